What follows belongs to an exercise in optimizing a design on an open flow for small area and a short achievable clock period; a production flow would make more cautious choices.
Where RTL was checked, it was by simulation tests only, not by an equivalence proof against the original.
Runs are listed by start time; runs that overlapped did not see each other's results, and the first one shown may already differ from the original design.
Some runs may be left out. An edit can pass the tests and still lose a function that they never use.
Function not checked in runs 1 to 3, 7, 8, 10, 11, 16, 19, 21, 22, 25 and 30 to 34: the RTL went through the layout flow alone.
Power is estimated from default activity; no workload was simulated.

<file path="run.sh">
#!/bin/bash
# synth_recipe.tcl (not shown) runs the flow's synth.tcl, then flattens the netlist and writes it again
# the make line also repeats each setting of config.mk as NAME=value (left out here)
make -C /OpenROAD-flow-scripts/flow DESIGN_CONFIG=/design/flow/config.mk WORK_HOME=/design/flow/orfs CLKGATE_MAP_FILE= SYNTH_SCRIPT=/design/flow/synth_recipe.tcl finish
</file>
<file path="config.mk">
export PLATFORM = sky130hd
export DESIGN_NAME = arith_eg3_mod
export DESIGN_NICKNAME = arith_eg3_mod
export VERILOG_FILES = /design/flow/design.v
export SDC_FILE = /design/flow/constraint.sdc
export NUM_CORES = 4
export LEC_CHECK = 0
export CAP_MARGIN = 20
export CORE_MARGIN = 2
export CORE_UTILIZATION = 40
export SLEW_MARGIN = 20
</file>
<file path="constraint.sdc">
create_clock -name core_clock -period 75.0 [get_ports {clk}]
set_input_delay 15.0000 -clock core_clock [delete_from_list [all_inputs] [get_ports {clk}]]
set_output_delay 15.0000 -clock core_clock [all_outputs]
set_load 0.01 [all_outputs]
</file>
<file path="design.v">
module arith_eg3_mod(
    input clk,
    input rst,
    input int a,
    input int b,
    input [1:0] sel,
    output int r
);
    int w_a;
    int w_b;
    int w_r;
    logic [1:0] w_s;
    always_ff @(posedge clk) begin
        if(rst) begin
            r <= 0;
        end
        else begin
            w_a <= a;
            w_b <= b;
            w_s <= sel;
            r   <= w_r;
        end
    end
    always_comb begin
        case (w_s)
            2'b00: w_r = w_a + w_b;
            2'b01: w_r = w_a - w_b;
            2'b10: w_r = w_a * w_b;
            2'b11: w_r = (w_b != 0) ? ((w_a == 32'h80000000 && w_b == -1) ? 32'sh80000000 : w_a / w_b) : -1;
        endcase      
    end
endmodule
</file>
==> results of run 1 <==
## metal layers
| layer | up-vias | GRT usage |
|---|---|---|
| met5 | - | 0 |
| met4 | 16 | 0.1639 |
| met3 | 681 | 0.06837 |
| met2 | 2801 | 0.5760 |
| met1 | 28160 | 0.4793 |
| li1 | 26250 | - |
## worst reg2reg max path: cells and delay by family (launching register included)
family | cells | cell delay, ns
AND/OR/NAND/NOR | 94 | 17.86
AO/OA/AOI/OAI | 177 | 36.94
XOR/XNOR | 2 | 0.51
adder cells (fa/ha/maj) | 32 | 8.81
flip-flops | 1 | 0.60
buffers and inverters | 45 | 6.77
multiplexers | 3 | 0.87
## cell type report
class | instances | area (µm²) | area share
Antenna cell | 2 | 5.005 | 0.00007576
Clock buffer | 9 | 225.2 | 0.003409
Clock inverter | 7 | 78.83 | 0.001193
Inverter | 688 | 2587 | 0.03917
Multi-Input combinational cell | 5846 | 47940 | 0.7257
Sequential cell | 98 | 2623 | 0.03970
Tap cell | 1742 | 2180 | 0.03299
Timing Repair Buffer | 1330 | 10420 | 0.1577
## stage by stage
step	worst slack, ns	setup TNS, ns
4_1_cts	0.005670	0
2_1_floorplan	0.05009	0
5_1_grt	-0.5754	-11.29
3_5_place_dp	-4.257	-114.84
3_3_place_gp	-3.413	-84.61
6_report	2.526	0
## placed cells by master, fill, tap and decap left out, drive strengths merged, types with 19 or more instances in the layout
master and n:
o21a 126, xnor2 344, and2 190, mux2i 29
buf 1230, or3 59, dfxtp 32, clkdlybuf4s50 99
mux2 78, o21bai 28, o22ai 19, a21o 209
or2 51, edfxtp 66, nor2b 80, a21boi 21
o21ai 297, nand3 151, fa 409, a21oi 420
o211ai 54, xor2 224, a221oi 27, nand2 854
a31oi 80, o31ai 64, o31a 19, ha 715
a211o 19, a211oi 54, or4 19, nor2 522
nand2b 71, nor3 174, inv 689, and3 49
nor4 47, nand4 84
## flip-flops by register name (all words and copies together) (netlist names)
| register | count |
|---|---|
| r | 32 |
| w_b | 32 |
| w_s | 2 |
| w_a | 32 |
## cell families after synthesis
| kind of cell | after synthesis |
|---|---|
| DFF | 98 |
| buffers and inverters | 981 |
| adders and majority gates | 1124 |
| muxes | 107 |
| and+or+nand+nor | 2398 |
| xor gates and xnor gates | 568 |
| AOI/OAI and AO/OA | 1649 |
## what timing repair did
action | in CTS | in global routing
hold buffers | 0 | 0
buffers inserted | 9 | 86
pin swaps | 13 | 145
hold endpoints to repair | 0 | 0
cloned | 1 | 1
setup endpoints to repair | 32 | 32
gates resized for setup | 100 | 331
## worst max-delay path by stage
stage | to | slack (ns) | cells past startpoint
floorplan | r[17] | 0.05 | 359
global placement | r[17] | -3.41 | 350
detailed placement | r[24] | -4.26 | 349
CTS | r[17] | 0.006 | 364
global route | r[17] | -0.58 | 373
finish | r[17] | 2.53 | 353
==> run summary, run 1 <==
STA
The max-slew violation count was 0. The number of failing hold endpoints at the final stage was 0. The worst clock skew is around 0.018 ns. Final hold analysis gives a worst-case slack of just over 0.9 ns. Setup violations remaining at the end of the flow were counted as 0. The final worst-path cycle share is 0.9663. Static timing analysis puts the maximum clock frequency at 13.80 MHz. The worst path in the final design needs a cycle of 72.47 ns, including I/O delays and setup. For the pin with the worst max-slew slack, the measured transition is 1.082 ns. The headroom to the max-slew limit is 0.2785.

Clock network
TritonCTS built the clock tree. The clock passes through at most 2 buffers. The H-tree depth is 3. The clock root buffer is sky130_fd_sc_hd__clkbuf_16. The later pin in the worst-skew pair is clocked with a latency of ~0.44 ns. Clock tree synthesis inserted a total of 9 buffers. The clock sink count is 98.

The clock-pin slew on the worst setup and hold paths is around 0.1 ns.

Yosys
Ranked by total cell area, the synthesized netlist is headed by sky130_fd_sc_hd__ha_1 (17%), sky130_fd_sc_hd__fa_1 (16%), sky130_fd_sc_hd__nand2_1 (6.2%), sky130_fd_sc_hd__xnor2_1 (5.8%), sky130_fd_sc_hd__inv_1 (5.0%). The mux share of post-synthesis cell area is 0.02257. For this run, the number of Yosys warnings is 1. The share of the synthesized area in the top cell type is 0.1722. Of the total synthesized cell area, the portion taken by full adders, half adders and majority gates is 0.3298.

The mapped netlist covers just over 0.05 mm². Counting instances in the post-synthesis netlist gives the leading cell types as sky130_fd_sc_hd__nand2_1 (854), sky130_fd_sc_hd__ha_1 (715), sky130_fd_sc_hd__inv_1 (686), sky130_fd_sc_hd__nor2_1 (522), sky130_fd_sc_hd__a21oi_1 (420). Of all flip-flops after synthesis, the portion carrying an async set or reset was 0.

The number of nets produced by synthesis is roughly 8100. After synthesis, the largest family of logic cells by area is adder cells. The complex-gate fraction of the synthesized area is 0.2103. In the synthesized netlist the dominant register cell turns out to be sky130_fd_sc_hd__edfxtp_1. The number of enable flip-flop cells after synthesis is 66. Of the total synthesized cell area, the portion taken by XOR and XNOR cells is 0.09576. The synthesized flop and latch total is 98. The netlist uses 95 different library cells. The most common cell in the netlist is sky130_fd_sc_hd__nand2_1. For this run, the register share of the synthesized area comes to 0.05048. The largest area contributor in the netlist is sky130_fd_sc_hd__ha_1. In the synthesized netlist, the number of instances is roughly 6900. Each instance of the synthesized netlist takes up on average 7.502 µm². The area share of and/or/nand/nor cells after synthesis is 0.2193.

Route
For this block, the initial DRC count from the detailed router was 5753. For this block, the routed nets add up to 249300 µm of wire. The count of vias placed by the detailed router is a little under 60000.

The final routed wire length divided by cell count is ~26 µm. Wire segments on met3 add up to approximately 23000 µm in the final route. The first detailed-routing pass took 9 iterations.

The average via count per standard cell is ~6. The remaining routing DRC violations is 0. The count of nets left with antenna violations once routing finished came out at 0. The met1 layer wirelength in the final routing is 104000 µm. The uppermost layer routed is met5. The wire length on met2 is roughly 110000 µm.

Cells and area
Relative to the synthesized area, the layout overhead comes to 27.17%. The number of nets in the finished design is slightly above 9000. Measured on the finished design, the core utilization comes to 0.5115.

After the flow finishes, the layout carries non-filler instances totaling ~9700. The area of all placed cells without fillers is about 0.066 mm². The fill cell instance count of the final layout is 12700. In the final layout, the share of cells above drive strength 1 is 0.2226.

Critical path
The required time reported for the critical path endpoint is 75.30 ns. The critical path is of the reg2reg type. The length in cells of the worst reg-to-reg path is approximately 350. The slowest stage of the critical path is the sky130_fd_sc_hd__or4b_2 cell.

The worst setup path is captured at a flop. The setup slack of the most critical reg-to-reg path is approximately 2.5 ns. For this run, the slowest stage of the critical path takes 0.66 ns. The most frequent cell on the critical path is sky130_fd_sc_hd__buf_4.

The data arrival time of the critical path is between 70 and 80 ns. In this run the critical register-to-register path is captured at r[17]. In this run the critical register-to-register path is launched from w_a[2]. On the critical path the largest part of the delay comes from compound AO/OA/AOI/OAI gates.

STA classifies the critical path startpoint as a flop. The critical path startpoint is w_a[2]. The critical path buffer and inverter count is 45. In this run the worst path has a maximum fanout of 21.

GRT
The largest net degree at the start of global routing is 61. The number of global-route vias before repair is 55850. In the global route stage, overall resource usage came out at 0.3637. The final global-route overflow total is 0. The global-route wire length before repair is roughly 360000 µm. The initial antenna violation count is 11.

Place
Once detailed placement completed, the half-perimeter wirelength came to 199400 µm. After detailed placement, the total cell area comes to 0.06305 mm². The number of cells in the design after placement is ~9600. The count of buffers inserted at the top-level ports is 99. The congestion estimate from routability-driven global placement came to 1.064.

Floorplan
After floorplanning, the core was divided into 132 placement rows. The vertical extent of the die is roughly 360 µm. For this configuration, the core starts out at a cell density of 0.4022. The die is around 360 µm wide. The boundary pin count is 100.

The total area inside the core boundary comes to 0.1292 mm². The total die area is ~0.13 mm².

Worst hold path
The path class of the tightest hold or removal check is reg2reg. In this run the most critical hold path is launched from w_s[1]. The worst-case hold path end point is r[31]. The count of cells along the worst hold path is 3.

Flow run
The max-capacitance violation count is 0.

Status
The flow ran to the end and the layout has no timing, DRC or antenna violations.
Power of run 1 is not shown: default switching activity piles up to over one toggle a cycle in this logic, so the estimate is an artifact.
==> inputs of run 2 (changes only) <==
==> design.v (replaced) <==
module arith_eg3_mod(
    input clk,
    input rst,
    input int a,
    input int b,
    input [1:0] sel,
    output int r
);
    localparam int K1 = 11;
    localparam int K2 = 24;
    localparam int RIPPLE_MAX = 4;    
    logic        mul0, mul1, mul2;       
    logic        div0, div1, div2;       
    logic        inv0, inv1, inv2;       
    logic        nq0,  nq1,  nq2;        
    logic [31:0] ns0,  ns1,  ns2;        
    logic [31:0] y0,   y1,   y2;         
    logic [31:0] xr1,  xr2;              
    logic [31:0] qr1,  qr2;              
    wire  [2:0]        m_mul = {mul2, mul1, mul0};
    wire  [2:0]        m_div = {div2, div1, div0};
    wire  [2:0]        m_inv = {inv2, inv1, inv0};
    wire  [2:0][31:0]  nsrc  = {ns2, ns1, ns0};
    wire  [2:0][31:0]  y     = {y2, y1, y0};
    wire  [2:0][31:0]  xreg  = {xr2, xr1, 32'd0};
    wire  [31:0][31:0] xo;       
    wire  [31:0] qc;               
    wire        s_div = (sel == 2'd3);
    wire        s_mul = (sel == 2'd2);
    wire        s_inv = sel[0];
    wire [31:0] a_abs = a[31] ? -a : a;
    wire [31:0] b_abs = b[31] ? -b : b;
    assign mul0 = s_mul;
    assign div0 = s_div;
    assign inv0 = s_inv;
    assign nq0  = s_div & (a[31] ^ b[31]) & (b != 32'd0);
    assign ns0  = s_div ? a_abs : a;
    assign y0   = (s_div ? b_abs : b) ^ {32{s_inv}};
    for (genvar k = 0; k < 32; k++) begin : row
        localparam int S = (k < K1) ? 0 : (k < K2) ? 1 : 2;
        wire         nb = ~m_mul[S] & nsrc[S][31-k];
        wire [k:0]   xin;
        if (k == 0)                  assign xin = nb;
        else if (k == K1 || k == K2) assign xin = {xreg[S][k-1:0], nb};
        else                         assign xin = {xo[k-1][k-1:0], nb};
        wire [k:0]   s;
        wire         co;
        alu_row #(.W(k+1), .FAST(k >= RIPPLE_MAX)) add (.x(xin), .y(y[S][k:0]), .ci(m_inv[S]), .s(s), .co(co));
        wire hz;
        if (k == 31) assign hz = 1'b1;
        else         assign hz = &y[S][31:k+1];
        wire keep = m_mul[S] ? nsrc[S][31-k] : m_div[S] ? (co & hz) : (k == 31);
        assign qc[31-k] = keep;
        assign xo[k] = {{(31-k){1'b0}}, keep ? s : xin};
    end
    logic sd, sx;    
    always_ff @(posedge clk) begin
        mul1 <= mul0;
        div1 <= div0;
        inv1 <= inv0;
        nq1  <= nq0;
        ns1  <= ns0;
        y1   <= y0;
        xr1  <= xo[K1-1];
        qr1  <= qc;
        mul2 <= mul1;
        div2 <= div1;
        inv2 <= inv1;
        nq2  <= nq1;
        ns2  <= ns1;
        y2   <= y1;
        xr2  <= xo[K2-1];
        qr2  <= {qr1[31:32-K1], qc[31-K1:0]};
        if (rst) begin
            sd <= 1'b0;
            sx <= 1'b0;
        end else begin
            sd <= div1;
            sx <= ~div1;
        end
    end
    wire [31:0] q = {qr2[31:32-K2], qc[31-K2:0]};
    wire [31:0] qf = nq2 ? -q : q;
    assign r = ({32{sd}} & qf) | ({32{sx}} & xo[31]);
endmodule
module alu_row #(parameter int W = 8, parameter bit FAST = 1) (
    input  [W-1:0] x,
    input  [W-1:0] y,
    input          ci,
    output [W-1:0] s,
    output         co
);
    wire [W-1:0] p = x ^ y;
    wire [W:0]   c;
    assign c[0] = ci;
    if (!FAST || W < 3) begin : ripple
        for (genvar j = 0; j < W; j++) begin : bit_
            assign c[j+1] = (x[j] & y[j]) | (c[j] & p[j]);
        end
    end else begin : prefix
        localparam int L = $clog2(W);
        wire [W-1:0] g [0:L];
        wire [W-1:0] q [0:L];
        assign g[0][0] = (x[0] & y[0]) | (ci & p[0]);
        assign q[0][0] = 1'b0;
        for (genvar j = 1; j < W; j++) begin : gp
            assign g[0][j] = x[j] & y[j];
            assign q[0][j] = p[j];
        end
        for (genvar l = 0; l < L; l++) begin : lev
            for (genvar j = 0; j < W; j++) begin : node
                if ((j >> l) & 1) begin : comb
                    localparam int J = ((j >> (l + 1)) << (l + 1)) + (1 << l) - 1;
                    assign g[l+1][j] = g[l][j] | (q[l][j] & g[l][J]);
                    assign q[l+1][j] = q[l][j] & q[l][J];
                end else begin : pass
                    assign g[l+1][j] = g[l][j];
                    assign q[l+1][j] = q[l][j];
                end
            end
        end
        for (genvar j = 0; j < W; j++) begin : carry
            assign c[j+1] = g[L][j];
        end
    end
    assign s  = p ^ c[W-1:0];
    assign co = c[W];
endmodule
==> run 2 against run 1 <==
Effect of this change:
- still clean
- via count is 42% lower
- sequential share of layout area up 5.2 points
- hold slack worse by 0.59 ns
- register-to-register slack better by 32 ns
- global-route usage shrank 9.1 points
- clock skew decreased by 0.0033 ns
- synthesized area decreased by 33%
- cell count is 41% lower
- non-clock buffer count shrank 1172
- critical path depth is 262 lower
- critical endpoint is now r[30]
==> run summary, run 2 <==
Critical path
The data arrival time of the critical path is ~30 ns. The kind of critical path is reg2out. The nature of the critical path endpoint is an output port.

The nature of the critical path startpoint is a flop. Measured in cells, the most critical reg-to-reg path has a length of about 140. The largest individual stage delay along the critical path comes from the cell sky130_fd_sc_hd__o21ai_1. Among the stages of the critical path, the cell type that occurs most often is sky130_fd_sc_hd__inv_1. The delay of the slowest cell on the worst path is roughly 0.73 ns. The highest net fanout along the worst path is 39. The required time reported for the critical path endpoint is 60.00 ns.

Yosys
A synthesized cell averages 7.762 µm². In the synthesized netlist the async set-or-reset flop fraction comes to 0. The netlist uses around 120 different library cells. During synthesis, Yosys emitted a total of 29 warnings. Sorting the synthesized cells by area gives the leading types as sky130_fd_sc_hd__ha_1 (17%), sky130_fd_sc_hd__dfxtp_1 (9.9%), sky130_fd_sc_hd__fa_1 (8.7%), sky130_fd_sc_hd__xnor2_1 (6.8%), sky130_fd_sc_hd__a21oi_1 (5.0%). The post-synthesis sequential area ratio is 0.09918. By count the netlist is led by sky130_fd_sc_hd__ha_1 (462), sky130_fd_sc_hd__nor2_1 (398), sky130_fd_sc_hd__nand2_1 (394), sky130_fd_sc_hd__a21oi_1 (350), sky130_fd_sc_hd__xnor2_1 (270). Synthesis produced between 4000 and 5000 cells.

The number of nets in the synthesized netlist is slightly above 5000. sky130_fd_sc_hd__ha_1 is the most common cell in the netlist. sky130_fd_sc_hd__ha_1 takes more of the synthesized area than any other cell. The combined area of all synthesized cells is approximately 0.035 mm².

The share of synthesized area in the top cell type comes to 0.1655. In this run, synthesis produced a sequential element count of between 150 and 200. The synthesized design contains 0 enable-type register cells. The most used flip-flop cell after synthesis is sky130_fd_sc_hd__dfxtp_1.

STA
The final worst-path cycle share is 0.5991. The count of endpoints failing setup in the final report is 0. For the pin with the worst max-slew slack, the measured transition is ~1.0 ns. The number of failing hold endpoints at the final stage is 0. The shortest period the worst path allows is 44.93 ns.

Setup slack closes at 30.07 ns. Setup repair after global routing left no endpoint under its margin. The headroom to the max-slew limit is 0.3034. The max-slew violation count came to 0. Timing would allow up to approximately 22 MHz. Across the routed clock network, the largest skew measured is ~0.015 ns. On the final layout, the worst hold slack is about 0.33 ns. In the final timing run, aggregate negative setup slack is 0 ns.

Clock network
The clock root buffer is sky130_fd_sc_hd__clkbuf_16. The CTS tree is yes. The number of buffers created by CTS is 17.

The insertion delay to the later sink of the worst-skew pair is about 0.48 ns. Post-CTS repair changed the size of 0 cells. The maximum clock insertion buffer count is 2. The number of buffers inserted for hold repair after clock tree synthesis is 0. The clock tree synthesis step divided the H-tree into 4 levels.

The clock sink count is ~170. The post-CTS repair timing setup buffer count is 0. Clock-pin slew was measured on the worst setup and hold paths at about 0.07 ns.

Status
The flow ran to the end and the layout has no timing, DRC or antenna violations.

Route
Once detail routing completed, the nets flagged for antenna violations numbered 0. In this run, the number of DRC markers left after iteration 0 of detailed routing was around 2900. The final routed wire length divided by cell count is ~22 µm. The routed layout has about 34000 vias. The remaining routing DRC violations is 0.

The average via count per standard cell is approximately 5.9. The first detailed-routing pass ran for 5 iterations. The post-detailed-routing wire length is approximately 120000 µm.

Cells and area
The number of nets in the finished design is about 5200. In the final layout, the registers with the most flip-flops are y1: 32 flops, y2: 32 flops. The library cells used most frequently in the layout, excluding fill and tap cells, are sky130_fd_sc_hd__ha_1 (462), sky130_fd_sc_hd__nor2_1 (397), sky130_fd_sc_hd__nand2_1 (394), sky130_fd_sc_hd__a21oi_1 (350), sky130_fd_sc_hd__xnor2_1 (270). The most common library cell in the layout ignoring fill and taps is sky130_fd_sc_hd__ha_1. The synthesis-to-layout area growth is 8.227%. Of the cells placed in the final design, the portion with a size suffix greater than 1 is 0.06113. Leaving out filler cells and counting taps, the final layout contains between 5000 and 6000. The repair_antennas step left the layout with diodes totalling 0.

Worst hold path
The min-delay analysis places its worst path in the category reg2reg. The worst hold path was traced through 0 stages.

Floorplan
The floorplan die width is between 200 and 300 µm. The number of cell rows is approximately 110. The vertical extent of the die is around 300 µm. The region available for standard cell placement spans around 0.087 mm². For this design the top-level I/O count stands at 100. The initial standard-cell utilization of the core is 0.4031. The total die area is around 0.090 mm².

Place
The count of buffers inserted at the top-level ports is slightly below 100. At the end of routability-driven placement, the weighted congestion stood at 0.9645. Timing analysis after detailed placement gives a worst setup slack of between 30 and 40 ns.

In this run, placement finished with an instance count of between 5000 and 6000. The placed wire-length estimate after detailed placement is between 100000 and 150000 µm.

GRT
Entering global routing, the biggest net connects 63 pins. The global-route wire length before repair is roughly 190000 µm. The total overflow left after global routing is 0. The number of global-route vias before repair is between 30000 and 40000. The overall track demand over capacity in global routing is 0.2725.

The initial antenna violation count is 5.

Flow run
Max-cap violations in this run came to 0.
run 2: cell count changes in the layout (fill, tap and decap cells not counted), moves of 141 or more:
cell | previous run | this run
sky130_fd_sc_hd__nand2_1 | 844 | 394
sky130_fd_sc_hd__and2_1 | 188 | 47
sky130_fd_sc_hd__buf_4 | 1203 | 59
sky130_fd_sc_hd__inv_1 | 684 | 245
sky130_fd_sc_hd__fa_1 | 409 | 151
sky130_fd_sc_hd__ha_1 | 695 | 462
run 2: worst paths after layout:
kind              startpoint  slack, ns  endpoint
setup / recovery        inv2      30.07     r[30]
hold / removal        ns1[2]       0.33    ns2[2]
setup reg to reg        mul1      34.74   xr2[18]
hold reg to reg       ns1[2]       0.33    ns2[2]
run 2: cell families (layout without fill, tap and decap cells):
family	count (synthesis)	after routing	share of synthesized area
AO/OA/AOI/OAI	1376	1376	0.2617
XOR/XNOR	421	421	0.1060
adder cells (fa/ha/maj)	613	613	0.2521
buffers and inverters	390	439	0.04400
flip-flops	173	173	0.09918
multiplexers	150	150	0.04604
AND/OR/NAND/NOR	1376	1376	0.1910
run 2: final cells by class:
class,count,area [µm²]
Timing Repair Buffer,158,1429
Clock buffer,19,442.9
Fill cell,8818,48830
Sequential cell,173,3465
Tap cell,1155,1445
Inverter,249,934.6
Multi-Input combinational cell,3936,29950
Clock inverter,13,125.1
run 2: through the flow:
step,cell area (µm²),util
floorplan,34920,-
global placement,37220,0.4297
detailed placement,37220,0.4297
CTS,37790,0.4362
global route,37790,0.4363
finish,37790,0.4363
run 2: layer usage:
metal / vias to the layer above / share of wire / GRT usage
met2: 1180 / 0.45 / 0.4467
met3: 167 / 0.064 / 0.03044
li1: 16440 / - / -
met1: 16080 / 0.45 / 0.3746
met4: 2 / 0.034 / 0.08321
met5: - / 0.000081 / 0
run 2: critical path, delay by kind of cell, from the launching register on:
family                     cells  cell delay (ns)
AOI/OAI and AO/OA             48            15.46
xor gates and xnor gates       1             0.09
buffers and inverters         13             3.25
and+or+nand+nor               16             4.97
adders and majority gates     10             3.54
DFF                            1             0.68
muxes                          3             1.33
Power of run 2 is not shown: the default activity estimate is doubtful for this run.
==> inputs of run 3 (changes only) <==
--- a/config.mk
+++ b/config.mk
@@ -9,3 +9,4 @@
 export CORE_MARGIN = 2
-export CORE_UTILIZATION = 40
+export CORE_UTILIZATION = 65
+export PLACE_DENSITY = 0.75
 export SLEW_MARGIN = 20
==> run 3 against run 2 <==
Effect of this change:
- synthesized cell count stayed put
- first-iteration DRC count is 27% higher
- core utilization is 27 points higher
- hold slack hardly changed
==> run summary, run 3 <==
Status
The run finished with no timing, DRC or antenna violations.

STA
The max-slew violation count came to 0. The fmax is 22.21 MHz. The headroom to the max-slew limit is 0.2245. The final worst-path cycle share is 0.6004. The transition time at the pin with the least slew margin is 1.163 ns. The clock arrives with 0.01950 ns of skew. The setup TNS is 0 ns. The number of failing hold endpoints at the final stage is 0. Setup repair after global routing left no endpoint under its margin. The count of endpoints failing setup in the final report is 0. The clock period could shrink to 45.03 ns.

Yosys
The share of synthesized area in the top cell type comes to 0.1655. The post-synthesis cell type count is 119. Of the total synthesized cell area, the portion taken by XOR and XNOR cells is 0.1060. Among all flip-flop cells after synthesis, the most frequent one is sky130_fd_sc_hd__dfxtp_1. The commonest cells after synthesis are sky130_fd_sc_hd__ha_1 (462), sky130_fd_sc_hd__nor2_1 (398), sky130_fd_sc_hd__nand2_1 (394), sky130_fd_sc_hd__a21oi_1 (350), sky130_fd_sc_hd__xnor2_1 (270). By instance count, the leading cell after synthesis is sky130_fd_sc_hd__ha_1.

The mapped netlist covers roughly 0.035 mm². Of all cell types, the one taking the most synthesized area is sky130_fd_sc_hd__ha_1. After synthesis, the largest family of logic cells by area is compound AO/OA/AOI/OAI gates.

After synthesis the netlist holds a flip-flop and latch count of 173. The mean instance size in the synthesized netlist is between 7 and 8 µm². The count of synthesis-stage warnings from yosys is 29.

The complex-gate fraction of the synthesized area is 0.2617. Of the total synthesized cell area, the portion taken by AND, OR, NAND and NOR gates is 0.1910. The post-synthesis async set-or-reset flop share is 0. Ranked by total cell area, the synthesized netlist is headed by sky130_fd_sc_hd__ha_1 (17%), sky130_fd_sc_hd__dfxtp_1 (9.9%), sky130_fd_sc_hd__fa_1 (8.7%), sky130_fd_sc_hd__xnor2_1 (6.8%), sky130_fd_sc_hd__a21oi_1 (5.0%).

The gate count of the mapped netlist is roughly 4500. The mux share of post-synthesis cell area is 0.04604. The post-synthesis sequential area ratio is 0.09918. The area share of fa/ha/maj cells after synthesis is 0.2521. The number of nets produced by synthesis is roughly 5200. Yosys mapped a number of flops with a built-in enable equal to 0.

GRT
The largest net degree at the start of global routing is 63. The busiest layer in global routing is met2. The global-route wire length before repair is roughly 180000 µm. Across every metal layer, demand over resource in global routing totals 0.4073.

The met1 track demand over resource is 0.5470. The met2 usage in global routing is 0.6425. For met3 alone, demand over resource in global routing was 0.06448.

The initial antenna violation count is 4. The final global-route overflow total is 0. The number of global-route vias before repair is around 32000.

Worst hold path
The path class of the lowest-slack min-delay path is reg2reg. The worst hold path was traced through 0 stages. The beginning of the worst hold path is ns1[6].

Cells and area
The total area of sequential cells is approximately 0.0035 mm². The fill cell instance count of the final layout is 4555. Relative to the synthesized area, the layout overhead comes to 6.557%.

The largest registers in the layout are y1: 32 flops, y2: 32 flops. Of the cells placed in the final design, the portion with a size suffix greater than 1 is 0.06011. In the final layout, the multi-input gates occupy between 0.02 and 0.03 mm². The most common library cell in the layout ignoring fill and taps is sky130_fd_sc_hd__ha_1. The number of nets in the finished design is 5210. The library cells used most frequently in the layout, excluding fill and tap cells, are sky130_fd_sc_hd__ha_1 (462), sky130_fd_sc_hd__nor2_1 (396), sky130_fd_sc_hd__nand2_1 (394), sky130_fd_sc_hd__a21oi_1 (350), sky130_fd_sc_hd__xnor2_1 (270).

Floorplan
In this run the standard cell core region covers 0.05287 mm². The floorplan die width is between 200 and 250 µm. Measured along the y axis, the die boundary spans 235.8 µm. The number of cell rows is 84.

The initial standard-cell utilization of the core is 0.6605. The total die area is 0.05559 mm². In this run the count of I/O pins placed on the die edge is 100.

Clock network
No sink is reached through more buffers than the 2 on the longest clock path. In this run, CTS created clock tree buffers numbering 17. Buffers added to address setup during post-CTS repair amount to 0. Gates resized during post-CTS repair numbered 0. The clock-pin slew on the worst setup and hold paths is roughly 0.07 ns. The H-tree depth is 4. The CTS tree is yes.

For this design, the CTS-stage hold fixing added 0 buffers. The root buffer cell chosen for the clock tree is sky130_fd_sc_hd__clkbuf_16. Clock tree synthesis found a total of between 150 and 200 sinks.

The clock reaches the later pin of the worst-skew pair after between 0.4 and 0.5 ns.

Route
The first-pass iteration count of the detailed router is 7. The count of vias placed by the detailed router is between 30000 and 40000. The average via count per standard cell is 6.624. The detail route stage leaves a number of antenna-violating nets equal to 0. The initial detailed-routing violation count is around 3700. The post-detailed-routing wire length is between 100000 and 150000 µm. The final routed wire length divided by cell count is ~22 µm. In the routed design, unresolved DRC markers number 0.

Critical path
In this run the register-to-register setup slack is around 34 ns. The delay of the slowest cell on the worst path is ~0.71 ns. In this run the critical register-to-register path is launched from mul1.

The endpoint identified for the worst register-to-register timing path is xr2[18]. The most critical setup path has its startpoint at inv2. The nature of the critical path startpoint is a flop. The highest net fanout along the worst path is 39. Counting cells, the worst reg-to-reg path comes to 142. The largest individual stage delay along the critical path comes from the cell sky130_fd_sc_hd__o21ai_1. The kind of critical path is reg2out.

At the worst endpoint, the arrival time is roughly 30 ns. STA classifies the critical path endpoint as an output port. For the worst setup path, the data required time is ~60 ns. The worst setup path endpoint is r[30].

Place
The congestion estimate from routability-driven global placement came to between 1 and 1.5. Detailed placement finished with a half-perimeter wire length of 92910 µm. During placement, the flow inserted port buffers numbering around 100.

Flow run
Max-cap violations in this run came to 0.
## run 3: area by class of cell
| cell class | count | share of cell area |
|---|---|---|
| Antenna cell | 3 | 0.0002018 |
| Inverter | 249 | 0.02512 |
| Multi-Input combinational cell | 3936 | 0.8050 |
| Tap cell | 688 | 0.02313 |
| Clock buffer | 18 | 0.01180 |
| Clock inverter | 14 | 0.004472 |
| Timing Repair Buffer | 152 | 0.03719 |
| Sequential cell | 173 | 0.09311 |
## run 3: critical path: cells and delay by family (launching register included)
kind / cells / cell delay [ns]
AOI/OAI and AO/OA: 49 / 16.19
and+or+nand+nor: 17 / 4.71
adders and majority gates: 10 / 3.53
buffers and inverters: 12 / 3.41
muxes: 2 / 0.87
DFF: 1 / 0.68
xor gates and xnor gates: 1 / 0.10
## run 3: metrics by stage
step / cell area, µm² / cells / hold slack [ns] / setup slack [ns] / utilization
2_1_floorplan: 34920 / 4499 / 0.3096 / 36.31 / -
3_3_place_gp: 36590 / 5198 / 0.3103 / 31.02 / 0.6921
5_1_grt: 37210 / 5233 / 0.3289 / 28.18 / 0.7038
4_1_cts: 37190 / 5230 / 0.3268 / 30.34 / 0.7035
6_report: 37210 / 5233 / 0.3270 / 29.97 / 0.7038
3_5_place_dp: 36590 / 5198 / 0.3121 / 30.98 / 0.6921
## run 3: kinds of logic (layout without fill, tap and decap cells)
group           count (synthesis)  in the layout
other cells                     0              3
fa+ha+maj                     613            613
mux                           150            150
compound gates               1376           1376
buf+inv                       390            433
simple gates                 1376           1376
flops                         173            173
xor+xnor                      421            421
## run 3: worst min path at each step
stage | end | slack, ns
after global routing | ns2[5] | 0.33
after detailed placement | qr2[21] | 0.31
final | ns2[6] | 0.33
after global placement | ns2[6] | 0.31
after floorplan | nq2 | 0.31
after CTS | ns2[6] | 0.33
## run 3: routing by layer
metal | part of all wire | up-vias
met2 | 0.43 | 1729
met4 | 0.050 | 0
li1 | - | 16430
met3 | 0.097 | 298
met5 | 0 | -
met1 | 0.42 | 16200
Power of run 3 is not shown: the default activity estimate is doubtful for this run.
==> inputs of run 4 (changes only) <==
--- a/design.v
+++ b/design.v
@@ -100,3 +100,3 @@
     end else begin : prefix
-        localparam int L = $clog2(W);
+        localparam int L = (W > 16) ? 5 : (W > 8) ? 4 : (W > 4) ? 3 : (W > 2) ? 2 : 1;
         wire [W-1:0] g [0:L];
--- a/config.mk
+++ b/config.mk
@@ -9,4 +9,3 @@
 export CORE_MARGIN = 2
-export CORE_UTILIZATION = 65
-export PLACE_DENSITY = 0.75
+export CORE_UTILIZATION = 40
 export SLEW_MARGIN = 20
==> run 4 against run 3 <==
Effect of this change:
- still clean on timing, DRC and antenna
- first-iteration DRC count decreased by 21%
- synthesized cell count stayed put
- maximum frequency increased by 0.23%
- via count decreased by 2.3%
- highest routed layer is now met5
- hold slack about the same
- global-route usage decreased by 13 points
==> run summary, run 4 <==
Status
The run finished with no timing, DRC or antenna violations.

STA
Static timing analysis puts the maximum clock frequency at 22.26 MHz. Measured against its own limit, the worst slew margin works out to 0.3034. The number of failing hold endpoints at the final stage came to 0. For the final database, setup skew stands at between 0.01 and 0.015 ns. The shortest period the worst path allows is about 45 ns.

The max-slew violation count is 0. The count of endpoints failing setup in the final report is 0. Setup repair after global routing left no endpoint under its margin. The final worst-path cycle share is 0.5991. For the final routed database, the setup TNS stands at 0 ns. The transition time at the pin with the least slew margin is 1.038 ns.

Worst hold path
The min-delay analysis places its worst path in the category reg2reg.

Clock network
The H-tree depth is 4. TritonCTS created 17 clock buffers. Buffers inserted to repair hold after CTS numbered 0. The clock sink count is 173.

The post-CTS repair timing setup buffer count is 0. The root buffer cell chosen for the clock tree is sky130_fd_sc_hd__clkbuf_16. The maximum clock insertion buffer count is 2. Once the clock tree was built, the resizer swapped 0 gates to a different size.

The insertion delay to the later sink of the worst-skew pair is 0.48 ns. The clock-pin slew on the worst setup and hold paths is ~0.070 ns. The CTS tree is yes.

Route
In this run, the number of DRC markers left after iteration 0 of detailed routing was 2895. For this run, the detailed router's first-pass iteration total came to 5. The count of vias placed by the detailed router is about 34000.

The routed design has 123900 µm of wire. Dividing the detail-routed wire length by the instance count gives approximately 22 µm. After detailed routing, the number of remaining DRC violations is 0. The final antenna-violating net count is 0. The average via count per standard cell is 5.938.

Critical path
The kind of critical path is reg2out. STA puts the critical path data arrival time at around 30 ns. The required time reported for the critical path endpoint is around 60 ns. Among the stages of the critical path, the cell type that occurs most often is sky130_fd_sc_hd__inv_1. On the critical path, the stage with the largest delay is an instance of sky130_fd_sc_hd__o21ai_1. The highest net fanout along the worst path is 39. The nature of the critical path startpoint is a flop.

The worst setup path is captured at an output port. In this design, the stage delay of the slowest critical-path cell is between 0.7 and 0.8 ns.

Yosys
The most used flip-flop cell after synthesis is sky130_fd_sc_hd__dfxtp_1. The count of synthesis-stage warnings from yosys is 29. The post-synthesis sequential area ratio is 0.09918. After synthesis, the netlist uses approximately 120 different library cells.

After synthesis, the mean cell area works out to 7.762 µm². Sorting the synthesized cells by area gives the leading types as sky130_fd_sc_hd__ha_1 (17%), sky130_fd_sc_hd__dfxtp_1 (9.9%), sky130_fd_sc_hd__fa_1 (8.7%), sky130_fd_sc_hd__xnor2_1 (6.8%), sky130_fd_sc_hd__a21oi_1 (5.0%). Among all cell types in the netlist, the one instantiated most often is sky130_fd_sc_hd__ha_1.

Summed over all instances, the cell type with the most area after synthesis is sky130_fd_sc_hd__ha_1. For this run, asynchronously set or reset flops after synthesis account for 0. The number of enable flip-flop cells after synthesis is 0. The synthesized flop and latch total is between 150 and 200. The share of the synthesized area in the top cell type is 0.1655. The commonest cells after synthesis are sky130_fd_sc_hd__ha_1 (462), sky130_fd_sc_hd__nor2_1 (398), sky130_fd_sc_hd__nand2_1 (394), sky130_fd_sc_hd__a21oi_1 (350), sky130_fd_sc_hd__xnor2_1 (270). The combined area of all synthesized cells is 0.03492 mm².

The number of nets produced by synthesis is 5180. The gate count of the mapped netlist is 4499.

GRT
The initial antenna violation count came to 5. The global-route wire length before repair is 191600 µm. The largest net degree at the start of global routing is between 60 and 70.

For this run, the total global-route usage over all layers was measured as 0.2725. For this run the aggregate overflow at the end of global routing stands at 0. The number of global-route vias before repair is approximately 32000.

Cells and area
The area growth from synthesis to layout is 8.227%. The layout has 8818 filler cells. The number of antenna diodes in the final layout is 0. In the final design database the tool counted roughly 5200 nets.

Leaving out fill and tap cells, the most frequent cells in the layout are sky130_fd_sc_hd__ha_1 (462), sky130_fd_sc_hd__nor2_1 (397), sky130_fd_sc_hd__nand2_1 (394), sky130_fd_sc_hd__a21oi_1 (350), sky130_fd_sc_hd__xnor2_1 (270). In the final layout, the multi-input gates occupy ~0.03 mm². The library cell used most frequently in the layout, excluding fill and tap cells, is sky130_fd_sc_hd__ha_1. The largest registers in the layout are y1: 32 flops, y2: 32 flops. The share of layout cells above drive strength 1 is 0.06113. Registers take around 0.0035 mm².

Floorplan
The die is ~300 µm wide. The total area inside the core boundary comes to approximately 0.087 mm². The floorplan has about 110 rows. The initial standard-cell utilization of the core is 0.4031. The boundary pin count is 100.

The floorplan step set the die height to about 300 µm. The total die area is roughly 0.090 mm².

Place
The count of buffers inserted at the top-level ports is between 90 and 100. At the end of routability-driven placement, the weighted congestion stood at between 0.9 and 1. The HPWL after detailed placement is 100600 µm.

Flow run
Across the run, the number of max-cap violations was 0.
run 4: stage by stage:
stage | utilization | hold slack, ns | std cells | cell area (µm²) | setup WS, ns
detailed placement | 0.4297 | 0.3121 | 5671 | 37220 | 31.05
global route | 0.4363 | 0.3330 | 5703 | 37790 | 27.95
CTS | 0.4362 | 0.3290 | 5703 | 37790 | 30.37
finish | 0.4363 | 0.3274 | 5703 | 37790 | 30.07
global placement | 0.4297 | 0.3100 | 5671 | 37220 | 30.98
floorplan | - | 0.3096 | 4499 | 34920 | 36.31
run 4: critical path, delay by kind of cell, from the launching register on:
kind            cells  cell delay, ns
compound gates     48           15.46
simple gates       16            4.97
fa+ha+maj          10            3.54
buf+inv            13            3.25
mux                 3            1.33
flops               1            0.68
xor+xnor            1            0.09
run 4: kinds of logic after synthesis:
| group | count (synthesis) | synth area share |
|---|---|---|
| AND/OR/NAND/NOR | 1376 | 0.1910 |
| AO/OA/AOI/OAI | 1376 | 0.2617 |
| multiplexers | 150 | 0.04604 |
| flip-flops | 173 | 0.09918 |
| adder cells (fa/ha/maj) | 613 | 0.2521 |
| buffers and inverters | 390 | 0.04400 |
| XOR/XNOR | 421 | 0.1060 |
run 4: layout make-up:
type | instances | share of cell area
Multi-Input combinational cell | 3936 | 0.7925
Sequential cell | 173 | 0.09167
Tap cell | 1155 | 0.03824
Timing Repair Buffer | 158 | 0.03781
Inverter | 249 | 0.02473
Clock buffer | 19 | 0.01172
Clock inverter | 13 | 0.003311
run 4: metal layers:
metal | track usage | vias to the layer above | wire length (µm)
met5 | 0 | - | 10
met4 | 0.08321 | 2 | 4193
met3 | 0.03044 | 167 | 7975
met2 | 0.4467 | 1180 | 55650
met1 | 0.3746 | 16080 | 56070
li1 | - | 16440 | -
run 4: final timing paths:
kind,from,to,slack (ns),depth (start not counted)
worst min-delay path,ns1[2],ns2[2],0.33,0
worst max register to register,mul1,xr2[18],34.74,144
worst min register to register,ns1[2],ns2[2],0.33,0
worst max-delay path,inv2,r[30],30.07,91
Power of run 4 is not shown: the default activity estimate is doubtful for this run.
==> inputs of run 5 (changes only) <==
--- a/config.mk
+++ b/config.mk
@@ -7,5 +7,5 @@
 export LEC_CHECK = 0
-export CAP_MARGIN = 20
+export CAP_MARGIN = 85
 export CORE_MARGIN = 2
 export CORE_UTILIZATION = 40
-export SLEW_MARGIN = 20
+export SLEW_MARGIN = 92
==> run 5 against run 4 <==
Effect of this change:
- the run now fails in 3_5_place_dp
- synthesized cell count is the same
- synthesized area is the same
==> run summary, run 5 <==
Yosys
The largest total area in the synthesized netlist belongs to sky130_fd_sc_hd__ha_1. Yosys instantiated no cell more often than sky130_fd_sc_hd__ha_1. The number of enable flip-flop cells after synthesis is 0. Ranked by instance count, the synthesized netlist is headed by sky130_fd_sc_hd__ha_1 (462), sky130_fd_sc_hd__nor2_1 (398), sky130_fd_sc_hd__nand2_1 (394), sky130_fd_sc_hd__a21oi_1 (350), sky130_fd_sc_hd__xnor2_1 (270).

The leading register cell type out of synthesis is sky130_fd_sc_hd__dfxtp_1. A synthesized cell averages a little under 8 µm². Of the total synthesized cell area, the portion taken by XOR and XNOR cells is 0.1060. The area share of and/or/nand/nor cells after synthesis is 0.1910.

The combined area of all synthesized cells is between 0.03 and 0.04 mm². The complex-gate fraction of the synthesized area is 0.2617. The number of nets produced by synthesis is about 5200. Of the total synthesized cell area, the portion taken by full adders, half adders and majority gates is 0.2521. The count of synthesis-stage warnings from yosys is 29. The post-synthesis sequential area ratio is 0.09918. The mux share of post-synthesis cell area is 0.04604. In this run, synthesis produced a sequential element count of between 150 and 200.

Sorting the synthesized cells by area gives the leading types as sky130_fd_sc_hd__ha_1 (17%), sky130_fd_sc_hd__dfxtp_1 (9.9%), sky130_fd_sc_hd__fa_1 (8.7%), sky130_fd_sc_hd__xnor2_1 (6.8%), sky130_fd_sc_hd__a21oi_1 (5.0%). Of the post-synthesis cell area, the dominant cell type holds 0.1655. The gate count of the mapped netlist is 4499. Yosys mapped the design onto around 120 distinct sky130hd cell types. After synthesis, the largest family of logic cells by area is compound AO/OA/AOI/OAI gates.

In the synthesized netlist the async set-or-reset flop fraction comes to 0.

Place
The placer's final routability congestion estimate is 0.9645. The count of buffers inserted at the top-level ports is between 90 and 100.

Floorplan
The vertical extent of the die is approximately 300 µm. The floorplan has 108 rows. For this configuration, the core starts out at a cell density of 0.4031.

The boundary pin count is 100. The floorplan die width is about 300 µm.

Status
The tool reported: "[ERROR DPL-0038] Utilization greater than 100%, impossible to legalize". The last flow stage reached is 3_5_place_dp. The run stopped with a tool error.
## run 5: cell counts after synthesis
Identical to the previous run, type by type.
## run 5: kinds of logic after synthesis
kind of cell | Yosys count
compound gates | 1376
fa+ha+maj | 613
simple gates | 1376
flops | 173
mux | 150
buf+inv | 390
xor+xnor | 421
## run 5: how the worst min path moves through the flow
stage,from,end,cells past startpoint
3_3_place_gp,ns1[7],ns2[7],0
2_1_floorplan,nq1,nq2,0
## run 5: metrics by stage
step / instance area, µm² / std cells / setup WS [ns] / hold WS (ns)
floorplan: 34920 / 4499 / 36.31 / 0.3096
global placement: 37220 / 5671 / 30.98 / 0.3100
==> inputs of run 6 (changes only) <==
--- a/config.mk
+++ b/config.mk
@@ -7,5 +7,5 @@
 export LEC_CHECK = 0
-export CAP_MARGIN = 85
+export CAP_MARGIN = 20
 export CORE_MARGIN = 2
 export CORE_UTILIZATION = 40
-export SLEW_MARGIN = 92
+export SLEW_MARGIN = 50
==> run 6 against run 5 <==
Effect of this change:
- synthesized cell count stayed put
- the run now finishes clean
- synthesized area stayed put
==> run summary, run 6 <==
Route
The first-pass iteration count of the detailed router is 6. Routed signal wires occupy layers up through met5. The post-detailed-routing wire length is roughly 120000 µm.

The initial detailed-routing violation count is 2709. Summed over all nets, wire length on met3 after detailed routing comes to slightly below 8000 µm. The routed layout has 33940 vias. In the final routed layout, each cell accounts on average for ~22 µm. The wire length on met2 is roughly 55000 µm. The met1 layer wirelength in the final routing is approximately 56000 µm. The remaining routing DRC violations is 0. Dividing the detail-routed via count by the number of cells gives 5.950. The final antenna-violating net count is 0.

Place
The placer's final routability congestion estimate is roughly 0.96. The placed wire-length estimate after detailed placement is 100500 µm. In this run the tool buffered the top-level ports with between 90 and 100 buffer cells.

GRT
The first global-routing pass estimated around 190000 µm of wire. Entering global routing, the biggest net connects 63 pins. The initial antenna violation count is 5. The number of global-route vias before repair is about 32000.

The final global-route overflow total is 0. The overall track demand over capacity in global routing is 0.2713.

Cells and area
The most common library cell in the layout ignoring fill and taps is sky130_fd_sc_hd__ha_1. The share of layout cells above drive strength 1 is 0.06772. The largest registers in the layout are y1: 32 flops, y2: 32 flops. Relative to the synthesized area, the layout overhead comes to 8.606%.

The number of nets in the finished design is around 5200. Fill cells in the final layout number between 8000 and 9000. Leaving out fill and tap cells, the most frequent cells in the layout are sky130_fd_sc_hd__ha_1 (462), sky130_fd_sc_hd__nor2_1 (395), sky130_fd_sc_hd__nand2_1 (392), sky130_fd_sc_hd__a21oi_1 (348), sky130_fd_sc_hd__xnor2_1 (269).

Clock network
At the later pin of the worst-skew pair, clock insertion delay measures roughly 0.47 ns. After clock tree synthesis, the clock-pin slew on the worst setup and hold paths is roughly 0.07 ns. TritonCTS built the clock tree.

The post-cts gate resize count is 0. The tree built by TritonCTS fans out to around 170 sinks. Buffers inserted during clock tree synthesis total 17. Post-CTS timing repair inserted 0 buffers for setup.

The H-tree depth is 4. The number of buffers inserted for hold repair after clock tree synthesis is 0. The clock root buffer is sky130_fd_sc_hd__clkbuf_16.

The clock passes through at most 2 buffers.

Critical path
The highest net fanout along the worst path is 29. The critical path contains buffers and inverters numbering 12 combined. The worst register-to-register path begins at mul1. The nature of the critical path startpoint is a flop.

Among all stages on the critical path, the largest delay is contributed by sky130_fd_sc_hd__a2111oi_2. The required time reported for the critical path endpoint is approximately 60 ns. The nature of the critical path endpoint is an output port. The worst register-to-register path has a depth of between 100 and 150. The worst register-to-register path ends at xr2[18]. The delay of the slowest cell on the worst path is approximately 0.80 ns. The critical path startpoint is inv2.

The most frequent cell on the critical path is sky130_fd_sc_hd__ha_1. The critical path's top delay family is compound AO/OA/AOI/OAI gates. Data on the critical path arrives at its endpoint at 29.19 ns. The kind of critical path is reg2out. The worst register-to-register path has a setup slack of roughly 36 ns.

Yosys
The number of nets produced by synthesis is ~5200. The mean instance size in the synthesized netlist is slightly below 8 µm². The post-synthesis cell type count is ~120.

By count the netlist is led by sky130_fd_sc_hd__ha_1 (462), sky130_fd_sc_hd__nor2_1 (398), sky130_fd_sc_hd__nand2_1 (394), sky130_fd_sc_hd__a21oi_1 (350), sky130_fd_sc_hd__xnor2_1 (270). Of the post-synthesis cell area, the dominant cell type holds 0.1655. The combined area of all synthesized cells is approximately 0.035 mm².

The count of synthesis-stage warnings from yosys is 29. Synthesis produced a netlist whose cell count is 4499. The number of enable flip-flop cells after synthesis is 0. After synthesis, the share of flip-flops with an asynchronous set or reset is 0. In this run, synthesis produced a sequential element count of ~170. The largest total area in the synthesized netlist belongs to sky130_fd_sc_hd__ha_1. The post-synthesis sequential area ratio is 0.09918. By area the synthesized netlist is led by sky130_fd_sc_hd__ha_1 (17%), sky130_fd_sc_hd__dfxtp_1 (9.9%), sky130_fd_sc_hd__fa_1 (8.7%), sky130_fd_sc_hd__xnor2_1 (6.8%), sky130_fd_sc_hd__a21oi_1 (5.0%). The most common cell in the netlist is sky130_fd_sc_hd__ha_1. The leading register cell type out of synthesis is sky130_fd_sc_hd__dfxtp_1.

STA
For this run, the top clock speed supported by timing is approximately 23 MHz. On the final layout, the worst clock skew is around 0.014 ns. The max-slew violation count was 0.

The count of endpoints failing setup in the final report is 0. In the final timing run, aggregate negative setup slack is 0 ns. The number of failing hold endpoints at the final stage is 0.

In this run the tightest slew margin relative to its limit is 0.4730. At the pin with the least slew margin, the transition time is approximately 0.77 ns. Subtracting the final worst setup slack from the clock period gives between 40 and 50 ns. Setup repair after global routing left no endpoint under its margin. In the finished design, the share of the clock period the worst path needs comes to 0.5892.

Floorplan
The die covers 0.08968 mm². The area of the core is 0.08662 mm². The floorplan die width is about 300 µm. The initial utilization of the core area, before any placement, comes to 0.4031. The floorplan has roughly 110 rows.

For this design the top-level I/O count stands at 100. The vertical extent of the die is roughly 300 µm.

Worst hold path
The beginning of the worst hold path is ns1[2]. The path class of the lowest-slack min-delay path is reg2reg. The worst-case hold path end point is ns2[2]. The count of cells along the worst hold path is 0.

Status
The flow ran to the end and the layout has no timing, DRC or antenna violations.

Flow run
The max-capacitance violation count is 0.
run 6: how the worst max path moves through the flow:
stage	end	slack, ns	depth (start not counted)
2_1_floorplan	r[30]	36.31	104
3_3_place_gp	r[30]	30.98	93
3_5_place_dp	r[30]	31.61	92
4_1_cts	r[30]	30.93	92
5_1_grt	r[30]	28.68	95
6_report	r[30]	30.81	92
run 6: worst register-to-register path: cells and delay by family, from the launching register on:
kind	cells	cell delay (ns)
and+or+nand+nor	24	3.84
buffers and inverters	26	7.24
AOI/OAI and AO/OA	77	20.92
muxes	3	1.30
DFF	1	0.30
adders and majority gates	15	5.24
run 6: stage by stage:
| stage | cell area [µm²] | util | instances | setup slack (ns) | hold slack (ns) |
|---|---|---|---|---|---|
| floorplan | 34920 | - | 4499 | 36.31 | 0.3096 |
| global placement | 37220 | 0.4297 | 5671 | 30.98 | 0.3100 |
| detailed placement | 37310 | 0.4307 | 5673 | 31.61 | 0.3143 |
| CTS | 37890 | 0.4374 | 5703 | 30.93 | 0.3295 |
| global route | 37920 | 0.4378 | 5703 | 28.68 | 0.3336 |
| finish | 37930 | 0.4378 | 5705 | 30.81 | 0.3266 |
run 6: cell families (layout without fill, tap and decap cells):
group,Yosys count,after routing,share of synthesized area
AO/OA/AOI/OAI,1376,1376,0.2617
XOR/XNOR,421,421,0.1060
adder cells (fa/ha/maj),613,613,0.2521
buffers and inverters,390,439,0.04400
flip-flops,173,173,0.09918
multiplexers,150,150,0.04604
other,0,2,0
AND/OR/NAND/NOR,1376,1376,0.1910
run 6: per-layer routing:
metal | track usage | up-vias
li1 | - | 16420
met1 | 0.3733 | 16100
met2 | 0.4408 | 1201
met3 | 0.02798 | 219
met4 | 0.09405 | 2
met5 | 0 | -
run 6: cell type report:
cell class              instances  area [µm²]  share of cell area
clock buffers                  18       429.2             0.01132
diodes                          2       5.005           0.0001320
inverters                     249       934.6             0.02464
multi-input cells            3936       30040              0.7920
clock inverters                12       155.1            0.004091
flip-flops and latches        173        3475             0.09162
well taps                    1155        1445             0.03811
repair buffers                160        1445             0.03811
Power of run 6 is not shown: the default activity estimate is doubtful for this run.
==> inputs of run 7 (changes only) <==
--- a/design.v
+++ b/design.v
@@ -9,3 +9,3 @@
     localparam int K1 = 11;
-    localparam int K2 = 24;
+    localparam int K2 = 25;
     localparam int RIPPLE_MAX = 4;    
--- a/config.mk
+++ b/config.mk
@@ -10,2 +10,2 @@
 export CORE_UTILIZATION = 40
-export SLEW_MARGIN = 50
+export SLEW_MARGIN = 70
==> run 7 against run 6 <==
Effect of this change:
- critical path type is now reg2reg
- worst setup slack better by 1.0 ns
- first-iteration DRC count grew 5.6%
- core utilization increased by 2.1 points
- wire length increased by 2.5%
- synthesized cell count down 1.4%
==> run summary, run 7 <==
Critical path
The worst register-to-register path has a depth of 168. Tracing the worst setup path back leads to its startpoint at mul1. Across all register-to-register paths, the minimum setup slack is between 30 and 40 ns. The worst register-to-register path ends at xr2[20]. The data arrival time of the critical path is approximately 44 ns. The worst setup path is captured at a flop.

The most frequent cell on the critical path is sky130_fd_sc_hd__a21o_1. The slowest stage of the critical path belongs to the cell sky130_fd_sc_hd__or4b_2. The critical path is of the reg2reg type. The largest single stage delay on the critical path is approximately 0.76 ns. In this run the critical register-to-register path is launched from mul1.

Along the worst path, the maximum fanout reaches between 40 and 50. Data on the critical path is required at its endpoint by approximately 75 ns. The nature of the critical path startpoint is a flop.

Yosys
Of the post-synthesis cell area, the dominant cell type holds 0.1670. The biggest area contributor in the post-synthesis netlist is sky130_fd_sc_hd__ha_1. The cell area that synthesis handed to floorplanning was between 0.03 and 0.04 mm². Among all cell types in the netlist, the one instantiated most often is sky130_fd_sc_hd__ha_1.

In this run, synthesis inferred 0 flip-flops with an integrated enable. The count of synthesis-stage warnings from yosys is 29. The post-synthesis sequential area ratio is 0.1006. Yosys attributes the largest share of cell area to sky130_fd_sc_hd__ha_1 (17%), sky130_fd_sc_hd__dfxtp_1 (10%), sky130_fd_sc_hd__fa_1 (8.7%), sky130_fd_sc_hd__xnor2_1 (6.8%), sky130_fd_sc_hd__a21oi_1 (4.7%). The post-synthesis async set-or-reset flop share is 0. Sorting the synthesized cells by how often they occur yields sky130_fd_sc_hd__ha_1 (462), sky130_fd_sc_hd__nand2_1 (385), sky130_fd_sc_hd__nor2_1 (363), sky130_fd_sc_hd__a21oi_1 (323), sky130_fd_sc_hd__xnor2_1 (269). The synthesized flop and latch total is between 150 and 200. The cell count after synthesis came out at between 4000 and 5000. The post-synthesis cell type count is 94. After synthesis, the mean cell area works out to slightly below 8 µm². The most used flip-flop cell after synthesis is sky130_fd_sc_hd__dfxtp_1. When the netlist entered floorplanning its net count stood at 5116.

Route
The initial detailed-routing violation count is ~2900. In the routed design, unresolved DRC markers number 0. The final layout contains routed wiring with a total length of approximately 130000 µm. Dividing the detail-routed via count by the number of cells gives between 6 and 7. The final antenna-violating net count is 0. After detailed routing, the average wire length per cell comes to between 20 and 25 µm.

For this block, the via count after detailed routing is 34380. The first TritonRoute pass finished after 8 iterations.

Worst hold path
The count of cells along the worst hold path is 0. The path class of the lowest-slack min-delay path is reg2reg. The worst hold path terminates at ns2[2]. The worst hold path begins at ns1[2].

STA
Setup violations remaining at the end of the flow were counted as 0. The number of failing hold endpoints at the final stage is 0. Adding up every negative setup slack in the final design gives 0 ns.

The transition time at the pin with the least slew margin is around 0.48 ns. The max-slew violation count is 0. The worst clock skew is around 0.02 ns. The final worst-path cycle share is 0.5757.

The shortest period the worst path allows is about 43 ns. The headroom to the max-slew limit is 0.6808. Setup repair after global routing left no endpoint under its margin. For this run, the top clock speed supported by timing is around 23 MHz.

Clock network
The maximum clock insertion buffer count is 2. Clock-pin slew was measured on the worst setup and hold paths at around 0.070 ns. The post-cts gate resize count is 0. The clock sink count is 174. After clock tree synthesis, the flow added hold-fix buffers numbering 0. The post-CTS repair timing setup buffer count is 0. The number of buffers created by CTS is 17.

The CTS tree is yes. In this run the clock root is driven by a sky130_fd_sc_hd__clkbuf_16. The clock tree synthesis step divided the H-tree into 4 levels.

Clock latency on the worst-skew pair, taken at its later pin, is roughly 0.50 ns.

Place
During placement, the flow inserted port buffers numbering a little under 100. The placer's final routability congestion estimate is approximately 0.95. The placed wire-length estimate after detailed placement is 100900 µm.

Floorplan
The vertical extent of the die is approximately 300 µm. The boundary pin count is 100. The number of cell rows is 107.

The floorplan die width is 298.2 µm. The die covers 0.08891 mm². The initial standard-cell utilization of the core is 0.4053. The area of the core is 0.08541 mm².

Cells and area
In the layout the commonest cells are sky130_fd_sc_hd__ha_1 (462), sky130_fd_sc_hd__nand2_1 (380), sky130_fd_sc_hd__nor2_1 (351), sky130_fd_sc_hd__a21oi_1 (309), sky130_fd_sc_hd__xnor2_1 (262). The share of layout cells above drive strength 1 is 0.1159. The synthesis-to-layout area growth is 13.19%. The most common library cell in the layout ignoring fill and taps is sky130_fd_sc_hd__ha_1. The number of nets in the finished design is just over 5000.

The fill cell instance count of the final layout is approximately 8600. The largest registers in the layout are y1: 32 flops, y2: 32 flops. The number of antenna diodes in the final layout is 0.

GRT
The number of global-route vias before repair is around 32000. The initial antenna violation count is 3. The first global-routing pass estimated between 150000 and 200000 µm of wire.

For this run, the total global-route usage over all layers was measured as 0.2777. The final global-route overflow total is 0. The largest net degree at the start of global routing is 45.

Status
The run finished with no timing, DRC or antenna violations.

Flow run
The tool flagged a number of max-cap violations equal to 0.
## run 7: how the worst max path moves through the flow
stage / endpoint / slack (ns)
4_1_cts: xr2[20] / 32.21
3_3_place_gp: xr2[16] / 27.46
5_1_grt: xr2[20] / 28.82
3_5_place_dp: xr2[16] / 32.41
2_1_floorplan: xr2[20] / 35.38
6_report: xr2[20] / 31.82
## run 7: stage by stage
stage                     instance area [µm²]  setup slack, ns  cells  utilization  hold slack [ns]
after CTS                               38720            32.21   5664       0.4533           0.3271
after global placement                  37040            27.46   5604       0.4337           0.3119
final                                   39180            31.82   5672       0.4587           0.3268
after detailed placement                38120            32.41   5632       0.4463           0.3121
after floorplan                         34620            35.38   4435            -           0.3096
after global routing                    39180            28.82   5672       0.4587           0.3345
## run 7: cell type report
cell class                      instances  area [µm²]  share of cell area
Clock buffer                           17       425.4             0.01086
Multi-Input combinational cell       3899       31060              0.7929
Tap cell                             1144        1431             0.03653
Sequential cell                       174        3547             0.09053
Clock inverter                         15       170.2            0.004343
Inverter                              223       847.1             0.02162
Timing Repair Buffer                  200        1694             0.04324
## run 7: critical path: cells and delay by family, from the launching register on
family          cells  cell delay, ns
compound gates     89           20.73
fa+ha+maj          16            5.63
buf+inv            33            8.57
flops               1            0.32
mux                 2            0.76
simple gates       28            6.91
## run 7: kinds of logic after synthesis
logic type	share of synthesized area
AOI/OAI and AO/OA	0.2687
DFF	0.1006
buffers and inverters	0.04019
adders and majority gates	0.2543
muxes	0.04460
xor gates and xnor gates	0.1063
and+or+nand+nor	0.1853
## run 7: routing by layer
metal  wire [µm]  track usage  share of wire  vias up
li1            -            -              -    16440
met1       58080       0.3903           0.46    16520
met2       56080       0.4422           0.44     1232
met3        8504      0.03274          0.067      186
met4        4269      0.08507          0.034        0
met5           0            0              0        -
Power of run 7 is not shown: the default activity estimate is doubtful for this run.
==> inputs of run 8 (changes only) <==
--- a/config.mk
+++ b/config.mk
@@ -10,2 +10,2 @@
 export CORE_UTILIZATION = 40
-export SLEW_MARGIN = 70
+export SLEW_MARGIN = 75
==> run 8 against run 7 <==
Effect of this change:
- synthesized cell count unchanged
- core utilization up 1.6 points
- global-route usage up 0.17 points
- critical path depth up 2
- first-iteration DRC count up 4.1%
- highest routed layer unchanged
==> run summary, run 8 <==
Status
The flow ran to the end and the layout has no timing, DRC or antenna violations.

Yosys
The most common cell in the netlist is sky130_fd_sc_hd__ha_1. The number of enable flip-flop cells after synthesis is 0. After synthesis, the mean cell area works out to between 7 and 8 µm². Among all flip-flop cells after synthesis, the most frequent one is sky130_fd_sc_hd__dfxtp_1. After synthesis the cells add up to around 0.035 mm². The number of nets produced by synthesis is about 5000. The post-synthesis cell type count is 94.

By area the synthesized netlist is led by sky130_fd_sc_hd__ha_1 (17%), sky130_fd_sc_hd__dfxtp_1 (10%), sky130_fd_sc_hd__fa_1 (8.7%), sky130_fd_sc_hd__xnor2_1 (6.8%), sky130_fd_sc_hd__a21oi_1 (4.7%). Yosys printed 29 warnings. The commonest cells after synthesis are sky130_fd_sc_hd__ha_1 (462), sky130_fd_sc_hd__nand2_1 (385), sky130_fd_sc_hd__nor2_1 (363), sky130_fd_sc_hd__a21oi_1 (323), sky130_fd_sc_hd__xnor2_1 (269). For this run, asynchronously set or reset flops after synthesis account for 0. Of the synthesized area, sequential elements account for 0.1006. The synthesized design contains 174 register bits.

The largest area contributor in the netlist is sky130_fd_sc_hd__ha_1. The share of the synthesized area in the top cell type is 0.1670. The cell count after synthesis came out at 4435.

Place
Routability-driven placement finished with a final weighted congestion of 0.9518. In this run the tool buffered the top-level ports with 99 buffer cells. The number of placed instances, taps included, is between 5000 and 6000. The placed wire-length estimate after detailed placement is between 100000 and 150000 µm.

Critical path
Counting stages on the worst path, the most repeated cell is sky130_fd_sc_hd__a21o_1. The critical path's top delay family is compound AO/OA/AOI/OAI gates. The nature of the critical path endpoint is a flop. The critical path buffer and inverter count is 34. The kind of critical path is reg2reg. On the worst path, the slowest cell contributes a delay of ~0.59 ns. The nature of the critical path startpoint is a flop. On the critical path, the stage with the largest delay is an instance of sky130_fd_sc_hd__clkdlybuf4s50_1. For the worst setup path, the data arrival time is between 40 and 50 ns. The highest net fanout along the worst path is 44. The required time reported for the critical path endpoint is 75.44 ns.

Floorplan
The total die area is about 0.089 mm². The boundary pin count is 100. The vertical extent of the die is 298.2 µm. After floorplanning, the core was sized to cover approximately 0.085 mm². For this configuration, the core starts out at a cell density of 0.4053. The initialized floorplan defines 107 standard-cell rows. The floorplan die width is slightly below 300 µm.

Clock network
Buffers added to address setup during post-CTS repair amount to 0. The clock-pin slew on the worst setup and hold paths is approximately 0.08 ns. Counting along the longest clock path gives a buffer depth of 2. The number of buffers inserted for hold repair after clock tree synthesis is 0. The tree is rooted in a sky130_fd_sc_hd__clkbuf_16. TritonCTS built the clock tree. The post-cts gate resize count is 0. The H-tree depth is 4. For this design, the sink count on the clock tree is approximately 170.

The insertion delay to the later sink of the worst-skew pair is ~0.50 ns. The number of buffers created by CTS is 17.

STA
The count of endpoints failing setup in the final report is 0. The transition time at the pin with the least slew margin is 0.4207 ns. The number of failing hold endpoints at the final stage was 0. The final worst-path cycle share is 0.5554. The max-slew violation count is 0.

Setup repair after global routing left no endpoint under its margin. The shortest period the worst path allows is approximately 42 ns. The headroom to the max-slew limit is 0.7171. For the final database, setup skew stands at ~0.027 ns. For this run, the top clock speed supported by timing is 24.00 MHz. The worst hold slack is 0.3279 ns.

The setup TNS is 0 ns.

GRT
The final global-route overflow total is 0. For this run, the total global-route usage over all layers was measured as 0.2794. The initial antenna violation count is 3. The largest net degree at the start of global routing is 45. The first global-routing pass estimated 194800 µm of wire.

The number of global-route vias before repair was around 33000.

Cells and area
The library cells used most frequently in the layout, excluding fill and tap cells, are sky130_fd_sc_hd__ha_1 (462), sky130_fd_sc_hd__nand2_1 (380), sky130_fd_sc_hd__nor2_1 (345), sky130_fd_sc_hd__a21oi_1 (291), sky130_fd_sc_hd__xnor2_1 (256). Once layout is complete, the cells apart from fillers number 5712. In the final layout, the registers with the most flip-flops are y1: 32 flops, y2: 32 flops. Measured on the finished design, the core utilization comes to 0.4746.

The most common library cell in the layout ignoring fill and taps is sky130_fd_sc_hd__ha_1. The number of nets in the finished design is ~5200. The number of antenna diodes in the final layout is 0. The synthesis-to-layout area growth is 17.11%. The share of layout cells above drive strength 1 is 0.1486.

Route
Dividing the detail-routed wire length by the instance count gives 22.33 µm. The average via count per standard cell is 6.054. The remaining routing DRC violations is 0. The first-pass iteration count of the detailed router is 6. The final antenna-violating net count is 0. The count of vias placed by the detailed router is around 35000. The post-detailed-routing wire length is approximately 130000 µm. The initial detailed-routing violation count is just under 3000.

Flow run
Across the run, the number of max-cap violations was 0.

Worst hold path
The path class of the lowest-slack min-delay path is reg2reg.
run 8: logic make-up after synthesis:
logic type,synth area share
flops,0.1006
buf+inv,0.04019
simple gates,0.1853
fa+ha+maj,0.2543
mux,0.04460
compound gates,0.2687
xor+xnor,0.1063
run 8: area by class of cell:
class                           count  area (µm²)
Clock inverter                     15       146.4
Multi-Input combinational cell   3899       32100
Fill cell                        8496       44880
Inverter                          223       872.1
Tap cell                         1144        1431
Sequential cell                   174        3558
Timing Repair Buffer              240        2006
Clock buffer                       17       425.4
run 8: worst reg2reg max path: cells and delay by family, from the launching register on:
kind	cells	cell delay, ns
AOI/OAI and AO/OA	86	19.06
DFF	1	0.32
adders and majority gates	16	5.76
and+or+nand+nor	32	7.15
muxes	2	0.80
buffers and inverters	34	8.48
run 8: worst paths after layout:
| check | start | to | slack [ns] | cells past startpoint |
|---|---|---|---|---|
| max reg2reg | mul1 | xr2[20] | 33.34 | 170 |
| min | ns1[1] | ns2[1] | 0.33 | 0 |
| max | mul1 | xr2[20] | 33.34 | 170 |
| min reg2reg | ns1[1] | ns2[1] | 0.33 | 0 |
run 8: per-stage QoR:
step / cell area (µm²) / setup WS [ns]
3_5_place_dp: 39230 / 33.18
6_report: 40540 / 33.34
5_1_grt: 40540 / 30.68
4_1_cts: 39800 / 33.03
3_3_place_gp: 37040 / 27.46
2_1_floorplan: 34620 / 35.38
run 8: metal layers:
layer	wire length, µm	track usage
met5	0	0
met4	4753	0.09584
met3	9101	0.03529
met2	56140	0.4425
met1	57570	0.3893
Power of run 8 is not shown: the default activity estimate is doubtful for this run.
==> inputs of run 9 (changes only) <==
--- a/design.v
+++ b/design.v
@@ -9,3 +9,3 @@
     localparam int K1 = 11;
-    localparam int K2 = 25;
+    localparam int K2 = 24;
     localparam int RIPPLE_MAX = 4;    
--- a/config.mk
+++ b/config.mk
@@ -10,2 +10,2 @@
 export CORE_UTILIZATION = 40
-export SLEW_MARGIN = 75
+export SLEW_MARGIN = 65
==> run 9 against run 8 <==
Effect of this change:
- die area rose by 0.87%
- cell count about the same
- hold slack improved by 0.0016 ns
- worst setup slack got worse by 0.44 ns
- critical path type is now reg2out
- largest cell class unchanged
==> run summary, run 9 <==
Worst hold path
The count of cells along the worst hold path is 0. The worst hold path terminates at qr2[27]. The path class of the tightest hold or removal check is reg2reg. The worst hold path begins at qr1[27].

Clock network
After clock tree synthesis, the clock-pin slew on the worst setup and hold paths is 0.07 ns. The post-cts gate resize count is 0. TritonCTS built the clock tree. The post-CTS repair timing setup buffer count is 0.

The clock sink count is around 170. In this run, post-CTS hold repair placed 0 buffers. The H-tree was split into 4 levels. In this run, CTS created clock tree buffers numbering 17. No sink is reached through more buffers than the 2 on the longest clock path.

The insertion delay to the later sink of the worst-skew pair is 0.48 ns. The clock root buffer is sky130_fd_sc_hd__clkbuf_16.

Critical path
The endpoint of the most critical register-to-register path is xr2[18]. Measured in cells, the most critical reg-to-reg path has a length of 146. The nature of the critical path endpoint is an output port. In this run the worst path has a maximum fanout of 39. The required time reported for the critical path endpoint is about 60 ns.

For flop-to-flop paths, the worst setup slack is between 30 and 40 ns. The origin of the critical flop-to-flop path is mul1. The data arrival time of the critical path is 27.10 ns. The largest single stage delay on the critical path is slightly above 0.6 ns.

The setup path with the least slack is of type reg2out. The most numerous cell type found on the critical path is sky130_fd_sc_hd__a21o_1. The slowest stage of the critical path is the sky130_fd_sc_hd__dfxtp_1 cell.

The nature of the critical path startpoint is a flop.

STA
The max-slew violation count was 0. The shortest period the worst path allows is approximately 42 ns. The fmax is approximately 24 MHz. At the pin with the least slew margin, the transition time is 0.5166 ns. In the post-route analysis, the smallest setup slack over all paths is about 33 ns. The number of failing hold endpoints at the final stage came to 0. The final worst-path cycle share is 0.5613. Summed over all failing endpoints, the final setup total negative slack is 0 ns. On the final layout, the worst clock skew is around 0.013 ns.

Setup violations remaining at the end of the flow were counted as 0. Setup repair after global routing left no endpoint under its margin. The headroom to the max-slew limit is 0.6457.

Route
The post-detailed-routing wire length is between 100000 and 150000 µm. The detail route stage leaves a number of antenna-violating nets equal to 0. The first-pass iteration count of the detailed router is 6.

In this run, the number of DRC markers left after iteration 0 of detailed routing was roughly 2700. After detailed routing, the number of vias per cell comes to about 6.0. In the routed design, unresolved DRC markers number 0. Across all layers, the routed design uses around 34000 vias. The final routed wire length divided by cell count is 21.75 µm.

Cells and area
0 antenna diodes ended up in the layout. The largest registers in the layout are y1: 32 flops, y2: 32 flops. The total area of multi-input combinational cells is roughly 0.03 mm². Measured on the finished design, the core utilization comes to 0.4439. The share of layout cells above drive strength 1 is 0.09440. Leaving out fill and tap cells, the most frequent cells in the layout are sky130_fd_sc_hd__ha_1 (462), sky130_fd_sc_hd__nor2_1 (393), sky130_fd_sc_hd__nand2_1 (392), sky130_fd_sc_hd__a21oi_1 (337), sky130_fd_sc_hd__xnor2_1 (266). In the final layout, flip-flops and latches occupy approximately 0.0035 mm². The fill cell instance count of the final layout is ~8700. At the end of the flow, the number of nets in the layout was ~5200. The most common library cell in the layout ignoring fill and taps is sky130_fd_sc_hd__ha_1. The synthesis-to-layout area growth is 10.11%.

Floorplan
The total die area is roughly 0.090 mm². In this run the horizontal extent of the chip is 299.5 µm. The boundary pin count is 100. The area of the core is about 0.087 mm². The initial standard-cell utilization of the core is 0.4031. The number of cell rows is 108. The vertical extent of the die is ~300 µm.

Yosys
The mux share of post-synthesis cell area is 0.04604. A synthesized cell averages roughly 7.8 µm². The leading register cell type out of synthesis is sky130_fd_sc_hd__dfxtp_1. Counting flops with a built-in enable in the synthesized netlist gives 0. By area the synthesized netlist is led by sky130_fd_sc_hd__ha_1 (17%), sky130_fd_sc_hd__dfxtp_1 (9.9%), sky130_fd_sc_hd__fa_1 (8.7%), sky130_fd_sc_hd__xnor2_1 (6.8%), sky130_fd_sc_hd__a21oi_1 (5.0%). The xor/xnor cell area share of the yosys netlist is 0.1060. Yosys printed 29 warnings. Of the total synthesized cell area, the portion taken by AND, OR, NAND and NOR gates is 0.1910. Of all flip-flops after synthesis, the portion carrying an async set or reset was 0. The largest total area in the synthesized netlist belongs to sky130_fd_sc_hd__ha_1.

The complex-gate fraction of the synthesized area was 0.2617. The mapped netlist covers approximately 0.035 mm². The synthesized flop and latch total is approximately 170. The number of nets produced by synthesis is 5180. Sorting the synthesized cells by how often they occur yields sky130_fd_sc_hd__ha_1 (462), sky130_fd_sc_hd__nor2_1 (398), sky130_fd_sc_hd__nand2_1 (394), sky130_fd_sc_hd__a21oi_1 (350), sky130_fd_sc_hd__xnor2_1 (270). Of the total synthesized cell area, the portion taken by full adders, half adders and majority gates is 0.2521. After technology mapping, the gate count stands at between 4000 and 5000. The post-synthesis sequential area ratio is 0.09918. After synthesis, the netlist uses 119 different library cells. The most common cell in the netlist is sky130_fd_sc_hd__ha_1.

Of the post-synthesis cell area, the dominant cell type holds 0.1655. The dominant combinational cell family by area after synthesis is compound AO/OA/AOI/OAI gates.

GRT
Across every metal layer, demand over resource in global routing totals 0.2712. Entering global routing, the biggest net connects between 60 and 70 pins. The number of global-route vias before repair is between 30000 and 40000. The first global-routing pass estimated roughly 190000 µm of wire.

The initial antenna violation count is 2. The final global-route overflow total is 0.

Place
The placer's final routability congestion estimate is approximately 0.96. Prior to clock tree synthesis, the placed netlist has a worst setup slack of 33.55 ns. Buffers placed on the I/O ports in this run total between 90 and 100.

The HPWL after detailed placement is around 100000 µm.

Status
The run finished with no timing, DRC or antenna violations.

Flow run
The tool flagged a number of max-cap violations equal to 0.
## run 9: cell types whose count changed after synthesis, moves of 11 or more
| cell | delta |
|---|---|
| sky130_fd_sc_hd__nor2_1 | +35 |
| sky130_fd_sc_hd__inv_1 | +31 |
| sky130_fd_sc_hd__a21oi_1 | +27 |
| sky130_fd_sc_hd__nand3_1 | +27 |
| sky130_fd_sc_hd__buf_2 | +24 |
| sky130_fd_sc_hd__clkbuf_1 | -24 |
| sky130_fd_sc_hd__mux2i_1 | +18 |
| sky130_fd_sc_hd__a31oi_1 | -15 |
| sky130_fd_sc_hd__nor3_1 | -11 |
| sky130_fd_sc_hd__o211ai_1 | -11 |
## run 9: worst max path at each step
stage	start	slack (ns)	end	depth (start not counted)
2_1_floorplan	mul2	36.31	r[30]	104
3_3_place_gp	inv2	30.98	r[30]	93
3_5_place_dp	y2[0]	33.55	r[30]	94
4_1_cts	y2[0]	32.88	r[30]	94
5_1_grt	y2[0]	31.06	r[30]	93
6_report	y2[0]	32.90	r[30]	93
## run 9: logic make-up (layout without fill, tap and decap cells)
logic type	Yosys count	count (layout)
AO/OA/AOI/OAI	1376	1376
XOR/XNOR	421	421
adder cells (fa/ha/maj)	613	613
buffers and inverters	390	446
flip-flops	173	173
multiplexers	150	150
AND/OR/NAND/NOR	1376	1376
## run 9: critical path: cells and delay by family (launching register included)
family | cells | cell delay (ns)
fa+ha+maj | 10 | 3.71
simple gates | 20 | 4.73
xor+xnor | 1 | 0.10
mux | 3 | 1.15
buf+inv | 13 | 3.65
compound gates | 46 | 12.52
flops | 1 | 0.62
## run 9: final cells by class
| cell class | instances | area share |
|---|---|---|
| Inverter | 249 | 0.02434 |
| Clock inverter | 15 | 0.004002 |
| Sequential cell | 173 | 0.09124 |
| Tap cell | 1155 | 0.03758 |
| Multi-Input combinational cell | 3936 | 0.7938 |
| Timing Repair Buffer | 165 | 0.03801 |
| Clock buffer | 17 | 0.01106 |
## run 9: layer usage
metal  up-vias  GRT usage  routed length (µm)
met5         -          0                  10
met4         2    0.09393                4749
met3       193    0.03747                8093
met2      1123     0.4408               55300
met1     16280     0.3673               56020
li1      16450          -                   -
## run 9: per-stage QoR
stage                     std cells  instance area, µm²  hold WS, ns
after CTS                      5709               38290       0.3298
final                          5710               38450       0.3295
after global placement         5671               37220       0.3100
after global routing           5710               38450       0.3342
after floorplan                4499               34920       0.3096
after detailed placement       5677               37710       0.3121
Power of run 9 is not shown: the default activity estimate is doubtful for this run.
==> inputs of run 10 (changes only) <==
--- a/design.v
+++ b/design.v
@@ -9,3 +9,3 @@
     localparam int K1 = 11;
-    localparam int K2 = 24;
+    localparam int K2 = 25;
     localparam int RIPPLE_MAX = 4;    
--- a/config.mk
+++ b/config.mk
@@ -7,2 +7,3 @@
 export LEC_CHECK = 0
+export ABC_AREA = 1
 export CAP_MARGIN = 20
==> run 10 against run 9 <==
Effect of this change:
- still clean on timing, DRC and antenna
- register-to-register slack worse by 2.6 ns
- sequential share of layout area up 0.066 points
- via count is 3.6% higher
- first-iteration DRC count is 11% lower
- design area is 0.65% lower
- worst setup slack gained 2.9 ns
- critical endpoint is now r[10]
==> run summary, run 10 <==
Cells and area
The largest registers in the layout are y1: 32 flops, y2: 32 flops. The final standard cell count with taps included and fillers excluded is 6734. The most common library cell in the layout ignoring fill and taps is sky130_fd_sc_hd__nand2_1.

The net count of the finished layout is between 6000 and 7000. Of the cells placed in the final design, the portion with a size suffix greater than 1 is 0.07225. The library cells used most frequently in the layout, excluding fill and tap cells, are sky130_fd_sc_hd__nand2_1 (1607), sky130_fd_sc_hd__nand3_1 (645), sky130_fd_sc_hd__inv_1 (619), sky130_fd_sc_hd__ha_1 (462), sky130_fd_sc_hd__nor2_1 (307). The area of all placed cells without fillers is between 0.03 and 0.04 mm².

The synthesis-to-layout area growth is 8.612%.

Place
The count of buffers inserted at the top-level ports is roughly 100. The congestion estimate from routability-driven global placement came to a little over 0.9. Detailed placement ended at an HPWL of ~96000 µm. The number of cells in the design after placement is 6698. The standard cell area after detailed placement is around 0.037 mm².

Floorplan
The initial standard-cell utilization of the core is 0.4048. The core region is a little under 0.09 mm². In this run the vertical extent of the chip is ~300 µm.

100 I/O pins were placed. The number of cell rows is ~110. The floorplan die width is between 300 and 400 µm. The total die area is 0.09032 mm².

Yosys
Yosys printed 29 warnings. sky130_fd_sc_hd__nand2_1 is the most common cell in the netlist. The gate count of the mapped netlist is 5516. The largest area contributor in the netlist is sky130_fd_sc_hd__nand2_1.

Counting every net in the synthesized netlist gives a little over 6000. The share of synthesized area in the top cell type comes to 0.1721. The dominant combinational cell family by area after synthesis is simple AND/OR/NAND/NOR gates.

The synthesized netlist occupies a cell area of 0.03517 mm². The leading register cell type out of synthesis is sky130_fd_sc_hd__dfxtp_1. The post-synthesis cell type count is 71. The area share of and/or/nand/nor cells after synthesis is 0.3777. Ranked by total cell area, the synthesized netlist is headed by sky130_fd_sc_hd__nand2_1 (17%), sky130_fd_sc_hd__ha_1 (16%), sky130_fd_sc_hd__dfxtp_1 (9.9%), sky130_fd_sc_hd__nand3_1 (9.2%), sky130_fd_sc_hd__fa_1 (8.6%).

Averaged over all synthesized cells, the footprint is 6.376 µm². The area share of fa/ha/maj cells after synthesis is 0.2503. The synthesized flop and latch total is around 170. Counting instances in the post-synthesis netlist gives the leading cell types as sky130_fd_sc_hd__nand2_1 (1613), sky130_fd_sc_hd__nand3_1 (645), sky130_fd_sc_hd__inv_1 (632), sky130_fd_sc_hd__ha_1 (462), sky130_fd_sc_hd__nor2_1 (307). The number of enable flip-flop cells after synthesis is 0. The mux share of post-synthesis cell area is 0.0005692. In the synthesized netlist the async set-or-reset flop fraction comes to 0. The complex-gate fraction of the synthesized area was 0.1014.

The post-synthesis sequential area ratio is 0.09904. Of the total synthesized cell area, the portion taken by XOR and XNOR cells is 0.08121.

Critical path
The most frequent cell on the critical path is sky130_fd_sc_hd__nand2_1. Setup slack on the worst reg-to-reg path comes out at ~36 ns. STA classifies the critical path startpoint as a flop. The length in cells of the worst reg-to-reg path is 261. The highest net fanout along the worst path is 42. The kind of critical path is reg2out. The delay of the slowest cell on the worst path is roughly 0.6 ns. The origin of the critical flop-to-flop path is mul1.

The slowest cell on the critical path is sky130_fd_sc_hd__dfxtp_1. The critical path startpoint is inv2. The nature of the critical path endpoint is an output port.

The worst register-to-register path ends at xr2[0]. Data arrives at the worst endpoint at ~24 ns. The required time reported for the critical path endpoint is about 60 ns.

GRT
The number of global-route vias before repair is ~34000. The overall track demand over capacity in global routing is 0.2584. The initial antenna violation count is 2. The total overflow left after global routing is 0. The global-route wire length before repair is 184700 µm.

The largest net degree at the start of global routing is 44.

Clock network
The number of buffers created by CTS is 17. The post-CTS repair timing setup buffer count is 0. No sink is reached through more buffers than the 2 on the longest clock path. The H-tree depth is 4. Buffers inserted to repair hold after CTS numbered 0.

The CTS tree is yes. The clock sink count is roughly 170. The clock-pin slew on the worst setup and hold paths is approximately 0.07 ns. The insertion delay to the later sink of the worst-skew pair is around 0.48 ns. The post-cts gate resize count is 0.

The clock root buffer is sky130_fd_sc_hd__clkbuf_16.

Route
The final antenna-violating net count is 0. The count of vias placed by the detailed router is approximately 35000. In the routed design, unresolved DRC markers number 0. In the routed layout, each cell is associated on average with a via count of 5.238. The post-detailed-routing wire length is ~120000 µm. After the first detailed-routing iteration, the DRC count stood at 2423. After detailed routing, the average wire length per cell comes to roughly 17 µm. The first-pass iteration count of the detailed router is 6.

Worst hold path
For hold timing, the worst endpoint is ns2[4]. Counting instances, the worst hold path has a depth of 0. In this run the worst hold path is classified as reg2reg.

In this run the most critical hold path is launched from ns1[4].

STA
The setup TNS is 0 ns. Timing would allow up to 25.50 MHz. Dividing the final minimum period by the clock period gives 0.5229. The max-slew violation count is 0. The worst clock skew is between 0.015 and 0.02 ns. Setup repair after global routing left no endpoint under its margin.

Setup violations remaining at the end of the flow were counted as 0. The transition time at the pin with the least slew margin is 0.5100 ns. The shortest period the worst path allows is approximately 40 ns. The number of failing hold endpoints at the final stage is 0.

Measured against its own limit, the worst slew margin works out to 0.6592.

Flow run
Max-cap violations in this run came to 0.

Power
For this design the static power due to leakage is approximately 20 nW. The ratio of total power to cell area is 38.06 mW/mm². The maximum vdd drop is between 0.02 and 0.025 mV.

Status
The flow ran to the end and the layout has no timing, DRC or antenna violations.
[run 10: cell count changes in the layout (fill, tap and decap cells not counted), sizes merged, moves of 76 or more]
cell   before   now
or2        25   148
inv       255   670
nor2      400   321
nand2     395  1645
mux2       85     0
o21a       80     4
nand3     110   666
a21o      190    36
xnor2     272   133
[run 10: worst max path at each step]
stage / endpoint / slack, ns / cells past startpoint
floorplan: xr1[1] / 41.64 / 133
global placement: xr2[0] / 32.71 / 262
detailed placement: xr2[0] / 36.14 / 261
CTS: r[10] / 35.74 / 149
global route: xr2[0] / 31.47 / 260
finish: r[10] / 35.78 / 149
[run 10: worst max-delay path, delay by kind of cell, from the launching register on]
kind | cells | cell delay, ns
DFF | 1 | 0.60
adders and majority gates | 9 | 3.32
buffers and inverters | 17 | 4.10
and+or+nand+nor | 84 | 8.37
AOI/OAI and AO/OA | 39 | 7.25
[run 10: cell families (layout without fill, tap and decap cells)]
family / Yosys count / in the layout
compound gates: 627 / 627
xor+xnor: 321 / 321
fa+ha+maj: 613 / 613
buf+inv: 786 / 848
flops: 174 / 174
mux: 2 / 2
other cells: 0 / 1
simple gates: 2993 / 2993
[run 10: metal layers]
layer  global-route usage  share of wire  vias up
met3              0.03225          0.051      179
met2               0.4294           0.45      882
met5                    0              0        -
met1               0.3435           0.46    16160
met4              0.09204          0.037        0
li1                     -              -    18050
[run 10: metrics by stage]
stage	util	setup slack (ns)	hold WS, ns	power, W
floorplan	-	41.64	0.3096	0.001067
CTS	0.4383	35.74	0.3288	0.001447
global placement	0.4295	32.71	0.3108	0.001337
finish	0.4397	35.78	0.3276	0.001454
detailed placement	0.4315	36.14	0.3121	0.001350
global route	0.4396	31.47	0.3339	0.001643
[run 10: layout make-up]
cell class              count  area, µm²
well taps                1155       1445
clock inverters            13      138.9
clock buffers              19      452.9
fillers                  9292      48690
repair buffers            152       1449
flip-flops and latches    174       3511
diodes                      1      2.502
inverters                 664       2502
multi-input cells        4556      28700
[run 10: power by group]
| group | total [W] | internal [W] | switching (W) |
|---|---|---|---|
| registers | 0.000132 | 0.000109 | 0.0000231 |
| clock network | 0.0000895 | 0.0000461 | 0.0000434 |
| logic | 0.00123 | 0.000488 | 0.000744 |
| total | 0.00145 | 0.000643 | 0.000811 |
==> inputs of run 11 (changes only) <==
--- a/config.mk
+++ b/config.mk
@@ -11,2 +11,2 @@
 export CORE_UTILIZATION = 40
-export SLEW_MARGIN = 65
+export SLEW_MARGIN = 72
==> run 11 against run 10 <==
Effect of this change:
- still clean on timing, DRC and antenna
- synthesized area is the same
- clock power is 2% higher
- wire length about the same
- first-iteration DRC count decreased by 3.7%
- combinational power hardly changed
- cell count barely moved
- global-route usage shrank 0.18 points
- die area unchanged
- sequential share of layout area hardly changed
- clock skew grew 0.0073 ns
- power rose by 0.54%
- via count up 0.14%
- critical path type unchanged
- largest cell class unchanged
- largest power group unchanged
==> run summary, run 11 <==
Critical path
The worst setup path is of the reg2out kind. The largest single stage delay on the critical path is about 0.53 ns. The slowest cell on the critical path is sky130_fd_sc_hd__clkdlybuf4s50_1.

The highest net fanout along the worst path is between 40 and 50. The critical path's top delay family is simple AND/OR/NAND/NOR gates. The required time reported for the critical path endpoint is roughly 60 ns. The worst setup path is launched from a flop. The nature of the critical path endpoint is an output port.

The most frequent cell on the critical path is sky130_fd_sc_hd__nand2_1. The critical path buffer and inverter count is 17. For the worst setup path, the data arrival time is around 23 ns.

Cells and area
After routing the design area is approximately 0.038 mm². The number of diodes added for antenna fixing is 0. In the final layout, the share of cells above drive strength 1 is 0.08311. Counting the fill cells in the layout gives between 9000 and 10000. The total area of multi-input combinational cells is 0.02889 mm². The most common library cell in the layout ignoring fill and taps is sky130_fd_sc_hd__nand2_1. In the layout the commonest cells are sky130_fd_sc_hd__nand2_1 (1600), sky130_fd_sc_hd__nand3_1 (645), sky130_fd_sc_hd__inv_1 (613), sky130_fd_sc_hd__ha_1 (462), sky130_fd_sc_hd__nor2_1 (306). In the final layout, the registers with the most flip-flops are y1: 32 flops, y2: 32 flops. The synthesis-to-layout area growth is 9.345%. The total area of sequential cells is between 0.003 and 0.004 mm². The net count of the finished layout is 6251.

Place
The standard cell area after detailed placement is 0.03772 mm². Summed over all nets, the half-perimeter wirelength after detailed placement is roughly 96000 µm. The count of buffers inserted at the top-level ports is around 100.

The congestion estimate from routability-driven global placement came to between 0.9 and 1.

GRT
The first global-routing pass estimated 183500 µm of wire. The final global-route overflow total is 0. The initial antenna violation count is 2.

Entering global routing, the biggest net connects 44 pins. The number of global-route vias before repair came to 33360. The overall track demand over capacity in global routing is 0.2566.

Yosys
The synthesized netlist contains 71 unique library cells. The largest area contributor in the netlist is sky130_fd_sc_hd__nand2_1. Counting every instance in the synthesized netlist gives 5516.

The count of synthesis-stage warnings from yosys is 29. In the post-synthesis netlist, the cell with the most instances is sky130_fd_sc_hd__nand2_1. After synthesis the netlist holds a flip-flop and latch count of between 150 and 200. The most used flip-flop cell after synthesis is sky130_fd_sc_hd__dfxtp_1.

For this run, asynchronously set or reset flops after synthesis account for 0. By count the netlist is led by sky130_fd_sc_hd__nand2_1 (1613), sky130_fd_sc_hd__nand3_1 (645), sky130_fd_sc_hd__inv_1 (632), sky130_fd_sc_hd__ha_1 (462), sky130_fd_sc_hd__nor2_1 (307). In this run the mean area of a mapped cell was approximately 6.4 µm². The share of the synthesized area in the top cell type is 0.1721. The number of nets produced by synthesis is ~6200. The mapped netlist covers ~0.035 mm².

The number of enable flip-flop cells after synthesis is 0. Of the synthesized area, sequential elements account for 0.09904. By area the synthesized netlist is led by sky130_fd_sc_hd__nand2_1 (17%), sky130_fd_sc_hd__ha_1 (16%), sky130_fd_sc_hd__dfxtp_1 (9.9%), sky130_fd_sc_hd__nand3_1 (9.2%), sky130_fd_sc_hd__fa_1 (8.6%).

STA
The shortest period the worst path allows is just under 40 ns. The final worst-path cycle share is 0.5127. Setup repair after global routing left no endpoint under its margin. The number of failing hold endpoints at the final stage was 0. On the final layout, the worst clock skew is roughly 0.023 ns. The count of endpoints failing setup in the final report is 0. The max-slew violation count is 0.

Based on the critical path, the design can be clocked at up to 26.01 MHz. In this run the tightest slew margin relative to its limit is 0.7153. The setup TNS is 0 ns. At the pin with the least slew margin, the transition time is 0.4236 ns.

Route
The final layout contains routed wiring with a total length of 115900 µm. The count of vias placed by the detailed router is about 35000. After detailed routing, the average wire length per cell comes to 17.21 µm. The remaining routing DRC violations is 0. The average via count per standard cell is around 5.2. After the first detailed-routing iteration, the DRC count stood at 2334.

The final antenna-violating net count is 0. The first-pass iteration count of the detailed router is 5.

Clock network
The clock passes through at most 2 buffers. The post-cts gate resize count is 0. The clock sink count is ~170. The clock root buffer is sky130_fd_sc_hd__clkbuf_16. TritonCTS built the clock tree. The number of buffers inserted for hold repair after clock tree synthesis is 0. The H-tree depth is 4. The clock-pin slew on the worst setup and hold paths is around 0.070 ns. The later pin in the worst-skew pair is clocked with a latency of roughly 0.48 ns. The number of clock buffers added by TritonCTS is 17.

In this run the post-CTS setup repair buffer count came out at 0.

Power
The maximum vdd drop is a little over 0.02 mV. The internal cell power is between 0.0006 and 0.0007 W. The part of the total power dissipated in sequential elements is 0.090.

The combinational fraction of design power is 0.848. Power spread over the standard cell area amounts to ~38 mW/mm². The overall power is between 0.001 and 0.0015 W. The switching share of power is 0.5582. The clock network fraction of total power is 0.062. The cell leakage power is roughly 20 nW. The switching power is ~0.00082 W.

Worst hold path
The path class of the lowest-slack min-delay path is reg2reg.

Floorplan
The total die area is between 0.09 and 0.1 mm². The floorplan has 108 rows. The initial standard-cell utilization of the core is 0.4048.

The vertical extent of the die is 300.5 µm. The core region is a little under 0.09 mm². During I/O placement, the number of pins put on the boundary was 100.

The floorplan die width is 300.5 µm.

Flow run
Max-cap violations in this run came to 0.

Status
The run finished with no timing, DRC or antenna violations.
run 11: logic make-up after synthesis:
kind of cell               after synthesis  share of synthesized area
xor gates and xnor gates               321                    0.08121
muxes                                    2                  0.0005692
DFF                                    174                    0.09904
buffers and inverters                  786                    0.08979
and+or+nand+nor                       2993                     0.3777
adders and majority gates              613                     0.2503
AOI/OAI and AO/OA                      627                     0.1014
run 11: worst register-to-register path: cells and delay by family, from the launching register on:
family          cells  cell delay [ns]
buf+inv            26             4.55
fa+ha+maj          16             6.20
simple gates      171            17.74
compound gates     44             8.15
flops               1             0.32
run 11: final timing paths:
check / from / endpoint / slack [ns] / cells past startpoint
hold / removal: qr1[24] / qr2[24] / 0.33 / 0
setup reg to reg: mul1 / xr2[0] / 37.87 / 257
setup / recovery: ns2[6] / r[10] / 36.55 / 150
hold reg to reg: qr1[24] / qr2[24] / 0.33 / 0
run 11: per-stage QoR:
step	hold slack (ns)	setup WS (ns)	std cells	util
final	0.3290	36.55	6738	0.4426
after detailed placement	0.3121	36.88	6706	0.4341
after CTS	0.3289	36.26	6738	0.4411
after global routing	0.3344	33.82	6738	0.4426
after floorplan	0.3096	41.64	5516	-
after global placement	0.3108	32.71	6695	0.4295
run 11: per-layer routing:
metal,track usage,vias up,wire length (µm)
met2,0.4372,781,53970
met3,0.02071,118,4895
met4,0.07048,0,3004
met5,0,-,0
li1,-,18050,-
met1,0.3472,16370,54070
run 11: area by class of cell:
type | count | area share
well taps | 1155 | 0.03758
flip-flops and latches | 174 | 0.09220
clock inverters | 14 | 0.004327
inverters | 664 | 0.06536
multi-input cells | 4556 | 0.7511
clock buffers | 18 | 0.01142
repair buffers | 157 | 0.03800
run 11: power by group through the flow:
stage           clock, W  combinational, W  sequential [W]
2_1_floorplan          0          0.000942        0.000125
3_3_place_gp           0           0.00120        0.000135
3_5_place_dp           0           0.00122        0.000134
4_1_cts        0.0000929           0.00123        0.000132
5_1_grt        0.0000966           0.00142        0.000133
6_report       0.0000909           0.00124        0.000132
==> inputs of run 12 (changes only) <==
--- a/design.v
+++ b/design.v
@@ -8,3 +8,3 @@
 );
-    localparam int K1 = 11;
+    localparam int K1 = 12;
     localparam int K2 = 25;
--- a/config.mk
+++ b/config.mk
@@ -11,2 +11,2 @@
 export CORE_UTILIZATION = 40
-export SLEW_MARGIN = 72
+export SLEW_MARGIN = 65
==> run 12 against run 11 <==
Effect of this change:
- power down 4.6%
- synthesized cell count increased by 1.1%
- clock skew grew 0.0051 ns
- synthesized area is essentially flat
- design area decreased by 0.67%
- non-clock buffer count increased by 1
- critical path depth unchanged
- sequential share of layout area is 0.055 points higher
- core utilization decreased by 0.30 points
- first-iteration DRC count grew 6.6%
- sequential cell count up 1
- count of clock-buffer cells in the layout decreased by 1
==> run summary, run 12 <==
Status
The flow ran to the end and the layout has no timing, DRC or antenna violations.

Route
The wire length on met2 is roughly 55000 µm. Across all layers, the routed design uses around 36000 vias. The post-detailed-routing wire length is approximately 120000 µm. The final antenna-violating net count is 0. The initial detailed-routing violation count is about 2500. The average via count per standard cell is approximately 5.2. The met1 layer wirelength in the final routing is 54060 µm. Wire segments on met3 add up to ~6500 µm in the final route.

Routed signal wires occupy layers up through met5. The first detailed-routing pass ran for 5 iterations. The remaining routing DRC violations is 0. In the final routed layout, each cell accounts on average for between 15 and 20 µm.

Cells and area
The most common library cell in the layout ignoring fill and taps is sky130_fd_sc_hd__nand2_1. After the last flow step, the layout net total stands at between 6000 and 7000. The largest registers in the layout are y1: 32 flops, y2: 32 flops. Once layout is complete, the utilization of the core stands at 0.4397.

The area growth from synthesis to layout is 8.627%. In the final layout, the share of cells above drive strength 1 is 0.07152. The top cell types in the final layout, fill and taps aside, are sky130_fd_sc_hd__nand2_1 (1664), sky130_fd_sc_hd__nand3_1 (680), sky130_fd_sc_hd__inv_1 (662), sky130_fd_sc_hd__ha_1 (462), sky130_fd_sc_hd__nor2_1 (285).

Clock network
The post-CTS repair timing setup buffer count is 0. The number of buffers created by CTS is 17. The post-cts gate resize count is 0. In this run the deepest clock path goes through 2 buffers. For this design, the CTS-stage hold fixing added 0 buffers. The CTS tree is yes.

The clock root buffer is sky130_fd_sc_hd__clkbuf_16. The clock-pin slew on the worst setup and hold paths is about 0.08 ns. The H-tree generated during clock tree synthesis spans 4 levels. The clock sink count is ~180. For the worst-skew pair, the clock arrives at the later sink with an insertion delay of 0.48 ns.

Floorplan
The floorplan step set the die height to between 300 and 400 µm. In this run the standard cell core region covers 0.08689 mm². The initial standard-cell utilization of the core is 0.4048.

The total die area is around 0.090 mm². The boundary pin count is 100. The number of cell rows is roughly 110. In this run the horizontal extent of the chip is ~300 µm.

Yosys
Counting flops with an async set or reset pin after synthesis yields a share of 0. The synthesized design contains between 150 and 200 register bits. The share of the synthesized area in the top cell type is 0.1778.

The number of enable flip-flop cells after synthesis is 0. By area the synthesized netlist is led by sky130_fd_sc_hd__nand2_1 (18%), sky130_fd_sc_hd__ha_1 (16%), sky130_fd_sc_hd__dfxtp_1 (10%), sky130_fd_sc_hd__nand3_1 (9.7%), sky130_fd_sc_hd__fa_1 (8.5%). For this run, the number of Yosys warnings is 29.

By instance count, the leading cell after synthesis is sky130_fd_sc_hd__nand2_1. The gate count of the mapped netlist is around 5600. After synthesis the cells add up to about 0.035 mm². The most used flip-flop cell after synthesis is sky130_fd_sc_hd__dfxtp_1. Ranked by instance count, the synthesized netlist is headed by sky130_fd_sc_hd__nand2_1 (1666), sky130_fd_sc_hd__nand3_1 (680), sky130_fd_sc_hd__inv_1 (672), sky130_fd_sc_hd__ha_1 (462), sky130_fd_sc_hd__nor2_1 (287).

Counting every net in the synthesized netlist gives about 6300. The post-synthesis sequential area ratio is 0.09962. The largest area contributor in the netlist is sky130_fd_sc_hd__nand2_1. The mean instance size in the synthesized netlist is 6.305 µm². The post-synthesis cell type count is 64.

GRT
For this run the aggregate overflow at the end of global routing stands at 0. The number of global-route vias before repair came to ~34000. The largest net degree at the start of global routing is 41. The global-route wire length before repair is about 190000 µm. The initial antenna violation count is 6.

In the global route stage, overall resource usage came out at 0.2634.

Critical path
The slowest stage of the critical path is the sky130_fd_sc_hd__dfxtp_1 cell. The highest net fanout along the worst path is 40. The setup slack of the most critical reg-to-reg path is 37.73 ns.

The most frequent cell on the critical path is sky130_fd_sc_hd__nand2_1. The nature of the critical path endpoint is an output port. The required time reported for the critical path endpoint is ~60 ns. The nature of the critical path startpoint is a flop. For this run, the slowest stage of the critical path takes a little under 0.6 ns. The kind of critical path is reg2out.

Data arrives at the worst endpoint at around 24 ns.

STA
The clock arrives with roughly 0.028 ns of skew. The number of failing hold endpoints at the final stage is 0. Static timing analysis puts the maximum clock frequency at ~26 MHz. Setup violations remaining at the end of the flow were counted as 0.

For the pin with the worst max-slew slack, the measured transition is about 0.55 ns. The worst hold slack is 0.3242 ns. In the finished design, the share of the clock period the worst path needs comes to 0.5218. The setup TNS is 0 ns.

Setup repair after global routing left no endpoint under its margin. The shortest period the worst path allows is roughly 40 ns. The max-slew violation count is 0.

The headroom to the max-slew limit is 0.6329.

Flow run
Max-cap violations in this run came to 0.

Worst hold path
In this run the worst hold path is classified as reg2reg.

Power
In this run the power density over the cells is ~37 mW/mm². The cell leakage power is about 20 nW. The maximum vdd drop is around 0.015 mV.

Place
Routability-driven placement finished with a final weighted congestion of between 0.9 and 1. The count of buffers inserted at the top-level ports is 99. The wire-length estimate of the detail-placed layout is between 90000 and 100000 µm.
==> run 12: changes by cell type after synthesis, sizes merged, moves of 6 or more <==
cell	previous run	this run
or2	148	162
o21bai	12	18
a21o	36	24
nand3	666	691
inv	662	698
buf	84	77
nand4	40	28
xnor2	133	124
a21oi	288	272
nand2	1645	1693
and2	71	84
o21ai	214	208
nor2	321	306
==> run 12: worst paths after layout <==
path | from | end | cells after the start
hold / removal | ns1[4] | ns2[4] | 0
setup / recovery | y2[0] | r[20] | 150
hold reg to reg | ns1[4] | ns2[4] | 0
setup reg to reg | mul1 | xr2[0] | 269
==> run 12: routing by layer <==
layer / up-vias / GRT usage
met4: 4 / 0.07667
met3: 174 / 0.03658
met5: - / 0
met1: 16310 / 0.3479
li1: 18170 / -
met2: 875 / 0.4451
==> run 12: layout make-up <==
class                           count  area, µm²
Clock buffer                       17      425.4
Timing Repair Buffer              158       1450
Inverter                          703       2660
Clock inverter                     15      161.4
Multi-Input combinational cell   4581      28510
Sequential cell                   175       3543
Tap cell                         1155       1445
Antenna cell                        2      5.005
Fill cell                        9326      48690
==> run 12: kinds of logic after synthesis <==
family | after synthesis | share of synthesized area
flops | 175 | 0.09962
buf+inv | 822 | 0.09246
xor+xnor | 309 | 0.07738
compound gates | 591 | 0.09499
fa+ha+maj | 612 | 0.2498
simple gates | 3069 | 0.3858
==> run 12: metrics by stage <==
step           instances  cell area (µm²)  setup slack, ns  total power [W]
3_5_place_dp        6771            37570            36.26         0.001286
6_report            6806            38200            35.87         0.001394
3_3_place_gp        6767            37410            35.12         0.001275
4_1_cts             6803            38160            35.82         0.001387
2_1_floorplan       5578            35170            39.69         0.001013
5_1_grt             6804            38200            33.42         0.001570
==> run 12: report_power, final <==
group,total (W),leakage [nW],switching [W],internal (W)
Combinational,0.00116,18.4,0.000704,0.000460
Clock,0.0000940,0.279,0.0000444,0.0000495
Sequential,0.000137,1.47,0.0000273,0.000109
==> run 12: critical path: cells and delay by family (launching register included) <==
family                   cells  cell delay, ns
flip-flops                   1            0.58
AND/OR/NAND/NOR             83            8.52
adder cells (fa/ha/maj)      9            2.86
AO/OA/AOI/OAI               41            7.68
buffers and inverters       17            3.93
==> inputs of run 13 (changes only) <==
--- a/config.mk
+++ b/config.mk
@@ -10,3 +10,4 @@
 export CORE_MARGIN = 2
-export CORE_UTILIZATION = 40
-export SLEW_MARGIN = 65
+export CORE_UTILIZATION = 55
+export PLACE_DENSITY = 0.7
+export SLEW_MARGIN = 72
==> run 13 against run 12 <==
Effect of this change:
- design area shrank 0.47%
- sequential share of layout area is 0.16 points higher
- highest routed layer unchanged
- still clean
- via count rose by 0.26%
- largest cell class unchanged
- global-route usage increased by 7.4 points
- largest power group unchanged
- synthesized area stayed put
==> run summary, run 13 <==
STA
Between clock sinks in the finished design, the worst skew comes to 0.03233 ns. The number of failing hold endpoints at the final stage is 0. Subtracting the final worst setup slack from the clock period gives roughly 40 ns. The final worst-path cycle share is 0.5207. At the pin with the least slew margin, the transition time is around 0.43 ns.

After routing, the total negative slack on setup checks comes to 0 ns. The count of endpoints failing setup in the final report is 0. The worst hold slack is 0.3278 ns.

Setup repair after global routing left no endpoint under its margin. The fmax is roughly 26 MHz. The max-slew violation count is 0. The worst pin sits at a relative slew slack of 0.7113.

GRT
The overall track demand over capacity in global routing is 0.3374. The largest net degree at the start of global routing is between 40 and 50. Summed over all layers, the global routing overflow is 0.

The number of global-route vias before repair is 33440. The global-route wire length before repair is about 180000 µm. The initial antenna violation count is 4.

Yosys
The post-synthesis async set-or-reset flop share is 0. The combined area of all synthesized cells is between 0.03 and 0.04 mm². The count of synthesis-stage warnings from yosys is 29. The area share of fa/ha/maj cells after synthesis is 0.2498. The share of synthesized area in the top cell type comes to 0.1778.

Averaged over all synthesized cells, the footprint is between 6 and 7 µm². Ranked by instance count, the synthesized netlist is headed by sky130_fd_sc_hd__nand2_1 (1666), sky130_fd_sc_hd__nand3_1 (680), sky130_fd_sc_hd__inv_1 (672), sky130_fd_sc_hd__ha_1 (462), sky130_fd_sc_hd__nor2_1 (287). Of the total synthesized cell area, the portion taken by AND, OR, NAND and NOR gates is 0.3858. The xor/xnor cell area share of the yosys netlist is 0.07738. The complex-gate fraction of the synthesized area was 0.09499.

The mux share of post-synthesis cell area is 0. The share of the Yosys chip area taken by registers is 0.09962. The dominant combinational cell family by area after synthesis is simple AND/OR/NAND/NOR gates. The gate count of the mapped netlist is around 5600. The number of enable flip-flop cells after synthesis is 0.

By area the synthesized netlist is led by sky130_fd_sc_hd__nand2_1 (18%), sky130_fd_sc_hd__ha_1 (16%), sky130_fd_sc_hd__dfxtp_1 (10%), sky130_fd_sc_hd__nand3_1 (9.7%), sky130_fd_sc_hd__fa_1 (8.5%). The most common cell in the netlist is sky130_fd_sc_hd__nand2_1. The post-synthesis cell type count is 64. The leading register cell type out of synthesis is sky130_fd_sc_hd__dfxtp_1. The number of nets produced by synthesis is 6258.

The synthesized flop and latch total is around 180. The largest area contributor in the netlist is sky130_fd_sc_hd__nand2_1.

Critical path
For this run, the slowest stage of the critical path takes 0.53 ns. Data on the critical path arrives at its endpoint at 24.05 ns. Among all stages on the critical path, the largest delay is contributed by sky130_fd_sc_hd__clkdlybuf4s50_1. STA classifies the critical path endpoint as an output port. At the worst endpoint, the required time is 60.00 ns. The critical path in this run is classified as reg2out. The nature of the critical path startpoint is a flop. In this run the worst path has a maximum fanout of 39. By instance count, the cell type seen most on the critical path is sky130_fd_sc_hd__nand2_1.

Clock network
Clock-pin slew was measured on the worst setup and hold paths at 0.06 ns. TritonCTS built the clock tree. The insertion delay to the later sink of the worst-skew pair is ~0.5 ns. The clock passes through at most 2 buffers. Clock tree synthesis found a total of ~180 sinks. After clock tree synthesis, the flow added hold-fix buffers numbering 0. The root buffer cell chosen for the clock tree is sky130_fd_sc_hd__clkbuf_16. The post-cts gate resize count is 0. The number of clock buffers added by TritonCTS is 17.

The clock tree synthesis step divided the H-tree into 4 levels. The post-CTS repair timing setup buffer count is 0.

Cells and area
In the final layout, the registers with the most flip-flops are y1: 32 flops, y2: 32 flops. Relative to the synthesized area, the layout overhead comes to 8.112%. The share of layout cells above drive strength 1 is 0.07974. Leaving out fill and tap cells, the most frequent cells in the layout are sky130_fd_sc_hd__nand2_1 (1658), sky130_fd_sc_hd__nand3_1 (680), sky130_fd_sc_hd__inv_1 (657), sky130_fd_sc_hd__ha_1 (462), sky130_fd_sc_hd__nor2_1 (283). After the last flow step, the layout net total stands at approximately 6300. The number of diodes added for antenna fixing is 0. The library cell used most frequently in the layout, excluding fill and tap cells, is sky130_fd_sc_hd__nand2_1.

Floorplan
The initialized floorplan defines between 90 and 100 standard-cell rows. The vertical extent of the die is about 260 µm. The floorplan die width is about 260 µm. The boundary pin count is 100. The core region is 0.06320 mm². The total die area is 0.06598 mm². The initial utilization of the core area, before any placement, comes to 0.5565.

Route
For this block, the initial DRC count from the detailed router was around 2700. The count of vias placed by the detailed router is between 30000 and 40000. The first-pass iteration count of the detailed router is 6.

The remaining routing DRC violations is 0. The final antenna-violating net count is 0. The post-detailed-routing wire length is about 110000 µm. The average via count per standard cell is 5.490. Dividing the detail-routed wire length by the instance count gives ~17 µm.

Power
The clock network fraction of total power is 0.065. The switching share of power is 0.5560. Of the total power, registers draw 0.099. The switching power is roughly 0.00077 W.

Cell internal power was estimated by the tool at slightly above 0.0006 W. The maximum vdd drop is about 0.021 mV. For this design the static power due to leakage is slightly above 20 nW. The combinational fraction of design power is 0.836. Power spread over the standard cell area amounts to about 37 mW/mm².

Status
The run finished with no timing, DRC or antenna violations.

Place
The count of buffers added on input and output ports is just under 100. Routability-driven placement finished with a final weighted congestion of between 0.9 and 1. The placed wire-length estimate after detailed placement is a little over 90000 µm.

Flow run
The max-capacitance violation count is 0.

Worst hold path
The path class of the lowest-slack min-delay path is reg2reg.
## run 13: cell types whose count changed in the layout (fill, tap and decap cells not counted), moves of 4 or more
cell,delta
sky130_fd_sc_hd__dfxtp_1,-25
sky130_fd_sc_hd__clkinv_8,+4
sky130_fd_sc_hd__nand2_1,-6
sky130_fd_sc_hd__buf_4,-14
sky130_fd_sc_hd__dfxtp_4,+5
sky130_fd_sc_hd__inv_1,-5
sky130_fd_sc_hd__dfxtp_2,+20
sky130_fd_sc_hd__o21ai_1,+7
sky130_fd_sc_hd__nand2_2,+6
sky130_fd_sc_hd__o21ai_0,-9
sky130_fd_sc_hd__buf_6,+6
## run 13: cell families (layout without fill, tap and decap cells)
family | after synthesis | in the layout
flip-flops | 175 | 175
adder cells (fa/ha/maj) | 612 | 612
AO/OA/AOI/OAI | 591 | 591
XOR/XNOR | 309 | 309
AND/OR/NAND/NOR | 3069 | 3069
buffers and inverters | 822 | 887
## run 13: worst max-delay path: cells and delay by family, from the launching register on
kind | cells | cell delay, ns
and+or+nand+nor | 88 | 9.52
DFF | 1 | 0.30
AOI/OAI and AO/OA | 39 | 6.98
buffers and inverters | 18 | 3.37
adders and majority gates | 9 | 3.40
## run 13: through the flow
stage,cells,instance area [µm²],setup WS (ns),total power [W],util
6_report,6489,38020,35.95,0.001388,0.6016
3_5_place_dp,6456,37340,36.49,0.001280,0.5908
2_1_floorplan,5578,35170,39.69,0.001013,-
3_3_place_gp,6451,36970,35.35,0.001263,0.5850
4_1_cts,6488,37920,35.87,0.001377,0.6000
5_1_grt,6489,38020,33.45,0.001565,0.6016
## run 13: power by group through the flow
stage          clock network [W]  logic, W  registers, W
2_1_floorplan                  0  0.000888      0.000125
3_3_place_gp                   0   0.00112      0.000138
3_5_place_dp                   0   0.00114      0.000139
4_1_cts                0.0000916   0.00115      0.000137
5_1_grt                0.0000950   0.00133      0.000139
6_report               0.0000904   0.00116      0.000138
## run 13: cell type report
type,instances,area [µm²]
Multi-Input combinational cell,4581,28690
Clock inverter,14,150.1
Clock buffer,18,429.2
Tap cell,846,1059
Fill cell,6209,25170
Sequential cell,175,3587
Inverter,703,2670
Timing Repair Buffer,152,1438
## run 13: layer usage
metal  up-vias  GRT usage  routed length [µm]
met5         -          0                  43
met4         6     0.1101                3728
met3       204    0.03586                6153
met2      1001     0.5712               51210
met1     16240     0.4485               50250
li1      18170          -                   -
## run 13: worst paths after layout
path | startpoint | endpoint | slack [ns] | depth (start not counted)
min | ns1[6] | ns2[6] | 0.33 | 0
max reg2reg | mul1 | xr2[7] | 39.22 | 267
min reg2reg | ns1[6] | ns2[6] | 0.33 | 0
max | mul2 | r[20] | 35.95 | 154
==> inputs of run 14 (changes only) <==
--- a/config.mk
+++ b/config.mk
@@ -10,4 +10,3 @@
 export CORE_MARGIN = 2
-export CORE_UTILIZATION = 55
-export PLACE_DENSITY = 0.7
+export CORE_UTILIZATION = 40
 export SLEW_MARGIN = 72
==> run 14 against run 13 <==
Effect of this change:
- die area grew 37%
- clock skew shrank 0.015 ns
- sequential share of layout area shrank 0.13 points
- core utilization shrank 16 points
- wire length grew 6.7%
- power grew 0.56%
- maximum frequency grew 1.7%
- design area grew 1.2%
- largest cell class unchanged
- largest power group unchanged
==> run summary, run 14 <==
Yosys
The most used flip-flop cell after synthesis is sky130_fd_sc_hd__dfxtp_1. In this run the cell area of the synthesized design comes to about 0.035 mm². For this run, the register share of the synthesized area comes to 0.09962. In this run, synthesis inferred 0 flip-flops with an integrated enable. The largest area contributor in the netlist is sky130_fd_sc_hd__nand2_1. The number of nets produced by synthesis is around 6300. The Yosys step of the flow raised 29 warnings. After synthesis the netlist holds a flip-flop and latch count of approximately 180. The post-synthesis async set-or-reset flop share is 0. The gate count of the mapped netlist is 5578. In this run, distinct cell masters in the synthesized netlist total 64. The mean instance size in the synthesized netlist is 6.305 µm².

The most common cell in the synthesized netlist is sky130_fd_sc_hd__nand2_1. The share of synthesized area in the top cell type comes to 0.1778. After synthesis, the cell types taking the most area are sky130_fd_sc_hd__nand2_1 (18%), sky130_fd_sc_hd__ha_1 (16%), sky130_fd_sc_hd__dfxtp_1 (10%), sky130_fd_sc_hd__nand3_1 (9.7%), sky130_fd_sc_hd__fa_1 (8.5%).

In the synthesized netlist, the cells that appear most often are sky130_fd_sc_hd__nand2_1 (1666), sky130_fd_sc_hd__nand3_1 (680), sky130_fd_sc_hd__inv_1 (672), sky130_fd_sc_hd__ha_1 (462), sky130_fd_sc_hd__nor2_1 (287).

Route
The detail route stage leaves a number of antenna-violating nets equal to 0. The remaining routing DRC violations is 0. Dividing the detail-routed wire length by the instance count gives around 17 µm. The first detailed-routing pass ran for 6 iterations. The post-detailed-routing wire length is ~120000 µm.

The routed layout has around 36000 vias. The average via count per standard cell is 5.238. For this block, the initial DRC count from the detailed router was ~2300.

GRT
Entering global routing, the biggest net connects 41 pins. The first global-routing pass estimated roughly 190000 µm of wire. The overall track demand over capacity in global routing is 0.2644.

The initial antenna violation count is 8. The final global-route overflow total is 0. The number of global-route vias before repair is 34430.

Power
The cell leakage power is between 20 and 25 nW. The ratio of total power to cell area is ~36 mW/mm². The worst-case IR drop observed on VDD is 0.01938 mV.

Place
Counting tap cells, the placed design contains a total of between 6000 and 7000 instances. The setup slack after placement is between 30 and 40 ns. The placed wire-length estimate after detailed placement is ~98000 µm. Summing all placed instances gives a cell area of around 0.038 mm².

The count of buffers added on input and output ports is 99. Routability-driven placement finished with a final weighted congestion of 0.9347.

Critical path
The startpoint identified for the worst register-to-register timing path is mul1. The slowest stage of the critical path belongs to the cell sky130_fd_sc_hd__dfxtp_1. The critical path buffer and inverter count is 16. Data on the critical path arrives at its endpoint at around 23 ns. The worst setup path is launched from a flop. In this run the register-to-register setup slack is roughly 40 ns.

The worst setup path is of the reg2out kind. The highest net fanout along the worst path is 40. The length in cells of the worst reg-to-reg path is 270. The critical path's top delay family is simple AND/OR/NAND/NOR gates. The most frequent cell on the critical path is sky130_fd_sc_hd__nand2_1. The delay of the slowest cell on the worst path is 0.54 ns.

The critical path startpoint is mul2. The nature of the critical path endpoint is an output port. The endpoint of the most critical register-to-register path is xr2[7]. The required time reported for the critical path endpoint is roughly 60 ns.

Worst hold path
The worst-case hold path end point is qr2[24]. The min-delay analysis places its worst path in the category reg2reg. The count of cells along the worst hold path is 0. The beginning of the worst hold path is qr1[24].

Floorplan
The initial utilization of the core area, before any placement, comes to 0.4048. The core region is around 0.087 mm². 100 I/O pins were placed.

The floorplan die width is 300.5 µm. The total die area is approximately 0.09 mm². The die is between 300 and 400 µm tall. The floorplan has roughly 110 rows.

Cells and area
The repair_antennas step left the layout with diodes totalling 0. After the flow finishes, the layout carries non-filler instances totaling 6809. The largest registers in the layout are y1: 32 flops, y2: 32 flops. The sequential cells in the finished layout cover a total of 0.003578 mm². With fillers left out, the area of the finished cells amounts to 0.03847 mm².

The library cell used most frequently in the layout, excluding fill and tap cells, is sky130_fd_sc_hd__nand2_1. In the final layout, the share of cells above drive strength 1 is 0.08224. After filler insertion, the fill cell instance count of the layout stands at between 9000 and 10000.

Leaving out fill and tap cells, the most frequent cells in the layout are sky130_fd_sc_hd__nand2_1 (1660), sky130_fd_sc_hd__nand3_1 (680), sky130_fd_sc_hd__inv_1 (654), sky130_fd_sc_hd__ha_1 (462), sky130_fd_sc_hd__nor2_1 (282). Compared with the post-synthesis result, the final layout area differs by 9.399%. At the end of the flow, the number of nets in the layout was about 6300.

The total area of multi-input combinational cells is between 0.02 and 0.03 mm².

STA
The headroom to the max-slew limit is 0.6969. In the finished design, the share of the clock period the worst path needs comes to 0.5118. Setup repair after global routing left no endpoint under its margin. The setup TNS is 0 ns. Setup violations remaining at the end of the flow were counted as 0. The least setup slack across all paths after layout is between 30 and 40 ns. For the final database, setup skew stands at approximately 0.018 ns. Derived from the worst setup path, the maximum achievable clock frequency is between 20 and 30 MHz.

The number of failing hold endpoints at the final stage is 0. The transition time at the pin with the least slew margin is around 0.45 ns. For the finished layout, the period the worst path requires is roughly 38 ns. The max-slew violation count is 0.

Clock network
The CTS tree is yes. The number of hold buffers added after CTS was 0. The clock reaches the later pin of the worst-skew pair after about 0.48 ns. In this run the post-CTS setup repair buffer count came out at 0. The maximum clock insertion buffer count is 2. The clock root buffer is sky130_fd_sc_hd__clkbuf_16. Clock tree synthesis found a total of roughly 180 sinks.

The post-cts gate resize count is 0. After clock tree synthesis, the clock-pin slew on the worst setup and hold paths is approximately 0.080 ns. Buffers inserted during clock tree synthesis total 17. The H-tree depth is 4.

Flow run
Max-cap violations in this run came to 0.

Status
The run finished with no timing, DRC or antenna violations.
run 14: cell types whose count changed in the layout (fill, tap and decap cells not counted), moves of 3 or more:
cell	before	now
sky130_fd_sc_hd__inv_4	9	13
sky130_fd_sc_hd__nand2_2	32	29
sky130_fd_sc_hd__inv_1	657	654
sky130_fd_sc_hd__clkinv_8	4	0
sky130_fd_sc_hd__dfxtp_4	10	7
sky130_fd_sc_hd__buf_4	40	48
run 14: how the worst max path moves through the flow:
stage          endpoint  cells after the start
2_1_floorplan   xr1[10]                    154
3_3_place_gp       r[7]                    144
3_5_place_dp     xr1[3]                    153
4_1_cts           r[20]                    150
5_1_grt           r[20]                    151
6_report          r[20]                    151
run 14: final cells by class:
class                           instances  area share
Clock inverter                         14    0.003154
Sequential cell                       175     0.09301
Inverter                              703     0.06959
Timing Repair Buffer                  163     0.03974
Multi-Input combinational cell       4581      0.7452
Tap cell                             1155     0.03756
Clock buffer                           18     0.01171
run 14: layer usage:
| layer | share of wire | wire (µm) | vias to the layer above | GRT usage |
|---|---|---|---|---|
| li1 | - | - | 18180 | - |
| met1 | 0.46 | 54560 | 16420 | 0.3528 |
| met2 | 0.47 | 55340 | 889 | 0.4532 |
| met3 | 0.049 | 5883 | 175 | 0.02835 |
| met4 | 0.026 | 3072 | 4 | 0.06702 |
| met5 | 0.00019 | 23 | - | 0 |
run 14: cells by family after synthesis:
family / after synthesis / synth area share
AND/OR/NAND/NOR: 3069 / 0.3858
buffers and inverters: 822 / 0.09246
AO/OA/AOI/OAI: 591 / 0.09499
flip-flops: 175 / 0.09962
adder cells (fa/ha/maj): 612 / 0.2498
XOR/XNOR: 309 / 0.07738
run 14: power breakdown:
group | internal (W) | switching (W) | total [W]
Sequential | 0.000110 | 0.0000258 | 0.000136
Clock | 0.0000456 | 0.0000459 | 0.0000915
Combinational | 0.000463 | 0.000706 | 0.00117
run 14: stage by stage:
stage / utilization / total power (W) / hold slack [ns]
global route: 0.4428 / 0.001572 / 0.3348
CTS: 0.4415 / 0.001388 / 0.3302
floorplan: - / 0.001013 / 0.3096
detailed placement: 0.4349 / 0.001289 / 0.3121
global placement: 0.4305 / 0.001275 / 0.3109
finish: 0.4428 / 0.001396 / 0.3288
run 14: worst reg2reg max path: cells and delay by family (launching register included):
family	cells	cell delay [ns]
compound gates	37	5.41
fa+ha+maj	15	5.57
buf+inv	38	6.46
flops	1	0.30
simple gates	180	18.05
==> inputs of run 15 (changes only) <==
--- a/config.mk
+++ b/config.mk
@@ -8,3 +8,3 @@
 export ABC_AREA = 1
-export CAP_MARGIN = 20
+export CAP_MARGIN = 60
 export CORE_MARGIN = 2
==> run 15 against run 14 <==
Effect of this change:
- first-iteration DRC count unchanged
- power stayed put
- clock power about the same
- sequential cell count is the same
- critical path depth unchanged
- die area did not move
- highest routed layer unchanged
==> run summary, run 15 <==
Status
The flow ran to the end and the layout has no timing, DRC or antenna violations.

Cells and area
The number of nets in the finished design is 6321. Leaving out fill and tap cells, the most frequent cell in the layout is sky130_fd_sc_hd__nand2_1. The number of antenna diodes in the final layout is 0. The final standard cell count with taps included and fillers excluded is 6809. The layout has approximately 9200 filler cells.

The synthesis-to-layout area growth is 9.399%. In the final layout, the share of cells above drive strength 1 is 0.08224. The largest registers in the layout are y1: 32 flops, y2: 32 flops. The area of all placed cells without fillers is 0.03847 mm². The library cells used most frequently in the layout, excluding fill and tap cells, are sky130_fd_sc_hd__nand2_1 (1660), sky130_fd_sc_hd__nand3_1 (680), sky130_fd_sc_hd__inv_1 (654), sky130_fd_sc_hd__ha_1 (462), sky130_fd_sc_hd__nor2_1 (282).

Route
The first-pass iteration count of the detailed router is 6. Dividing the detail-routed wire length by the instance count gives about 17 µm. The remaining routing DRC violations is 0. The post-detailed-routing wire length is between 100000 and 150000 µm. The detail route stage leaves a number of antenna-violating nets equal to 0. The detailed router finished its first iteration with ~2300 violations. The count of vias placed by the detailed router is 35670.

The average via count per standard cell is about 5.2.

Power
Summed over all nets, the switching power comes to between 0.0007 and 0.0008 W. The combinational fraction of design power is 0.837. The part of the total power dissipated in sequential elements is 0.097.

The internal power of the cells totals 0.0006178 W. Of the total power, the share spent switching nets is 0.5573. Of the total power, the clock network draws 0.066.

The overall power is 0.001396 W. Summed over all cells, the static leakage comes to 20.27 nW. Power spread over the standard cell area amounts to between 30 and 40 mW/mm². The maximum vdd drop is around 0.019 mV.

Place
Detailed placement finished with a half-perimeter wire length of ~98000 µm. Once placement finished, the instance area stood at 0.03779 mm². The number of cells in the design after placement is 6775. The count of buffers inserted at the top-level ports is 99.

The placer's final routability congestion estimate is between 0.9 and 1.

Critical path
On the critical path, the stage with the largest delay is an instance of sky130_fd_sc_hd__dfxtp_1. The delay of the slowest cell on the worst path is 0.54 ns. The critical path buffer and inverter count is 16. By startpoint and endpoint, the worst setup path is classified as reg2out. The length in cells of the worst reg-to-reg path is 270. The worst setup path is launched from a flop. STA classifies the critical path endpoint as an output port. The most frequent cell on the critical path is sky130_fd_sc_hd__nand2_1. The data arrival time of the critical path is 23.39 ns. In this run the number of cells on the critical path is approximately 150. Of all nets on the critical path, the largest fanout is 40. The cell family contributing the most delay on the critical path is simple AND/OR/NAND/NOR gates. The required time reported for the critical path endpoint is 60.00 ns.

GRT
The largest net degree at the start of global routing is 41. The number of global-route vias before repair is 34430. For this run the aggregate overflow at the end of global routing stands at 0. The first global-routing pass estimated about 190000 µm of wire. The overall track demand over capacity in global routing is 0.2644. The initial antenna violation count is 8.

Clock network
The H-tree depth is 4. The clock reaches the later pin of the worst-skew pair after 0.48 ns. The clock sink count is around 180.

The root buffer cell chosen for the clock tree is sky130_fd_sc_hd__clkbuf_16. The maximum clock insertion buffer count is 2. The number of gates resized after CTS was 0. Clock-pin slew was measured on the worst setup and hold paths at roughly 0.080 ns.

The post-CTS repair timing setup buffer count is 0. In this run, post-CTS hold repair placed 0 buffers. TritonCTS built the clock tree. In this run, CTS created clock tree buffers numbering 17.

Flow run
The max-capacitance violation count is 0.

STA
After layout, the minimum clock period comes to about 38 ns. Setup repair after global routing left no endpoint under its margin. The worst hold slack is around 0.33 ns.

In the final timing run, aggregate negative setup slack is 0 ns. Of the available clock period, the critical path in the final layout requires 0.5118. The number of failing hold endpoints at the final stage is 0. Setup violations remaining at the end of the flow were counted as 0.

The worst clock skew is roughly 0.018 ns. The fmax is ~26 MHz. For the pin with the worst max-slew slack, the measured transition is 0.4529 ns. The max-slew violation count is 0. In this run the tightest slew margin relative to its limit is 0.6969.

Yosys
The share of the synthesized area in the top cell type is 0.1778. The leading register cell type out of synthesis is sky130_fd_sc_hd__dfxtp_1. The post-synthesis cell type count is 64. The synthesized flop and latch total is 175. Counting every net in the synthesized netlist gives 6258.

The mean instance size in the synthesized netlist is around 6.3 µm². Sorting the synthesized cells by how often they occur yields sky130_fd_sc_hd__nand2_1 (1666), sky130_fd_sc_hd__nand3_1 (680), sky130_fd_sc_hd__inv_1 (672), sky130_fd_sc_hd__ha_1 (462), sky130_fd_sc_hd__nor2_1 (287). The most common cell in the netlist is sky130_fd_sc_hd__nand2_1. The largest area contributor in the netlist is sky130_fd_sc_hd__nand2_1. Yosys attributes the largest share of cell area to sky130_fd_sc_hd__nand2_1 (18%), sky130_fd_sc_hd__ha_1 (16%), sky130_fd_sc_hd__dfxtp_1 (10%), sky130_fd_sc_hd__nand3_1 (9.7%), sky130_fd_sc_hd__fa_1 (8.5%). The count of synthesis-stage warnings from yosys is 29. Counting flops with a built-in enable in the synthesized netlist gives 0. Synthesis handed over a netlist of about 5600 instances. Counting flops with an async set or reset pin after synthesis yields a share of 0. The combined area of all synthesized cells is between 0.03 and 0.04 mm².

The post-synthesis sequential area ratio is 0.09962.

Floorplan
The die covers 0.09031 mm². The number of cell rows is about 110. From left edge to right edge, the die measures 300.5 µm.

Pin placement for this block handled 100 I/O pins. For this configuration, the core starts out at a cell density of 0.4048. The core region is 0.08689 mm².

The die is between 300 and 400 µm tall.

Worst hold path
The worst hold path belongs to the class reg2reg. The count of cells along the worst hold path is 0.
## run 15: cell counts after synthesis
Identical to the previous run, type by type.
## run 15: cells by family (layout without fill, tap and decap cells)
logic type / count (synthesis) / after routing / synth area share
and+or+nand+nor: 3069 / 3069 / 0.3858
adders and majority gates: 612 / 612 / 0.2498
AOI/OAI and AO/OA: 591 / 591 / 0.09499
buffers and inverters: 822 / 898 / 0.09246
DFF: 175 / 175 / 0.09962
xor gates and xnor gates: 309 / 309 / 0.07738
## run 15: per-layer routing
metal	up-vias	track usage	wire length, µm
met2	889	0.4532	55340
met5	-	0	23
met1	16420	0.3528	54560
met3	175	0.02835	5883
li1	18180	-	-
met4	4	0.06702	3072
## run 15: area by class of cell
cell class | instances | area, µm² | share of cell area
multi-input combinational | 4581 | 28670 | 0.7452
sequential | 175 | 3578 | 0.09301
inverter | 703 | 2678 | 0.06959
timing repair buffer | 163 | 1529 | 0.03974
tap | 1155 | 1445 | 0.03756
clock buffer | 18 | 450.4 | 0.01171
clock inverter | 14 | 121.4 | 0.003154
## run 15: power by group through the flow
stage,logic (W),clock network (W),registers (W)
floorplan,0.000888,0,0.000125
global placement,0.00114,0,0.000138
detailed placement,0.00115,0,0.000138
CTS,0.00116,0.0000937,0.000136
global route,0.00134,0.0000969,0.000137
finish,0.00117,0.0000915,0.000136
## run 15: final timing paths
check	start	to	slack, ns
worst max register to register	mul1	xr2[7]	39.03
worst min-delay path	qr1[24]	qr2[24]	0.33
worst max-delay path	mul2	r[20]	36.61
worst min register to register	qr1[24]	qr2[24]	0.33
## run 15: worst reg2reg max path, delay by kind of cell, from the launching register on
family / cells / cell delay, ns
AOI/OAI and AO/OA: 37 / 5.41
adders and majority gates: 15 / 5.57
DFF: 1 / 0.30
and+or+nand+nor: 180 / 18.05
buffers and inverters: 38 / 6.46
## run 15: through the flow
step           setup WS, ns    util
3_3_place_gp          35.12  0.4305
6_report              36.61  0.4428
4_1_cts               36.60  0.4415
3_5_place_dp          36.69  0.4349
2_1_floorplan         39.69       -
5_1_grt               34.20  0.4428
==> inputs of run 16 (changes only) <==
--- a/design.v
+++ b/design.v
@@ -8,5 +8,6 @@
 );
-    localparam int K1 = 12;
+    localparam int K1 = 11;
     localparam int K2 = 25;
     localparam int RIPPLE_MAX = 4;    
+    localparam int STYLE = 2;         
     logic        mul0, mul1, mul2;       
@@ -47,3 +48,3 @@
         wire         co;
-        alu_row #(.W(k+1), .FAST(k >= RIPPLE_MAX)) add (.x(xin), .y(y[S][k:0]), .ci(m_inv[S]), .s(s), .co(co));
+        alu_row #(.W(k+1), .FAST(k >= RIPPLE_MAX), .STYLE(STYLE)) add (.x(xin), .y(y[S][k:0]), .ci(m_inv[S]), .s(s), .co(co));
         wire hz;
@@ -85,3 +86,3 @@
 endmodule
-module alu_row #(parameter int W = 8, parameter bit FAST = 1) (
+module alu_row #(parameter int W = 8, parameter bit FAST = 1, parameter int STYLE = 0) (
     input  [W-1:0] x,
@@ -98,2 +99,35 @@
             assign c[j+1] = (x[j] & y[j]) | (c[j] & p[j]);
+        end
+    end else if (STYLE == 2) begin : plain
+        wire [W:0] t = {1'b0, x} + {1'b0, y} + {{W{1'b0}}, ci};
+        assign c[W:1] = t[W:1] ^ {1'b0, p[W-1:1]};
+    end else if (STYLE == 1) begin : bk
+        localparam int L = (W > 16) ? 5 : (W > 8) ? 4 : (W > 4) ? 3 : (W > 2) ? 2 : 1;
+        localparam int NL = 2 * L - 1;
+        wire [W-1:0] g [0:NL];
+        wire [W-1:0] q [0:NL];
+        assign g[0][0] = (x[0] & y[0]) | (ci & p[0]);
+        assign q[0][0] = 1'b0;
+        for (genvar j = 1; j < W; j++) begin : gp
+            assign g[0][j] = x[j] & y[j];
+            assign q[0][j] = p[j];
+        end
+        for (genvar i = 0; i < NL; i++) begin : lev
+            localparam int UP = (i < L);
+            localparam int LL = UP ? i : (2 * L - 2 - i);
+            for (genvar j = 0; j < W; j++) begin : node
+                localparam bit DO = UP ? (((j + 1) % (1 << (LL + 1))) == 0)
+                                       : ((((j + 1) % (1 << (LL + 1))) == (1 << LL)) && (j >= (1 << (LL + 1))));
+                if (DO) begin : comb
+                    localparam int J = j - (1 << LL);
+                    assign g[i+1][j] = g[i][j] | (q[i][j] & g[i][J]);
+                    assign q[i+1][j] = q[i][j] & q[i][J];
+                end else begin : pass
+                    assign g[i+1][j] = g[i][j];
+                    assign q[i+1][j] = q[i][j];
+                end
+            end
+        end
+        for (genvar j = 0; j < W; j++) begin : carry
+            assign c[j+1] = g[NL][j];
         end
--- a/config.mk
+++ b/config.mk
@@ -8,3 +8,3 @@
 export ABC_AREA = 1
-export CAP_MARGIN = 60
+export CAP_MARGIN = 20
 export CORE_MARGIN = 2
==> run 16 against run 15 <==
Effect of this change:
- combinational power grew 31%
- global-route usage increased by 1.4 points
- largest power group unchanged
- count of clock-buffer cells in the layout shrank 1
- largest cell class unchanged
- clock skew decreased by 0.0025 ns
- highest routed layer is now met4
- wire length rose by 16%
- synthesized area rose by 7.9%
- sequential cell count decreased by 1
- hold slack got worse by 0.0086 ns
- cell count increased by 11%
- worst setup slack gained 1.6 ns
- first-iteration DRC count up 41%
- still clean
- maximum frequency grew 4.3%
==> run summary, run 16 <==
Power
In this run the power spent charging and discharging nets is 0.001011 W. The maximum vdd drop is ~0.021 mV. Of the total power, the share spent switching nets is 0.5749. Of the total power, combinational logic draws 0.870. The clock network fraction of total power is 0.053. Of the total power, registers draw 0.077.

The cell leakage power is 20.72 nW. Power spread over the standard cell area amounts to about 43 mW/mm². The internal power of the cells totals 0.0007477 W.

Critical path
At the worst endpoint, the arrival time is approximately 22 ns. On the worst path, the slowest cell contributes a delay of 0.53 ns. The slowest cell on the critical path is sky130_fd_sc_hd__clkdlybuf4s50_1. The required time reported for the critical path endpoint is 60.00 ns. The nature of the critical path startpoint is a flop. The nature of the critical path endpoint is an output port. In this design, the critical path's most frequently occurring cell is sky130_fd_sc_hd__nand2_1. The critical path is of the reg2out type. The highest net fanout along the worst path is 50.

STA
In this run the tightest slew margin relative to its limit is 0.6846. The transition time at the pin with the least slew margin is between 0.4 and 0.5 ns. The number of failing hold endpoints at the final stage is 0. In the finished design, the share of the clock period the worst path needs comes to 0.4909. The worst clock skew is around 0.015 ns.

Setup total negative slack on the finished layout was measured at 0 ns. Setup repair after global routing left no endpoint under its margin. The max-slew violation count was 0. The count of endpoints failing setup in the final report is 0.

Timing would allow up to ~27 MHz. The smallest clock period supported by the final layout is computed as 36.82 ns.

Clock network
CTS built an H-tree with a depth of 4. The post-CTS repair timing setup buffer count is 0. The maximum clock insertion buffer count is 2. The number of buffers inserted for hold repair after clock tree synthesis is 0. Once the clock tree was built, the resizer swapped 0 gates to a different size. The CTS tree is yes. At the later pin of the worst-skew pair, clock insertion delay measures a little under 0.5 ns. The number of clock buffers added by TritonCTS is 17. The clock root buffer is sky130_fd_sc_hd__clkbuf_16.

The clock-pin slew on the worst setup and hold paths is approximately 0.070 ns. The clock sink count is 174.

Yosys
The leading register cell type out of synthesis is sky130_fd_sc_hd__dfxtp_1. Of the total synthesized cell area, the portion taken by XOR and XNOR cells is 0.1120. The number of enable flip-flop cells after synthesis is 0. The commonest cells after synthesis are sky130_fd_sc_hd__nand2_1 (1774), sky130_fd_sc_hd__inv_1 (643), sky130_fd_sc_hd__a21oi_1 (531), sky130_fd_sc_hd__ha_1 (495), sky130_fd_sc_hd__nand3_1 (441). By area, the combinational part of the netlist is dominated by simple AND/OR/NAND/NOR gates. The largest total area in the synthesized netlist belongs to sky130_fd_sc_hd__nand2_1. The area share of and/or/nand/nor cells after synthesis is 0.3379. Dividing the synthesized area by the synthesized cell count gives between 6 and 7 µm². Sorting the synthesized cells by area gives the leading types as sky130_fd_sc_hd__nand2_1 (18%), sky130_fd_sc_hd__ha_1 (16%), sky130_fd_sc_hd__dfxtp_1 (9.2%), sky130_fd_sc_hd__a21oi_1 (7.0%), sky130_fd_sc_hd__inv_1 (6.4%).

The netlist uses between 70 and 80 different library cells. The gate count of the mapped netlist is around 6200. The mux share of post-synthesis cell area is 0. Summing every instance area after synthesis gives between 0.03 and 0.04 mm². Of the total synthesized cell area, the portion taken by full adders, half adders and majority gates is 0.1923. The share of the Yosys chip area taken by registers is 0.09183. The most common cell in the netlist is sky130_fd_sc_hd__nand2_1. The number of nets produced by synthesis is between 6000 and 7000.

The post-synthesis async set-or-reset flop share is 0. The share of the synthesized area in the top cell type is 0.1755. The count of synthesis-stage warnings from yosys is 1. The complex-gate fraction of the synthesized area is 0.1825. In this run, synthesis produced a sequential element count of around 170.

Floorplan
The initial standard-cell utilization of the core is 0.4052. The initialized floorplan defines between 100 and 150 standard-cell rows. The total die area is ~0.097 mm². Measured along the x axis, the die boundary spans 311.9 µm. The boundary pin count is 100. The die is slightly above 300 µm tall. After floorplanning, the core was sized to cover 0.09361 mm².

Route
The average via count per standard cell is ~5.4. After detailed routing, the number of remaining DRC violations is 0. For this block, the initial DRC count from the detailed router was between 3000 and 4000. The final antenna-violating net count is 0. In the final routed layout, each cell accounts on average for about 18 µm. The routed design has between 100000 and 150000 µm of wire. Detailed routing inserted a total of 40910 vias. The first detailed-routing pass ran for 6 iterations.

Place
The congestion estimate from routability-driven global placement came to a little under 1. The count of buffers inserted at the top-level ports is 99. The placed wire-length estimate after detailed placement is 111600 µm. In this run, placement finished with an instance count of about 7500.

Cells and area
Once layout is complete, the cells apart from fillers number roughly 7500. 0 antenna diodes ended up in the layout. The largest registers in the layout are y1: 32 flops, y2: 32 flops. The synthesis-to-layout area growth is 9.011%. The library cell used most frequently in the layout, excluding fill and tap cells, is sky130_fd_sc_hd__nand2_1. In the final layout, the share of cells above drive strength 1 is 0.06160.

In the layout the commonest cells are sky130_fd_sc_hd__nand2_1 (1771), sky130_fd_sc_hd__inv_1 (628), sky130_fd_sc_hd__a21oi_1 (528), sky130_fd_sc_hd__ha_1 (495), sky130_fd_sc_hd__nand3_1 (441). In the final design database the tool counted 6887 nets.

GRT
Across every metal layer, demand over resource in global routing totals 0.2781. The number of global-route vias before repair is around 39000. Summed over all layers, the global routing overflow is 0. The initial antenna violation count is 5.

The global-route wire length before repair is ~220000 µm. Entering global routing, the biggest net connects slightly above 50 pins.

Status
The run finished with no timing, DRC or antenna violations.

Worst hold path
The tightest min-delay check is of the reg2reg type.

Flow run
The max-capacitance violation count is 0.
==> run 16: critical path: cells and delay by family, from the launching register on <==
kind	cells	cell delay, ns
and+or+nand+nor	69	7.52
adders and majority gates	9	2.87
buffers and inverters	20	3.93
AOI/OAI and AO/OA	37	6.22
DFF	1	0.52
xor gates and xnor gates	1	0.14
==> run 16: power by group through the flow <==
stage               sequential [W]  combinational, W   clock, W
CTS                       0.000136           0.00151  0.0000947
floorplan                 0.000124           0.00115          0
global route              0.000136           0.00173  0.0000979
global placement          0.000137           0.00149          0
detailed placement        0.000138           0.00150          0
finish                    0.000136           0.00153  0.0000930
==> run 16: logic make-up after synthesis <==
group / Yosys count
flip-flops: 174
AO/OA/AOI/OAI: 1238
buffers and inverters: 794
adder cells (fa/ha/maj): 550
XOR/XNOR: 468
AND/OR/NAND/NOR: 2987
==> run 16: stage by stage <==
step	hold WS, ns	util	setup slack [ns]	total power [W]	area (µm²)
finish	0.3201	0.4417	38.18	0.001759	41350
global route	0.3328	0.4417	36.18	0.001960	41350
CTS	0.3265	0.4404	38.10	0.001738	41230
detailed placement	0.3121	0.4341	38.72	0.001636	40630
global placement	0.3097	0.4298	36.74	0.001630	40230
floorplan	0.3096	-	42.48	0.001277	37930
==> run 16: layer usage <==
layer	wire length (µm)	vias up	share of wire	global-route usage
li1	-	20830	-	-
met1	63810	18620	0.46	0.3779
met2	60350	1237	0.44	0.4486
met3	8443	233	0.061	0.03723
met4	5363	0	0.039	0.1006
met5	0	-	0	0
==> run 16: final timing paths <==
path | start | endpoint | slack (ns) | cells after the start
worst min-delay path | qr1[21] | qr2[21] | 0.32 | 0
worst max register to register | mul1 | xr2[23] | 41.01 | 208
worst max-delay path | inv2 | r[30] | 38.18 | 136
worst min register to register | qr1[21] | qr2[21] | 0.32 | 0
==> run 16: final cells by class <==
cell class	instances	area (µm²)
Fill cell	10200	52260
Multi-Input combinational cell	5243	31530
Sequential cell	174	3572
Inverter	678	2596
Tap cell	1254	1569
Timing Repair Buffer	155	1489
Clock buffer	17	425.4
Clock inverter	15	168.9
==> inputs of run 17 (changes only) <==
--- a/design.v
+++ b/design.v
@@ -8,6 +8,5 @@
 );
-    localparam int K1 = 11;
+    localparam int K1 = 12;
     localparam int K2 = 25;
     localparam int RIPPLE_MAX = 4;    
-    localparam int STYLE = 2;         
     logic        mul0, mul1, mul2;       
@@ -48,3 +47,3 @@
         wire         co;
-        alu_row #(.W(k+1), .FAST(k >= RIPPLE_MAX), .STYLE(STYLE)) add (.x(xin), .y(y[S][k:0]), .ci(m_inv[S]), .s(s), .co(co));
+        alu_row #(.W(k+1), .FAST(k >= RIPPLE_MAX)) add (.x(xin), .y(y[S][k:0]), .ci(m_inv[S]), .s(s), .co(co));
         wire hz;
@@ -86,3 +85,3 @@
 endmodule
-module alu_row #(parameter int W = 8, parameter bit FAST = 1, parameter int STYLE = 0) (
+module alu_row #(parameter int W = 8, parameter bit FAST = 1) (
     input  [W-1:0] x,
@@ -99,35 +98,2 @@
             assign c[j+1] = (x[j] & y[j]) | (c[j] & p[j]);
-        end
-    end else if (STYLE == 2) begin : plain
-        wire [W:0] t = {1'b0, x} + {1'b0, y} + {{W{1'b0}}, ci};
-        assign c[W:1] = t[W:1] ^ {1'b0, p[W-1:1]};
-    end else if (STYLE == 1) begin : bk
-        localparam int L = (W > 16) ? 5 : (W > 8) ? 4 : (W > 4) ? 3 : (W > 2) ? 2 : 1;
-        localparam int NL = 2 * L - 1;
-        wire [W-1:0] g [0:NL];
-        wire [W-1:0] q [0:NL];
-        assign g[0][0] = (x[0] & y[0]) | (ci & p[0]);
-        assign q[0][0] = 1'b0;
-        for (genvar j = 1; j < W; j++) begin : gp
-            assign g[0][j] = x[j] & y[j];
-            assign q[0][j] = p[j];
-        end
-        for (genvar i = 0; i < NL; i++) begin : lev
-            localparam int UP = (i < L);
-            localparam int LL = UP ? i : (2 * L - 2 - i);
-            for (genvar j = 0; j < W; j++) begin : node
-                localparam bit DO = UP ? (((j + 1) % (1 << (LL + 1))) == 0)
-                                       : ((((j + 1) % (1 << (LL + 1))) == (1 << LL)) && (j >= (1 << (LL + 1))));
-                if (DO) begin : comb
-                    localparam int J = j - (1 << LL);
-                    assign g[i+1][j] = g[i][j] | (q[i][j] & g[i][J]);
-                    assign q[i+1][j] = q[i][j] & q[i][J];
-                end else begin : pass
-                    assign g[i+1][j] = g[i][j];
-                    assign q[i+1][j] = q[i][j];
-                end
-            end
-        end
-        for (genvar j = 0; j < W; j++) begin : carry
-            assign c[j+1] = g[NL][j];
         end
--- a/config.mk
+++ b/config.mk
@@ -11,2 +11,2 @@
 export CORE_UTILIZATION = 40
-export SLEW_MARGIN = 72
+export SLEW_MARGIN = 76
==> run 17 against run 16 <==
Effect of this change:
- core utilization rose by 0.45 points
- design area decreased by 6.2%
- highest routed layer is now met5
- worst setup slack worse by 1.6 ns
- sequential share of layout area up 0.63 points
- first-iteration DRC count fell by 29%
- critical path depth up 17
- non-clock buffer count grew 19
- cell count decreased by 9.5%
- critical endpoint is now r[20]
- maximum frequency is 4.1% lower
- hold slack improved by 0.0066 ns
- still clean
==> run summary, run 17 <==
Floorplan
The boundary pin count is 100. The vertical extent of the die is between 300 and 400 µm. The floorplan die width is between 300 and 400 µm. The total die area is roughly 0.090 mm². For this configuration, the core starts out at a cell density of 0.4048.

In this run the standard cell core region covers just under 0.09 mm². In this run the core area contains roughly 110 standard-cell rows.

Status
The flow ran to the end and the layout has no timing, DRC or antenna violations.

Critical path
STA classifies the critical path endpoint as an output port. The critical path buffer and inverter count is 18. The worst setup path is launched from a flop. In this design, the stage delay of the slowest critical-path cell is 0.54 ns. By startpoint and endpoint, the worst setup path is classified as reg2out. For the worst setup path, the data arrival time is between 20 and 25 ns. The most numerous cell type found on the critical path is sky130_fd_sc_hd__nand2_1. In this run the worst path has a maximum fanout of 40. The kind of cell with the highest combined delay along the critical path is simple AND/OR/NAND/NOR gates. The required time reported for the critical path endpoint is 60.00 ns. The slowest cell on the critical path is sky130_fd_sc_hd__dfxtp_1.

Power
Of the total power, registers draw 0.096. In this run the power spent charging and discharging nets is 0.0007807 W. Of the total power, the share spent switching nets is 0.5548.

Internal power comes to roughly 0.00063 W. The share of total power dissipated in the clock network is 0.070. The overall power is 0.001407 W. Across the VDD grid, the largest voltage drop is approximately 0.017 mV. Summed over all cells, the static leakage comes to 20.37 nW. The ratio of total power to cell area is approximately 36 mW/mm². The combinational fraction of design power is 0.835.

Route
The count of vias placed by the detailed router is ~36000. The count of nets left with antenna violations once routing finished came out at 0. After detailed routing, the number of remaining DRC violations is 0. The first-pass iteration count of the detailed router is 6. The post-detailed-routing wire length is 118300 µm. The average via count per standard cell is between 5 and 6. The initial detailed-routing violation count is between 2000 and 2500.

Dividing the detail-routed wire length by the instance count gives 17.35 µm.

Clock network
The maximum clock insertion buffer count is 2. The post-cts gate resize count is 0. Clock tree synthesis selected as its root buffer the cell sky130_fd_sc_hd__clkbuf_16. The number of buffers created by CTS is 17. The clock drives 175 sinks. In this run, post-CTS hold repair placed 0 buffers. The H-tree depth is 4. TritonCTS built the clock tree. At the later pin of the worst-skew pair, clock insertion delay measures ~0.48 ns.

The post-CTS repair timing setup buffer count is 0. Clock-pin slew was measured on the worst setup and hold paths at about 0.090 ns.

STA
The final worst-path cycle share is 0.5119. Between clock sinks in the finished design, the worst skew comes to roughly 0.024 ns. Setup repair after global routing left no endpoint under its margin. The count of endpoints failing setup in the final report is 0. The fmax is between 20 and 30 MHz. After routing, the total negative slack on setup checks comes to 0 ns.

The headroom to the max-slew limit is 0.7603. The number of failing hold endpoints at the final stage was 0. The max-slew violation count is 0.

The shortest period the worst path allows is around 38 ns. Final hold analysis gives a worst-case slack of 0.3267 ns. Setup slack closes at ~37 ns.

The transition time at the pin with the least slew margin is between 0.3 and 0.4 ns.

Yosys
For this run, the leading register cell type out of synthesis is sky130_fd_sc_hd__dfxtp_1. By count the netlist is led by sky130_fd_sc_hd__nand2_1 (1666), sky130_fd_sc_hd__nand3_1 (680), sky130_fd_sc_hd__inv_1 (672), sky130_fd_sc_hd__ha_1 (462), sky130_fd_sc_hd__nor2_1 (287). The post-synthesis sequential area ratio is 0.09962. The count of synthesis-stage warnings from yosys is 29. The combined area of all synthesized cells is approximately 0.035 mm².

The mean instance size in the synthesized netlist is ~6.3 µm². For this run, asynchronously set or reset flops after synthesis account for 0. In this run, synthesis produced a sequential element count of approximately 180. Sorting the synthesized cells by area gives the leading types as sky130_fd_sc_hd__nand2_1 (18%), sky130_fd_sc_hd__ha_1 (16%), sky130_fd_sc_hd__dfxtp_1 (10%), sky130_fd_sc_hd__nand3_1 (9.7%), sky130_fd_sc_hd__fa_1 (8.5%). The number of enable flip-flop cells after synthesis is 0. The gate count of the mapped netlist is ~5600. The synthesized netlist contains 64 unique library cells. The share of the synthesized area in the top cell type is 0.1778. Summed over all instances, the cell type with the most area after synthesis is sky130_fd_sc_hd__nand2_1.

The number of nets in the synthesized netlist is between 6000 and 7000. The most common cell in the netlist is sky130_fd_sc_hd__nand2_1.

Cells and area
The repair_antennas step left the layout with diodes totalling 0. The net count of the finished layout is 6332. In the final layout, the registers with the most flip-flops are y1: 32 flops, y2: 32 flops.

The synthesis-to-layout area growth is 10.25%. The filler cells instantiated in the layout total about 9000. The most common library cell in the layout ignoring fill and taps is sky130_fd_sc_hd__nand2_1. At the end of the flow the core is filled with cells to 0.4462. In the final layout, the share of cells above drive strength 1 is 0.08932.

The library cells used most frequently in the layout, excluding fill and tap cells, are sky130_fd_sc_hd__nand2_1 (1659), sky130_fd_sc_hd__nand3_1 (679), sky130_fd_sc_hd__inv_1 (653), sky130_fd_sc_hd__ha_1 (462), sky130_fd_sc_hd__nor2_1 (281).

Worst hold path
The tightest min-delay check is of the reg2reg type.

Place
The setup slack after placement is 37.12 ns. The count of buffers inserted at the top-level ports is 99. The placer's final routability congestion estimate is around 0.93.

The placed wire-length estimate after detailed placement is roughly 98000 µm.

GRT
The largest net degree at the start of global routing is a little over 40. The global-route wire length before repair is around 190000 µm. Global routing finished with a remaining overflow of 0. The initial antenna violation count was 2. The number of global-route vias before repair came to between 30000 and 40000. The overall track demand over capacity in global routing is 0.2642.

Flow run
The max-capacitance violation count is 0.
## run 17: metrics by stage
step | area (µm²) | instances
floorplan | 35170 | 5578
global placement | 37410 | 6767
detailed placement | 38020 | 6787
CTS | 38630 | 6819
global route | 38770 | 6820
finish | 38770 | 6820
## run 17: area by class of cell
class,count,area [µm²],area share
clock inverter,15,188.9,0.004873
multi-input combinational,4581,28800,0.7429
clock buffer,17,425.4,0.01097
tap,1155,1445,0.03727
inverter,703,2688,0.06932
timing repair buffer,174,1630,0.04205
sequential,175,3592,0.09265
## run 17: worst register-to-register path, delay by kind of cell, from the launching register on
family / cells / cell delay [ns]
adder cells (fa/ha/maj): 15 / 5.59
flip-flops: 1 / 0.31
buffers and inverters: 38 / 6.40
AO/OA/AOI/OAI: 37 / 5.47
AND/OR/NAND/NOR: 179 / 17.85
## run 17: kinds of logic (layout without fill, tap and decap cells)
family	count (synthesis)	after routing	share of synthesized area
and+or+nand+nor	3069	3069	0.3858
buffers and inverters	822	909	0.09246
adders and majority gates	612	612	0.2498
AOI/OAI and AO/OA	591	591	0.09499
xor gates and xnor gates	309	309	0.07738
DFF	175	175	0.09962
## run 17: path summary, 6_finish.rpt
kind | start | to | depth (start not counted) | slack [ns]
worst min register to register | qr1[20] | qr2[20] | 0 | 0.33
worst max register to register | mul1 | xr2[0] | 269 | 39.25
worst max-delay path | mul2 | r[20] | 153 | 36.60
worst min-delay path | qr1[20] | qr2[20] | 0 | 0.33
## run 17: power by group through the flow
stage	Sequential [W]	Clock [W]	Combinational, W
after floorplan	0.000125	0	0.000888
after global placement	0.000138	0	0.00114
final	0.000135	0.0000980	0.00117
after global routing	0.000136	0.000103	0.00135
after detailed placement	0.000137	0	0.00116
after CTS	0.000135	0.0000996	0.00116
## run 17: layer usage
layer  global-route usage  vias to the layer above  part of all wire
met5                    0                        -           0.00011
li1                     -                    18220                 -
met3              0.02590                      160             0.046
met4              0.06821                        2             0.028
met1               0.3544                    16480              0.46
met2               0.4520                      846              0.47
==> inputs of run 18 (changes only) <==
--- a/config.mk
+++ b/config.mk
@@ -11,2 +11,2 @@
 export CORE_UTILIZATION = 40
-export SLEW_MARGIN = 76
+export SLEW_MARGIN = 78
==> run 18 against run 17 <==
Effect of this change:
- largest cell class unchanged
- largest power group unchanged
- hold slack got worse by 0.0017 ns
- power increased by 0.61%
- synthesized cell count unchanged
==> run summary, run 18 <==
Yosys
Counting flops and latches in the post-synthesis netlist gives approximately 180. Of all cell types, the one taking the most synthesized area is sky130_fd_sc_hd__nand2_1. The mean instance size in the synthesized netlist is approximately 6.3 µm². The post-synthesis sequential area ratio is 0.09962. Of the post-synthesis cell area, the dominant cell type holds 0.1778.

Synthesis handed over a netlist of between 5000 and 6000 instances. The post-synthesis cell type count is 64. The post-synthesis async set-or-reset flop share is 0.

In the post-synthesis netlist, the cell with the most instances is sky130_fd_sc_hd__nand2_1. After synthesis, the most frequently instantiated cells are sky130_fd_sc_hd__nand2_1 (1666), sky130_fd_sc_hd__nand3_1 (680), sky130_fd_sc_hd__inv_1 (672), sky130_fd_sc_hd__ha_1 (462), sky130_fd_sc_hd__nor2_1 (287). Sorting the synthesized cells by area gives the leading types as sky130_fd_sc_hd__nand2_1 (18%), sky130_fd_sc_hd__ha_1 (16%), sky130_fd_sc_hd__dfxtp_1 (10%), sky130_fd_sc_hd__nand3_1 (9.7%), sky130_fd_sc_hd__fa_1 (8.5%).

The Yosys step of the flow raised 29 warnings. The leading register cell type out of synthesis is sky130_fd_sc_hd__dfxtp_1. The number of enable flip-flop cells after synthesis is 0.

In this run the cell area of the synthesized design comes to ~0.035 mm². The number of nets produced by synthesis is roughly 6300.

Critical path
Along the worst path, the maximum fanout reaches 40. The slowest cell on the critical path is sky130_fd_sc_hd__clkdlybuf4s50_1. The most frequent cell on the critical path is sky130_fd_sc_hd__nand2_1. The nature of the critical path endpoint is an output port. The data arrival time of the critical path is 23.11 ns. STA puts the critical path data required time at 60.00 ns. By startpoint and endpoint, the worst setup path is classified as reg2out. The nature of the critical path startpoint is a flop. For this run, the slowest stage of the critical path takes roughly 0.53 ns.

Cells and area
Leaving out fill and tap cells, the most frequent cell in the layout is sky130_fd_sc_hd__nand2_1. After routing the design area is slightly below 0.04 mm². The largest registers in the layout are y1: 32 flops, y2: 32 flops.

The library cells used most frequently in the layout, excluding fill and tap cells, are sky130_fd_sc_hd__nand2_1 (1658), sky130_fd_sc_hd__nand3_1 (678), sky130_fd_sc_hd__inv_1 (651), sky130_fd_sc_hd__ha_1 (462), sky130_fd_sc_hd__nor2_1 (278). The number of diodes added for antenna fixing is 0. The share of layout cells above drive strength 1 is 0.09459.

The net count of the finished layout is about 6300. The synthesis-to-layout area growth is 11.07%.

Floorplan
The total die area is about 0.09 mm². The initial utilization of the core area, before any placement, comes to 0.4048. The vertical extent of the die is 300.5 µm. Row generation in the floorplan step produced 108 rows.

The floorplan die width is 300.5 µm. The area of the core is 0.08689 mm². 100 I/O pins were placed.

Clock network
The number of buffers inserted for hold repair after clock tree synthesis is 0. The CTS tree is yes. Clock-pin slew was measured on the worst setup and hold paths at 0.09 ns. The clock drives roughly 180 sinks.

The post-CTS repair timing setup buffer count is 0. The number of buffers created by CTS is 17. The insertion delay to the later sink of the worst-skew pair is around 0.48 ns.

The number of gates resized after CTS was 0. The clock root buffer is sky130_fd_sc_hd__clkbuf_16. The H-tree depth is 4. The maximum clock insertion buffer count is 2.

Place
The standard cell area after detailed placement is about 0.038 mm². Buffers placed on the I/O ports in this run total 99. Summed over all nets, the half-perimeter wirelength after detailed placement is 98450 µm.

The placer's final routability congestion estimate is around 0.93.

Power
The ratio of total power to cell area is around 36 mW/mm². IR analysis of the VDD net gives a maximum drop of ~0.017 mV. The cell leakage power is roughly 20 nW.

Status
The flow ran to the end and the layout has no timing, DRC or antenna violations.

GRT
The number of global-route vias before repair was roughly 34000. The total overflow left after global routing is 0. Entering global routing, the biggest net connects slightly above 40 pins. The initial antenna violation count is 3.

Across every metal layer, demand over resource in global routing totals 0.2636. The global-route wire length before repair is approximately 190000 µm.

STA
The worst pin sits at a relative slew slack of 0.7613. Setup repair after global routing left no endpoint under its margin. Static timing analysis puts the maximum clock frequency at approximately 26 MHz. For the pin with the worst max-slew slack, the measured transition is about 0.36 ns.

Clock skew on the completed layout was measured at approximately 0.024 ns. The number of failing hold endpoints at the final stage is 0. The max-slew violation count is 0. Setup violations remaining at the end of the flow were counted as 0.

The shortest period the worst path allows is roughly 38 ns. The final worst-path cycle share is 0.5081. The setup TNS is 0 ns.

Flow run
Across the run, the number of max-cap violations was 0.

Route
The first-pass iteration count of the detailed router is 6. The post-detailed-routing wire length is roughly 120000 µm. The initial detailed-routing violation count is around 2400. Across all layers, the routed design uses around 36000 vias.

The final routed wire length divided by cell count is around 17 µm. For this run, design rule violations remaining after detail routing come to 0. The detail route stage leaves a number of antenna-violating nets equal to 0. The average via count per standard cell is about 5.2.

Worst hold path
The path class of the lowest-slack min-delay path is reg2reg.
[run 18: cell counts after synthesis]
Identical to the previous run, type by type.
[run 18: power by group]
part / switching (W) / internal, W / leakage (nW)
Clock: 0.0000440 / 0.0000537 / 0.301
Sequential: 0.0000248 / 0.000110 / 1.48
Combinational: 0.000714 / 0.000469 / 18.7
Total: 0.000783 / 0.000633 / 20.5
[run 18: cell families (layout without fill, tap and decap cells)]
group,Yosys count,after routing,synth area share
AOI/OAI and AO/OA,591,591,0.09499
adders and majority gates,612,612,0.2498
and+or+nand+nor,3069,3069,0.3858
buffers and inverters,822,921,0.09246
xor gates and xnor gates,309,309,0.07738
DFF,175,175,0.09962
[run 18: final timing paths]
| path | startpoint | endpoint | slack (ns) | cells past startpoint |
|---|---|---|---|---|
| hold reg to reg | ns1[2] | ns2[2] | 0.32 | 0 |
| hold / removal | ns1[2] | ns2[2] | 0.32 | 0 |
| setup / recovery | mul2 | r[20] | 36.89 | 156 |
| setup reg to reg | mul1 | xr2[0] | 39.49 | 269 |
[run 18: cell type report]
class,instances,area (µm²)
inverter,703,2710
multi-input combinational,4581,28970
sequential,175,3600
timing repair buffer,186,1714
clock buffer,20,479.2
fill,9190,47830
clock inverter,12,143.9
tap,1155,1445
[run 18: worst max-delay path, delay by kind of cell, from the launching register on]
family	cells	cell delay, ns
compound gates	38	6.30
fa+ha+maj	9	3.16
buf+inv	20	3.42
flops	1	0.40
simple gates	89	9.20
[run 18: routing by layer]
layer	wire length, µm	vias up	track usage
li1	-	18230	-
met1	54040	16540	0.3523
met2	55610	891	0.4557
met3	5823	149	0.02482
met4	2994	0	0.06298
met5	0	-	0
[run 18: through the flow]
| step | std cells | setup slack, ns | hold slack [ns] | utilization | power (W) |
|---|---|---|---|---|---|
| after floorplan | 5578 | 39.69 | 0.3096 | - | 0.001013 |
| after global placement | 6767 | 35.12 | 0.3109 | 0.4305 | 0.001275 |
| after detailed placement | 6796 | 37.37 | 0.3121 | 0.4400 | 0.001300 |
| after CTS | 6828 | 36.75 | 0.3278 | 0.4472 | 0.001405 |
| after global routing | 6832 | 34.50 | 0.3354 | 0.4496 | 0.001594 |
| final | 6832 | 36.89 | 0.3250 | 0.4496 | 0.001416 |
==> inputs of run 19 (changes only) <==
--- a/design.v
+++ b/design.v
@@ -49,4 +49,5 @@
         wire hz;
-        if (k == 31) assign hz = 1'b1;
-        else         assign hz = &y[S][31:k+1];
+        if (k == 31)     assign hz = 1'b1;
+        else if (S == 0) assign hz = b[31] ? (&b[31:k+1] & |b[k:0]) : ~|b[31:k+1];
+        else             assign hz = &y[S][31:k+1];
         wire keep = m_mul[S] ? nsrc[S][31-k] : m_div[S] ? (co & hz) : (k == 31);
--- a/config.mk
+++ b/config.mk
@@ -11,2 +11,2 @@
 export CORE_UTILIZATION = 40
-export SLEW_MARGIN = 78
+export SLEW_MARGIN = 72
==> run 19 against run 18 <==
Effect of this change:
- via count rose by 2.1%
- sequential cell count did not move
- critical path depth is 15 lower
- clock skew shrank 0.0021 ns
- register-to-register slack gained 2.9 ns
- global-route usage down 1.3 points
- non-clock buffer count decreased by 34
- first-iteration DRC count is 3.8% lower
- hold slack improved by 0.0067 ns
- design area rose by 3.5%
- synthesized cell count rose by 3.9%
- critical path type unchanged
- critical endpoint is now r[12]
- largest power group unchanged
==> run summary, run 19 <==
Floorplan
In this run the vertical extent of the chip is between 300 and 400 µm. The die covers between 0.09 and 0.1 mm². For this configuration, the core starts out at a cell density of 0.4014. The core region is between 0.09 and 0.1 mm². The boundary pin count is 100. Row generation in the floorplan step produced 112 rows. The die is 309.4 µm wide.

Clock network
The post-cts gate resize count is 0. The CTS tree is yes. The H-tree depth is 4.

Counting along the longest clock path gives a buffer depth of 2. In this run, post-CTS hold repair placed 0 buffers. Buffers added to address setup during post-CTS repair amount to 0. Clock tree synthesis inserted a total of 17 buffers. The clock root buffer is sky130_fd_sc_hd__clkbuf_16.

Counting every sink on the clock net gives roughly 180. Clock latency on the worst-skew pair, taken at its later pin, is ~0.46 ns. The clock-pin slew on the worst setup and hold paths is 0.08 ns.

Yosys
Of the total synthesized cell area, the portion taken by AND, OR, NAND and NOR gates is 0.3978. Measured against the total synthesized area, the mux share comes to 0.0005367. Counting distinct cell types in the post-synthesis netlist gives 74.

Yosys printed 29 warnings. Of the total synthesized cell area, the portion taken by XOR and XNOR cells is 0.07655. Of the total synthesized cell area, the portion taken by full adders, half adders and majority gates is 0.2365. Counting every instance in the synthesized netlist gives 5798. The commonest cells after synthesis are sky130_fd_sc_hd__nand2_1 (1633), sky130_fd_sc_hd__inv_1 (734), sky130_fd_sc_hd__nand3_1 (641), sky130_fd_sc_hd__ha_1 (465), sky130_fd_sc_hd__nor2_1 (304).

Yosys mapped a number of flops with a built-in enable equal to 0. The largest area contributor in the netlist is sky130_fd_sc_hd__nand2_1. The dominant combinational cell family by area after synthesis is simple AND/OR/NAND/NOR gates. The synthesized design contains about 180 register bits. In the synthesized netlist the async set-or-reset flop fraction comes to 0. The number of nets produced by synthesis is between 6000 and 7000. The most used flip-flop cell after synthesis is sky130_fd_sc_hd__dfxtp_1.

The share of the synthesized area in the top cell type is 0.1643. For this run, the register share of the synthesized area comes to 0.09393. The mapped netlist covers roughly 0.037 mm². Ranked by total cell area, the synthesized netlist is headed by sky130_fd_sc_hd__nand2_1 (16%), sky130_fd_sc_hd__ha_1 (16%), sky130_fd_sc_hd__dfxtp_1 (9.4%), sky130_fd_sc_hd__nand3_1 (8.6%), sky130_fd_sc_hd__fa_1 (8.1%). The most common cell in the netlist is sky130_fd_sc_hd__nand2_1. The mean instance size in the synthesized netlist is 6.433 µm².

The complex-gate fraction of the synthesized area is 0.09460.

GRT
The final global-route overflow total is 0. The first global-routing pass estimated around 190000 µm of wire. The largest net degree at the start of global routing is 46. The overall track demand over capacity in global routing is 0.2502. The initial antenna violation count is 7. The number of global-route vias before repair is between 30000 and 40000.

STA
Derived from the worst setup path, the maximum achievable clock frequency is about 27 MHz. Across all hold checks on the routed design, the worst slack comes to roughly 0.33 ns. The number of failing hold endpoints at the final stage is 0. The final worst-path cycle share is 0.4946. The shortest period the worst path allows is about 37 ns. The worst clock skew is about 0.021 ns.

Setup repair after global routing left no endpoint under its margin. At the pin with the least slew margin, the transition time is roughly 0.44 ns. The max-slew violation count is 0. In this run the tightest slew margin relative to its limit is 0.7054. Setup violations remaining at the end of the flow were counted as 0. For the final routed database, the setup TNS stands at 0 ns.

Route
The final routed wire length divided by cell count is 16.62 µm. Dividing the detail-routed via count by the number of cells gives 5.146. The first-pass iteration count of the detailed router is 5.

The initial detailed-routing violation count is 2305. The detail route stage leaves a number of antenna-violating nets equal to 0. The remaining routing DRC violations is 0. The post-detailed-routing wire length is approximately 120000 µm. The count of vias placed by the detailed router is roughly 37000.

Critical path
The slowest cell on the critical path is sky130_fd_sc_hd__clkdlybuf4s50_1. At the worst endpoint, the arrival time is approximately 22 ns. By startpoint and endpoint, the worst setup path is classified as reg2out. STA classifies the critical path startpoint as a flop.

The length in cells of the worst reg-to-reg path is 233. The most frequent cell on the critical path is sky130_fd_sc_hd__nand2_1. On the worst path, the slowest cell contributes a delay of 0.57 ns. STA classifies the critical path endpoint as an output port. For the worst setup path, the data required time is 60.00 ns. Of all nets on the critical path, the largest fanout is 45.

Power
The ratio of total power to cell area is roughly 38 mW/mm². The maximum vdd drop is around 0.015 mV. In this run the static leakage power is roughly 21 nW.

Place
The HPWL after detailed placement is 99340 µm. The count of buffers inserted at the top-level ports is 99. The placer's final routability congestion estimate is about 0.95. The number of cells in the design after placement is ~7100.

Cells and area
The count of cells in the finished layout, fillers not included, comes to about 7100. In the final layout, the registers with the most flip-flops are y1: 32 flops, y2: 32 flops. The final cell utilization of the core is 0.4352. The number of antenna diodes in the final layout is 0. The most common library cell in the layout ignoring fill and taps is sky130_fd_sc_hd__nand2_1. The number of nets in the finished design is 6524.

The filler cells instantiated in the layout total ~9800. Of the cells placed in the final design, the portion with a size suffix greater than 1 is 0.1016. The top cell types in the final layout, fill and taps aside, are sky130_fd_sc_hd__nand2_1 (1627), sky130_fd_sc_hd__inv_1 (722), sky130_fd_sc_hd__nand3_1 (641), sky130_fd_sc_hd__ha_1 (465), sky130_fd_sc_hd__nor2_1 (301). The synthesis-to-layout area growth is 8.407%.

Status
The flow ran to the end and the layout has no timing, DRC or antenna violations.

Worst hold path
Counting instances, the worst hold path has a depth of 0. The worst hold path belongs to the class reg2reg.

Flow run
The max-capacitance violation count is 0.
==> run 19: path summary, 6_finish.rpt <==
check	startpoint	end	slack [ns]
worst min-delay path	ns1[3]	ns2[3]	0.33
worst min register to register	ns1[3]	ns2[3]	0.33
worst max register to register	mul1	xr2[7]	42.43
worst max-delay path	mul2	r[12]	37.91
==> run 19: cell families after synthesis <==
logic type	Yosys count
flip-flops	175
multiplexers	2
XOR/XNOR	326
AND/OR/NAND/NOR	3181
adder cells (fa/ha/maj)	615
buffers and inverters	896
AO/OA/AOI/OAI	603
==> run 19: worst max-delay path, delay by kind of cell (launching register included) <==
kind | cells | cell delay [ns]
and+or+nand+nor | 88 | 9.75
buffers and inverters | 20 | 4.54
AOI/OAI and AO/OA | 24 | 3.84
adders and majority gates | 9 | 2.89
DFF | 1 | 0.30
==> run 19: routing by layer <==
metal	up-vias	wire length (µm)	global-route usage
li1	18860	-	-
met3	135	4907	0.02234
met5	-	23	0
met2	716	55990	0.4402
met1	16860	54540	0.3302
met4	4	2689	0.05701
==> run 19: per-stage QoR <==
step	total power, W	cell area [µm²]	setup WS, ns
final	0.001528	40430	37.91
after floorplan	0.001136	37300	40.38
after global routing	0.001737	40430	35.70
after CTS	0.001528	40320	37.74
after detailed placement	0.001428	39690	37.47
after global placement	0.001407	39340	36.38
==> run 19: final cells by class <==
| class | count | area (µm²) | area share |
|---|---|---|---|
| Sequential cell | 175 | 3552 | 0.08785 |
| Inverter | 768 | 2922 | 0.07226 |
| Multi-Input combinational cell | 4727 | 30330 | 0.7501 |
| Clock buffer | 17 | 425.4 | 0.01052 |
| Timing Repair Buffer | 152 | 1434 | 0.03546 |
| Tap cell | 1254 | 1569 | 0.03880 |
| Clock inverter | 15 | 203.9 | 0.005044 |
==> run 19: where the power goes <==
group | internal, W | switching, W | total (W)
Combinational | 0.000513 | 0.000784 | 0.00130
Sequential | 0.000111 | 0.0000271 | 0.000138
Clock | 0.0000460 | 0.0000474 | 0.0000934
Total | 0.000670 | 0.000858 | 0.00153
==> inputs of run 20 (changes only) <==
--- a/design.v
+++ b/design.v
@@ -49,5 +49,4 @@
         wire hz;
-        if (k == 31)     assign hz = 1'b1;
-        else if (S == 0) assign hz = b[31] ? (&b[31:k+1] & |b[k:0]) : ~|b[31:k+1];
-        else             assign hz = &y[S][31:k+1];
+        if (k == 31) assign hz = 1'b1;
+        else         assign hz = &y[S][31:k+1];
         wire keep = m_mul[S] ? nsrc[S][31-k] : m_div[S] ? (co & hz) : (k == 31);
--- a/config.mk
+++ b/config.mk
@@ -11,2 +11,4 @@
 export CORE_UTILIZATION = 40
+export GPL_ROUTABILITY_DRIVEN = 0
+export PLACE_DENSITY = 0.8
 export SLEW_MARGIN = 72
==> run 20 against run 19 <==
Effect of this change:
- still clean
- synthesized area shrank 5.7%
- clock power is 6.1% lower
- die area shrank 5.6%
- wire length down 7.0%
- clock skew shrank 0.010 ns
- sequential power about the same
- cell count shrank 4.4%
- design area down 5.2%
- largest power group unchanged
==> run summary, run 20 <==
Yosys
The biggest area contributor in the post-synthesis netlist is sky130_fd_sc_hd__nand2_1. The count of synthesis-stage warnings from yosys is 29. The number of nets produced by synthesis is approximately 6300.

The number of enable flip-flop cells after synthesis is 0. After synthesis, the mean cell area works out to around 6.3 µm². In the post-synthesis netlist, the biggest area contributors are sky130_fd_sc_hd__nand2_1 (18%), sky130_fd_sc_hd__ha_1 (16%), sky130_fd_sc_hd__dfxtp_1 (10%), sky130_fd_sc_hd__nand3_1 (9.7%), sky130_fd_sc_hd__fa_1 (8.5%). The post-synthesis cell type count is 64.

The most common cell in the netlist is sky130_fd_sc_hd__nand2_1. The commonest cells after synthesis are sky130_fd_sc_hd__nand2_1 (1666), sky130_fd_sc_hd__nand3_1 (680), sky130_fd_sc_hd__inv_1 (672), sky130_fd_sc_hd__ha_1 (462), sky130_fd_sc_hd__nor2_1 (287). Of the post-synthesis cell area, the dominant cell type holds 0.1778. The post-synthesis sequential area ratio is 0.09962. The leading register cell type out of synthesis is sky130_fd_sc_hd__dfxtp_1. The synthesized flop and latch total is 175. The combined area of all synthesized cells is between 0.03 and 0.04 mm².

The gate count of the mapped netlist is between 5000 and 6000. The post-synthesis async set-or-reset flop share is 0.

GRT
The initial antenna violation count is 2. The overall track demand over capacity in global routing is 0.2399. Summed over all layers, the global routing overflow is 0. Entering global routing, the biggest net connects 42 pins. The global-route wire length before repair is approximately 180000 µm. The number of global-route vias before repair is about 35000.

Critical path
The worst setup path endpoint is r[19]. In this run the critical register-to-register path is launched from mul1. The slowest cell on the critical path is sky130_fd_sc_hd__clkdlybuf4s50_1. By startpoint and endpoint, the worst setup path is classified as reg2out.

STA puts the critical path data required time at about 60 ns. The critical path startpoint is inv2. The nature of the critical path startpoint is a flop. The highest net fanout along the worst path is 41. The nature of the critical path endpoint is an output port. The delay of the slowest cell on the worst path is 0.56 ns.

Data arrives at the worst endpoint at ~24 ns. The setup slack of the most critical reg-to-reg path is 38.63 ns. Measured in cells, the most critical reg-to-reg path has a length of roughly 260. The endpoint of the most critical register-to-register path is xr2[9]. By instance count, the cell type seen most on the critical path is sky130_fd_sc_hd__nand2_1.

Power
The switching power is ~0.00078 W. Of the total power, registers draw 0.097. The ratio of total power to cell area is 36.36 mW/mm². The share of total power dissipated in combinational logic is 0.840.

The cell leakage power is approximately 20 nW. Of the total power, the clock network draws 0.063. The maximum vdd drop is roughly 0.022 mV. The switching share of power is 0.5570.

Cell internal power was estimated by the tool at a little over 0.0006 W.

STA
The max-slew violation count is 0. The count of endpoints failing setup in the final report is 0. The setup TNS is 0 ns. Headroom to the max-slew limit came out at 0.7068. Clock skew on the completed layout was measured at between 0.01 and 0.015 ns. The shortest period the worst path allows is 38.91 ns. Dividing the final minimum period by the clock period gives 0.5188. Setup repair after global routing left no endpoint under its margin. Derived from the worst setup path, the maximum achievable clock frequency is between 20 and 30 MHz. The transition time at the pin with the least slew margin is roughly 0.44 ns. The number of failing hold endpoints at the final stage is 0.

Clock network
The number of buffers inserted for hold repair after clock tree synthesis is 0. The insertion delay to the later sink of the worst-skew pair is approximately 0.48 ns. After clock tree synthesis, the clock-pin slew on the worst setup and hold paths is roughly 0.08 ns. The post-CTS repair timing setup buffer count is 0.

The clock passes through at most 2 buffers. CTS built an H-tree with a depth of 4. In this run, post-CTS repair resized a total of 0 instances. TritonCTS built the clock tree. The tree is rooted in a sky130_fd_sc_hd__clkbuf_16.

Clock tree synthesis found a total of roughly 180 sinks. The number of buffers created by CTS is 17.

Cells and area
The net count of the finished layout is about 6300. The number of diodes added for antenna fixing is 0. Leaving out fill and tap cells, the most frequent cell in the layout is sky130_fd_sc_hd__nand2_1. In the final layout, the share of cells above drive strength 1 is 0.07797. The top cell types in the final layout, fill and taps aside, are sky130_fd_sc_hd__nand2_1 (1658), sky130_fd_sc_hd__nand3_1 (680), sky130_fd_sc_hd__inv_1 (657), sky130_fd_sc_hd__ha_1 (462), sky130_fd_sc_hd__nor2_1 (283).

The area of all placed cells without fillers is 0.03834 mm². The fill cell instance count of the final layout is 8755. The largest registers in the layout are y1: 32 flops, y2: 32 flops. The synthesis-to-layout area growth is 9.026%.

Status
The flow ran to the end and the layout has no timing, DRC or antenna violations.

Floorplan
The area of the core is 0.08689 mm². The initial utilization of the core area, before any placement, comes to 0.4048. After floorplanning, the core was divided into 108 placement rows. 100 I/O pins were placed. The total die area is 0.09031 mm². The floorplan die width is roughly 300 µm. The vertical extent of the die is roughly 300 µm.

Worst hold path
The path class of the lowest-slack min-delay path is reg2reg.

Route
The count of nets left with antenna violations once routing finished came out at 0. The average via count per standard cell is 5.449. The post-detailed-routing wire length is about 110000 µm. Before antenna repair, the detailed router went through 8 iterations.

After detailed routing, the average wire length per cell comes to around 16 µm. The final route contains 37040 vias. After detailed routing, the number of remaining DRC violations is 0.

In this run, the number of DRC markers left after iteration 0 of detailed routing was 2919.

Place
The placed instances occupy a cell area of around 0.038 mm². In this run the tool buffered the top-level ports with 99 buffer cells. The placed wire-length estimate after detailed placement is 89670 µm.

Flow run
The max-capacitance violation count is 0.
[run 20: cell types whose count changed after synthesis, sizes merged, moves of 22 or more]
cell / change
nand3b: +22
o21ai: +29
nand2: -31
or2: +23
inv: -69
a21oi: -26
nand3: -69
[run 20: worst min-delay path by stage]
stage / endpoint / cells past startpoint / start / slack (ns)
5_1_grt: qr2[31] / 0 / qr1[31] / 0.33
6_report: qr2[31] / 0 / qr1[31] / 0.32
3_3_place_gp: qr2[22] / 0 / qr1[22] / 0.31
3_5_place_dp: ns2[2] / 0 / ns1[2] / 0.31
2_1_floorplan: nq2 / 0 / nq1 / 0.31
4_1_cts: qr2[31] / 0 / qr1[31] / 0.33
[run 20: layer usage]
metal,global-route usage,wire length [µm]
met5,0,45
met4,0.1327,6361
met3,0.03254,8225
met2,0.4006,49810
met1,0.2977,45390
[run 20: area by class of cell]
| class | instances | area, µm² | share of cell area |
|---|---|---|---|
| multi-input combinational | 4581 | 28680 | 0.7479 |
| clock buffer | 18 | 429.2 | 0.01119 |
| tap | 1155 | 1445 | 0.03769 |
| inverter | 703 | 2676 | 0.06980 |
| timing repair buffer | 152 | 1410 | 0.03678 |
| sequential | 175 | 3568 | 0.09307 |
| clock inverter | 14 | 138.9 | 0.003622 |
[run 20: through the flow]
stage	hold WS (ns)	setup slack (ns)	cells	power, W	util
after floorplan	0.3096	39.69	5578	0.001013	-
after global placement	0.3127	35.30	6757	0.001237	0.4297
after detailed placement	0.3121	36.76	6765	0.001278	0.4333
after CTS	0.3264	36.16	6797	0.001373	0.4398
after global routing	0.3266	34.02	6798	0.001553	0.4413
final	0.3221	36.09	6798	0.001394	0.4413
[run 20: power groups by stage]
stage	logic, W	clock network (W)	registers [W]
after floorplan	0.000888	0	0.000125
after global placement	0.00110	0	0.000136
after detailed placement	0.00114	0	0.000136
after CTS	0.00115	0.0000888	0.000134
after global routing	0.00132	0.0000923	0.000136
final	0.00117	0.0000877	0.000136
[run 20: critical path, delay by kind of cell, from the launching register on]
| family | cells | cell delay [ns] |
|---|---|---|
| AOI/OAI and AO/OA | 41 | 7.65 |
| and+or+nand+nor | 81 | 8.25 |
| adders and majority gates | 8 | 3.06 |
| buffers and inverters | 19 | 3.88 |
| DFF | 1 | 0.55 |
[run 20: cell families after synthesis]
logic type / Yosys count / synth area share
and+or+nand+nor: 3069 / 0.3858
buffers and inverters: 822 / 0.09246
adders and majority gates: 612 / 0.2498
AOI/OAI and AO/OA: 591 / 0.09499
xor gates and xnor gates: 309 / 0.07738
DFF: 175 / 0.09962
==> inputs of run 21 (changes only) <==
--- a/design.v
+++ b/design.v
@@ -8,4 +8,4 @@
 );
-    localparam int K1 = 12;
-    localparam int K2 = 25;
+    localparam int K1 = 8;
+    localparam int K2 = 28;
     localparam int RIPPLE_MAX = 4;    
@@ -97,3 +97,3 @@
         for (genvar j = 0; j < W; j++) begin : bit_
-            assign c[j+1] = (x[j] & y[j]) | (c[j] & p[j]);
+            assign c[j+1] = p[j] ? c[j] : x[j];
         end
@@ -103,6 +103,6 @@
         wire [W-1:0] q [0:L];
-        assign g[0][0] = (x[0] & y[0]) | (ci & p[0]);
+        assign g[0][0] = p[0] ? ci : x[0];
         assign q[0][0] = 1'b0;
         for (genvar j = 1; j < W; j++) begin : gp
-            assign g[0][j] = x[j] & y[j];
+            assign g[0][j] = x[j];
             assign q[0][j] = p[j];
@@ -113,3 +113,3 @@
                     localparam int J = ((j >> (l + 1)) << (l + 1)) + (1 << l) - 1;
-                    assign g[l+1][j] = g[l][j] | (q[l][j] & g[l][J]);
+                    assign g[l+1][j] = q[l][j] ? g[l][J] : g[l][j];
                     assign q[l+1][j] = q[l][j] & q[l][J];
--- a/config.mk
+++ b/config.mk
@@ -11,4 +11,2 @@
 export CORE_UTILIZATION = 40
-export GPL_ROUTABILITY_DRIVEN = 0
-export PLACE_DENSITY = 0.8
 export SLEW_MARGIN = 72
==> run 21 against run 20 <==
Effect of this change:
- highest routed layer is now met4
- synthesized area up 16%
- non-clock buffer count is 25 higher
- critical endpoint is now xr2[25]
- maximum frequency grew 16%
- design area up 13%
- cell count increased by 30%
- clock power is 8.3% higher
==> run summary, run 21 <==
Cells and area
Of the cells placed in the final design, the portion with a size suffix greater than 1 is 0.1551. The largest registers in the layout are y1: 32 flops, y2: 32 flops. Once layout is done, the placed cells without fillers occupy between 0.04 and 0.05 mm². Summing all flip-flop and latch instances after layout gives 0.003506 mm². The fill cell instance count of the final layout is ~11000. Leaving out fill and tap cells, the most frequent cell in the layout is sky130_fd_sc_hd__nand2_1. The number of nets in the finished design is around 7500. In the layout the commonest cells are sky130_fd_sc_hd__nand2_1 (2548), sky130_fd_sc_hd__nand3_1 (788), sky130_fd_sc_hd__inv_1 (777), sky130_fd_sc_hd__nand2_2 (551), sky130_fd_sc_hd__nor2_1 (443). The synthesis-to-layout area growth is 5.895%. The total area of multi-input combinational cells is approximately 0.033 mm². The final cell utilization of the core is 0.4267.

GRT
The initial antenna violation count is 4. The final global-route overflow total is 0. The overall track demand over capacity in global routing is 0.2751. Entering global routing, the biggest net connects 53 pins. The first global-routing pass estimated approximately 230000 µm of wire.

The number of global-route vias before repair was between 40000 and 50000.

STA
The fmax is between 20 and 30 MHz. Setup repair after global routing left no endpoint under its margin. The setup TNS is 0 ns.

The worst clock skew is 0.02397 ns. The headroom to the max-slew limit is 0.6989. The number of failing hold endpoints at the final stage is 0.

The count of endpoints failing setup in the final report is 0. The routed design could run at a clock period as short as around 34 ns. Dividing the final minimum period by the clock period gives 0.4468.

For the pin with the worst max-slew slack, the measured transition is 0.4486 ns. The max-slew violation count came to 0.

Floorplan
During I/O placement, the number of pins put on the boundary was 100. In this run the standard cell core region covers a little over 0.1 mm². The floorplan has between 100 and 150 rows. The total die area is 0.1049 mm².

The die is approximately 320 µm tall. For this configuration, the core starts out at a cell density of 0.4030. The floorplan die width is 323.9 µm.

Clock network
The maximum clock insertion buffer count is 2. The post-CTS repair timing setup buffer count is 0. The clock root buffer is sky130_fd_sc_hd__clkbuf_16. The H-tree depth is 4. The number of buffers created by CTS is 17.

The number of buffers inserted for hold repair after clock tree synthesis is 0. The clock-pin slew on the worst setup and hold paths is approximately 0.090 ns. After clock tree synthesis, the repair step resized 0 gates. The CTS tree is yes. The clock sink count is between 150 and 200.

Clock latency on the worst-skew pair, taken at its later pin, is around 0.5 ns.

Yosys
Counting flops and latches in the post-synthesis netlist gives around 170. The cell area that synthesis handed to floorplanning was just over 0.04 mm². The netlist uses 85 different library cells. Ranked by total cell area, the synthesized netlist is headed by sky130_fd_sc_hd__nand2_1 (23%), sky130_fd_sc_hd__nand3_1 (9.6%), sky130_fd_sc_hd__dfxtp_1 (8.5%), sky130_fd_sc_hd__nand2_2 (8.3%), sky130_fd_sc_hd__inv_1 (7.2%). The share of the synthesized area in the top cell type is 0.2346. The count of synthesis-stage warnings from yosys is 29. The post-synthesis async set-or-reset flop share is 0. The largest area contributor in the netlist is sky130_fd_sc_hd__nand2_1. The synthesized design contains 0 enable-type register cells. Counting every net in the synthesized netlist gives 7527. The mean instance size in the synthesized netlist is approximately 5.5 µm². Ranked by instance count, the synthesized netlist is headed by sky130_fd_sc_hd__nand2_1 (2559), sky130_fd_sc_hd__inv_1 (790), sky130_fd_sc_hd__nand3_1 (788), sky130_fd_sc_hd__nand2_2 (543), sky130_fd_sc_hd__nor2_1 (450). The leading register cell type out of synthesis is sky130_fd_sc_hd__dfxtp_1.

For this run, the register share of the synthesized area comes to 0.08508. sky130_fd_sc_hd__nand2_1 is the most common cell in the netlist. Synthesis produced a netlist whose cell count is between 7000 and 8000.

Power
The internal cell power is between 0.0006 and 0.0007 W. IR analysis of the VDD net gives a maximum drop of 0.01747 mV. Of the total power, registers draw 0.081.

The switching share of power is 0.6060. The combinational fraction of design power is 0.860. Summed over all cells, the static leakage comes to 22.96 nW.

The clock network fraction of total power is 0.059. The switching power is 0.0009708 W. Power spread over the standard cell area amounts to 36.95 mW/mm².

Critical path
Counting cells, the worst reg-to-reg path comes to around 270. The worst setup path is captured at a flop. The endpoint of the most critical register-to-register path is xr2[25]. By startpoint and endpoint, the worst setup path is classified as reg2reg. The slowest stage of the critical path is the sky130_fd_sc_hd__nand2_4 cell. The most frequent cell on the critical path is sky130_fd_sc_hd__nand2_1. The data arrival time of the critical path is approximately 34 ns. The setup slack of the most critical reg-to-reg path is 41.49 ns.

The nature of the critical path startpoint is a flop. Of all nets on the critical path, the largest fanout is 37. The origin of the critical flop-to-flop path is mul1.

For this run, the slowest stage of the critical path takes about 0.35 ns. The required time reported for the critical path endpoint is 75.36 ns.

Place
Port buffering added just under 100 buffers. The placer's final routability congestion estimate is ~0.96. In this run the cell area measured after placement is roughly 0.043 mm². After legalization and detailed placement, the total HPWL measured roughly 120000 µm.

Status
The flow ran to the end and the layout has no timing, DRC or antenna violations.

Route
The remaining routing DRC violations is 0. The first-pass iteration count of the detailed router is 5. The final antenna-violating net count is 0. The post-detailed-routing wire length is roughly 150000 µm. The average via count per standard cell is about 5.3.

The detailed router finished its first iteration with 3894 violations. The count of vias placed by the detailed router is between 40000 and 50000. The final routed wire length divided by cell count is 16.69 µm.

Worst hold path
The beginning of the worst hold path is nq1. The count of cells along the worst hold path is 0. The path with the worst hold slack has its endpoint at nq2. The path class of the lowest-slack min-delay path is reg2reg.

Flow run
Across the run, the number of max-cap violations was 0.
==> run 21: changes by cell type after synthesis, sizes merged, moves of 57 or more <==
cell	delta
a21oi	-102
and2	-57
clkbuf	+63
fa	-150
ha	-459
inv	+143
nand2	+1493
nand3	+172
nor2	+237
o21ai	+213
or2	-97
xor2	+131
==> run 21: final cells by class <==
type                       count  area share
antenna                        1  0.00005772
clock buffer                  17    0.009812
clock inverter                14    0.004012
inverter                     862     0.07625
multi-input combinational   6221      0.7511
sequential                   174     0.08087
tap                         1368     0.03948
timing repair buffer         177     0.03847
==> run 21: layer usage <==
metal,wire [µm],track usage
met1,66860,0.3694
met2,66910,0.4639
met3,9119,0.02435
met4,4518,0.08426
met5,0,0
==> run 21: cell families (layout without fill, tap and decap cells) <==
group                    after synthesis  after routing  synth area share
other                                  0              1                 0
AND/OR/NAND/NOR                     4903           4903            0.5621
XOR/XNOR                             486            486            0.1040
AO/OA/AOI/OAI                        818            818            0.1171
multiplexers                           6              6          0.001467
flip-flops                           174            174           0.08508
buffers and inverters               1061           1070            0.1281
adder cells (fa/ha/maj)                8              8          0.002139
==> run 21: worst max-delay path by stage <==
stage                      from       to  depth (start not counted)
final                      mul1  xr2[25]                        267
after global routing       mul1  xr2[25]                        271
after CTS                  mul1  xr2[25]                        267
after detailed placement  y1[2]  xr2[25]                        266
after global placement     mul1  xr2[25]                        265
after floorplan            inv2    r[26]                         92
==> run 21: worst max-delay path: cells and delay by family (launching register included) <==
kind / cells / cell delay [ns]
AOI/OAI and AO/OA: 2 / 0.46
and+or+nand+nor: 244 / 29.24
buffers and inverters: 21 / 3.03
DFF: 1 / 0.33
==> run 21: power groups by stage <==
stage                     Clock (W)  Sequential [W]  Combinational (W)
after floorplan                   0        0.000121            0.00108
after global placement            0        0.000130            0.00134
after detailed placement          0        0.000131            0.00136
after CTS                 0.0000955        0.000129            0.00136
after global routing      0.0000990        0.000131            0.00155
final                     0.0000950        0.000129            0.00138
==> run 21: per-stage QoR <==
step / setup slack (ns) / power (W) / instances / hold slack (ns)
after floorplan: 47.07 / 0.001196 / 7456 / 0.3096
after CTS: 41.52 / 0.001586 / 8832 / 0.3287
after global routing: 37.72 / 0.001776 / 8833 / 0.3358
after global placement: 40.08 / 0.001468 / 8785 / 0.3106
after detailed placement: 41.62 / 0.001486 / 8801 / 0.3121
final: 41.49 / 0.001602 / 8834 / 0.3277
==> inputs of run 22 (changes only) <==
--- a/design.v
+++ b/design.v
@@ -8,4 +8,4 @@
 );
-    localparam int K1 = 8;
-    localparam int K2 = 28;
+    localparam int K1 = 7;
+    localparam int K2 = 29;
     localparam int RIPPLE_MAX = 4;    
==> run 22 against run 21 <==
Effect of this change:
- still clean on timing, DRC and antenna
- synthesized area up 4.7%
- register-to-register slack worse by 2.5 ns
- via count up 2.7%
- sequential cell count unchanged
- cell count up 3.2%
- combinational power about the same
- core utilization down 0.27 points
- sequential share of layout area down 0.32 points
- clock power up 2.9%
- sequential power about the same
- wire length up 4.3%
- critical endpoint is now xr2[13]
==> run summary, run 22 <==
Place
The placed wire-length estimate after detailed placement is between 100000 and 150000 µm. The number of cells in the design after placement is just over 9000. At the end of routability-driven placement, the weighted congestion stood at around 0.95.

Input and output buffers added on the ports amount to 99.

STA
For the final routed database, the setup TNS stands at 0 ns. The fmax is around 28 MHz. The count of endpoints failing setup in the final report is 0. The max-slew violation count came to 0. For the pin with the worst max-slew slack, the measured transition is between 0.4 and 0.5 ns. The worst clock skew is 0.01233 ns. Measured against its own limit, the worst slew margin works out to 0.6965. The number of failing hold endpoints at the final stage was 0. The worst path needs between 30 and 40 ns of the cycle, external delays included. Setup repair after global routing left no endpoint under its margin. In the finished design, the share of the clock period the worst path needs comes to 0.4800.

Yosys
The number of nets produced by synthesis is 7779. The mean instance size in the synthesized netlist is 5.559 µm². The post-synthesis async set-or-reset flop share is 0. The post-synthesis sequential area ratio is 0.08129.

The largest area contributor in the netlist is sky130_fd_sc_hd__nand2_1. The combined area of all synthesized cells is around 0.043 mm². By instance count, the leading cell after synthesis is sky130_fd_sc_hd__nand2_1.

By count the netlist is led by sky130_fd_sc_hd__nand2_1 (2566), sky130_fd_sc_hd__inv_1 (844), sky130_fd_sc_hd__nand3_1 (841), sky130_fd_sc_hd__nand2_2 (686), sky130_fd_sc_hd__nor2_1 (434). The Yosys step of the flow raised 29 warnings. By area the synthesized netlist is led by sky130_fd_sc_hd__nand2_1 (22%), sky130_fd_sc_hd__nand2_2 (10%), sky130_fd_sc_hd__nand3_1 (9.8%), sky130_fd_sc_hd__dfxtp_1 (8.1%), sky130_fd_sc_hd__inv_1 (7.4%). The synthesized flop and latch total is 174. Counting flops with a built-in enable in the synthesized netlist gives 0.

The synthesized netlist contains 89 unique library cells. The share of synthesized area in the top cell type comes to 0.2248. The gate count of the mapped netlist is between 7000 and 8000.

For this run, the leading register cell type out of synthesis is sky130_fd_sc_hd__dfxtp_1.

Route
The detail route stage leaves a number of antenna-violating nets equal to 0. The first-pass iteration count of the detailed router is 6. After detailed routing, the average wire length per cell comes to about 17 µm. The count of vias placed by the detailed router is 47970. The remaining routing DRC violations is 0. In the routed layout, each cell is associated on average with a via count of between 5 and 6. Wires add up to approximately 150000 µm.

The initial detailed-routing violation count is 3600.

Cells and area
The area growth from synthesis to layout is 5.478%. The number of nets in the finished design is roughly 7800. After filler insertion, the fill cell instance count of the layout stands at ~12000. The most common library cell in the layout ignoring fill and taps is sky130_fd_sc_hd__nand2_1. Leaving out fill and tap cells, the most frequent cells in the layout are sky130_fd_sc_hd__nand2_1 (2557), sky130_fd_sc_hd__nand3_1 (840), sky130_fd_sc_hd__inv_1 (835), sky130_fd_sc_hd__nand2_2 (689), sky130_fd_sc_hd__nor2_1 (432). In the final layout, the registers with the most flip-flops are y1: 32 flops, y2: 32 flops. For this run, the number of standard cells in the final layout without fillers is 9117. The multi-input combinational cells in the finished layout cover a total of between 0.03 and 0.04 mm².

The sequential cells in the finished layout cover a total of around 0.0035 mm². The share of layout cells above drive strength 1 is 0.1814.

Flow run
Across the run, the number of max-cap violations was 0.

Worst hold path
The path class of the lowest-slack min-delay path is reg2reg.

GRT
The number of global-route vias before repair is 43360. Global routing finished with a remaining overflow of 0. The overall track demand over capacity in global routing is 0.2705. The largest net degree at the start of global routing is 44. The first global-routing pass estimated roughly 240000 µm of wire. The initial antenna violation count is 10.

Critical path
The worst setup path is captured at a flop. For this design, the slowest cell found on the critical path is sky130_fd_sc_hd__o21ai_1. The kind of critical path is reg2reg. Setup slack on the worst reg-to-reg path comes out at between 30 and 40 ns.

Data on the critical path arrives at its endpoint at between 30 and 40 ns. The nature of the critical path startpoint is a flop. In this design, the critical path's most frequently occurring cell is sky130_fd_sc_hd__nand2_1.

The delay of the slowest cell on the worst path is 0.34 ns. The required time reported for the critical path endpoint is around 75 ns. In this run the worst path has a maximum fanout of 37.

Floorplan
The area of the core is about 0.11 mm². The floorplan die width is roughly 330 µm. The vertical extent of the die is roughly 330 µm.

The initial standard-cell utilization of the core is 0.4020. The floorplan step defined a die boundary enclosing 0.1098 mm². After floorplanning, the core was divided into 120 placement rows.

The boundary pin count is 100.

Power
The maximum vdd drop is between 0.015 and 0.02 mV. Of the total power, registers draw 0.080. The ratio of total power to cell area is between 30 and 40 mW/mm². For this design the static power due to leakage is between 20 and 25 nW. The share of total power dissipated in combinational logic is 0.857.

The clock network fraction of total power is 0.062. The switching share of power is 0.6045. The internal cell power is 0.0006235 W. Summed over all nets, the switching power comes to 0.0009528 W.

Clock network
After clock tree synthesis, the repair step resized 0 gates. The clock sink count is approximately 170. The post-CTS repair timing setup buffer count is 0. The maximum clock insertion buffer count is 2. The H-tree was split into 4 levels. CTS placed an instance of sky130_fd_sc_hd__clkbuf_16 at the clock tree root.

Clock-pin slew was measured on the worst setup and hold paths at roughly 0.080 ns. The number of buffers created by CTS is 17. Hold repair after CTS inserted 0 buffers.

The insertion delay to the later sink of the worst-skew pair is ~0.5 ns. The CTS tree is yes.

Status
The run finished with no timing, DRC or antenna violations.
-- run 22: cell types whose count changed after synthesis, sizes merged, moves of 12 or more --
cell    previous run  this run
nand3b            61        83
nand2           3186      3349
inv              841       911
nand3            863       933
o211ai            49        36
o21ai            421       385
nor2             543       555
xor2             316       277
-- run 22: cell families (layout without fill, tap and decap cells) --
kind of cell | after synthesis | count (layout) | synth area share
XOR/XNOR | 444 | 444 | 0.09075
adder cells (fa/ha/maj) | 5 | 5 | 0.001343
AO/OA/AOI/OAI | 766 | 766 | 0.1070
multiplexers | 5 | 5 | 0.001168
other | 0 | 6 | 0
flip-flops | 174 | 174 | 0.08129
buffers and inverters | 1144 | 1144 | 0.1350
AND/OR/NAND/NOR | 5170 | 5170 | 0.5835
-- run 22: cell type report --
cell class,instances,area share
Clock inverter,14,0.003765
Tap cell,1403,0.03884
Timing Repair Buffer,178,0.03898
Sequential cell,174,0.07770
Clock buffer,18,0.009495
Inverter,934,0.07934
Multi-Input combinational cell,6390,0.7516
Antenna cell,6,0.0003322
-- run 22: through the flow --
step	hold WS, ns	area (µm²)	setup slack, ns	total power (W)	util
after floorplan	0.3096	42850	48.26	0.001181	-
after global placement	0.3110	43890	36.87	0.001445	0.4117
after detailed placement	0.3118	44370	39.35	0.001460	0.4162
after CTS	0.3262	44960	39.25	0.001562	0.4218
after global routing	0.3297	45190	35.05	0.001744	0.4240
final	0.3262	45200	39.00	0.001576	0.4240
-- run 22: per-layer routing --
layer	wire length (µm)	GRT usage	vias to the layer above
li1	-	-	24420
met1	68270	0.3553	21930
met2	71470	0.4621	1345
met3	8779	0.02368	270
met4	5265	0.09404	0
met5	0	0	-
-- run 22: worst max-delay path: cells and delay by family, from the launching register on --
kind | cells | cell delay, ns
compound gates | 4 | 1.10
buf+inv | 21 | 3.25
flops | 1 | 0.31
simple gates | 259 | 30.85
-- run 22: worst paths after layout --
path         startpoint      end  depth (start not counted)
max              y1[23]  xr2[13]                        284
min                 nq1      nq2                          0
max reg2reg      y1[23]  xr2[13]                        284
min reg2reg         nq1      nq2                          0
-- run 22: power by group through the flow --
stage               combinational [W]  sequential (W)   clock, W
detailed placement            0.00133        0.000128          0
CTS                           0.00134        0.000126  0.0000992
finish                        0.00135        0.000127  0.0000978
floorplan                     0.00106        0.000119          0
global placement              0.00132        0.000128          0
global route                  0.00151        0.000128   0.000103
==> inputs of run 23 (changes only) <==
--- a/design.v
+++ b/design.v
@@ -8,4 +8,4 @@
 );
-    localparam int K1 = 7;
-    localparam int K2 = 29;
+    localparam int K1 = 9;
+    localparam int K2 = 28;
     localparam int RIPPLE_MAX = 4;    
--- a/config.mk
+++ b/config.mk
@@ -11,2 +11,2 @@
 export CORE_UTILIZATION = 40
-export SLEW_MARGIN = 72
+export SLEW_MARGIN = 60
==> run 23 against run 22 <==
Effect of this change:
- synthesized area down 2.7%
- wire length down 5.4%
- die area down 2.6%
- critical path type unchanged
- highest routed layer unchanged
==> run summary, run 23 <==
Clock network
The number of buffers inserted for hold repair after clock tree synthesis is 0. The H-tree depth is 4. The clock sink count is 175.

The number of gates resized after CTS was 0. The later pin in the worst-skew pair is clocked with a latency of approximately 0.47 ns. In this run, CTS created clock tree buffers numbering 17. The post-CTS repair timing setup buffer count is 0. The maximum clock insertion buffer count is 2. TritonCTS built the clock tree. The clock-pin slew on the worst setup and hold paths is 0.08 ns. The clock root buffer is sky130_fd_sc_hd__clkbuf_16.

Cells and area
The most common library cell in the layout ignoring fill and taps is sky130_fd_sc_hd__nand2_1. From synthesis to final layout, the design area changed by 4.733%. In the final layout, the registers with the most flip-flops are y1: 32 flops, y2: 32 flops. The number of diodes added for antenna fixing is 0.

With fillers left out, the area of the finished cells amounts to between 0.04 and 0.05 mm². The share of layout cells above drive strength 1 is 0.1516. For this run, the post-layout net count is between 7000 and 8000. The top cell types in the final layout, fill and taps aside, are sky130_fd_sc_hd__nand2_1 (2591), sky130_fd_sc_hd__inv_1 (834), sky130_fd_sc_hd__nand3_1 (735), sky130_fd_sc_hd__nand2_2 (555), sky130_fd_sc_hd__nor2_1 (479). Once layout is complete, the cells apart from fillers number roughly 9000. For this run, the share of the core covered by cells in the final layout is 0.4221.

Floorplan
In this run the vertical extent of the chip is 326.9 µm. The floorplan has 118 rows. The floorplan die width is approximately 330 µm. The die covers roughly 0.11 mm². The area of the core is roughly 0.10 mm². The boundary pin count is 100. For this configuration, the core starts out at a cell density of 0.4031.

Critical path
The kind of critical path is reg2reg. The nature of the critical path startpoint is a flop. On the worst path, the slowest cell contributes a delay of approximately 0.54 ns.

In this design, the critical path's most frequently occurring cell is sky130_fd_sc_hd__nand2_2. The slowest cell on the critical path is sky130_fd_sc_hd__dfxtp_2. The required time reported for the critical path endpoint is around 75 ns. The worst setup path is captured at a flop. The data arrival time of the critical path is 33.91 ns. The highest net fanout along the worst path is 37.

GRT
The initial antenna violation count came to 10. For this run, the total global-route usage over all layers was measured as 0.2628. The final global-route overflow total is 0. The first global-routing pass estimated 226000 µm of wire.

The number of global-route vias before repair is between 40000 and 50000. Entering global routing, the biggest net connects 55 pins.

Yosys
During synthesis, Yosys emitted a total of 29 warnings. The gate count of the mapped netlist is ~7600. Counting flops with an async set or reset pin after synthesis yields a share of 0. Among all flip-flop cells after synthesis, the most frequent one is sky130_fd_sc_hd__dfxtp_1. Of the synthesized area, sequential elements account for 0.08398. After synthesis, the most frequently instantiated cells are sky130_fd_sc_hd__nand2_1 (2595), sky130_fd_sc_hd__inv_1 (841), sky130_fd_sc_hd__nand3_1 (735), sky130_fd_sc_hd__nand2_2 (555), sky130_fd_sc_hd__nor2_1 (481).

The largest area contributor in the netlist is sky130_fd_sc_hd__nand2_1. Counting every net in the synthesized netlist gives between 7000 and 8000. A synthesized cell averages ~5.5 µm². The combined area of all synthesized cells is 0.04172 mm². The number of enable flip-flop cells after synthesis is 0. Synthesis instantiated between 80 and 90 different standard cells from the library. Yosys attributes the largest share of cell area to sky130_fd_sc_hd__nand2_1 (23%), sky130_fd_sc_hd__nand3_1 (8.8%), sky130_fd_sc_hd__dfxtp_1 (8.4%), sky130_fd_sc_hd__nand2_2 (8.3%), sky130_fd_sc_hd__inv_1 (7.6%).

Of the post-synthesis cell area, the dominant cell type holds 0.2335. Counting flops and latches in the post-synthesis netlist gives about 180. The most common cell in the netlist is sky130_fd_sc_hd__nand2_1.

Place
The count of buffers inserted at the top-level ports is around 100. In this run, placement finished with an instance count of between 8000 and 9000. The placer's final routability congestion estimate is roughly 0.94. The wire-length estimate of the detail-placed layout is roughly 110000 µm. Summing all placed instances gives a cell area of ~0.043 mm².

Route
For this block, the initial DRC count from the detailed router was between 3000 and 4000. The average via count per standard cell is ~5.2. The first-pass iteration count of the detailed router is 6. The count of nets left with antenna violations once routing finished came out at 0. The count of vias placed by the detailed router is between 40000 and 50000.

After detailed routing, the total wire length is between 100000 and 150000 µm. For this run, design rule violations remaining after detail routing come to 0. The final routed wire length divided by cell count is about 16 µm.

STA
The smallest clock period supported by the final layout is computed as about 34 ns. The number of failing hold endpoints at the final stage came to 0. Setup repair after global routing left no endpoint under its margin. For the pin with the worst max-slew slack, the measured transition is between 0.6 and 0.7 ns. The worst clock skew is 0.01932 ns.

The count of endpoints failing setup in the final report is 0. The headroom to the max-slew limit is 0.5872. The fmax is 29.79 MHz. In the finished design, the share of the clock period the worst path needs comes to 0.4476.

The max-slew violation count is 0. Adding up every negative setup slack in the final design gives 0 ns.

Worst hold path
The path class of the tightest hold or removal check is reg2reg.

Power
The overall power is about 0.0016 W. The ratio of total power to cell area is roughly 37 mW/mm². The cell leakage power is approximately 23 nW. The maximum vdd drop is around 0.018 mV.

Flow run
Across the run, the number of max-cap violations was 0.

Status
The flow ran to the end and the layout has no timing, DRC or antenna violations.
==> run 23: kinds of logic (layout without fill, tap and decap cells) <==
group           after synthesis  in the layout  share of synthesized area
simple gates               4932           4932                     0.5557
buf+inv                    1143           1133                     0.1348
compound gates              838            838                     0.1177
xor+xnor                    491            491                     0.1031
flops                       175            175                    0.08398
fa+ha+maj                    12             12                   0.003059
mux                           7              7                   0.001710
==> run 23: worst paths after layout <==
check,from,end,slack [ns],cells after the start
hold / removal,ns1[2],ns2[2],0.33,0
setup / recovery,y1[23],xr2[18],41.43,250
hold reg to reg,ns1[2],ns2[2],0.33,0
setup reg to reg,y1[23],xr2[18],41.43,250
==> run 23: per-layer routing <==
metal | vias up | track usage | wire length (µm)
met4 | 0 | 0.06970 | 4135
met1 | 21150 | 0.3541 | 65960
met5 | - | 0 | 0
met3 | 220 | 0.03076 | 9617
li1 | 24010 | - | -
met2 | 1279 | 0.4421 | 65730
==> run 23: cell type report <==
| cell class | instances | area, µm² |
|---|---|---|
| inverters | 942 | 3591 |
| multi-input cells | 6280 | 32770 |
| repair buffers | 159 | 1446 |
| well taps | 1380 | 1727 |
| clock buffers | 17 | 425.4 |
| fillers | 11460 | 59810 |
| clock inverters | 15 | 214.0 |
| flip-flops and latches | 175 | 3513 |
==> run 23: power by group <==
group          total (W)  switching, W  internal, W
combinational    0.00139      0.000911     0.000483
sequential      0.000129     0.0000196     0.000109
clock          0.0000994     0.0000476    0.0000517
total            0.00162      0.000978     0.000644
==> run 23: critical path, delay by kind of cell, from the launching register on <==
| kind | cells | cell delay (ns) |
|---|---|---|
| compound gates | 3 | 0.73 |
| flops | 1 | 0.54 |
| buf+inv | 19 | 3.04 |
| simple gates | 228 | 28.75 |
==> run 23: metrics by stage <==
stage / hold WS (ns) / worst slack (ns)
2_1_floorplan: 0.3096 / 46.50
3_3_place_gp: 0.3102 / 40.48
3_5_place_dp: 0.3121 / 41.56
4_1_cts: 0.3307 / 41.46
5_1_grt: 0.3395 / 37.53
6_report: 0.3308 / 41.43
==> inputs of run 24 (changes only) <==
--- a/config.mk
+++ b/config.mk
@@ -11,2 +11,2 @@
 export CORE_UTILIZATION = 40
-export SLEW_MARGIN = 60
+export SLEW_MARGIN = 72
==> run 24 against run 23 <==
Effect of this change:
- wire length grew 0.15%
- maximum frequency grew 4.4%
- hold slack gained 0.0017 ns
- largest cell class unchanged
- critical path type unchanged
- global-route usage grew 0.13 points
- design area grew 1.2%
- sequential cell count is the same
- register-to-register slack gained 1.4 ns
- still clean on timing, DRC and antenna
- sequential share of layout area shrank 0.069 points
- power grew 0.59%
- die area is the same
==> run summary, run 24 <==
Yosys
The mean instance size in the synthesized netlist is between 5 and 6 µm². Of all flip-flops after synthesis, the portion carrying an async set or reset was 0. The number of enable flip-flop cells after synthesis is 0.

Counting every instance in the synthesized netlist gives 7598. The combined area of all synthesized cells is roughly 0.042 mm². By area the synthesized netlist is led by sky130_fd_sc_hd__nand2_1 (23%), sky130_fd_sc_hd__nand3_1 (8.8%), sky130_fd_sc_hd__dfxtp_1 (8.4%), sky130_fd_sc_hd__nand2_2 (8.3%), sky130_fd_sc_hd__inv_1 (7.6%).

The synthesized flop and latch total is 175. The largest area contributor in the netlist is sky130_fd_sc_hd__nand2_1. The share of the synthesized area in the top cell type is 0.2335. The most common cell in the netlist is sky130_fd_sc_hd__nand2_1. The leading register cell type out of synthesis is sky130_fd_sc_hd__dfxtp_1.

The post-synthesis cell type count is approximately 90. The post-synthesis sequential area ratio is 0.08398. The Yosys step of the flow raised 29 warnings. By count the netlist is led by sky130_fd_sc_hd__nand2_1 (2595), sky130_fd_sc_hd__inv_1 (841), sky130_fd_sc_hd__nand3_1 (735), sky130_fd_sc_hd__nand2_2 (555), sky130_fd_sc_hd__nor2_1 (481). The number of nets produced by synthesis is between 7000 and 8000.

Route
In this run the remaining antenna-violating nets after routing total 0. In the final routing, the length of wire on met1 measures around 67000 µm. The first routing iteration left approximately 3800 violations. For this block, the routed nets add up to ~150000 µm of wire.

The count of vias placed by the detailed router is 46680. The met3 wire length is 8418 µm. For this run, design rule violations remaining after detail routing come to 0. In the routed layout, each cell is associated on average with a via count of just over 5.

For this run, the detailed router's first-pass iteration total came to 6. The uppermost layer routed is met4. The final routed wire length divided by cell count is between 15 and 20 µm. In the detailed route, the total length drawn on met2 is ~67000 µm.

Clock network
The maximum clock insertion buffer count is 2. The insertion delay to the later sink of the worst-skew pair is 0.47 ns. The clock root buffer is sky130_fd_sc_hd__clkbuf_16.

The clock sink count is 175. After clock tree synthesis, the clock-pin slew on the worst setup and hold paths is roughly 0.08 ns. The CTS tree is yes. After clock tree synthesis, the repair step resized 0 gates. In this run, CTS created clock tree buffers numbering 17. The H-tree depth is 4. The post-CTS repair timing setup buffer count is 0.

In this run, post-CTS hold repair placed 0 buffers.

Cells and area
Leaving out fill and tap cells, the most frequent cell in the layout is sky130_fd_sc_hd__nand2_1. Compared with the post-synthesis result, the final layout area differs by 6.017%. The largest registers in the layout are y1: 32 flops, y2: 32 flops. The number of diodes added for antenna fixing is 0. The number of nets in the finished design is approximately 7700. The top cell types in the final layout, fill and taps aside, are sky130_fd_sc_hd__nand2_1 (2582), sky130_fd_sc_hd__inv_1 (831), sky130_fd_sc_hd__nand3_1 (735), sky130_fd_sc_hd__nand2_2 (560), sky130_fd_sc_hd__nor2_1 (479). Fill cells in the final layout number approximately 11000. Of the cells placed in the final design, the portion with a size suffix greater than 1 is 0.1590.

The finished cells cover 0.04423 mm². The finished layout holds roughly 9000 standard cells, fillers aside. Measured on the finished design, the core utilization comes to 0.4273.

Place
The placer's final routability congestion estimate is approximately 0.94. The count of buffers inserted at the top-level ports is 99. Once placement finished, the instance area stood at between 0.04 and 0.05 mm². The placed wire-length estimate after detailed placement is about 110000 µm.

The number of cells in the design after placement is approximately 9000.

Critical path
At the worst endpoint, the arrival time is 32.50 ns. The most frequent cell on the critical path is sky130_fd_sc_hd__nand2_2. STA classifies the critical path endpoint as a flop.

On the worst path, the slowest cell contributes a delay of 0.57 ns. The kind of critical path is reg2reg. The nature of the critical path startpoint is a flop.

STA puts the critical path data required time at between 70 and 80 ns. The highest net fanout along the worst path is 37. The largest individual stage delay along the critical path comes from the cell sky130_fd_sc_hd__dfxtp_2.

Floorplan
The number of cell rows is 118. From left edge to right edge, the die measures between 300 and 400 µm. In this run the count of I/O pins placed on the die edge is 100.

The total die area is 0.1069 mm². For this configuration, the core starts out at a cell density of 0.4031. The vertical extent of the die is about 330 µm. The area of the core is around 0.10 mm².

STA
The max-slew violation count came to 0. Clock skew on the completed layout was measured at about 0.026 ns. The setup TNS is 0 ns.

For the pin with the worst max-slew slack, the measured transition is 0.4339 ns. Timing would allow up to around 31 MHz. The headroom to the max-slew limit is 0.7107. The number of failing hold endpoints at the final stage is 0. The final worst-path cycle share is 0.4288. The worst path in the final design needs a cycle of 32.16 ns, including I/O delays and setup. Setup violations remaining at the end of the flow were counted as 0. Setup repair after global routing left no endpoint under its margin.

Worst hold path
The path class of the lowest-slack min-delay path is reg2reg.

GRT
The initial antenna violation count is 10. The overall track demand over capacity in global routing is 0.2642. Entering global routing, the biggest net connects 55 pins. The number of global-route vias before repair is between 40000 and 50000. For this run the aggregate overflow at the end of global routing stands at 0.

The first global-routing pass estimated around 230000 µm of wire.

Power
Power spread over the standard cell area amounts to 36.88 mW/mm². The maximum vdd drop is roughly 0.022 mV. In this run the static leakage power is between 20 and 25 nW. The overall power is about 0.0016 W.

Status
The flow ran to the end and the layout has no timing, DRC or antenna violations.

Flow run
Max-cap violations in this run came to 0.
[run 24: cell counts after synthesis]
No cell type changed its count.
[run 24: power breakdown]
group          switching (W)  leakage, nW  internal, W
Combinational       0.000914         21.7     0.000489
Clock              0.0000474        0.310    0.0000516
Sequential         0.0000200         1.47     0.000109
[run 24: final timing paths]
path,start,end,slack (ns),cells after the start
max,y1[23],xr2[19],42.84,256
min,nq1,nq2,0.33,0
min reg2reg,nq1,nq2,0.33,0
max reg2reg,y1[23],xr2[19],42.84,256
[run 24: worst max-delay path: cells and delay by family, from the launching register on]
kind,cells,cell delay [ns]
flip-flops,1,0.57
buffers and inverters,22,2.97
AO/OA/AOI/OAI,3,0.79
AND/OR/NAND/NOR,231,27.32
[run 24: logic make-up (layout without fill, tap and decap cells)]
| group | count (synthesis) | after routing | synth area share |
|---|---|---|---|
| adder cells (fa/ha/maj) | 12 | 12 | 0.003059 |
| AO/OA/AOI/OAI | 838 | 838 | 0.1177 |
| AND/OR/NAND/NOR | 4932 | 4932 | 0.5557 |
| buffers and inverters | 1143 | 1150 | 0.1348 |
| multiplexers | 7 | 7 | 0.001710 |
| flip-flops | 175 | 175 | 0.08398 |
| XOR/XNOR | 491 | 491 | 0.1031 |
[run 24: cell type report]
cell class / instances / area [µm²] / share of cell area
timing repair buffer: 176 / 1687 / 0.03814
clock inverter: 15 / 217.7 / 0.004923
sequential: 175 / 3526 / 0.07972
tap: 1380 / 1727 / 0.03904
clock buffer: 17 / 425.4 / 0.009619
inverter: 942 / 3602 / 0.08145
multi-input combinational: 6280 / 33040 / 0.7471
[run 24: stage by stage]
step                      setup WS (ns)  hold WS, ns
final                             42.84       0.3325
after global routing              39.26       0.3409
after detailed placement          42.81       0.3128
after CTS                         42.76       0.3321
after floorplan                   46.50       0.3096
after global placement            40.48       0.3102
[run 24: layer usage]
metal | up-vias | global-route usage
met2 | 1213 | 0.4472
met3 | 195 | 0.02798
li1 | 24060 | -
met1 | 21220 | 0.3584
met5 | - | 0
met4 | 0 | 0.06203
==> inputs of run 25 (changes only) <==
--- a/design.v
+++ b/design.v
@@ -11,2 +11,3 @@
     localparam int RIPPLE_MAX = 4;    
+    localparam int STYLE = 1;         
     logic        mul0, mul1, mul2;       
@@ -47,3 +48,3 @@
         wire         co;
-        alu_row #(.W(k+1), .FAST(k >= RIPPLE_MAX)) add (.x(xin), .y(y[S][k:0]), .ci(m_inv[S]), .s(s), .co(co));
+        alu_row #(.W(k+1), .FAST(k >= RIPPLE_MAX), .STYLE(STYLE)) add (.x(xin), .y(y[S][k:0]), .ci(m_inv[S]), .s(s), .co(co));
         wire hz;
@@ -85,3 +86,3 @@
 endmodule
-module alu_row #(parameter int W = 8, parameter bit FAST = 1) (
+module alu_row #(parameter int W = 8, parameter bit FAST = 1, parameter int STYLE = 0) (
     input  [W-1:0] x,
@@ -97,8 +98,12 @@
         for (genvar j = 0; j < W; j++) begin : bit_
-            assign c[j+1] = p[j] ? c[j] : x[j];
+            assign c[j+1] = (x[j] & y[j]) | (c[j] & p[j]);
         end
-    end else begin : prefix
+    end else if (STYLE == 2) begin : plain
+        wire [W:0] t = {1'b0, x} + {1'b0, y} + {{W{1'b0}}, ci};
+        assign c[W:1] = t[W:1] ^ {1'b0, p[W-1:1]};
+    end else if (STYLE == 1) begin : bk
         localparam int L = (W > 16) ? 5 : (W > 8) ? 4 : (W > 4) ? 3 : (W > 2) ? 2 : 1;
-        wire [W-1:0] g [0:L];
-        wire [W-1:0] q [0:L];
+        localparam int NL = 2 * L - 1;
+        wire [W-1:0] g [0:NL];
+        wire [W-1:0] q [0:NL];
         assign g[0][0] = p[0] ? ci : x[0];
@@ -109,2 +114,31 @@
         end
+        for (genvar i = 0; i < NL; i++) begin : lev
+            localparam int UP = (i < L);
+            localparam int LL = UP ? i : (2 * L - 2 - i);
+            for (genvar j = 0; j < W; j++) begin : node
+                localparam bit DO = UP ? (((j + 1) % (1 << (LL + 1))) == 0)
+                                       : ((((j + 1) % (1 << (LL + 1))) == (1 << LL)) && (j >= (1 << (LL + 1))));
+                if (DO) begin : comb
+                    localparam int J = j - (1 << LL);
+                    assign g[i+1][j] = q[i][j] ? g[i][J] : g[i][j];
+                    assign q[i+1][j] = q[i][j] & q[i][J];
+                end else begin : pass
+                    assign g[i+1][j] = g[i][j];
+                    assign q[i+1][j] = q[i][j];
+                end
+            end
+        end
+        for (genvar j = 0; j < W; j++) begin : carry
+            assign c[j+1] = g[NL][j];
+        end
+    end else begin : prefix
+        localparam int L = (W > 16) ? 5 : (W > 8) ? 4 : (W > 4) ? 3 : (W > 2) ? 2 : 1;
+        wire [W-1:0] g [0:L];
+        wire [W-1:0] q [0:L];
+        assign g[0][0] = (x[0] & y[0]) | (ci & p[0]);
+        assign q[0][0] = 1'b0;
+        for (genvar j = 1; j < W; j++) begin : gp
+            assign g[0][j] = x[j] & y[j];
+            assign q[0][j] = p[j];
+        end
         for (genvar l = 0; l < L; l++) begin : lev
@@ -113,3 +147,3 @@
                     localparam int J = ((j >> (l + 1)) << (l + 1)) + (1 << l) - 1;
-                    assign g[l+1][j] = q[l][j] ? g[l][J] : g[l][j];
+                    assign g[l+1][j] = g[l][j] | (q[l][j] & g[l][J]);
                     assign q[l+1][j] = q[l][j] & q[l][J];
==> run 25 against run 24 <==
Effect of this change:
- hold slack lost 0.0026 ns
- die area fell by 9.9%
- critical path type is now reg2out
- still clean
- global-route usage grew 0.48 points
- maximum frequency down 10%
==> run summary, run 25 <==
Yosys
After synthesis, the cell types taking the most area are sky130_fd_sc_hd__nand2_1 (25%), sky130_fd_sc_hd__nand3_1 (10%), sky130_fd_sc_hd__dfxtp_1 (9.3%), sky130_fd_sc_hd__inv_1 (7.6%), sky130_fd_sc_hd__xor2_1 (6.4%). The share of synthesized area in the top cell type comes to 0.2549. By instance count, the leading cell after synthesis is sky130_fd_sc_hd__nand2_1. The combined area of all synthesized cells is around 0.038 mm². By count the netlist is led by sky130_fd_sc_hd__nand2_1 (2550), sky130_fd_sc_hd__nand3_1 (786), sky130_fd_sc_hd__inv_1 (762), sky130_fd_sc_hd__nor2_1 (441), sky130_fd_sc_hd__o21ai_0 (333). Counting flops with a built-in enable in the synthesized netlist gives 0.

The post-synthesis async set-or-reset flop share is 0. The gate count of the mapped netlist is between 6000 and 7000. The Yosys step of the flow raised 29 warnings. For this run, the register share of the synthesized area comes to 0.09330. The synthesized flop and latch total is between 150 and 200.

Synthesis produced a netlist with a net count of roughly 7100. The biggest area contributor in the post-synthesis netlist is sky130_fd_sc_hd__nand2_1. Yosys mapped the design onto 83 distinct sky130hd cell types.

The leading register cell type out of synthesis is sky130_fd_sc_hd__dfxtp_1. A synthesized cell averages about 5.4 µm².

Cells and area
The multi-input combinational cells in the finished layout cover a total of ~0.030 mm². The number of nets in the finished design is 7062. The share of layout cells above drive strength 1 is 0.1273.

After routing the design area is 0.04010 mm². The largest registers in the layout are y1: 32 flops, y2: 32 flops. Summing all flip-flop and latch instances after layout gives approximately 0.0035 mm². In the layout the commonest cells are sky130_fd_sc_hd__nand2_1 (2538), sky130_fd_sc_hd__nand3_1 (786), sky130_fd_sc_hd__inv_1 (752), sky130_fd_sc_hd__nor2_1 (438), sky130_fd_sc_hd__nand2_2 (342). The final cell utilization of the core is 0.4304. Fill cells in the final layout number a little over 10000. The synthesis-to-layout area growth is 6.808%. Leaving out fill and tap cells, the most frequent cell in the layout is sky130_fd_sc_hd__nand2_1.

STA
The routed design could run at a clock period as short as 35.87 ns. For this run, the top clock speed supported by timing is between 20 and 30 MHz. Setup total negative slack on the finished layout was measured at 0 ns.

At the pin with the least slew margin, the transition time is between 0.4 and 0.5 ns. Dividing the final minimum period by the clock period gives 0.4782. Clock skew on the completed layout was measured at around 0.030 ns. Setup violations remaining at the end of the flow were counted as 0.

The headroom to the max-slew limit is 0.7057. The max-slew violation count is 0. The number of failing hold endpoints at the final stage is 0.

The tightest hold path in the finished design has a slack of 0.3299 ns. Setup repair after global routing left no endpoint under its margin.

Clock network
The tree is rooted in a sky130_fd_sc_hd__clkbuf_16. TritonCTS built the clock tree. Once the clock tree was built, the setup fixing pass inserted 0 buffers. At the later pin of the worst-skew pair, clock insertion delay measures between 0.4 and 0.5 ns. After clock tree synthesis, the clock-pin slew on the worst setup and hold paths is ~0.070 ns. The clock sink count is about 180. Once the clock tree was built, the resizer swapped 0 gates to a different size. The number of buffers created by CTS is 17. Counting along the longest clock path gives a buffer depth of 2.

The number of buffers inserted for hold repair after clock tree synthesis is 0. The clock tree synthesis step divided the H-tree into 4 levels.

Worst hold path
The worst hold path passes through 0 cells. The path class of the lowest-slack min-delay path is reg2reg. The path with the worst hold slack has its endpoint at ns2[0]. In this run the most critical hold path is launched from ns1[0].

Route
For this block, the routed nets add up to 131100 µm of wire. The final routed wire length divided by cell count is about 16 µm. The remaining routing DRC violations is 0. The first-pass iteration count of the detailed router is 6. The count of vias placed by the detailed router is around 43000. The count of nets left with antenna violations once routing finished came out at 0. After the first detailed-routing iteration, the DRC count stood at between 3000 and 4000. The average via count per standard cell is just over 5.

Floorplan
Pin placement for this block handled 100 I/O pins. The initial utilization of the core area, before any placement, comes to 0.4029. The number of cell rows is ~110.

The total area inside the core boundary comes to a little over 0.09 mm². The die covers just under 0.1 mm². The vertical extent of the die is 310.4 µm. The floorplan die width is between 300 and 400 µm.

Power
The combinational fraction of design power is 0.826. Of the total power, registers draw 0.099. In this run the power density over the cells is 31.78 mW/mm². The switching power is around 0.00074 W. The clock network fraction of total power is 0.075.

The analysis attributes to cell leakage a power of between 20 and 25 nW. Internal power comes to between 0.0005 and 0.0006 W. The maximum vdd drop is about 0.020 mV. The overall power is roughly 0.0013 W. Of the total power, the share spent switching nets is 0.5845.

Place
In this run the cell area measured after placement is ~0.039 mm². The congestion estimate from routability-driven global placement came to approximately 0.96. The placed wire-length estimate after detailed placement is 105100 µm.

During placement, the flow inserted port buffers numbering 99.

GRT
For this run the aggregate overflow at the end of global routing stands at 0. The overall track demand over capacity in global routing is 0.2690. The first global-routing pass estimated slightly above 200000 µm of wire.

The number of global-route vias before repair is roughly 38000. The initial antenna violation count is 10. The largest net degree at the start of global routing is 52.

Status
The run finished with no timing, DRC or antenna violations.

Critical path
The worst register-to-register path ends at xr2[0]. At the worst endpoint, the arrival time is approximately 21 ns. Data on the critical path is required at its endpoint by about 60 ns. In this run the critical register-to-register path is launched from y1[2]. The critical path's top delay family is compound AO/OA/AOI/OAI gates. The setup slack of the most critical reg-to-reg path is roughly 41 ns. In this run the worst setup path begins at ns2[3].

The length in cells of the worst reg-to-reg path is around 280. The largest single stage delay on the critical path is 0.56 ns. By instance count, the cell type seen most on the critical path is sky130_fd_sc_hd__nand2_1. Counting both buffers and inverters, the worst setup path holds a total of 16. The kind of critical path is reg2out. Along the worst path, the maximum fanout reaches 51.

The largest individual stage delay along the critical path comes from the cell sky130_fd_sc_hd__clkdlybuf4s50_1. The worst setup path is launched from a flop. STA classifies the critical path endpoint as an output port.

Flow run
The max-capacitance violation count is 0.
[run 25: how the worst max path moves through the flow]
stage	depth (start not counted)	to	slack, ns
final	118	r[28]	39.13
after floorplan	114	r[28]	43.03
after CTS	117	r[28]	38.46
after global placement	116	r[28]	37.54
after global routing	118	r[28]	36.60
after detailed placement	117	r[28]	39.02
[run 25: metrics by stage]
step,setup slack [ns],std cells
2_1_floorplan,43.03,6991
3_3_place_gp,37.54,8206
3_5_place_dp,39.02,8219
4_1_cts,38.46,8250
5_1_grt,36.60,8253
6_report,39.13,8254
[run 25: cells by family (layout without fill, tap and decap cells)]
group                    Yosys count  count (layout)  synth area share
XOR/XNOR                         409             409           0.09540
other                              0               3                 0
buffers and inverters           1026            1032            0.1289
multiplexers                       5               5          0.001333
AO/OA/AOI/OAI                    754             754            0.1177
flip-flops                       175             175           0.09330
AND/OR/NAND/NOR                 4604            4604            0.5567
adder cells (fa/ha/maj)           18              18          0.006598
[run 25: area by class of cell]
cell class                      count  area share
Multi-Input combinational cell   5790      0.7404
Clock inverter                     13    0.004274
Antenna cell                        3   0.0001872
Sequential cell                   175     0.08782
Clock buffer                       18     0.01095
Tap cell                         1254     0.03912
Inverter                          831     0.07887
Timing Repair Buffer              170     0.03834
[run 25: power by group through the flow]
stage | Sequential (W) | Combinational, W | Clock (W)
after floorplan | 0.000119 | 0.000836 | 0
after global placement | 0.000128 | 0.00102 | 0
after detailed placement | 0.000128 | 0.00104 | 0
after CTS | 0.000126 | 0.00104 | 0.0000961
after global routing | 0.000128 | 0.00119 | 0.0000993
final | 0.000127 | 0.00105 | 0.0000952
[run 25: per-layer routing]
metal  vias to the layer above  share of wire  track usage
li1                      22220              -            -
met1                     19420           0.46       0.3600
met2                      1096           0.46       0.4609
met3                       176          0.056      0.02118
met4                         0          0.029      0.07550
met5                         -              0            0
==> inputs of run 26 (changes only) <==
==> design.v: back to that of run 23 <==
--- a/config.mk
+++ b/config.mk
@@ -10,3 +10,4 @@
 export CORE_MARGIN = 2
-export CORE_UTILIZATION = 40
+export CORE_UTILIZATION = 60
+export PLACE_DENSITY = 0.75
 export SLEW_MARGIN = 72
==> run 26 against run 25 <==
Effect of this change:
- critical endpoint is now xr2[0]
- critical path depth rose by 137
- via count rose by 11%
- count of clock-buffer cells in the layout did not move
- clock skew fell by 0.0029 ns
- first-iteration DRC count rose by 25%
- die area fell by 26%
- largest cell class unchanged
- synthesized area rose by 11%
==> run summary, run 26 <==
Place
Once placement finished, the instance area stood at approximately 0.043 mm². The congestion estimate from routability-driven global placement came to between 1 and 1.5. After detailed placement, the design holds a cell count of 8500. The setup slack after placement is between 40 and 50 ns. The wire-length estimate of the detail-placed layout is 107500 µm.

The count of buffers inserted at the top-level ports is slightly below 100.

Cells and area
Of the cells placed in the final design, the portion with a size suffix greater than 1 is 0.1577. Relative to the synthesized area, the layout overhead comes to 4.385%. The total area of sequential cells is ~0.0035 mm². The total area of multi-input combinational cells is about 0.033 mm². Leaving out fill and tap cells, the most frequent cells in the layout are sky130_fd_sc_hd__nand2_1 (2585), sky130_fd_sc_hd__inv_1 (831), sky130_fd_sc_hd__nand3_1 (735), sky130_fd_sc_hd__nand2_2 (560), sky130_fd_sc_hd__nor2_1 (481). The filler cells instantiated in the layout total ~7000. The area of all placed cells without fillers is 0.04355 mm². The finished layout holds 8535 standard cells, fillers aside.

The largest registers in the layout are y1: 32 flops, y2: 32 flops. The number of nets in the finished design is ~7700. Leaving out fill and tap cells, the most frequent cell in the layout is sky130_fd_sc_hd__nand2_1.

Yosys
Averaged over all synthesized cells, the footprint is 5.490 µm². The synthesized netlist occupies a cell area of approximately 0.042 mm². Sorting the synthesized cells by how often they occur yields sky130_fd_sc_hd__nand2_1 (2595), sky130_fd_sc_hd__inv_1 (841), sky130_fd_sc_hd__nand3_1 (735), sky130_fd_sc_hd__nand2_2 (555), sky130_fd_sc_hd__nor2_1 (481). For this run, the leading register cell type out of synthesis is sky130_fd_sc_hd__dfxtp_1.

The post-synthesis async set-or-reset flop share is 0. After technology mapping, the gate count stands at around 7600. Counting distinct cell types in the post-synthesis netlist gives slightly below 90. Counting every net in the synthesized netlist gives roughly 7700. Synthesis inferred between 150 and 200 register bits.

Ranked by total cell area, the synthesized netlist is headed by sky130_fd_sc_hd__nand2_1 (23%), sky130_fd_sc_hd__nand3_1 (8.8%), sky130_fd_sc_hd__dfxtp_1 (8.4%), sky130_fd_sc_hd__nand2_2 (8.3%), sky130_fd_sc_hd__inv_1 (7.6%). Of the post-synthesis cell area, the dominant cell type holds 0.2335. The number of enable flip-flop cells after synthesis is 0.

Yosys printed 29 warnings. The most common cell in the netlist is sky130_fd_sc_hd__nand2_1. The largest area contributor in the netlist is sky130_fd_sc_hd__nand2_1. Of the synthesized area, sequential elements account for 0.08398.

Critical path
The critical path is of the reg2reg type. Data on the critical path is required at its endpoint by roughly 75 ns. The highest net fanout along the worst path is 37. The nature of the critical path endpoint is a flop.

The worst setup path is launched from a flop. The data arrival time of the critical path is 32.87 ns. The delay of the slowest cell on the worst path is 0.54 ns. In this design, the critical path's most frequently occurring cell is sky130_fd_sc_hd__nand2_2. The slowest cell on the critical path is sky130_fd_sc_hd__dfxtp_4.

Route
The final antenna-violating net count is 0. The routed layout has 47540 vias. After detailed routing, the average wire length per cell comes to approximately 16 µm.

The initial detailed-routing violation count is 4183. In the routed design, unresolved DRC markers number 0. After detailed routing, the number of vias per cell comes to 5.570.

The post-detailed-routing wire length is 136900 µm. The first TritonRoute pass finished after 8 iterations.

Power
The maximum vdd drop is a little over 0.02 mV. In this run the static leakage power is roughly 23 nW. Power spread over the standard cell area amounts to about 37 mW/mm².

Worst hold path
The min-delay analysis places its worst path in the category reg2reg.

STA
Across all setup checks in the final design, the least slack found is between 40 and 50 ns. The fmax is a little over 30 MHz. The final worst-path cycle share is 0.4338. The shortest period the worst path allows is between 30 and 40 ns. The headroom to the max-slew limit is 0.7029.

The max-slew violation count is 0. The number of failing hold endpoints at the final stage was 0. Across the routed clock network, the largest skew measured is ~0.027 ns. Setup repair after global routing left no endpoint under its margin. The setup TNS is 0 ns.

Setup violations remaining at the end of the flow were counted as 0. The transition time at the pin with the least slew margin is roughly 0.45 ns.

GRT
The initial antenna violation count is 12. The first global-routing pass estimated around 220000 µm of wire. Entering global routing, the biggest net connects 56 pins. The number of global-route vias before repair is ~42000. In the global route stage, overall resource usage came out at 0.3723. For this run the aggregate overflow at the end of global routing stands at 0.

Clock network
The number of gates resized after CTS was 0. The CTS tree is yes. In this run the post-CTS setup repair buffer count came out at 0. The clock-pin slew on the worst setup and hold paths is around 0.09 ns.

The clock root buffer is sky130_fd_sc_hd__clkbuf_16. The insertion delay to the later sink of the worst-skew pair is about 0.47 ns. The number of buffers inserted for hold repair after clock tree synthesis is 0. No sink is reached through more buffers than the 2 on the longest clock path. The clock sink count is approximately 180. In this run the number of H-tree levels came out at 4.

TritonCTS created 17 clock buffers.

Status
The run finished with no timing, DRC or antenna violations.

Floorplan
The initial standard-cell utilization of the core is 0.6072. The core region is 0.06871 mm². From left edge to right edge, the die measures about 270 µm. The floorplan has between 90 and 100 rows.

The floorplan step set the die height to approximately 270 µm. The boundary pin count is 100. The total die area is 0.07165 mm².

Flow run
The tool flagged a number of max-cap violations equal to 0.
[run 26: cell types whose count changed after synthesis, sizes merged, moves of 25 or more]
cell    before   now
a21oi      144   186
clkbuf      93   118
inv        810   908
nand2     2937  3221
nor2       495   578
or2        102    70
xnor2      136   185
xor2       273   306
[run 26: area by class of cell]
| type | instances | area share |
|---|---|---|
| Multi-Input combinational cell | 6280 | 0.7586 |
| Tap cell | 931 | 0.02675 |
| Clock buffer | 18 | 0.01009 |
| Sequential cell | 175 | 0.08103 |
| Clock inverter | 14 | 0.004281 |
| Inverter | 942 | 0.08246 |
| Antenna cell | 2 | 0.0001149 |
| Timing Repair Buffer | 173 | 0.03672 |
[run 26: metal layers]
layer	wire [µm]	vias to the layer above	global-route usage	part of all wire
met4	6187	4	0.1582	0.045
met1	57320	21310	0.4795	0.42
met5	24	-	0	0.00018
li1	-	24060	-	-
met2	60950	1810	0.6112	0.45
met3	12390	363	0.06280	0.091
[run 26: worst max-delay path: cells and delay by family (launching register included)]
family,cells,cell delay (ns)
flip-flops,1,0.54
AO/OA/AOI/OAI,3,0.82
AND/OR/NAND/NOR,233,28.09
buffers and inverters,19,2.67
[run 26: through the flow]
| stage | utilization | total power [W] | hold WS (ns) |
|---|---|---|---|
| after detailed placement | 0.6231 | 0.001499 | 0.3157 |
| after global routing | 0.6337 | 0.001791 | 0.3392 |
| after global placement | 0.6157 | 0.001471 | 0.3114 |
| after floorplan | - | 0.001233 | 0.3096 |
| after CTS | 0.6322 | 0.001597 | 0.3337 |
| final | 0.6338 | 0.001619 | 0.3325 |
[run 26: final timing paths]
path,cells past startpoint,slack (ns),start,end
worst max register to register,255,42.46,y1[23],xr2[0]
worst min-delay path,0,0.33,ns1[0],ns2[0]
worst max-delay path,255,42.46,y1[23],xr2[0]
worst min register to register,0,0.33,ns1[0],ns2[0]
[run 26: logic make-up (layout without fill, tap and decap cells)]
logic type | after synthesis | after routing | synth area share
multiplexers | 7 | 7 | 0.001710
AO/OA/AOI/OAI | 838 | 838 | 0.1177
AND/OR/NAND/NOR | 4932 | 4932 | 0.5557
buffers and inverters | 1143 | 1147 | 0.1348
XOR/XNOR | 491 | 491 | 0.1031
flip-flops | 175 | 175 | 0.08398
adder cells (fa/ha/maj) | 12 | 12 | 0.003059
other | 0 | 2 | 0
[run 26: report_power, final]
| part | switching [W] | internal, W | total, W |
|---|---|---|---|
| logic | 0.000908 | 0.000487 | 0.00140 |
| registers | 0.0000214 | 0.000109 | 0.000131 |
| clock network | 0.0000468 | 0.0000464 | 0.0000932 |
==> inputs of run 27 (changes only) <==
--- a/config.mk
+++ b/config.mk
@@ -10,4 +10,4 @@
 export CORE_MARGIN = 2
-export CORE_UTILIZATION = 60
-export PLACE_DENSITY = 0.75
+export CORE_UTILIZATION = 40
+export PLACE_DENSITY = 0.9
 export SLEW_MARGIN = 72
==> run 27 against run 26 <==
Effect of this change:
- core utilization shrank 21 points
- worst setup slack got worse by 0.32 ns
- synthesized area did not move
- hold slack improved by 0.0056 ns
- synthesized cell count stayed put
- first-iteration DRC count up 33%
- die area increased by 49%
- critical endpoint is now xr2[12]
==> run summary, run 27 <==
Status
The flow ran to the end and the layout has no timing, DRC or antenna violations.

GRT
The first global-routing pass estimated about 230000 µm of wire. The number of global-route vias before repair is approximately 45000. The largest net degree at the start of global routing is 49. The overall track demand over capacity in global routing is 0.2592.

The initial antenna violation count is 6. Summed over all layers, the global routing overflow is 0.

Cells and area
In the final layout, the share of cells above drive strength 1 is 0.1583. The largest registers in the layout are y1: 32 flops, y2: 32 flops. The most common library cell in the layout ignoring fill and taps is sky130_fd_sc_hd__nand2_1. The final layout contains between 7000 and 8000 nets. The final cell utilization of the core is 0.4272.

From synthesis to final layout, the design area changed by 5.984%. The fill cell instance count of the final layout is between 10000 and 15000. Leaving out fill and tap cells, the most frequent cells in the layout are sky130_fd_sc_hd__nand2_1 (2582), sky130_fd_sc_hd__inv_1 (831), sky130_fd_sc_hd__nand3_1 (735), sky130_fd_sc_hd__nand2_2 (563), sky130_fd_sc_hd__nor2_1 (480). 0 antenna diodes ended up in the layout. After routing the design area is 0.04421 mm².

Critical path
Broken down by cell family, the worst path's largest delay share belongs to simple AND/OR/NAND/NOR gates. On the critical path, the stage with the largest delay is an instance of sky130_fd_sc_hd__clkinv_2. The length in cells of the worst reg-to-reg path is between 200 and 250. The highest net fanout along the worst path is 37.

The kind of critical path is reg2reg. The delay of the slowest cell on the worst path is 0.40 ns. The critical path contains buffers and inverters numbering 23 combined. For the worst setup path, the data arrival time is between 30 and 40 ns. The required time reported for the critical path endpoint is about 75 ns.

The origin of the critical flop-to-flop path is y1[0]. Counting stages on the worst path, the most repeated cell is sky130_fd_sc_hd__nand2_2. The endpoint identified for the worst register-to-register timing path is xr2[12]. Across all register-to-register paths, the minimum setup slack is roughly 42 ns. The worst setup path is captured at a flop.

The nature of the critical path startpoint is a flop.

Yosys
After synthesis, the cell types taking the most area are sky130_fd_sc_hd__nand2_1 (23%), sky130_fd_sc_hd__nand3_1 (8.8%), sky130_fd_sc_hd__dfxtp_1 (8.4%), sky130_fd_sc_hd__nand2_2 (8.3%), sky130_fd_sc_hd__inv_1 (7.6%). The post-synthesis async set-or-reset flop share is 0. The count of synthesis-stage warnings from yosys is 29. The most common cell in the netlist is sky130_fd_sc_hd__nand2_1. The synthesized design contains 0 enable-type register cells. The biggest area contributor in the post-synthesis netlist is sky130_fd_sc_hd__nand2_1. After synthesis, the most frequently instantiated cells are sky130_fd_sc_hd__nand2_1 (2595), sky130_fd_sc_hd__inv_1 (841), sky130_fd_sc_hd__nand3_1 (735), sky130_fd_sc_hd__nand2_2 (555), sky130_fd_sc_hd__nor2_1 (481).

In this run the cell area of the synthesized design comes to around 0.042 mm². The average instance in the mapped netlist occupies between 5 and 6 µm². The synthesized flop and latch total is 175. Yosys mapped the design onto 88 distinct sky130hd cell types. The post-synthesis sequential area ratio is 0.08398. Of the post-synthesis cell area, the dominant cell type holds 0.2335. Synthesis handed over a netlist of roughly 7600 instances.

The leading register cell type out of synthesis is sky130_fd_sc_hd__dfxtp_1. The number of nets produced by synthesis is approximately 7700.

Place
The placer's final routability congestion estimate is approximately 1.0. The count of buffers inserted at the top-level ports is a little under 100. The setup slack after placement is around 43 ns.

Summed over all nets, the half-perimeter wirelength after detailed placement is 112600 µm. Once placement finished, the instance area stood at 0.04335 mm².

STA
The fmax is 30.44 MHz. The headroom to the max-slew limit is 0.6675. The max-slew violation count is 0. The shortest period the worst path allows is about 33 ns. The count of endpoints failing setup in the final report is 0. The transition time at the pin with the least slew margin is between 0.4 and 0.5 ns. The setup TNS is 0 ns. Clock skew on the completed layout was measured at 0.02549 ns. The number of failing hold endpoints at the final stage was 0. The least setup slack across all paths after layout is roughly 42 ns.

Setup repair after global routing left no endpoint under its margin. The final worst-path cycle share is 0.4380.

Power
Power spread over the standard cell area amounts to between 30 and 40 mW/mm². The cell leakage power is between 20 and 25 nW. IR analysis of the VDD net gives a maximum drop of ~0.018 mV.

Clock network
In this run, post-CTS hold repair placed 0 buffers. Counting the buffers created by CTS gives 17. The post-CTS repair timing setup buffer count is 0. Clock latency on the worst-skew pair, taken at its later pin, is ~0.47 ns. The post-cts gate resize count is 0. The maximum clock insertion buffer count is 2. CTS placed an instance of sky130_fd_sc_hd__clkbuf_16 at the clock tree root. TritonCTS built the clock tree. The H-tree depth is 4. Clock-pin slew was measured on the worst setup and hold paths at around 0.08 ns. The clock sink count is about 180.

Floorplan
The floorplan die width is 326.9 µm. The number of cell rows is about 120. 100 I/O pins were placed. The initial standard-cell utilization of the core is 0.4031.

The die is about 330 µm tall. The area of the core is 0.1035 mm². The total die area is about 0.11 mm².

Route
In this run the remaining antenna-violating nets after routing total 0. For this run, design rule violations remaining after detail routing come to 0. The average via count per standard cell is 5.489.

The final routed wire length divided by cell count is 16.18 µm. For this block, the via count after detailed routing is roughly 49000. The post-detailed-routing wire length is between 100000 and 150000 µm. In this run, the number of DRC markers left after iteration 0 of detailed routing was ~5600. The first detailed-routing pass took 7 iterations.

Flow run
The max-capacitance violation count is 0.

Worst hold path
The beginning of the worst hold path is ns1[2]. The path with the worst hold slack has its endpoint at ns2[2]. The count of cells along the worst hold path is 0. The path class of the tightest hold or removal check is reg2reg.
## run 27: worst max path at each step
stage          startpoint      end  slack, ns  cells past startpoint
2_1_floorplan        b[0]   xr1[4]      46.50                    102
3_3_place_gp       y1[25]  xr2[11]      41.47                    244
3_5_place_dp        y1[0]  xr2[12]      42.74                    253
4_1_cts             y1[0]  xr2[12]      42.62                    253
5_1_grt             y1[0]  xr2[11]      39.07                    253
6_report            y1[0]  xr2[12]      42.15                    245
## run 27: layer usage
metal	vias to the layer above	routed length (µm)	part of all wire	track usage
met4	4	9544	0.066	0.1467
met3	619	16710	0.12	0.04257
li1	24030	-	-	-
met5	-	27	0.00019	0
met2	2599	60950	0.42	0.4052
met1	22030	58020	0.40	0.3377
## run 27: kinds of logic (layout without fill, tap and decap cells)
kind of cell | count (synthesis) | count (layout) | share of synthesized area
multiplexers | 7 | 7 | 0.001710
adder cells (fa/ha/maj) | 12 | 12 | 0.003059
buffers and inverters | 1143 | 1144 | 0.1348
XOR/XNOR | 491 | 491 | 0.1031
AO/OA/AOI/OAI | 838 | 838 | 0.1177
AND/OR/NAND/NOR | 4932 | 4932 | 0.5557
flip-flops | 175 | 175 | 0.08398
## run 27: final cells by class
| class | count | area [µm²] | area share |
|---|---|---|---|
| clock buffers | 18 | 429.2 | 0.009707 |
| clock inverters | 14 | 210.2 | 0.004754 |
| inverters | 942 | 3590 | 0.08119 |
| multi-input cells | 6280 | 33070 | 0.7480 |
| flip-flops and latches | 175 | 3527 | 0.07978 |
| well taps | 1380 | 1727 | 0.03905 |
| repair buffers | 170 | 1659 | 0.03753 |
## run 27: power by group
group | leakage [nW] | switching (W) | total, W | internal (W)
Sequential | 1.47 | 0.0000246 | 0.000134 | 0.000109
Clock | 0.310 | 0.0000465 | 0.0000982 | 0.0000518
Combinational | 21.7 | 0.000941 | 0.00143 | 0.000490
Total | 23.4 | 0.00101 | 0.00166 | 0.000651
## run 27: metrics by stage
step / total power, W / cells / hold WS, ns
after detailed placement: 0.001519 / 8943 / 0.3143
final: 0.001663 / 8979 / 0.3381
after CTS: 0.001623 / 8975 / 0.3354
after global routing: 0.001823 / 8979 / 0.3433
after floorplan: 0.001233 / 7598 / 0.3096
after global placement: 0.001476 / 8930 / 0.3118
==> inputs of run 28 (changes only) <==
--- a/design.v
+++ b/design.v
@@ -11,2 +11,4 @@
     localparam int RIPPLE_MAX = 4;    
+    localparam int MID_STYLE = 1;     
+    localparam int END_STYLE = 0;     
     logic        mul0, mul1, mul2;       
@@ -47,3 +49,3 @@
         wire         co;
-        alu_row #(.W(k+1), .FAST(k >= RIPPLE_MAX)) add (.x(xin), .y(y[S][k:0]), .ci(m_inv[S]), .s(s), .co(co));
+        alu_row #(.W(k+1), .FAST(k >= RIPPLE_MAX), .STYLE(S == 1 ? MID_STYLE : END_STYLE)) add (.x(xin), .y(y[S][k:0]), .ci(m_inv[S]), .s(s), .co(co));
         wire hz;
@@ -85,3 +87,3 @@
 endmodule
-module alu_row #(parameter int W = 8, parameter bit FAST = 1) (
+module alu_row #(parameter int W = 8, parameter bit FAST = 1, parameter int STYLE = 0) (
     input  [W-1:0] x,
@@ -98,2 +100,32 @@
             assign c[j+1] = p[j] ? c[j] : x[j];
+        end
+    end else if (STYLE == 1) begin : bk
+        localparam int L = (W > 16) ? 5 : (W > 8) ? 4 : (W > 4) ? 3 : (W > 2) ? 2 : 1;
+        localparam int NL = 2 * L - 1;
+        wire [W-1:0] g [0:NL];
+        wire [W-1:0] q [0:NL];
+        assign g[0][0] = p[0] ? ci : x[0];
+        assign q[0][0] = 1'b0;
+        for (genvar j = 1; j < W; j++) begin : gp
+            assign g[0][j] = x[j];
+            assign q[0][j] = p[j];
+        end
+        for (genvar i = 0; i < NL; i++) begin : lev
+            localparam int UP = (i < L);
+            localparam int LL = UP ? i : (2 * L - 2 - i);
+            for (genvar j = 0; j < W; j++) begin : node
+                localparam bit DO = UP ? (((j + 1) % (1 << (LL + 1))) == 0)
+                                       : ((((j + 1) % (1 << (LL + 1))) == (1 << LL)) && (j >= (1 << (LL + 1))));
+                if (DO) begin : comb
+                    localparam int J = j - (1 << LL);
+                    assign g[i+1][j] = q[i][j] ? g[i][J] : g[i][j];
+                    assign q[i+1][j] = q[i][j] & q[i][J];
+                end else begin : pass
+                    assign g[i+1][j] = g[i][j];
+                    assign q[i+1][j] = q[i][j];
+                end
+            end
+        end
+        for (genvar j = 0; j < W; j++) begin : carry
+            assign c[j+1] = g[NL][j];
         end
--- a/config.mk
+++ b/config.mk
@@ -11,3 +11,2 @@
 export CORE_UTILIZATION = 40
-export PLACE_DENSITY = 0.9
 export SLEW_MARGIN = 72
==> run 28 against run 27 <==
Effect of this change:
- synthesized cell count fell by 6.2%
- combinational power fell by 13%
- worst setup slack got worse by 0.26 ns
- register-to-register slack improved by 0.42 ns
- count of clock-buffer cells in the layout fell by 1
- core utilization rose by 0.11 points
- clock skew fell by 0.011 ns
- hold slack got worse by 0.0068 ns
- design area fell by 4.8%
- die area fell by 4.9%
- critical endpoint is now xr1[4]
- highest routed layer unchanged
==> run summary, run 28 <==
Yosys
Of the synthesized area, sequential elements account for 0.08837. Synthesis produced a netlist with a net count of approximately 7200. The mux share of post-synthesis cell area is 0.001546. The synthesized flop and latch total is ~180. The gate count of the mapped netlist is a little over 7000. By count the netlist is led by sky130_fd_sc_hd__nand2_1 (2383), sky130_fd_sc_hd__inv_1 (773), sky130_fd_sc_hd__nand3_1 (678), sky130_fd_sc_hd__nand2_2 (557), sky130_fd_sc_hd__nor2_1 (456). The complex-gate fraction of the synthesized area is 0.1207. The most common cell in the netlist is sky130_fd_sc_hd__nand2_1.

The synthesized design contains 0 enable-type register cells. In this run, distinct cell masters in the synthesized netlist total 90. Of the total synthesized cell area, the portion taken by XOR and XNOR cells is 0.1058. In this run the cell area of the synthesized design comes to about 0.040 mm².

Of the total synthesized cell area, the portion taken by AND, OR, NAND and NOR gates is 0.5500. By area, the combinational part of the netlist is dominated by simple AND/OR/NAND/NOR gates. The most used flip-flop cell after synthesis is sky130_fd_sc_hd__dfxtp_1. The mean instance size in the synthesized netlist is approximately 5.6 µm².

The post-synthesis async set-or-reset flop share is 0. The count of synthesis-stage warnings from yosys is 29. Of the total synthesized cell area, the portion taken by full adders, half adders and majority gates is 0.002967. Summed over all instances, the cell type with the most area after synthesis is sky130_fd_sc_hd__nand2_1. Ranked by total cell area, the synthesized netlist is headed by sky130_fd_sc_hd__nand2_1 (23%), sky130_fd_sc_hd__dfxtp_1 (8.8%), sky130_fd_sc_hd__nand2_2 (8.8%), sky130_fd_sc_hd__nand3_1 (8.6%), sky130_fd_sc_hd__inv_1 (7.3%). The share of the synthesized area in the top cell type is 0.2256.

Clock network
The insertion delay to the later sink of the worst-skew pair is 0.47 ns. The CTS tree is yes. CTS saw about 180 sinks. The H-tree depth is 4. The clock-pin slew on the worst setup and hold paths is ~0.08 ns. The tree is rooted in a sky130_fd_sc_hd__clkbuf_16. Once the clock tree was built, the setup fixing pass inserted 0 buffers. The number of gates resized after CTS was 0. The number of buffers created by CTS is 17.

Hold repair after CTS inserted 0 buffers. The clock passes through at most 2 buffers.

GRT
The global-route wire length before repair is 217900 µm. The final global-route overflow total is 0. In the global route stage, overall resource usage came out at 0.2672. The number of global-route vias before repair is between 30000 and 40000. Entering global routing, the biggest net connects 56 pins. The initial antenna violation count came to 7.

Cells and area
After routing the design area is between 0.04 and 0.05 mm². The final cell utilization of the core is 0.4283. In the layout the commonest cells are sky130_fd_sc_hd__nand2_1 (2369), sky130_fd_sc_hd__inv_1 (763), sky130_fd_sc_hd__nand3_1 (677), sky130_fd_sc_hd__nand2_2 (569), sky130_fd_sc_hd__nor2_1 (453). Relative to the synthesized area, the layout overhead comes to 6.176%. In the final layout, the registers with the most flip-flops are y1: 32 flops, y2: 32 flops.

Of the cells placed in the final design, the portion with a size suffix greater than 1 is 0.1699. Leaving out fill and tap cells, the most frequent cell in the layout is sky130_fd_sc_hd__nand2_1. The fill cell instance count of the final layout is about 11000.

The number of nets in the finished design is a little over 7000.

Critical path
The critical path is of the in2reg type. The worst setup path is captured at a flop. The highest net fanout along the worst path is 20. The nature of the critical path startpoint is a primary input.

The delay of the slowest cell on the worst path is approximately 0.4 ns. Data on the critical path is required at its endpoint by between 70 and 80 ns. The data arrival time of the critical path is roughly 33 ns. The slowest stage of the critical path belongs to the cell sky130_fd_sc_hd__o21ai_0. The most frequent cell on the critical path is sky130_fd_sc_hd__nand2_1.

Route
The average via count per standard cell is about 5.2. The initial detailed-routing violation count is 3843. After detailed routing, the number of remaining DRC violations is 0. The final antenna-violating net count is 0. The first-pass iteration count of the detailed router is 6. Summed over all layers, the routed wires come to between 100000 and 150000 µm. The final routed wire length divided by cell count is about 17 µm.

The count of vias placed by the detailed router is roughly 44000.

Place
The placer's final routability congestion estimate is approximately 0.94. The standard cell area after detailed placement is between 0.04 and 0.05 mm². The count of buffers inserted at the top-level ports is ~100. After legalization and detailed placement, the total HPWL measured between 100000 and 150000 µm.

Floorplan
The total die area is roughly 0.10 mm². The floorplan die width is ~320 µm. The initial utilization of the core area, before any placement, comes to 0.4034. In this run the count of I/O pins placed on the die edge is 100.

Measured along the y axis, the die boundary spans around 320 µm. The core region is ~0.098 mm². The floorplan has between 100 and 150 rows.

Power
The analysis attributes to cell leakage a power of between 20 and 25 nW. In this run the power density over the cells is approximately 35 mW/mm². The maximum vdd drop is ~0.014 mV. The design draws about 0.0015 W.

STA
Of the available clock period, the critical path in the final layout requires 0.4415. The max-slew violation count came to 0. Timing would allow up to between 30 and 40 MHz. For the final routed database, the setup TNS stands at 0 ns.

The number of failing hold endpoints at the final stage is 0. The headroom to the max-slew limit is 0.6804. At the pin with the least slew margin, the transition time is ~0.48 ns.

The worst path in the final design needs a cycle of 33.11 ns, including I/O delays and setup. The count of endpoints failing setup in the final report is 0. The worst clock skew is between 0.01 and 0.015 ns.

The worst hold slack is between 0.3 and 0.4 ns. Setup repair after global routing left no endpoint under its margin.

Flow run
Max-cap violations in this run came to 0.

Worst hold path
In this run the worst hold path is classified as reg2reg.

Status
The flow ran to the end and the layout has no timing, DRC or antenna violations.
[run 28: changes by cell type in the layout (fill, tap and decap cells not counted), moves of 25 or more]
cell                      change
sky130_fd_sc_hd__inv_1       -68
sky130_fd_sc_hd__a21oi_1     -25
sky130_fd_sc_hd__o21ai_1     +27
sky130_fd_sc_hd__o21ai_2     +35
sky130_fd_sc_hd__nor2_1      -27
sky130_fd_sc_hd__nand3_1     -58
sky130_fd_sc_hd__o21ai_0     -59
sky130_fd_sc_hd__nand2_1    -213
[run 28: power by group]
part	total, W	leakage [nW]	switching, W	internal (W)
logic	0.00125	20.4	0.000818	0.000436
registers	0.000131	1.47	0.0000221	0.000109
clock network	0.0000947	0.298	0.0000487	0.0000460
[run 28: per-stage QoR]
stage / instances / worst slack [ns]
after floorplan: 7125 / 45.71
after global placement: 8373 / 40.00
after detailed placement: 8392 / 41.56
after CTS: 8424 / 41.96
after global routing: 8426 / 39.02
final: 8427 / 41.89
[run 28: path summary, 6_finish.rpt]
kind | start | to | slack (ns) | cells after the start
max reg2reg | y1[14] | xr2[14] | 42.57 | 261
min | qr1[29] | qr2[29] | 0.33 | 0
max | b[0] | xr1[4] | 41.89 | 108
min reg2reg | qr1[29] | qr2[29] | 0.33 | 0
[run 28: layer usage]
metal / vias to the layer above / GRT usage / wire length [µm]
li1: 22520 / - / -
met1: 20080 / 0.3650 / 63240
met2: 1301 / 0.4483 / 63230
met3: 188 / 0.02928 / 9789
met4: 2 / 0.06182 / 3373
met5: - / 0 / 13
[run 28: critical path: cells and delay by family]
kind                       cells  cell delay [ns]
adders and majority gates      3             0.80
xor gates and xnor gates      15             3.28
buffers and inverters         10             1.64
AOI/OAI and AO/OA             23             4.78
and+or+nand+nor               57             7.93
[run 28: cell families (layout without fill, tap and decap cells)]
group                    count (synthesis)  in the layout
XOR/XNOR                               479            479
AO/OA/AOI/OAI                          792            792
multiplexers                             6              6
AND/OR/NAND/NOR                       4614           4614
flip-flops                             175            175
adder cells (fa/ha/maj)                 11             11
other                                    0              1
buffers and inverters                 1048           1062
[run 28: cell type report]
class / instances / area [µm²] / share of cell area
Multi-Input combinational cell: 5902 / 31420 / 0.7465
Inverter: 850 / 3242 / 0.07702
Antenna cell: 1 / 2.502 / 0.00005945
Sequential cell: 175 / 3516 / 0.08353
Timing Repair Buffer: 180 / 1673 / 0.03974
Clock buffer: 17 / 425.4 / 0.01011
Clock inverter: 15 / 202.7 / 0.004815
Tap cell: 1287 / 1610 / 0.03826
==> inputs of run 29 (changes only) <==
--- a/config.mk
+++ b/config.mk
@@ -11,2 +11,2 @@
 export CORE_UTILIZATION = 40
-export SLEW_MARGIN = 72
+export SLEW_MARGIN = 76
==> run 29 against run 28 <==
Effect of this change:
- die area unchanged
- largest cell class unchanged
- clock power is 1% higher
- power increased by 0.93%
- largest power group unchanged
- combinational power barely moved
- first-iteration DRC count shrank 0.23%
==> run summary, run 29 <==
Cells and area
Leaving out fill and tap cells, the most frequent cell in the layout is sky130_fd_sc_hd__nand2_1. The library cells used most frequently in the layout, excluding fill and tap cells, are sky130_fd_sc_hd__nand2_1 (2364), sky130_fd_sc_hd__inv_1 (760), sky130_fd_sc_hd__nand3_1 (677), sky130_fd_sc_hd__nand2_2 (565), sky130_fd_sc_hd__nor2_1 (452). The share of layout cells above drive strength 1 is 0.1789.

In the final design database the tool counted 7217 nets. The largest registers in the layout are y1: 32 flops, y2: 32 flops. The synthesis-to-layout area growth is 7.979%. The number of antenna diodes in the final layout is 0. The final cell utilization of the core is 0.4356.

Clock network
The number of gates resized after CTS was 0. In this run, post-CTS hold repair placed 0 buffers. The clock-pin slew on the worst setup and hold paths is around 0.09 ns. The H-tree depth is 4.

TritonCTS built the clock tree. The clock sink count is ~180. The tree is rooted in a sky130_fd_sc_hd__clkbuf_16. The maximum clock insertion buffer count is 2. Clock tree synthesis inserted a total of 17 buffers. The post-CTS repair timing setup buffer count is 0. The clock reaches the later pin of the worst-skew pair after about 0.48 ns.

Critical path
The nature of the critical path endpoint is a flop. Of all nets on the critical path, the largest fanout is 36. The required time reported for the critical path endpoint is 75.38 ns. On the worst path, the slowest cell contributes a delay of 0.54 ns. The most frequent cell on the critical path is sky130_fd_sc_hd__nand2_2. The data arrival time of the critical path is ~33 ns. The nature of the critical path startpoint is a flop. The slowest stage of the critical path belongs to the cell sky130_fd_sc_hd__clkdlybuf4s50_1. The kind of critical path is reg2reg.

Route
After detailed routing, the average wire length per cell comes to ~17 µm. The average via count per standard cell is 5.247. For this run, the detailed router's first-pass iteration total came to 8. For this run, design rule violations remaining after detail routing come to 0. The count of vias placed by the detailed router is between 40000 and 50000.

Summed over all layers, the routed wires come to roughly 140000 µm. The detail route stage leaves a number of antenna-violating nets equal to 0. The initial detailed-routing violation count is between 3000 and 4000.

STA
The worst hold slack is 0.3334 ns. The max-slew violation count was 0. The shortest period the worst path allows is between 30 and 40 ns. The fmax is around 31 MHz.

The worst clock skew is 0.01702 ns. Adding up every negative setup slack in the final design gives 0 ns. The final worst-path cycle share is 0.4362. Headroom to the max-slew limit came out at 0.7467.

At the pin with the least slew margin, the transition time is roughly 0.38 ns. Setup repair after global routing left no endpoint under its margin. The number of failing hold endpoints at the final stage came to 0. The count of endpoints failing setup in the final report is 0.

Flow run
The max-capacitance violation count is 0.

Power
VDD sags by at most ~0.015 mV. The ratio of total power to cell area is roughly 35 mW/mm². Summed over all cells, the static leakage comes to 22.48 nW. The overall power is approximately 0.0015 W.

GRT
The largest net degree at the start of global routing is 56. The initial antenna violation count is 5. The global-route wire length before repair is 217900 µm. For this run, the total global-route usage over all layers was measured as 0.2670. The number of global-route vias before repair came to a little under 40000. After global routing the overflow that remains totals 0.

Yosys
The post-synthesis async set-or-reset flop share is 0. After synthesis, the netlist uses 90 different library cells. The gate count of the mapped netlist is approximately 7100. sky130_fd_sc_hd__nand2_1 takes more of the synthesized area than any other cell. The synthesized design contains around 180 register bits. The number of nets in the synthesized netlist is 7196. The mean instance size in the synthesized netlist is between 5 and 6 µm². The share of the synthesized area in the top cell type is 0.2256. Sorting the synthesized cells by how often they occur yields sky130_fd_sc_hd__nand2_1 (2383), sky130_fd_sc_hd__inv_1 (773), sky130_fd_sc_hd__nand3_1 (678), sky130_fd_sc_hd__nand2_2 (557), sky130_fd_sc_hd__nor2_1 (456). Counting flops with a built-in enable in the synthesized netlist gives 0. The cell area that synthesis handed to floorplanning was about 0.040 mm². Yosys attributes the largest share of cell area to sky130_fd_sc_hd__nand2_1 (23%), sky130_fd_sc_hd__dfxtp_1 (8.8%), sky130_fd_sc_hd__nand2_2 (8.8%), sky130_fd_sc_hd__nand3_1 (8.6%), sky130_fd_sc_hd__inv_1 (7.3%). The most common cell in the netlist is sky130_fd_sc_hd__nand2_1. In the synthesized netlist the dominant register cell turns out to be sky130_fd_sc_hd__dfxtp_1. The post-synthesis sequential area ratio is 0.08837. The count of synthesis-stage warnings from yosys is 29.

Floorplan
The initial standard-cell utilization of the core is 0.4034. Measured along the y axis, the die boundary spans between 300 and 400 µm. In this run the count of I/O pins placed on the die edge is 100. The core region is between 0.09 and 0.1 mm². In this run the horizontal extent of the chip is ~320 µm. The total die area is 0.1016 mm². In this run the core area contains between 100 and 150 standard-cell rows.

Worst hold path
The path class of the lowest-slack min-delay path is reg2reg.

Place
The placer's final routability congestion estimate is ~0.94. The placed wire-length estimate after detailed placement is 109400 µm. The count of buffers inserted at the top-level ports is 99.

Status
The run finished with no timing, DRC or antenna violations.
[run 29: changes by cell type in the layout (fill, tap and decap cells not counted), sizes merged]
| cell | before | now |
|---|---|---|
| clkinv | 39 | 38 |
| inv | 824 | 825 |
| diode | 1 | 0 |
| clkdlybuf4s18 | 0 | 1 |
| clkdlybuf4s50 | 94 | 95 |
| buf | 83 | 101 |
[run 29: worst paths after layout]
| check | from | end | slack (ns) | cells past startpoint |
|---|---|---|---|---|
| max | y1[0] | xr2[1] | 42.28 | 271 |
| min | ns1[0] | ns2[0] | 0.33 | 0 |
| max reg2reg | y1[0] | xr2[1] | 42.28 | 271 |
| min reg2reg | ns1[0] | ns2[0] | 0.33 | 0 |
[run 29: power breakdown]
part / total (W) / internal [W] / switching [W]
combinational: 0.00127 / 0.000443 / 0.000823
sequential: 0.000132 / 0.000109 / 0.0000228
clock: 0.0000959 / 0.0000460 / 0.0000499
total: 0.00149 / 0.000598 / 0.000896
[run 29: final cells by class]
type / instances / area (µm²)
clock buffer: 17 / 425.4
clock inverter: 15 / 202.7
fill: 10650 / 55470
inverter: 850 / 3253
multi-input combinational: 5902 / 31780
sequential: 175 / 3527
tap: 1287 / 1610
timing repair buffer: 200 / 2011
[run 29: logic make-up (layout without fill, tap and decap cells)]
logic type,Yosys count,after routing,share of synthesized area
adder cells (fa/ha/maj),11,11,0.002967
AND/OR/NAND/NOR,4614,4614,0.5500
AO/OA/AOI/OAI,792,792,0.1207
XOR/XNOR,479,479,0.1058
multiplexers,6,6,0.001547
buffers and inverters,1048,1082,0.1307
flip-flops,175,175,0.08837
[run 29: through the flow]
| step | instance area, µm² | setup slack, ns | std cells |
|---|---|---|---|
| 2_1_floorplan | 39640 | 45.71 | 7125 |
| 3_3_place_gp | 40760 | 40.00 | 8373 |
| 3_5_place_dp | 41770 | 41.89 | 8406 |
| 4_1_cts | 42390 | 42.27 | 8438 |
| 5_1_grt | 42810 | 38.92 | 8446 |
| 6_report | 42810 | 42.28 | 8446 |
[run 29: worst max-delay path, delay by kind of cell (launching register included)]
kind | cells | cell delay, ns
AND/OR/NAND/NOR | 236 | 24.82
buffers and inverters | 25 | 4.84
AO/OA/AOI/OAI | 10 | 2.32
flip-flops | 1 | 0.32
[run 29: per-layer routing]
| layer | share of wire | track usage | wire [µm] | vias to the layer above |
|---|---|---|---|---|
| met3 | 0.068 | 0.02985 | 9623 | 217 |
| li1 | - | - | - | 22570 |
| met1 | 0.45 | 0.3636 | 63790 | 20240 |
| met2 | 0.45 | 0.4465 | 63220 | 1295 |
| met5 | 0 | 0 | 0 | - |
| met4 | 0.028 | 0.06667 | 3949 | 0 |
==> inputs of run 30 (changes only) <==
--- a/design.v
+++ b/design.v
@@ -84,3 +84,4 @@
     wire [31:0] q = {qr2[31:32-K2], qc[31-K2:0]};
-    wire [31:0] qf = nq2 ? -q : q;
+    wire [30:0] qh_neg = -q[31:1];
+    wire [31:0] qf = !nq2 ? q : q[0] ? {~q[31:1], 1'b1} : {qh_neg, 1'b0};
     assign r = ({32{sd}} & qf) | ({32{sx}} & xo[31]);
--- a/config.mk
+++ b/config.mk
@@ -11,2 +11,2 @@
 export CORE_UTILIZATION = 40
-export SLEW_MARGIN = 76
+export SLEW_MARGIN = 72
==> run 30 against run 29 <==
Effect of this change:
- still clean
- wire length shrank 1.8%
- core utilization is 0.89 points lower
- sequential cell count did not move
- via count fell by 0.68%
- largest cell class unchanged
- highest routed layer unchanged
==> run summary, run 30 <==
Status
The flow ran to the end and the layout has no timing, DRC or antenna violations.

Cells and area
The largest registers in the layout are y1: 32 flops, y2: 32 flops. The library cell used most frequently in the layout, excluding fill and tap cells, is sky130_fd_sc_hd__nand2_1. In the layout the commonest cells are sky130_fd_sc_hd__nand2_1 (2314), sky130_fd_sc_hd__inv_1 (733), sky130_fd_sc_hd__nand3_1 (722), sky130_fd_sc_hd__nand2_2 (573), sky130_fd_sc_hd__nor2_1 (467).

The area of all placed cells without fillers is between 0.04 and 0.05 mm². In the final layout, the share of cells above drive strength 1 is 0.1716. Leaving out filler cells and counting taps, the final layout contains ~8400. The number of diodes added for antenna fixing is 0. The synthesis-to-layout area growth is 6.160%.

The number of nets in the finished design is around 7000.

Critical path
In this run the critical register-to-register path is launched from y1[18]. For the worst flop-to-flop path, the logic depth is 275. The nature of the critical path endpoint is a flop. The highest net fanout along the worst path is 21. The nature of the critical path startpoint is a primary input. The endpoint of the most critical register-to-register path is xr2[12]. The required time reported for the critical path endpoint is around 75 ns. The kind of critical path is in2reg.

Data on the critical path arrives at its endpoint at 34.23 ns. The setup slack of the most critical reg-to-reg path is between 40 and 50 ns. The slowest stage of the critical path belongs to the cell sky130_fd_sc_hd__or4_1.

The delay of the slowest cell on the worst path is 0.43 ns. Among the stages of the critical path, the cell type that occurs most often is sky130_fd_sc_hd__nand2_1.

STA
The headroom to the max-slew limit is 0.6975. The count of endpoints failing setup in the final report is 0. The final worst-path cycle share is 0.4510.

Static timing analysis puts the maximum clock frequency at a little under 30 MHz. The setup TNS is 0 ns. The worst path in the final design needs a cycle of 33.83 ns, including I/O delays and setup.

The max-slew violation count came to 0. Hold is met by approximately 0.33 ns. Setup repair after global routing left no endpoint under its margin. The number of failing hold endpoints at the final stage is 0.

For the pin with the worst max-slew slack, the measured transition is approximately 0.45 ns. The worst clock skew is 0.02349 ns.

Yosys
The share of the Yosys chip area taken by registers is 0.08909. In the post-synthesis netlist, the cell with the most instances is sky130_fd_sc_hd__nand2_1. The number of enable flip-flop cells after synthesis is 0. For this run, the number of Yosys warnings is 29.

The mux share of post-synthesis cell area is 0.001527. A synthesized cell averages 5.542 µm². By count the netlist is led by sky130_fd_sc_hd__nand2_1 (2329), sky130_fd_sc_hd__inv_1 (745), sky130_fd_sc_hd__nand3_1 (722), sky130_fd_sc_hd__nand2_2 (559), sky130_fd_sc_hd__nor2_1 (470). Of the total synthesized cell area, the portion taken by XOR and XNOR cells is 0.1031. Counting distinct cell types in the post-synthesis netlist gives just under 90. The combined area of all synthesized cells is around 0.039 mm². Synthesis inferred roughly 180 register bits. The share of the synthesized area in the top cell type is 0.2223. The leading register cell type out of synthesis is sky130_fd_sc_hd__dfxtp_1. The area share of and/or/nand/nor cells after synthesis is 0.5539. The complex-gate fraction of the synthesized area is 0.1203.

The largest area contributor in the netlist is sky130_fd_sc_hd__nand2_1. Ranked by total cell area, the synthesized netlist is headed by sky130_fd_sc_hd__nand2_1 (22%), sky130_fd_sc_hd__nand3_1 (9.2%), sky130_fd_sc_hd__dfxtp_1 (8.9%), sky130_fd_sc_hd__nand2_2 (8.9%), sky130_fd_sc_hd__inv_1 (7.1%). The gate count of the mapped netlist is between 7000 and 8000. Of the total synthesized cell area, the portion taken by full adders, half adders and majority gates is 0.003754.

By area, the combinational part of the netlist is dominated by simple AND/OR/NAND/NOR gates. The number of nets handed over by synthesis was roughly 7200. The post-synthesis async set-or-reset flop share is 0.

Floorplan
The initial standard-cell utilization of the core is 0.4019. The total die area is 0.1008 mm². In this run the standard cell core region covers approximately 0.098 mm². The boundary pin count is 100.

The floorplan die width is between 300 and 400 µm. The number of cell rows is 115. The vertical extent of the die is 317.5 µm.

Place
The placed wire-length estimate after detailed placement is about 110000 µm. The count of buffers inserted at the top-level ports is between 90 and 100. Counting tap cells, the placed design contains a total of around 8400 instances.

The standard cell area after detailed placement is around 0.041 mm². At the end of routability-driven placement, the weighted congestion stood at 0.9372.

GRT
Entering global routing, the biggest net connects 59 pins. The number of global-route vias before repair is around 40000. The overall track demand over capacity in global routing is 0.2657.

The global-route wire length before repair is 215600 µm. For this run the aggregate overflow at the end of global routing stands at 0. The initial antenna violation count was 6.

Route
The routed layout has approximately 44000 vias. The final routed wire length divided by cell count is between 15 and 20 µm. The initial detailed-routing violation count is around 3500. The first detailed-routing pass ran for 8 iterations.

The post-detailed-routing wire length is 138100 µm. In this run the remaining antenna-violating nets after routing total 0. After detailed routing, the number of remaining DRC violations is 0. In the routed layout, each cell is associated on average with a via count of about 5.2.

Power
The cell leakage power is between 20 and 25 nW. IR analysis of the VDD net gives a maximum drop of 0.02079 mV. Power spread over the standard cell area amounts to around 35 mW/mm².

Worst hold path
In this run the most critical hold path is launched from nq1. The path class of the lowest-slack min-delay path is reg2reg. The count of cells along the worst hold path is 0. The worst hold path terminates at nq2.

Clock network
The clock root buffer is sky130_fd_sc_hd__clkbuf_16. The clock-pin slew on the worst setup and hold paths is about 0.090 ns. The number of hold buffers added after CTS was 0. Once the clock tree was built, the resizer swapped 0 gates to a different size. The longest clock path from root to sink contains 2 buffers. The insertion delay to the later sink of the worst-skew pair is about 0.52 ns. The H-tree depth is 4. Buffers added to address setup during post-CTS repair amount to 0. The number of buffers created by CTS is 17. The clock sink count is 175. TritonCTS built the clock tree.

Flow run
Max-cap violations in this run came to 0.
-- run 30: changes by cell type after synthesis, sizes merged, moves of 7 or more --
cell	before	now
nand2	3024	2961
o22ai	2	10
nand3	754	793
nor2	530	551
nand4	54	61
a21boi	63	55
xor2	311	297
inv	818	805
o21ai	444	458
-- run 30: how the worst max path moves through the flow --
stage          from  slack [ns]  cells after the start     end
2_1_floorplan  b[0]       44.50                    115  xr1[4]
3_3_place_gp   b[0]       40.28                    110  xr1[5]
3_5_place_dp   b[0]       40.85                    113  xr1[5]
4_1_cts        b[0]       41.31                    113  xr1[5]
5_1_grt        b[0]       39.14                    113  xr1[5]
6_report       b[0]       41.17                    113  xr1[3]
-- run 30: cells by family after synthesis --
| kind of cell | Yosys count |
|---|---|
| AOI/OAI and AO/OA | 798 |
| xor gates and xnor gates | 463 |
| adders and majority gates | 14 |
| buffers and inverters | 1023 |
| DFF | 175 |
| muxes | 6 |
| and+or+nand+nor | 4616 |
-- run 30: critical path, delay by kind of cell --
family                     cells  cell delay (ns)
and+or+nand+nor               68             9.87
AOI/OAI and AO/OA             20             3.32
xor gates and xnor gates      11             2.41
adders and majority gates      6             2.31
buffers and inverters          8             1.23
-- run 30: layout make-up --
class / instances / area, µm²
Timing Repair Buffer: 169 / 1575
Sequential cell: 175 / 3527
Fill cell: 10770 / 56100
Clock inverter: 15 / 183.9
Clock buffer: 17 / 425.4
Tap cell: 1287 / 1610
Inverter: 830 / 3177
Multi-Input combinational cell: 5897 / 31250
-- run 30: metrics by stage --
step	util	total power, W	setup WS (ns)
2_1_floorplan	-	0.001097	44.50
3_3_place_gp	0.4140	0.001333	40.28
3_5_place_dp	0.4191	0.001353	40.85
4_1_cts	0.4253	0.001458	41.31
5_1_grt	0.4267	0.001631	39.14
6_report	0.4267	0.001471	41.17
-- run 30: report_power, final --
part	switching, W	total [W]	internal [W]
Sequential	0.0000199	0.000129	0.000109
Combinational	0.000809	0.00124	0.000433
Clock	0.0000543	0.0000999	0.0000456
-- run 30: metal layers --
metal / share of wire / track usage
met1: 0.46 / 0.3579
met2: 0.45 / 0.4377
met3: 0.060 / 0.03344
met4: 0.032 / 0.08677
met5: 0 / 0
==> inputs of run 31 (changes only) <==
--- a/design.v
+++ b/design.v
@@ -34,2 +34,13 @@
     wire [31:0] b_abs = b[31] ? -b : b;
+    wire [31:0] b_ones, b_zero, b_low;
+    assign b_ones[31] = 1'b1;
+    assign b_zero[31] = 1'b1;
+    assign b_low[0]   = b[0];
+    for (genvar j = 30; j >= 0; j--) begin : bsuf
+        assign b_ones[j] = b_ones[j+1] & b[j+1];
+        assign b_zero[j] = b_zero[j+1] & ~b[j+1];
+    end
+    for (genvar j = 1; j < 32; j++) begin : bpre
+        assign b_low[j] = b_low[j-1] | b[j];
+    end
     assign mul0 = s_mul;
@@ -51,4 +62,5 @@
         wire hz;
-        if (k == 31) assign hz = 1'b1;
-        else         assign hz = &y[S][31:k+1];
+        if (k == 31)     assign hz = 1'b1;
+        else if (S == 0) assign hz = b[31] ? (b_ones[k] & b_low[k]) : b_zero[k];
+        else             assign hz = &y[S][31:k+1];
         wire keep = m_mul[S] ? nsrc[S][31-k] : m_div[S] ? (co & hz) : (k == 31);
==> run 31 against run 30 <==
Effect of this change:
- clock power is 6.2% lower
- die area rose by 0.87%
- global-route usage down 0.45 points
- core utilization grew 0.11 points
- sequential share of layout area shrank 0.052 points
- largest cell class unchanged
==> run summary, run 31 <==
Critical path
The required time reported for the critical path endpoint is about 75 ns. The worst register-to-register path has a depth of 265. In this run the critical register-to-register path is captured at xr2[0]. By instance count, the cell type seen most on the critical path is sky130_fd_sc_hd__nand2_2.

The slowest cell on the critical path is sky130_fd_sc_hd__o21ai_1. The worst setup path endpoint is xr2[0]. The delay of the slowest cell on the worst path is roughly 0.46 ns. The origin of the critical flop-to-flop path is y1[21]. Data on the critical path arrives at its endpoint at 33.14 ns.

The highest net fanout along the worst path is 49. STA classifies the critical path startpoint as a flop. The kind of critical path is reg2reg. The critical path startpoint is y1[21]. Across all register-to-register paths, the minimum setup slack is around 42 ns. The nature of the critical path endpoint is a flop.

Route
In the routed design, unresolved DRC markers number 0. The count of vias placed by the detailed router is 43910. The initial detailed-routing violation count is approximately 4000. In the final routed layout, each cell accounts on average for 16.19 µm. The detail route stage leaves a number of antenna-violating nets equal to 0. Dividing the detail-routed via count by the number of cells gives between 5 and 6. The post-detailed-routing wire length is between 100000 and 150000 µm. For this run, the detailed router's first-pass iteration total came to 6.

Yosys
The gate count of the mapped netlist is slightly above 7000. sky130_fd_sc_hd__nand2_1 takes more of the synthesized area than any other cell. The number of nets produced by synthesis is 7193. The number of enable flip-flop cells after synthesis is 0. The post-synthesis sequential area ratio is 0.08831. In the synthesized netlist the dominant register cell turns out to be sky130_fd_sc_hd__dfxtp_1. Ranked by total cell area, the synthesized netlist is headed by sky130_fd_sc_hd__nand2_1 (22%), sky130_fd_sc_hd__dfxtp_1 (8.8%), sky130_fd_sc_hd__nand3_1 (8.8%), sky130_fd_sc_hd__nand2_2 (8.7%), sky130_fd_sc_hd__inv_1 (7.1%). The share of synthesized area in the top cell type comes to 0.2160. The post-synthesis async set-or-reset flop share is 0.

The Yosys step of the flow raised 29 warnings. The synthesized flop and latch total is around 180. The synthesized netlist contains slightly below 90 unique library cells.

Ranked by instance count, the synthesized netlist is headed by sky130_fd_sc_hd__nand2_1 (2283), sky130_fd_sc_hd__inv_1 (755), sky130_fd_sc_hd__nand3_1 (694), sky130_fd_sc_hd__nand2_2 (549), sky130_fd_sc_hd__nor2_1 (459). The combined area of all synthesized cells is a little under 0.04 mm². The most common cell in the netlist is sky130_fd_sc_hd__nand2_1. The mean instance size in the synthesized netlist is approximately 5.6 µm².

Cells and area
For this run, the post-layout net count is approximately 7200. The final cell utilization of the core is 0.4277. The share of layout cells above drive strength 1 is 0.1759. Compared with the post-synthesis result, the final layout area differs by 5.964%. The top cell types in the final layout, fill and taps aside, are sky130_fd_sc_hd__nand2_1 (2273), sky130_fd_sc_hd__inv_1 (745), sky130_fd_sc_hd__nand3_1 (693), sky130_fd_sc_hd__nand2_2 (557), sky130_fd_sc_hd__nor2_1 (458). The most common library cell in the layout ignoring fill and taps is sky130_fd_sc_hd__nand2_1. The largest registers in the layout are y1: 32 flops, y2: 32 flops.

GRT
The met2 usage in global routing is 0.4397. The met1 track demand over resource is 0.3513. The number of global-route vias before repair was 39510.

Entering global routing, the biggest net connects between 60 and 70 pins. The first global-routing pass estimated approximately 210000 µm of wire. After global routing the overflow that remains totals 0. The initial antenna violation count is 13. The global routing met3 resource utilization is 0.02883. The overall track demand over capacity in global routing is 0.2611. After global routing, the most crowded layer is met2.

STA
The max-slew violation count is 0. Once routing completed, OpenROAD measured the worst setup slack at about 42 ns. After routing, the total negative slack on setup checks comes to 0 ns.

The count of endpoints failing setup in the final report is 0. The final worst-path cycle share is 0.4369. Setup repair after global routing left no endpoint under its margin. The transition time at the pin with the least slew margin is about 0.45 ns. The fmax is 30.52 MHz. The tightest hold path in the finished design has a slack of between 0.3 and 0.4 ns.

The smallest clock period supported by the final layout is computed as around 33 ns. The headroom to the max-slew limit is 0.6976. The number of failing hold endpoints at the final stage is 0.

The clock arrives with about 0.025 ns of skew.

Flow run
The max-capacitance violation count is 0.

Floorplan
From bottom edge to top edge, the die measures between 300 and 400 µm. The area of the core is between 0.09 and 0.1 mm². The number of cell rows is 115. The boundary pin count is 100. The floorplan die width is around 320 µm. The total die area is roughly 0.1 mm².

For this configuration, the core starts out at a cell density of 0.4037.

Power
Of the total power, registers draw 0.087. Of the total power, the share spent switching nets is 0.5985. The share of total power dissipated in the clock network is 0.062.

The cell leakage power is ~22 nW. The combinational fraction of design power is 0.851. For this design the total switching power over the nets is 0.0009046 W. The internal cell power is ~0.00061 W. Across the VDD grid, the largest voltage drop is approximately 0.016 mV. In this run the power density over the cells is 35.96 mW/mm².

Clock network
The CTS tree is yes. The post-CTS repair timing setup buffer count is 0. For the worst-skew pair, the clock arrives at the later sink with an insertion delay of 0.48 ns. The H-tree depth is 4. The cell sitting at the root of the clock tree is a sky130_fd_sc_hd__clkbuf_16.

Clock tree synthesis found a total of 175 sinks. The maximum clock insertion buffer count is 2. Post-CTS repair changed the size of 0 cells. Counting the buffers created by CTS gives 17. After clock tree synthesis, the flow added hold-fix buffers numbering 0.

After clock tree synthesis, the clock-pin slew on the worst setup and hold paths is ~0.080 ns.

Place
The setup slack after placement is approximately 42 ns. Input and output buffers added on the ports amount to 99. The placer's final routability congestion estimate is ~0.93. Once detailed placement completed, the half-perimeter wirelength came to between 100000 and 150000 µm.

Status
The run finished with no timing, DRC or antenna violations.

Worst hold path
In this run the worst hold path is classified as reg2reg.
==> run 31: area by class of cell <==
cell class                 instances  area (µm²)
sequential                       175        3530
antenna                            1       2.502
multi-input combinational       5885       31470
timing repair buffer             165        1516
inverter                         861        3299
clock buffer                      17       425.4
fill                           10740       56240
tap                             1287        1610
clock inverter                    15       180.2
==> run 31: critical path, delay by kind of cell (launching register included) <==
family	cells	cell delay [ns]
AND/OR/NAND/NOR	244	27.48
AO/OA/AOI/OAI	6	1.88
buffers and inverters	15	2.65
flip-flops	1	0.31
==> run 31: layer usage <==
| layer | up-vias | routed length (µm) | share of wire |
|---|---|---|---|
| li1 | 22610 | - | - |
| met1 | 19850 | 61220 | 0.45 |
| met2 | 1240 | 61690 | 0.45 |
| met3 | 210 | 9292 | 0.068 |
| met4 | 0 | 3871 | 0.028 |
| met5 | - | 0 | 0 |
==> run 31: worst min path at each step <==
stage	start	endpoint	slack, ns	cells past startpoint
3_5_place_dp	ns1[1]	ns2[1]	0.31	0
4_1_cts	ns1[1]	ns2[1]	0.33	0
6_report	nq1	nq2	0.33	0
3_3_place_gp	ns1[0]	ns2[0]	0.31	0
5_1_grt	ns1[1]	ns2[1]	0.35	0
2_1_floorplan	nq1	nq2	0.31	0
==> run 31: logic make-up after synthesis <==
family,synth area share
AO/OA/AOI/OAI,0.1297
XOR/XNOR,0.1020
adder cells (fa/ha/maj),0.002271
buffers and inverters,0.1308
flip-flops,0.08831
multiplexers,0.0005047
AND/OR/NAND/NOR,0.5464
==> run 31: per-stage QoR <==
step | power (W) | cells | area, µm²
2_1_floorplan | 0.001141 | 7121 | 39670
3_3_place_gp | 0.001378 | 8359 | 40790
3_5_place_dp | 0.001400 | 8371 | 41310
4_1_cts | 0.001498 | 8403 | 41920
5_1_grt | 0.001680 | 8405 | 42030
6_report | 0.001512 | 8406 | 42040
==> run 31: power by group through the flow <==
stage / Clock, W / Combinational (W) / Sequential [W]
after global routing: 0.0000992 / 0.00145 / 0.000133
after detailed placement: 0 / 0.00127 / 0.000133
after global placement: 0 / 0.00125 / 0.000132
after CTS: 0.0000947 / 0.00127 / 0.000131
after floorplan: 0 / 0.00102 / 0.000122
final: 0.0000937 / 0.00129 / 0.000131
==> inputs of run 32 (changes only) <==
--- a/design.v
+++ b/design.v
@@ -8,3 +8,3 @@
 );
-    localparam int K1 = 9;
+    localparam int K1 = 10;
     localparam int K2 = 28;
==> run 32 against run 31 <==
Effect of this change:
- non-clock buffer count rose by 8
- maximum frequency fell by 3.5%
- global-route usage fell by 0.80 points
- power rose by 1.6%
- register-to-register slack improved by 1.6 ns
- clock power fell by 1%
- first-iteration DRC count fell by 11%
- wire length fell by 0.68%
- via count fell by 0.88%
- critical endpoint is now xr1[0]
- largest power group unchanged
- highest routed layer is now met5
==> run summary, run 32 <==
Status
The run finished with no timing, DRC or antenna violations.

Clock network
The number of buffers created by CTS is 17. In this run the number of H-tree levels came out at 4. For this design, the CTS-stage hold fixing added 0 buffers. In this run the clock root is driven by a sky130_fd_sc_hd__clkbuf_16. The insertion delay to the later sink of the worst-skew pair is ~0.47 ns. TritonCTS built the clock tree. The clock sink count is 176. No sink is reached through more buffers than the 2 on the longest clock path. Post-CTS timing repair inserted 0 buffers for setup. Clock-pin slew was measured on the worst setup and hold paths at 0.08 ns. Once the clock tree was built, the resizer swapped 0 gates to a different size.

Route
The final routed wire length divided by cell count is 15.90 µm. The final antenna-violating net count is 0. The count of vias placed by the detailed router is 43520. After detailed routing, the number of remaining DRC violations is 0.

The first-pass iteration count of the detailed router is 6. The average via count per standard cell is 5.122. The post-detailed-routing wire length is around 140000 µm. In this run, the number of DRC markers left after iteration 0 of detailed routing was around 3500.

Place
Port buffering added slightly below 100 buffers. Summed over all nets, the half-perimeter wirelength after detailed placement is ~110000 µm. The number of cells in the design after placement is between 8000 and 9000.

The placer's final routability congestion estimate is 0.9277.

Critical path
The worst setup path endpoint is xr1[0]. The slowest cell on the critical path is sky130_fd_sc_hd__clkdlybuf4s50_1. The most critical setup path has its startpoint at a[1]. The data arrival time of the critical path is between 30 and 40 ns. The endpoint of the most critical register-to-register path is xr2[1]. The delay of the slowest cell on the worst path is between 0.4 and 0.5 ns. The most frequent cell on the critical path is sky130_fd_sc_hd__nand2_1. The highest net fanout along the worst path is 18. The required time reported for the critical path endpoint is 75.35 ns. For the worst flop-to-flop path, the logic depth is between 200 and 300. Setup slack on the worst reg-to-reg path comes out at 43.82 ns. The kind of critical path is in2reg. The nature of the critical path startpoint is a primary input. The origin of the critical flop-to-flop path is y1[2]. The worst setup path is captured at a flop.

Worst hold path
The beginning of the worst hold path is nq1. The path class of the lowest-slack min-delay path is reg2reg.

GRT
Summed over all layers, the global routing overflow is 0. The overall track demand over capacity in global routing is 0.2531. The global-route wire length before repair is 211500 µm. Entering global routing, the biggest net connects 54 pins.

The number of global-route vias before repair is approximately 39000. The initial antenna violation count is 11.

Cells and area
From synthesis to final layout, the design area changed by 5.456%. Of the cells placed in the final design, the portion with a size suffix greater than 1 is 0.1990. The largest registers in the layout are y1: 32 flops, y2: 32 flops. Once layout is complete, the cells apart from fillers number 8497. The library cell used most frequently in the layout, excluding fill and tap cells, is sky130_fd_sc_hd__nand2_1. The final layout contains slightly above 7000 nets.

The top cell types in the final layout, fill and taps aside, are sky130_fd_sc_hd__nand2_1 (2181), sky130_fd_sc_hd__inv_1 (740), sky130_fd_sc_hd__nand3_1 (659), sky130_fd_sc_hd__nand2_2 (611), sky130_fd_sc_hd__nor2_1 (454).

STA
The transition time at the pin with the least slew margin is 0.4608 ns. The final worst-path cycle share is 0.4525. The fmax is 29.47 MHz. The worst hold slack is about 0.33 ns. Subtracting the final worst setup slack from the clock period gives ~34 ns. The clock arrives with 0.02412 ns of skew. The count of endpoints failing setup in the final report is 0.

The max-slew violation count is 0. The number of failing hold endpoints at the final stage is 0. The setup TNS is 0 ns. The headroom to the max-slew limit is 0.6914.

Setup repair after global routing left no endpoint under its margin.

Yosys
The post-synthesis sequential area ratio is 0.08608. The synthesized flop and latch total is ~180. The mapped netlist covers between 0.04 and 0.05 mm². The largest area contributor in the netlist is sky130_fd_sc_hd__nand2_1. The cell count after synthesis came out at around 7000. sky130_fd_sc_hd__nand2_1 is the most common cell in the netlist. The number of nets produced by synthesis is slightly above 7000. The share of the synthesized area in the top cell type is 0.2014. For this run, the leading register cell type out of synthesis is sky130_fd_sc_hd__dfxtp_1.

The count of synthesis-stage warnings from yosys is 29. The number of enable flip-flop cells after synthesis is 0. The mean instance size in the synthesized netlist is around 5.7 µm². The post-synthesis async set-or-reset flop share is 0. Ranked by instance count, the synthesized netlist is headed by sky130_fd_sc_hd__nand2_1 (2196), sky130_fd_sc_hd__inv_1 (752), sky130_fd_sc_hd__nand3_1 (659), sky130_fd_sc_hd__nand2_2 (597), sky130_fd_sc_hd__nor2_1 (457).

The post-synthesis cell type count is approximately 100. Ranked by total cell area, the synthesized netlist is headed by sky130_fd_sc_hd__nand2_1 (20%), sky130_fd_sc_hd__nand2_2 (9.1%), sky130_fd_sc_hd__dfxtp_1 (8.6%), sky130_fd_sc_hd__nand3_1 (8.1%), sky130_fd_sc_hd__inv_1 (6.9%).

Power
Summed over all cells, the static leakage comes to between 20 and 25 nW. The maximum vdd drop is approximately 0.025 mV. The ratio of total power to cell area is between 30 and 40 mW/mm².

Floorplan
The boundary pin count is 100. The initial standard-cell utilization of the core is 0.4029. In this run the standard cell core region covers ~0.1 mm². The vertical extent of the die is around 320 µm.

The floorplan step set the die width to 323.9 µm. The die covers around 0.10 mm². The number of cell rows is 117.

Flow run
The max-capacitance violation count is 0.
==> run 32: cells by family (layout without fill, tap and decap cells) <==
logic type                 after synthesis  count (layout)  synth area share
adders and majority gates               15              15          0.003913
and+or+nand+nor                       4535            4535            0.5456
muxes                                    6               6          0.001589
AOI/OAI and AO/OA                      838             838            0.1258
DFF                                    176             176           0.08608
xor gates and xnor gates               477             477            0.1021
buffers and inverters                 1081            1080            0.1349
other                                    0               2                 0
==> run 32: how the worst min path moves through the flow <==
stage / to / slack, ns / depth (start not counted)
after detailed placement: nq2 / 0.32 / 0
after CTS: nq2 / 0.33 / 0
after global routing: nq2 / 0.34 / 0
after global placement: nq2 / 0.32 / 0
final: nq2 / 0.33 / 0
after floorplan: nq2 / 0.31 / 0
==> run 32: per-stage QoR <==
stage               power, W    util  area, µm²  worst slack, ns
CTS                 0.001527  0.4234      43010            41.06
global route        0.001704  0.4249      43160            38.43
global placement    0.001409  0.4130      41960            40.55
floorplan           0.001184       -      40930            44.26
finish              0.001535  0.4249      43170            41.06
detailed placement  0.001429  0.4175      42420            40.66
==> run 32: critical path: cells and delay by family <==
family | cells | cell delay [ns]
XOR/XNOR | 12 | 2.21
AO/OA/AOI/OAI | 31 | 5.11
buffers and inverters | 11 | 1.49
AND/OR/NAND/NOR | 67 | 8.96
adder cells (fa/ha/maj) | 5 | 1.47
==> run 32: routing by layer <==
layer	up-vias	part of all wire	global-route usage
met5	-	0.000096	0
met4	2	0.024	0.05761
met3	164	0.053	0.02672
met2	987	0.46	0.4318
met1	19800	0.46	0.3408
li1	22570	-	-
==> run 32: power by group <==
group	switching [W]	total (W)	internal (W)
clock network	0.0000479	0.0000928	0.0000448
registers	0.0000194	0.000130	0.000111
logic	0.000850	0.00131	0.000463
==> run 32: cell type report <==
type	instances	area, µm²
diodes	2	5.005
well taps	1368	1712
fillers	11060	58430
clock inverters	14	161.4
multi-input cells	5871	32260
inverters	875	3416
clock buffers	18	429.2
repair buffers	173	1637
flip-flops and latches	176	3541
==> inputs of run 33 (changes only) <==
--- a/design.v
+++ b/design.v
@@ -8,3 +8,3 @@
 );
-    localparam int K1 = 10;
+    localparam int K1 = 9;
     localparam int K2 = 28;
--- a/config.mk
+++ b/config.mk
@@ -11,2 +11,2 @@
 export CORE_UTILIZATION = 40
-export SLEW_MARGIN = 72
+export SLEW_MARGIN = 75
==> run 33 against run 32 <==
Effect of this change:
- worst setup slack improved by 1.5 ns
- first-iteration DRC count rose by 7.1%
- largest cell class unchanged
- via count rose by 0.82%
- design area fell by 1.8%
- count of clock-buffer cells in the layout fell by 1
- register-to-register slack got worse by 1.3 ns
- sequential cell count fell by 1
- clock power rose by 2.6%
==> run summary, run 33 <==
Yosys
The share of the Yosys chip area taken by registers is 0.08831. The post-synthesis async set-or-reset flop share is 0. The largest area contributor in the netlist is sky130_fd_sc_hd__nand2_1. The count of synthesis-stage warnings from yosys is 29.

By instance count, the leading cell after synthesis is sky130_fd_sc_hd__nand2_1. The post-synthesis cell type count is 87. Synthesis inferred ~180 register bits.

The combined area of all synthesized cells is roughly 0.040 mm². Ranked by total cell area, the synthesized netlist is headed by sky130_fd_sc_hd__nand2_1 (22%), sky130_fd_sc_hd__dfxtp_1 (8.8%), sky130_fd_sc_hd__nand3_1 (8.8%), sky130_fd_sc_hd__nand2_2 (8.7%), sky130_fd_sc_hd__inv_1 (7.1%). The mean instance size in the synthesized netlist is 5.571 µm². The number of nets produced by synthesis is slightly above 7000.

By count the netlist is led by sky130_fd_sc_hd__nand2_1 (2283), sky130_fd_sc_hd__inv_1 (755), sky130_fd_sc_hd__nand3_1 (694), sky130_fd_sc_hd__nand2_2 (549), sky130_fd_sc_hd__nor2_1 (459). The leading register cell type out of synthesis is sky130_fd_sc_hd__dfxtp_1. The gate count of the mapped netlist is about 7000. The share of the synthesized area in the top cell type is 0.2160.

In this run, synthesis inferred 0 flip-flops with an integrated enable.

Power
The switching share of power is 0.5975. For this design the total switching power over the nets is slightly above 0.0009 W. Overall power consumption after layout is estimated at between 0.0015 and 0.002 W.

The share of total power dissipated in combinational logic is 0.851. The part of the total power dissipated in sequential elements is 0.087. VDD sags by at most 0.01582 mV.

The clock network fraction of total power is 0.063. Summed over all cells, the static leakage comes to between 20 and 25 nW. In this run the power density over the cells is 35.85 mW/mm². The internal portion of the total power is around 0.00061 W.

Critical path
Among the stages of the critical path, the cell type that occurs most often is sky130_fd_sc_hd__nand2_2. Among all stages on the critical path, the largest delay is contributed by sky130_fd_sc_hd__o21ai_2. The nature of the critical path startpoint is a flop. The highest net fanout along the worst path is a little under 50.

The delay of the slowest cell on the worst path is between 0.3 and 0.4 ns. Data on the critical path is required at its endpoint by approximately 75 ns. The kind of critical path is reg2reg. STA puts the critical path data arrival time at roughly 33 ns. The nature of the critical path endpoint is a flop.

Cells and area
The fill cell instance count of the final layout is between 10000 and 15000. The number of nets in the finished design is slightly above 7000. The most common library cell in the layout ignoring fill and taps is sky130_fd_sc_hd__nand2_1. The share of layout cells above drive strength 1 is 0.1817. The total area of multi-input combinational cells is between 0.03 and 0.04 mm².

The largest registers in the layout are y1: 32 flops, y2: 32 flops. Excluding fillers, the count of instances in the completed layout stands at roughly 8400. The total area of sequential cells is ~0.0035 mm². The top cell types in the final layout, fill and taps aside, are sky130_fd_sc_hd__nand2_1 (2270), sky130_fd_sc_hd__inv_1 (743), sky130_fd_sc_hd__nand3_1 (693), sky130_fd_sc_hd__nand2_2 (557), sky130_fd_sc_hd__nor2_1 (457). Compared with the post-synthesis result, the final layout area differs by 6.888%. The number of diodes added for antenna fixing is 0. Once layout is done, the placed cells without fillers occupy around 0.042 mm².

Clock network
The post-cts gate resize count is 0. The number of buffers created by CTS is 17. The H-tree was split into 4 levels. The tree is rooted in a sky130_fd_sc_hd__clkbuf_16.

The insertion delay to the later sink of the worst-skew pair is between 0.4 and 0.5 ns. The maximum clock insertion buffer count is 2. The clock sink count is 175.

The number of setup buffers added after CTS is 0. The clock-pin slew on the worst setup and hold paths is 0.09 ns. TritonCTS built the clock tree. In this run, post-CTS hold repair placed 0 buffers.

Route
The final route contains ~44000 vias. The first-pass iteration count of the detailed router is 6. The remaining routing DRC violations is 0. The final antenna-violating net count is 0. After detailed routing, the total wire length is approximately 140000 µm. The final routed wire length divided by cell count is between 15 and 20 µm. In this run, the number of DRC markers left after iteration 0 of detailed routing was 3711. Using the TritonRoute via totals, the vias-per-cell ratio works out to roughly 5.2.

Floorplan
The area of the core is 0.09828 mm². The floorplan die width is around 320 µm. The floorplan step defined a die boundary enclosing just over 0.1 mm². The number of cell rows is ~120.

The initial utilization of the core area, before any placement, comes to 0.4037. The die is 318.9 µm tall. The boundary pin count is 100.

Place
Summed over all nets, the half-perimeter wirelength after detailed placement is 107700 µm. After detailed placement, the design holds a cell count of between 8000 and 9000. The count of buffers inserted at the top-level ports is slightly below 100. The congestion estimate from routability-driven global placement came to between 0.9 and 1. The standard cell area after detailed placement is roughly 0.042 mm².

GRT
The final global-route overflow total is 0. The busiest layer in global routing is met2. The number of global-route vias before repair was 39310. The met1 track demand over resource is 0.3554. The met2 usage in global routing is 0.4401. The global routing met3 resource utilization is 0.02038. The initial antenna violation count came to 14. The global-route wire length before repair is 213600 µm.

The overall track demand over capacity in global routing is 0.2602. The largest net degree at the start of global routing is 62.

STA
Setup repair after global routing left no endpoint under its margin. For this run, the top clock speed supported by timing is roughly 31 MHz. For the finished layout, the period the worst path requires is between 30 and 40 ns. The headroom to the max-slew limit is 0.7225. The final worst-path cycle share is 0.4331. The max-slew violation count came to 0.

The worst clock skew is 0.02852 ns. Setup total negative slack on the finished layout was measured at 0 ns. The count of endpoints failing setup in the final report is 0. The transition time at the pin with the least slew margin is approximately 0.4 ns. The number of failing hold endpoints at the final stage was 0.

Flow run
Max-cap violations in this run came to 0.

Status
The flow ran to the end and the layout has no timing, DRC or antenna violations.

Worst hold path
In this run the worst hold path is classified as reg2reg.
[run 33: worst paths after layout]
| check | startpoint | endpoint | slack [ns] | cells after the start |
|---|---|---|---|---|
| worst max-delay path | y1[21] | xr2[0] | 42.52 | 272 |
| worst min-delay path | ns1[2] | ns2[2] | 0.33 | 0 |
| worst max register to register | y1[21] | xr2[0] | 42.52 | 272 |
| worst min register to register | ns1[2] | ns2[2] | 0.33 | 0 |
[run 33: metrics by stage]
stage	setup slack [ns]	util	hold WS, ns
6_report	42.52	0.4315	0.3284
4_1_cts	42.63	0.4292	0.3286
3_5_place_dp	42.37	0.4229	0.3121
2_1_floorplan	46.67	-	0.3096
3_3_place_gp	40.44	0.4150	0.3131
5_1_grt	39.16	0.4315	0.3451
[run 33: per-layer routing]
layer	vias up	part of all wire
met3	184	0.059
met5	-	0
li1	22650	-
met4	0	0.028
met2	1135	0.45
met1	19910	0.46
[run 33: kinds of logic after synthesis]
group,share of synthesized area
mux,0.0005047
buf+inv,0.1308
fa+ha+maj,0.002271
compound gates,0.1297
simple gates,0.5464
xor+xnor,0.1020
flops,0.08831
[run 33: area by class of cell]
class                           count  area share
Clock buffer                       17     0.01003
Clock inverter                     15    0.004692
Tap cell                         1287     0.03798
Inverter                          861     0.07793
Multi-Input combinational cell   5885      0.7463
Sequential cell                   175     0.08351
Timing Repair Buffer              176     0.03954
[run 33: critical path, delay by kind of cell (launching register included)]
family	cells	cell delay [ns]
AOI/OAI and AO/OA	5	1.60
buffers and inverters	15	2.51
DFF	1	0.31
and+or+nand+nor	252	27.60
[run 33: power groups by stage]
stage          registers [W]  clock network (W)  logic (W)
2_1_floorplan       0.000122                  0    0.00102
3_3_place_gp        0.000132                  0    0.00125
3_5_place_dp        0.000133                  0    0.00127
4_1_cts             0.000131          0.0000962    0.00128
5_1_grt             0.000133           0.000100    0.00145
6_report            0.000132          0.0000952    0.00129
==> inputs of run 34 (changes only) <==
--- a/config.mk
+++ b/config.mk
@@ -11,2 +11,2 @@
 export CORE_UTILIZATION = 40
-export SLEW_MARGIN = 75
+export SLEW_MARGIN = 68
==> run 34 against run 33 <==
Effect of this change:
- largest power group unchanged
- synthesized cell count stayed put
- design area is 1.5% lower
- highest routed layer unchanged
- synthesized area stayed put
- core utilization is 0.63 points lower
- sequential share of layout area is 0.077 points higher
- power is 1.1% lower
- largest cell class unchanged
==> run summary, run 34 <==
Status
The run finished with no timing, DRC or antenna violations.

STA
The worst hold slack is 0.3309 ns. The transition time at the pin with the least slew margin is about 0.48 ns. The number of failing hold endpoints at the final stage is 0. For the final database, setup skew stands at ~0.027 ns. The setup TNS is 0 ns. The max-slew violation count is 0.

In the finished design, the share of the clock period the worst path needs comes to 0.4428. The smallest clock period supported by the final layout is computed as ~33 ns. The headroom to the max-slew limit is 0.6750. The count of endpoints failing setup in the final report is 0. Setup repair after global routing left no endpoint under its margin. The fmax is roughly 30 MHz.

Clock network
The root buffer cell chosen for the clock tree is sky130_fd_sc_hd__clkbuf_16. TritonCTS created 17 clock buffers. In this run, post-CTS repair resized a total of 0 instances. The CTS tree is yes. The clock-pin slew on the worst setup and hold paths is about 0.080 ns. The longest clock path from root to sink contains 2 buffers. The clock net in this run drives a total of around 180 sinks. The H-tree depth is 4. At the later pin of the worst-skew pair, clock insertion delay measures 0.48 ns. The post-CTS repair timing setup buffer count is 0. The number of buffers inserted for hold repair after clock tree synthesis is 0.

Route
The count of vias placed by the detailed router is roughly 44000. The final routed wire length divided by cell count is ~16 µm. In the routed layout, each cell is associated on average with a via count of 5.213. The initial detailed-routing violation count is 3708.

The remaining routing DRC violations is 0. The first-pass iteration count of the detailed router is 6. Summed over all layers, the routed wires come to about 140000 µm. In this run the remaining antenna-violating nets after routing total 0.

Power
The cell leakage power is between 20 and 25 nW. Power spread over the standard cell area amounts to approximately 36 mW/mm². The maximum vdd drop is approximately 0.016 mV.

Critical path
The nature of the critical path endpoint is a flop. The kind of critical path is reg2reg. The highest net fanout along the worst path is 49.

On the worst path, the slowest cell contributes a delay of about 0.43 ns. The slowest cell on the critical path is sky130_fd_sc_hd__o21ai_1. The required time reported for the critical path endpoint is around 75 ns. The nature of the critical path startpoint is a flop.

The worst register-to-register path has a depth of approximately 270. The data arrival time of the critical path is about 34 ns. The most frequent cell on the critical path is sky130_fd_sc_hd__nand2_2.

GRT
The final global-route overflow total is 0. The number of global-route vias before repair is a little under 40000. The global-route wire length before repair is around 210000 µm.

The initial antenna violation count is 13. The largest net degree at the start of global routing is 62. The overall track demand over capacity in global routing is 0.2606.

Yosys
Counting flops with an async set or reset pin after synthesis yields a share of 0. Summing every instance area after synthesis gives just under 0.04 mm². The area share of and/or/nand/nor cells after synthesis is 0.5464. The number of nets produced by synthesis is 7193. Of the synthesized area, sequential elements account for 0.08831. The share of synthesized area in the top cell type comes to 0.2160. The synthesized flop and latch total is roughly 180. The mux share of post-synthesis cell area is 0.0005046. The leading register cell type out of synthesis is sky130_fd_sc_hd__dfxtp_1. The mean instance size in the synthesized netlist is about 5.6 µm². After synthesis, the largest family of logic cells by area is simple AND/OR/NAND/NOR gates. After synthesis, the cell types taking the most area are sky130_fd_sc_hd__nand2_1 (22%), sky130_fd_sc_hd__dfxtp_1 (8.8%), sky130_fd_sc_hd__nand3_1 (8.8%), sky130_fd_sc_hd__nand2_2 (8.7%), sky130_fd_sc_hd__inv_1 (7.1%). Of all cell types, the one taking the most synthesized area is sky130_fd_sc_hd__nand2_1. Of the total synthesized cell area, the portion taken by XOR and XNOR cells is 0.1020. The complex-gate fraction of the synthesized area is 0.1297. The count of synthesis-stage warnings from yosys is 29. Of the total synthesized cell area, the portion taken by full adders, half adders and majority gates is 0.002271. The most common cell in the netlist is sky130_fd_sc_hd__nand2_1. The gate count of the mapped netlist is between 7000 and 8000. After synthesis, the most frequently instantiated cells are sky130_fd_sc_hd__nand2_1 (2283), sky130_fd_sc_hd__inv_1 (755), sky130_fd_sc_hd__nand3_1 (694), sky130_fd_sc_hd__nand2_2 (549), sky130_fd_sc_hd__nor2_1 (459). After synthesis, the netlist uses 87 different library cells. The number of enable flip-flop cells after synthesis is 0.

Cells and area
The most common library cell in the layout ignoring fill and taps is sky130_fd_sc_hd__nand2_1. The share of layout cells above drive strength 1 is 0.1715. Compared with the post-synthesis result, the final layout area differs by 5.318%. The library cells used most frequently in the layout, excluding fill and tap cells, are sky130_fd_sc_hd__nand2_1 (2274), sky130_fd_sc_hd__inv_1 (745), sky130_fd_sc_hd__nand3_1 (694), sky130_fd_sc_hd__nand2_2 (558), sky130_fd_sc_hd__nor2_1 (458). The number of nets in the finished design is 7171. 0 antenna diodes ended up in the layout. The largest registers in the layout are y1: 32 flops, y2: 32 flops.

Floorplan
For this configuration, the core starts out at a cell density of 0.4037. From left edge to right edge, the die measures approximately 320 µm. After floorplanning, the core was divided into between 100 and 150 placement rows. The die covers between 0.1 and 0.15 mm². The core region is between 0.09 and 0.1 mm². The vertical extent of the die is roughly 320 µm. 100 I/O pins were placed.

Flow run
The max-capacitance violation count is 0.

Worst hold path
The min-delay analysis places its worst path in the category reg2reg. The worst hold path was traced through 0 stages.

Place
The placed wire-length estimate after detailed placement is approximately 110000 µm. At the end of routability-driven placement, the weighted congestion stood at 0.9259. The count of buffers inserted at the top-level ports is a little under 100.
run 34: cell counts after synthesis:
Identical to the previous run, type by type.
run 34: report_power, final:
| part | switching, W | total (W) | internal (W) |
|---|---|---|---|
| Clock | 0.0000483 | 0.0000937 | 0.0000454 |
| Combinational | 0.000830 | 0.00128 | 0.000448 |
| Sequential | 0.0000209 | 0.000131 | 0.000110 |
| Total | 0.000900 | 0.00150 | 0.000603 |
run 34: area by class of cell:
class                   instances  area [µm²]
clock inverters                15       182.7
repair buffers                159        1471
inverters                     861        3286
multi-input cells            5885       31280
fillers                     10790       56500
clock buffers                  17       425.4
well taps                    1287        1610
flip-flops and latches        175        3521
run 34: cells by family after synthesis:
family | Yosys count
buffers and inverters | 1061
muxes | 2
and+or+nand+nor | 4551
AOI/OAI and AO/OA | 862
adders and majority gates | 8
DFF | 175
xor gates and xnor gates | 462
run 34: final timing paths:
check             startpoint      to  slack, ns
setup / recovery      y1[14]  xr2[1]      41.79
hold / removal        ns1[1]  ns2[1]       0.33
setup reg to reg      y1[14]  xr2[1]      41.79
hold reg to reg       ns1[1]  ns2[1]       0.33
run 34: through the flow:
step | setup slack [ns] | instance area [µm²] | std cells | power (W) | utilization
global placement | 40.44 | 40790 | 8359 | 0.001378 | 0.4150
detailed placement | 42.12 | 41080 | 8365 | 0.001394 | 0.4181
CTS | 42.04 | 41690 | 8397 | 0.001492 | 0.4242
finish | 41.79 | 41780 | 8399 | 0.001503 | 0.4251
floorplan | 46.67 | 39670 | 7121 | 0.001141 | -
global route | 38.51 | 41780 | 8399 | 0.001672 | 0.4251
run 34: layer usage:
metal	wire length, µm	share of wire	track usage
met1	62040	0.46	0.3532
met2	62130	0.46	0.4397
met3	8637	0.063	0.02731
met4	3452	0.025	0.06393
met5	0	0	0
run 34: critical path: cells and delay by family (launching register included):
kind | cells | cell delay, ns
buf+inv | 20 | 3.13
flops | 1 | 0.34
compound gates | 6 | 1.91
simple gates | 242 | 27.46

static timing again, ports no longer ideal:
The flow's constraints put no driver on any port. The routed layouts listed below were extracted and timed again, unchanged, in two steps. Step 1: set_driving_cell puts a clkbuf_16 on clk and a buf_2 on each other input, an assumption about the parent block. Step 2 moves the port delays by t, midway between the first and last clock arrival at a register: inputs arrive t later, outputs are due t later. That takes back most of the time a late clock gives input paths. Three values: ideal ports, drivers, drivers and shift; two values: the first two.
run	t (ns)	setup WS [ns]	worst setup path at the end	latest minus earliest clock arrival (ns)	worst data-port slew with drivers (ns)
run 1	0.497	2.526 / 2.526 / 2.526	register to register	0.018 / 0.018	0.11
run 2	0.524	30.071 / 30.016 / 30.540	register to output	0.015 / 0.014	0.12
run 3	0.526	29.968 / 29.905 / 30.431	register to output	0.022 / 0.022	0.10
run 4	0.524	30.071 / 30.016 / 30.540	register to output	0.015 / 0.014	0.12
run 6	0.520	30.811 / 30.755 / 31.275	register to output	0.016 / 0.017	0.12
run 7	0.541	31.821 / 31.821 / 31.821	register to register	0.020 / 0.020	0.14
run 8	0.544	33.341 / 33.341 / 33.341	register to register	0.027 / 0.027	0.15
run 9	0.523	32.900 / 32.846 / 33.369	register to output	0.014 / 0.014	0.12
run 10	0.538	35.782 / 35.711 / 35.817	register to register	0.016 / 0.016	0.05
run 11	0.538	36.548 / 36.483 / 37.021	register to output	0.023 / 0.023	0.04
run 12	0.526	35.867 / 35.807 / 36.333	register to output	0.028 / 0.029	0.14
run 13	0.547	35.949 / 35.885 / 36.432	register to output	0.033 / 0.032	0.12
run 14	0.534	36.615 / 36.551 / 36.682	input to register	0.017 / 0.018	0.12
run 15	0.534	36.615 / 36.551 / 36.682	input to register	0.017 / 0.018	0.12
run 16	0.551	38.183 / 38.116 / 38.667	register to output	0.017 / 0.018	0.09
run 17	0.532	36.605 / 36.542 / 37.073	register to output	0.024 / 0.023	0.12
run 18	0.524	36.890 / 36.828 / 37.305	input to register	0.029 / 0.028	0.12
run 19	0.510	37.907 / 37.849 / 37.528	input to register	0.025 / 0.025	0.12
run 20	0.524	36.087 / 36.033 / 36.239	input to register	0.015 / 0.015	0.06
run 21	0.532	41.487 / 41.487 / 41.487	register to register	0.025 / 0.025	0.06
run 22	0.542	39.003 / 39.003 / 39.003	register to register	0.015 / 0.015	0.14
run 23	0.516	41.430 / 41.430 / 41.430	register to register	0.019 / 0.019	0.06
run 24	0.513	42.838 / 42.838 / 42.541	input to register	0.025 / 0.026	0.06
run 25	0.510	39.133 / 39.079 / 39.589	register to output	0.031 / 0.031	0.09
run 26	0.521	42.463 / 42.463 / 42.463	register to register	0.027 / 0.028	0.07
run 27	0.508	42.148 / 42.148 / 42.148	register to register	0.025 / 0.025	0.05
run 28	0.524	41.891 / 41.920 / 41.396	input to register	0.016 / 0.016	0.08
run 29	0.527	42.283 / 42.283 / 41.986	input to register	0.018 / 0.018	0.09
run 30	0.569	41.175 / 41.218 / 40.649	input to register	0.025 / 0.024	0.11
run 31	0.531	42.234 / 42.234 / 42.234	register to register	0.026 / 0.026	0.08
run 32	0.530	41.063 / 41.102 / 40.571	input to register	0.029 / 0.029	0.08
run 33	0.520	42.516 / 42.516 / 42.469	input to register	0.029 / 0.029	0.08
run 34	0.521	41.789 / 41.789 / 41.789	register to register	0.028 / 0.028	0.09
After both steps setup and hold are still met in every run listed. The setup slack of run 30, which loses most, moves by +0.043 ns with the drivers and by -0.526 ns with both steps.
